Source: an optimization exercise on an open RTL-to-GDS flow (aim: small area, a short achievable clock period and few clock cycles). Production flows keep margins and buffers that such runs may drop.
Where RTL was checked, it was by simulation tests only, not by an equivalence proof against the original.
Order is by start time. A run may have started before the one above it ended, and the first run may already hold edits.
Not every run is shown, and edits may drop behaviour that the tests do not exercise.
The RTL of runs 4, 5, 7, 11, 12, 22 and 28 was laid out without a check of its function.

## flow/design.v

```verilog
`timescale 1ns/100ps
`default_nettype none
module US_CSC (
   input  logic            Clock,
   input  logic            Resetn,
   output logic   		   SRAM_we_n,
   output logic   [17:0]   SRAM_address,
   input  logic   [15:0]   SRAM_read_data,
   output logic   [15:0]   SRAM_write_data,
	input  logic 				US_CSC_enable,
	output logic				US_CSC_complete
);
localparam logic [4:0]
	S_US_CSC_IDLE             = 5'd0,
	S_US_CSC_LEADIN_NEW_ROW   = 5'd1,
	S_US_CSC_LEADIN_DELAY_0   = 5'd2,
	S_US_CSC_LEADIN_DELAY_1   = 5'd3,
	S_US_CSC_LEADIN_MULTI_U_0 = 5'd4,
	S_US_CSC_LEADIN_MULTI_U_1 = 5'd5,
	S_US_CSC_LEADIN_MULTI_V_0 = 5'd6,
	S_US_CSC_LEADIN_MULTI_V_1 = 5'd7,
	S_US_CSC_LEADIN_YUV_PRIME = 5'd8,
	S_US_CSC_LEADIN_RB        = 5'd9,
	S_US_CSC_WRITE_0          = 5'd10,
	S_US_CSC_READ_Y           = 5'd11,
	S_US_CSC_READ_U           = 5'd12,
	S_US_CSC_WRITE_1          = 5'd13,
	S_US_CSC_WRITE_2          = 5'd14,
	S_US_CSC_READ_V           = 5'd15,
	S_US_CSC_DELAY            = 5'd16,
	S_US_CSC_END              = 5'd17;
localparam logic [17:0]
	U_START_ADDRESS = 18'd38400,
	V_START_ADDRESS = 18'd57600,
	Y_START_ADDRESS = 18'd0,
	RGB_START_ADRRESS = 18'd146944;
logic [4:0] US_CSC_state;
logic CSC_select;
logic U_V_RB_G_select;
logic [16:0] write_address_counter;
logic [15:0] read_address_counter;
logic [7:0] col_counter;
logic [7:0] U_prime, V_prime, Y_prime;
logic [7:0] Y_buf;
logic [7:0] U_buf [4:0];
logic [15:0] U_21 [4:0];
logic [15:0] U_52 [2:0];
logic [15:0] U_159;
logic [7:0] V_buf [3:0];
logic [15:0] V_21 [4:0];
logic [15:0] V_52 [2:0];
logic [15:0] V_159;
logic [7:0] R, G, B;
logic signed [31:0] R_acc, G_acc, B_acc;
logic [7:0] R_buf, B_buf;
logic signed [31:0] Multi0_op1, Multi0_op2, Multi1_op1, Multi1_op2, Multi2_op1, Multi2_op2;
logic signed [31:0] Multi0_out, Multi1_out, Multi2_out;
assign Multi0_out = Multi0_op1 * Multi0_op2;
assign Multi1_out = Multi1_op1 * Multi1_op2;
assign Multi2_out = Multi2_op1 * Multi2_op2;
always_comb begin
if (col_counter == 8'b0) begin						 
	Multi0_op1 = 32'd21;
	Multi1_op1 = 32'd52;
	if (CSC_select == 1'b0) Multi2_op1 = 32'd159;
	else Multi2_op1 = 32'd21;
	if (U_V_RB_G_select == 1'b0) begin 
		if (CSC_select == 1'b0) begin
			Multi0_op2 = U_buf[0];
			Multi1_op2 = U_buf[0];
			Multi2_op2 = U_buf[0];
		end
		else begin
			Multi0_op2 = U_buf[1];
			Multi1_op2 = U_buf[1];
			Multi2_op2 = U_buf[2];
		end
	end
	else begin
		if (CSC_select == 1'b0) begin
			Multi0_op2 = V_buf[0];
			Multi1_op2 = V_buf[0];
			Multi2_op2 = V_buf[0];
		end
		else begin
			Multi0_op2 = V_buf[1];
			Multi1_op2 = V_buf[1];
			Multi2_op2 = V_buf[2];
		end
	end
end
else begin										 
	if (CSC_select == 1'b0) begin 				 
		Multi0_op1 = 32'd21;
		Multi1_op1 = 32'd52;
		Multi2_op1 = 32'd159;
		if (U_V_RB_G_select == 1'b0) begin			 
			Multi0_op2 = U_buf[2];
			Multi1_op2 = U_buf[1];
			Multi2_op2 = U_buf[0];
		end
		else begin											 
			Multi0_op2 = V_buf[2];
			Multi1_op2 = V_buf[1];
			Multi2_op2 = V_buf[0];
		end
	end
	else begin											 
		Multi0_op1 = Y_prime-8'd16;
		Multi1_op1 = U_prime-8'd128;
		Multi2_op1 = V_prime-8'd128;
		Multi0_op2 = 32'd76284;
		if (U_V_RB_G_select == 1'b0) begin			 
			Multi1_op2 = 32'd132251;
			Multi2_op2 = 32'd104595;
		end
		else begin											 
			Multi1_op2 = -32'd25624;
			Multi2_op2 = -32'd53281;
		end
	end
end
end
logic signed [31:0] U_acc, V_acc;
logic [7:0] U, V;
assign U_acc = U_21[0] - U_52[0] + U_159 + Multi2_out - Multi1_out + Multi0_out + 32'd128;
assign V_acc = V_21[0] - V_52[0] + V_159 + Multi2_out - Multi1_out + Multi0_out + 32'd128;
assign U = U_acc[31] ? 8'b0 : ((U_acc[30:16] > 1'b0) ? 8'hff : U_acc[15:8]);
assign V = V_acc[31] ? 8'b0 : ((V_acc[30:16] > 1'b0) ? 8'hff : V_acc[15:8]);
assign R_acc = Multi0_out + Multi2_out;
assign G_acc = Multi0_out + Multi1_out + Multi2_out;
assign B_acc = Multi0_out + Multi1_out;
assign R = R_acc[31] ? 8'b0 : ((R_acc[30:24] > 1'b0) ? 8'hff : R_acc[23:16]);
assign G = G_acc[31] ? 8'b0 : ((G_acc[30:24] > 1'b0) ? 8'hff : G_acc[23:16]);
assign B = B_acc[31] ? 8'b0 : ((B_acc[30:24] > 1'b0) ? 8'hff : B_acc[23:16]);
integer i;
always_ff @ (posedge Clock or negedge Resetn) begin
	if (Resetn == 1'b0) begin
		US_CSC_state <= S_US_CSC_IDLE;
		SRAM_we_n <= 1'b1;
		SRAM_address <= 18'd0;
		SRAM_write_data <= 16'd0;
		CSC_select <= 1'b0;
		U_V_RB_G_select <= 1'b0;
		write_address_counter <= 17'b0;
		read_address_counter <= 16'b0;
		col_counter <= 8'b0;
		US_CSC_complete <= 1'b0;
		Y_prime <= 8'b0;		
		U_prime <= 8'b0;
		V_prime <= 8'b0;
		for (i=0; i < 5; i=i+1) U_21[i] <= 16'b0;
		for (i=0; i < 3; i=i+1) U_52[i] <= 16'b0;
		U_159 <= 8'b0;
		for (i=0; i < 5; i=i+1) V_21[i] <= 16'b0;
		for (i=0; i < 3; i=i+1) V_52[i] <= 16'b0;
		V_159 <= 8'b0;
		for (i=0; i < 5; i=i+1) U_buf[i] <= 8'b0;
		for (i=0; i < 4; i=i+1) V_buf[i] <= 8'b0;
	end else begin
		case (US_CSC_state)
		S_US_CSC_IDLE: begin
			if (US_CSC_enable == 1'b1) begin
				write_address_counter <= 17'b0;
				read_address_counter <= 16'b0;
				US_CSC_state <= S_US_CSC_LEADIN_NEW_ROW;
			end
		end
		S_US_CSC_LEADIN_NEW_ROW: begin							 
			SRAM_address <= U_START_ADDRESS + (read_address_counter >> 1);
			SRAM_we_n <= 1'b1;
			US_CSC_state <= S_US_CSC_LEADIN_DELAY_0;
		end
		S_US_CSC_LEADIN_DELAY_0: begin							 
			SRAM_address <= U_START_ADDRESS + (read_address_counter >> 1) + 1'b1;
			US_CSC_state <= S_US_CSC_LEADIN_DELAY_1;
		end
		S_US_CSC_LEADIN_DELAY_1: begin							 
			SRAM_address <= V_START_ADDRESS + (read_address_counter >> 1);
			US_CSC_state <= S_US_CSC_LEADIN_MULTI_U_0;
		end
		S_US_CSC_LEADIN_MULTI_U_0: begin						 
			SRAM_address <= V_START_ADDRESS + (read_address_counter >> 1) + 1'b1;
			CSC_select <= 1'b0;
			U_V_RB_G_select <= 1'b0;
			U_buf[0] <= SRAM_read_data[15:8];
			U_buf[1] <= SRAM_read_data[7:0];
			US_CSC_state <= S_US_CSC_LEADIN_MULTI_U_1;
		end
		S_US_CSC_LEADIN_MULTI_U_1: begin						 
			SRAM_address <= Y_START_ADDRESS + read_address_counter;
			CSC_select <= 1'b1;
			U_buf[2] <= SRAM_read_data[15:8];
			U_buf[3] <= SRAM_read_data[7:0];
			U_21[0] <= Multi0_out[15:0];
			U_21[1] <= Multi0_out[15:0];
			U_21[2] <= Multi0_out[15:0];
			U_52[0] <= Multi1_out[15:0];
			U_52[1] <= Multi1_out[15:0];
			U_159 <= Multi2_out[15:0];
			US_CSC_state <= S_US_CSC_LEADIN_MULTI_V_0;
		end 
		S_US_CSC_LEADIN_MULTI_V_0: begin						 
			CSC_select <= 1'b0;
			U_V_RB_G_select <= 1'b1;
			V_buf[0] <= SRAM_read_data[15:8];
			V_buf[1] <= SRAM_read_data[7:0];
			U_21[3] <= Multi0_out;
			U_52[2] <= Multi1_out;
			U_21[4] <= Multi2_out;
			US_CSC_state <= S_US_CSC_LEADIN_MULTI_V_1;
		end 
		S_US_CSC_LEADIN_MULTI_V_1: begin								 
			CSC_select <= 1'b1;
			V_buf[2] <= SRAM_read_data[15:8];
			V_buf[3] <= SRAM_read_data[7:0];
			V_21[0] <= Multi0_out[15:0];
			V_21[1] <= Multi0_out[15:0];
			V_21[2] <= Multi0_out[15:0];
			V_52[0] <= Multi1_out[15:0];
			V_52[1] <= Multi1_out[15:0];
			V_159 <= Multi2_out[15:0];
			US_CSC_state <= S_US_CSC_LEADIN_YUV_PRIME;
		end 
		S_US_CSC_LEADIN_YUV_PRIME: begin								 
			U_V_RB_G_select <= 1'b0;
			U_prime <= U_buf[0];
			V_prime <= V_buf[0];
			Y_prime <= SRAM_read_data[15:8];
			Y_buf <= SRAM_read_data[7:0];
			col_counter <= col_counter + 8'b1;
			read_address_counter <= read_address_counter + 16'b1;
			V_21[3] <= Multi0_out;
			V_52[2] <= Multi1_out;
			V_21[4] <= Multi2_out;
			US_CSC_state <= S_US_CSC_LEADIN_RB;
		end 
		S_US_CSC_LEADIN_RB: begin										 
			U_V_RB_G_select <= 1'b1;
			R_buf <= R;
			B_buf <= B;
			US_CSC_state <= S_US_CSC_WRITE_0;
		end
		S_US_CSC_WRITE_0: begin											 
			SRAM_we_n <= 1'b0;
			SRAM_address <= RGB_START_ADRRESS + write_address_counter;
			write_address_counter <= write_address_counter + 17'b1;
			SRAM_write_data <= {R_buf, G};
			CSC_select <= 1'b0;
			U_V_RB_G_select <= 1'b0;		
			for (i=1; i<5;i=i+1) U_buf[i-1] <= U_buf[i];
			U_buf[4] <= 8'b0;
			US_CSC_state <= S_US_CSC_READ_Y;
		end
		S_US_CSC_READ_Y: begin 											 
			SRAM_we_n <= 1'b1;
			SRAM_address <= Y_START_ADDRESS + read_address_counter; 
			U_V_RB_G_select <= 1'b1;		
			for (i=1; i<5;i=i+1) U_21[i-1] <= U_21[i];
			U_21[4] <= Multi0_out[15:0];			
			for (i=1; i<3;i=i+1) U_52[i-1] <= U_52[i];
			U_52[2] <= Multi1_out[15:0];
			U_159 <= Multi2_out[15:0];
			V_buf[0] <= V_buf[1];
			V_buf[1] <= V_buf[2];
			if (read_address_counter[0] == 1'b1) begin
				V_buf[2] <= V_buf[3];
				V_buf[3] <= 8'b0;
			end
			else begin
				if (col_counter == 8'd158 || col_counter == 8'd160) begin
					V_buf[2] <= V_buf[2];
					V_buf[3] <= V_buf[2];
				end
				else begin
					V_buf[2] <= SRAM_read_data[15:8];
					V_buf[3] <= SRAM_read_data[7:0];
				end
			end
			U_prime <= U;
			Y_prime <= Y_buf;
			US_CSC_state <= S_US_CSC_READ_U;
		end
		S_US_CSC_READ_U: begin											 
			if (read_address_counter[0] == 16'b1) begin
				SRAM_address <= U_START_ADDRESS + (read_address_counter >> 1) + 16'd2; 
			end
			CSC_select <= 1'b1;
			U_V_RB_G_select <= 1'b0;		
			for (i=1; i<5;i=i+1) V_21[i-1] <= V_21[i];
			V_21[4] <= Multi0_out[15:0];
			for (i=1; i<3;i=i+1) V_52[i-1] <= V_52[i];
			V_52[2] <= Multi1_out[15:0];
			V_159 <= Multi2_out[15:0];
			V_prime <= V;
			US_CSC_state <= S_US_CSC_WRITE_1;
		end
		S_US_CSC_WRITE_1: begin 										 
			U_V_RB_G_select <= 1'b1;
			SRAM_we_n <= 1'b0;
			SRAM_address <= RGB_START_ADRRESS + write_address_counter;
			write_address_counter <= write_address_counter + 17'b1;
			SRAM_write_data <= {B_buf, R};
			B_buf <= B;
			US_CSC_state <= S_US_CSC_WRITE_2;
		end
		S_US_CSC_WRITE_2: begin 										 
			SRAM_address <= RGB_START_ADRRESS + write_address_counter;
			write_address_counter <= write_address_counter + 17'b1;
			SRAM_write_data <= {G, B_buf};
			Y_prime <= SRAM_read_data[15:8];
			U_prime <= U_buf[0];
			V_prime <= V_buf[0];
			Y_buf <= SRAM_read_data[7:0];			
			US_CSC_state <= S_US_CSC_READ_V;
		end
		S_US_CSC_READ_V: begin 											 
			SRAM_we_n <= 1'b1;
			if (read_address_counter[0] == 1'b1) begin
				SRAM_address <= V_START_ADDRESS + (read_address_counter >> 1) + 16'd2;
			end
			U_V_RB_G_select <= 1'b0;
			if (col_counter == 8'd157 || col_counter == 8'd159) begin  
				U_buf[3] <= U_buf[2];
				U_buf[4] <= U_buf[2];
			end
			else begin
				if (read_address_counter[0] == 1'b1) begin 
					U_buf[3] <= SRAM_read_data[15:8];
					U_buf[4] <= SRAM_read_data[7:0];
				end
			end
			US_CSC_state <= S_US_CSC_DELAY;
		end
		S_US_CSC_DELAY: begin 											 
			U_V_RB_G_select <= 1'b1;
			R_buf <= R;
			B_buf <= B;
			if (col_counter == 8'd160) begin
				col_counter <= 8'b0;
				US_CSC_state <= S_US_CSC_LEADIN_NEW_ROW;
				if (write_address_counter == 17'd115200)
					US_CSC_state <= S_US_CSC_END;
			end
			else begin
				col_counter <= col_counter + 8'b1;
				read_address_counter <= read_address_counter + 16'b1;
				US_CSC_state <= S_US_CSC_WRITE_0;
			end
		end
		S_US_CSC_END: begin
			US_CSC_complete <= 1'b1;
		end
		default: US_CSC_state <= S_US_CSC_IDLE;
		endcase
	end
end
endmodule
```

## flow/run.sh

```bash
#!/bin/bash
# synth_recipe.tcl (not shown) runs the flow's synth.tcl, then flattens the netlist and writes it again
# the make line also repeats each setting of config.mk as NAME=value (left out here)
make -C /OpenROAD-flow-scripts/flow DESIGN_CONFIG=/design/flow/config.mk WORK_HOME=/design/flow/orfs CLKGATE_MAP_FILE= SYNTH_SCRIPT=/design/flow/synth_recipe.tcl finish
```

## flow/config.mk

```make
export PLATFORM = sky130hd
export DESIGN_NAME = US_CSC
export DESIGN_NICKNAME = US_CSC
export VERILOG_FILES = /design/flow/design.v
export SDC_FILE = /design/flow/constraint.sdc
export NUM_CORES = 4
export LEC_CHECK = 0
export CAP_MARGIN = 20
export CORE_MARGIN = 2
export CORE_UTILIZATION = 40
export SLEW_MARGIN = 20
```

## flow/constraint.sdc

```tcl
create_clock -name core_clock -period 13.5 [get_ports {Clock}]
set_input_delay 2.7000 -clock core_clock [delete_from_list [all_inputs] [get_ports {Clock}]]
set_output_delay 2.7000 -clock core_clock [all_outputs]
set_load 0.01 [all_outputs]
```

==> results_dict.tcl, run 1 <==
set metrics [dict create \
    num_io_pins 55 \
    num_rows 139 \
    avgSynthCellArea_um2 9.27 \
    dp_worst_setup_slack_ns -0.251 \
    cap_viol_max_count 0 \
    reg2regPathDepth 54 \
    yosysUniqueCellTypes 106 \
    finalMaxSlewViolations 0 \
    ff2ff_setup_slack_ns 0.54 \
    min_path_type "reg -> reg" \
    ys.warnings.count 7 \
    yosysSeqAreaShare_pct 21.6 \
    synthCells 6221 \
    worstPathMaxFanout 19 \
    dr_total_vias 45633 \
    place_area_mm2 0.0615 \
    initial_core_util_pct 40.2 \
    fp.dieH_um 384 \
    final_layout_size_suffix_gt1_share_pct 6.87 \
    port_buffers 54 \
    grt_overflow 0 \
    r2r-end "V_prime[5]" \
    crit_end "V_prime[5]" \
    skew_ns 0.0544 \
    final_nets 7678 \
    max_slew.worst_pin.slew_ns 1.12 \
    clkTransAtPathRegs_ns 0.07 \
    root_buffer "clkbuf_16" \
    worstPathRequired_ns 13.98 \
    cts.sinks 492 \
    drtPass1Iterations 8 \
    cp_slowest_stage_delay_ns 0.65 \
    cp-startpoint "col_counter[1]" \
    netlist_area_mm2 0.0576 \
    clock_path_buffers 3 \
    drc 0 \
    hold_viol 0 \
    cp.arrival_ns 13.45 \
    wl_per_cell_um 21.8 \
    finalSetupViolCount 0 \
    area_growth_pct 10.5 \
    fin_crit_sh_pct 96.0 \
    cp-end-kind "flop" \
    cts_inserted_buffers 52 \
    fin_util_pct 44.4 \
    finalWorstSetupSlack_ns 0.535 \
    grt_max_degree 180 \
    relSlewSlack_pct 25.3 \
    fmax_ghz 0.0771 \
    min_period_ns 12.96 \
    status "complete, no violations" \
    finalWirelength_um 181000 \
    fp.dieArea_mm2 0.147 \
    async_reset_ff_share_pct 95.1 \
    path_class "reg -> reg" \
    clk-insertion-delay-late_ns 0.64 \
    dieWidth_um 384 \
    cts_max_level 2 \
    drtIter0Drc 3884 \
    synth_edf_count 24 \
    coreArea_mm2 0.143 \
    grt_pass1_vias 46504 \
    antenna_found_initial 2 \
    cpMostUsedCell "fa_1" \
    design_area_mm2 0.0637 \
    crit_slowest_cell "fa_1" \
    hold_buffers 0 \
    ant_nets 0 \
    grt_first_pass_wirelength_um 283000 \
    gp_congestion 0.998 \
    hpwl_um 145000 \
    timing.rr.start "col_counter[1]" \
    cts_tree "done" \
    viasPerCell 5.50 \
    cp-start-kind "flop" \
    finalSetupTns_ns 0 \
    gr-usage-all-layers_pct 24.9 \
    ys_ff_latch 492 \
    synth_top_flop_cell "dfrtp_1" \
]
worst min-delay path by stage:
stage	from	cells after the start	to
2_1_floorplan	Y_buf[0]	2	Y_prime[0]
3_3_place_gp	Y_buf[2]	2	Y_prime[2]
3_5_place_dp	Y_buf[3]	2	Y_prime[3]
4_1_cts	Y_buf[3]	2	Y_prime[3]
5_1_grt	Y_buf[3]	2	Y_prime[3]
6_report	Y_buf[3]	2	Y_prime[3]
Yosys cell counts (10+ instances only):
| master | instances | share of area (%) |
|---|---|---|
| a211oi_1 | 25 | 0.33 |
| a21boi_0 | 26 | 0.34 |
| a21o_1 | 83 | 1.1 |
| a21oi_1 | 278 | 2.4 |
| a221o_1 | 159 | 2.8 |
| a221oi_1 | 30 | 0.46 |
| a22oi_1 | 44 | 0.57 |
| a31oi_1 | 67 | 0.73 |
| and2_1 | 34 | 0.37 |
| and3_1 | 62 | 0.67 |
| buf_1 | 23 | 0.15 |
| clkbuf_1 | 181 | 1.2 |
| dfrtp_1 | 467 | 20 |
| edfxtp_1 | 24 | 1.3 |
| fa_1 | 702 | 24 |
| ha_1 | 607 | 13 |
| inv_1 | 1152 | 7.5 |
| mux2i_1 | 27 | 0.47 |
| nand2_1 | 511 | 3.3 |
| nand2b_1 | 40 | 0.43 |
| nand3_1 | 72 | 0.63 |
| nand4_1 | 21 | 0.23 |
| nor2_1 | 447 | 2.9 |
| nor2b_1 | 40 | 0.43 |
| nor3_1 | 74 | 0.64 |
| nor4_1 | 20 | 0.22 |
| o211ai_1 | 20 | 0.26 |
| o21a_1 | 60 | 0.78 |
| o21ai_0 | 303 | 2.6 |
| o21ai_1 | 10 | 0.087 |
| o21bai_1 | 26 | 0.34 |
| o221ai_1 | 22 | 0.33 |
| o22ai_1 | 28 | 0.30 |
| o31ai_1 | 24 | 0.31 |
| or2_2 | 15 | 0.16 |
| or3_1 | 32 | 0.35 |
| xnor2_1 | 200 | 3.0 |
| xor2_1 | 87 | 1.3 |
critical path: cells and delay by family (launching register included):
kind            cells  cell delay (ns)
simple gates       12             2.20
xor+xnor            1             0.28
flops               1             0.39
buf+inv            17             2.14
fa+ha+maj          14             5.99
compound gates     10             1.79
per-layer routing:
metal	global-route usage [%]	vias to the layer above	part of all wire, %
li1	-	20917	-
met1	35.5	22946	45
met2	39.1	1506	45
met4	7.20	0	3.2
met5	0	-	0
met3	3.82	264	6.9
cells in the final DEF (no fill, tap or decap), types with 54 or more instances in the layout:
cell type / synthesis / layout
a31oi_1: 67 / 67
xnor2_1: 200 / 187
a21oi_1: 278 / 268
buf_4: 0 / 201
o21a_1: 60 / 60
a221o_1: 159 / 159
ha_1: 607 / 607
clkbuf_16: 0 / 54
nand2_1: 511 / 508
xor2_1: 87 / 83
dfrtp_1: 467 / 465
and3_1: 62 / 61
fa_1: 702 / 700
nor3_1: 74 / 67
o21ai_0: 303 / 297
nor2_1: 447 / 438
nand3_1: 72 / 68
a21o_1: 83 / 83
inv_1: 1152 / 1149
cell type report:
class | instances | area, um^2
Clock inverter | 22 | 230
Tap cell | 1903 | 2380
Sequential cell | 492 | 12400
Clock buffer | 72 | 1510
Inverter | 1154 | 4330
Timing Repair Buffer | 262 | 2190
Fill cell | 14032 | 79600
Multi-Input combinational cell | 4388 | 40600
Antenna cell | 1 | 2.50
flip-flops by register name (all words and copies together) (netlist names), 17 cells and up:
signal and count:
U_21 80, V_21 80, U_52 48, V_52 48
U_buf 40, V_buf 32, SRAM_address 18, write_address_counter 17
cells by family (layout without fill, tap and decap cells):
kind of cell | Yosys count | in the layout | synth area share, %
AOI/OAI and AO/OA | 1311 | 1311 | 15.6
and+or+nand+nor | 1406 | 1406 | 10.9
buffers and inverters | 1366 | 1510 | 8.92
DFF | 492 | 492 | 21.6
muxes | 42 | 42 | 0.879
xor gates and xnor gates | 292 | 292 | 4.55
other | 2 | 28 | 0.0130
adders and majority gates | 1310 | 1310 | 37.6
metrics by stage:
step           hold WS, ns  instances
2_1_floorplan        0.438       6246
3_3_place_gp         0.451       8194
3_5_place_dp         0.460       8194
4_1_cts              0.467       8288
5_1_grt              0.482       8293
6_report             0.462       8294
timing repair:
action,CTS,global route
gates resized for setup,6,66
pin swaps,0,9
gates cloned,0,1
buffers inserted,0,4
endpoints found under the setup margin,22,32
Testbench counts, summed over its fixed seeds: cycles 2,167,704.
Power of run 1 is left out: the tool's default activity adds up to more than one toggle a clock period on the data nets, which glitch-free logic cannot reach.
==> run 2, diff against run 1 <==
==> flow/design.v (replaced) <==
`timescale 1ns/100ps
`default_nettype none
module US_CSC (
   input  logic            Clock,
   input  logic            Resetn,
   output logic            SRAM_we_n,
   output logic   [17:0]   SRAM_address,
   input  logic   [15:0]   SRAM_read_data,
   output logic   [15:0]   SRAM_write_data,
   input  logic            US_CSC_enable,
   output logic            US_CSC_complete
);
localparam logic [17:0] U_BASE = 18'd38400, V_BASE = 18'd57600, RGB_BASE = 18'd146944;
localparam logic [14:0] LAST_FR = 15'd19203;    
logic        run;           
logic [3:0]  ph;            
logic [14:0] fr;            
logic [6:0]  col;           
logic        wact;          
logic [17:0] waddr;         
logic [7:0]  sr [0:15];     
logic [15:0] ys;            
logic [7:0]  yp, up, vp;    
logic [7:0]  ufr;           
logic [7:0]  bufr, bufb;    
logic even_f;               
logic c0, c78, c79;         
assign even_f = (ph == 4'd8) || (ph == 4'd9);
assign c0 = (col == 7'd0);
assign c78 = (col == 7'd78);
assign c79 = (col == 7'd79);
logic [7:0] ta, tb, tc, td, te, tf;
always_comb begin
   ta = sr[0]; tb = sr[2]; tc = sr[4]; td = sr[6]; te = sr[8]; tf = sr[10];
   if (even_f) begin
      if (c0)  begin ta = sr[4]; tb = sr[4]; end
      if (c79) begin te = sr[6]; tf = sr[6]; end
   end else begin
      if (c0)  ta = sr[2];
      if (c78) tf = sr[8];
      if (c79) begin td = sr[4]; te = sr[4]; tf = sr[4]; end
   end
end
logic [8:0]  sA, sB, sC;
logic [18:0] facc;          
logic [7:0]  fout;
assign sA = {1'b0, ta} + {1'b0, tf};
assign sB = {1'b0, tb} + {1'b0, te};
assign sC = {1'b0, tc} + {1'b0, td};
assign facc = ({10'd0, sA} << 4) + ({10'd0, sA} << 2) + {10'd0, sA}
            - ({10'd0, sB} << 5) - ({10'd0, sB} << 4) - ({10'd0, sB} << 2)
            + ({10'd0, sC} << 7) + ({10'd0, sC} << 4) + ({10'd0, sC} << 3) + ({10'd0, sC} << 2)
            + ({10'd0, sC} << 1) + {10'd0, sC} + 19'd128;
assign fout = facc[18] ? 8'd0 : (facc[17:16] != 2'd0 ? 8'hff : facc[15:8]);
logic [26:0] racc, gacc, bacc, Y, U, V, yt;
logic [7:0] rr, gg, bb;
assign Y = {19'd0, yp};
assign U = {19'd0, up};
assign V = {19'd0, vp};
assign yt   = (Y << 16) + (Y << 13) + (Y << 11) + (Y << 9) - (Y << 2);
assign racc = yt + (V << 16) + (V << 15) + (V << 12) + (V << 11) + (V << 7) + (V << 4) + (V << 1) + V
            - 27'd14608704;
assign gacc = yt - (U << 14) - (U << 13) - (U << 10) - (U << 4) - (U << 3)
            - (V << 15) - (V << 14) - (V << 12) - (V << 5) - V + 27'd8879296;
assign bacc = yt + (U << 17) + (U << 10) + (U << 7) + (U << 4) + (U << 3) + (U << 1) + U
            - 27'd18148672;
assign rr = racc[26] ? 8'd0 : (racc[25:24] != 2'd0 ? 8'hff : racc[23:16]);
assign gg = gacc[26] ? 8'd0 : (gacc[25:24] != 2'd0 ? 8'hff : gacc[23:16]);
assign bb = bacc[26] ? 8'd0 : (bacc[25:24] != 2'd0 ? 8'hff : bacc[23:16]);
integer i;
always_ff @(posedge Clock) begin
   ufr <= fout;
   case (ph)
      4'd9:    yp <= SRAM_read_data[7:0];
      4'd2:    yp <= ys[7:0];
      default: yp <= ys[15:8];
   endcase
   if (ph == 4'd9 || ph == 4'd2) begin up <= ufr;   vp <= fout;  end
   else                          begin up <= sr[2]; vp <= sr[3]; end
   if (ph == 4'd9 || ph == 4'd0) ys <= SRAM_read_data;
   if (ph == 4'd8 || ph == 4'd9 || ph == 4'd1 || ph == 4'd2) begin
      for (i = 0; i < 15; i = i + 1) sr[i] <= sr[i+1];
      if (ph == 4'd1 || ph == 4'd2) begin
         sr[13] <= SRAM_read_data[15:8];
         sr[15] <= SRAM_read_data[7:0];
      end
   end
   case (ph)
      4'd0, 4'd3: begin SRAM_write_data <= {gg, bb}; bufr <= rr; end
      4'd1, 4'd4: begin SRAM_write_data <= {rr, gg}; bufb <= bb; end
      default:    SRAM_write_data <= {bufb, bufr};
   endcase
end
always_ff @(posedge Clock or negedge Resetn) begin
   if (!Resetn) begin
      run <= 1'b0;
      ph <= 4'd0;
      fr <= 15'd0;
      col <= 7'd77;
      wact <= 1'b0;
      waddr <= RGB_BASE + 18'd2;
      SRAM_we_n <= 1'b1;
      SRAM_address <= 18'd0;
      US_CSC_complete <= 1'b0;
   end else if (!run) begin
      SRAM_we_n <= 1'b1;
      if (US_CSC_enable && !US_CSC_complete) begin
         run <= 1'b1;
         ph <= 4'd9;
         SRAM_address <= U_BASE;           
      end
   end else begin
      ph <= (ph == 4'd9) ? 4'd0 : ph + 4'd1;
      if (ph == 4'd0) fr <= fr + 15'd1;
      if (ph == 4'd2) col <= (col == 7'd79) ? 7'd0 : col + 7'd1;
      if (ph == 4'd9 && fr == 15'd3) wact <= 1'b1;
      case (ph)
         4'd0, 4'd1, 4'd2, 4'd3, 4'd4, 4'd5: begin
            SRAM_address <= waddr;
            SRAM_we_n <= ~wact;
            if (wact) begin
               if (ph == 4'd0 || ph == 4'd3)      waddr <= waddr - 18'd2;
               else if (ph == 4'd1 || ph == 4'd4) waddr <= waddr + 18'd1;
               else                               waddr <= waddr + 18'd4;
            end
         end
         4'd6: begin
            SRAM_we_n <= 1'b1;
            SRAM_address <= {2'b00, fr - 15'd3, 1'b0};
            if (fr == LAST_FR) begin
               run <= 1'b0;
               US_CSC_complete <= 1'b1;
            end
         end
         4'd7: SRAM_address <= {2'b00, fr - 15'd3, 1'b1};
         4'd8: SRAM_address <= U_BASE + {3'd0, fr};
         default: SRAM_address <= V_BASE + {3'd0, fr};
      endcase
   end
end
endmodule
==> run 2 against run 1 <==
Effect of this change:
- fmax up 16%
- non-clock buffer count fell by 195
- clock-buffer cell count is 33 lower
- flip-flop and latch count is 218 lower
- utilization is 0.14 points higher
- critical endpoint is now vp[5]
- global-route usage down 6.6 points
- critical path depth shrank 22
- worst setup slack improved by 1.8 ns
- die area down 56%
- via count down 62%
- clock skew down 0.039 ns
- register-to-register slack better by 1.8 ns
==> results_dict.tcl, run 2 <==
set metrics [dict create \
    status "complete, no violations" \
    largest_register "sr" \
    fmax_ghz 0.0892 \
    synth_area_leaders "ha_1, edfxtp_1, fa_1, inv_1, dfrtp_1" \
    clock_path_buffers 3 \
    grt_overflow 0 \
    coreArea_mm2 0.0619 \
    final_cell_mix "inv_1, ha_1, fa_1" \
    fp.dieH_um 255 \
    largest_register_ffs 128 \
    gr-usage-all-layers_pct 18.3 \
    viasPerCell 5.18 \
    antenna_found_initial 0 \
    cp-start-kind "flop" \
    synth_most_common_cell "inv_1" \
    ys.warnings.count 2 \
    dr_total_vias 17320 \
    grt_first_pass_wirelength_um 93900 \
    gp_congestion 0.884 \
    cpMostUsedCell "fa_1" \
    cts_inserted_buffers 29 \
    min_path_type "reg -> reg" \
    ff2ff_setup_slack_ns 2.29 \
    final_layout_size_suffix_gt1_share_pct 5.07 \
    top_regs "sr: 128 flops, SRAM_address: 18 flops, waddr: 18 flops" \
    ant_nets 0 \
    cts_max_level 1 \
    synth_area_leader_cell "ha_1" \
    netlist_area_mm2 0.0252 \
    worstPathRequired_ns 13.99 \
    drtIter0Drc 1052 \
    holdPathEnd "sr[8][3]" \
    reg2regPathDepth 32 \
    worstPathMaxFanout 27 \
    root_buffer "clkbuf_16" \
    synth_common_cells "inv_1, ha_1, fa_1" \
    min_period_ns 11.21 \
    yosysTopAreaCellShare_pct 19.3 \
    area_growth_pct 9.72 \
    finalWirelength_um 58300 \
    synth_top_family_by_area "adder cells" \
    crit_slowest_cell "dfrtp_1" \
    max_slew.worst_pin.slew_ns 0.939 \
    finalSetupViolCount 0 \
    cap_viol_max_count 0 \
    cts_tree "done" \
    hpwl_um 47700 \
    dieWidth_um 255 \
    fp.dieArea_mm2 0.0649 \
    grt_pass1_vias 17493 \
    cp_slowest_stage_delay_ns 0.81 \
    cts.sinks 274 \
    synthCells 2441 \
    num_io_pins 55 \
    yosys.area_share.simple_pct 8.68 \
    cp.arrival_ns 11.70 \
    wl_per_cell_um 17.5 \
    clkTransAtPathRegs_ns 0.06 \
    drtPass1Iterations 5 \
    final_nets 3094 \
    dp_cells 3288 \
    synth_edf_count 160 \
    synth_xor_area_share_pct 5.50 \
    hold_buffers 0 \
    yosysUniqueCellTypes 90 \
    fin_crit_sh_pct 83.1 \
    initial_core_util_pct 40.6 \
    clk-insertion-delay-late_ns 0.59 \
    synth_top_flop_cell "edfxtp_1" \
    rsz0062_at_grt "no" \
    avgSynthCellArea_um2 10.3 \
    finalMaxSlewViolations 0 \
    async_reset_ff_share_pct 24.1 \
    num_rows 91 \
    num_antenna_cells 0 \
    ys_ff_latch 274 \
    skew_ns 0.0159 \
    hold_start "sr[9][3]" \
    final_cells 3342 \
    yosysSeqAreaShare_pct 29.5 \
    cp-end-kind "flop" \
    r2r-end "vp[5]" \
    relSlewSlack_pct 37.1 \
    hold_viol 0 \
    finalSetupTns_ns 0 \
    port_buffers 54 \
    synth_compound_area_share_pct 11.0 \
    layout_commonest_cell "inv_1" \
    timing.rr.start "ph[3]" \
    cts_setup_buffers 0 \
    path_class "reg -> reg" \
    synthAdderAreaFrac_pct 35.6 \
    synth.area.mux_share_pct 2.28 \
    holdPathStages 0 \
    drc 0 \
    grt_max_degree 67 \
    cts.repair.resized 0 \
]
[run 2: cell types whose count changed in the layout (fill, tap and decap cells not counted), moves of 154 or more]
| cell | before | now |
|---|---|---|
| inv_1 | 1149 | 437 |
| nor2_1 | 438 | 112 |
| ha_1 | 607 | 388 |
| a221o_1 | 159 | 5 |
| a21oi_1 | 268 | 102 |
| buf_4 | 201 | 13 |
| nand2_1 | 508 | 168 |
| fa_1 | 700 | 205 |
| dfrtp_1 | 465 | 54 |
| o21ai_0 | 297 | 83 |
[run 2: kinds of logic (layout without fill, tap and decap cells)]
logic type,count (synthesis),count (layout)
fa+ha+maj,593,593
simple gates,464,464
mux,54,54
flops,274,274
compound gates,410,410
buf+inv,496,560
xor+xnor,150,150
[run 2: how the worst max path moves through the flow]
stage	start	depth (start not counted)	slack, ns	to
2_1_floorplan	ph[3]	41	3.42	vp[4]
3_3_place_gp	ph[3]	37	2.60	vp[1]
3_5_place_dp	ph[3]	32	2.33	vp[5]
4_1_cts	ph[3]	32	2.33	vp[5]
5_1_grt	ph[3]	37	1.48	vp[5]
6_report	ph[3]	32	2.29	vp[5]
[run 2: area by class of cell]
type                    instances  area (um^2)
fillers                      5887        34300
multi-input cells            1671        15900
well taps                     837         1050
flip-flops and latches        274         7430
clock inverters                15          121
repair buffers                 67          633
clock buffers                  39          845
inverters                     439         1650
[run 2: metal layers]
layer  share of wire [%]  GRT usage, %  vias to the layer above  wire length, um
li1                    -             -                     8364                -
met1                  46          25.4                     8594            26900
met2                  48          30.9                      309            28300
met3                 3.9          1.82                       53             2260
met4                 1.5          3.76                        0              903
met5                   0             0                        -                0
[run 2: through the flow]
stage / instance area (um^2) / hold WS [ns] / util (%) / worst slack [ns]
4_1_cts: 27600 / 0.419 / 44.6 / 2.33
5_1_grt: 27600 / 0.422 / 44.6 / 1.48
2_1_floorplan: 25200 / 0.400 / - / 3.42
6_report: 27600 / 0.417 / 44.6 / 2.29
3_5_place_dp: 26600 / 0.405 / 43.0 / 2.33
3_3_place_gp: 26600 / 0.401 / 43.0 / 2.60
[run 2: critical path: cells and delay by family (launching register included)]
kind,cells,cell delay (ns)
adders and majority gates,11,4.44
AOI/OAI and AO/OA,8,2.30
muxes,1,0.43
and+or+nand+nor,6,1.77
xor gates and xnor gates,3,0.85
buffers and inverters,3,0.50
DFF,1,0.81
Testbench counts for the RTL of run 2, summed over its fixed seeds: cycles 1,536,240.
Power of run 2 is left out for the same reason.
==> run 3, diff against run 2 <==
==> flow/design.v (replaced) <==
`timescale 1ns/100ps
`default_nettype none
module US_CSC (
   input  logic            Clock,
   input  logic            Resetn,
   output logic            SRAM_we_n,
   output logic   [17:0]   SRAM_address,
   input  logic   [15:0]   SRAM_read_data,
   output logic   [15:0]   SRAM_write_data,
   input  logic            US_CSC_enable,
   output logic            US_CSC_complete
);
localparam logic [17:0] U_BASE = 18'd38402, V_BASE = 18'd57602, RGB_BASE = 18'd146944;
localparam logic [15:0] LAST_FR = 16'd19199;
logic        run;           
logic [3:0]  ph;            
logic [15:0] fr;            
logic [6:0]  col;           
logic [17:0] waddr;         
logic [7:0]  sr [0:12];
logic [7:0]  ys;            
logic [7:0]  yp, up, vp;    
logic [7:0]  ufr;           
logic [7:0]  bufb, bufg;    
logic [8:0]  sA, sB, sC;    
logic e0, o0, e79, o78, o79;
logic [7:0] ta, tb, tc, td, te, tf;
logic na, nb, nd, ne, nf;
assign na = ~(e0 | o0);
assign nb = ~e0;
assign nd = ~o79;
assign ne = ~(e79 | o79);
assign nf = ~(e79 | o78 | o79);
always_comb begin
   for (int k = 0; k < 8; k++) begin
      ta[k] = (na & sr[0][k]) | (e0 & sr[4][k]) | (o0 & sr[2][k]);
      tb[k] = (nb & sr[2][k]) | (e0 & sr[4][k]);
      tc[k] = sr[4][k];
      td[k] = (nd & sr[6][k]) | (o79 & sr[4][k]);
      te[k] = (ne & sr[8][k]) | (e79 & sr[6][k]) | (o79 & sr[4][k]);
      tf[k] = (nf & sr[10][k]) | (e79 & sr[6][k]) | (o78 & sr[8][k]) | (o79 & sr[4][k]);
   end
end
wire fs_w1 = sA[7] ^ sA[5];
wire fs_w2 = sA[7] & sA[5];
wire fs_w3 = sA[8] ^ sA[6];
wire fs_w4 = sA[8] & sA[6];
wire fs_w5 = sA[4] ^ sA[2];
wire fs_w6 = sA[4] & sA[2];
wire fs_w7 = sA[5] ^ sA[3] ^ sA[1];
wire fs_w8 = (sA[5] & sA[3]) | (sA[5] & sA[1]) | (sA[3] & sA[1]);
wire fs_w9 = ~sB[3] ^ ~sB[1] ^ ~sB[0];
wire fs_w10 = (~sB[3] & ~sB[1]) | (~sB[3] & ~sB[0]) | (~sB[1] & ~sB[0]);
wire fs_w11 = sA[6] ^ sA[4] ^ sA[2];
wire fs_w12 = (sA[6] & sA[4]) | (sA[6] & sA[2]) | (sA[4] & sA[2]);
wire fs_w13 = ~sB[4] ^ ~sB[2] ^ ~sB[1];
wire fs_w14 = (~sB[4] & ~sB[2]) | (~sB[4] & ~sB[1]) | (~sB[2] & ~sB[1]);
wire fs_w15 = sA[3] ^ ~sB[5] ^ ~sB[3];
wire fs_w16 = (sA[3] & ~sB[5]) | (sA[3] & ~sB[3]) | (~sB[5] & ~sB[3]);
wire fs_w17 = ~sB[2] ^ ~sC[7] ^ sC[2];
wire fs_w18 = (~sB[2] & ~sC[7]) | (~sB[2] & sC[2]) | (~sC[7] & sC[2]);
wire fs_w19 = sC[0] ^ 1'b1;
wire fs_w20 = sC[0] & 1'b1;
wire fs_w21 = sA[4] ^ ~sB[6] ^ ~sB[4];
wire fs_w22 = (sA[4] & ~sB[6]) | (sA[4] & ~sB[4]) | (~sB[6] & ~sB[4]);
wire fs_w23 = ~sB[3] ^ ~sC[8] ^ sC[3];
wire fs_w24 = (~sB[3] & ~sC[8]) | (~sB[3] & sC[3]) | (~sC[8] & sC[3]);
wire fs_w25 = sC[1] ^ fs_w3 ^ fs_w2;
wire fs_w26 = (sC[1] & fs_w3) | (sC[1] & fs_w2) | (fs_w3 & fs_w2);
wire fs_w27 = sA[7] ^ sA[5] ^ ~sB[7];
wire fs_w28 = (sA[7] & sA[5]) | (sA[7] & ~sB[7]) | (sA[5] & ~sB[7]);
wire fs_w29 = ~sB[5] ^ ~sB[4] ^ sC[4];
wire fs_w30 = (~sB[5] & ~sB[4]) | (~sB[5] & sC[4]) | (~sB[4] & sC[4]);
wire fs_w31 = sC[2] ^ 1'b1 ^ fs_w4;
wire fs_w32 = (sC[2] & 1'b1) | (sC[2] & fs_w4) | (1'b1 & fs_w4);
wire fs_w33 = sA[8] ^ sA[6] ^ ~sB[8];
wire fs_w34 = (sA[8] & sA[6]) | (sA[8] & ~sB[8]) | (sA[6] & ~sB[8]);
wire fs_w35 = ~sB[6] ^ ~sB[5] ^ sC[5];
wire fs_w36 = (~sB[6] & ~sB[5]) | (~sB[6] & sC[5]) | (~sB[5] & sC[5]);
wire fs_w37 = sC[3] ^ 1'b1;
wire fs_w38 = sC[3] & 1'b1;
wire fs_w39 = sA[7] ^ ~sB[7] ^ ~sB[6];
wire fs_w40 = (sA[7] & ~sB[7]) | (sA[7] & ~sB[6]) | (~sB[7] & ~sB[6]);
wire fs_w41 = sA[8] ^ ~sB[8];
wire fs_w42 = sA[8] & ~sB[8];
wire fs_w43 = sA[2] ^ sA[0];
wire fs_w44 = sA[2] & sA[0];
wire fs_w45 = sA[3] ^ sA[1];
wire fs_w46 = sA[3] & sA[1];
wire fs_w47 = sA[0] ^ ~sB[2] ^ ~sB[0];
wire fs_w48 = (sA[0] & ~sB[2]) | (sA[0] & ~sB[0]) | (~sB[2] & ~sB[0]);
wire fs_w49 = ~sC[4] ^ 1'b1;
wire fs_w50 = ~sC[4] & 1'b1;
wire fs_w51 = ~sC[5] ^ sC[0] ^ 1'b1;
wire fs_w52 = (~sC[5] & sC[0]) | (~sC[5] & 1'b1) | (sC[0] & 1'b1);
wire fs_w53 = fs_w7 ^ fs_w9 ^ fs_w6;
wire fs_w54 = (fs_w7 & fs_w9) | (fs_w7 & fs_w6) | (fs_w9 & fs_w6);
wire fs_w55 = ~sC[6] ^ sC[1] ^ fs_w11;
wire fs_w56 = (~sC[6] & sC[1]) | (~sC[6] & fs_w11) | (sC[1] & fs_w11);
wire fs_w57 = fs_w13 ^ fs_w8 ^ fs_w10;
wire fs_w58 = (fs_w13 & fs_w8) | (fs_w13 & fs_w10) | (fs_w8 & fs_w10);
wire fs_w59 = fs_w1 ^ fs_w15 ^ fs_w17;
wire fs_w60 = (fs_w1 & fs_w15) | (fs_w1 & fs_w17) | (fs_w15 & fs_w17);
wire fs_w61 = fs_w19 ^ fs_w12 ^ fs_w14;
wire fs_w62 = (fs_w19 & fs_w12) | (fs_w19 & fs_w14) | (fs_w12 & fs_w14);
wire fs_w63 = fs_w21 ^ fs_w23 ^ fs_w25;
wire fs_w64 = (fs_w21 & fs_w23) | (fs_w21 & fs_w25) | (fs_w23 & fs_w25);
wire fs_w65 = fs_w16 ^ fs_w18 ^ fs_w20;
wire fs_w66 = (fs_w16 & fs_w18) | (fs_w16 & fs_w20) | (fs_w18 & fs_w20);
wire fs_w67 = fs_w27 ^ fs_w29 ^ fs_w31;
wire fs_w68 = (fs_w27 & fs_w29) | (fs_w27 & fs_w31) | (fs_w29 & fs_w31);
wire fs_w69 = fs_w22 ^ fs_w24 ^ fs_w26;
wire fs_w70 = (fs_w22 & fs_w24) | (fs_w22 & fs_w26) | (fs_w24 & fs_w26);
wire fs_w71 = fs_w33 ^ fs_w35 ^ fs_w37;
wire fs_w72 = (fs_w33 & fs_w35) | (fs_w33 & fs_w37) | (fs_w35 & fs_w37);
wire fs_w73 = fs_w28 ^ fs_w30 ^ fs_w32;
wire fs_w74 = (fs_w28 & fs_w30) | (fs_w28 & fs_w32) | (fs_w30 & fs_w32);
wire fs_w75 = sC[6] ^ sC[4] ^ fs_w39;
wire fs_w76 = (sC[6] & sC[4]) | (sC[6] & fs_w39) | (sC[4] & fs_w39);
wire fs_w77 = fs_w34 ^ fs_w36 ^ fs_w38;
wire fs_w78 = (fs_w34 & fs_w36) | (fs_w34 & fs_w38) | (fs_w36 & fs_w38);
wire fs_w79 = ~sB[7] ^ sC[7] ^ sC[5];
wire fs_w80 = (~sB[7] & sC[7]) | (~sB[7] & sC[5]) | (sC[7] & sC[5]);
wire fs_w81 = 1'b1 ^ fs_w41 ^ fs_w40;
wire fs_w82 = (1'b1 & fs_w41) | (1'b1 & fs_w40) | (fs_w41 & fs_w40);
wire fs_w83 = ~sB[8] ^ sC[8] ^ sC[6];
wire fs_w84 = (~sB[8] & sC[8]) | (~sB[8] & sC[6]) | (sC[8] & sC[6]);
wire fs_w85 = ~sB[0] ^ ~sC[2];
wire fs_w86 = ~sB[0] & ~sC[2];
wire fs_w87 = ~sB[1] ^ ~sC[3] ^ fs_w45;
wire fs_w88 = (~sB[1] & ~sC[3]) | (~sB[1] & fs_w45) | (~sC[3] & fs_w45);
wire fs_w89 = fs_w5 ^ fs_w47 ^ fs_w49;
wire fs_w90 = (fs_w5 & fs_w47) | (fs_w5 & fs_w49) | (fs_w47 & fs_w49);
wire fs_w91 = fs_w51 ^ fs_w53 ^ fs_w48;
wire fs_w92 = (fs_w51 & fs_w53) | (fs_w51 & fs_w48) | (fs_w53 & fs_w48);
wire fs_w93 = fs_w55 ^ fs_w57 ^ fs_w52;
wire fs_w94 = (fs_w55 & fs_w57) | (fs_w55 & fs_w52) | (fs_w57 & fs_w52);
wire fs_w95 = fs_w59 ^ fs_w61 ^ fs_w56;
wire fs_w96 = (fs_w59 & fs_w61) | (fs_w59 & fs_w56) | (fs_w61 & fs_w56);
wire fs_w97 = fs_w63 ^ fs_w65 ^ fs_w60;
wire fs_w98 = (fs_w63 & fs_w65) | (fs_w63 & fs_w60) | (fs_w65 & fs_w60);
wire fs_w99 = fs_w67 ^ fs_w69 ^ fs_w64;
wire fs_w100 = (fs_w67 & fs_w69) | (fs_w67 & fs_w64) | (fs_w69 & fs_w64);
wire fs_w101 = fs_w71 ^ fs_w73 ^ fs_w68;
wire fs_w102 = (fs_w71 & fs_w73) | (fs_w71 & fs_w68) | (fs_w73 & fs_w68);
wire fs_w103 = fs_w75 ^ fs_w77 ^ fs_w72;
wire fs_w104 = (fs_w75 & fs_w77) | (fs_w75 & fs_w72) | (fs_w77 & fs_w72);
wire fs_w105 = fs_w79 ^ fs_w81 ^ fs_w76;
wire fs_w106 = (fs_w79 & fs_w81) | (fs_w79 & fs_w76) | (fs_w81 & fs_w76);
wire fs_w107 = fs_w42 ^ fs_w83 ^ fs_w80;
wire fs_w108 = (fs_w42 & fs_w83) | (fs_w42 & fs_w80) | (fs_w83 & fs_w80);
wire fs_w109 = sA[0] ^ ~sC[0];
wire fs_w110 = sA[0] & ~sC[0];
wire fs_w111 = sA[1] ^ ~sC[1];
wire fs_w112 = sA[1] & ~sC[1];
wire fs_w113 = 1'b1 ^ fs_w43 ^ fs_w85;
wire fs_w114 = (1'b1 & fs_w43) | (1'b1 & fs_w85) | (fs_w43 & fs_w85);
wire fs_w115 = fs_w44 ^ fs_w87 ^ fs_w86;
wire fs_w116 = (fs_w44 & fs_w87) | (fs_w44 & fs_w86) | (fs_w87 & fs_w86);
wire fs_w117 = fs_w46 ^ fs_w89 ^ fs_w88;
wire fs_w118 = (fs_w46 & fs_w89) | (fs_w46 & fs_w88) | (fs_w89 & fs_w88);
wire fs_w119 = fs_w50 ^ fs_w91 ^ fs_w90;
wire fs_w120 = (fs_w50 & fs_w91) | (fs_w50 & fs_w90) | (fs_w91 & fs_w90);
wire fs_w121 = fs_w54 ^ fs_w93 ^ fs_w92;
wire fs_w122 = (fs_w54 & fs_w93) | (fs_w54 & fs_w92) | (fs_w93 & fs_w92);
wire fs_w123 = fs_w58 ^ fs_w95 ^ fs_w94;
wire fs_w124 = (fs_w58 & fs_w95) | (fs_w58 & fs_w94) | (fs_w95 & fs_w94);
wire fs_w125 = fs_w62 ^ fs_w97 ^ fs_w96;
wire fs_w126 = (fs_w62 & fs_w97) | (fs_w62 & fs_w96) | (fs_w97 & fs_w96);
wire fs_w127 = fs_w66 ^ fs_w99 ^ fs_w98;
wire fs_w128 = (fs_w66 & fs_w99) | (fs_w66 & fs_w98) | (fs_w99 & fs_w98);
wire fs_w129 = fs_w70 ^ fs_w101 ^ fs_w100;
wire fs_w130 = (fs_w70 & fs_w101) | (fs_w70 & fs_w100) | (fs_w101 & fs_w100);
wire fs_w131 = fs_w74 ^ fs_w103 ^ fs_w102;
wire fs_w132 = (fs_w74 & fs_w103) | (fs_w74 & fs_w102) | (fs_w103 & fs_w102);
wire fs_w133 = fs_w78 ^ fs_w105 ^ fs_w104;
wire fs_w134 = (fs_w78 & fs_w105) | (fs_w78 & fs_w104) | (fs_w105 & fs_w104);
wire fs_w135 = fs_w82 ^ fs_w107 ^ fs_w106;
wire fs_w136 = (fs_w82 & fs_w107) | (fs_w82 & fs_w106) | (fs_w107 & fs_w106);
wire fs_w137 = sC[7] ^ fs_w84 ^ fs_w108;
wire fs_w138 = (sC[7] & fs_w84) | (sC[7] & fs_w108) | (fs_w84 & fs_w108);
wire fs_w139 = sC[8] ^ 1'b1;
wire fs_w140 = sC[8] & 1'b1;
wire fs_w141 = 1'b1 & fs_w109;
wire fs_w142 = 1'b1 ^ fs_w109;
wire fs_w143 = fs_w111 & fs_w110;
wire fs_w144 = fs_w111 ^ fs_w110;
wire fs_w145 = fs_w113 & fs_w112;
wire fs_w146 = fs_w113 ^ fs_w112;
wire fs_w147 = fs_w115 & fs_w114;
wire fs_w148 = fs_w115 ^ fs_w114;
wire fs_w149 = fs_w117 & fs_w116;
wire fs_w150 = fs_w117 ^ fs_w116;
wire fs_w151 = fs_w119 & fs_w118;
wire fs_w152 = fs_w119 ^ fs_w118;
wire fs_w153 = fs_w121 & fs_w120;
wire fs_w154 = fs_w121 ^ fs_w120;
wire fs_w155 = fs_w123 & fs_w122;
wire fs_w156 = fs_w123 ^ fs_w122;
wire fs_w157 = fs_w125 & fs_w124;
wire fs_w158 = fs_w125 ^ fs_w124;
wire fs_w159 = fs_w127 & fs_w126;
wire fs_w160 = fs_w127 ^ fs_w126;
wire fs_w161 = fs_w129 & fs_w128;
wire fs_w162 = fs_w129 ^ fs_w128;
wire fs_w163 = fs_w131 & fs_w130;
wire fs_w164 = fs_w131 ^ fs_w130;
wire fs_w165 = fs_w133 & fs_w132;
wire fs_w166 = fs_w133 ^ fs_w132;
wire fs_w167 = fs_w135 & fs_w134;
wire fs_w168 = fs_w135 ^ fs_w134;
wire fs_w169 = fs_w137 & fs_w136;
wire fs_w170 = fs_w137 ^ fs_w136;
wire fs_w171 = fs_w139 & fs_w138;
wire fs_w172 = fs_w139 ^ fs_w138;
wire fs_w173 = 1'b1 & fs_w140;
wire fs_w174 = 1'b1 ^ fs_w140;
wire fs_w175 = 1'b1 & 1'b0;
wire fs_w176 = 1'b1 ^ 1'b0;
wire fs_w177 = fs_w143 | (fs_w144 & fs_w141);
wire fs_w178 = fs_w144 & fs_w142;
wire fs_w179 = fs_w147 | (fs_w148 & fs_w145);
wire fs_w180 = fs_w148 & fs_w146;
wire fs_w181 = fs_w151 | (fs_w152 & fs_w149);
wire fs_w182 = fs_w152 & fs_w150;
wire fs_w183 = fs_w155 | (fs_w156 & fs_w153);
wire fs_w184 = fs_w156 & fs_w154;
wire fs_w185 = fs_w159 | (fs_w160 & fs_w157);
wire fs_w186 = fs_w160 & fs_w158;
wire fs_w187 = fs_w163 | (fs_w164 & fs_w161);
wire fs_w188 = fs_w164 & fs_w162;
wire fs_w189 = fs_w167 | (fs_w168 & fs_w165);
wire fs_w190 = fs_w168 & fs_w166;
wire fs_w191 = fs_w171 | (fs_w172 & fs_w169);
wire fs_w192 = fs_w172 & fs_w170;
wire fs_w193 = fs_w175 | (fs_w176 & fs_w173);
wire fs_w194 = fs_w176 & fs_w174;
wire fs_w195 = fs_w145 | (fs_w146 & fs_w177);
wire fs_w196 = fs_w146 & fs_w178;
wire fs_w197 = fs_w179 | (fs_w180 & fs_w177);
wire fs_w198 = fs_w180 & fs_w178;
wire fs_w199 = fs_w153 | (fs_w154 & fs_w181);
wire fs_w200 = fs_w154 & fs_w182;
wire fs_w201 = fs_w183 | (fs_w184 & fs_w181);
wire fs_w202 = fs_w184 & fs_w182;
wire fs_w203 = fs_w161 | (fs_w162 & fs_w185);
wire fs_w204 = fs_w162 & fs_w186;
wire fs_w205 = fs_w187 | (fs_w188 & fs_w185);
wire fs_w206 = fs_w188 & fs_w186;
wire fs_w207 = fs_w169 | (fs_w170 & fs_w189);
wire fs_w208 = fs_w170 & fs_w190;
wire fs_w209 = fs_w191 | (fs_w192 & fs_w189);
wire fs_w210 = fs_w192 & fs_w190;
wire fs_w211 = fs_w149 | (fs_w150 & fs_w197);
wire fs_w212 = fs_w150 & fs_w198;
wire fs_w213 = fs_w181 | (fs_w182 & fs_w197);
wire fs_w214 = fs_w182 & fs_w198;
wire fs_w215 = fs_w199 | (fs_w200 & fs_w197);
wire fs_w216 = fs_w200 & fs_w198;
wire fs_w217 = fs_w201 | (fs_w202 & fs_w197);
wire fs_w218 = fs_w202 & fs_w198;
wire fs_w219 = fs_w165 | (fs_w166 & fs_w205);
wire fs_w220 = fs_w166 & fs_w206;
wire fs_w221 = fs_w189 | (fs_w190 & fs_w205);
wire fs_w222 = fs_w190 & fs_w206;
wire fs_w223 = fs_w207 | (fs_w208 & fs_w205);
wire fs_w224 = fs_w208 & fs_w206;
wire fs_w225 = fs_w209 | (fs_w210 & fs_w205);
wire fs_w226 = fs_w210 & fs_w206;
wire fs_w227 = fs_w157 | (fs_w158 & fs_w217);
wire fs_w228 = fs_w158 & fs_w218;
wire fs_w229 = fs_w185 | (fs_w186 & fs_w217);
wire fs_w230 = fs_w186 & fs_w218;
wire fs_w231 = fs_w203 | (fs_w204 & fs_w217);
wire fs_w232 = fs_w204 & fs_w218;
wire fs_w233 = fs_w205 | (fs_w206 & fs_w217);
wire fs_w234 = fs_w206 & fs_w218;
wire fs_w235 = fs_w219 | (fs_w220 & fs_w217);
wire fs_w236 = fs_w220 & fs_w218;
wire fs_w237 = fs_w221 | (fs_w222 & fs_w217);
wire fs_w238 = fs_w222 & fs_w218;
wire fs_w239 = fs_w223 | (fs_w224 & fs_w217);
wire fs_w240 = fs_w224 & fs_w218;
wire fs_w241 = fs_w225 | (fs_w226 & fs_w217);
wire fs_w242 = fs_w226 & fs_w218;
wire fs_w243 = fs_w173 | (fs_w174 & fs_w241);
wire fs_w244 = fs_w174 & fs_w242;
wire fs_w245 = fs_w193 | (fs_w194 & fs_w241);
wire fs_w246 = fs_w194 & fs_w242;
wire [17:0] fs_s;
assign fs_s[8] = fs_w158 ^ fs_w217;
assign fs_s[9] = fs_w160 ^ fs_w227;
assign fs_s[10] = fs_w162 ^ fs_w229;
assign fs_s[11] = fs_w164 ^ fs_w231;
assign fs_s[12] = fs_w166 ^ fs_w233;
assign fs_s[13] = fs_w168 ^ fs_w235;
assign fs_s[14] = fs_w170 ^ fs_w237;
assign fs_s[15] = fs_w172 ^ fs_w239;
assign fs_s[16] = fs_w174 ^ fs_w241;
assign fs_s[17] = fs_w176 ^ fs_w243;
assign fs_s[7:0] = 8'd0;
logic [7:0] fout;
assign fout = fs_s[17] ? 8'd0 : (fs_s[16] ? 8'hff : fs_s[15:8]);
wire rs_w1 = yp[7] ^ yp[5] ^ yp[3];
wire rs_w2 = (yp[7] & yp[5]) | (yp[7] & yp[3]) | (yp[5] & yp[3]);
wire rs_w3 = yp[0] ^ vp[5];
wire rs_w4 = yp[0] & vp[5];
wire rs_w5 = yp[6] ^ yp[4] ^ yp[1];
wire rs_w6 = (yp[6] & yp[4]) | (yp[6] & yp[1]) | (yp[4] & yp[1]);
wire rs_w7 = vp[6] ^ vp[5];
wire rs_w8 = vp[6] & vp[5];
wire rs_w9 = yp[7] ^ yp[5] ^ yp[2];
wire rs_w10 = (yp[7] & yp[5]) | (yp[7] & yp[2]) | (yp[5] & yp[2]);
wire rs_w11 = vp[7] ^ vp[6];
wire rs_w12 = vp[7] & vp[6];
wire rs_w13 = yp[6] ^ yp[3];
wire rs_w14 = yp[6] & yp[3];
wire rs_w15 = ~yp[4] ^ vp[6];
wire rs_w16 = ~yp[4] & vp[6];
wire rs_w17 = ~yp[5] ^ vp[7] ^ vp[6];
wire rs_w18 = (~yp[5] & vp[7]) | (~yp[5] & vp[6]) | (vp[7] & vp[6]);
wire rs_w19 = vp[3] ^ vp[0];
wire rs_w20 = vp[3] & vp[0];
wire rs_w21 = ~yp[6] ^ vp[7] ^ vp[4];
wire rs_w22 = (~yp[6] & vp[7]) | (~yp[6] & vp[4]) | (vp[7] & vp[4]);
wire rs_w23 = ~yp[7] ^ yp[0] ^ vp[5];
wire rs_w24 = (~yp[7] & yp[0]) | (~yp[7] & vp[5]) | (yp[0] & vp[5]);
wire rs_w25 = yp[2] ^ yp[0];
wire rs_w26 = yp[2] & yp[0];
wire rs_w27 = yp[3] ^ yp[1] ^ vp[5];
wire rs_w28 = (yp[3] & yp[1]) | (yp[3] & vp[5]) | (yp[1] & vp[5]);
wire rs_w29 = vp[1] ^ vp[0];
wire rs_w30 = vp[1] & vp[0];
wire rs_w31 = yp[4] ^ yp[2] ^ yp[0];
wire rs_w32 = (yp[4] & yp[2]) | (yp[4] & yp[0]) | (yp[2] & yp[0]);
wire rs_w33 = vp[6] ^ vp[2] ^ vp[1];
wire rs_w34 = (vp[6] & vp[2]) | (vp[6] & vp[1]) | (vp[2] & vp[1]);
wire rs_w35 = yp[5] ^ yp[3] ^ yp[1];
wire rs_w36 = (yp[5] & yp[3]) | (yp[5] & yp[1]) | (yp[3] & yp[1]);
wire rs_w37 = vp[7] ^ vp[3] ^ vp[2];
wire rs_w38 = (vp[7] & vp[3]) | (vp[7] & vp[2]) | (vp[3] & vp[2]);
wire rs_w39 = yp[6] ^ yp[4] ^ yp[2];
wire rs_w40 = (yp[6] & yp[4]) | (yp[6] & yp[2]) | (yp[4] & yp[2]);
wire rs_w41 = vp[4] ^ vp[3] ^ vp[0];
wire rs_w42 = (vp[4] & vp[3]) | (vp[4] & vp[0]) | (vp[3] & vp[0]);
wire rs_w43 = vp[4] ^ vp[1] ^ vp[0];
wire rs_w44 = (vp[4] & vp[1]) | (vp[4] & vp[0]) | (vp[1] & vp[0]);
wire rs_w45 = 1'b1 ^ rs_w1 ^ rs_w3;
wire rs_w46 = (1'b1 & rs_w1) | (1'b1 & rs_w3) | (rs_w1 & rs_w3);
wire rs_w47 = vp[2] ^ vp[1] ^ rs_w5;
wire rs_w48 = (vp[2] & vp[1]) | (vp[2] & rs_w5) | (vp[1] & rs_w5);
wire rs_w49 = rs_w7 ^ rs_w2 ^ rs_w4;
wire rs_w50 = (rs_w7 & rs_w2) | (rs_w7 & rs_w4) | (rs_w2 & rs_w4);
wire rs_w51 = vp[3] ^ vp[2] ^ rs_w9;
wire rs_w52 = (vp[3] & vp[2]) | (vp[3] & rs_w9) | (vp[2] & rs_w9);
wire rs_w53 = rs_w11 ^ rs_w6 ^ rs_w8;
wire rs_w54 = (rs_w11 & rs_w6) | (rs_w11 & rs_w8) | (rs_w6 & rs_w8);
wire rs_w55 = vp[7] ^ vp[4] ^ vp[3];
wire rs_w56 = (vp[7] & vp[4]) | (vp[7] & vp[3]) | (vp[4] & vp[3]);
wire rs_w57 = rs_w13 ^ rs_w10 ^ rs_w12;
wire rs_w58 = (rs_w13 & rs_w10) | (rs_w13 & rs_w12) | (rs_w10 & rs_w12);
wire rs_w59 = yp[7] ^ yp[4] ^ vp[5];
wire rs_w60 = (yp[7] & yp[4]) | (yp[7] & vp[5]) | (yp[4] & vp[5]);
wire rs_w61 = vp[4] ^ rs_w14;
wire rs_w62 = vp[4] & rs_w14;
wire rs_w63 = yp[5] ^ vp[6] ^ vp[5];
wire rs_w64 = (yp[5] & vp[6]) | (yp[5] & vp[5]) | (vp[6] & vp[5]);
wire rs_w65 = ~yp[0] ^ vp[2];
wire rs_w66 = ~yp[0] & vp[2];
wire rs_w67 = ~yp[1] ^ vp[3];
wire rs_w68 = ~yp[1] & vp[3];
wire rs_w69 = ~yp[2] ^ vp[4] ^ vp[3];
wire rs_w70 = (~yp[2] & vp[4]) | (~yp[2] & vp[3]) | (vp[4] & vp[3]);
wire rs_w71 = ~yp[3] ^ vp[5] ^ vp[4];
wire rs_w72 = (~yp[3] & vp[5]) | (~yp[3] & vp[4]) | (vp[5] & vp[4]);
wire rs_w73 = vp[5] ^ vp[2] ^ 1'b1;
wire rs_w74 = (vp[5] & vp[2]) | (vp[5] & 1'b1) | (vp[2] & 1'b1);
wire rs_w75 = 1'b1 ^ rs_w17 ^ rs_w19;
wire rs_w76 = (1'b1 & rs_w17) | (1'b1 & rs_w19) | (rs_w17 & rs_w19);
wire rs_w77 = vp[1] ^ rs_w21 ^ rs_w18;
wire rs_w78 = (vp[1] & rs_w21) | (vp[1] & rs_w18) | (rs_w21 & rs_w18);
wire rs_w79 = vp[2] ^ 1'b1 ^ rs_w23;
wire rs_w80 = (vp[2] & 1'b1) | (vp[2] & rs_w23) | (1'b1 & rs_w23);
wire rs_w81 = yp[1] ^ vp[6] ^ vp[3];
wire rs_w82 = (yp[1] & vp[6]) | (yp[1] & vp[3]) | (vp[6] & vp[3]);
wire rs_w83 = vp[7] ^ vp[4] ^ vp[0];
wire rs_w84 = (vp[7] & vp[4]) | (vp[7] & vp[0]) | (vp[4] & vp[0]);
wire rs_w85 = 1'b1 ^ rs_w27 ^ rs_w29;
wire rs_w86 = (1'b1 & rs_w27) | (1'b1 & rs_w29) | (rs_w27 & rs_w29);
wire rs_w87 = rs_w31 ^ rs_w33 ^ rs_w28;
wire rs_w88 = (rs_w31 & rs_w33) | (rs_w31 & rs_w28) | (rs_w33 & rs_w28);
wire rs_w89 = rs_w35 ^ rs_w37 ^ rs_w32;
wire rs_w90 = (rs_w35 & rs_w37) | (rs_w35 & rs_w32) | (rs_w37 & rs_w32);
wire rs_w91 = rs_w39 ^ rs_w41 ^ rs_w36;
wire rs_w92 = (rs_w39 & rs_w41) | (rs_w39 & rs_w36) | (rs_w41 & rs_w36);
wire rs_w93 = rs_w43 ^ rs_w45 ^ rs_w40;
wire rs_w94 = (rs_w43 & rs_w45) | (rs_w43 & rs_w40) | (rs_w45 & rs_w40);
wire rs_w95 = rs_w47 ^ rs_w49 ^ rs_w44;
wire rs_w96 = (rs_w47 & rs_w49) | (rs_w47 & rs_w44) | (rs_w49 & rs_w44);
wire rs_w97 = rs_w51 ^ rs_w53 ^ rs_w48;
wire rs_w98 = (rs_w51 & rs_w53) | (rs_w51 & rs_w48) | (rs_w53 & rs_w48);
wire rs_w99 = rs_w55 ^ rs_w57 ^ rs_w52;
wire rs_w100 = (rs_w55 & rs_w57) | (rs_w55 & rs_w52) | (rs_w57 & rs_w52);
wire rs_w101 = rs_w59 ^ rs_w61 ^ rs_w56;
wire rs_w102 = (rs_w59 & rs_w61) | (rs_w59 & rs_w56) | (rs_w61 & rs_w56);
wire rs_w103 = 1'b1 ^ rs_w63 ^ rs_w60;
wire rs_w104 = (1'b1 & rs_w63) | (1'b1 & rs_w60) | (rs_w63 & rs_w60);
wire rs_w105 = yp[6] ^ vp[7] ^ vp[6];
wire rs_w106 = (yp[6] & vp[7]) | (yp[6] & vp[6]) | (vp[7] & vp[6]);
wire rs_w107 = vp[1] ^ 1'b1;
wire rs_w108 = vp[1] & 1'b1;
wire rs_w109 = vp[2] ^ rs_w67 ^ rs_w66;
wire rs_w110 = (vp[2] & rs_w67) | (vp[2] & rs_w66) | (rs_w67 & rs_w66);
wire rs_w111 = vp[0] ^ rs_w69 ^ rs_w68;
wire rs_w112 = (vp[0] & rs_w69) | (vp[0] & rs_w68) | (rs_w69 & rs_w68);
wire rs_w113 = vp[1] ^ rs_w71 ^ rs_w70;
wire rs_w114 = (vp[1] & rs_w71) | (vp[1] & rs_w70) | (rs_w71 & rs_w70);
wire rs_w115 = rs_w15 ^ rs_w73 ^ rs_w72;
wire rs_w116 = (rs_w15 & rs_w73) | (rs_w15 & rs_w72) | (rs_w73 & rs_w72);
wire rs_w117 = rs_w16 ^ rs_w75 ^ rs_w74;
wire rs_w118 = (rs_w16 & rs_w75) | (rs_w16 & rs_w74) | (rs_w75 & rs_w74);
wire rs_w119 = rs_w20 ^ rs_w77 ^ rs_w76;
wire rs_w120 = (rs_w20 & rs_w77) | (rs_w20 & rs_w76) | (rs_w77 & rs_w76);
wire rs_w121 = rs_w22 ^ rs_w79 ^ rs_w78;
wire rs_w122 = (rs_w22 & rs_w79) | (rs_w22 & rs_w78) | (rs_w79 & rs_w78);
wire rs_w123 = rs_w24 ^ rs_w81 ^ rs_w80;
wire rs_w124 = (rs_w24 & rs_w81) | (rs_w24 & rs_w80) | (rs_w81 & rs_w80);
wire rs_w125 = rs_w25 ^ rs_w83 ^ rs_w82;
wire rs_w126 = (rs_w25 & rs_w83) | (rs_w25 & rs_w82) | (rs_w83 & rs_w82);
wire rs_w127 = rs_w26 ^ rs_w85 ^ rs_w84;
wire rs_w128 = (rs_w26 & rs_w85) | (rs_w26 & rs_w84) | (rs_w85 & rs_w84);
wire rs_w129 = rs_w30 ^ rs_w87 ^ rs_w86;
wire rs_w130 = (rs_w30 & rs_w87) | (rs_w30 & rs_w86) | (rs_w87 & rs_w86);
wire rs_w131 = rs_w34 ^ rs_w89 ^ rs_w88;
wire rs_w132 = (rs_w34 & rs_w89) | (rs_w34 & rs_w88) | (rs_w89 & rs_w88);
wire rs_w133 = rs_w38 ^ rs_w91 ^ rs_w90;
wire rs_w134 = (rs_w38 & rs_w91) | (rs_w38 & rs_w90) | (rs_w91 & rs_w90);
wire rs_w135 = rs_w42 ^ rs_w93 ^ rs_w92;
wire rs_w136 = (rs_w42 & rs_w93) | (rs_w42 & rs_w92) | (rs_w93 & rs_w92);
wire rs_w137 = rs_w46 ^ rs_w95 ^ rs_w94;
wire rs_w138 = (rs_w46 & rs_w95) | (rs_w46 & rs_w94) | (rs_w95 & rs_w94);
wire rs_w139 = rs_w50 ^ rs_w97 ^ rs_w96;
wire rs_w140 = (rs_w50 & rs_w97) | (rs_w50 & rs_w96) | (rs_w97 & rs_w96);
wire rs_w141 = rs_w54 ^ rs_w99 ^ rs_w98;
wire rs_w142 = (rs_w54 & rs_w99) | (rs_w54 & rs_w98) | (rs_w99 & rs_w98);
wire rs_w143 = rs_w58 ^ rs_w101 ^ rs_w100;
wire rs_w144 = (rs_w58 & rs_w101) | (rs_w58 & rs_w100) | (rs_w101 & rs_w100);
wire rs_w145 = rs_w62 ^ rs_w103 ^ rs_w102;
wire rs_w146 = (rs_w62 & rs_w103) | (rs_w62 & rs_w102) | (rs_w103 & rs_w102);
wire rs_w147 = rs_w64 ^ rs_w105 ^ rs_w104;
wire rs_w148 = (rs_w64 & rs_w105) | (rs_w64 & rs_w104) | (rs_w105 & rs_w104);
wire rs_w149 = yp[7] ^ vp[7] ^ rs_w106;
wire rs_w150 = (yp[7] & vp[7]) | (yp[7] & rs_w106) | (vp[7] & rs_w106);
wire rs_w151 = vp[0] & 1'b0;
wire rs_w152 = vp[0] ^ 1'b0;
wire rs_w153 = vp[1] & vp[0];
wire rs_w154 = vp[1] ^ vp[0];
wire rs_w155 = rs_w65 & rs_w107;
wire rs_w156 = rs_w65 ^ rs_w107;
wire rs_w157 = rs_w109 & rs_w108;
wire rs_w158 = rs_w109 ^ rs_w108;
wire rs_w159 = rs_w111 & rs_w110;
wire rs_w160 = rs_w111 ^ rs_w110;
wire rs_w161 = rs_w113 & rs_w112;
wire rs_w162 = rs_w113 ^ rs_w112;
wire rs_w163 = rs_w115 & rs_w114;
wire rs_w164 = rs_w115 ^ rs_w114;
wire rs_w165 = rs_w117 & rs_w116;
wire rs_w166 = rs_w117 ^ rs_w116;
wire rs_w167 = rs_w119 & rs_w118;
wire rs_w168 = rs_w119 ^ rs_w118;
wire rs_w169 = rs_w121 & rs_w120;
wire rs_w170 = rs_w121 ^ rs_w120;
wire rs_w171 = rs_w123 & rs_w122;
wire rs_w172 = rs_w123 ^ rs_w122;
wire rs_w173 = rs_w125 & rs_w124;
wire rs_w174 = rs_w125 ^ rs_w124;
wire rs_w175 = rs_w127 & rs_w126;
wire rs_w176 = rs_w127 ^ rs_w126;
wire rs_w177 = rs_w129 & rs_w128;
wire rs_w178 = rs_w129 ^ rs_w128;
wire rs_w179 = rs_w131 & rs_w130;
wire rs_w180 = rs_w131 ^ rs_w130;
wire rs_w181 = rs_w133 & rs_w132;
wire rs_w182 = rs_w133 ^ rs_w132;
wire rs_w183 = rs_w135 & rs_w134;
wire rs_w184 = rs_w135 ^ rs_w134;
wire rs_w185 = rs_w137 & rs_w136;
wire rs_w186 = rs_w137 ^ rs_w136;
wire rs_w187 = rs_w139 & rs_w138;
wire rs_w188 = rs_w139 ^ rs_w138;
wire rs_w189 = rs_w141 & rs_w140;
wire rs_w190 = rs_w141 ^ rs_w140;
wire rs_w191 = rs_w143 & rs_w142;
wire rs_w192 = rs_w143 ^ rs_w142;
wire rs_w193 = rs_w145 & rs_w144;
wire rs_w194 = rs_w145 ^ rs_w144;
wire rs_w195 = rs_w147 & rs_w146;
wire rs_w196 = rs_w147 ^ rs_w146;
wire rs_w197 = rs_w149 & rs_w148;
wire rs_w198 = rs_w149 ^ rs_w148;
wire rs_w199 = 1'b1 & rs_w150;
wire rs_w200 = 1'b1 ^ rs_w150;
wire rs_w201 = 1'b1 & 1'b0;
wire rs_w202 = 1'b1 ^ 1'b0;
wire rs_w203 = 1'b1 & 1'b0;
wire rs_w204 = 1'b1 ^ 1'b0;
wire rs_w205 = rs_w153 | (rs_w154 & rs_w151);
wire rs_w206 = rs_w154 & rs_w152;
wire rs_w207 = rs_w157 | (rs_w158 & rs_w155);
wire rs_w208 = rs_w158 & rs_w156;
wire rs_w209 = rs_w161 | (rs_w162 & rs_w159);
wire rs_w210 = rs_w162 & rs_w160;
wire rs_w211 = rs_w165 | (rs_w166 & rs_w163);
wire rs_w212 = rs_w166 & rs_w164;
wire rs_w213 = rs_w169 | (rs_w170 & rs_w167);
wire rs_w214 = rs_w170 & rs_w168;
wire rs_w215 = rs_w173 | (rs_w174 & rs_w171);
wire rs_w216 = rs_w174 & rs_w172;
wire rs_w217 = rs_w177 | (rs_w178 & rs_w175);
wire rs_w218 = rs_w178 & rs_w176;
wire rs_w219 = rs_w181 | (rs_w182 & rs_w179);
wire rs_w220 = rs_w182 & rs_w180;
wire rs_w221 = rs_w185 | (rs_w186 & rs_w183);
wire rs_w222 = rs_w186 & rs_w184;
wire rs_w223 = rs_w189 | (rs_w190 & rs_w187);
wire rs_w224 = rs_w190 & rs_w188;
wire rs_w225 = rs_w193 | (rs_w194 & rs_w191);
wire rs_w226 = rs_w194 & rs_w192;
wire rs_w227 = rs_w197 | (rs_w198 & rs_w195);
wire rs_w228 = rs_w198 & rs_w196;
wire rs_w229 = rs_w201 | (rs_w202 & rs_w199);
wire rs_w230 = rs_w202 & rs_w200;
wire rs_w231 = rs_w155 | (rs_w156 & rs_w205);
wire rs_w232 = rs_w156 & rs_w206;
wire rs_w233 = rs_w207 | (rs_w208 & rs_w205);
wire rs_w234 = rs_w208 & rs_w206;
wire rs_w235 = rs_w163 | (rs_w164 & rs_w209);
wire rs_w236 = rs_w164 & rs_w210;
wire rs_w237 = rs_w211 | (rs_w212 & rs_w209);
wire rs_w238 = rs_w212 & rs_w210;
wire rs_w239 = rs_w171 | (rs_w172 & rs_w213);
wire rs_w240 = rs_w172 & rs_w214;
wire rs_w241 = rs_w215 | (rs_w216 & rs_w213);
wire rs_w242 = rs_w216 & rs_w214;
wire rs_w243 = rs_w179 | (rs_w180 & rs_w217);
wire rs_w244 = rs_w180 & rs_w218;
wire rs_w245 = rs_w219 | (rs_w220 & rs_w217);
wire rs_w246 = rs_w220 & rs_w218;
wire rs_w247 = rs_w187 | (rs_w188 & rs_w221);
wire rs_w248 = rs_w188 & rs_w222;
wire rs_w249 = rs_w223 | (rs_w224 & rs_w221);
wire rs_w250 = rs_w224 & rs_w222;
wire rs_w251 = rs_w195 | (rs_w196 & rs_w225);
wire rs_w252 = rs_w196 & rs_w226;
wire rs_w253 = rs_w227 | (rs_w228 & rs_w225);
wire rs_w254 = rs_w228 & rs_w226;
wire rs_w255 = rs_w203 | (rs_w204 & rs_w229);
wire rs_w256 = rs_w204 & rs_w230;
wire rs_w257 = rs_w159 | (rs_w160 & rs_w233);
wire rs_w258 = rs_w160 & rs_w234;
wire rs_w259 = rs_w209 | (rs_w210 & rs_w233);
wire rs_w260 = rs_w210 & rs_w234;
wire rs_w261 = rs_w235 | (rs_w236 & rs_w233);
wire rs_w262 = rs_w236 & rs_w234;
wire rs_w263 = rs_w237 | (rs_w238 & rs_w233);
wire rs_w264 = rs_w238 & rs_w234;
wire rs_w265 = rs_w175 | (rs_w176 & rs_w241);
wire rs_w266 = rs_w176 & rs_w242;
wire rs_w267 = rs_w217 | (rs_w218 & rs_w241);
wire rs_w268 = rs_w218 & rs_w242;
wire rs_w269 = rs_w243 | (rs_w244 & rs_w241);
wire rs_w270 = rs_w244 & rs_w242;
wire rs_w271 = rs_w245 | (rs_w246 & rs_w241);
wire rs_w272 = rs_w246 & rs_w242;
wire rs_w273 = rs_w191 | (rs_w192 & rs_w249);
wire rs_w274 = rs_w192 & rs_w250;
wire rs_w275 = rs_w225 | (rs_w226 & rs_w249);
wire rs_w276 = rs_w226 & rs_w250;
wire rs_w277 = rs_w251 | (rs_w252 & rs_w249);
wire rs_w278 = rs_w252 & rs_w250;
wire rs_w279 = rs_w253 | (rs_w254 & rs_w249);
wire rs_w280 = rs_w254 & rs_w250;
wire rs_w281 = rs_w167 | (rs_w168 & rs_w263);
wire rs_w282 = rs_w168 & rs_w264;
wire rs_w283 = rs_w213 | (rs_w214 & rs_w263);
wire rs_w284 = rs_w214 & rs_w264;
wire rs_w285 = rs_w239 | (rs_w240 & rs_w263);
wire rs_w286 = rs_w240 & rs_w264;
wire rs_w287 = rs_w241 | (rs_w242 & rs_w263);
wire rs_w288 = rs_w242 & rs_w264;
wire rs_w289 = rs_w265 | (rs_w266 & rs_w263);
wire rs_w290 = rs_w266 & rs_w264;
wire rs_w291 = rs_w267 | (rs_w268 & rs_w263);
wire rs_w292 = rs_w268 & rs_w264;
wire rs_w293 = rs_w269 | (rs_w270 & rs_w263);
wire rs_w294 = rs_w270 & rs_w264;
wire rs_w295 = rs_w271 | (rs_w272 & rs_w263);
wire rs_w296 = rs_w272 & rs_w264;
wire rs_w297 = rs_w199 | (rs_w200 & rs_w279);
wire rs_w298 = rs_w200 & rs_w280;
wire rs_w299 = rs_w229 | (rs_w230 & rs_w279);
wire rs_w300 = rs_w230 & rs_w280;
wire rs_w301 = rs_w255 | (rs_w256 & rs_w279);
wire rs_w302 = rs_w256 & rs_w280;
wire rs_w303 = rs_w183 | (rs_w184 & rs_w295);
wire rs_w304 = rs_w184 & rs_w296;
wire rs_w305 = rs_w221 | (rs_w222 & rs_w295);
wire rs_w306 = rs_w222 & rs_w296;
wire rs_w307 = rs_w247 | (rs_w248 & rs_w295);
wire rs_w308 = rs_w248 & rs_w296;
wire rs_w309 = rs_w249 | (rs_w250 & rs_w295);
wire rs_w310 = rs_w250 & rs_w296;
wire rs_w311 = rs_w273 | (rs_w274 & rs_w295);
wire rs_w312 = rs_w274 & rs_w296;
wire rs_w313 = rs_w275 | (rs_w276 & rs_w295);
wire rs_w314 = rs_w276 & rs_w296;
wire rs_w315 = rs_w277 | (rs_w278 & rs_w295);
wire rs_w316 = rs_w278 & rs_w296;
wire rs_w317 = rs_w279 | (rs_w280 & rs_w295);
wire rs_w318 = rs_w280 & rs_w296;
wire rs_w319 = rs_w297 | (rs_w298 & rs_w295);
wire rs_w320 = rs_w298 & rs_w296;
wire rs_w321 = rs_w299 | (rs_w300 & rs_w295);
wire rs_w322 = rs_w300 & rs_w296;
wire rs_w323 = rs_w301 | (rs_w302 & rs_w295);
wire rs_w324 = rs_w302 & rs_w296;
wire [26:0] rs_s;
assign rs_s[16] = rs_w184 ^ rs_w295;
assign rs_s[17] = rs_w186 ^ rs_w303;
assign rs_s[18] = rs_w188 ^ rs_w305;
assign rs_s[19] = rs_w190 ^ rs_w307;
assign rs_s[20] = rs_w192 ^ rs_w309;
assign rs_s[21] = rs_w194 ^ rs_w311;
assign rs_s[22] = rs_w196 ^ rs_w313;
assign rs_s[23] = rs_w198 ^ rs_w315;
assign rs_s[24] = rs_w200 ^ rs_w317;
assign rs_s[25] = rs_w202 ^ rs_w319;
assign rs_s[26] = rs_w204 ^ rs_w321;
assign rs_s[15:0] = 16'd0;
wire gs_w1 = yp[7] ^ yp[5];
wire gs_w2 = yp[7] & yp[5];
wire gs_w3 = yp[6] ^ yp[4];
wire gs_w4 = yp[6] & yp[4];
wire gs_w5 = yp[7] ^ yp[5];
wire gs_w6 = yp[7] & yp[5];
wire gs_w7 = yp[4] ^ yp[2];
wire gs_w8 = yp[4] & yp[2];
wire gs_w9 = yp[5] ^ yp[3] ^ yp[1];
wire gs_w10 = (yp[5] & yp[3]) | (yp[5] & yp[1]) | (yp[3] & yp[1]);
wire gs_w11 = ~up[4] ^ ~up[1] ^ ~up[0];
wire gs_w12 = (~up[4] & ~up[1]) | (~up[4] & ~up[0]) | (~up[1] & ~up[0]);
wire gs_w13 = yp[6] ^ yp[4] ^ yp[2];
wire gs_w14 = (yp[6] & yp[4]) | (yp[6] & yp[2]) | (yp[4] & yp[2]);
wire gs_w15 = ~up[5] ^ ~up[2] ^ ~up[1];
wire gs_w16 = (~up[5] & ~up[2]) | (~up[5] & ~up[1]) | (~up[2] & ~up[1]);
wire gs_w17 = ~vp[3] ^ ~vp[1];
wire gs_w18 = ~vp[3] & ~vp[1];
wire gs_w19 = yp[3] ^ yp[0] ^ ~up[6];
wire gs_w20 = (yp[3] & yp[0]) | (yp[3] & ~up[6]) | (yp[0] & ~up[6]);
wire gs_w21 = ~up[3] ^ ~up[2] ^ ~vp[4];
wire gs_w22 = (~up[3] & ~up[2]) | (~up[3] & ~vp[4]) | (~up[2] & ~vp[4]);
wire gs_w23 = ~vp[2] ^ ~vp[1] ^ gs_w1;
wire gs_w24 = (~vp[2] & ~vp[1]) | (~vp[2] & gs_w1) | (~vp[1] & gs_w1);
wire gs_w25 = yp[1] ^ ~up[7] ^ ~up[4];
wire gs_w26 = (yp[1] & ~up[7]) | (yp[1] & ~up[4]) | (~up[7] & ~up[4]);
wire gs_w27 = ~up[3] ^ ~vp[5] ^ ~vp[3];
wire gs_w28 = (~up[3] & ~vp[5]) | (~up[3] & ~vp[3]) | (~vp[5] & ~vp[3]);
wire gs_w29 = ~vp[2] ^ gs_w3 ^ gs_w2;
wire gs_w30 = (~vp[2] & gs_w3) | (~vp[2] & gs_w2) | (gs_w3 & gs_w2);
wire gs_w31 = yp[2] ^ ~up[5] ^ ~up[4];
wire gs_w32 = (yp[2] & ~up[5]) | (yp[2] & ~up[4]) | (~up[5] & ~up[4]);
wire gs_w33 = ~vp[6] ^ ~vp[4] ^ ~vp[3];
wire gs_w34 = (~vp[6] & ~vp[4]) | (~vp[6] & ~vp[3]) | (~vp[4] & ~vp[3]);
wire gs_w35 = 1'b1 ^ gs_w5 ^ gs_w4;
wire gs_w36 = (1'b1 & gs_w5) | (1'b1 & gs_w4) | (gs_w5 & gs_w4);
wire gs_w37 = yp[6] ^ yp[3] ^ ~up[6];
wire gs_w38 = (yp[6] & yp[3]) | (yp[6] & ~up[6]) | (yp[3] & ~up[6]);
wire gs_w39 = ~up[5] ^ ~vp[7] ^ ~vp[5];
wire gs_w40 = (~up[5] & ~vp[7]) | (~up[5] & ~vp[5]) | (~vp[7] & ~vp[5]);
wire gs_w41 = ~vp[4] ^ gs_w6;
wire gs_w42 = ~vp[4] & gs_w6;
wire gs_w43 = yp[7] ^ yp[4] ^ ~up[7];
wire gs_w44 = (yp[7] & yp[4]) | (yp[7] & ~up[7]) | (yp[4] & ~up[7]);
wire gs_w45 = ~up[6] ^ ~vp[6] ^ ~vp[5];
wire gs_w46 = (~up[6] & ~vp[6]) | (~up[6] & ~vp[5]) | (~vp[6] & ~vp[5]);
wire gs_w47 = ~yp[2] ^ ~up[1];
wire gs_w48 = ~yp[2] & ~up[1];
wire gs_w49 = ~yp[3] ^ ~up[2] ^ ~up[1];
wire gs_w50 = (~yp[3] & ~up[2]) | (~yp[3] & ~up[1]) | (~up[2] & ~up[1]);
wire gs_w51 = ~vp[5] ^ ~vp[0];
wire gs_w52 = ~vp[5] & ~vp[0];
wire gs_w53 = ~yp[4] ^ ~up[3] ^ ~up[2];
wire gs_w54 = (~yp[4] & ~up[3]) | (~yp[4] & ~up[2]) | (~up[3] & ~up[2]);
wire gs_w55 = ~vp[6] ^ ~vp[1] ^ 1'b1;
wire gs_w56 = (~vp[6] & ~vp[1]) | (~vp[6] & 1'b1) | (~vp[1] & 1'b1);
wire gs_w57 = ~yp[5] ^ ~up[4] ^ ~up[3];
wire gs_w58 = (~yp[5] & ~up[4]) | (~yp[5] & ~up[3]) | (~up[4] & ~up[3]);
wire gs_w59 = ~vp[7] ^ ~vp[2] ^ 1'b1;
wire gs_w60 = (~vp[7] & ~vp[2]) | (~vp[7] & 1'b1) | (~vp[2] & 1'b1);
wire gs_w61 = ~yp[6] ^ ~up[5] ^ ~up[4];
wire gs_w62 = (~yp[6] & ~up[5]) | (~yp[6] & ~up[4]) | (~up[5] & ~up[4]);
wire gs_w63 = ~vp[3] ^ 1'b1;
wire gs_w64 = ~vp[3] & 1'b1;
wire gs_w65 = ~yp[7] ^ yp[0] ^ ~up[6];
wire gs_w66 = (~yp[7] & yp[0]) | (~yp[7] & ~up[6]) | (yp[0] & ~up[6]);
wire gs_w67 = ~up[5] ^ ~vp[4] ^ 1'b1;
wire gs_w68 = (~up[5] & ~vp[4]) | (~up[5] & 1'b1) | (~vp[4] & 1'b1);
wire gs_w69 = yp[1] ^ ~up[7] ^ ~up[6];
wire gs_w70 = (yp[1] & ~up[7]) | (yp[1] & ~up[6]) | (~up[7] & ~up[6]);
wire gs_w71 = ~up[0] ^ ~vp[5];
wire gs_w72 = ~up[0] & ~vp[5];
wire gs_w73 = yp[2] ^ yp[0] ^ ~up[7];
wire gs_w74 = (yp[2] & yp[0]) | (yp[2] & ~up[7]) | (yp[0] & ~up[7]);
wire gs_w75 = ~up[1] ^ ~vp[6];
wire gs_w76 = ~up[1] & ~vp[6];
wire gs_w77 = yp[3] ^ yp[1] ^ ~up[2];
wire gs_w78 = (yp[3] & yp[1]) | (yp[3] & ~up[2]) | (yp[1] & ~up[2]);
wire gs_w79 = ~vp[7] ^ ~vp[0] ^ 1'b1;
wire gs_w80 = (~vp[7] & ~vp[0]) | (~vp[7] & 1'b1) | (~vp[0] & 1'b1);
wire gs_w81 = yp[0] ^ ~up[3] ^ ~up[0];
wire gs_w82 = (yp[0] & ~up[3]) | (yp[0] & ~up[0]) | (~up[3] & ~up[0]);
wire gs_w83 = ~vp[1] ^ 1'b1 ^ gs_w7;
wire gs_w84 = (~vp[1] & 1'b1) | (~vp[1] & gs_w7) | (1'b1 & gs_w7);
wire gs_w85 = ~vp[2] ^ ~vp[0] ^ 1'b1;
wire gs_w86 = (~vp[2] & ~vp[0]) | (~vp[2] & 1'b1) | (~vp[0] & 1'b1);
wire gs_w87 = gs_w9 ^ gs_w11 ^ gs_w8;
wire gs_w88 = (gs_w9 & gs_w11) | (gs_w9 & gs_w8) | (gs_w11 & gs_w8);
wire gs_w89 = ~vp[0] ^ gs_w13 ^ gs_w15;
wire gs_w90 = (~vp[0] & gs_w13) | (~vp[0] & gs_w15) | (gs_w13 & gs_w15);
wire gs_w91 = gs_w17 ^ gs_w10 ^ gs_w12;
wire gs_w92 = (gs_w17 & gs_w10) | (gs_w17 & gs_w12) | (gs_w10 & gs_w12);
wire gs_w93 = gs_w19 ^ gs_w21 ^ gs_w23;
wire gs_w94 = (gs_w19 & gs_w21) | (gs_w19 & gs_w23) | (gs_w21 & gs_w23);
wire gs_w95 = gs_w14 ^ gs_w16 ^ gs_w18;
wire gs_w96 = (gs_w14 & gs_w16) | (gs_w14 & gs_w18) | (gs_w16 & gs_w18);
wire gs_w97 = gs_w25 ^ gs_w27 ^ gs_w29;
wire gs_w98 = (gs_w25 & gs_w27) | (gs_w25 & gs_w29) | (gs_w27 & gs_w29);
wire gs_w99 = gs_w20 ^ gs_w22 ^ gs_w24;
wire gs_w100 = (gs_w20 & gs_w22) | (gs_w20 & gs_w24) | (gs_w22 & gs_w24);
wire gs_w101 = gs_w31 ^ gs_w33 ^ gs_w35;
wire gs_w102 = (gs_w31 & gs_w33) | (gs_w31 & gs_w35) | (gs_w33 & gs_w35);
wire gs_w103 = gs_w26 ^ gs_w28 ^ gs_w30;
wire gs_w104 = (gs_w26 & gs_w28) | (gs_w26 & gs_w30) | (gs_w28 & gs_w30);
wire gs_w105 = gs_w37 ^ gs_w39 ^ gs_w41;
wire gs_w106 = (gs_w37 & gs_w39) | (gs_w37 & gs_w41) | (gs_w39 & gs_w41);
wire gs_w107 = gs_w32 ^ gs_w34 ^ gs_w36;
wire gs_w108 = (gs_w32 & gs_w34) | (gs_w32 & gs_w36) | (gs_w34 & gs_w36);
wire gs_w109 = 1'b1 ^ gs_w43 ^ gs_w45;
wire gs_w110 = (1'b1 & gs_w43) | (1'b1 & gs_w45) | (gs_w43 & gs_w45);
wire gs_w111 = gs_w38 ^ gs_w40 ^ gs_w42;
wire gs_w112 = (gs_w38 & gs_w40) | (gs_w38 & gs_w42) | (gs_w40 & gs_w42);
wire gs_w113 = yp[5] ^ ~up[7] ^ ~vp[7];
wire gs_w114 = (yp[5] & ~up[7]) | (yp[5] & ~vp[7]) | (~up[7] & ~vp[7]);
wire gs_w115 = ~vp[6] ^ gs_w44 ^ gs_w46;
wire gs_w116 = (~vp[6] & gs_w44) | (~vp[6] & gs_w46) | (gs_w44 & gs_w46);
wire gs_w117 = yp[6] ^ ~vp[7];
wire gs_w118 = yp[6] & ~vp[7];
wire gs_w119 = ~yp[1] ^ ~up[0];
wire gs_w120 = ~yp[1] & ~up[0];
wire gs_w121 = ~up[0] ^ ~vp[4] ^ 1'b1;
wire gs_w122 = (~up[0] & ~vp[4]) | (~up[0] & 1'b1) | (~vp[4] & 1'b1);
wire gs_w123 = 1'b1 ^ gs_w49 ^ gs_w51;
wire gs_w124 = (1'b1 & gs_w49) | (1'b1 & gs_w51) | (gs_w49 & gs_w51);
wire gs_w125 = gs_w53 ^ gs_w55 ^ gs_w50;
wire gs_w126 = (gs_w53 & gs_w55) | (gs_w53 & gs_w50) | (gs_w55 & gs_w50);
wire gs_w127 = gs_w57 ^ gs_w59 ^ gs_w54;
wire gs_w128 = (gs_w57 & gs_w59) | (gs_w57 & gs_w54) | (gs_w59 & gs_w54);
wire gs_w129 = gs_w61 ^ gs_w63 ^ gs_w58;
wire gs_w130 = (gs_w61 & gs_w63) | (gs_w61 & gs_w58) | (gs_w63 & gs_w58);
wire gs_w131 = gs_w65 ^ gs_w67 ^ gs_w62;
wire gs_w132 = (gs_w65 & gs_w67) | (gs_w65 & gs_w62) | (gs_w67 & gs_w62);
wire gs_w133 = gs_w69 ^ gs_w71 ^ gs_w66;
wire gs_w134 = (gs_w69 & gs_w71) | (gs_w69 & gs_w66) | (gs_w71 & gs_w66);
wire gs_w135 = gs_w73 ^ gs_w75 ^ gs_w70;
wire gs_w136 = (gs_w73 & gs_w75) | (gs_w73 & gs_w70) | (gs_w75 & gs_w70);
wire gs_w137 = gs_w77 ^ gs_w79 ^ gs_w74;
wire gs_w138 = (gs_w77 & gs_w79) | (gs_w77 & gs_w74) | (gs_w79 & gs_w74);
wire gs_w139 = gs_w81 ^ gs_w83 ^ gs_w78;
wire gs_w140 = (gs_w81 & gs_w83) | (gs_w81 & gs_w78) | (gs_w83 & gs_w78);
wire gs_w141 = gs_w85 ^ gs_w87 ^ gs_w82;
wire gs_w142 = (gs_w85 & gs_w87) | (gs_w85 & gs_w82) | (gs_w87 & gs_w82);
wire gs_w143 = gs_w89 ^ gs_w91 ^ gs_w86;
wire gs_w144 = (gs_w89 & gs_w91) | (gs_w89 & gs_w86) | (gs_w91 & gs_w86);
wire gs_w145 = gs_w93 ^ gs_w95 ^ gs_w90;
wire gs_w146 = (gs_w93 & gs_w95) | (gs_w93 & gs_w90) | (gs_w95 & gs_w90);
wire gs_w147 = gs_w97 ^ gs_w99 ^ gs_w94;
wire gs_w148 = (gs_w97 & gs_w99) | (gs_w97 & gs_w94) | (gs_w99 & gs_w94);
wire gs_w149 = gs_w101 ^ gs_w103 ^ gs_w98;
wire gs_w150 = (gs_w101 & gs_w103) | (gs_w101 & gs_w98) | (gs_w103 & gs_w98);
wire gs_w151 = gs_w105 ^ gs_w107 ^ gs_w102;
wire gs_w152 = (gs_w105 & gs_w107) | (gs_w105 & gs_w102) | (gs_w107 & gs_w102);
wire gs_w153 = gs_w109 ^ gs_w111 ^ gs_w106;
wire gs_w154 = (gs_w109 & gs_w111) | (gs_w109 & gs_w106) | (gs_w111 & gs_w106);
wire gs_w155 = gs_w113 ^ gs_w115 ^ gs_w110;
wire gs_w156 = (gs_w113 & gs_w115) | (gs_w113 & gs_w110) | (gs_w115 & gs_w110);
wire gs_w157 = 1'b1 ^ gs_w117 ^ gs_w114;
wire gs_w158 = (1'b1 & gs_w117) | (1'b1 & gs_w114) | (gs_w117 & gs_w114);
wire gs_w159 = ~yp[0] ^ ~vp[2];
wire gs_w160 = ~yp[0] & ~vp[2];
wire gs_w161 = ~vp[3] ^ 1'b1 ^ gs_w119;
wire gs_w162 = (~vp[3] & 1'b1) | (~vp[3] & gs_w119) | (1'b1 & gs_w119);
wire gs_w163 = gs_w47 ^ gs_w121 ^ gs_w120;
wire gs_w164 = (gs_w47 & gs_w121) | (gs_w47 & gs_w120) | (gs_w121 & gs_w120);
wire gs_w165 = gs_w48 ^ gs_w123 ^ gs_w122;
wire gs_w166 = (gs_w48 & gs_w123) | (gs_w48 & gs_w122) | (gs_w123 & gs_w122);
wire gs_w167 = gs_w52 ^ gs_w125 ^ gs_w124;
wire gs_w168 = (gs_w52 & gs_w125) | (gs_w52 & gs_w124) | (gs_w125 & gs_w124);
wire gs_w169 = gs_w56 ^ gs_w127 ^ gs_w126;
wire gs_w170 = (gs_w56 & gs_w127) | (gs_w56 & gs_w126) | (gs_w127 & gs_w126);
wire gs_w171 = gs_w60 ^ gs_w129 ^ gs_w128;
wire gs_w172 = (gs_w60 & gs_w129) | (gs_w60 & gs_w128) | (gs_w129 & gs_w128);
wire gs_w173 = gs_w64 ^ gs_w131 ^ gs_w130;
wire gs_w174 = (gs_w64 & gs_w131) | (gs_w64 & gs_w130) | (gs_w131 & gs_w130);
wire gs_w175 = gs_w68 ^ gs_w133 ^ gs_w132;
wire gs_w176 = (gs_w68 & gs_w133) | (gs_w68 & gs_w132) | (gs_w133 & gs_w132);
wire gs_w177 = gs_w72 ^ gs_w135 ^ gs_w134;
wire gs_w178 = (gs_w72 & gs_w135) | (gs_w72 & gs_w134) | (gs_w135 & gs_w134);
wire gs_w179 = gs_w76 ^ gs_w137 ^ gs_w136;
wire gs_w180 = (gs_w76 & gs_w137) | (gs_w76 & gs_w136) | (gs_w137 & gs_w136);
wire gs_w181 = gs_w80 ^ gs_w139 ^ gs_w138;
wire gs_w182 = (gs_w80 & gs_w139) | (gs_w80 & gs_w138) | (gs_w139 & gs_w138);
wire gs_w183 = gs_w84 ^ gs_w141 ^ gs_w140;
wire gs_w184 = (gs_w84 & gs_w141) | (gs_w84 & gs_w140) | (gs_w141 & gs_w140);
wire gs_w185 = gs_w88 ^ gs_w143 ^ gs_w142;
wire gs_w186 = (gs_w88 & gs_w143) | (gs_w88 & gs_w142) | (gs_w143 & gs_w142);
wire gs_w187 = gs_w92 ^ gs_w145 ^ gs_w144;
wire gs_w188 = (gs_w92 & gs_w145) | (gs_w92 & gs_w144) | (gs_w145 & gs_w144);
wire gs_w189 = gs_w96 ^ gs_w147 ^ gs_w146;
wire gs_w190 = (gs_w96 & gs_w147) | (gs_w96 & gs_w146) | (gs_w147 & gs_w146);
wire gs_w191 = gs_w100 ^ gs_w149 ^ gs_w148;
wire gs_w192 = (gs_w100 & gs_w149) | (gs_w100 & gs_w148) | (gs_w149 & gs_w148);
wire gs_w193 = gs_w104 ^ gs_w151 ^ gs_w150;
wire gs_w194 = (gs_w104 & gs_w151) | (gs_w104 & gs_w150) | (gs_w151 & gs_w150);
wire gs_w195 = gs_w108 ^ gs_w153 ^ gs_w152;
wire gs_w196 = (gs_w108 & gs_w153) | (gs_w108 & gs_w152) | (gs_w153 & gs_w152);
wire gs_w197 = gs_w112 ^ gs_w155 ^ gs_w154;
wire gs_w198 = (gs_w112 & gs_w155) | (gs_w112 & gs_w154) | (gs_w155 & gs_w154);
wire gs_w199 = gs_w116 ^ gs_w157 ^ gs_w156;
wire gs_w200 = (gs_w116 & gs_w157) | (gs_w116 & gs_w156) | (gs_w157 & gs_w156);
wire gs_w201 = yp[7] ^ gs_w118 ^ gs_w158;
wire gs_w202 = (yp[7] & gs_w118) | (yp[7] & gs_w158) | (gs_w118 & gs_w158);
wire gs_w203 = ~vp[0] & 1'b1;
wire gs_w204 = ~vp[0] ^ 1'b1;
wire gs_w205 = ~vp[1] & 1'b0;
wire gs_w206 = ~vp[1] ^ 1'b0;
wire gs_w207 = 1'b1 & gs_w159;
wire gs_w208 = 1'b1 ^ gs_w159;
wire gs_w209 = gs_w161 & gs_w160;
wire gs_w210 = gs_w161 ^ gs_w160;
wire gs_w211 = gs_w163 & gs_w162;
wire gs_w212 = gs_w163 ^ gs_w162;
wire gs_w213 = gs_w165 & gs_w164;
wire gs_w214 = gs_w165 ^ gs_w164;
wire gs_w215 = gs_w167 & gs_w166;
wire gs_w216 = gs_w167 ^ gs_w166;
wire gs_w217 = gs_w169 & gs_w168;
wire gs_w218 = gs_w169 ^ gs_w168;
wire gs_w219 = gs_w171 & gs_w170;
wire gs_w220 = gs_w171 ^ gs_w170;
wire gs_w221 = gs_w173 & gs_w172;
wire gs_w222 = gs_w173 ^ gs_w172;
wire gs_w223 = gs_w175 & gs_w174;
wire gs_w224 = gs_w175 ^ gs_w174;
wire gs_w225 = gs_w177 & gs_w176;
wire gs_w226 = gs_w177 ^ gs_w176;
wire gs_w227 = gs_w179 & gs_w178;
wire gs_w228 = gs_w179 ^ gs_w178;
wire gs_w229 = gs_w181 & gs_w180;
wire gs_w230 = gs_w181 ^ gs_w180;
wire gs_w231 = gs_w183 & gs_w182;
wire gs_w232 = gs_w183 ^ gs_w182;
wire gs_w233 = gs_w185 & gs_w184;
wire gs_w234 = gs_w185 ^ gs_w184;
wire gs_w235 = gs_w187 & gs_w186;
wire gs_w236 = gs_w187 ^ gs_w186;
wire gs_w237 = gs_w189 & gs_w188;
wire gs_w238 = gs_w189 ^ gs_w188;
wire gs_w239 = gs_w191 & gs_w190;
wire gs_w240 = gs_w191 ^ gs_w190;
wire gs_w241 = gs_w193 & gs_w192;
wire gs_w242 = gs_w193 ^ gs_w192;
wire gs_w243 = gs_w195 & gs_w194;
wire gs_w244 = gs_w195 ^ gs_w194;
wire gs_w245 = gs_w197 & gs_w196;
wire gs_w246 = gs_w197 ^ gs_w196;
wire gs_w247 = gs_w199 & gs_w198;
wire gs_w248 = gs_w199 ^ gs_w198;
wire gs_w249 = gs_w201 & gs_w200;
wire gs_w250 = gs_w201 ^ gs_w200;
wire gs_w251 = 1'b1 & gs_w202;
wire gs_w252 = 1'b1 ^ gs_w202;
wire gs_w253 = 1'b1 & 1'b0;
wire gs_w254 = 1'b1 ^ 1'b0;
wire gs_w255 = 1'b1 & 1'b0;
wire gs_w256 = 1'b1 ^ 1'b0;
wire gs_w257 = gs_w205 | (gs_w206 & gs_w203);
wire gs_w258 = gs_w206 & gs_w204;
wire gs_w259 = gs_w209 | (gs_w210 & gs_w207);
wire gs_w260 = gs_w210 & gs_w208;
wire gs_w261 = gs_w213 | (gs_w214 & gs_w211);
wire gs_w262 = gs_w214 & gs_w212;
wire gs_w263 = gs_w217 | (gs_w218 & gs_w215);
wire gs_w264 = gs_w218 & gs_w216;
wire gs_w265 = gs_w221 | (gs_w222 & gs_w219);
wire gs_w266 = gs_w222 & gs_w220;
wire gs_w267 = gs_w225 | (gs_w226 & gs_w223);
wire gs_w268 = gs_w226 & gs_w224;
wire gs_w269 = gs_w229 | (gs_w230 & gs_w227);
wire gs_w270 = gs_w230 & gs_w228;
wire gs_w271 = gs_w233 | (gs_w234 & gs_w231);
wire gs_w272 = gs_w234 & gs_w232;
wire gs_w273 = gs_w237 | (gs_w238 & gs_w235);
wire gs_w274 = gs_w238 & gs_w236;
wire gs_w275 = gs_w241 | (gs_w242 & gs_w239);
wire gs_w276 = gs_w242 & gs_w240;
wire gs_w277 = gs_w245 | (gs_w246 & gs_w243);
wire gs_w278 = gs_w246 & gs_w244;
wire gs_w279 = gs_w249 | (gs_w250 & gs_w247);
wire gs_w280 = gs_w250 & gs_w248;
wire gs_w281 = gs_w253 | (gs_w254 & gs_w251);
wire gs_w282 = gs_w254 & gs_w252;
wire gs_w283 = gs_w207 | (gs_w208 & gs_w257);
wire gs_w284 = gs_w208 & gs_w258;
wire gs_w285 = gs_w259 | (gs_w260 & gs_w257);
wire gs_w286 = gs_w260 & gs_w258;
wire gs_w287 = gs_w215 | (gs_w216 & gs_w261);
wire gs_w288 = gs_w216 & gs_w262;
wire gs_w289 = gs_w263 | (gs_w264 & gs_w261);
wire gs_w290 = gs_w264 & gs_w262;
wire gs_w291 = gs_w223 | (gs_w224 & gs_w265);
wire gs_w292 = gs_w224 & gs_w266;
wire gs_w293 = gs_w267 | (gs_w268 & gs_w265);
wire gs_w294 = gs_w268 & gs_w266;
wire gs_w295 = gs_w231 | (gs_w232 & gs_w269);
wire gs_w296 = gs_w232 & gs_w270;
wire gs_w297 = gs_w271 | (gs_w272 & gs_w269);
wire gs_w298 = gs_w272 & gs_w270;
wire gs_w299 = gs_w239 | (gs_w240 & gs_w273);
wire gs_w300 = gs_w240 & gs_w274;
wire gs_w301 = gs_w275 | (gs_w276 & gs_w273);
wire gs_w302 = gs_w276 & gs_w274;
wire gs_w303 = gs_w247 | (gs_w248 & gs_w277);
wire gs_w304 = gs_w248 & gs_w278;
wire gs_w305 = gs_w279 | (gs_w280 & gs_w277);
wire gs_w306 = gs_w280 & gs_w278;
wire gs_w307 = gs_w255 | (gs_w256 & gs_w281);
wire gs_w308 = gs_w256 & gs_w282;
wire gs_w309 = gs_w211 | (gs_w212 & gs_w285);
wire gs_w310 = gs_w212 & gs_w286;
wire gs_w311 = gs_w261 | (gs_w262 & gs_w285);
wire gs_w312 = gs_w262 & gs_w286;
wire gs_w313 = gs_w287 | (gs_w288 & gs_w285);
wire gs_w314 = gs_w288 & gs_w286;
wire gs_w315 = gs_w289 | (gs_w290 & gs_w285);
wire gs_w316 = gs_w290 & gs_w286;
wire gs_w317 = gs_w227 | (gs_w228 & gs_w293);
wire gs_w318 = gs_w228 & gs_w294;
wire gs_w319 = gs_w269 | (gs_w270 & gs_w293);
wire gs_w320 = gs_w270 & gs_w294;
wire gs_w321 = gs_w295 | (gs_w296 & gs_w293);
wire gs_w322 = gs_w296 & gs_w294;
wire gs_w323 = gs_w297 | (gs_w298 & gs_w293);
wire gs_w324 = gs_w298 & gs_w294;
wire gs_w325 = gs_w243 | (gs_w244 & gs_w301);
wire gs_w326 = gs_w244 & gs_w302;
wire gs_w327 = gs_w277 | (gs_w278 & gs_w301);
wire gs_w328 = gs_w278 & gs_w302;
wire gs_w329 = gs_w303 | (gs_w304 & gs_w301);
wire gs_w330 = gs_w304 & gs_w302;
wire gs_w331 = gs_w305 | (gs_w306 & gs_w301);
wire gs_w332 = gs_w306 & gs_w302;
wire gs_w333 = gs_w219 | (gs_w220 & gs_w315);
wire gs_w334 = gs_w220 & gs_w316;
wire gs_w335 = gs_w265 | (gs_w266 & gs_w315);
wire gs_w336 = gs_w266 & gs_w316;
wire gs_w337 = gs_w291 | (gs_w292 & gs_w315);
wire gs_w338 = gs_w292 & gs_w316;
wire gs_w339 = gs_w293 | (gs_w294 & gs_w315);
wire gs_w340 = gs_w294 & gs_w316;
wire gs_w341 = gs_w317 | (gs_w318 & gs_w315);
wire gs_w342 = gs_w318 & gs_w316;
wire gs_w343 = gs_w319 | (gs_w320 & gs_w315);
wire gs_w344 = gs_w320 & gs_w316;
wire gs_w345 = gs_w321 | (gs_w322 & gs_w315);
wire gs_w346 = gs_w322 & gs_w316;
wire gs_w347 = gs_w323 | (gs_w324 & gs_w315);
wire gs_w348 = gs_w324 & gs_w316;
wire gs_w349 = gs_w251 | (gs_w252 & gs_w331);
wire gs_w350 = gs_w252 & gs_w332;
wire gs_w351 = gs_w281 | (gs_w282 & gs_w331);
wire gs_w352 = gs_w282 & gs_w332;
wire gs_w353 = gs_w307 | (gs_w308 & gs_w331);
wire gs_w354 = gs_w308 & gs_w332;
wire gs_w355 = gs_w235 | (gs_w236 & gs_w347);
wire gs_w356 = gs_w236 & gs_w348;
wire gs_w357 = gs_w273 | (gs_w274 & gs_w347);
wire gs_w358 = gs_w274 & gs_w348;
wire gs_w359 = gs_w299 | (gs_w300 & gs_w347);
wire gs_w360 = gs_w300 & gs_w348;
wire gs_w361 = gs_w301 | (gs_w302 & gs_w347);
wire gs_w362 = gs_w302 & gs_w348;
wire gs_w363 = gs_w325 | (gs_w326 & gs_w347);
wire gs_w364 = gs_w326 & gs_w348;
wire gs_w365 = gs_w327 | (gs_w328 & gs_w347);
wire gs_w366 = gs_w328 & gs_w348;
wire gs_w367 = gs_w329 | (gs_w330 & gs_w347);
wire gs_w368 = gs_w330 & gs_w348;
wire gs_w369 = gs_w331 | (gs_w332 & gs_w347);
wire gs_w370 = gs_w332 & gs_w348;
wire gs_w371 = gs_w349 | (gs_w350 & gs_w347);
wire gs_w372 = gs_w350 & gs_w348;
wire gs_w373 = gs_w351 | (gs_w352 & gs_w347);
wire gs_w374 = gs_w352 & gs_w348;
wire gs_w375 = gs_w353 | (gs_w354 & gs_w347);
wire gs_w376 = gs_w354 & gs_w348;
wire [26:0] gs_s;
assign gs_s[16] = gs_w236 ^ gs_w347;
assign gs_s[17] = gs_w238 ^ gs_w355;
assign gs_s[18] = gs_w240 ^ gs_w357;
assign gs_s[19] = gs_w242 ^ gs_w359;
assign gs_s[20] = gs_w244 ^ gs_w361;
assign gs_s[21] = gs_w246 ^ gs_w363;
assign gs_s[22] = gs_w248 ^ gs_w365;
assign gs_s[23] = gs_w250 ^ gs_w367;
assign gs_s[24] = gs_w252 ^ gs_w369;
assign gs_s[25] = gs_w254 ^ gs_w371;
assign gs_s[26] = gs_w256 ^ gs_w373;
assign gs_s[15:0] = 16'd0;
wire bs_w1 = ~yp[4] ^ ~up[6];
wire bs_w2 = ~yp[4] & ~up[6];
wire bs_w3 = ~yp[5] ^ ~up[7] ^ ~up[5];
wire bs_w4 = (~yp[5] & ~up[7]) | (~yp[5] & ~up[5]) | (~up[7] & ~up[5]);
wire bs_w5 = up[2] ^ up[0];
wire bs_w6 = up[2] & up[0];
wire bs_w7 = ~yp[6] ^ ~up[6] ^ up[3];
wire bs_w8 = (~yp[6] & ~up[6]) | (~yp[6] & up[3]) | (~up[6] & up[3]);
wire bs_w9 = up[1] ^ 1'b1;
wire bs_w10 = up[1] & 1'b1;
wire bs_w11 = ~yp[7] ^ yp[0] ^ ~up[7];
wire bs_w12 = (~yp[7] & yp[0]) | (~yp[7] & ~up[7]) | (yp[0] & ~up[7]);
wire bs_w13 = up[4] ^ up[2];
wire bs_w14 = up[4] & up[2];
wire bs_w15 = yp[1] ^ up[5] ^ up[3];
wire bs_w16 = (yp[1] & up[5]) | (yp[1] & up[3]) | (up[5] & up[3]);
wire bs_w17 = yp[2] ^ yp[0] ^ up[6];
wire bs_w18 = (yp[2] & yp[0]) | (yp[2] & up[6]) | (yp[0] & up[6]);
wire bs_w19 = up[4] ^ up[1];
wire bs_w20 = up[4] & up[1];
wire bs_w21 = yp[3] ^ yp[1] ^ up[7];
wire bs_w22 = (yp[3] & yp[1]) | (yp[3] & up[7]) | (yp[1] & up[7]);
wire bs_w23 = up[5] ^ up[2];
wire bs_w24 = up[5] & up[2];
wire bs_w25 = yp[4] ^ yp[2] ^ yp[0];
wire bs_w26 = (yp[4] & yp[2]) | (yp[4] & yp[0]) | (yp[2] & yp[0]);
wire bs_w27 = up[6] ^ up[3];
wire bs_w28 = up[6] & up[3];
wire bs_w29 = yp[5] ^ yp[3] ^ yp[1];
wire bs_w30 = (yp[5] & yp[3]) | (yp[5] & yp[1]) | (yp[3] & yp[1]);
wire bs_w31 = up[7] ^ up[4];
wire bs_w32 = up[7] & up[4];
wire bs_w33 = yp[6] ^ yp[4] ^ yp[2];
wire bs_w34 = (yp[6] & yp[4]) | (yp[6] & yp[2]) | (yp[4] & yp[2]);
wire bs_w35 = yp[7] ^ yp[5] ^ yp[3];
wire bs_w36 = (yp[7] & yp[5]) | (yp[7] & yp[3]) | (yp[5] & yp[3]);
wire bs_w37 = yp[0] ^ up[6];
wire bs_w38 = yp[0] & up[6];
wire bs_w39 = yp[6] ^ yp[4] ^ yp[1];
wire bs_w40 = (yp[6] & yp[4]) | (yp[6] & yp[1]) | (yp[4] & yp[1]);
wire bs_w41 = up[7] ^ up[0] ^ 1'b1;
wire bs_w42 = (up[7] & up[0]) | (up[7] & 1'b1) | (up[0] & 1'b1);
wire bs_w43 = yp[7] ^ yp[5] ^ yp[2];
wire bs_w44 = (yp[7] & yp[5]) | (yp[7] & yp[2]) | (yp[5] & yp[2]);
wire bs_w45 = yp[6] ^ yp[3];
wire bs_w46 = yp[6] & yp[3];
wire bs_w47 = ~yp[1] ^ ~up[3];
wire bs_w48 = ~yp[1] & ~up[3];
wire bs_w49 = ~yp[2] ^ ~up[4];
wire bs_w50 = ~yp[2] & ~up[4];
wire bs_w51 = ~yp[3] ^ ~up[5] ^ ~up[3];
wire bs_w52 = (~yp[3] & ~up[5]) | (~yp[3] & ~up[3]) | (~up[5] & ~up[3]);
wire bs_w53 = ~up[4] ^ up[1] ^ 1'b1;
wire bs_w54 = (~up[4] & up[1]) | (~up[4] & 1'b1) | (up[1] & 1'b1);
wire bs_w55 = 1'b1 ^ bs_w3 ^ bs_w5;
wire bs_w56 = (1'b1 & bs_w3) | (1'b1 & bs_w5) | (bs_w3 & bs_w5);
wire bs_w57 = bs_w7 ^ bs_w9 ^ bs_w4;
wire bs_w58 = (bs_w7 & bs_w9) | (bs_w7 & bs_w4) | (bs_w9 & bs_w4);
wire bs_w59 = bs_w11 ^ bs_w13 ^ bs_w8;
wire bs_w60 = (bs_w11 & bs_w13) | (bs_w11 & bs_w8) | (bs_w13 & bs_w8);
wire bs_w61 = up[0] ^ bs_w15 ^ bs_w12;
wire bs_w62 = (up[0] & bs_w15) | (up[0] & bs_w12) | (bs_w15 & bs_w12);
wire bs_w63 = 1'b1 ^ bs_w17 ^ bs_w19;
wire bs_w64 = (1'b1 & bs_w17) | (1'b1 & bs_w19) | (bs_w17 & bs_w19);
wire bs_w65 = bs_w21 ^ bs_w23 ^ bs_w18;
wire bs_w66 = (bs_w21 & bs_w23) | (bs_w21 & bs_w18) | (bs_w23 & bs_w18);
wire bs_w67 = bs_w25 ^ bs_w27 ^ bs_w22;
wire bs_w68 = (bs_w25 & bs_w27) | (bs_w25 & bs_w22) | (bs_w27 & bs_w22);
wire bs_w69 = bs_w29 ^ bs_w31 ^ bs_w26;
wire bs_w70 = (bs_w29 & bs_w31) | (bs_w29 & bs_w26) | (bs_w31 & bs_w26);
wire bs_w71 = up[5] ^ bs_w33 ^ bs_w30;
wire bs_w72 = (up[5] & bs_w33) | (up[5] & bs_w30) | (bs_w33 & bs_w30);
wire bs_w73 = 1'b1 ^ bs_w35 ^ bs_w37;
wire bs_w74 = (1'b1 & bs_w35) | (1'b1 & bs_w37) | (bs_w35 & bs_w37);
wire bs_w75 = bs_w39 ^ bs_w41 ^ bs_w36;
wire bs_w76 = (bs_w39 & bs_w41) | (bs_w39 & bs_w36) | (bs_w41 & bs_w36);
wire bs_w77 = up[1] ^ bs_w43 ^ bs_w40;
wire bs_w78 = (up[1] & bs_w43) | (up[1] & bs_w40) | (bs_w43 & bs_w40);
wire bs_w79 = up[2] ^ 1'b1 ^ bs_w45;
wire bs_w80 = (up[2] & 1'b1) | (up[2] & bs_w45) | (1'b1 & bs_w45);
wire bs_w81 = yp[7] ^ yp[4] ^ up[3];
wire bs_w82 = (yp[7] & yp[4]) | (yp[7] & up[3]) | (yp[4] & up[3]);
wire bs_w83 = yp[5] ^ up[4];
wire bs_w84 = yp[5] & up[4];
wire bs_w85 = yp[6] ^ up[5];
wire bs_w86 = yp[6] & up[5];
wire bs_w87 = yp[7] ^ up[6];
wire bs_w88 = yp[7] & up[6];
wire bs_w89 = ~yp[0] ^ ~up[2];
wire bs_w90 = ~yp[0] & ~up[2];
wire bs_w91 = ~up[1] ^ 1'b1 ^ bs_w47;
wire bs_w92 = (~up[1] & 1'b1) | (~up[1] & bs_w47) | (1'b1 & bs_w47);
wire bs_w93 = ~up[2] ^ bs_w49 ^ bs_w48;
wire bs_w94 = (~up[2] & bs_w49) | (~up[2] & bs_w48) | (bs_w49 & bs_w48);
wire bs_w95 = up[0] ^ bs_w51 ^ bs_w50;
wire bs_w96 = (up[0] & bs_w51) | (up[0] & bs_w50) | (bs_w51 & bs_w50);
wire bs_w97 = bs_w1 ^ bs_w53 ^ bs_w52;
wire bs_w98 = (bs_w1 & bs_w53) | (bs_w1 & bs_w52) | (bs_w53 & bs_w52);
wire bs_w99 = bs_w2 ^ bs_w55 ^ bs_w54;
wire bs_w100 = (bs_w2 & bs_w55) | (bs_w2 & bs_w54) | (bs_w55 & bs_w54);
wire bs_w101 = bs_w6 ^ bs_w57 ^ bs_w56;
wire bs_w102 = (bs_w6 & bs_w57) | (bs_w6 & bs_w56) | (bs_w57 & bs_w56);
wire bs_w103 = bs_w10 ^ bs_w59 ^ bs_w58;
wire bs_w104 = (bs_w10 & bs_w59) | (bs_w10 & bs_w58) | (bs_w59 & bs_w58);
wire bs_w105 = bs_w14 ^ bs_w61 ^ bs_w60;
wire bs_w106 = (bs_w14 & bs_w61) | (bs_w14 & bs_w60) | (bs_w61 & bs_w60);
wire bs_w107 = bs_w16 ^ bs_w63 ^ bs_w62;
wire bs_w108 = (bs_w16 & bs_w63) | (bs_w16 & bs_w62) | (bs_w63 & bs_w62);
wire bs_w109 = bs_w20 ^ bs_w65 ^ bs_w64;
wire bs_w110 = (bs_w20 & bs_w65) | (bs_w20 & bs_w64) | (bs_w65 & bs_w64);
wire bs_w111 = bs_w24 ^ bs_w67 ^ bs_w66;
wire bs_w112 = (bs_w24 & bs_w67) | (bs_w24 & bs_w66) | (bs_w67 & bs_w66);
wire bs_w113 = bs_w28 ^ bs_w69 ^ bs_w68;
wire bs_w114 = (bs_w28 & bs_w69) | (bs_w28 & bs_w68) | (bs_w69 & bs_w68);
wire bs_w115 = bs_w32 ^ bs_w71 ^ bs_w70;
wire bs_w116 = (bs_w32 & bs_w71) | (bs_w32 & bs_w70) | (bs_w71 & bs_w70);
wire bs_w117 = bs_w34 ^ bs_w73 ^ bs_w72;
wire bs_w118 = (bs_w34 & bs_w73) | (bs_w34 & bs_w72) | (bs_w73 & bs_w72);
wire bs_w119 = bs_w38 ^ bs_w75 ^ bs_w74;
wire bs_w120 = (bs_w38 & bs_w75) | (bs_w38 & bs_w74) | (bs_w75 & bs_w74);
wire bs_w121 = bs_w42 ^ bs_w77 ^ bs_w76;
wire bs_w122 = (bs_w42 & bs_w77) | (bs_w42 & bs_w76) | (bs_w77 & bs_w76);
wire bs_w123 = bs_w44 ^ bs_w79 ^ bs_w78;
wire bs_w124 = (bs_w44 & bs_w79) | (bs_w44 & bs_w78) | (bs_w79 & bs_w78);
wire bs_w125 = bs_w46 ^ bs_w81 ^ bs_w80;
wire bs_w126 = (bs_w46 & bs_w81) | (bs_w46 & bs_w80) | (bs_w81 & bs_w80);
wire bs_w127 = 1'b1 ^ bs_w83 ^ bs_w82;
wire bs_w128 = (1'b1 & bs_w83) | (1'b1 & bs_w82) | (bs_w83 & bs_w82);
wire bs_w129 = 1'b1 ^ bs_w85 ^ bs_w84;
wire bs_w130 = (1'b1 & bs_w85) | (1'b1 & bs_w84) | (bs_w85 & bs_w84);
wire bs_w131 = 1'b1 ^ bs_w87 ^ bs_w86;
wire bs_w132 = (1'b1 & bs_w87) | (1'b1 & bs_w86) | (bs_w87 & bs_w86);
wire bs_w133 = up[7] ^ bs_w88;
wire bs_w134 = up[7] & bs_w88;
wire bs_w135 = ~up[0] & 1'b1;
wire bs_w136 = ~up[0] ^ 1'b1;
wire bs_w137 = ~up[1] & 1'b0;
wire bs_w138 = ~up[1] ^ 1'b0;
wire bs_w139 = ~up[0] & bs_w89;
wire bs_w140 = ~up[0] ^ bs_w89;
wire bs_w141 = bs_w91 & bs_w90;
wire bs_w142 = bs_w91 ^ bs_w90;
wire bs_w143 = bs_w93 & bs_w92;
wire bs_w144 = bs_w93 ^ bs_w92;
wire bs_w145 = bs_w95 & bs_w94;
wire bs_w146 = bs_w95 ^ bs_w94;
wire bs_w147 = bs_w97 & bs_w96;
wire bs_w148 = bs_w97 ^ bs_w96;
wire bs_w149 = bs_w99 & bs_w98;
wire bs_w150 = bs_w99 ^ bs_w98;
wire bs_w151 = bs_w101 & bs_w100;
wire bs_w152 = bs_w101 ^ bs_w100;
wire bs_w153 = bs_w103 & bs_w102;
wire bs_w154 = bs_w103 ^ bs_w102;
wire bs_w155 = bs_w105 & bs_w104;
wire bs_w156 = bs_w105 ^ bs_w104;
wire bs_w157 = bs_w107 & bs_w106;
wire bs_w158 = bs_w107 ^ bs_w106;
wire bs_w159 = bs_w109 & bs_w108;
wire bs_w160 = bs_w109 ^ bs_w108;
wire bs_w161 = bs_w111 & bs_w110;
wire bs_w162 = bs_w111 ^ bs_w110;
wire bs_w163 = bs_w113 & bs_w112;
wire bs_w164 = bs_w113 ^ bs_w112;
wire bs_w165 = bs_w115 & bs_w114;
wire bs_w166 = bs_w115 ^ bs_w114;
wire bs_w167 = bs_w117 & bs_w116;
wire bs_w168 = bs_w117 ^ bs_w116;
wire bs_w169 = bs_w119 & bs_w118;
wire bs_w170 = bs_w119 ^ bs_w118;
wire bs_w171 = bs_w121 & bs_w120;
wire bs_w172 = bs_w121 ^ bs_w120;
wire bs_w173 = bs_w123 & bs_w122;
wire bs_w174 = bs_w123 ^ bs_w122;
wire bs_w175 = bs_w125 & bs_w124;
wire bs_w176 = bs_w125 ^ bs_w124;
wire bs_w177 = bs_w127 & bs_w126;
wire bs_w178 = bs_w127 ^ bs_w126;
wire bs_w179 = bs_w129 & bs_w128;
wire bs_w180 = bs_w129 ^ bs_w128;
wire bs_w181 = bs_w131 & bs_w130;
wire bs_w182 = bs_w131 ^ bs_w130;
wire bs_w183 = bs_w133 & bs_w132;
wire bs_w184 = bs_w133 ^ bs_w132;
wire bs_w185 = 1'b1 & bs_w134;
wire bs_w186 = 1'b1 ^ bs_w134;
wire bs_w187 = 1'b1 & 1'b0;
wire bs_w188 = 1'b1 ^ 1'b0;
wire bs_w189 = bs_w137 | (bs_w138 & bs_w135);
wire bs_w190 = bs_w138 & bs_w136;
wire bs_w191 = bs_w141 | (bs_w142 & bs_w139);
wire bs_w192 = bs_w142 & bs_w140;
wire bs_w193 = bs_w145 | (bs_w146 & bs_w143);
wire bs_w194 = bs_w146 & bs_w144;
wire bs_w195 = bs_w149 | (bs_w150 & bs_w147);
wire bs_w196 = bs_w150 & bs_w148;
wire bs_w197 = bs_w153 | (bs_w154 & bs_w151);
wire bs_w198 = bs_w154 & bs_w152;
wire bs_w199 = bs_w157 | (bs_w158 & bs_w155);
wire bs_w200 = bs_w158 & bs_w156;
wire bs_w201 = bs_w161 | (bs_w162 & bs_w159);
wire bs_w202 = bs_w162 & bs_w160;
wire bs_w203 = bs_w165 | (bs_w166 & bs_w163);
wire bs_w204 = bs_w166 & bs_w164;
wire bs_w205 = bs_w169 | (bs_w170 & bs_w167);
wire bs_w206 = bs_w170 & bs_w168;
wire bs_w207 = bs_w173 | (bs_w174 & bs_w171);
wire bs_w208 = bs_w174 & bs_w172;
wire bs_w209 = bs_w177 | (bs_w178 & bs_w175);
wire bs_w210 = bs_w178 & bs_w176;
wire bs_w211 = bs_w181 | (bs_w182 & bs_w179);
wire bs_w212 = bs_w182 & bs_w180;
wire bs_w213 = bs_w185 | (bs_w186 & bs_w183);
wire bs_w214 = bs_w186 & bs_w184;
wire bs_w215 = bs_w139 | (bs_w140 & bs_w189);
wire bs_w216 = bs_w140 & bs_w190;
wire bs_w217 = bs_w191 | (bs_w192 & bs_w189);
wire bs_w218 = bs_w192 & bs_w190;
wire bs_w219 = bs_w147 | (bs_w148 & bs_w193);
wire bs_w220 = bs_w148 & bs_w194;
wire bs_w221 = bs_w195 | (bs_w196 & bs_w193);
wire bs_w222 = bs_w196 & bs_w194;
wire bs_w223 = bs_w155 | (bs_w156 & bs_w197);
wire bs_w224 = bs_w156 & bs_w198;
wire bs_w225 = bs_w199 | (bs_w200 & bs_w197);
wire bs_w226 = bs_w200 & bs_w198;
wire bs_w227 = bs_w163 | (bs_w164 & bs_w201);
wire bs_w228 = bs_w164 & bs_w202;
wire bs_w229 = bs_w203 | (bs_w204 & bs_w201);
wire bs_w230 = bs_w204 & bs_w202;
wire bs_w231 = bs_w171 | (bs_w172 & bs_w205);
wire bs_w232 = bs_w172 & bs_w206;
wire bs_w233 = bs_w207 | (bs_w208 & bs_w205);
wire bs_w234 = bs_w208 & bs_w206;
wire bs_w235 = bs_w179 | (bs_w180 & bs_w209);
wire bs_w236 = bs_w180 & bs_w210;
wire bs_w237 = bs_w211 | (bs_w212 & bs_w209);
wire bs_w238 = bs_w212 & bs_w210;
wire bs_w239 = bs_w187 | (bs_w188 & bs_w213);
wire bs_w240 = bs_w188 & bs_w214;
wire bs_w241 = bs_w143 | (bs_w144 & bs_w217);
wire bs_w242 = bs_w144 & bs_w218;
wire bs_w243 = bs_w193 | (bs_w194 & bs_w217);
wire bs_w244 = bs_w194 & bs_w218;
wire bs_w245 = bs_w219 | (bs_w220 & bs_w217);
wire bs_w246 = bs_w220 & bs_w218;
wire bs_w247 = bs_w221 | (bs_w222 & bs_w217);
wire bs_w248 = bs_w222 & bs_w218;
wire bs_w249 = bs_w159 | (bs_w160 & bs_w225);
wire bs_w250 = bs_w160 & bs_w226;
wire bs_w251 = bs_w201 | (bs_w202 & bs_w225);
wire bs_w252 = bs_w202 & bs_w226;
wire bs_w253 = bs_w227 | (bs_w228 & bs_w225);
wire bs_w254 = bs_w228 & bs_w226;
wire bs_w255 = bs_w229 | (bs_w230 & bs_w225);
wire bs_w256 = bs_w230 & bs_w226;
wire bs_w257 = bs_w175 | (bs_w176 & bs_w233);
wire bs_w258 = bs_w176 & bs_w234;
wire bs_w259 = bs_w209 | (bs_w210 & bs_w233);
wire bs_w260 = bs_w210 & bs_w234;
wire bs_w261 = bs_w235 | (bs_w236 & bs_w233);
wire bs_w262 = bs_w236 & bs_w234;
wire bs_w263 = bs_w237 | (bs_w238 & bs_w233);
wire bs_w264 = bs_w238 & bs_w234;
wire bs_w265 = bs_w151 | (bs_w152 & bs_w247);
wire bs_w266 = bs_w152 & bs_w248;
wire bs_w267 = bs_w197 | (bs_w198 & bs_w247);
wire bs_w268 = bs_w198 & bs_w248;
wire bs_w269 = bs_w223 | (bs_w224 & bs_w247);
wire bs_w270 = bs_w224 & bs_w248;
wire bs_w271 = bs_w225 | (bs_w226 & bs_w247);
wire bs_w272 = bs_w226 & bs_w248;
wire bs_w273 = bs_w249 | (bs_w250 & bs_w247);
wire bs_w274 = bs_w250 & bs_w248;
wire bs_w275 = bs_w251 | (bs_w252 & bs_w247);
wire bs_w276 = bs_w252 & bs_w248;
wire bs_w277 = bs_w253 | (bs_w254 & bs_w247);
wire bs_w278 = bs_w254 & bs_w248;
wire bs_w279 = bs_w255 | (bs_w256 & bs_w247);
wire bs_w280 = bs_w256 & bs_w248;
wire bs_w281 = bs_w183 | (bs_w184 & bs_w263);
wire bs_w282 = bs_w184 & bs_w264;
wire bs_w283 = bs_w213 | (bs_w214 & bs_w263);
wire bs_w284 = bs_w214 & bs_w264;
wire bs_w285 = bs_w239 | (bs_w240 & bs_w263);
wire bs_w286 = bs_w240 & bs_w264;
wire bs_w287 = bs_w167 | (bs_w168 & bs_w279);
wire bs_w288 = bs_w168 & bs_w280;
wire bs_w289 = bs_w205 | (bs_w206 & bs_w279);
wire bs_w290 = bs_w206 & bs_w280;
wire bs_w291 = bs_w231 | (bs_w232 & bs_w279);
wire bs_w292 = bs_w232 & bs_w280;
wire bs_w293 = bs_w233 | (bs_w234 & bs_w279);
wire bs_w294 = bs_w234 & bs_w280;
wire bs_w295 = bs_w257 | (bs_w258 & bs_w279);
wire bs_w296 = bs_w258 & bs_w280;
wire bs_w297 = bs_w259 | (bs_w260 & bs_w279);
wire bs_w298 = bs_w260 & bs_w280;
wire bs_w299 = bs_w261 | (bs_w262 & bs_w279);
wire bs_w300 = bs_w262 & bs_w280;
wire bs_w301 = bs_w263 | (bs_w264 & bs_w279);
wire bs_w302 = bs_w264 & bs_w280;
wire bs_w303 = bs_w281 | (bs_w282 & bs_w279);
wire bs_w304 = bs_w282 & bs_w280;
wire bs_w305 = bs_w283 | (bs_w284 & bs_w279);
wire bs_w306 = bs_w284 & bs_w280;
wire bs_w307 = bs_w285 | (bs_w286 & bs_w279);
wire bs_w308 = bs_w286 & bs_w280;
wire [26:0] bs_s;
assign bs_s[16] = bs_w168 ^ bs_w279;
assign bs_s[17] = bs_w170 ^ bs_w287;
assign bs_s[18] = bs_w172 ^ bs_w289;
assign bs_s[19] = bs_w174 ^ bs_w291;
assign bs_s[20] = bs_w176 ^ bs_w293;
assign bs_s[21] = bs_w178 ^ bs_w295;
assign bs_s[22] = bs_w180 ^ bs_w297;
assign bs_s[23] = bs_w182 ^ bs_w299;
assign bs_s[24] = bs_w184 ^ bs_w301;
assign bs_s[25] = bs_w186 ^ bs_w303;
assign bs_s[26] = bs_w188 ^ bs_w305;
assign bs_s[15:0] = 16'd0;
logic [7:0] rr, gg, bb;
assign rr = rs_s[26] ? 8'd0 : (rs_s[25:24] != 2'd0 ? 8'hff : rs_s[23:16]);
assign gg = gs_s[26] ? 8'd0 : (gs_s[25:24] != 2'd0 ? 8'hff : gs_s[23:16]);
assign bb = bs_s[26] ? 8'd0 : (bs_s[25:24] != 2'd0 ? 8'hff : bs_s[23:16]);
integer i;
always_ff @(posedge Clock) begin
   e0  <= (col == 7'd0)  && (ph == 4'd0 || ph == 4'd1);
   e79 <= (col == 7'd79) && (ph == 4'd0 || ph == 4'd1);
   o0  <= (col == 7'd0)  && (ph == 4'd3 || ph == 4'd4);
   o78 <= (col == 7'd78) && (ph == 4'd3 || ph == 4'd4);
   o79 <= (col == 7'd79) && (ph == 4'd3 || ph == 4'd4);
   sA <= {1'b0, ta} + {1'b0, tf};
   sB <= {1'b0, tb} + {1'b0, te};
   sC <= {1'b0, tc} + {1'b0, td};
   ufr <= fout;
   if (ph == 4'd2 || ph == 4'd5) yp <= SRAM_read_data[15:8];
   else                          yp <= ys;
   if (ph == 4'd3 || ph == 4'd6) begin up <= ufr;   vp <= fout;  end
   else                          begin up <= sr[3]; vp <= sr[4]; end
   if (ph == 4'd2 || ph == 4'd5) ys <= SRAM_read_data[7:0];
   if (ph == 4'd1 || ph == 4'd2 || ph == 4'd4 || ph == 4'd5) begin
      for (i = 0; i < 12; i = i + 1) sr[i] <= sr[i+1];
   end
   if (ph == 4'd3 || ph == 4'd4) begin
      sr[10] <= SRAM_read_data[15:8];
      sr[12] <= SRAM_read_data[7:0];
   end
   case (ph)
      4'd3, 4'd6: begin SRAM_write_data <= {rr, gg}; bufb <= bb; end
      4'd4, 4'd7: begin SRAM_write_data <= {bufb, rr}; bufg <= gg; bufb <= bb; end
      default:    SRAM_write_data <= {bufg, bufb};
   endcase
end
always_ff @(posedge Clock or negedge Resetn) begin
   if (!Resetn) begin
      run <= 1'b0;
      ph <= 4'd0;
      fr <= 16'hfffe;
      col <= 7'd78;
      waddr <= RGB_BASE;
      SRAM_we_n <= 1'b1;
      SRAM_address <= 18'd0;
      US_CSC_complete <= 1'b0;
   end else if (!run) begin
      SRAM_we_n <= 1'b1;
      if (US_CSC_enable && !US_CSC_complete) begin
         run <= 1'b1;
         ph <= 4'd1;
         SRAM_address <= U_BASE - 18'd2;    
      end
   end else begin
      ph <= (ph == 4'd9) ? 4'd0 : ph + 4'd1;
      if (ph == 4'd9) begin
         fr <= fr + 16'd1;
         col <= (col == 7'd79) ? 7'd0 : col + 7'd1;
      end
      case (ph)
         4'd0: SRAM_address <= U_BASE + {{2{fr[15]}}, fr};
         4'd1: SRAM_address <= V_BASE + {{2{fr[15]}}, fr};
         4'd2: SRAM_address <= {1'b0, fr, 1'b1};
         4'd9: SRAM_address <= {1'b0, fr + 16'd1, 1'b0};
         default: SRAM_address <= waddr;
      endcase
      if (ph >= 4'd3 && ph <= 4'd8 && !fr[15]) begin
         SRAM_we_n <= 1'b0;
         waddr <= waddr + 18'd1;
      end else
         SRAM_we_n <= 1'b1;
      if (ph == 4'd9 && fr == LAST_FR) begin
         run <= 1'b0;
         US_CSC_complete <= 1'b1;
      end
   end
end
endmodule
==> run 3 against run 2 <==
Effect of this change:
- synthesized area fell by 17%
- global-route usage rose by 0.91 points
- highest routed layer is now met5
- sequential share of layout area rose by 3.6 points
- cell count fell by 19%
==> results_dict.tcl, run 3 <==
set metrics [dict create \
    status "complete, no violations" \
    drtIter0Drc 1110 \
    clock_path_buffers 3 \
    crit_end "SRAM_write_data[2]" \
    fp.dieArea_mm2 0.0539 \
    synth_area_leader_cell "fa_1" \
    final_nets 2459 \
    gp_congestion 0.910 \
    cp_slowest_stage_delay_ns 0.77 \
    layout_commonest_cell "inv_1" \
    fin_crit_sh_pct 43.8 \
    finalWirelength_um 49700 \
    r2r-end "SRAM_write_data[2]" \
    timing.rr.start "yp[0]" \
    num_rows 83 \
    synth_compound_area_share_pct 9.32 \
    synth_top_flop_cell "edfxtp_1" \
    largest_register "sr" \
    relSlewSlack_pct 35.2 \
    crit_buf_inv 4 \
    synth.area.mux_share_pct 2.10 \
    final_layout_size_suffix_gt1_share_pct 7.53 \
    crit_slowest_cell "dfxtp_1" \
    skew_ns 0.0194 \
    synthAdderAreaFrac_pct 34.7 \
    ys.warnings.count 2 \
    rsz0062_at_grt "no" \
    cp-startpoint "yp[0]" \
    gr-usage-all-layers_pct 19.2 \
    top_regs "sr: 104 flops, SRAM_address: 18 flops, waddr: 18 flops" \
    num_antenna_cells 0 \
    final_cell_mix "inv_1, fa_1, ha_1" \
    finalSetupTns_ns 0 \
    synth_top_family_by_area "adder cells" \
    clkTransAtPathRegs_ns 0.07 \
    cts.sinks 274 \
    yosysTopAreaCellShare_pct 21.4 \
    port_buffers 54 \
    clk-insertion-delay-late_ns 0.60 \
    yosys.area_share.simple_pct 7.57 \
    initial_core_util_pct 40.5 \
    path_cells "inv_1 > fa_1 > inv_1 > fa_1 > inv_1 > fa_1 > inv_1 > fa_1 > ha_1 > a21o_1 > a21o_1 > a21o_1 > nor3_1 > o21ai_1 > a41o_1 > maj3_1 > a22oi_1 > o21ai_0" \
    worstPathMaxFanout 10 \
    ff2ff_setup_slack_ns 7.58 \
    fp.dieH_um 232 \
    async_reset_ff_share_pct 24.1 \
    cp-start-kind "flop" \
    grt_pass1_vias 14176 \
    cp_top_family "adder cells" \
    cp-end-kind "flop" \
    hpwl_um 39300 \
    dp_cells 2654 \
    netlist_area_mm2 0.0208 \
    dieWidth_um 232 \
    yosysSeqAreaShare_pct 34.2 \
    antenna_found_initial 3 \
    synth_common_cells "inv_1, fa_1, ha_1" \
    nFillCells 4718 \
    cap_viol_max_count 0 \
    viasPerCell 5.03 \
    wl_per_cell_um 18.3 \
    dr_total_vias 13646 \
    drc 0 \
    area_growth_pct 12.1 \
    final_cells 2712 \
    path_class "reg -> reg" \
    synth_xor_area_share_pct 3.87 \
    grt_overflow 0 \
    synth_most_common_cell "inv_1" \
    cp.arrival_ns 6.39 \
    min_path_type "reg -> reg" \
    max_slew.worst_pin.slew_ns 0.971 \
    synth_area_leaders "fa_1, edfxtp_1, ha_1, dfxtp_1, inv_1" \
    drtPass1Iterations 6 \
    finalSetupViolCount 0 \
    avgSynthCellArea_um2 10.7 \
    cts_max_level 1 \
    ys_ff_latch 274 \
    num_io_pins 55 \
    hold_buffers 0 \
    cts_inserted_buffers 31 \
    coreArea_mm2 0.0514 \
    reg2regPathDepth 18 \
    synthCells 1948 \
    hold_viol 0 \
    cts_setup_buffers 0 \
    ant_nets 0 \
    largest_register_ffs 104 \
    root_buffer "clkbuf_16" \
    cp.depth 18 \
    finalMaxSlewViolations 0 \
    fmax_ghz 0.169 \
    grt_first_pass_wirelength_um 80000 \
    yosysUniqueCellTypes 71 \
    worstPathRequired_ns 13.97 \
    cts.repair.resized 0 \
    cts_tree "done" \
    min_period_ns 5.92 \
    grt_max_degree 89 \
    synth_edf_count 128 \
]
## run 3: changes by cell type in the layout (fill, tap and decap cells not counted), sizes merged, moves of 15 or more
cell,delta
a21oi,-16
a22oi,+19
dfxtp,+32
edfxtp,-32
fa,+18
ha,-178
inv,-28
mux2i,-26
nor2,-55
o21ai,-22
o221ai,-15
xnor2,-39
xor2,-16
## run 3: final cells by class
class | instances | area, um^2 | area share, %
Sequential cell | 274 | 7130 | 30.6
Tap cell | 680 | 851 | 3.65
Clock buffer | 40 | 882 | 3.78
Timing Repair Buffer | 69 | 652 | 2.79
Clock inverter | 18 | 260 | 1.12
Inverter | 409 | 1540 | 6.58
Multi-Input combinational cell | 1222 | 12000 | 51.5
## run 3: how the worst min path moves through the flow
stage / depth (start not counted) / startpoint / to
2_1_floorplan: 2 / ufr[0] / up[0]
3_3_place_gp: 2 / ufr[3] / up[3]
3_5_place_dp: 2 / ufr[6] / up[6]
4_1_cts: 0 / sr[7][5] / sr[6][5]
5_1_grt: 0 / sr[9][7] / sr[8][7]
6_report: 0 / sr[7][5] / sr[6][5]
## run 3: per-stage QoR
stage	util, %	hold slack (ns)	instance area [um^2]	setup slack [ns]
after floorplan	-	0.392	20800	7.61
after global placement	43.1	0.398	22200	7.67
after detailed placement	43.1	0.401	22200	7.62
after CTS	45.4	0.415	23300	7.61
after global routing	45.4	0.423	23300	7.26
final	45.4	0.412	23300	7.58
## run 3: cells by family (layout without fill, tap and decap cells)
| logic type | after synthesis | count (layout) |
|---|---|---|
| flops | 274 | 274 |
| compound gates | 300 | 300 |
| simple gates | 344 | 344 |
| buf+inv | 452 | 536 |
| xor+xnor | 92 | 92 |
| fa+ha+maj | 447 | 447 |
| mux | 39 | 39 |
## run 3: routing by layer
metal	global-route usage (%)	wire length, um
met5	0	44
met4	4.15	1020
met3	3.28	2580
met2	30.4	22500
met1	27.4	23600
Testbench counts for the RTL of run 3, summed over its fixed seeds: cycles 1,536,168.
Power of run 3 is left out for the same reason.
==> run 4, diff against run 3 <==
--- a/flow/design.v
+++ b/flow/design.v
@@ -1367,7 +1367,7 @@
    else                          yp <= ys;
    if (ph == 4'd3 || ph == 4'd6) begin up <= ufr;   vp <= fout;  end
    else                          begin up <= sr[3]; vp <= sr[4]; end
-   if (ph == 4'd2 || ph == 4'd5) ys <= SRAM_read_data[7:0];
+   ys <= SRAM_read_data[7:0];    
    if (ph == 4'd1 || ph == 4'd2 || ph == 4'd4 || ph == 4'd5) begin
       for (i = 0; i < 12; i = i + 1) sr[i] <= sr[i+1];
    end
@@ -1375,9 +1375,11 @@
       sr[10] <= SRAM_read_data[15:8];
       sr[12] <= SRAM_read_data[7:0];
    end
+   bufb <= bb;
+   bufg <= gg;
    case (ph)
-      4'd3, 4'd6: begin SRAM_write_data <= {rr, gg}; bufb <= bb; end
-      4'd4, 4'd7: begin SRAM_write_data <= {bufb, rr}; bufg <= gg; bufb <= bb; end
+      4'd3, 4'd6: SRAM_write_data <= {rr, gg};
+      4'd4, 4'd7: SRAM_write_data <= {bufb, rr};
       default:    SRAM_write_data <= {bufg, bufb};
    endcase
 end
==> flow/flow/run.sh (new file) <==
#!/bin/bash
# Standard ORFS layout at the design's clock period and constraints; repair_timing
# is asked to keep 9 ns of setup slack, so it works on every path over 4.5 ns.
bash standard.sh SETUP_SLACK_MARGIN=9 CORE_UTILIZATION=60 finish > standard_run.log 2>&1
==> flow/standard.sh (new file) <==
#!/bin/bash
# synth_recipe.tcl (not shown) runs the flow's synth.tcl, then flattens the netlist and writes it again
# the make line also repeats each setting of config.mk as NAME=value (left out here)
make -C /OpenROAD-flow-scripts/flow DESIGN_CONFIG=/design/flow/config.mk WORK_HOME=/design/flow/orfs CLKGATE_MAP_FILE= SYNTH_SCRIPT=/design/flow/synth_recipe.tcl "${@:-finish}"
removed: flow/run.sh
==> run 4 against run 3 <==
Effect of this change:
- critical path depth fell by 4
- clock skew decreased by 0.0059 ns
- fmax rose by 22%
- first-iteration DRC count is 18% lower
- via count up 7.4%
- highest routed layer unchanged
==> results_dict.tcl, run 4 <==
set metrics [dict create \
    status "complete, no violations" \
    avgSynthCellArea_um2 10.5 \
    synth_area_leaders "fa_1, edfxtp_1, ha_1, dfxtp_1, inv_1" \
    cp-start-kind "flop" \
    grt_first_pass_wirelength_um 81900 \
    root_buffer "clkbuf_16" \
    grt_max_degree 72 \
    drc 0 \
    initial_core_util_pct 60.9 \
    yosysTopAreaCellShare_pct 21.3 \
    nFillCells 2507 \
    finalSetupViolCount 0 \
    ys_ff_latch 274 \
    finalMaxSlewViolations 0 \
    holdPathStages 2 \
    cts_inserted_buffers 29 \
    cap_viol_max_count 0 \
    cts.sinks 274 \
    relSlewSlack_pct 27.8 \
    holdPathEnd "up[5]" \
    synth_common_cells "inv_1, fa_1, ha_1" \
    num_io_pins 55 \
    fp.dieH_um 191 \
    synth_xor_area_share_pct 3.92 \
    antenna_found_initial 1 \
    fin_util_pct 71.6 \
    hold_start "ufr[5]" \
    skew_ns 0.0135 \
    ff2ff_setup_slack_ns 8.64 \
    grt_pass1_vias 15054 \
    final_nets 2600 \
    synth_area_leader_cell "fa_1" \
    min_path_type "reg -> reg" \
    hpwl_um 39400 \
    gp_congestion 0.956 \
    synthAdderAreaFrac_pct 34.4 \
    netlist_area_mm2 0.0210 \
    clkTransAtPathRegs_ns 0.06 \
    yosysUniqueCellTypes 84 \
    drtIter0Drc 909 \
    rsz0062_at_grt "yes" \
    gr-usage-all-layers_pct 29.3 \
    fin_crit_sh_pct 36.0 \
    cp.arrival_ns 5.29 \
    max_slew.worst_pin.slew_ns 1.08 \
    drtPass1Iterations 5 \
    timing.rr.start "yp[1]" \
    final_layout_size_suffix_gt1_share_pct 19.8 \
    r2r-end "SRAM_write_data[2]" \
    largest_register_ffs 104 \
    whs_ns 0.406 \
    yosysSeqAreaShare_pct 32.8 \
    synthCells 1999 \
    path_class "reg -> reg" \
    async_reset_ff_share_pct 24.1 \
    synth.area.mux_share_pct 2.19 \
    synth_most_common_cell "inv_1" \
    fp.dieArea_mm2 0.0365 \
    synth_compound_area_share_pct 10.3 \
    synth_top_flop_cell "edfxtp_1" \
    ys.warnings.count 2 \
    dr_total_vias 14656 \
    final_cell_mix "inv_1, fa_1, ha_1" \
    worstPathRequired_ns 13.93 \
    worstPathMaxFanout 6 \
    finalWirelength_um 52300 \
    synth_top_family_by_area "adder cells" \
    hold_buffers 0 \
    coreArea_mm2 0.0345 \
    port_buffers 54 \
    dieWidth_um 191 \
    cp-end-kind "flop" \
    finalSetupTns_ns 0 \
    grt_overflow 0 \
    top_regs "sr: 104 flops, SRAM_address: 18 flops, waddr: 18 flops" \
    largest_register "sr" \
    cts_tree "done" \
    hold_viol 0 \
    cts_max_level 1 \
    viasPerCell 5.58 \
    area_growth_pct 17.5 \
    clk-insertion-delay-late_ns 0.56 \
    clock_path_buffers 3 \
    ant_nets 0 \
    min_period_ns 4.86 \
    reg2regPathDepth 14 \
    fmax_ghz 0.206 \
    num_rows 68 \
    synth_edf_count 104 \
    wl_per_cell_um 19.9 \
    yosys.area_share.simple_pct 8.04 \
    layout_commonest_cell "inv_1" \
]
==> run 4: cells by family after synthesis <==
kind of cell,count (synthesis)
flops,274
compound gates,325
fa+ha+maj,446
simple gates,367
buf+inv,452
mux,41
xor+xnor,94
==> run 4: worst max-delay path by stage <==
stage           from            endpoint  slack, ns  cells past startpoint
6_report       yp[1]  SRAM_write_data[2]       8.64                     14
5_1_grt        yp[5]  SRAM_write_data[2]       8.52                     17
4_1_cts        yp[6]  SRAM_write_data[2]       8.61                     15
3_5_place_dp   yp[2]  SRAM_write_data[5]       8.36                     16
3_3_place_gp   yp[5]  SRAM_write_data[5]       8.44                     14
2_1_floorplan  yp[6]  SRAM_write_data[5]       8.78                     16
==> run 4: metal layers <==
layer | track usage, % | up-vias | wire length [um] | part of all wire [%]
met5 | 0 | - | 16 | 0.031
met4 | 7.84 | 2 | 1530 | 2.9
met3 | 5.98 | 83 | 3100 | 5.9
met2 | 45.8 | 374 | 23900 | 46
met1 | 41.8 | 7324 | 23800 | 45
li1 | - | 6873 | - | -
==> run 4: cell type report <==
cell class	instances	area, um^2	area share [%]
Tap cell	455	569	2.31
Clock inverter	9	45.0	0.183
Sequential cell	274	6990	28.4
Inverter	403	1560	6.33
Antenna cell	1	2.50	0.0101
Timing Repair Buffer	167	1470	5.97
Clock buffer	44	885	3.59
Multi-Input combinational cell	1273	13100	53.3
==> run 4: timing repair <==
action                                  4_1_cts  5_1_grt
resized for setup                           104       95
pin swaps                                    54       90
endpoints found under the setup margin       48       48
setup buffers                                66       37
==> run 4: worst max-delay path: stages (launching register included) <==
cell,delay [ns]
dfxtp_4,0.37
buf_4,0.15
buf_12,0.12
fa_1,0.51
fa_1,0.57
fa_1,0.44
fa_2,0.59
ha_4,0.21
a21o_1,0.17
a21o_1,0.20
a21o_1,0.20
a211o_1,0.28
o21a_4,0.23
maj3_2,0.33
a221o_1,0.35
==> run 4: per-stage QoR <==
step / area, um^2 / instances / setup slack, ns
global route: 24700 / 2625 / 8.52
CTS: 24000 / 2588 / 8.61
floorplan: 21200 / 1999 / 8.78
finish: 24700 / 2626 / 8.64
detailed placement: 22200 / 2469 / 8.36
global placement: 22100 / 2469 / 8.44
Power of run 4 is left out for the same reason.
==> run 5, diff against run 4 <==
==> flow/flow/run.sh (replaced) <==
#!/bin/bash
# Standard ORFS layout at the design's clock period and constraints; repair_timing
# is asked to keep 9 ns of setup slack, so it works on every path over 4.5 ns.
bash standard.sh SETUP_SLACK_MARGIN=9 finish > standard_run.log 2>&1
==> run 5 against run 4 <==
Effect of this change:
- still clean
- non-clock buffer count is 10 higher
- cell count is 8.9% higher
- worst setup slack worse by 0.039 ns
- synthesized cell count stayed put
==> results_dict.tcl, run 5 <==
set metrics [dict create \
    synth_common_cells "inv_1, fa_1, ha_1" \
    drc 0 \
    async_reset_ff_share_pct 24.1 \
    drtIter0Drc 861 \
    max_slew.worst_pin.slew_ns 1.05 \
    cp-startpoint "yp[7]" \
    top_regs "sr: 104 flops, SRAM_address: 18 flops, waddr: 18 flops" \
    timing.rr.start "yp[7]" \
    fin_util_pct 48.4 \
    dp_cells 2693 \
    num_rows 83 \
    rsz0062_at_grt "yes" \
    fp.dieArea_mm2 0.0543 \
    antenna_found_initial 0 \
    ys.warnings.count 2 \
    yosysSeqAreaShare_pct 32.8 \
    holdPathEnd "sr[4][4]" \
    fin_crit_sh_pct 36.3 \
    status "complete, no violations" \
    port_buffers 54 \
    wl_per_cell_um 18.8 \
    ant_nets 0 \
    cts.sinks 274 \
    grt_pass1_vias 14993 \
    dr_total_vias 14548 \
    min_period_ns 4.90 \
    synth_top_flop_cell "edfxtp_1" \
    fmax_ghz 0.204 \
    nFillCells 4719 \
    final_cell_mix "inv_1, fa_1, ha_1" \
    finalSetupViolCount 0 \
    gp_congestion 0.906 \
    worstPathMaxFanout 7 \
    finalWorstSetupSlack_ns 8.60 \
    relSlewSlack_pct 29.8 \
    yosysTopAreaCellShare_pct 21.3 \
    clock_path_buffers 3 \
    hpwl_um 40000 \
    dieWidth_um 233 \
    layout_commonest_cell "inv_1" \
    synth_area_leader_cell "fa_1" \
    finalMaxSlewViolations 0 \
    yosysUniqueCellTypes 84 \
    ff2ff_setup_slack_ns 8.60 \
    gr-usage-all-layers_pct 20.1 \
    cp-start-kind "flop" \
    min_path_type "reg -> reg" \
    num_io_pins 55 \
    largest_register_ffs 104 \
    area_growth_pct 19.1 \
    hold_start "sr[5][4]" \
    holdPathStages 0 \
    cap_viol_max_count 0 \
    clk-insertion-delay-late_ns 0.59 \
    cp-end-kind "flop" \
    ys_ff_latch 274 \
    num_antenna_cells 0 \
    finalSetupTns_ns 0 \
    cts_max_level 1 \
    clkTransAtPathRegs_ns 0.07 \
    synth_most_common_cell "inv_1" \
    cp.arrival_ns 5.37 \
    finalWirelength_um 53800 \
    reg2regPathDepth 18 \
    r2r-end "SRAM_write_data[5]" \
    final_cells 2861 \
    hold_viol 0 \
    final_nets 2610 \
    synthCells 1999 \
    synth_area_leaders "fa_1, edfxtp_1, ha_1, dfxtp_1, inv_1" \
    grt_overflow 0 \
    synth_edf_count 104 \
    dp_worst_setup_slack_ns 8.35 \
    avgSynthCellArea_um2 10.5 \
    final_layout_size_suffix_gt1_share_pct 20.3 \
    cts_tree "done" \
    hold_buffers 0 \
    largest_register "sr" \
    cts_inserted_buffers 29 \
    skew_ns 0.0179 \
    worstPathRequired_ns 13.97 \
    grt_first_pass_wirelength_um 84100 \
    root_buffer "clkbuf_16" \
    viasPerCell 5.08 \
    fp.dieH_um 233 \
    coreArea_mm2 0.0516 \
    netlist_area_mm2 0.0210 \
    path_class "reg -> reg" \
    initial_core_util_pct 40.7 \
    grt_max_degree 87 \
    drtPass1Iterations 7 \
]
-- run 5: logic make-up (layout without fill, tap and decap cells) --
kind of cell | after synthesis | after routing | synth area share [%]
compound gates | 325 | 325 | 10.3
xor+xnor | 94 | 94 | 3.92
fa+ha+maj | 446 | 446 | 34.4
buf+inv | 452 | 634 | 8.24
flops | 274 | 274 | 32.8
mux | 41 | 41 | 2.19
simple gates | 367 | 367 | 8.04
-- run 5: worst max-delay path, stage by stage (launching register included) --
cell	delay, ns
dfxtp_4	0.40
ha_4	0.28
inv_2	0.04
fa_1	0.47
inv_1	0.05
fa_2	0.52
inv_2	0.04
fa_2	0.52
inv_2	0.04
fa_2	0.46
ha_4	0.18
a21o_1	0.15
a21o_1	0.19
a21oi_2	0.19
nor2_2	0.08
or3_4	0.40
xor2_2	0.15
maj3_2	0.32
a221o_1	0.31
-- run 5: routing by layer --
| layer | share of wire, % | track usage (%) | up-vias |
|---|---|---|---|
| met3 | 4.8 | 2.88 | 81 |
| met4 | 2.5 | 4.98 | 0 |
| met2 | 47 | 33.1 | 322 |
| met1 | 45 | 27.8 | 7247 |
| met5 | 0 | 0 | - |
| li1 | - | - | 6898 |
-- run 5: how the worst max path moves through the flow --
stage,to,slack (ns)
after detailed placement,SRAM_write_data[5],8.35
after global routing,SRAM_write_data[2],8.50
after floorplan,SRAM_write_data[5],8.78
after CTS,SRAM_write_data[5],8.63
after global placement,SRAM_write_data[5],8.40
final,SRAM_write_data[5],8.60
-- run 5: layout make-up --
type | instances | area, um^2 | area share (%)
clock inverter | 18 | 155 | 0.621
inverter | 403 | 1570 | 6.26
tap | 680 | 851 | 3.40
timing repair buffer | 177 | 1540 | 6.15
sequential | 274 | 6990 | 28.0
multi-input combinational | 1273 | 13100 | 52.4
clock buffer | 36 | 792 | 3.17
-- run 5: timing repair --
| action | in CTS | in global routing |
|---|---|---|
| hold endpoints to repair | 0 | 0 |
| resized for setup | 107 | 86 |
| endpoints found under the setup margin | 48 | 48 |
| buffers inserted | 85 | 29 |
| pin swaps | 58 | 83 |
-- run 5: stage by stage --
stage	hold slack, ns	area, um^2
3_5_place_dp	0.405	22400
4_1_cts	0.408	24400
3_3_place_gp	0.401	22400
2_1_floorplan	0.391	21200
5_1_grt	0.416	25000
6_report	0.417	25000
Power of run 5 is left out for the same reason.
==> run 6, diff against run 5 <==
--- a/flow/design.v
+++ b/flow/design.v
@@ -1367,7 +1367,7 @@
    else                          yp <= ys;
    if (ph == 4'd3 || ph == 4'd6) begin up <= ufr;   vp <= fout;  end
    else                          begin up <= sr[3]; vp <= sr[4]; end
-   ys <= SRAM_read_data[7:0];    
+   if (ph == 4'd2 || ph == 4'd5) ys <= SRAM_read_data[7:0];
    if (ph == 4'd1 || ph == 4'd2 || ph == 4'd4 || ph == 4'd5) begin
       for (i = 0; i < 12; i = i + 1) sr[i] <= sr[i+1];
    end
@@ -1375,11 +1375,9 @@
       sr[10] <= SRAM_read_data[15:8];
       sr[12] <= SRAM_read_data[7:0];
    end
-   bufb <= bb;
-   bufg <= gg;
    case (ph)
-      4'd3, 4'd6: SRAM_write_data <= {rr, gg};
-      4'd4, 4'd7: SRAM_write_data <= {bufb, rr};
+      4'd3, 4'd6: begin SRAM_write_data <= {rr, gg}; bufb <= bb; end
+      4'd4, 4'd7: begin SRAM_write_data <= {bufb, rr}; bufg <= gg; bufb <= bb; end
       default:    SRAM_write_data <= {bufg, bufb};
    endcase
 end
==> run 6 against run 5 <==
Effect of this change:
- still clean on timing, DRC and antenna
- die area down 0.79%
- utilization down 0.84 points
- worst hold slack about the same
- critical path depth down 2
- sequential share of layout area up 1.6 points
- via count down 3.1%
- cell area down 2.1%
- cell count down 2.5%
- global-route usage down 0.77 points
- register-to-register slack worse by 0.03 ns
- non-clock buffer count down 24
- critical path type unchanged
- highest routed layer unchanged
==> results_dict.tcl, run 6 <==
set metrics [dict create \
    async_reset_ff_share_pct 24.1 \
    cap_viol_max_count 0 \
    fp.dieH_um 232 \
    crit_slowest_cell "fa_2" \
    nFillCells 4658 \
    initial_core_util_pct 40.5 \
    port_buffers 54 \
    num_rows 83 \
    layout_commonest_cell "inv_1" \
    synth_area_leaders "fa_1, edfxtp_1, ha_1, dfxtp_1, inv_1" \
    avgSynthCellArea_um2 10.7 \
    grt_overflow 0 \
    cts.sinks 274 \
    min_path_type "reg -> reg" \
    largest_register "sr" \
    finalWirelength_um 50800 \
    clk-insertion-delay-late_ns 0.58 \
    ys_ff_latch 274 \
    final_nets 2540 \
    wl_per_cell_um 18.2 \
    rsz0062_at_grt "yes" \
    final_layout_size_suffix_gt1_share_pct 17.5 \
    cp_slowest_stage_delay_ns 0.65 \
    num_antenna_cells 0 \
    max_slew.worst_pin.slew_ns 1.04 \
    num_io_pins 55 \
    grt_pass1_vias 14766 \
    cp-start-kind "flop" \
    ant_nets 0 \
    coreArea_mm2 0.0514 \
    synth_edf_count 128 \
    finalSetupViolCount 0 \
    path_cells "buf_6 > fa_2 > fa_1 > inv_1 > fa_1 > fa_1 > inv_2 > ha_4 > a21o_1 > a21oi_2 > o221ai_1 > or2_4 > a211o_1 > xor2_1 > maj3_2 > a221o_1" \
    path_class "reg -> reg" \
    synthCells 1948 \
    yosysSeqAreaShare_pct 34.2 \
    fin_crit_sh_pct 36.5 \
    synth_area_leader_cell "fa_1" \
    viasPerCell 5.05 \
    fmax_ghz 0.203 \
    synth_common_cells "inv_1, fa_1, ha_1" \
    worstPathRequired_ns 13.96 \
    largest_register_ffs 104 \
    relSlewSlack_pct 30.4 \
    area_growth_pct 17.5 \
    synth_most_common_cell "inv_1" \
    cts_inserted_buffers 28 \
    antenna_found_initial 0 \
    gr-usage-all-layers_pct 19.3 \
    worstPathMaxFanout 4 \
    drtPass1Iterations 5 \
    grt_max_degree 67 \
    yosysUniqueCellTypes 71 \
    yosysTopAreaCellShare_pct 21.4 \
    cts_tree "done" \
    whs_ns 0.417 \
    cp.arrival_ns 5.38 \
    ys.warnings.count 2 \
    drtIter0Drc 795 \
    final_cell_mix "inv_1, fa_1, ha_1" \
    dieWidth_um 232 \
    dr_total_vias 14095 \
    gp_congestion 0.896 \
    cp-end-kind "flop" \
    ff2ff_setup_slack_ns 8.57 \
    cts_max_level 1 \
    synth_top_flop_cell "edfxtp_1" \
    clkTransAtPathRegs_ns 0.07 \
    skew_ns 0.0156 \
    min_period_ns 4.93 \
    hpwl_um 38700 \
    netlist_area_mm2 0.0208 \
    hold_viol 0 \
    finalSetupTns_ns 0 \
    cpMostUsedCell "fa_1" \
    finalMaxSlewViolations 0 \
    top_regs "sr: 104 flops, SRAM_address: 18 flops, waddr: 18 flops" \
    root_buffer "clkbuf_16" \
    grt_first_pass_wirelength_um 81100 \
    fp.dieArea_mm2 0.0539 \
    status "complete, no violations" \
    clock_path_buffers 3 \
    drc 0 \
]
run 6: cell count changes after synthesis, moves of 13 or more:
| cell | change |
|---|---|
| dfxtp_1 | -24 |
| edfxtp_1 | +24 |
| a21oi_1 | -13 |
| nor2_1 | -20 |
run 6: path summary, 6_finish.rpt:
check	startpoint	end	cells after the start
min in group asynchronous	Resetn	SRAM_address[16]	2
min	sr[12][2]	sr[11][2]	0
min reg2reg	sr[12][2]	sr[11][2]	0
max	yp[6]	SRAM_write_data[6]	16
max in group asynchronous	Resetn	col[0]	2
max reg2reg	yp[6]	SRAM_write_data[6]	16
run 6: area by class of cell:
type | count | area [um^2] | share of cell area (%)
Multi-Input combinational cell | 1222 | 12500 | 51.3
Inverter | 409 | 1580 | 6.46
Clock buffer | 39 | 772 | 3.16
Sequential cell | 274 | 7220 | 29.5
Timing Repair Buffer | 153 | 1340 | 5.46
Clock inverter | 13 | 149 | 0.609
Tap cell | 680 | 851 | 3.48
run 6: metrics by stage:
stage	worst slack, ns	utilization, %	area (um^2)	instances
2_1_floorplan	8.71	-	21000	1948
3_3_place_gp	8.21	43.4	22300	2651
3_5_place_dp	8.05	43.4	22300	2651
4_1_cts	8.56	46.8	24100	2767
5_1_grt	8.37	47.6	24500	2790
6_report	8.57	47.6	24500	2790
run 6: logic make-up after synthesis:
family,Yosys count,synth area share [%]
AOI/OAI and AO/OA,300,9.32
xor gates and xnor gates,92,3.87
adders and majority gates,447,34.7
buffers and inverters,452,8.15
DFF,274,34.2
muxes,39,2.10
and+or+nand+nor,344,7.57
run 6: routing by layer:
metal | routed length, um | track usage, % | vias to the layer above | part of all wire [%]
li1 | - | - | 6668 | -
met2 | 24500 | 32.2 | 332 | 48
met4 | 1270 | 5.37 | 0 | 2.5
met5 | 0 | 0 | - | 0
met3 | 2710 | 2.98 | 80 | 5.3
met1 | 22300 | 26.1 | 7015 | 44
run 6: worst max-delay path, delay by kind of cell (launching register included):
family                   cells  cell delay [ns]
adder cells (fa/ha/maj)      6             2.61
AO/OA/AOI/OAI                5             1.08
flip-flops                   1             0.37
AND/OR/NAND/NOR              1             0.31
buffers and inverters        3             0.26
XOR/XNOR                     1             0.17
run 6: what timing repair did:
action                                  4_1_cts  5_1_grt
resized for setup                           103       48
hold buffers                                  0        0
buffers inserted                             64       23
pin swaps                                    60       40
endpoints found under the setup margin       48       48
Testbench counts for the RTL of run 6, summed over its fixed seeds: cycles 1,536,168.
Power of run 6 is left out for the same reason.
## Run 7: large edit since run 6, in outline
flow/design.v: 1425 -> 1394 lines; modules unchanged: 0
  US_CSC: edited, 1423 -> 1392 lines, shown in part
==> module US_CSC as of run 7, first 52 of 1392 lines <==
module US_CSC (
   input  logic            Clock,
   input  logic            Resetn,
   output logic            SRAM_we_n,
   output logic   [17:0]   SRAM_address,
   input  logic   [15:0]   SRAM_read_data,
   output logic   [15:0]   SRAM_write_data,
   input  logic            US_CSC_enable,
   output logic            US_CSC_complete
);
localparam logic [17:0] U_BASE = 18'd38402, V_BASE = 18'd57602, RGB_BASE = 18'd146944;
localparam logic [15:0] LAST_FR = 16'd19199;
logic        run;           
logic [3:0]  ph;            
logic [15:0] fr;            
logic [6:0]  col;           
logic [17:0] waddr;         
logic [7:0]  sr [0:12];
logic [7:0]  ys;            
logic [7:0]  yp, up, vp;    
logic [9:0]  up3;           
logic [7:0]  usel;
logic [7:0]  ufr;           
logic [7:0]  bufb, bufg;    
logic [8:0]  sA, sB, sC;    
logic e0, o0, e79, o78, o79;
logic [7:0] ta, tb, tc, td, te, tf;
logic na, nb, nd, ne, nf;
assign na = ~(e0 | o0);
assign nb = ~e0;
assign nd = ~o79;
assign ne = ~(e79 | o79);
assign nf = ~(e79 | o78 | o79);
always_comb begin
   for (int k = 0; k < 8; k++) begin
      ta[k] = (na & sr[0][k]) | (e0 & sr[4][k]) | (o0 & sr[2][k]);
      tb[k] = (nb & sr[2][k]) | (e0 & sr[4][k]);
      tc[k] = sr[4][k];
      td[k] = (nd & sr[6][k]) | (o79 & sr[4][k]);
      te[k] = (ne & sr[8][k]) | (e79 & sr[6][k]) | (o79 & sr[4][k]);
      tf[k] = (nf & sr[10][k]) | (e79 & sr[6][k]) | (o78 & sr[8][k]) | (o79 & sr[4][k]);
   end
end
assign usel = (ph == 4'd3 || ph == 4'd6) ? ufr : sr[3];
wire fs_w1 = sA[7] ^ sA[5];
wire fs_w2 = sA[7] & sA[5];
wire fs_w3 = sA[8] ^ sA[6];
wire fs_w4 = sA[8] & sA[6];
wire fs_w5 = sA[4] ^ sA[2];
wire fs_w6 = sA[4] & sA[2];
wire fs_w7 = sA[5] ^ sA[3] ^ sA[1];
wire fs_w8 = (sA[5] & sA[3]) | (sA[5] & sA[1]) | (sA[3] & sA[1]);
==> flow/flow/run.sh (replaced) <==
#!/bin/bash
# Standard ORFS layout at the design's clock period and constraints; repair_timing
# is asked to keep 9 ns of setup slack, so it works on every path over 4.5 ns.
bash standard.sh SETUP_SLACK_MARGIN=9 CORE_UTILIZATION=60 finish > standard_run.log 2>&1
==> run 7 against run 6 <==
Effect of this change:
- utilization up 23 points
- still clean on timing, DRC and antenna
- fmax grew 0.27%
- cell count is 6.1% lower
- worst hold slack worse by 0.0011 ns
- non-clock buffer count increased by 12
- first-iteration DRC count rose by 28%
- via count increased by 3.3%
- critical path depth rose by 2
- flip-flop and latch count grew 9
- largest cell class unchanged
==> results_dict.tcl, run 7 <==
set metrics [dict create \
    status "complete, no violations" \
    hold_buffers 0 \
    worstPathMaxFanout 2 \
    r2r-end "SRAM_write_data[0]" \
    synth_area_leaders "fa_1, edfxtp_1, ha_1, dfxtp_1, inv_1" \
    finalMaxSlewViolations 0 \
    largest_register_ffs 104 \
    worstPathRequired_ns 13.95 \
    finalSetupTns_ns 0 \
    cp_slowest_stage_delay_ns 0.58 \
    dieWidth_um 190 \
    cp.arrival_ns 5.36 \
    yosysTopAreaCellShare_pct 19.2 \
    ys_ff_latch 283 \
    clk-insertion-delay-late_ns 0.57 \
    final_nets 2570 \
    dr_total_vias 14561 \
    netlist_area_mm2 0.0207 \
    ys.warnings.count 2 \
    path_cells "inv_8 > fa_2 > inv_2 > fa_1 > inv_1 > fa_1 > inv_2 > fa_1 > ha_4 > nand3_4 > nor2_4 > o2111ai_4 > buf_4 > buf_4 > nand3_4 > fa_2 > maj3_2 > a221o_1" \
    synthCells 1993 \
    avgSynthCellArea_um2 10.4 \
    antenna_found_initial 0 \
    num_io_pins 55 \
    max_slew.worst_pin.slew_ns 0.953 \
    holdPathStages 0 \
    holdPathEnd "sr[0][2]" \
    finalWirelength_um 51400 \
    largest_register "sr" \
    synth_most_common_cell "inv_1" \
    cpMostUsedCell "fa_1" \
    whs_ns 0.416 \
    skew_ns 0.0191 \
    drtPass1Iterations 5 \
    fin_util_pct 70.9 \
    ff2ff_setup_slack_ns 8.59 \
    synth_area_leader_cell "fa_1" \
    min_path_type "reg -> reg" \
    area_growth_pct 17.4 \
    drc 0 \
    root_buffer "clkbuf_16" \
    grt_pass1_vias 14808 \
    cap_viol_max_count 0 \
    layout_commonest_cell "inv_1" \
    wl_met3_um 2470 \
    wl_per_cell_um 19.6 \
    rsz0062_at_grt "yes" \
    fmax_ghz 0.204 \
    synth_top_flop_cell "dfxtp_1" \
    num_antenna_cells 0 \
    cts_max_level 1 \
    cp-end-kind "flop" \
    num_rows 68 \
    grt_max_degree 89 \
    path_class "reg -> reg" \
    ant_nets 0 \
    port_buffers 54 \
    hpwl_um 38700 \
    highest-signal-layer "met4" \
    final_cell_mix "inv_1, ha_1, fa_1" \
    wl_met1_um 22700 \
    top_regs "sr: 104 flops, SRAM_address: 18 flops, waddr: 18 flops" \
    relSlewSlack_pct 36.2 \
    min_period_ns 4.91 \
    hold_viol 0 \
    fp.dieH_um 190 \
    timing.rr.start "yp[4]" \
    gr-usage-all-layers_pct 29.0 \
    grt_first_pass_wirelength_um 81100 \
    fin_crit_sh_pct 36.4 \
    wl_met2_um 24600 \
    finalSetupViolCount 0 \
    cts.sinks 283 \
    synth_common_cells "inv_1, ha_1, fa_1" \
    final_layout_size_suffix_gt1_share_pct 17.3 \
    cp_top_family "adder cells" \
    async_reset_ff_share_pct 23.3 \
    crit_buf_inv 6 \
    drtIter0Drc 1021 \
    clock_path_buffers 3 \
    initial_core_util_pct 60.4 \
    clkTransAtPathRegs_ns 0.07 \
    yosysSeqAreaShare_pct 34.1 \
    crit_slowest_cell "fa_2" \
    hold_start "sr[1][2]" \
    cts_tree "done" \
    yosysUniqueCellTypes 75 \
    cts_inserted_buffers 29 \
    synth_edf_count 104 \
    coreArea_mm2 0.0343 \
    grt_overflow 0 \
    fp.dieArea_mm2 0.0360 \
    viasPerCell 5.56 \
    cp-start-kind "flop" \
    reg2regPathDepth 18 \
    gp_congestion 0.933 \
]
[run 7: area by class of cell]
type / instances / area (um^2)
Multi-Input combinational cell: 1269 / 12700
Fill cell: 2534 / 9980
Sequential cell: 283 / 7140
Inverter: 394 / 1530
Timing Repair Buffer: 165 / 1410
Clock buffer: 36 / 762
Tap cell: 455 / 569
Clock inverter: 18 / 245
[run 7: worst register-to-register path, cell delays in order, from the launching register on]
cell and delay (ns):
dfxtp_4 0.41, inv_8 0.05, fa_2 0.58, inv_2 0.04, fa_1 0.49, inv_1 0.05
fa_1 0.49, inv_2 0.04, fa_1 0.48, ha_4 0.31, nand3_4 0.09, nor2_4 0.11
o2111ai_4 0.13, buf_4 0.17, buf_4 0.13, nand3_4 0.09, fa_2 0.46, maj3_2 0.35
a221o_1 0.32
[run 7: cell families after synthesis]
logic type,synth area share (%)
AO/OA/AOI/OAI,10.4
XOR/XNOR,4.53
adder cells (fa/ha/maj),32.7
buffers and inverters,7.99
flip-flops,34.1
multiplexers,1.93
AND/OR/NAND/NOR,8.29
[run 7: layer usage]
layer	vias to the layer above	track usage (%)
li1	6859	-
met3	111	3.15
met1	7227	40.9
met5	-	0
met4	0	8.77
met2	364	47.8
[run 7: repair_timing]
| action | 4_1_cts | 5_1_grt |
|---|---|---|
| setup buffers | 52 | 48 |
| pin swaps | 43 | 71 |
| hold endpoints to repair | 0 | 0 |
| endpoints found under the setup margin | 48 | 48 |
| cloned | 0 | 0 |
| resized for setup | 87 | 69 |
[run 7: metrics by stage]
stage | cells | worst slack, ns | cell area [um^2]
after floorplan | 1993 | 8.85 | 20900
after global placement | 2466 | 8.33 | 21900
after detailed placement | 2466 | 8.28 | 21900
after CTS | 2572 | 8.63 | 23700
after global routing | 2620 | 8.47 | 24300
final | 2620 | 8.59 | 24300
[run 7: worst max-delay path by stage]
stage,cells past startpoint,endpoint,from,slack [ns]
after floorplan,18,SRAM_write_data[6],yp[6],8.85
after global placement,18,SRAM_write_data[6],yp[4],8.33
after detailed placement,18,SRAM_write_data[4],yp[4],8.28
after CTS,18,SRAM_write_data[6],yp[4],8.63
after global routing,18,SRAM_write_data[4],yp[4],8.47
final,18,SRAM_write_data[0],yp[4],8.59
Power of run 7 is left out for the same reason.
==> run 8, diff against run 7 <==
--- a/flow/design.v
+++ b/flow/design.v
@@ -24,6 +24,8 @@
 logic [7:0]  usel;
 logic [7:0]  ufr;           
 logic [7:0]  bufb, bufg;    
+logic [7:0]  rreg, greg, breg;   
+logic        osel1, osel2;       
 logic [8:0]  sA, sB, sC;    
 logic e0, o0, e79, o78, o79;
 logic [7:0] ta, tb, tc, td, te, tf;
@@ -44,6 +46,7 @@
    end
 end
 assign usel = (ph == 4'd3 || ph == 4'd6) ? ufr : sr[3];
+assign SRAM_write_data = osel1 ? {bufb, rreg} : (osel2 ? {bufg, bufb} : {rreg, greg});
 wire fs_w1 = sA[7] ^ sA[5];
 wire fs_w2 = sA[7] & sA[5];
 wire fs_w3 = sA[8] ^ sA[6];
@@ -1342,13 +1345,21 @@
       sr[10] <= SRAM_read_data[15:8];
       sr[12] <= SRAM_read_data[7:0];
    end
-   bufb <= bb;
-   bufg <= gg;
-   case (ph)
-      4'd3, 4'd6: SRAM_write_data <= {rr, gg};
-      4'd4, 4'd7: SRAM_write_data <= {bufb, rr};
-      default:    SRAM_write_data <= {bufg, bufb};
+   if (!run) SRAM_address <= U_BASE - 18'd2;    
+   else case (ph)
+      4'd0: SRAM_address <= U_BASE + {{2{fr[15]}}, fr};
+      4'd1: SRAM_address <= V_BASE + {{2{fr[15]}}, fr};
+      4'd2: SRAM_address <= {1'b0, fr, 1'b1};
+      4'd9: SRAM_address <= {1'b0, fr + 16'd1, 1'b0};
+      default: SRAM_address <= waddr;
    endcase
+   rreg <= rr;
+   greg <= gg;
+   breg <= bb;
+   bufb <= breg;
+   bufg <= greg;
+   osel1 <= (ph == 4'd4 || ph == 4'd7);
+   osel2 <= (ph == 4'd5 || ph == 4'd8);
 end
 always_ff @(posedge Clock or negedge Resetn) begin
    if (!Resetn) begin
@@ -1358,14 +1369,12 @@
       col <= 7'd78;
       waddr <= RGB_BASE;
       SRAM_we_n <= 1'b1;
-      SRAM_address <= 18'd0;
       US_CSC_complete <= 1'b0;
    end else if (!run) begin
       SRAM_we_n <= 1'b1;
       if (US_CSC_enable && !US_CSC_complete) begin
          run <= 1'b1;
          ph <= 4'd1;
-         SRAM_address <= U_BASE - 18'd2;    
       end
    end else begin
       ph <= (ph == 4'd9) ? 4'd0 : ph + 4'd1;
@@ -1373,13 +1382,6 @@
          fr <= fr + 16'd1;
          col <= (col == 7'd79) ? 7'd0 : col + 7'd1;
       end
-      case (ph)
-         4'd0: SRAM_address <= U_BASE + {{2{fr[15]}}, fr};
-         4'd1: SRAM_address <= V_BASE + {{2{fr[15]}}, fr};
-         4'd2: SRAM_address <= {1'b0, fr, 1'b1};
-         4'd9: SRAM_address <= {1'b0, fr + 16'd1, 1'b0};
-         default: SRAM_address <= waddr;
-      endcase
       if (ph >= 4'd3 && ph <= 4'd8 && !fr[15]) begin
          SRAM_we_n <= 1'b0;
          waddr <= waddr + 18'd1;
==> run 8 against run 7 <==
Effect of this change:
- worst hold slack worse by 0.091 ns
- cell area down 0.62%
- synthesized area down 0.12%
- via count down 4.6%
- fmax up 4.6%
- critical path depth down 14
- largest cell class unchanged
- synthesized cell count down 2.6%
- clock skew down 0.0057 ns
- first-iteration DRC count down 3.0%
- global-route usage down 0.33 points
- clock-buffer cell count up 5
==> results_dict.tcl, run 8 <==
set metrics [dict create \
    yosysTopAreaCellShare_pct 19.9 \
    holdPathStages 0 \
    clkTransAtPathRegs_ns 0.06 \
    synth_common_cells "inv_1, ha_1, fa_1" \
    ant_nets 0 \
    ys.warnings.count 2 \
    timing.rr.start "sB[2]" \
    avgSynthCellArea_um2 10.6 \
    fp.dieArea_mm2 0.0360 \
    grt_overflow 0 \
    yosysSeqAreaShare_pct 34.7 \
    synth_area_leaders "fa_1, edfxtp_1, dfxtp_1, ha_1, inv_1" \
    cap_viol_max_count 0 \
    cp.arrival_ns 2.00 \
    async_reset_ff_share_pct 16.4 \
    dr_total_vias 13896 \
    top_regs "sr: 104 flops, SRAM_address: 18 flops, waddr: 18 flops" \
    wl_per_cell_um 19.6 \
    fin_crit_sh_pct 34.8 \
    synth_top_flop_cell "dfxtp_1" \
    cts_max_level 1 \
    area_growth_pct 16.8 \
    finalWirelength_um 49600 \
    fmax_ghz 0.213 \
    ys_ff_latch 293 \
    coreArea_mm2 0.0337 \
    path_class "reg -> out" \
    holdPathEnd "bufb[3]" \
    port_buffers 54 \
    largest_register "sr" \
    final_cell_mix "inv_1, fa_1, ha_1" \
    hpwl_um 37800 \
    rsz0062_at_grt "yes" \
    hold_viol 0 \
    viasPerCell 5.48 \
    cp-start-kind "flop" \
    grt_max_degree 81 \
    num_antenna_cells 0 \
    fp.dieH_um 190 \
    cts_inserted_buffers 31 \
    hold_start "breg[3]" \
    drtIter0Drc 990 \
    antenna_found_initial 0 \
    largest_register_ffs 104 \
    worstPathRequired_ns 10.80 \
    r2r-end "vp[6]" \
    clock_path_buffers 3 \
    finalSetupTns_ns 0 \
    max_slew.worst_pin.slew_ns 0.991 \
    layout_commonest_cell "inv_1" \
    synth_most_common_cell "inv_1" \
    status "complete, no violations" \
    final_layout_size_suffix_gt1_share_pct 17.9 \
    min_path_type "reg -> reg" \
    num_rows 67 \
    cts_tree "done" \
    final_nets 2496 \
    hold_buffers 0 \
    initial_core_util_pct 61.4 \
    place_area_mm2 0.0217 \
    grt_first_pass_wirelength_um 79200 \
    ff2ff_setup_slack_ns 8.85 \
    netlist_area_mm2 0.0207 \
    reg2regPathDepth 17 \
    finalMaxSlewViolations 0 \
    dieWidth_um 190 \
    synth_area_leader_cell "fa_1" \
    design_area_mm2 0.0242 \
    synth_edf_count 104 \
    relSlewSlack_pct 33.9 \
    worstPathMaxFanout 13 \
    drtPass1Iterations 7 \
    cts.sinks 293 \
    cp-end-kind "output port" \
    skew_ns 0.0135 \
    gr-usage-all-layers_pct 28.7 \
    gp_congestion 0.923 \
    grt_pass1_vias 14427 \
    synthCells 1942 \
    min_period_ns 4.70 \
    drc 0 \
    root_buffer "clkbuf_16" \
    num_io_pins 55 \
    finalSetupViolCount 0 \
    clk-insertion-delay-late_ns 0.58 \
    yosysUniqueCellTypes 74 \
]
[run 8: cell count changes in the layout (fill, tap and decap cells not counted), moves of 13 or more]
cell	before	now
buf_4	102	71
nor2_1	85	59
nand2_1	153	132
dfrtp_1	40	22
dfxtp_1	85	102
mux2i_1	7	24
inv_1	368	384
mux2_2	26	39
[run 8: cell families (layout without fill, tap and decap cells)]
family / count (synthesis) / count (layout) / synth area share (%)
XOR/XNOR: 97 / 97 / 4.11
AO/OA/AOI/OAI: 301 / 301 / 9.39
multiplexers: 67 / 67 / 3.50
flip-flops: 293 / 293 / 34.7
buffers and inverters: 454 / 599 / 8.30
adder cells (fa/ha/maj): 424 / 424 / 33.0
AND/OR/NAND/NOR: 306 / 306 / 6.96
[run 8: per-stage QoR]
stage | worst slack [ns] | util, % | instances | hold WS, ns
2_1_floorplan | 8.85 | - | 1942 | 0.310
3_3_place_gp | 8.19 | 64.4 | 2404 | 0.316
3_5_place_dp | 8.19 | 64.4 | 2404 | 0.313
4_1_cts | 8.78 | 70.0 | 2508 | 0.327
5_1_grt | 8.67 | 71.7 | 2535 | 0.336
6_report | 8.80 | 71.7 | 2535 | 0.325
[run 8: what timing repair did]
| action | CTS | global route |
|---|---|---|
| gates resized for setup | 115 | 84 |
| setup endpoints to repair | 56 | 56 |
| pin swaps | 39 | 56 |
| buffers inserted | 46 | 27 |
[run 8: how the worst max path moves through the flow]
stage,startpoint,to,slack [ns],cells after the start
global route,osel2,SRAM_write_data[6],8.67,4
detailed placement,yp[0],greg[1],8.19,15
finish,osel2,SRAM_write_data[6],8.80,4
global placement,yp[0],greg[1],8.19,15
floorplan,vp[4],greg[0],8.85,17
CTS,sC[7],vp[6],8.78,17
[run 8: layout make-up]
class | count | area [um^2]
multi-input cells | 1195 | 12400
fillers | 2458 | 9540
flip-flops and latches | 293 | 7290
inverters | 408 | 1560
repair buffers | 133 | 1180
clock buffers | 41 | 896
well taps | 448 | 561
clock inverters | 17 | 229
[run 8: per-layer routing]
metal	up-vias	track usage, %	wire length (um)
met2	398	44.3	22100
met1	6851	42.6	23300
met3	66	5.04	3230
met4	0	6.35	871
li1	6581	-	-
met5	-	0	0
[run 8: worst max-delay path, stage by stage, from the launching register on]
cell and delay [ns]:
dfxtp_4 0.47, buf_12 0.14, mux2i_1 0.06, o21ai_0 0.17, clkdlybuf4s50_1 0.58
Testbench counts for the RTL of run 8, summed over its fixed seeds: cycles 1,536,168.
Power of run 8 is left out for the same reason.
==> run 9, diff against run 8 <==
==> flow/flow/run.sh (replaced) <==
#!/bin/bash
# Standard ORFS layout at the design's clock period and constraints; repair_timing
# is asked to keep extra setup slack so it works on the longest paths.
bash standard.sh SETUP_SLACK_MARGIN=9 CORE_UTILIZATION=60 CTS_BUF_LIST=sky130_fd_sc_hd__clkbuf_4 finish > standard_run.log 2>&1
==> run 9 against run 8 <==
Effect of this change:
- still clean on timing, DRC and antenna
- wire length up 1.2%
- synthesized cell count stayed put
- global-route usage grew 0.35 points
- cell area shrank 0.61%
- clock skew up 0.057 ns
- critical path depth increased by 13
- worst hold slack better by 0.00062 ns
- cell count grew 3.4%
- critical path type is now reg -> reg
- largest cell class unchanged
==> results_dict.tcl, run 9 <==
set metrics [dict create \
    status "complete, no violations" \
    cts.sinks 293 \
    clkTransAtPathRegs_ns 0.06 \
    netlist_area_mm2 0.0207 \
    final_layout_size_suffix_gt1_share_pct 21.2 \
    antenna_found_initial 1 \
    fin_util_pct 71.3 \
    hold_start "breg[3]" \
    holdPathEnd "bufb[3]" \
    finalMaxSlewViolations 0 \
    cpMostUsedCell "fa_1" \
    grt_first_pass_wirelength_um 79600 \
    r2r-end "vp[3]" \
    root_buffer "clkbuf_4" \
    path_class "reg -> reg" \
    final_cell_mix "inv_1, fa_1, ha_1" \
    cp.arrival_ns 5.33 \
    hpwl_um 37800 \
    wl_per_cell_um 19.1 \
    gr-usage-all-layers_pct 29.0 \
    cts_max_level 3 \
    drtPass1Iterations 5 \
    synth_top_flop_cell "dfxtp_1" \
    grt_max_degree 81 \
    top_regs "sr: 104 flops, SRAM_address: 18 flops, waddr: 18 flops" \
    largest_register_ffs 104 \
    final_nets 2541 \
    cts_inserted_buffers 78 \
    synthCells 1942 \
    ys_ff_latch 293 \
    layout_commonest_cell "inv_1" \
    min_period_ns 4.70 \
    num_io_pins 55 \
    multi_input_area_mm2 0.0124 \
    ys.warnings.count 2 \
    clk-insertion-delay-late_ns 0.78 \
    port_buffers 54 \
    min_path_type "reg -> reg" \
    viasPerCell 5.41 \
    fin_crit_sh_pct 34.8 \
    ff2ff_setup_slack_ns 8.80 \
    grt_overflow 0 \
    crit_slowest_cell "fa_1" \
    cp-start-kind "flop" \
    avgSynthCellArea_um2 10.6 \
    cts_tree "done" \
    initial_core_util_pct 61.4 \
    fp.dieArea_mm2 0.0360 \
    hold_viol 0 \
    timing.rr.start "sB[0]" \
    dr_total_vias 14176 \
    gp_congestion 0.923 \
    holdPathStages 0 \
    cap_viol_max_count 0 \
    hold_buffers 0 \
    cp-end-kind "flop" \
    rsz0062_at_grt "yes" \
    synth_common_cells "inv_1, ha_1, fa_1" \
    yosysUniqueCellTypes 74 \
    synth_edf_count 104 \
    synth_most_common_cell "inv_1" \
    async_reset_ff_share_pct 16.4 \
    yosysSeqAreaShare_pct 34.7 \
    worstPathRequired_ns 14.12 \
    finalSetupTns_ns 0 \
    skew_ns 0.0709 \
    yosysTopAreaCellShare_pct 19.9 \
    fmax_ghz 0.213 \
    finalSetupViolCount 0 \
    seq_area_mm2 0.00729 \
    drc 0 \
    synth_area_leader_cell "fa_1" \
    finalWirelength_um 50200 \
    drtIter0Drc 887 \
    path_cells "fa_1 > inv_1 > fa_1 > inv_1 > fa_1 > fa_1 > inv_1 > ha_4 > a21oi_2 > o211ai_1 > a21oi_2 > o311ai_4 > a31oi_2 > o21ba_4 > ha_4 > a21oi_4 > mux2_4" \
    whs_ns 0.326 \
    relSlewSlack_pct 33.8 \
    cp_slowest_stage_delay_ns 0.52 \
    reg2regPathDepth 17 \
    worstPathMaxFanout 8 \
    fp.dieH_um 190 \
    max_slew.worst_pin.slew_ns 0.993 \
    grt_pass1_vias 14862 \
    synth_area_leaders "fa_1, edfxtp_1, dfxtp_1, ha_1, inv_1" \
    nFillCells 2554 \
    coreArea_mm2 0.0337 \
    area_growth_pct 16.1 \
    ant_nets 0 \
    largest_register "sr" \
    clock_path_buffers 3 \
    num_rows 67 \
    dieWidth_um 190 \
]
## run 9: cell counts after synthesis
Identical to the previous run, type by type.
## run 9: worst max path at each step
stage / startpoint / endpoint / slack [ns] / cells past startpoint
after CTS: sC[7] / vp[6] / 8.77 / 17
after detailed placement: yp[0] / greg[1] / 8.19 / 15
final: sB[0] / vp[3] / 8.80 / 17
after global placement: yp[0] / greg[1] / 8.19 / 15
after global routing: yp[4] / greg[3] / 8.61 / 18
after floorplan: vp[4] / greg[0] / 8.85 / 17
## run 9: metrics by stage
stage | cell area [um^2] | std cells | setup slack (ns)
6_report | 24000 | 2621 | 8.80
5_1_grt | 24000 | 2621 | 8.61
4_1_cts | 23500 | 2592 | 8.77
3_5_place_dp | 21700 | 2404 | 8.19
3_3_place_gp | 21700 | 2404 | 8.19
2_1_floorplan | 20700 | 1942 | 8.85
## run 9: area by class of cell
cell class	count	area share [%]
well taps	448	2.33
clock buffers	118	3.69
diodes	1	0.0104
inverters	408	6.48
clock inverters	27	0.703
repair buffers	131	4.60
multi-input cells	1195	51.8
flip-flops and latches	293	30.3
## run 9: metal layers
layer  vias up  routed length, um  GRT usage, %
met1      6955              23300          41.5
met5         -                  0             0
met3        76               3620          6.53
met2       413              22200          44.3
met4         0               1050          9.09
li1       6732                  -             -
## run 9: logic make-up after synthesis
kind of cell	share of synthesized area, %
simple gates	6.96
buf+inv	8.30
flops	34.7
mux	3.50
compound gates	9.39
fa+ha+maj	33.0
xor+xnor	4.11
## run 9: critical path, delay by kind of cell (launching register included)
family	cells	cell delay [ns]
buf+inv	3	0.17
flops	1	0.33
fa+ha+maj	6	2.62
mux	1	0.30
compound gates	7	1.18
## run 9: what timing repair did
item,CTS,global route
setup buffers,43,28
gates resized for setup,186,83
pin swaps,44,53
endpoints found under the setup margin,57,50
gates cloned,0,0
Power of run 9 is left out for the same reason.
==> run 10, diff against run 9 <==
==> flow/flow/run.sh (replaced) <==
#!/bin/bash
# Standard ORFS layout at the design's clock period and constraints; repair_timing
# is asked to keep extra setup slack so it works on the longest paths.
bash standard.sh SETUP_SLACK_MARGIN=9 CORE_UTILIZATION=70 finish > standard_run.log 2>&1
==> run 10 against run 9 <==
Effect of this change:
- cell count shrank 6.5%
- utilization is 11 points higher
- sequential share of layout area grew 0.29 points
- worst hold slack got worse by 0.0021 ns
- critical path depth increased by 1
- worst setup slack worse by 0.12 ns
- wire length shrank 0.64%
- synthesized area unchanged
- flip-flop and latch count stayed put
- first-iteration DRC count rose by 29%
- die area shrank 14%
==> results_dict.tcl, run 10 <==
set metrics [dict create \
    avgSynthCellArea_um2 10.6 \
    netlist_area_mm2 0.0207 \
    coreArea_mm2 0.0289 \
    finalWorstSetupSlack_ns 8.68 \
    grt_pass1_vias 14756 \
    cp-start-kind "flop" \
    yosysUniqueCellTypes 74 \
    synth_top_flop_cell "dfxtp_1" \
    fmax_ghz 0.207 \
    antenna_found_initial 0 \
    cts_inserted_buffers 28 \
    viasPerCell 5.82 \
    grt_max_degree 81 \
    cts.sinks 293 \
    port_buffers 54 \
    layout_commonest_cell "inv_1" \
    finalWirelength_um 49800 \
    yosysTopAreaCellShare_pct 19.9 \
    synthCells 1942 \
    gp_congestion 0.922 \
    wl_per_cell_um 20.3 \
    num_io_pins 55 \
    timing.rr.start "sB[1]" \
    synth_common_cells "inv_1, ha_1, fa_1" \
    min_path_type "reg -> reg" \
    root_buffer "clkbuf_16" \
    dp_cells 2339 \
    grt_first_pass_wirelength_um 78400 \
    path_class "reg -> reg" \
    fp.dieH_um 176 \
    synth_area_leaders "fa_1, edfxtp_1, dfxtp_1, ha_1, inv_1" \
    dr_total_vias 14263 \
    cts_tree "done" \
    final_cell_mix "inv_1, fa_1, ha_1" \
    finalSetupViolCount 0 \
    skew_ns 0.0291 \
    seq_area_mm2 0.00728 \
    worstPathRequired_ns 13.94 \
    synth_most_common_cell "inv_1" \
    async_reset_ff_share_pct 16.4 \
    drtIter0Drc 1147 \
    worstPathMaxFanout 3 \
    hold_start "breg[7]" \
    dieWidth_um 176 \
    dp_worst_setup_slack_ns 8.20 \
    cp-end-kind "flop" \
    multi_input_area_mm2 0.0124 \
    fin_crit_sh_pct 35.7 \
    top_regs "sr: 104 flops, SRAM_address: 18 flops, waddr: 18 flops" \
    cap_viol_max_count 0 \
    final_nets 2478 \
    hold_viol 0 \
    ys_ff_latch 293 \
    area_growth_pct 14.9 \
    rsz0062_at_grt "yes" \
    final_layout_size_suffix_gt1_share_pct 17.5 \
    yosysSeqAreaShare_pct 34.7 \
    finalMaxSlewViolations 0 \
    synth_area_leader_cell "fa_1" \
    initial_core_util_pct 71.5 \
    finalSetupTns_ns 0 \
    fin_util_pct 82.1 \
    largest_register_ffs 104 \
    max_slew.worst_pin.slew_ns 0.979 \
    gr-usage-all-layers_pct 32.7 \
    min_period_ns 4.82 \
    grt_overflow 0 \
    cts_max_level 1 \
    ant_nets 0 \
    drtPass1Iterations 5 \
    nFillCells 1661 \
    largest_register "sr" \
    cp.arrival_ns 5.26 \
    hold_buffers 0 \
    synth_edf_count 104 \
    hpwl_um 36200 \
    fp.dieArea_mm2 0.0309 \
    relSlewSlack_pct 34.5 \
    clkTransAtPathRegs_ns 0.07 \
    num_rows 62 \
    cp-startpoint "sB[1]" \
    ys.warnings.count 2 \
    clock_path_buffers 3 \
    status "complete, no violations" \
    num_antenna_cells 0 \
    clk-insertion-delay-late_ns 0.58 \
    drc 0 \
    final_cells 2450 \
]
==> run 10: cell counts after synthesis <==
No cell type changed its count.
==> run 10: kinds of logic (layout without fill, tap and decap cells) <==
family	Yosys count	count (layout)	synth area share, %
AOI/OAI and AO/OA	301	301	9.39
xor gates and xnor gates	97	97	4.11
and+or+nand+nor	306	306	6.96
DFF	293	293	34.7
muxes	67	67	3.50
buffers and inverters	454	578	8.30
adders and majority gates	424	424	33.0
==> run 10: worst paths after layout <==
check	endpoint	slack (ns)	depth (start not counted)
worst max-delay path	vp[5]	8.68	18
worst min-delay path	bufb[7]	0.32	0
worst max register to register	vp[5]	8.68	18
worst min register to register	bufb[7]	0.32	0
max in group asynchronous	fr[0]	10.95	1
min in group asynchronous	ph[0]	2.14	1
==> run 10: layer usage <==
metal,GRT usage (%),share of wire [%],up-vias
met5,0,0,-
met4,8.23,2.5,0
met3,4.63,7.7,92
met2,52.5,47,559
met1,47.6,43,7050
li1,-,-,6562
==> run 10: area by class of cell <==
class | instances | area share [%]
clock buffers | 31 | 3.04
clock inverters | 21 | 1.13
inverters | 408 | 6.54
multi-input cells | 1195 | 52.3
flip-flops and latches | 293 | 30.6
well taps | 384 | 2.02
repair buffers | 118 | 4.37
==> run 10: what timing repair did <==
action	4_1_cts	5_1_grt
setup endpoints to repair	56	40
pin swaps	31	47
buffers inserted	42	17
endpoints found under the hold margin	0	0
gates resized for setup	124	88
==> run 10: stage by stage <==
| stage | hold slack, ns | instance area (um^2) |
|---|---|---|
| after floorplan | 0.310 | 20700 |
| after global placement | 0.317 | 21600 |
| after detailed placement | 0.316 | 21600 |
| after CTS | 0.327 | 23300 |
| after global routing | 0.330 | 23800 |
| final | 0.324 | 23800 |
==> run 10: worst max-delay path, cell delays in order, from the launching register on <==
cell and delay [ns]:
dfxtp_4 0.37, inv_2 0.04, fa_2 0.46, fa_1 0.51, inv_2 0.05, fa_1 0.49
fa_1 0.49, inv_1 0.04, ha_1 0.30, nand2_2 0.08, nor2_1 0.17, a21oi_2 0.12
buf_4 0.15, buf_4 0.13, o31ai_2 0.41, a21oi_2 0.13, xor2_1 0.31, a21oi_4 0.13
mux2_4 0.29
Power of run 10 is left out for the same reason.
--- run 11: outline of the changes from run 10 ---
flow/design.v: 1396 -> 1561 lines; modules unchanged: 0
  US_CSC: edited, 1394 -> 1559 lines, not shown
==> flow/flow/run.sh (replaced) <==
#!/bin/bash
# Standard ORFS layout at the design's clock period and constraints; repair_timing
# is asked to keep extra setup slack so it works on the longest paths.
bash standard.sh SETUP_SLACK_MARGIN=9 CORE_UTILIZATION=60 CTS_BUF_LIST=sky130_fd_sc_hd__clkbuf_8 finish > standard_run.log 2>&1
==> run 11 against run 10 <==
Effect of this change:
- still clean
- fmax grew 6.1%
- non-clock buffer count increased by 28
- sequential share of layout area fell by 1.1 points
- synthesized cell count increased by 3.1%
- flip-flop and latch count is 2 higher
- highest routed layer unchanged
- largest cell class unchanged
- utilization down 11 points
- wire length increased by 3.0%
==> results_dict.tcl, run 11 <==
set metrics [dict create \
    hold_buffers 0 \
    cts.sinks 295 \
    worstPathRequired_ns 13.98 \
    cp-start-kind "flop" \
    largest_register_ffs 104 \
    holdPathEnd "bufb[2]" \
    coreArea_mm2 0.0347 \
    synth_top_flop_cell "dfxtp_1" \
    synthAdderAreaFrac_pct 33.1 \
    viasPerCell 5.46 \
    wl_met3_um 2990 \
    root_buffer "clkbuf_8" \
    ys_ff_latch 295 \
    synth_edf_count 104 \
    worstPathMaxFanout 7 \
    gp_congestion 0.926 \
    status "complete, no violations" \
    cap_viol_max_count 0 \
    timing.rr.start "yp[5]" \
    cts_inserted_buffers 48 \
    synth.area.mux_share_pct 3.44 \
    yosysSeqAreaShare_pct 33.9 \
    min_path_type "reg -> reg" \
    num_antenna_cells 0 \
    drc 0 \
    wl_met1_um 24200 \
    ff2ff_setup_slack_ns 8.96 \
    finalWirelength_um 51300 \
    wl_met2_um 23000 \
    fp.dieArea_mm2 0.0370 \
    dr_total_vias 14440 \
    fmax_ghz 0.220 \
    grt_first_pass_wirelength_um 80600 \
    final_cell_mix "inv_1, ha_1, fa_1" \
    drtPass1Iterations 5 \
    skew_ns 0.0257 \
    synth_area_leader_cell "fa_1" \
    largest_register "sr" \
    clock_path_buffers 3 \
    grt_pass1_vias 14812 \
    wl_per_cell_um 19.4 \
    avgSynthCellArea_um2 10.6 \
    synth_area_leaders "fa_1, edfxtp_1, dfxtp_1, ha_1, inv_1" \
    top_regs "sr: 104 flops, SRAM_address: 18 flops, waddr: 18 flops" \
    final_nets 2596 \
    relSlewSlack_pct 32.6 \
    hold_viol 0 \
    cp_top_family "adder cells" \
    cp_slowest_stage_delay_ns 0.58 \
    cp-startpoint "yp[5]" \
    path_class "reg -> reg" \
    num_io_pins 55 \
    grt_max_degree 81 \
    synth_xor_area_share_pct 4.70 \
    async_reset_ff_share_pct 16.3 \
    cts_max_level 2 \
    cp-end-kind "flop" \
    synth_compound_area_share_pct 9.36 \
    hold_start "breg[2]" \
    area_growth_pct 16.2 \
    clk-insertion-delay-late_ns 0.61 \
    num_rows 68 \
    yosysUniqueCellTypes 86 \
    netlist_area_mm2 0.0213 \
    finalSetupViolCount 0 \
    r2r-end "greg[2]" \
    grt_overflow 0 \
    synth_most_common_cell "inv_1" \
    fin_crit_sh_pct 33.6 \
    clkTransAtPathRegs_ns 0.07 \
    finalSetupTns_ns 0 \
    ant_nets 0 \
    layout_commonest_cell "inv_1" \
    finalMaxSlewViolations 0 \
    ys.warnings.count 2 \
    rsz0062_at_grt "yes" \
    yosys.area_share.simple_pct 7.53 \
    drtIter0Drc 880 \
    synth_top_family_by_area "adder cells" \
    crit_buf_inv 4 \
    dieWidth_um 192 \
    synth_common_cells "inv_1, ha_1, fa_1" \
    fp.dieH_um 192 \
    yosysTopAreaCellShare_pct 19.3 \
    crit_slowest_cell "fa_1" \
    gr-usage-all-layers_pct 28.7 \
    max_slew.worst_pin.slew_ns 1.01 \
    antenna_found_initial 0 \
    cp.arrival_ns 5.03 \
    highest-signal-layer "met4" \
    port_buffers 54 \
    cts_tree "done" \
    hpwl_um 38200 \
    final_layout_size_suffix_gt1_share_pct 18.6 \
    reg2regPathDepth 16 \
    min_period_ns 4.54 \
    holdPathStages 0 \
    path_cells "clkinvlp_4 > fa_1 > inv_2 > fa_1 > inv_2 > fa_1 > inv_2 > fa_2 > ha_4 > nand4_1 > nor2b_2 > a22oi_2 > nand2_2 > o21a_1 > a211o_4 > maj3_2" \
    nFillCells 2595 \
    initial_core_util_pct 61.3 \
    synthCells 2003 \
]
-- run 11: cell types whose count changed after synthesis, sizes merged, moves of 6 or more --
| cell | delta |
|---|---|
| maj3 | +7 |
| a21boi | +13 |
| and3 | +6 |
| a21oi | -29 |
| mux2i | +15 |
| inv | -12 |
| mux2 | -13 |
| xnor2 | +14 |
| nor2 | +11 |
| ha | +13 |
| or2 | +7 |
| nor2b | +8 |
| nor3 | +9 |
-- run 11: what timing repair did --
item | CTS | global route
resized for setup | 135 | 113
pin swaps | 43 | 86
setup buffers | 50 | 35
endpoints found under the setup margin | 62 | 54
-- run 11: logic make-up after synthesis --
kind of cell,after synthesis
AOI/OAI and AO/OA,290
xor gates and xnor gates,114
adders and majority gates,443
buffers and inverters,445
DFF,295
muxes,69
and+or+nand+nor,347
-- run 11: stage by stage --
stage	setup WS [ns]	instances	utilization (%)	cell area, um^2	hold WS [ns]
2_1_floorplan	8.98	2003	-	21300	0.310
3_3_place_gp	8.32	2470	64.1	22200	0.324
3_5_place_dp	8.25	2470	64.1	22200	0.318
4_1_cts	8.80	2610	69.2	24000	0.327
5_1_grt	8.82	2645	71.2	24700	0.343
6_report	8.96	2645	71.2	24700	0.325
-- run 11: layout make-up --
cell class / count / area [um^2] / share of cell area [%]
multi-input cells: 1263 / 13100 / 52.9
flip-flops and latches: 295 / 7310 / 29.6
inverters: 396 / 1530 / 6.17
repair buffers: 146 / 1270 / 5.13
clock buffers: 55 / 757 / 3.06
well taps: 455 / 569 / 2.30
clock inverters: 35 / 210 / 0.851
-- run 11: layer usage --
layer  vias to the layer above  GRT usage [%]
met5                         -              0
met4                         0           7.90
met3                        76           4.35
met2                       369           44.5
met1                      7115           42.3
li1                       6880              -
-- run 11: worst max-delay path by stage --
stage               slack (ns)                  end  cells past startpoint
global placement          8.32              greg[0]                     16
global route              8.82                vp[7]                     20
detailed placement        8.25              greg[6]                     16
finish                    8.96              greg[2]                     16
CTS                       8.80  SRAM_write_data[12]                      3
floorplan                 8.98              greg[6]                     14
Power of run 11 is left out for the same reason.
--- run 12: outline of the changes from run 11 ---
flow/design.v: 1561 -> 1670 lines; modules unchanged: 0
  US_CSC: edited, 1559 -> 1668 lines, shown in part
==> module US_CSC, changes in run 12, first 51 of 2227 lines <==
@@ -9,17 +9,18 @@
    output logic            US_CSC_complete
 );
 localparam logic [17:0] U_BASE = 18'd38402, V_BASE = 18'd57602, RGB_BASE = 18'd146944;
-localparam logic [15:0] LAST_FR = 16'd19199;
+localparam logic [15:0] LAST_FR = 16'd19200;    
 logic        run;           
 logic [3:0]  ph;            
 logic [15:0] fr;            
 logic [6:0]  col;           
 logic [17:0] waddr;         
-logic [7:0]  sr [0:12];
-logic [7:0]  ys;            
-logic [7:0]  yp, up, vp;    
+logic [7:0]  sr [0:13];
+logic [15:0] ys;            
+logic [22:0] yq;            
+logic [7:0]  up, vp;        
 logic [9:0]  up3;           
-logic [7:0]  usel;
+logic [7:0]  usel, ysel;
 logic [7:0]  ufr;           
 logic [7:0]  bufb, bufg;    
 logic [7:0]  rreg, greg, breg;   
@@ -45,6 +46,7 @@
    end
 end
 assign usel = (ph == 4'd3 || ph == 4'd6) ? ufr : sr[3];
+assign ysel = (ph == 4'd2 || ph == 4'd5) ? ys[15:8] : ys[7:0];
 assign SRAM_write_data = osel1 ? {bufb, rreg} : (osel2 ? {bufg, bufb} : {rreg, greg});
 wire dd_w1 = ta[1] ^ tf[1];
 wire dd_w2 = ta[1] & tf[1];
@@ -470,1014 +472,1111 @@
 assign fs_s[7:0] = 8'd0;
 logic [7:0] fout;
 assign fout = fs_s[17] ? 8'd0 : (fs_s[16] ? 8'hff : fs_s[15:8]);
-wire rs_w1 = yp[7] ^ yp[5] ^ yp[3];
-wire rs_w2 = (yp[7] & yp[5]) | (yp[7] & yp[3]) | (yp[5] & yp[3]);
-wire rs_w3 = yp[0] ^ vp[5];
-wire rs_w4 = yp[0] & vp[5];
-wire rs_w5 = yp[6] ^ yp[4] ^ yp[1];
-wire rs_w6 = (yp[6] & yp[4]) | (yp[6] & yp[1]) | (yp[4] & yp[1]);
-wire rs_w7 = vp[6] ^ vp[5];
-wire rs_w8 = vp[6] & vp[5];
-wire rs_w9 = yp[7] ^ yp[5] ^ yp[2];
-wire rs_w10 = (yp[7] & yp[5]) | (yp[7] & yp[2]) | (yp[5] & yp[2]);
-wire rs_w11 = vp[7] ^ vp[6];
-wire rs_w12 = vp[7] & vp[6];
-wire rs_w13 = yp[6] ^ yp[3];
-wire rs_w14 = yp[6] & yp[3];
-wire rs_w15 = ~yp[4] ^ vp[6];
==> run 12 against run 11 <==
Effect of this change:
- still clean
- utilization fell by 2.5 points
- via count is 7.3% higher
- synthesized area up 6.7%
- cell area up 4.2%
- cell count up 7.5%
- sequential share of layout area grew 2.6 points
- fmax is 2.9% higher
- die area up 6.6%
- flip-flop and latch count increased by 31
- clock-buffer cell count up 8
- worst setup slack better by 0.13 ns
- critical path depth is 11 lower
- critical path type is now reg -> out
==> results_dict.tcl, run 12 <==
set metrics [dict create \
    status "complete, no violations" \
    largest_register "sr" \
    dr_total_vias 15498 \
    finalMaxSlewViolations 0 \
    synth_most_common_cell "inv_1" \
    viasPerCell 5.45 \
    top_regs "sr: 112 flops, yq: 23 flops" \
    synth_top_flop_cell "edfxtp_1" \
    rsz0062_at_grt "yes" \
    grt_overflow 0 \
    final_nets 2735 \
    dp_cells 2694 \
    cap_viol_max_count 0 \
    gr-usage-all-layers_pct 27.2 \
    grt_first_pass_wirelength_um 82700 \
    port_buffers 54 \
    fmax_ghz 0.227 \
    hold_viol 0 \
    hpwl_um 38900 \
    grt_pass1_vias 15760 \
    clock_path_buffers 3 \
    async_reset_ff_share_pct 14.7 \
    cp-end-kind "output port" \
    ant_nets 0 \
    relSlewSlack_pct 28.8 \
    skew_ns 0.0459 \
    grt_max_degree 81 \
    min_path_type "reg -> reg" \
    clk-insertion-delay-late_ns 0.68 \
    initial_core_util_pct 60.5 \
    worstPathMaxFanout 8 \
    num_rows 71 \
    final_layout_size_suffix_gt1_share_pct 12.3 \
    fin_util_pct 68.7 \
    ys.warnings.count 2 \
    final_cells 2844 \
    yosysTopAreaCellShare_pct 19.1 \
    finalSetupTns_ns 0 \
    ys_ff_latch 326 \
    fp.dieArea_mm2 0.0394 \
    wl_per_cell_um 18.1 \
    cts.sinks 326 \
    root_buffer "clkbuf_8" \
    synthCells 2188 \
    cts_tree "done" \
    area_growth_pct 13.4 \
    yosysSeqAreaShare_pct 36.3 \
    ff2ff_setup_slack_ns 9.14 \
    dieWidth_um 198 \
    drtPass1Iterations 6 \
    num_antenna_cells 0 \
    hold_buffers 0 \
    cp.arrival_ns 1.71 \
    cts_inserted_buffers 56 \
    finalSetupViolCount 0 \
    fin_crit_sh_pct 32.7 \
    largest_register_ffs 112 \
    num_io_pins 55 \
    fp.dieH_um 198 \
    netlist_area_mm2 0.0227 \
    synth_area_leader_cell "edfxtp_1" \
    final_cell_mix "inv_1, ha_1, nand2_1" \
    layout_commonest_cell "inv_1" \
    yosysUniqueCellTypes 80 \
    cp-start-kind "flop" \
    max_slew.worst_pin.slew_ns 1.07 \
    synth_area_leaders "edfxtp_1, fa_1, ha_1, dfxtp_1, inv_1" \
    clkTransAtPathRegs_ns 0.06 \
    nFillCells 2968 \
    drc 0 \
    synth_common_cells "inv_1, ha_1, nand2_1" \
    cts_max_level 2 \
    antenna_found_initial 0 \
    synth_edf_count 144 \
    avgSynthCellArea_um2 10.4 \
    min_period_ns 4.41 \
    path_class "reg -> out" \
    coreArea_mm2 0.0375 \
    worstPathRequired_ns 10.80 \
    drtIter0Drc 1138 \
    gp_congestion 0.914 \
    finalWirelength_um 51500 \
]
## run 12: cell types whose count changed in the layout (fill, tap and decap cells not counted), sizes merged, moves of 12 or more
| cell | delta |
|---|---|
| xnor2 | -13 |
| o21ai | +29 |
| a31oi | +14 |
| a21oi | +16 |
| ha | +30 |
| nand2 | +54 |
| buf | -30 |
| dlygate4sd2 | -12 |
| maj3 | -16 |
| edfxtp | +40 |
| a21o | +12 |
| mux2 | -16 |
| nor2 | +21 |
| fa | -26 |
## run 12: worst max-delay path, cell delays in order (launching register included)
cell     delay, ns
dfxtp_4       0.37
buf_12        0.13
buf_16        0.13
mux2i_1       0.19
o21ai_1       0.07
buf_2         0.15
## run 12: final timing paths
check	endpoint	cells past startpoint	start
hold reg to reg	bufb[0]	0	breg[0]
max in group asynchronous	ph[2]	2	Resetn
min in group asynchronous	waddr[14]	2	Resetn
setup / recovery	SRAM_write_data[11]	5	osel2
hold / removal	bufb[0]	0	breg[0]
setup reg to reg	yq[22]	17	ph[2]
## run 12: what timing repair did
item	CTS	global route
pin swaps	7	18
cloned	2	1
gates resized for setup	110	65
buffers inserted	9	32
setup endpoints to repair	68	56
## run 12: layout make-up
type / count / area, um^2 / share of cell area (%)
Clock buffer: 63 / 867 / 3.37
Multi-Input combinational cell: 1396 / 13100 / 51.0
Sequential cell: 326 / 8290 / 32.2
Timing Repair Buffer: 103 / 893 / 3.47
Tap cell: 511 / 639 / 2.48
Inverter: 402 / 1520 / 5.91
Clock inverter: 43 / 404 / 1.57
## run 12: logic make-up after synthesis
logic type	count (synthesis)	share of synthesized area (%)
fa+ha+maj	431	29.7
mux	57	2.59
compound gates	362	10.5
buf+inv	468	7.84
simple gates	434	8.86
xor+xnor	110	4.25
flops	326	36.3
## run 12: layer usage
layer | part of all wire [%] | GRT usage (%) | vias up
met2 | 46 | 43.7 | 351
met5 | 0 | 0 | -
met3 | 4.7 | 3.92 | 78
met1 | 47 | 38.6 | 7594
li1 | - | - | 7475
met4 | 2.4 | 7.85 | 0
## run 12: metrics by stage
stage                     area, um^2  setup WS (ns)  hold WS (ns)
after floorplan                22700           9.04         0.386
after global routing           25700           8.89         0.413
after detailed placement       23700           8.29         0.389
final                          25700           9.09         0.402
after CTS                      25300           8.94         0.402
after global placement         23700           8.44         0.389
Power of run 12 is left out for the same reason.
==> run 13, diff against run 12 <==
==> flow/design.v: back to that of run 8 <==
==> run 13 against run 12 <==
Effect of this change:
- wire length is 4.3% lower
- fmax is 5.4% lower
- sequential share of layout area is 1.7 points lower
- register-to-register slack worse by 0.31 ns
- worst setup slack worse by 0.25 ns
- highest routed layer unchanged
- die area is 8.7% lower
- synthesized area is 8.9% lower
==> results_dict.tcl, run 13 <==
set metrics [dict create \
    dr_total_vias 13876 \
    yosysTopAreaCellShare_pct 19.9 \
    synth_area_leaders "fa_1, edfxtp_1, dfxtp_1, ha_1, inv_1" \
    yosys.area_share.simple_pct 6.96 \
    fin_crit_sh_pct 34.6 \
    largest_register "sr" \
    synth_xor_area_share_pct 4.11 \
    synthCells 1942 \
    path_class "reg -> reg" \
    clk-insertion-delay-late_ns 0.59 \
    ys_ff_latch 293 \
    path_cells "inv_2 > fa_1 > fa_1 > inv_1 > fa_1 > fa_1 > inv_2 > ha_4 > nand2_4 > o211ai_1 > a21oi_2 > o311ai_2 > a31oi_2 > o21ba_4 > ha_4 > a21oi_2 > mux2_2" \
    hold_viol 0 \
    root_buffer "clkbuf_8" \
    viasPerCell 5.44 \
    synth_top_flop_cell "dfxtp_1" \
    worstPathRequired_ns 13.97 \
    synth.area.mux_share_pct 3.50 \
    relSlewSlack_pct 34.2 \
    min_path_type "reg -> reg" \
    finalSetupTns_ns 0 \
    synth_common_cells "inv_1, ha_1, fa_1" \
    synth_compound_area_share_pct 9.39 \
    worstPathMaxFanout 8 \
    max_slew.worst_pin.slew_ns 0.988 \
    top_regs "sr: 104 flops, SRAM_address: 18 flops, waddr: 18 flops" \
    rsz0062_at_grt "yes" \
    grt_first_pass_wirelength_um 79300 \
    cts.sinks 293 \
    final_nets 2498 \
    min_period_ns 4.67 \
    gp_congestion 0.923 \
    cts_tree "done" \
    crit_slowest_cell "fa_1" \
    crit_buf_inv 3 \
    clkTransAtPathRegs_ns 0.06 \
    reg2regPathDepth 17 \
    fp.dieH_um 190 \
    avgSynthCellArea_um2 10.6 \
    yosysSeqAreaShare_pct 34.7 \
    layout_commonest_cell "inv_1" \
    synth_area_leader_cell "fa_1" \
    wl_per_cell_um 19.3 \
    num_rows 67 \
    ant_nets 0 \
    hpwl_um 37800 \
    area_growth_pct 15.4 \
    clock_path_buffers 3 \
    final_cell_mix "inv_1, fa_1, ha_1" \
    yosysUniqueCellTypes 74 \
    cp.arrival_ns 5.14 \
    cp-start-kind "flop" \
    drtIter0Drc 874 \
    largest_register_ffs 104 \
    grt_pass1_vias 14614 \
    coreArea_mm2 0.0337 \
    fp.dieArea_mm2 0.0360 \
    port_buffers 54 \
    netlist_area_mm2 0.0207 \
    synth_most_common_cell "inv_1" \
    status "complete, no violations" \
    num_antenna_cells 0 \
    synth_top_family_by_area "adder cells" \
    grt_overflow 0 \
    cp_top_family "adder cells" \
    ys.warnings.count 2 \
    async_reset_ff_share_pct 16.4 \
    cap_viol_max_count 0 \
    grt_max_degree 81 \
    synth_edf_count 104 \
    hold_buffers 0 \
    ff2ff_setup_slack_ns 8.83 \
    nFillCells 2545 \
    initial_core_util_pct 61.4 \
    finalWirelength_um 49300 \
    final_layout_size_suffix_gt1_share_pct 17.9 \
    synthAdderAreaFrac_pct 33.0 \
    antenna_found_initial 0 \
    cts_inserted_buffers 49 \
    finalSetupViolCount 0 \
    num_io_pins 55 \
    cp-end-kind "flop" \
    gr-usage-all-layers_pct 28.7 \
    holdPathStages 0 \
    cts_max_level 2 \
    cpMostUsedCell "fa_1" \
    dieWidth_um 190 \
    drc 0 \
    drtPass1Iterations 6 \
    cp.depth 17 \
    skew_ns 0.0203 \
    fmax_ghz 0.214 \
    finalMaxSlewViolations 0 \
    cp_slowest_stage_delay_ns 0.53 \
]
run 13: cell types whose count changed in the layout (fill, tap and decap cells not counted), moves of 26 or more:
cell,previous run,this run
edfxtp_1,144,104
nor2_1,92,59
mux2_2,14,40
ha_1,247,194
o21ai_0,82,50
nand2_1,187,132
run 13: cells by family after synthesis:
family                   Yosys count
XOR/XNOR                          97
AND/OR/NAND/NOR                  306
flip-flops                       293
adder cells (fa/ha/maj)          424
AO/OA/AOI/OAI                    301
buffers and inverters            454
multiplexers                      67
run 13: through the flow:
| stage | cells | instance area [um^2] | setup slack [ns] | hold slack, ns | utilization (%) |
|---|---|---|---|---|---|
| 2_1_floorplan | 1942 | 20700 | 8.85 | 0.310 | - |
| 3_3_place_gp | 2404 | 21700 | 8.19 | 0.316 | 64.4 |
| 3_5_place_dp | 2404 | 21700 | 8.19 | 0.313 | 64.4 |
| 4_1_cts | 2536 | 23500 | 8.79 | 0.324 | 69.6 |
| 5_1_grt | 2551 | 23900 | 8.64 | 0.336 | 70.8 |
| 6_report | 2551 | 23900 | 8.83 | 0.322 | 70.8 |
run 13: final timing paths:
kind / startpoint / end
max: sC[7] / vp[7]
min: breg[6] / bufb[6]
max in group asynchronous: Resetn / col[0]
min reg2reg: breg[6] / bufb[6]
min in group asynchronous: Resetn / US_CSC_complete
max reg2reg: sC[7] / vp[7]
run 13: metal layers:
layer / track usage [%] / vias up / wire, um
li1: - / 6596 / -
met1: 42.1 / 6828 / 23100
met2: 43.9 / 381 / 21900
met3: 5.66 / 71 / 3280
met4: 7.96 / 0 / 1060
met5: 0 / - / 0
run 13: repair_timing:
action | CTS | global route
buffers inserted | 42 | 15
pin swaps | 43 | 45
setup endpoints to repair | 56 | 45
gates resized for setup | 147 | 74
run 13: cell type report:
| cell class | count | area (um^2) | share of cell area (%) |
|---|---|---|---|
| clock inverter | 32 | 278 | 1.16 |
| multi-input combinational | 1195 | 12400 | 51.9 |
| tap | 448 | 561 | 2.35 |
| clock buffer | 58 | 798 | 3.35 |
| inverter | 408 | 1560 | 6.56 |
| timing repair buffer | 117 | 1010 | 4.22 |
| sequential | 293 | 7280 | 30.5 |
run 13: worst reg2reg max path: stages (launching register included):
cell and delay [ns]:
dfxtp_2 0.33, inv_2 0.05, fa_1 0.50, fa_1 0.53, inv_1 0.05, fa_1 0.45
fa_1 0.51, inv_2 0.05, ha_4 0.27, nand2_4 0.06, o211ai_1 0.21, a21oi_2 0.09
o311ai_2 0.33, a31oi_2 0.16, o21ba_4 0.22, ha_4 0.35, a21oi_2 0.11, mux2_2 0.30
Testbench counts for the RTL of run 13, summed over its fixed seeds: cycles 1,536,168.
Power of run 13 is left out for the same reason.
==> run 14, diff against run 13 <==
==> flow/flow/run.sh (replaced) <==
#!/bin/bash
# Standard ORFS layout at the design's clock period and constraints; repair_timing
# is asked to keep extra setup slack so it works on the longest paths.
bash standard.sh SETUP_SLACK_MARGIN=9 CORE_UTILIZATION=60 CTS_BUF_LIST=sky130_fd_sc_hd__clkbuf_8 CTS_CLUSTER_SIZE=20 CTS_CLUSTER_DIAMETER=60 finish > standard_run.log 2>&1
==> run 14 against run 13 <==
Effect of this change:
- still clean
- die area did not move
- worst hold slack improved by 0.016 ns
- flip-flop and latch count did not move
- register-to-register slack got worse by 0.04 ns
- critical path depth fell by 3
- sequential share of layout area rose by 0.39 points
- clock skew rose by 0.0090 ns
- fmax fell by 0.83%
- global-route usage fell by 0.54 points
- critical path type unchanged
- highest routed layer unchanged
==> results_dict.tcl, run 14 <==
set metrics [dict create \
    status "complete, no violations" \
    netlist_area_mm2 0.0207 \
    synth_top_flop_cell "dfxtp_1" \
    hold_viol 0 \
    synth_most_common_cell "inv_1" \
    clk-insertion-delay-late_ns 0.64 \
    num_io_pins 55 \
    largest_register "sr" \
    ant_nets 0 \
    synth_area_leaders "fa_1, edfxtp_1, dfxtp_1, ha_1, inv_1" \
    cap_viol_max_count 0 \
    synth_area_leader_cell "fa_1" \
    final_layout_size_suffix_gt1_share_pct 18.0 \
    path_cells "buf_6 > fa_2 > fa_1 > fa_1 > fa_1 > ha_4 > and3_4 > nor2b_2 > o211ai_1 > a31oi_2 > o21a_1 > o21ai_2 > nand2b_4 > maj3_1" \
    rsz0062_at_grt "yes" \
    design_area_mm2 0.0236 \
    skew_ns 0.0293 \
    finalMaxSlewViolations 0 \
    cp-end-kind "flop" \
    cts_tree "done" \
    crit_slowest_cell "fa_1" \
    ys.warnings.count 2 \
    min_path_type "reg -> reg" \
    finalSetupViolCount 0 \
    initial_core_util_pct 61.4 \
    num_rows 67 \
    yosysSeqAreaShare_pct 34.7 \
    grt_pass1_vias 14252 \
    hpwl_um 37800 \
    area_growth_pct 14.0 \
    drc 0 \
    grt_first_pass_wirelength_um 78000 \
    cp-start-kind "flop" \
    synth_common_cells "inv_1, ha_1, fa_1" \
    grtUsageMet3_pct 5.39 \
    top_regs "sr: 104 flops, SRAM_address: 18 flops, waddr: 18 flops" \
    synth_edf_count 104 \
    max_slew.worst_pin.slew_ns 0.991 \
    coreArea_mm2 0.0337 \
    layout_commonest_cell "inv_1" \
    avgSynthCellArea_um2 10.6 \
    worstPathMaxFanout 7 \
    yosysUniqueCellTypes 74 \
    cts.sinks 293 \
    root_buffer "clkbuf_8" \
    clock_path_buffers 3 \
    cp_slowest_stage_delay_ns 0.58 \
    worstPathRequired_ns 14.00 \
    fmax_ghz 0.213 \
    wl_per_cell_um 19.4 \
    met1_usage_pct 41.9 \
    ys_ff_latch 293 \
    fp.dieArea_mm2 0.0360 \
    fin_crit_sh_pct 34.9 \
    synthCells 1942 \
    dr_total_vias 13801 \
    fin_util_pct 70.0 \
    antenna_found_initial 1 \
    largest_register_ffs 104 \
    final_cell_mix "inv_1, fa_1, ha_1" \
    yosysTopAreaCellShare_pct 19.9 \
    nFillCells 2572 \
    clkTransAtPathRegs_ns 0.11 \
    finalSetupTns_ns 0 \
    finalWirelength_um 49000 \
    drtPass1Iterations 7 \
    grt.busiest_layer "met2" \
    dieWidth_um 190 \
    cpMostUsedCell "fa_1" \
    gr-usage-all-layers_pct 28.2 \
    relSlewSlack_pct 33.9 \
    grt_util_met2_pct 43.2 \
    viasPerCell 5.46 \
    num_antenna_cells 0 \
    cts_max_level 1 \
    drtIter0Drc 1009 \
    grt_max_degree 81 \
    async_reset_ff_share_pct 16.4 \
    hold_buffers 0 \
    grt_overflow 0 \
    cts_inserted_buffers 26 \
    gp_congestion 0.923 \
    final_nets 2493 \
    place_area_mm2 0.0217 \
    path_class "reg -> reg" \
    fp.dieH_um 190 \
    cp.arrival_ns 5.21 \
    port_buffers 54 \
    min_period_ns 4.71 \
]
## run 14: cell counts after synthesis
No cell type changed its count.
## run 14: path summary, 6_finish.rpt
check	startpoint	slack, ns	to	cells after the start
max	yp[4]	8.80	greg[0]	14
min	breg[3]	0.34	bufb[3]	0
max reg2reg	yp[4]	8.80	greg[0]	14
min reg2reg	breg[3]	0.34	bufb[3]	0
max in group asynchronous	Resetn	10.93	col[4]	2
min in group asynchronous	Resetn	2.15	US_CSC_complete	2
## run 14: critical path, delay by kind of cell (launching register included)
kind	cells	cell delay [ns]
fa+ha+maj	6	2.71
simple gates	3	0.46
compound gates	4	0.87
flops	1	0.41
buf+inv	1	0.14
## run 14: stage by stage
step	hold slack [ns]	cells	setup slack, ns
floorplan	0.310	1942	8.85
global placement	0.316	2404	8.19
detailed placement	0.313	2404	8.19
CTS	0.340	2490	8.78
global route	0.349	2527	8.63
finish	0.338	2527	8.80
## run 14: what timing repair did
action                                  in CTS  in global routing
gates resized for setup                    144                 98
endpoints found under the hold margin        0                  0
endpoints found under the setup margin      56                 49
buffers inserted                            38                 37
pin swaps                                   29                 46
## run 14: cell type report
class | instances | area (um^2) | share of cell area (%)
Inverter | 408 | 1560 | 6.60
Clock inverter | 20 | 204 | 0.865
Timing Repair Buffer | 135 | 1160 | 4.91
Multi-Input combinational cell | 1195 | 12400 | 52.7
Tap cell | 448 | 561 | 2.38
Sequential cell | 293 | 7280 | 30.9
Clock buffer | 28 | 385 | 1.63
## run 14: logic make-up after synthesis
family / count (synthesis) / synth area share [%]
multiplexers: 67 / 3.50
AND/OR/NAND/NOR: 306 / 6.96
XOR/XNOR: 97 / 4.11
flip-flops: 293 / 34.7
adder cells (fa/ha/maj): 424 / 33.0
AO/OA/AOI/OAI: 301 / 9.39
buffers and inverters: 454 / 8.30
## run 14: per-layer routing
metal | wire length, um | part of all wire, % | vias to the layer above
li1 | - | - | 6569
met1 | 23400 | 48 | 6822
met2 | 21700 | 44 | 357
met3 | 3060 | 6.3 | 53
met4 | 867 | 1.8 | 0
met5 | 0 | 0 | -
Power of run 14 is left out for the same reason.
==> run 15, diff against run 14 <==
==> flow/flow/run.sh (replaced) <==
#!/bin/bash
# Standard ORFS layout at the design's clock period and constraints; repair_timing
# is asked to keep extra setup slack so it works on the longest paths.
bash standard.sh SETUP_SLACK_MARGIN=9 CORE_UTILIZATION=60 CTS_BUF_LIST=sky130_fd_sc_hd__clkbuf_16 CTS_CLUSTER_SIZE=24 CTS_CLUSTER_DIAMETER=60 finish > standard_run.log 2>&1
==> run 15 against run 14 <==
Effect of this change:
- synthesized cell count is the same
- utilization is essentially flat
- clock skew shrank 0.012 ns
- register-to-register slack is essentially flat
- sequential share of layout area is essentially flat
- via count shrank 0.97%
- critical endpoint is now vp[6]
- largest cell class unchanged
- highest routed layer unchanged
==> results_dict.tcl, run 15 <==
set metrics [dict create \
    status "complete, no violations" \
    synth_area_leaders "fa_1, edfxtp_1, dfxtp_1, ha_1, inv_1" \
    path_cells "inv_2 > fa_1 > fa_1 > inv_1 > fa_1 > fa_1 > inv_2 > ha_4 > nand2_4 > o211ai_1 > a21oi_2 > o311ai_4 > a31oi_2 > o21ba_4 > ha_4 > a21oi_4 > mux2_4" \
    cp-start-kind "flop" \
    cts_inserted_buffers 25 \
    top_regs "sr: 104 flops, SRAM_address: 18 flops, waddr: 18 flops" \
    finalSetupViolCount 0 \
    clock_path_buffers 3 \
    synth_edf_count 104 \
    fp.dieArea_mm2 0.0360 \
    cts_tree "done" \
    grt_max_degree 81 \
    final_layout_size_suffix_gt1_share_pct 15.8 \
    ys.warnings.count 2 \
    relSlewSlack_pct 33.9 \
    ff2ff_setup_slack_ns 8.80 \
    cts_max_level 1 \
    largest_register_ffs 104 \
    num_rows 67 \
    worstPathMaxFanout 8 \
    port_buffers 54 \
    min_path_type "reg -> reg" \
    hold_viol 0 \
    min_period_ns 4.70 \
    initial_core_util_pct 61.4 \
    yosysSeqAreaShare_pct 34.7 \
    clk-insertion-delay-late_ns 0.56 \
    fp.dieH_um 190 \
    num_io_pins 55 \
    nFillCells 2564 \
    antenna_found_initial 0 \
    ys_ff_latch 293 \
    fmax_ghz 0.213 \
    netlist_area_mm2 0.0207 \
    wl_per_cell_um 19.4 \
    cpMostUsedCell "fa_1" \
    rsz0062_at_grt "yes" \
    synthCells 1942 \
    synth_top_flop_cell "dfxtp_1" \
    dieWidth_um 190 \
    worstPathRequired_ns 13.95 \
    layout_commonest_cell "inv_1" \
    final_cell_mix "inv_1, fa_1, ha_1" \
    gr-usage-all-layers_pct 28.4 \
    dr_total_vias 13667 \
    clkTransAtPathRegs_ns 0.08 \
    synth_area_leader_cell "fa_1" \
    synth_common_cells "inv_1, ha_1, fa_1" \
    final_nets 2472 \
    coreArea_mm2 0.0337 \
    largest_register "sr" \
    drc 0 \
    cap_viol_max_count 0 \
    cp-end-kind "flop" \
    cp_slowest_stage_delay_ns 0.54 \
    async_reset_ff_share_pct 16.4 \
    max_slew.worst_pin.slew_ns 0.992 \
    synth_most_common_cell "inv_1" \
    root_buffer "clkbuf_16" \
    grt_pass1_vias 14298 \
    avgSynthCellArea_um2 10.6 \
    cp.arrival_ns 5.15 \
    ant_nets 0 \
    drtIter0Drc 919 \
    cts.sinks 293 \
    finalSetupTns_ns 0 \
    num_antenna_cells 0 \
    yosysUniqueCellTypes 74 \
    path_class "reg -> reg" \
    grt_overflow 0 \
    area_growth_pct 14.1 \
    crit_slowest_cell "fa_1" \
    finalWirelength_um 48600 \
    drtPass1Iterations 5 \
    grt_first_pass_wirelength_um 78300 \
    hpwl_um 37800 \
    yosysTopAreaCellShare_pct 19.9 \
    skew_ns 0.0173 \
    finalMaxSlewViolations 0 \
    viasPerCell 5.46 \
    fin_crit_sh_pct 34.8 \
    gp_congestion 0.923 \
]
run 15: final timing paths:
path,startpoint,end,depth (start not counted)
max in group asynchronous,Resetn,col[4],2
setup reg to reg,sB[5],vp[6],17
hold reg to reg,breg[3],bufb[3],0
min in group asynchronous,Resetn,US_CSC_complete,2
hold / removal,breg[3],bufb[3],0
setup / recovery,sB[5],vp[6],17
run 15: final cells by class:
cell class	count	area, um^2	share of cell area (%)
Timing Repair Buffer	115	1010	4.28
Inverter	408	1550	6.58
Sequential cell	293	7280	30.9
Clock buffer	25	626	2.65
Tap cell	448	561	2.38
Clock inverter	21	224	0.949
Multi-Input combinational cell	1195	12300	52.3
run 15: timing repair:
item / 4_1_cts / 5_1_grt
hold buffers: 0 / 0
setup buffers: 40 / 15
pin swaps: 39 / 34
gates resized for setup: 117 / 45
endpoints found under the setup margin: 56 / 56
run 15: layer usage:
| metal | GRT usage [%] | part of all wire [%] | vias to the layer above |
|---|---|---|---|
| met1 | 41.9 | 48 | 6700 |
| li1 | - | - | 6529 |
| met4 | 6.59 | 2.0 | 0 |
| met2 | 43.6 | 44 | 376 |
| met3 | 5.42 | 6.2 | 62 |
| met5 | 0 | 0 | - |
run 15: metrics by stage:
step	worst slack [ns]	hold WS [ns]	utilization (%)	cell area, um^2	instances
6_report	8.80	0.329	70.0	23600	2505
4_1_cts	8.80	0.331	69.1	23300	2490
2_1_floorplan	8.85	0.310	-	20700	1942
3_3_place_gp	8.19	0.316	64.4	21700	2404
3_5_place_dp	8.19	0.313	64.4	21700	2404
5_1_grt	8.66	0.341	70.0	23600	2505
run 15: worst max-delay path: cells and delay by family, from the launching register on:
| family | cells | cell delay [ns] |
|---|---|---|
| AOI/OAI and AO/OA | 6 | 1.13 |
| adders and majority gates | 6 | 2.61 |
| buffers and inverters | 3 | 0.15 |
| DFF | 1 | 0.35 |
| muxes | 1 | 0.29 |
| and+or+nand+nor | 1 | 0.05 |
run 15: cells by family (layout without fill, tap and decap cells):
group	after synthesis	count (layout)	synth area share, %
buffers and inverters	454	569	8.30
adder cells (fa/ha/maj)	424	424	33.0
AND/OR/NAND/NOR	306	306	6.96
AO/OA/AOI/OAI	301	301	9.39
flip-flops	293	293	34.7
XOR/XNOR	97	97	4.11
multiplexers	67	67	3.50
Power of run 15 is left out for the same reason.
==> run 16, diff against run 15 <==
==> flow/flow/run.sh (replaced) <==
#!/bin/bash
# Standard ORFS layout at the design's clock period and constraints; repair_timing
# is asked to keep extra setup slack so it works on the longest paths.
bash standard.sh SETUP_SLACK_MARGIN=9 TNS_END_PERCENT=10 CORE_UTILIZATION=60 CTS_BUF_LIST=sky130_fd_sc_hd__clkbuf_8 finish > standard_run.log 2>&1
==> run 16 against run 15 <==
Effect of this change:
- global-route usage down 0.60 points
- register-to-register slack worse by 0.03 ns
- via count up 0.31%
- highest routed layer unchanged
- first-iteration DRC count increased by 7.2%
- still clean on timing, DRC and antenna
==> results_dict.tcl, run 16 <==
set metrics [dict create \
    final_layout_size_suffix_gt1_share_pct 17.0 \
    gp_congestion 0.914 \
    synth_most_common_cell "inv_1" \
    cts_max_level 2 \
    fmax_ghz 0.212 \
    root_buffer "clkbuf_8" \
    yosysUniqueCellTypes 74 \
    fp.dieArea_mm2 0.0360 \
    relSlewSlack_pct 34.1 \
    status "complete, no violations" \
    finalWirelength_um 47800 \
    synth_common_cells "inv_1, ha_1, fa_1" \
    num_antenna_cells 0 \
    coreArea_mm2 0.0337 \
    ff2ff_setup_slack_ns 8.78 \
    path_class "reg -> reg" \
    rsz0062_at_grt "yes" \
    ys_ff_latch 293 \
    final_nets 2491 \
    cts_tree "done" \
    finalSetupTns_ns 0 \
    fp.dieH_um 190 \
    top_regs "sr: 104 flops, SRAM_address: 18 flops, waddr: 18 flops" \
    grt_first_pass_wirelength_um 77000 \
    dp_cells 2405 \
    clk-insertion-delay-late_ns 0.58 \
    netlist_area_mm2 0.0207 \
    place_area_mm2 0.0217 \
    worstPathRequired_ns 13.95 \
    grt_overflow 0 \
    finalMaxSlewViolations 0 \
    ant_nets 0 \
    initial_core_util_pct 61.4 \
    cap_viol_max_count 0 \
    final_cell_mix "inv_1, fa_1, ha_1" \
    design_area_mm2 0.0238 \
    finalSetupViolCount 0 \
    hpwl_um 36800 \
    cp-end-kind "flop" \
    hold_start "breg[6]" \
    cp-start-kind "flop" \
    drtIter0Drc 985 \
    hold_viol 0 \
    timing.rr.start "sA[2]" \
    port_buffers 54 \
    area_growth_pct 15.1 \
    cpMostUsedCell "fa_1" \
    num_rows 67 \
    wl_per_cell_um 18.8 \
    cts.sinks 293 \
    synth_area_leaders "fa_1, edfxtp_1, dfxtp_1, ha_1, inv_1" \
    gr-usage-all-layers_pct 27.8 \
    antenna_found_initial 0 \
    synth_area_leader_cell "fa_1" \
    yosysSeqAreaShare_pct 34.7 \
    holdPathStages 0 \
    max_slew.worst_pin.slew_ns 0.989 \
    synth_top_flop_cell "dfxtp_1" \
    cp_slowest_stage_delay_ns 0.53 \
    dieWidth_um 190 \
    drtPass1Iterations 5 \
    min_path_type "reg -> reg" \
    num_io_pins 55 \
    grt_max_degree 82 \
    async_reset_ff_share_pct 16.4 \
    cts_inserted_buffers 45 \
    cp.arrival_ns 5.17 \
    drc 0 \
    holdPathEnd "bufb[6]" \
    dr_total_vias 13710 \
    avgSynthCellArea_um2 10.6 \
    crit_slowest_cell "fa_1" \
    clock_path_buffers 3 \
    reg2regPathDepth 16 \
    worstPathMaxFanout 8 \
    ys.warnings.count 2 \
    grt_pass1_vias 14228 \
    synthCells 1942 \
    clkTransAtPathRegs_ns 0.07 \
    largest_register "sr" \
    skew_ns 0.0313 \
    nFillCells 2569 \
    min_period_ns 4.72 \
    fin_crit_sh_pct 35.0 \
    synth_edf_count 104 \
    yosysTopAreaCellShare_pct 19.9 \
    final_cells 2542 \
    largest_register_ffs 104 \
    viasPerCell 5.39 \
    layout_commonest_cell "inv_1" \
    path_cells "fa_1 > inv_1 > fa_1 > fa_1 > fa_1 > inv_1 > ha_1 > nand2_2 > o211ai_1 > a21oi_2 > o311ai_4 > a31oi_4 > o21ba_4 > ha_4 > a21oi_4 > mux2_4" \
    r2r-end "vp[7]" \
]
-- run 16: timing repair --
action,in CTS,in global routing
setup endpoints to repair,56,55
gates resized for setup,122,68
hold buffers,0,0
endpoints found under the hold margin,0,0
buffers inserted,33,19
pin swaps,48,40
-- run 16: worst max-delay path by stage --
stage	slack, ns	startpoint	endpoint	cells after the start
after global placement	8.12	yp[6]	greg[0]	17
after floorplan	8.77	yp[7]	greg[0]	16
final	8.78	sA[2]	vp[7]	16
after CTS	8.78	osel2	SRAM_write_data[0]	4
after detailed placement	8.09	yp[6]	greg[0]	17
after global routing	8.65	sA[2]	vp[7]	16
-- run 16: area by class of cell --
| type | instances | area (um^2) | share of cell area (%) |
|---|---|---|---|
| Tap cell | 448 | 561 | 2.36 |
| Inverter | 408 | 1570 | 6.59 |
| Multi-Input combinational cell | 1195 | 12400 | 51.9 |
| Clock buffer | 53 | 729 | 3.07 |
| Clock inverter | 31 | 275 | 1.16 |
| Timing Repair Buffer | 114 | 1040 | 4.37 |
| Sequential cell | 293 | 7270 | 30.6 |
-- run 16: metal layers --
metal	track usage, %	vias to the layer above	wire length [um]
li1	-	6589	-
met1	41.9	6765	23500
met2	42.9	300	21200
met3	4.32	56	2390
met4	5.52	0	768
met5	0	-	0
-- run 16: cells by family after synthesis --
kind of cell	count (synthesis)	share of synthesized area [%]
buf+inv	454	8.30
fa+ha+maj	424	33.0
simple gates	306	6.96
compound gates	301	9.39
flops	293	34.7
xor+xnor	97	4.11
mux	67	3.50
-- run 16: worst max-delay path: cells and delay by family (launching register included) --
kind | cells | cell delay [ns]
AO/OA/AOI/OAI | 6 | 1.14
adder cells (fa/ha/maj) | 6 | 2.65
buffers and inverters | 2 | 0.09
flip-flops | 1 | 0.35
multiplexers | 1 | 0.30
AND/OR/NAND/NOR | 1 | 0.07
-- run 16: metrics by stage --
stage | setup WS (ns) | util [%] | hold WS [ns]
3_3_place_gp | 8.12 | 64.3 | 0.314
5_1_grt | 8.65 | 70.6 | 0.338
3_5_place_dp | 8.09 | 64.3 | 0.315
6_report | 8.78 | 70.6 | 0.326
4_1_cts | 8.78 | 69.2 | 0.329
2_1_floorplan | 8.77 | - | 0.310
Power of run 16 is left out for the same reason.
==> run 17, diff against run 16 <==
==> flow/flow/run.sh (replaced) <==
#!/bin/bash
# Standard ORFS layout at the design's clock period and constraints; repair_timing
# is asked to keep extra setup slack so it works on the longest paths.
bash standard.sh SETUP_SLACK_MARGIN=8.8 CORE_UTILIZATION=60 CTS_BUF_LIST=sky130_fd_sc_hd__clkbuf_8 finish > standard_run.log 2>&1
==> run 17 against run 16 <==
Effect of this change:
- worst hold slack improved by 0.0085 ns
- via count grew 1.3%
- first-iteration DRC count is 12% lower
- register-to-register slack gained 0.02 ns
- clock-buffer cell count down 1
- clock skew is 0.015 ns lower
- global-route usage rose by 0.84 points
- utilization shrank 0.53 points
- non-clock buffer count grew 5
- cell area down 0.76%
==> results_dict.tcl, run 17 <==
set metrics [dict create \
    drc 0 \
    gp_congestion 0.951 \
    top_regs "sr: 104 flops, SRAM_address: 18 flops, waddr: 18 flops" \
    fp.dieH_um 190 \
    fin_crit_sh_pct 34.8 \
    largest_register "sr" \
    final_layout_size_suffix_gt1_share_pct 16.1 \
    synth_area_leaders "fa_1, edfxtp_1, dfxtp_1, ha_1, inv_1" \
    clock_path_buffers 3 \
    cp.arrival_ns 5.21 \
    coreArea_mm2 0.0337 \
    nFillCells 2607 \
    rsz0062_at_grt "yes" \
    netlist_area_mm2 0.0207 \
    area_growth_pct 14.2 \
    num_antenna_cells 0 \
    largest_register_ffs 104 \
    path_class "reg -> reg" \
    yosysTopAreaCellShare_pct 19.9 \
    drtIter0Drc 863 \
    gr-usage-all-layers_pct 28.6 \
    root_buffer "clkbuf_8" \
    initial_core_util_pct 61.4 \
    grt_pass1_vias 14428 \
    hold_buffers 0 \
    cts_max_level 2 \
    hpwl_um 37100 \
    synthCells 1942 \
    grt_overflow 0 \
    fp.dieArea_mm2 0.0360 \
    clkTransAtPathRegs_ns 0.07 \
    yosysUniqueCellTypes 74 \
    port_buffers 54 \
    avgSynthCellArea_um2 10.6 \
    cts.sinks 293 \
    async_reset_ff_share_pct 16.4 \
    relSlewSlack_pct 32.5 \
    finalWirelength_um 49100 \
    antenna_found_initial 1 \
    synth_top_flop_cell "dfxtp_1" \
    yosysSeqAreaShare_pct 34.7 \
    grt_max_degree 82 \
    layout_commonest_cell "inv_1" \
    ys_ff_latch 293 \
    min_path_type "reg -> reg" \
    ys.warnings.count 2 \
    synth_common_cells "inv_1, ha_1, fa_1" \
    final_cell_mix "inv_1, fa_1, ha_1" \
    fmax_ghz 0.213 \
    synth_edf_count 104 \
    skew_ns 0.0165 \
    finalSetupViolCount 0 \
    cts_tree "done" \
    synth_most_common_cell "inv_1" \
    cp-end-kind "flop" \
    dr_total_vias 13889 \
    ant_nets 0 \
    drtPass1Iterations 5 \
    grt_first_pass_wirelength_um 78700 \
    min_period_ns 4.70 \
    hold_viol 0 \
    cts_inserted_buffers 49 \
    max_slew.worst_pin.slew_ns 1.01 \
    finalMaxSlewViolations 0 \
    worstPathMaxFanout 8 \
    status "complete, no violations" \
    viasPerCell 5.44 \
    num_io_pins 55 \
    finalSetupTns_ns 0 \
    num_rows 67 \
    final_nets 2500 \
    clk-insertion-delay-late_ns 0.62 \
    dieWidth_um 190 \
    synth_area_leader_cell "fa_1" \
    wl_per_cell_um 19.2 \
    cp-start-kind "flop" \
    cap_viol_max_count 0 \
    worstPathRequired_ns 14.01 \
]
run 17: metal layers:
layer  GRT usage [%]  share of wire, %  routed length [um]  vias up
met2            42.8                44               21700      380
li1                -                 -                   -     6595
met3            6.14               6.6                3260       82
met1            42.2                47               22900     6832
met4            8.32               2.5                1250        0
met5               0                 0                   0        -
run 17: what timing repair did:
item | 4_1_cts | 5_1_grt
resized for setup | 80 | 85
buffers inserted | 28 | 28
setup endpoints to repair | 56 | 41
pin swaps | 14 | 49
cloned | 0 | 0
run 17: per-stage QoR:
stage | util [%] | hold slack, ns | area, um^2 | setup slack (ns) | instances
finish | 70.1 | 0.334 | 23600 | 8.80 | 2554
global route | 70.1 | 0.344 | 23600 | 8.64 | 2554
CTS | 68.5 | 0.339 | 23100 | 8.80 | 2526
detailed placement | 64.3 | 0.319 | 21700 | 8.16 | 2407
global placement | 64.3 | 0.325 | 21700 | 8.25 | 2407
floorplan | - | 0.310 | 20700 | 8.80 | 1942
run 17: layout make-up:
type                       instances  area [um^2]  share of cell area [%]
multi-input combinational       1195        12200                    51.6
sequential                       293         7270                    30.8
inverter                         408         1570                    6.64
timing repair buffer             119         1030                    4.37
clock buffer                      52          716                    3.03
tap                              448          561                    2.37
clock inverter                    39          282                    1.19
run 17: worst paths after layout:
kind | endpoint | slack [ns] | cells after the start | startpoint
worst max register to register | vp[3] | 8.80 | 17 | sB[1]
worst min register to register | bufb[4] | 0.33 | 0 | breg[4]
max in group asynchronous | col[5] | 10.90 | 2 | Resetn
worst max-delay path | vp[3] | 8.80 | 17 | sB[1]
min in group asynchronous | ph[3] | 2.19 | 2 | Resetn
worst min-delay path | bufb[4] | 0.33 | 0 | breg[4]
run 17: logic make-up after synthesis:
kind of cell,Yosys count,share of synthesized area (%)
flip-flops,293,34.7
buffers and inverters,454,8.30
adder cells (fa/ha/maj),424,33.0
multiplexers,67,3.50
AO/OA/AOI/OAI,301,9.39
AND/OR/NAND/NOR,306,6.96
XOR/XNOR,97,4.11
run 17: critical path, cell delays in order, from the launching register on:
cell	delay, ns
dfxtp_4	0.36
inv_2	0.04
fa_1	0.51
fa_1	0.57
inv_1	0.05
fa_1	0.45
fa_1	0.49
inv_1	0.04
ha_1	0.28
nand2_2	0.07
o211ai_1	0.21
a21oi_2	0.10
o311ai_4	0.38
a31oi_4	0.14
o21ba_4	0.22
ha_4	0.33
a21oi_1	0.10
mux2_4	0.28
Power of run 17 is left out for the same reason.
==> run 18, diff against run 17 <==
--- a/flow/design.v
+++ b/flow/design.v
@@ -19,12 +19,16 @@
 logic [17:0] waddr;         
 logic [7:0]  sr [0:12];
 logic [7:0]  ys;            
-logic [7:0]  yp, up, vp;    
+logic [7:0]  yp, up;        
+logic [9:0]  vp;            
+logic [7:0]  vpc;           
 logic [9:0]  up3;           
 logic [7:0]  usel;
-logic [7:0]  ufr;           
+logic [9:0]  ufr;           
+logic [9:0]  usel10;
 logic [7:0]  bufb, bufg;    
-logic [7:0]  rreg, greg, breg;   
+logic [10:0] rreg, greg, breg;   
+logic [7:0]  rcl, gcl, bcl;      
 logic        osel1, osel2;       
 logic [8:0]  sA, sB, sC;    
 logic e0, o0, e79, o78, o79;
@@ -45,8 +49,13 @@
       tf[k] = (nf & sr[10][k]) | (e79 & sr[6][k]) | (o78 & sr[8][k]) | (o79 & sr[4][k]);
    end
 end
-assign usel = (ph == 4'd3 || ph == 4'd6) ? ufr : sr[3];
-assign SRAM_write_data = osel1 ? {bufb, rreg} : (osel2 ? {bufg, bufb} : {rreg, greg});
+assign usel10 = (ph == 4'd3 || ph == 4'd6) ? ufr : {2'b00, sr[3]};
+assign usel = usel10[9] ? 8'd0 : (usel10[8] ? 8'hff : usel10[7:0]);
+assign rcl = rreg[10] ? 8'd0 : (rreg[9:8] != 2'd0 ? 8'hff : rreg[7:0]);
+assign gcl = greg[10] ? 8'd0 : (greg[9:8] != 2'd0 ? 8'hff : greg[7:0]);
+assign bcl = breg[10] ? 8'd0 : (breg[9:8] != 2'd0 ? 8'hff : breg[7:0]);
+assign vpc = vp[9] ? 8'd0 : (vp[8] ? 8'hff : vp[7:0]);
+assign SRAM_write_data = osel1 ? {bufb, rcl} : (osel2 ? {bufg, bufb} : {rcl, gcl});
 wire fs_w1 = sA[7] ^ sA[5];
 wire fs_w2 = sA[7] & sA[5];
 wire fs_w3 = sA[8] ^ sA[6];
@@ -306,91 +315,92 @@
 assign fs_s[17] = fs_w176 ^ fs_w243;
 assign fs_s[7:0] = 8'd0;
 logic [7:0] fout;
+wire [9:0] fo10 = {fs_s[17], fs_s[16], fs_s[15:8]};
 assign fout = fs_s[17] ? 8'd0 : (fs_s[16] ? 8'hff : fs_s[15:8]);
 wire rs_w1 = yp[7] ^ yp[5] ^ yp[3];
 wire rs_w2 = (yp[7] & yp[5]) | (yp[7] & yp[3]) | (yp[5] & yp[3]);
-wire rs_w3 = yp[0] ^ vp[5];
-wire rs_w4 = yp[0] & vp[5];
+wire rs_w3 = yp[0] ^ vpc[5];
+wire rs_w4 = yp[0] & vpc[5];
 wire rs_w5 = yp[6] ^ yp[4] ^ yp[1];
 wire rs_w6 = (yp[6] & yp[4]) | (yp[6] & yp[1]) | (yp[4] & yp[1]);
-wire rs_w7 = vp[6] ^ vp[5];
-wire rs_w8 = vp[6] & vp[5];
+wire rs_w7 = vpc[6] ^ vpc[5];
+wire rs_w8 = vpc[6] & vpc[5];
 wire rs_w9 = yp[7] ^ yp[5] ^ yp[2];
 wire rs_w10 = (yp[7] & yp[5]) | (yp[7] & yp[2]) | (yp[5] & yp[2]);
-wire rs_w11 = vp[7] ^ vp[6];
-wire rs_w12 = vp[7] & vp[6];
+wire rs_w11 = vpc[7] ^ vpc[6];
+wire rs_w12 = vpc[7] & vpc[6];
 wire rs_w13 = yp[6] ^ yp[3];
 wire rs_w14 = yp[6] & yp[3];
-wire rs_w15 = ~yp[4] ^ vp[6];
-wire rs_w16 = ~yp[4] & vp[6];
-wire rs_w17 = ~yp[5] ^ vp[7] ^ vp[6];
-wire rs_w18 = (~yp[5] & vp[7]) | (~yp[5] & vp[6]) | (vp[7] & vp[6]);
-wire rs_w19 = vp[3] ^ vp[0];
-wire rs_w20 = vp[3] & vp[0];
-wire rs_w21 = ~yp[6] ^ vp[7] ^ vp[4];
-wire rs_w22 = (~yp[6] & vp[7]) | (~yp[6] & vp[4]) | (vp[7] & vp[4]);
-wire rs_w23 = ~yp[7] ^ yp[0] ^ vp[5];
-wire rs_w24 = (~yp[7] & yp[0]) | (~yp[7] & vp[5]) | (yp[0] & vp[5]);
+wire rs_w15 = ~yp[4] ^ vpc[6];
+wire rs_w16 = ~yp[4] & vpc[6];
+wire rs_w17 = ~yp[5] ^ vpc[7] ^ vpc[6];
+wire rs_w18 = (~yp[5] & vpc[7]) | (~yp[5] & vpc[6]) | (vpc[7] & vpc[6]);
+wire rs_w19 = vpc[3] ^ vpc[0];
+wire rs_w20 = vpc[3] & vpc[0];
+wire rs_w21 = ~yp[6] ^ vpc[7] ^ vpc[4];
+wire rs_w22 = (~yp[6] & vpc[7]) | (~yp[6] & vpc[4]) | (vpc[7] & vpc[4]);
+wire rs_w23 = ~yp[7] ^ yp[0] ^ vpc[5];
+wire rs_w24 = (~yp[7] & yp[0]) | (~yp[7] & vpc[5]) | (yp[0] & vpc[5]);
 wire rs_w25 = yp[2] ^ yp[0];
 wire rs_w26 = yp[2] & yp[0];
-wire rs_w27 = yp[3] ^ yp[1] ^ vp[5];
-wire rs_w28 = (yp[3] & yp[1]) | (yp[3] & vp[5]) | (yp[1] & vp[5]);
-wire rs_w29 = vp[1] ^ vp[0];
-wire rs_w30 = vp[1] & vp[0];
+wire rs_w27 = yp[3] ^ yp[1] ^ vpc[5];
+wire rs_w28 = (yp[3] & yp[1]) | (yp[3] & vpc[5]) | (yp[1] & vpc[5]);
+wire rs_w29 = vpc[1] ^ vpc[0];
+wire rs_w30 = vpc[1] & vpc[0];
 wire rs_w31 = yp[4] ^ yp[2] ^ yp[0];
 wire rs_w32 = (yp[4] & yp[2]) | (yp[4] & yp[0]) | (yp[2] & yp[0]);
-wire rs_w33 = vp[6] ^ vp[2] ^ vp[1];
-wire rs_w34 = (vp[6] & vp[2]) | (vp[6] & vp[1]) | (vp[2] & vp[1]);
+wire rs_w33 = vpc[6] ^ vpc[2] ^ vpc[1];
+wire rs_w34 = (vpc[6] & vpc[2]) | (vpc[6] & vpc[1]) | (vpc[2] & vpc[1]);
 wire rs_w35 = yp[5] ^ yp[3] ^ yp[1];
 wire rs_w36 = (yp[5] & yp[3]) | (yp[5] & yp[1]) | (yp[3] & yp[1]);
-wire rs_w37 = vp[7] ^ vp[3] ^ vp[2];
-wire rs_w38 = (vp[7] & vp[3]) | (vp[7] & vp[2]) | (vp[3] & vp[2]);
+wire rs_w37 = vpc[7] ^ vpc[3] ^ vpc[2];
+wire rs_w38 = (vpc[7] & vpc[3]) | (vpc[7] & vpc[2]) | (vpc[3] & vpc[2]);
 wire rs_w39 = yp[6] ^ yp[4] ^ yp[2];
 wire rs_w40 = (yp[6] & yp[4]) | (yp[6] & yp[2]) | (yp[4] & yp[2]);
-wire rs_w41 = vp[4] ^ vp[3] ^ vp[0];
-wire rs_w42 = (vp[4] & vp[3]) | (vp[4] & vp[0]) | (vp[3] & vp[0]);
-wire rs_w43 = vp[4] ^ vp[1] ^ vp[0];
-wire rs_w44 = (vp[4] & vp[1]) | (vp[4] & vp[0]) | (vp[1] & vp[0]);
+wire rs_w41 = vpc[4] ^ vpc[3] ^ vpc[0];
+wire rs_w42 = (vpc[4] & vpc[3]) | (vpc[4] & vpc[0]) | (vpc[3] & vpc[0]);
+wire rs_w43 = vpc[4] ^ vpc[1] ^ vpc[0];
+wire rs_w44 = (vpc[4] & vpc[1]) | (vpc[4] & vpc[0]) | (vpc[1] & vpc[0]);
 wire rs_w45 = 1'b1 ^ rs_w1 ^ rs_w3;
 wire rs_w46 = (1'b1 & rs_w1) | (1'b1 & rs_w3) | (rs_w1 & rs_w3);
-wire rs_w47 = vp[2] ^ vp[1] ^ rs_w5;
-wire rs_w48 = (vp[2] & vp[1]) | (vp[2] & rs_w5) | (vp[1] & rs_w5);
+wire rs_w47 = vpc[2] ^ vpc[1] ^ rs_w5;
+wire rs_w48 = (vpc[2] & vpc[1]) | (vpc[2] & rs_w5) | (vpc[1] & rs_w5);
 wire rs_w49 = rs_w7 ^ rs_w2 ^ rs_w4;
 wire rs_w50 = (rs_w7 & rs_w2) | (rs_w7 & rs_w4) | (rs_w2 & rs_w4);
-wire rs_w51 = vp[3] ^ vp[2] ^ rs_w9;
-wire rs_w52 = (vp[3] & vp[2]) | (vp[3] & rs_w9) | (vp[2] & rs_w9);
+wire rs_w51 = vpc[3] ^ vpc[2] ^ rs_w9;
+wire rs_w52 = (vpc[3] & vpc[2]) | (vpc[3] & rs_w9) | (vpc[2] & rs_w9);
 wire rs_w53 = rs_w11 ^ rs_w6 ^ rs_w8;
 wire rs_w54 = (rs_w11 & rs_w6) | (rs_w11 & rs_w8) | (rs_w6 & rs_w8);
-wire rs_w55 = vp[7] ^ vp[4] ^ vp[3];
-wire rs_w56 = (vp[7] & vp[4]) | (vp[7] & vp[3]) | (vp[4] & vp[3]);
+wire rs_w55 = vpc[7] ^ vpc[4] ^ vpc[3];
+wire rs_w56 = (vpc[7] & vpc[4]) | (vpc[7] & vpc[3]) | (vpc[4] & vpc[3]);
 wire rs_w57 = rs_w13 ^ rs_w10 ^ rs_w12;
 wire rs_w58 = (rs_w13 & rs_w10) | (rs_w13 & rs_w12) | (rs_w10 & rs_w12);
-wire rs_w59 = yp[7] ^ yp[4] ^ vp[5];
-wire rs_w60 = (yp[7] & yp[4]) | (yp[7] & vp[5]) | (yp[4] & vp[5]);
-wire rs_w61 = vp[4] ^ rs_w14;
-wire rs_w62 = vp[4] & rs_w14;
-wire rs_w63 = yp[5] ^ vp[6] ^ vp[5];
-wire rs_w64 = (yp[5] & vp[6]) | (yp[5] & vp[5]) | (vp[6] & vp[5]);
-wire rs_w65 = ~yp[0] ^ vp[2];
-wire rs_w66 = ~yp[0] & vp[2];
-wire rs_w67 = ~yp[1] ^ vp[3];
-wire rs_w68 = ~yp[1] & vp[3];
-wire rs_w69 = ~yp[2] ^ vp[4] ^ vp[3];
-wire rs_w70 = (~yp[2] & vp[4]) | (~yp[2] & vp[3]) | (vp[4] & vp[3]);
-wire rs_w71 = ~yp[3] ^ vp[5] ^ vp[4];
-wire rs_w72 = (~yp[3] & vp[5]) | (~yp[3] & vp[4]) | (vp[5] & vp[4]);
-wire rs_w73 = vp[5] ^ vp[2] ^ 1'b1;
-wire rs_w74 = (vp[5] & vp[2]) | (vp[5] & 1'b1) | (vp[2] & 1'b1);
+wire rs_w59 = yp[7] ^ yp[4] ^ vpc[5];
+wire rs_w60 = (yp[7] & yp[4]) | (yp[7] & vpc[5]) | (yp[4] & vpc[5]);
+wire rs_w61 = vpc[4] ^ rs_w14;
+wire rs_w62 = vpc[4] & rs_w14;
+wire rs_w63 = yp[5] ^ vpc[6] ^ vpc[5];
+wire rs_w64 = (yp[5] & vpc[6]) | (yp[5] & vpc[5]) | (vpc[6] & vpc[5]);
+wire rs_w65 = ~yp[0] ^ vpc[2];
+wire rs_w66 = ~yp[0] & vpc[2];
+wire rs_w67 = ~yp[1] ^ vpc[3];
+wire rs_w68 = ~yp[1] & vpc[3];
+wire rs_w69 = ~yp[2] ^ vpc[4] ^ vpc[3];
+wire rs_w70 = (~yp[2] & vpc[4]) | (~yp[2] & vpc[3]) | (vpc[4] & vpc[3]);
+wire rs_w71 = ~yp[3] ^ vpc[5] ^ vpc[4];
+wire rs_w72 = (~yp[3] & vpc[5]) | (~yp[3] & vpc[4]) | (vpc[5] & vpc[4]);
+wire rs_w73 = vpc[5] ^ vpc[2] ^ 1'b1;
+wire rs_w74 = (vpc[5] & vpc[2]) | (vpc[5] & 1'b1) | (vpc[2] & 1'b1);
 wire rs_w75 = 1'b1 ^ rs_w17 ^ rs_w19;
 wire rs_w76 = (1'b1 & rs_w17) | (1'b1 & rs_w19) | (rs_w17 & rs_w19);
-wire rs_w77 = vp[1] ^ rs_w21 ^ rs_w18;
-wire rs_w78 = (vp[1] & rs_w21) | (vp[1] & rs_w18) | (rs_w21 & rs_w18);
-wire rs_w79 = vp[2] ^ 1'b1 ^ rs_w23;
-wire rs_w80 = (vp[2] & 1'b1) | (vp[2] & rs_w23) | (1'b1 & rs_w23);
-wire rs_w81 = yp[1] ^ vp[6] ^ vp[3];
-wire rs_w82 = (yp[1] & vp[6]) | (yp[1] & vp[3]) | (vp[6] & vp[3]);
-wire rs_w83 = vp[7] ^ vp[4] ^ vp[0];
-wire rs_w84 = (vp[7] & vp[4]) | (vp[7] & vp[0]) | (vp[4] & vp[0]);
+wire rs_w77 = vpc[1] ^ rs_w21 ^ rs_w18;
+wire rs_w78 = (vpc[1] & rs_w21) | (vpc[1] & rs_w18) | (rs_w21 & rs_w18);
+wire rs_w79 = vpc[2] ^ 1'b1 ^ rs_w23;
+wire rs_w80 = (vpc[2] & 1'b1) | (vpc[2] & rs_w23) | (1'b1 & rs_w23);
+wire rs_w81 = yp[1] ^ vpc[6] ^ vpc[3];
+wire rs_w82 = (yp[1] & vpc[6]) | (yp[1] & vpc[3]) | (vpc[6] & vpc[3]);
+wire rs_w83 = vpc[7] ^ vpc[4] ^ vpc[0];
+wire rs_w84 = (vpc[7] & vpc[4]) | (vpc[7] & vpc[0]) | (vpc[4] & vpc[0]);
 wire rs_w85 = 1'b1 ^ rs_w27 ^ rs_w29;
 wire rs_w86 = (1'b1 & rs_w27) | (1'b1 & rs_w29) | (rs_w27 & rs_w29);
 wire rs_w87 = rs_w31 ^ rs_w33 ^ rs_w28;
@@ -411,16 +421,16 @@
 wire rs_w102 = (rs_w59 & rs_w61) | (rs_w59 & rs_w56) | (rs_w61 & rs_w56);
 wire rs_w103 = 1'b1 ^ rs_w63 ^ rs_w60;
 wire rs_w104 = (1'b1 & rs_w63) | (1'b1 & rs_w60) | (rs_w63 & rs_w60);
-wire rs_w105 = yp[6] ^ vp[7] ^ vp[6];
-wire rs_w106 = (yp[6] & vp[7]) | (yp[6] & vp[6]) | (vp[7] & vp[6]);
-wire rs_w107 = vp[1] ^ 1'b1;
-wire rs_w108 = vp[1] & 1'b1;
-wire rs_w109 = vp[2] ^ rs_w67 ^ rs_w66;
-wire rs_w110 = (vp[2] & rs_w67) | (vp[2] & rs_w66) | (rs_w67 & rs_w66);
-wire rs_w111 = vp[0] ^ rs_w69 ^ rs_w68;
-wire rs_w112 = (vp[0] & rs_w69) | (vp[0] & rs_w68) | (rs_w69 & rs_w68);
-wire rs_w113 = vp[1] ^ rs_w71 ^ rs_w70;
-wire rs_w114 = (vp[1] & rs_w71) | (vp[1] & rs_w70) | (rs_w71 & rs_w70);
+wire rs_w105 = yp[6] ^ vpc[7] ^ vpc[6];
+wire rs_w106 = (yp[6] & vpc[7]) | (yp[6] & vpc[6]) | (vpc[7] & vpc[6]);
+wire rs_w107 = vpc[1] ^ 1'b1;
+wire rs_w108 = vpc[1] & 1'b1;
+wire rs_w109 = vpc[2] ^ rs_w67 ^ rs_w66;
+wire rs_w110 = (vpc[2] & rs_w67) | (vpc[2] & rs_w66) | (rs_w67 & rs_w66);
+wire rs_w111 = vpc[0] ^ rs_w69 ^ rs_w68;
+wire rs_w112 = (vpc[0] & rs_w69) | (vpc[0] & rs_w68) | (rs_w69 & rs_w68);
+wire rs_w113 = vpc[1] ^ rs_w71 ^ rs_w70;
+wire rs_w114 = (vpc[1] & rs_w71) | (vpc[1] & rs_w70) | (rs_w71 & rs_w70);
 wire rs_w115 = rs_w15 ^ rs_w73 ^ rs_w72;
 wire rs_w116 = (rs_w15 & rs_w73) | (rs_w15 & rs_w72) | (rs_w73 & rs_w72);
 wire rs_w117 = rs_w16 ^ rs_w75 ^ rs_w74;
@@ -455,12 +465,12 @@
 wire rs_w146 = (rs_w62 & rs_w103) | (rs_w62 & rs_w102) | (rs_w103 & rs_w102);
 wire rs_w147 = rs_w64 ^ rs_w105 ^ rs_w104;
 wire rs_w148 = (rs_w64 & rs_w105) | (rs_w64 & rs_w104) | (rs_w105 & rs_w104);
-wire rs_w149 = yp[7] ^ vp[7] ^ rs_w106;
-wire rs_w150 = (yp[7] & vp[7]) | (yp[7] & rs_w106) | (vp[7] & rs_w106);
-wire rs_w151 = vp[0] & 1'b0;
-wire rs_w152 = vp[0] ^ 1'b0;
-wire rs_w153 = vp[1] & vp[0];
-wire rs_w154 = vp[1] ^ vp[0];
+wire rs_w149 = yp[7] ^ vpc[7] ^ rs_w106;
+wire rs_w150 = (yp[7] & vpc[7]) | (yp[7] & rs_w106) | (vpc[7] & rs_w106);
+wire rs_w151 = vpc[0] & 1'b0;
+wire rs_w152 = vpc[0] ^ 1'b0;
+wire rs_w153 = vpc[1] & vpc[0];
+wire rs_w154 = vpc[1] ^ vpc[0];
 wire rs_w155 = rs_w65 & rs_w107;
 wire rs_w156 = rs_w65 ^ rs_w107;
 wire rs_w157 = rs_w109 & rs_w108;
@@ -656,32 +666,32 @@
 wire gs_w10 = (yp[7] & yp[5]) | (yp[7] & yp[3]) | (yp[5] & yp[3]);
 wire gs_w11 = yp[0] ^ ~up3[3] ^ ~up[6];
 wire gs_w12 = (yp[0] & ~up3[3]) | (yp[0] & ~up[6]) | (~up3[3] & ~up[6]);
-wire gs_w13 = ~vp[4] ^ ~vp[2];
-wire gs_w14 = ~vp[4] & ~vp[2];
+wire gs_w13 = ~vpc[4] ^ ~vpc[2];
+wire gs_w14 = ~vpc[4] & ~vpc[2];
 wire gs_w15 = yp[6] ^ yp[4] ^ yp[1];
 wire gs_w16 = (yp[6] & yp[4]) | (yp[6] & yp[1]) | (yp[4] & yp[1]);
-wire gs_w17 = ~up3[4] ^ ~up[7] ^ ~vp[5];
-wire gs_w18 = (~up3[4] & ~up[7]) | (~up3[4] & ~vp[5]) | (~up[7] & ~vp[5]);
-wire gs_w19 = ~vp[3] ^ ~vp[2];
-wire gs_w20 = ~vp[3] & ~vp[2];
+wire gs_w17 = ~up3[4] ^ ~up[7] ^ ~vpc[5];
+wire gs_w18 = (~up3[4] & ~up[7]) | (~up3[4] & ~vpc[5]) | (~up[7] & ~vpc[5]);
+wire gs_w19 = ~vpc[3] ^ ~vpc[2];
+wire gs_w20 = ~vpc[3] & ~vpc[2];
 wire gs_w21 = yp[7] ^ yp[5] ^ yp[2];
 wire gs_w22 = (yp[7] & yp[5]) | (yp[7] & yp[2]) | (yp[5] & yp[2]);
-wire gs_w23 = ~up3[5] ^ ~vp[6] ^ ~vp[4];
-wire gs_w24 = (~up3[5] & ~vp[6]) | (~up3[5] & ~vp[4]) | (~vp[6] & ~vp[4]);
-wire gs_w25 = ~vp[3] ^ 1'b1;
-wire gs_w26 = ~vp[3] & 1'b1;
+wire gs_w23 = ~up3[5] ^ ~vpc[6] ^ ~vpc[4];
+wire gs_w24 = (~up3[5] & ~vpc[6]) | (~up3[5] & ~vpc[4]) | (~vpc[6] & ~vpc[4]);
+wire gs_w25 = ~vpc[3] ^ 1'b1;
+wire gs_w26 = ~vpc[3] & 1'b1;
 wire gs_w27 = yp[6] ^ yp[3] ^ ~up3[6];
 wire gs_w28 = (yp[6] & yp[3]) | (yp[6] & ~up3[6]) | (yp[3] & ~up3[6]);
-wire gs_w29 = ~vp[7] ^ ~vp[5];
-wire gs_w30 = ~vp[7] & ~vp[5];
+wire gs_w29 = ~vpc[7] ^ ~vpc[5];
+wire gs_w30 = ~vpc[7] & ~vpc[5];
 wire gs_w31 = yp[7] ^ yp[4] ^ ~up3[7];
 wire gs_w32 = (yp[7] & yp[4]) | (yp[7] & ~up3[7]) | (yp[4] & ~up3[7]);
 wire gs_w33 = ~yp[3] ^ ~up3[2];
 wire gs_w34 = ~yp[3] & ~up3[2];
-wire gs_w35 = ~yp[4] ^ ~up3[3] ^ ~vp[6];
-wire gs_w36 = (~yp[4] & ~up3[3]) | (~yp[4] & ~vp[6]) | (~up3[3] & ~vp[6]);
-wire gs_w37 = ~yp[5] ^ ~up3[4] ^ ~vp[7];
-wire gs_w38 = (~yp[5] & ~up3[4]) | (~yp[5] & ~vp[7]) | (~up3[4] & ~vp[7]);
+wire gs_w35 = ~yp[4] ^ ~up3[3] ^ ~vpc[6];
+wire gs_w36 = (~yp[4] & ~up3[3]) | (~yp[4] & ~vpc[6]) | (~up3[3] & ~vpc[6]);
+wire gs_w37 = ~yp[5] ^ ~up3[4] ^ ~vpc[7];
+wire gs_w38 = (~yp[5] & ~up3[4]) | (~yp[5] & ~vpc[7]) | (~up3[4] & ~vpc[7]);
 wire gs_w39 = ~yp[6] ^ ~up3[5];
 wire gs_w40 = ~yp[6] & ~up3[5];
 wire gs_w41 = ~yp[7] ^ yp[0] ^ ~up3[6];
@@ -690,26 +700,26 @@
 wire gs_w44 = yp[1] & ~up[0];
 wire gs_w45 = yp[2] ^ yp[0] ^ ~up[1];
 wire gs_w46 = (yp[2] & yp[0]) | (yp[2] & ~up[1]) | (yp[0] & ~up[1]);
-wire gs_w47 = ~up3[8] ^ ~vp[6];
-wire gs_w48 = ~up3[8] & ~vp[6];
+wire gs_w47 = ~up3[8] ^ ~vpc[6];
+wire gs_w48 = ~up3[8] & ~vpc[6];
 wire gs_w49 = yp[3] ^ yp[1] ^ ~up[2];
 wire gs_w50 = (yp[3] & yp[1]) | (yp[3] & ~up[2]) | (yp[1] & ~up[2]);
-wire gs_w51 = ~up3[9] ^ ~vp[7] ^ ~vp[0];
-wire gs_w52 = (~up3[9] & ~vp[7]) | (~up3[9] & ~vp[0]) | (~vp[7] & ~vp[0]);
+wire gs_w51 = ~up3[9] ^ ~vpc[7] ^ ~vpc[0];
+wire gs_w52 = (~up3[9] & ~vpc[7]) | (~up3[9] & ~vpc[0]) | (~vpc[7] & ~vpc[0]);
 wire gs_w53 = yp[0] ^ ~up3[0] ^ ~up[3];
 wire gs_w54 = (yp[0] & ~up3[0]) | (yp[0] & ~up[3]) | (~up3[0] & ~up[3]);
-wire gs_w55 = ~vp[1] ^ 1'b1 ^ gs_w1;
-wire gs_w56 = (~vp[1] & 1'b1) | (~vp[1] & gs_w1) | (1'b1 & gs_w1);
-wire gs_w57 = ~up3[1] ^ ~up[4] ^ ~vp[2];
-wire gs_w58 = (~up3[1] & ~up[4]) | (~up3[1] & ~vp[2]) | (~up[4] & ~vp[2]);
-wire gs_w59 = ~vp[0] ^ gs_w3 ^ gs_w2;
-wire gs_w60 = (~vp[0] & gs_w3) | (~vp[0] & gs_w2) | (gs_w3 & gs_w2);
-wire gs_w61 = ~vp[3] ^ ~vp[1] ^ ~vp[0];
-wire gs_w62 = (~vp[3] & ~vp[1]) | (~vp[3] & ~vp[0]) | (~vp[1] & ~vp[0]);
+wire gs_w55 = ~vpc[1] ^ 1'b1 ^ gs_w1;
+wire gs_w56 = (~vpc[1] & 1'b1) | (~vpc[1] & gs_w1) | (1'b1 & gs_w1);
+wire gs_w57 = ~up3[1] ^ ~up[4] ^ ~vpc[2];
+wire gs_w58 = (~up3[1] & ~up[4]) | (~up3[1] & ~vpc[2]) | (~up[4] & ~vpc[2]);
+wire gs_w59 = ~vpc[0] ^ gs_w3 ^ gs_w2;
+wire gs_w60 = (~vpc[0] & gs_w3) | (~vpc[0] & gs_w2) | (gs_w3 & gs_w2);
+wire gs_w61 = ~vpc[3] ^ ~vpc[1] ^ ~vpc[0];
+wire gs_w62 = (~vpc[3] & ~vpc[1]) | (~vpc[3] & ~vpc[0]) | (~vpc[1] & ~vpc[0]);
 wire gs_w63 = gs_w5 ^ gs_w7 ^ gs_w4;
 wire gs_w64 = (gs_w5 & gs_w7) | (gs_w5 & gs_w4) | (gs_w7 & gs_w4);
-wire gs_w65 = ~vp[1] ^ gs_w9 ^ gs_w11;
-wire gs_w66 = (~vp[1] & gs_w9) | (~vp[1] & gs_w11) | (gs_w9 & gs_w11);
+wire gs_w65 = ~vpc[1] ^ gs_w9 ^ gs_w11;
+wire gs_w66 = (~vpc[1] & gs_w9) | (~vpc[1] & gs_w11) | (gs_w9 & gs_w11);
 wire gs_w67 = gs_w13 ^ gs_w6 ^ gs_w8;
 wire gs_w68 = (gs_w13 & gs_w6) | (gs_w13 & gs_w8) | (gs_w6 & gs_w8);
 wire gs_w69 = gs_w15 ^ gs_w17 ^ gs_w19;
@@ -720,36 +730,36 @@
 wire gs_w74 = (gs_w21 & gs_w23) | (gs_w21 & gs_w25) | (gs_w23 & gs_w25);
 wire gs_w75 = gs_w16 ^ gs_w18 ^ gs_w20;
 wire gs_w76 = (gs_w16 & gs_w18) | (gs_w16 & gs_w20) | (gs_w18 & gs_w20);
-wire gs_w77 = ~vp[4] ^ gs_w27 ^ gs_w29;
-wire gs_w78 = (~vp[4] & gs_w27) | (~vp[4] & gs_w29) | (gs_w27 & gs_w29);
+wire gs_w77 = ~vpc[4] ^ gs_w27 ^ gs_w29;
+wire gs_w78 = (~vpc[4] & gs_w27) | (~vpc[4] & gs_w29) | (gs_w27 & gs_w29);
 wire gs_w79 = gs_w22 ^ gs_w24 ^ gs_w26;
 wire gs_w80 = (gs_w22 & gs_w24) | (gs_w22 & gs_w26) | (gs_w24 & gs_w26);
-wire gs_w81 = ~vp[6] ^ ~vp[5] ^ 1'b1;
-wire gs_w82 = (~vp[6] & ~vp[5]) | (~vp[6] & 1'b1) | (~vp[5] & 1'b1);
+wire gs_w81 = ~vpc[6] ^ ~vpc[5] ^ 1'b1;
+wire gs_w82 = (~vpc[6] & ~vpc[5]) | (~vpc[6] & 1'b1) | (~vpc[5] & 1'b1);
 wire gs_w83 = gs_w31 ^ gs_w28 ^ gs_w30;
 wire gs_w84 = (gs_w31 & gs_w28) | (gs_w31 & gs_w30) | (gs_w28 & gs_w30);
-wire gs_w85 = yp[5] ^ ~up3[8] ^ ~vp[7];
-wire gs_w86 = (yp[5] & ~up3[8]) | (yp[5] & ~vp[7]) | (~up3[8] & ~vp[7]);
-wire gs_w87 = ~vp[6] ^ 1'b1 ^ gs_w32;
-wire gs_w88 = (~vp[6] & 1'b1) | (~vp[6] & gs_w32) | (1'b1 & gs_w32);
+wire gs_w85 = yp[5] ^ ~up3[8] ^ ~vpc[7];
+wire gs_w86 = (yp[5] & ~up3[8]) | (yp[5] & ~vpc[7]) | (~up3[8] & ~vpc[7]);
+wire gs_w87 = ~vpc[6] ^ 1'b1 ^ gs_w32;
+wire gs_w88 = (~vpc[6] & 1'b1) | (~vpc[6] & gs_w32) | (1'b1 & gs_w32);
 wire gs_w89 = yp[6] ^ ~up3[9];
 wire gs_w90 = yp[6] & ~up3[9];
 wire gs_w91 = ~yp[1] ^ ~up3[0];
 wire gs_w92 = ~yp[1] & ~up3[0];
 wire gs_w93 = ~yp[2] ^ ~up3[1];
 wire gs_w94 = ~yp[2] & ~up3[1];
-wire gs_w95 = ~vp[5] ^ ~vp[0] ^ 1'b1;
-wire gs_w96 = (~vp[5] & ~vp[0]) | (~vp[5] & 1'b1) | (~vp[0] & 1'b1);
-wire gs_w97 = ~vp[1] ^ 1'b1 ^ gs_w35;
-wire gs_w98 = (~vp[1] & 1'b1) | (~vp[1] & gs_w35) | (1'b1 & gs_w35);
-wire gs_w99 = ~vp[2] ^ 1'b1 ^ gs_w37;
-wire gs_w100 = (~vp[2] & 1'b1) | (~vp[2] & gs_w37) | (1'b1 & gs_w37);
-wire gs_w101 = ~vp[3] ^ 1'b1 ^ gs_w39;
-wire gs_w102 = (~vp[3] & 1'b1) | (~vp[3] & gs_w39) | (1'b1 & gs_w39);
-wire gs_w103 = ~vp[4] ^ 1'b1 ^ gs_w41;
-wire gs_w104 = (~vp[4] & 1'b1) | (~vp[4] & gs_w41) | (1'b1 & gs_w41);
-wire gs_w105 = ~up3[7] ^ ~vp[5] ^ gs_w43;
-wire gs_w106 = (~up3[7] & ~vp[5]) | (~up3[7] & gs_w43) | (~vp[5] & gs_w43);
+wire gs_w95 = ~vpc[5] ^ ~vpc[0] ^ 1'b1;
+wire gs_w96 = (~vpc[5] & ~vpc[0]) | (~vpc[5] & 1'b1) | (~vpc[0] & 1'b1);
+wire gs_w97 = ~vpc[1] ^ 1'b1 ^ gs_w35;
+wire gs_w98 = (~vpc[1] & 1'b1) | (~vpc[1] & gs_w35) | (1'b1 & gs_w35);
+wire gs_w99 = ~vpc[2] ^ 1'b1 ^ gs_w37;
+wire gs_w100 = (~vpc[2] & 1'b1) | (~vpc[2] & gs_w37) | (1'b1 & gs_w37);
+wire gs_w101 = ~vpc[3] ^ 1'b1 ^ gs_w39;
+wire gs_w102 = (~vpc[3] & 1'b1) | (~vpc[3] & gs_w39) | (1'b1 & gs_w39);
+wire gs_w103 = ~vpc[4] ^ 1'b1 ^ gs_w41;
+wire gs_w104 = (~vpc[4] & 1'b1) | (~vpc[4] & gs_w41) | (1'b1 & gs_w41);
+wire gs_w105 = ~up3[7] ^ ~vpc[5] ^ gs_w43;
+wire gs_w106 = (~up3[7] & ~vpc[5]) | (~up3[7] & gs_w43) | (~vpc[5] & gs_w43);
 wire gs_w107 = 1'b1 ^ gs_w45 ^ gs_w47;
 wire gs_w108 = (1'b1 & gs_w45) | (1'b1 & gs_w47) | (gs_w45 & gs_w47);
 wire gs_w109 = gs_w49 ^ gs_w51 ^ gs_w46;
@@ -772,14 +782,14 @@
 wire gs_w126 = (gs_w81 & gs_w83) | (gs_w81 & gs_w78) | (gs_w83 & gs_w78);
 wire gs_w127 = gs_w85 ^ gs_w87 ^ gs_w82;
 wire gs_w128 = (gs_w85 & gs_w87) | (gs_w85 & gs_w82) | (gs_w87 & gs_w82);
-wire gs_w129 = ~vp[7] ^ gs_w89 ^ gs_w86;
-wire gs_w130 = (~vp[7] & gs_w89) | (~vp[7] & gs_w86) | (gs_w89 & gs_w86);
-wire gs_w131 = ~yp[0] ^ ~vp[2];
-wire gs_w132 = ~yp[0] & ~vp[2];
-wire gs_w133 = ~vp[3] ^ 1'b1 ^ gs_w91;
-wire gs_w134 = (~vp[3] & 1'b1) | (~vp[3] & gs_w91) | (1'b1 & gs_w91);
-wire gs_w135 = ~vp[4] ^ gs_w93 ^ gs_w92;
-wire gs_w136 = (~vp[4] & gs_w93) | (~vp[4] & gs_w92) | (gs_w93 & gs_w92);
+wire gs_w129 = ~vpc[7] ^ gs_w89 ^ gs_w86;
+wire gs_w130 = (~vpc[7] & gs_w89) | (~vpc[7] & gs_w86) | (gs_w89 & gs_w86);
+wire gs_w131 = ~yp[0] ^ ~vpc[2];
+wire gs_w132 = ~yp[0] & ~vpc[2];
+wire gs_w133 = ~vpc[3] ^ 1'b1 ^ gs_w91;
+wire gs_w134 = (~vpc[3] & 1'b1) | (~vpc[3] & gs_w91) | (1'b1 & gs_w91);
+wire gs_w135 = ~vpc[4] ^ gs_w93 ^ gs_w92;
+wire gs_w136 = (~vpc[4] & gs_w93) | (~vpc[4] & gs_w92) | (gs_w93 & gs_w92);
 wire gs_w137 = gs_w33 ^ gs_w95 ^ gs_w94;
 wire gs_w138 = (gs_w33 & gs_w95) | (gs_w33 & gs_w94) | (gs_w95 & gs_w94);
 wire gs_w139 = gs_w34 ^ gs_w97 ^ gs_w96;
@@ -818,10 +828,10 @@
 wire gs_w172 = (gs_w88 & gs_w129) | (gs_w88 & gs_w128) | (gs_w129 & gs_w128);
 wire gs_w173 = yp[7] ^ gs_w90 ^ gs_w130;
 wire gs_w174 = (yp[7] & gs_w90) | (yp[7] & gs_w130) | (gs_w90 & gs_w130);
-wire gs_w175 = ~vp[0] & 1'b1;
-wire gs_w176 = ~vp[0] ^ 1'b1;
-wire gs_w177 = ~vp[1] & 1'b0;
-wire gs_w178 = ~vp[1] ^ 1'b0;
+wire gs_w175 = ~vpc[0] & 1'b1;
+wire gs_w176 = ~vpc[0] ^ 1'b1;
+wire gs_w177 = ~vpc[1] & 1'b0;
+wire gs_w178 = ~vpc[1] ^ 1'b0;
 wire gs_w179 = 1'b1 & gs_w131;
 wire gs_w180 = 1'b1 ^ gs_w131;
 wire gs_w181 = gs_w133 & gs_w132;
@@ -1330,13 +1340,13 @@
    sA <= {1'b0, ta} + {1'b0, tf};
    sB <= {1'b0, tb} + {1'b0, te};
    sC <= {1'b0, tc} + {1'b0, td};
-   ufr <= fout;
+   ufr <= fo10;
    if (ph == 4'd2 || ph == 4'd5) yp <= SRAM_read_data[15:8];
    else                          yp <= ys;
    up <= usel;
    up3 <= {2'b00, usel} + {1'b0, usel, 1'b0};
-   if (ph == 4'd3 || ph == 4'd6) vp <= fout;
-   else                          vp <= sr[4];
+   if (ph == 4'd3 || ph == 4'd6) vp <= fo10;
+   else                          vp <= {2'b00, sr[4]};
    ys <= SRAM_read_data[7:0];    
    if (ph == 4'd1 || ph == 4'd2 || ph == 4'd4 || ph == 4'd5) begin
       for (i = 0; i < 12; i = i + 1) sr[i] <= sr[i+1];
@@ -1353,11 +1363,11 @@
       4'd9: SRAM_address <= {1'b0, fr + 16'd1, 1'b0};
       default: SRAM_address <= waddr;
    endcase
-   rreg <= rr;
-   greg <= gg;
-   breg <= bb;
-   bufb <= breg;
-   bufg <= greg;
+   rreg <= rs_s[26:16];
+   greg <= gs_s[26:16];
+   breg <= bs_s[26:16];
+   bufb <= bcl;
+   bufg <= gcl;
    osel1 <= (ph == 4'd4 || ph == 4'd7);
    osel2 <= (ph == 4'd5 || ph == 4'd8);
 end
==> flow/flow/run.sh (replaced) <==
#!/bin/bash
# Standard ORFS layout at the design's clock period and constraints; repair_timing
# is asked to keep extra setup slack so it works on the longest paths.
bash standard.sh SETUP_SLACK_MARGIN=9 CORE_UTILIZATION=60 CTS_BUF_LIST=sky130_fd_sc_hd__clkbuf_16 CTS_CLUSTER_SIZE=24 CTS_CLUSTER_DIAMETER=60 finish > standard_run.log 2>&1
==> run 18 against run 17 <==
Effect of this change:
- still clean on timing, DRC and antenna
- global-route usage fell by 1.3 points
- cell area rose by 0.98%
- fmax rose by 2.1%
- register-to-register slack improved by 0.099 ns
- non-clock buffer count rose by 4
- worst setup slack improved by 0.099 ns
- worst hold slack improved by 0.082 ns
- critical path type unchanged
- critical endpoint is now vp[9]
==> results_dict.tcl, run 18 <==
set metrics [dict create \
    wl_per_cell_um 18.5 \
    yosysTopAreaCellShare_pct 18.5 \
    ys_ff_latch 304 \
    cap_viol_max_count 0 \
    port_buffers 54 \
    hpwl_um 37200 \
    cp-startpoint "sA[6]" \
    path_cells "ha_4 > ha_4 > xor2_4 > fa_1 > fa_1 > inv_1 > fa_1 > inv_1 > ha_1 > and2_4 > nor3b_1 > a221oi_2 > buf_4 > a21oi_4 > a211oi_2 > and2b_1 > nor2_4 > ha_4 > and3_4" \
    yosysUniqueCellTypes 70 \
    grt_pass1_vias 14466 \
    cts.sinks 304 \
    r2r-end "vp[9]" \
    ys.warnings.count 2 \
    relSlewSlack_pct 32.2 \
    cp-start-kind "flop" \
    dieWidth_um 191 \
    status "complete, no violations" \
    crit_slowest_cell "fa_1" \
    fp.dieH_um 191 \
    synth_top_flop_cell "dfxtp_1" \
    grt_first_pass_wirelength_um 76300 \
    hold_viol 0 \
    synth_area_leaders "fa_1, edfxtp_1, dfxtp_1, ha_1, inv_1" \
    antenna_found_initial 0 \
    cp.arrival_ns 5.12 \
    drc 0 \
    netlist_area_mm2 0.0211 \
    fin_crit_sh_pct 34.1 \
    fp.dieArea_mm2 0.0366 \
    drtIter0Drc 914 \
    area_growth_pct 13.2 \
    finalSetupViolCount 0 \
    coreArea_mm2 0.0345 \
    final_layout_size_suffix_gt1_share_pct 13.7 \
    cts_max_level 1 \
    crit_end "vp[9]" \
    clock_path_buffers 3 \
    cp-end-kind "flop" \
    reg2regPathDepth 19 \
    clk-insertion-delay-late_ns 0.59 \
    synth_common_cells "inv_1, ha_1, fa_1" \
    final_cell_mix "inv_1, ha_1, fa_1" \
    largest_register_ffs 104 \
    finalWirelength_um 48100 \
    clkTransAtPathRegs_ns 0.08 \
    grt_overflow 0 \
    num_antenna_cells 0 \
    cts_inserted_buffers 25 \
    drtPass1Iterations 5 \
    max_slew.worst_pin.slew_ns 1.02 \
    yosysSeqAreaShare_pct 35.1 \
    root_buffer "clkbuf_16" \
    largest_register "sr" \
    cp_slowest_stage_delay_ns 0.50 \
    hold_buffers 0 \
    top_regs "sr: 104 flops, SRAM_address: 18 flops, waddr: 18 flops" \
    worstPathRequired_ns 14.02 \
    nFillCells 2725 \
    gr-usage-all-layers_pct 27.3 \
    timing.rr.start "sA[6]" \
    rsz0062_at_grt "yes" \
    num_io_pins 55 \
    cp_top_family "adder cells" \
    whs_ns 0.417 \
    synthCells 2033 \
    ff2ff_setup_slack_ns 8.90 \
    viasPerCell 5.51 \
    final_nets 2557 \
    grt_max_degree 84 \
    cts_tree "done" \
    gp_congestion 0.936 \
    cp.depth 19 \
    async_reset_ff_share_pct 15.8 \
    finalMaxSlewViolations 0 \
    synth_area_leader_cell "fa_1" \
    finalSetupTns_ns 0 \
    avgSynthCellArea_um2 10.4 \
    fmax_ghz 0.217 \
    crit_buf_inv 3 \
    path_class "reg -> reg" \
    synth_edf_count 104 \
    initial_core_util_pct 61.0 \
    layout_commonest_cell "inv_1" \
    num_rows 68 \
    dr_total_vias 14347 \
    min_path_type "reg -> reg" \
    synth_most_common_cell "inv_1" \
    ant_nets 0 \
    skew_ns 0.0274 \
    worstPathMaxFanout 3 \
    min_period_ns 4.60 \
]
## run 18: cell types whose count changed after synthesis, moves of 7 or more
cell and delta:
fa_1 -11, xnor2_1 +18, o21ai_0 -10, a211oi_1 +10, nor3_1 +7, nor2_1 +65, mux2i_1 -21, maj3_1 -7
nand2_1 +9, inv_1 -35, dfxtp_1 +11
## run 18: cell type report
class / instances / area (um^2) / share of cell area (%)
Sequential cell: 304 / 7470 / 31.3
Timing Repair Buffer: 123 / 1040 / 4.35
Clock inverter: 21 / 294 / 1.23
Inverter: 375 / 1450 / 6.07
Tap cell: 455 / 569 / 2.39
Clock buffer: 25 / 626 / 2.62
Multi-Input combinational cell: 1300 / 12400 / 52.0
## run 18: per-layer routing
metal / routed length, um / vias up / part of all wire [%] / global-route usage, %
met2: 22100 / 348 / 46 / 44.3
met1: 22100 / 7077 / 46 / 38.4
li1: - / 6861 / - / -
met3: 2850 / 61 / 5.9 / 4.68
met5: 0 / - / 0 / 0
met4: 1070 / 0 / 2.2 / 6.01
## run 18: worst register-to-register path, delay by kind of cell (launching register included)
family,cells,cell delay [ns]
AOI/OAI and AO/OA,3,0.51
xor gates and xnor gates,1,0.16
adders and majority gates,7,2.41
buffers and inverters,3,0.28
DFF,1,0.36
and+or+nand+nor,5,0.83
## run 18: metrics by stage
| step | area (um^2) | worst slack, ns | utilization, % | instances |
|---|---|---|---|---|
| after floorplan | 21100 | 9.01 | - | 2033 |
| after global placement | 22100 | 8.20 | 64.0 | 2497 |
| after detailed placement | 22100 | 8.00 | 64.0 | 2497 |
| after CTS | 23400 | 8.85 | 67.8 | 2575 |
| after global routing | 23800 | 8.74 | 69.0 | 2603 |
| final | 23800 | 8.90 | 69.0 | 2603 |
## run 18: logic make-up (layout without fill, tap and decap cells)
logic type,after synthesis,after routing,share of synthesized area [%]
flops,304,304,35.1
fa+ha+maj,411,411,31.3
xor+xnor,120,120,4.99
compound gates,324,324,9.96
mux,42,42,2.23
buf+inv,429,544,7.67
simple gates,403,403,8.71
## run 18: what timing repair did
action | in CTS | in global routing
setup endpoints to repair | 50 | 42
pin swaps | 19 | 20
gates resized for setup | 77 | 76
setup buffers | 32 | 28
cloned | 0 | 0
## run 18: worst min-delay path by stage
| stage | start | depth (start not counted) | endpoint | slack (ns) |
|---|---|---|---|---|
| after floorplan | sr[1][0] | 0 | sr[0][0] | 0.40 |
| after global placement | sr[5][1] | 0 | sr[4][1] | 0.40 |
| after detailed placement | sr[1][2] | 0 | sr[0][2] | 0.40 |
| after CTS | sr[5][2] | 0 | sr[4][2] | 0.42 |
| after global routing | sr[9][0] | 0 | sr[8][0] | 0.43 |
| final | sr[5][2] | 0 | sr[4][2] | 0.42 |
Testbench counts for the RTL of run 18, summed over its fixed seeds: cycles 1,536,168.
Power of run 18 is left out for the same reason.
==> run 19, diff against run 18 <==
--- a/flow/design.v
+++ b/flow/design.v
@@ -30,7 +30,8 @@
 logic [10:0] rreg, greg, breg;   
 logic [7:0]  rcl, gcl, bcl;      
 logic        osel1, osel2;       
-logic [8:0]  sA, sB, sC;    
+logic [9:0]  fD, fE;        
+logic [8:0]  fC;            
 logic e0, o0, e79, o78, o79;
 logic [7:0] ta, tb, tc, td, te, tf;
 logic na, nb, nd, ne, nf;
@@ -56,263 +57,427 @@
 assign bcl = breg[10] ? 8'd0 : (breg[9:8] != 2'd0 ? 8'hff : breg[7:0]);
 assign vpc = vp[9] ? 8'd0 : (vp[8] ? 8'hff : vp[7:0]);
 assign SRAM_write_data = osel1 ? {bufb, rcl} : (osel2 ? {bufg, bufb} : {rcl, gcl});
-wire fs_w1 = sA[7] ^ sA[5];
-wire fs_w2 = sA[7] & sA[5];
-wire fs_w3 = sA[8] ^ sA[6];
-wire fs_w4 = sA[8] & sA[6];
-wire fs_w5 = sA[4] ^ sA[2];
-wire fs_w6 = sA[4] & sA[2];
-wire fs_w7 = sA[5] ^ sA[3] ^ sA[1];
-wire fs_w8 = (sA[5] & sA[3]) | (sA[5] & sA[1]) | (sA[3] & sA[1]);
-wire fs_w9 = ~sB[3] ^ ~sB[1] ^ ~sB[0];
-wire fs_w10 = (~sB[3] & ~sB[1]) | (~sB[3] & ~sB[0]) | (~sB[1] & ~sB[0]);
-wire fs_w11 = sA[6] ^ sA[4] ^ sA[2];
-wire fs_w12 = (sA[6] & sA[4]) | (sA[6] & sA[2]) | (sA[4] & sA[2]);
-wire fs_w13 = ~sB[4] ^ ~sB[2] ^ ~sB[1];
-wire fs_w14 = (~sB[4] & ~sB[2]) | (~sB[4] & ~sB[1]) | (~sB[2] & ~sB[1]);
-wire fs_w15 = sA[3] ^ ~sB[5] ^ ~sB[3];
-wire fs_w16 = (sA[3] & ~sB[5]) | (sA[3] & ~sB[3]) | (~sB[5] & ~sB[3]);
-wire fs_w17 = ~sB[2] ^ ~sC[7] ^ sC[2];
-wire fs_w18 = (~sB[2] & ~sC[7]) | (~sB[2] & sC[2]) | (~sC[7] & sC[2]);
-wire fs_w19 = sC[0] ^ 1'b1;
-wire fs_w20 = sC[0] & 1'b1;
-wire fs_w21 = sA[4] ^ ~sB[6] ^ ~sB[4];
-wire fs_w22 = (sA[4] & ~sB[6]) | (sA[4] & ~sB[4]) | (~sB[6] & ~sB[4]);
-wire fs_w23 = ~sB[3] ^ ~sC[8] ^ sC[3];
-wire fs_w24 = (~sB[3] & ~sC[8]) | (~sB[3] & sC[3]) | (~sC[8] & sC[3]);
-wire fs_w25 = sC[1] ^ fs_w3 ^ fs_w2;
-wire fs_w26 = (sC[1] & fs_w3) | (sC[1] & fs_w2) | (fs_w3 & fs_w2);
-wire fs_w27 = sA[7] ^ sA[5] ^ ~sB[7];
-wire fs_w28 = (sA[7] & sA[5]) | (sA[7] & ~sB[7]) | (sA[5] & ~sB[7]);
-wire fs_w29 = ~sB[5] ^ ~sB[4] ^ sC[4];
-wire fs_w30 = (~sB[5] & ~sB[4]) | (~sB[5] & sC[4]) | (~sB[4] & sC[4]);
-wire fs_w31 = sC[2] ^ 1'b1 ^ fs_w4;
-wire fs_w32 = (sC[2] & 1'b1) | (sC[2] & fs_w4) | (1'b1 & fs_w4);
-wire fs_w33 = sA[8] ^ sA[6] ^ ~sB[8];
-wire fs_w34 = (sA[8] & sA[6]) | (sA[8] & ~sB[8]) | (sA[6] & ~sB[8]);
-wire fs_w35 = ~sB[6] ^ ~sB[5] ^ sC[5];
-wire fs_w36 = (~sB[6] & ~sB[5]) | (~sB[6] & sC[5]) | (~sB[5] & sC[5]);
-wire fs_w37 = sC[3] ^ 1'b1;
-wire fs_w38 = sC[3] & 1'b1;
-wire fs_w39 = sA[7] ^ ~sB[7] ^ ~sB[6];
-wire fs_w40 = (sA[7] & ~sB[7]) | (sA[7] & ~sB[6]) | (~sB[7] & ~sB[6]);
-wire fs_w41 = sA[8] ^ ~sB[8];
-wire fs_w42 = sA[8] & ~sB[8];
-wire fs_w43 = sA[2] ^ sA[0];
-wire fs_w44 = sA[2] & sA[0];
-wire fs_w45 = sA[3] ^ sA[1];
-wire fs_w46 = sA[3] & sA[1];
-wire fs_w47 = sA[0] ^ ~sB[2] ^ ~sB[0];
-wire fs_w48 = (sA[0] & ~sB[2]) | (sA[0] & ~sB[0]) | (~sB[2] & ~sB[0]);
-wire fs_w49 = ~sC[4] ^ 1'b1;
-wire fs_w50 = ~sC[4] & 1'b1;
-wire fs_w51 = ~sC[5] ^ sC[0] ^ 1'b1;
-wire fs_w52 = (~sC[5] & sC[0]) | (~sC[5] & 1'b1) | (sC[0] & 1'b1);
-wire fs_w53 = fs_w7 ^ fs_w9 ^ fs_w6;
-wire fs_w54 = (fs_w7 & fs_w9) | (fs_w7 & fs_w6) | (fs_w9 & fs_w6);
-wire fs_w55 = ~sC[6] ^ sC[1] ^ fs_w11;
-wire fs_w56 = (~sC[6] & sC[1]) | (~sC[6] & fs_w11) | (sC[1] & fs_w11);
-wire fs_w57 = fs_w13 ^ fs_w8 ^ fs_w10;
-wire fs_w58 = (fs_w13 & fs_w8) | (fs_w13 & fs_w10) | (fs_w8 & fs_w10);
-wire fs_w59 = fs_w1 ^ fs_w15 ^ fs_w17;
-wire fs_w60 = (fs_w1 & fs_w15) | (fs_w1 & fs_w17) | (fs_w15 & fs_w17);
-wire fs_w61 = fs_w19 ^ fs_w12 ^ fs_w14;
-wire fs_w62 = (fs_w19 & fs_w12) | (fs_w19 & fs_w14) | (fs_w12 & fs_w14);
-wire fs_w63 = fs_w21 ^ fs_w23 ^ fs_w25;
-wire fs_w64 = (fs_w21 & fs_w23) | (fs_w21 & fs_w25) | (fs_w23 & fs_w25);
-wire fs_w65 = fs_w16 ^ fs_w18 ^ fs_w20;
-wire fs_w66 = (fs_w16 & fs_w18) | (fs_w16 & fs_w20) | (fs_w18 & fs_w20);
-wire fs_w67 = fs_w27 ^ fs_w29 ^ fs_w31;
-wire fs_w68 = (fs_w27 & fs_w29) | (fs_w27 & fs_w31) | (fs_w29 & fs_w31);
-wire fs_w69 = fs_w22 ^ fs_w24 ^ fs_w26;
-wire fs_w70 = (fs_w22 & fs_w24) | (fs_w22 & fs_w26) | (fs_w24 & fs_w26);
-wire fs_w71 = fs_w33 ^ fs_w35 ^ fs_w37;
-wire fs_w72 = (fs_w33 & fs_w35) | (fs_w33 & fs_w37) | (fs_w35 & fs_w37);
-wire fs_w73 = fs_w28 ^ fs_w30 ^ fs_w32;
-wire fs_w74 = (fs_w28 & fs_w30) | (fs_w28 & fs_w32) | (fs_w30 & fs_w32);
-wire fs_w75 = sC[6] ^ sC[4] ^ fs_w39;
-wire fs_w76 = (sC[6] & sC[4]) | (sC[6] & fs_w39) | (sC[4] & fs_w39);
-wire fs_w77 = fs_w34 ^ fs_w36 ^ fs_w38;
-wire fs_w78 = (fs_w34 & fs_w36) | (fs_w34 & fs_w38) | (fs_w36 & fs_w38);
-wire fs_w79 = ~sB[7] ^ sC[7] ^ sC[5];
-wire fs_w80 = (~sB[7] & sC[7]) | (~sB[7] & sC[5]) | (sC[7] & sC[5]);
-wire fs_w81 = 1'b1 ^ fs_w41 ^ fs_w40;
-wire fs_w82 = (1'b1 & fs_w41) | (1'b1 & fs_w40) | (fs_w41 & fs_w40);
-wire fs_w83 = ~sB[8] ^ sC[8] ^ sC[6];
-wire fs_w84 = (~sB[8] & sC[8]) | (~sB[8] & sC[6]) | (sC[8] & sC[6]);
-wire fs_w85 = ~sB[0] ^ ~sC[2];
-wire fs_w86 = ~sB[0] & ~sC[2];
-wire fs_w87 = ~sB[1] ^ ~sC[3] ^ fs_w45;
-wire fs_w88 = (~sB[1] & ~sC[3]) | (~sB[1] & fs_w45) | (~sC[3] & fs_w45);
-wire fs_w89 = fs_w5 ^ fs_w47 ^ fs_w49;
-wire fs_w90 = (fs_w5 & fs_w47) | (fs_w5 & fs_w49) | (fs_w47 & fs_w49);
-wire fs_w91 = fs_w51 ^ fs_w53 ^ fs_w48;
-wire fs_w92 = (fs_w51 & fs_w53) | (fs_w51 & fs_w48) | (fs_w53 & fs_w48);
-wire fs_w93 = fs_w55 ^ fs_w57 ^ fs_w52;
-wire fs_w94 = (fs_w55 & fs_w57) | (fs_w55 & fs_w52) | (fs_w57 & fs_w52);
-wire fs_w95 = fs_w59 ^ fs_w61 ^ fs_w56;
-wire fs_w96 = (fs_w59 & fs_w61) | (fs_w59 & fs_w56) | (fs_w61 & fs_w56);
-wire fs_w97 = fs_w63 ^ fs_w65 ^ fs_w60;
-wire fs_w98 = (fs_w63 & fs_w65) | (fs_w63 & fs_w60) | (fs_w65 & fs_w60);
-wire fs_w99 = fs_w67 ^ fs_w69 ^ fs_w64;
-wire fs_w100 = (fs_w67 & fs_w69) | (fs_w67 & fs_w64) | (fs_w69 & fs_w64);
-wire fs_w101 = fs_w71 ^ fs_w73 ^ fs_w68;
-wire fs_w102 = (fs_w71 & fs_w73) | (fs_w71 & fs_w68) | (fs_w73 & fs_w68);
-wire fs_w103 = fs_w75 ^ fs_w77 ^ fs_w72;
-wire fs_w104 = (fs_w75 & fs_w77) | (fs_w75 & fs_w72) | (fs_w77 & fs_w72);
-wire fs_w105 = fs_w79 ^ fs_w81 ^ fs_w76;
-wire fs_w106 = (fs_w79 & fs_w81) | (fs_w79 & fs_w76) | (fs_w81 & fs_w76);
-wire fs_w107 = fs_w42 ^ fs_w83 ^ fs_w80;
-wire fs_w108 = (fs_w42 & fs_w83) | (fs_w42 & fs_w80) | (fs_w83 & fs_w80);
-wire fs_w109 = sA[0] ^ ~sC[0];
-wire fs_w110 = sA[0] & ~sC[0];
-wire fs_w111 = sA[1] ^ ~sC[1];
-wire fs_w112 = sA[1] & ~sC[1];
-wire fs_w113 = 1'b1 ^ fs_w43 ^ fs_w85;
-wire fs_w114 = (1'b1 & fs_w43) | (1'b1 & fs_w85) | (fs_w43 & fs_w85);
-wire fs_w115 = fs_w44 ^ fs_w87 ^ fs_w86;
-wire fs_w116 = (fs_w44 & fs_w87) | (fs_w44 & fs_w86) | (fs_w87 & fs_w86);
-wire fs_w117 = fs_w46 ^ fs_w89 ^ fs_w88;
-wire fs_w118 = (fs_w46 & fs_w89) | (fs_w46 & fs_w88) | (fs_w89 & fs_w88);
-wire fs_w119 = fs_w50 ^ fs_w91 ^ fs_w90;
-wire fs_w120 = (fs_w50 & fs_w91) | (fs_w50 & fs_w90) | (fs_w91 & fs_w90);
-wire fs_w121 = fs_w54 ^ fs_w93 ^ fs_w92;
-wire fs_w122 = (fs_w54 & fs_w93) | (fs_w54 & fs_w92) | (fs_w93 & fs_w92);
-wire fs_w123 = fs_w58 ^ fs_w95 ^ fs_w94;
-wire fs_w124 = (fs_w58 & fs_w95) | (fs_w58 & fs_w94) | (fs_w95 & fs_w94);
-wire fs_w125 = fs_w62 ^ fs_w97 ^ fs_w96;
-wire fs_w126 = (fs_w62 & fs_w97) | (fs_w62 & fs_w96) | (fs_w97 & fs_w96);
-wire fs_w127 = fs_w66 ^ fs_w99 ^ fs_w98;
-wire fs_w128 = (fs_w66 & fs_w99) | (fs_w66 & fs_w98) | (fs_w99 & fs_w98);
-wire fs_w129 = fs_w70 ^ fs_w101 ^ fs_w100;
-wire fs_w130 = (fs_w70 & fs_w101) | (fs_w70 & fs_w100) | (fs_w101 & fs_w100);
-wire fs_w131 = fs_w74 ^ fs_w103 ^ fs_w102;
-wire fs_w132 = (fs_w74 & fs_w103) | (fs_w74 & fs_w102) | (fs_w103 & fs_w102);
-wire fs_w133 = fs_w78 ^ fs_w105 ^ fs_w104;
-wire fs_w134 = (fs_w78 & fs_w105) | (fs_w78 & fs_w104) | (fs_w105 & fs_w104);
-wire fs_w135 = fs_w82 ^ fs_w107 ^ fs_w106;
-wire fs_w136 = (fs_w82 & fs_w107) | (fs_w82 & fs_w106) | (fs_w107 & fs_w106);
-wire fs_w137 = sC[7] ^ fs_w84 ^ fs_w108;
-wire fs_w138 = (sC[7] & fs_w84) | (sC[7] & fs_w108) | (fs_w84 & fs_w108);
-wire fs_w139 = sC[8] ^ 1'b1;
-wire fs_w140 = sC[8] & 1'b1;
-wire fs_w141 = 1'b1 & fs_w109;
-wire fs_w142 = 1'b1 ^ fs_w109;
-wire fs_w143 = fs_w111 & fs_w110;
-wire fs_w144 = fs_w111 ^ fs_w110;
-wire fs_w145 = fs_w113 & fs_w112;
-wire fs_w146 = fs_w113 ^ fs_w112;
-wire fs_w147 = fs_w115 & fs_w114;
-wire fs_w148 = fs_w115 ^ fs_w114;
-wire fs_w149 = fs_w117 & fs_w116;
-wire fs_w150 = fs_w117 ^ fs_w116;
-wire fs_w151 = fs_w119 & fs_w118;
-wire fs_w152 = fs_w119 ^ fs_w118;
-wire fs_w153 = fs_w121 & fs_w120;
-wire fs_w154 = fs_w121 ^ fs_w120;
-wire fs_w155 = fs_w123 & fs_w122;
-wire fs_w156 = fs_w123 ^ fs_w122;
-wire fs_w157 = fs_w125 & fs_w124;
-wire fs_w158 = fs_w125 ^ fs_w124;
-wire fs_w159 = fs_w127 & fs_w126;
-wire fs_w160 = fs_w127 ^ fs_w126;
-wire fs_w161 = fs_w129 & fs_w128;
-wire fs_w162 = fs_w129 ^ fs_w128;
-wire fs_w163 = fs_w131 & fs_w130;
-wire fs_w164 = fs_w131 ^ fs_w130;
-wire fs_w165 = fs_w133 & fs_w132;
-wire fs_w166 = fs_w133 ^ fs_w132;
-wire fs_w167 = fs_w135 & fs_w134;
-wire fs_w168 = fs_w135 ^ fs_w134;
-wire fs_w169 = fs_w137 & fs_w136;
-wire fs_w170 = fs_w137 ^ fs_w136;
-wire fs_w171 = fs_w139 & fs_w138;
-wire fs_w172 = fs_w139 ^ fs_w138;
-wire fs_w173 = 1'b1 & fs_w140;
-wire fs_w174 = 1'b1 ^ fs_w140;
-wire fs_w175 = 1'b1 & 1'b0;
-wire fs_w176 = 1'b1 ^ 1'b0;
-wire fs_w177 = fs_w143 | (fs_w144 & fs_w141);
-wire fs_w178 = fs_w144 & fs_w142;
-wire fs_w179 = fs_w147 | (fs_w148 & fs_w145);
-wire fs_w180 = fs_w148 & fs_w146;
-wire fs_w181 = fs_w151 | (fs_w152 & fs_w149);
-wire fs_w182 = fs_w152 & fs_w150;
-wire fs_w183 = fs_w155 | (fs_w156 & fs_w153);
-wire fs_w184 = fs_w156 & fs_w154;
-wire fs_w185 = fs_w159 | (fs_w160 & fs_w157);
-wire fs_w186 = fs_w160 & fs_w158;
-wire fs_w187 = fs_w163 | (fs_w164 & fs_w161);
-wire fs_w188 = fs_w164 & fs_w162;
-wire fs_w189 = fs_w167 | (fs_w168 & fs_w165);
-wire fs_w190 = fs_w168 & fs_w166;
-wire fs_w191 = fs_w171 | (fs_w172 & fs_w169);
-wire fs_w192 = fs_w172 & fs_w170;
-wire fs_w193 = fs_w175 | (fs_w176 & fs_w173);
-wire fs_w194 = fs_w176 & fs_w174;
-wire fs_w195 = fs_w145 | (fs_w146 & fs_w177);
-wire fs_w196 = fs_w146 & fs_w178;
-wire fs_w197 = fs_w179 | (fs_w180 & fs_w177);
-wire fs_w198 = fs_w180 & fs_w178;
-wire fs_w199 = fs_w153 | (fs_w154 & fs_w181);
-wire fs_w200 = fs_w154 & fs_w182;
-wire fs_w201 = fs_w183 | (fs_w184 & fs_w181);
-wire fs_w202 = fs_w184 & fs_w182;
-wire fs_w203 = fs_w161 | (fs_w162 & fs_w185);
-wire fs_w204 = fs_w162 & fs_w186;
-wire fs_w205 = fs_w187 | (fs_w188 & fs_w185);
-wire fs_w206 = fs_w188 & fs_w186;
-wire fs_w207 = fs_w169 | (fs_w170 & fs_w189);
-wire fs_w208 = fs_w170 & fs_w190;
-wire fs_w209 = fs_w191 | (fs_w192 & fs_w189);
-wire fs_w210 = fs_w192 & fs_w190;
-wire fs_w211 = fs_w149 | (fs_w150 & fs_w197);
-wire fs_w212 = fs_w150 & fs_w198;
-wire fs_w213 = fs_w181 | (fs_w182 & fs_w197);
-wire fs_w214 = fs_w182 & fs_w198;
-wire fs_w215 = fs_w199 | (fs_w200 & fs_w197);
-wire fs_w216 = fs_w200 & fs_w198;
-wire fs_w217 = fs_w201 | (fs_w202 & fs_w197);
-wire fs_w218 = fs_w202 & fs_w198;
-wire fs_w219 = fs_w165 | (fs_w166 & fs_w205);
-wire fs_w220 = fs_w166 & fs_w206;
-wire fs_w221 = fs_w189 | (fs_w190 & fs_w205);
-wire fs_w222 = fs_w190 & fs_w206;
-wire fs_w223 = fs_w207 | (fs_w208 & fs_w205);
-wire fs_w224 = fs_w208 & fs_w206;
-wire fs_w225 = fs_w209 | (fs_w210 & fs_w205);
-wire fs_w226 = fs_w210 & fs_w206;
-wire fs_w227 = fs_w157 | (fs_w158 & fs_w217);
-wire fs_w228 = fs_w158 & fs_w218;
-wire fs_w229 = fs_w185 | (fs_w186 & fs_w217);
-wire fs_w230 = fs_w186 & fs_w218;
-wire fs_w231 = fs_w203 | (fs_w204 & fs_w217);
-wire fs_w232 = fs_w204 & fs_w218;
-wire fs_w233 = fs_w205 | (fs_w206 & fs_w217);
-wire fs_w234 = fs_w206 & fs_w218;
-wire fs_w235 = fs_w219 | (fs_w220 & fs_w217);
-wire fs_w236 = fs_w220 & fs_w218;
-wire fs_w237 = fs_w221 | (fs_w222 & fs_w217);
-wire fs_w238 = fs_w222 & fs_w218;
-wire fs_w239 = fs_w223 | (fs_w224 & fs_w217);
-wire fs_w240 = fs_w224 & fs_w218;
-wire fs_w241 = fs_w225 | (fs_w226 & fs_w217);
-wire fs_w242 = fs_w226 & fs_w218;
-wire fs_w243 = fs_w173 | (fs_w174 & fs_w241);
-wire fs_w244 = fs_w174 & fs_w242;
-wire fs_w245 = fs_w193 | (fs_w194 & fs_w241);
-wire fs_w246 = fs_w194 & fs_w242;
+wire dd_w1 = ta[1] ^ tf[1];
+wire dd_w2 = ta[1] & tf[1];
+wire dd_w3 = ta[2] ^ tf[2];
+wire dd_w4 = ta[2] & tf[2];
+wire dd_w5 = ta[3] ^ tf[3];
+wire dd_w6 = ta[3] & tf[3];
+wire dd_w7 = ta[4] ^ tf[4];
+wire dd_w8 = ta[4] & tf[4];
+wire dd_w9 = ta[5] ^ tf[5];
+wire dd_w10 = ta[5] & tf[5];
+wire dd_w11 = ta[6] ^ tf[6];
+wire dd_w12 = ta[6] & tf[6];
+wire dd_w13 = ta[7] ^ tf[7];
+wire dd_w14 = ta[7] & tf[7];
+wire dd_w15 = ta[0] ^ tf[0];
+wire dd_w16 = ta[0] & tf[0];
+wire dd_w17 = ~tb[1] ^ ~te[1] ^ 1'b1;
+wire dd_w18 = (~tb[1] & ~te[1]) | (~tb[1] & 1'b1) | (~te[1] & 1'b1);
+wire dd_w19 = ~tb[2] ^ ~te[2] ^ dd_w3;
+wire dd_w20 = (~tb[2] & ~te[2]) | (~tb[2] & dd_w3) | (~te[2] & dd_w3);
+wire dd_w21 = ~tb[3] ^ ~te[3] ^ dd_w5;
+wire dd_w22 = (~tb[3] & ~te[3]) | (~tb[3] & dd_w5) | (~te[3] & dd_w5);
+wire dd_w23 = ~tb[4] ^ ~te[4] ^ dd_w7;
+wire dd_w24 = (~tb[4] & ~te[4]) | (~tb[4] & dd_w7) | (~te[4] & dd_w7);
+wire dd_w25 = ~tb[5] ^ ~te[5] ^ dd_w9;
+wire dd_w26 = (~tb[5] & ~te[5]) | (~tb[5] & dd_w9) | (~te[5] & dd_w9);
+wire dd_w27 = ~tb[6] ^ ~te[6] ^ dd_w11;
+wire dd_w28 = (~tb[6] & ~te[6]) | (~tb[6] & dd_w11) | (~te[6] & dd_w11);
+wire dd_w29 = ~tb[7] ^ ~te[7] ^ dd_w13;
+wire dd_w30 = (~tb[7] & ~te[7]) | (~tb[7] & dd_w13) | (~te[7] & dd_w13);
+wire dd_w31 = ~tb[0] ^ ~te[0];
+wire dd_w32 = ~tb[0] & ~te[0];
+wire dd_w33 = dd_w1 ^ dd_w17 ^ dd_w16;
+wire dd_w34 = (dd_w1 & dd_w17) | (dd_w1 & dd_w16) | (dd_w17 & dd_w16);
+wire dd_w35 = dd_w2 ^ dd_w19 ^ dd_w18;
+wire dd_w36 = (dd_w2 & dd_w19) | (dd_w2 & dd_w18) | (dd_w19 & dd_w18);
+wire dd_w37 = dd_w4 ^ dd_w21 ^ dd_w20;
+wire dd_w38 = (dd_w4 & dd_w21) | (dd_w4 & dd_w20) | (dd_w21 & dd_w20);
+wire dd_w39 = dd_w6 ^ dd_w23 ^ dd_w22;
+wire dd_w40 = (dd_w6 & dd_w23) | (dd_w6 & dd_w22) | (dd_w23 & dd_w22);
+wire dd_w41 = dd_w8 ^ dd_w25 ^ dd_w24;
+wire dd_w42 = (dd_w8 & dd_w25) | (dd_w8 & dd_w24) | (dd_w25 & dd_w24);
+wire dd_w43 = dd_w10 ^ dd_w27 ^ dd_w26;
+wire dd_w44 = (dd_w10 & dd_w27) | (dd_w10 & dd_w26) | (dd_w27 & dd_w26);
+wire dd_w45 = dd_w12 ^ dd_w29 ^ dd_w28;
+wire dd_w46 = (dd_w12 & dd_w29) | (dd_w12 & dd_w28) | (dd_w29 & dd_w28);
+wire dd_w47 = dd_w14 ^ dd_w30;
+wire dd_w48 = dd_w14 & dd_w30;
+wire dd_w49 = dd_w15 & dd_w31;
+wire dd_w50 = dd_w15 ^ dd_w31;
+wire dd_w51 = dd_w33 & dd_w32;
+wire dd_w52 = dd_w33 ^ dd_w32;
+wire dd_w53 = dd_w35 & dd_w34;
+wire dd_w54 = dd_w35 ^ dd_w34;
+wire dd_w55 = dd_w37 & dd_w36;
+wire dd_w56 = dd_w37 ^ dd_w36;
+wire dd_w57 = dd_w39 & dd_w38;
+wire dd_w58 = dd_w39 ^ dd_w38;
+wire dd_w59 = dd_w41 & dd_w40;
+wire dd_w60 = dd_w41 ^ dd_w40;
+wire dd_w61 = dd_w43 & dd_w42;
+wire dd_w62 = dd_w43 ^ dd_w42;
+wire dd_w63 = dd_w45 & dd_w44;
+wire dd_w64 = dd_w45 ^ dd_w44;
+wire dd_w65 = dd_w47 & dd_w46;
+wire dd_w66 = dd_w47 ^ dd_w46;
+wire dd_w67 = 1'b1 & dd_w48;
+wire dd_w68 = 1'b1 ^ dd_w48;
+wire dd_w69 = dd_w51 | (dd_w52 & dd_w49);
+wire dd_w70 = dd_w52 & dd_w50;
+wire dd_w71 = dd_w55 | (dd_w56 & dd_w53);
+wire dd_w72 = dd_w56 & dd_w54;
+wire dd_w73 = dd_w59 | (dd_w60 & dd_w57);
+wire dd_w74 = dd_w60 & dd_w58;
+wire dd_w75 = dd_w63 | (dd_w64 & dd_w61);
+wire dd_w76 = dd_w64 & dd_w62;
+wire dd_w77 = dd_w67 | (dd_w68 & dd_w65);
+wire dd_w78 = dd_w68 & dd_w66;
+wire dd_w79 = dd_w53 | (dd_w54 & dd_w69);
+wire dd_w80 = dd_w54 & dd_w70;
+wire dd_w81 = dd_w71 | (dd_w72 & dd_w69);
+wire dd_w82 = dd_w72 & dd_w70;
+wire dd_w83 = dd_w61 | (dd_w62 & dd_w73);
+wire dd_w84 = dd_w62 & dd_w74;
+wire dd_w85 = dd_w75 | (dd_w76 & dd_w73);
+wire dd_w86 = dd_w76 & dd_w74;
+wire dd_w87 = dd_w57 | (dd_w58 & dd_w81);
+wire dd_w88 = dd_w58 & dd_w82;
+wire dd_w89 = dd_w73 | (dd_w74 & dd_w81);
+wire dd_w90 = dd_w74 & dd_w82;
+wire dd_w91 = dd_w83 | (dd_w84 & dd_w81);
+wire dd_w92 = dd_w84 & dd_w82;
+wire dd_w93 = dd_w85 | (dd_w86 & dd_w81);
+wire dd_w94 = dd_w86 & dd_w82;
+wire dd_w95 = dd_w65 | (dd_w66 & dd_w93);
+wire dd_w96 = dd_w66 & dd_w94;
+wire dd_w97 = dd_w77 | (dd_w78 & dd_w93);
+wire dd_w98 = dd_w78 & dd_w94;
+wire [9:0] dd_s;
+assign dd_s[0] = dd_w50 ^ 1'b0;
+assign dd_s[1] = dd_w52 ^ dd_w49;
+assign dd_s[2] = dd_w54 ^ dd_w69;
+assign dd_s[3] = dd_w56 ^ dd_w79;
+assign dd_s[4] = dd_w58 ^ dd_w81;
+assign dd_s[5] = dd_w60 ^ dd_w87;
+assign dd_s[6] = dd_w62 ^ dd_w89;
+assign dd_s[7] = dd_w64 ^ dd_w91;
+assign dd_s[8] = dd_w66 ^ dd_w93;
+assign dd_s[9] = dd_w68 ^ dd_w95;
+wire [9:0] dd_o = dd_s;
+wire de_w1 = ta[1] ^ tf[1];
+wire de_w2 = ta[1] & tf[1];
+wire de_w3 = ta[2] ^ tf[2];
+wire de_w4 = ta[2] & tf[2];
+wire de_w5 = ta[3] ^ tf[3];
+wire de_w6 = ta[3] & tf[3];
+wire de_w7 = ta[4] ^ tf[4];
+wire de_w8 = ta[4] & tf[4];
+wire de_w9 = ta[5] ^ tf[5];
+wire de_w10 = ta[5] & tf[5];
+wire de_w11 = ta[6] ^ tf[6];
+wire de_w12 = ta[6] & tf[6];
+wire de_w13 = ta[7] ^ tf[7];
+wire de_w14 = ta[7] & tf[7];
+wire de_w15 = ta[0] ^ tf[0];
+wire de_w16 = ta[0] & tf[0];
+wire de_w17 = ~tc[1] ^ ~td[1] ^ 1'b1;
+wire de_w18 = (~tc[1] & ~td[1]) | (~tc[1] & 1'b1) | (~td[1] & 1'b1);
+wire de_w19 = ~tc[2] ^ ~td[2] ^ de_w3;
+wire de_w20 = (~tc[2] & ~td[2]) | (~tc[2] & de_w3) | (~td[2] & de_w3);
+wire de_w21 = ~tc[3] ^ ~td[3] ^ de_w5;
+wire de_w22 = (~tc[3] & ~td[3]) | (~tc[3] & de_w5) | (~td[3] & de_w5);
+wire de_w23 = ~tc[4] ^ ~td[4] ^ de_w7;
+wire de_w24 = (~tc[4] & ~td[4]) | (~tc[4] & de_w7) | (~td[4] & de_w7);
+wire de_w25 = ~tc[5] ^ ~td[5] ^ de_w9;
+wire de_w26 = (~tc[5] & ~td[5]) | (~tc[5] & de_w9) | (~td[5] & de_w9);
+wire de_w27 = ~tc[6] ^ ~td[6] ^ de_w11;
+wire de_w28 = (~tc[6] & ~td[6]) | (~tc[6] & de_w11) | (~td[6] & de_w11);
+wire de_w29 = ~tc[7] ^ ~td[7] ^ de_w13;
+wire de_w30 = (~tc[7] & ~td[7]) | (~tc[7] & de_w13) | (~td[7] & de_w13);
+wire de_w31 = ~tc[0] ^ ~td[0];
+wire de_w32 = ~tc[0] & ~td[0];
+wire de_w33 = de_w1 ^ de_w17 ^ de_w16;
+wire de_w34 = (de_w1 & de_w17) | (de_w1 & de_w16) | (de_w17 & de_w16);
+wire de_w35 = de_w2 ^ de_w19 ^ de_w18;
+wire de_w36 = (de_w2 & de_w19) | (de_w2 & de_w18) | (de_w19 & de_w18);
+wire de_w37 = de_w4 ^ de_w21 ^ de_w20;
+wire de_w38 = (de_w4 & de_w21) | (de_w4 & de_w20) | (de_w21 & de_w20);
+wire de_w39 = de_w6 ^ de_w23 ^ de_w22;
+wire de_w40 = (de_w6 & de_w23) | (de_w6 & de_w22) | (de_w23 & de_w22);
+wire de_w41 = de_w8 ^ de_w25 ^ de_w24;
+wire de_w42 = (de_w8 & de_w25) | (de_w8 & de_w24) | (de_w25 & de_w24);
+wire de_w43 = de_w10 ^ de_w27 ^ de_w26;
+wire de_w44 = (de_w10 & de_w27) | (de_w10 & de_w26) | (de_w27 & de_w26);
+wire de_w45 = de_w12 ^ de_w29 ^ de_w28;
+wire de_w46 = (de_w12 & de_w29) | (de_w12 & de_w28) | (de_w29 & de_w28);
+wire de_w47 = de_w14 ^ de_w30;
+wire de_w48 = de_w14 & de_w30;
+wire de_w49 = de_w15 & de_w31;
+wire de_w50 = de_w15 ^ de_w31;
+wire de_w51 = de_w33 & de_w32;
+wire de_w52 = de_w33 ^ de_w32;
+wire de_w53 = de_w35 & de_w34;
+wire de_w54 = de_w35 ^ de_w34;
+wire de_w55 = de_w37 & de_w36;
+wire de_w56 = de_w37 ^ de_w36;
+wire de_w57 = de_w39 & de_w38;
+wire de_w58 = de_w39 ^ de_w38;
+wire de_w59 = de_w41 & de_w40;
+wire de_w60 = de_w41 ^ de_w40;
+wire de_w61 = de_w43 & de_w42;
+wire de_w62 = de_w43 ^ de_w42;
+wire de_w63 = de_w45 & de_w44;
+wire de_w64 = de_w45 ^ de_w44;
+wire de_w65 = de_w47 & de_w46;
+wire de_w66 = de_w47 ^ de_w46;
+wire de_w67 = 1'b1 & de_w48;
+wire de_w68 = 1'b1 ^ de_w48;
+wire de_w69 = de_w51 | (de_w52 & de_w49);
+wire de_w70 = de_w52 & de_w50;
+wire de_w71 = de_w55 | (de_w56 & de_w53);
+wire de_w72 = de_w56 & de_w54;
+wire de_w73 = de_w59 | (de_w60 & de_w57);
+wire de_w74 = de_w60 & de_w58;
+wire de_w75 = de_w63 | (de_w64 & de_w61);
+wire de_w76 = de_w64 & de_w62;
+wire de_w77 = de_w67 | (de_w68 & de_w65);
+wire de_w78 = de_w68 & de_w66;
+wire de_w79 = de_w53 | (de_w54 & de_w69);
+wire de_w80 = de_w54 & de_w70;
+wire de_w81 = de_w71 | (de_w72 & de_w69);
+wire de_w82 = de_w72 & de_w70;
+wire de_w83 = de_w61 | (de_w62 & de_w73);
+wire de_w84 = de_w62 & de_w74;
+wire de_w85 = de_w75 | (de_w76 & de_w73);
+wire de_w86 = de_w76 & de_w74;
+wire de_w87 = de_w57 | (de_w58 & de_w81);
+wire de_w88 = de_w58 & de_w82;
+wire de_w89 = de_w73 | (de_w74 & de_w81);
+wire de_w90 = de_w74 & de_w82;
+wire de_w91 = de_w83 | (de_w84 & de_w81);
+wire de_w92 = de_w84 & de_w82;
+wire de_w93 = de_w85 | (de_w86 & de_w81);
+wire de_w94 = de_w86 & de_w82;
+wire de_w95 = de_w65 | (de_w66 & de_w93);
+wire de_w96 = de_w66 & de_w94;
+wire de_w97 = de_w77 | (de_w78 & de_w93);
+wire de_w98 = de_w78 & de_w94;
+wire [9:0] de_s;
+assign de_s[0] = de_w50 ^ 1'b0;
+assign de_s[1] = de_w52 ^ de_w49;
+assign de_s[2] = de_w54 ^ de_w69;
+assign de_s[3] = de_w56 ^ de_w79;
+assign de_s[4] = de_w58 ^ de_w81;
+assign de_s[5] = de_w60 ^ de_w87;
+assign de_s[6] = de_w62 ^ de_w89;
+assign de_s[7] = de_w64 ^ de_w91;
+assign de_s[8] = de_w66 ^ de_w93;
+assign de_s[9] = de_w68 ^ de_w95;
+wire [9:0] de_o = de_s;
+wire fs_w1 = fD[5] ^ fD[3];
+wire fs_w2 = fD[5] & fD[3];
+wire fs_w3 = fD[6] ^ fD[4];
+wire fs_w4 = fD[6] & fD[4];
+wire fs_w5 = fD[7] ^ fD[5] ^ fD[4];
+wire fs_w6 = (fD[7] & fD[5]) | (fD[7] & fD[4]) | (fD[5] & fD[4]);
+wire fs_w7 = fD[8] ^ fD[6];
+wire fs_w8 = fD[8] & fD[6];
+wire fs_w9 = fD[3] ^ fD[1] ^ fD[0];
+wire fs_w10 = (fD[3] & fD[1]) | (fD[3] & fD[0]) | (fD[1] & fD[0]);
+wire fs_w11 = fD[4] ^ fD[2] ^ fD[1];
+wire fs_w12 = (fD[4] & fD[2]) | (fD[4] & fD[1]) | (fD[2] & fD[1]);
+wire fs_w13 = fD[2] ^ fE[7] ^ ~fE[2];
+wire fs_w14 = (fD[2] & fE[7]) | (fD[2] & ~fE[2]) | (fE[7] & ~fE[2]);
+wire fs_w15 = fC[0] ^ 1'b1;
+wire fs_w16 = fC[0] & 1'b1;
+wire fs_w17 = fD[3] ^ fE[8] ^ ~fE[3];
+wire fs_w18 = (fD[3] & fE[8]) | (fD[3] & ~fE[3]) | (fE[8] & ~fE[3]);
+wire fs_w19 = fC[1] ^ fs_w3 ^ fs_w2;
+wire fs_w20 = (fC[1] & fs_w3) | (fC[1] & fs_w2) | (fs_w3 & fs_w2);
+wire fs_w21 = ~fE[9] ^ ~fE[4] ^ fC[2];
+wire fs_w22 = (~fE[9] & ~fE[4]) | (~fE[9] & fC[2]) | (~fE[4] & fC[2]);
+wire fs_w23 = 1'b1 ^ fs_w5 ^ fs_w4;
+wire fs_w24 = (1'b1 & fs_w5) | (1'b1 & fs_w4) | (fs_w5 & fs_w4);
+wire fs_w25 = fD[5] ^ ~fE[5] ^ fC[3];
+wire fs_w26 = (fD[5] & ~fE[5]) | (fD[5] & fC[3]) | (~fE[5] & fC[3]);
+wire fs_w27 = 1'b1 ^ fs_w7 ^ fs_w6;
+wire fs_w28 = (1'b1 & fs_w7) | (1'b1 & fs_w6) | (fs_w7 & fs_w6);
+wire fs_w29 = ~fD[9] ^ fD[7] ^ fD[6];
+wire fs_w30 = (~fD[9] & fD[7]) | (~fD[9] & fD[6]) | (fD[7] & fD[6]);
+wire fs_w31 = ~fE[6] ^ fC[4] ^ fs_w8;
+wire fs_w32 = (~fE[6] & fC[4]) | (~fE[6] & fs_w8) | (fC[4] & fs_w8);
+wire fs_w33 = fD[8] ^ fD[7] ^ ~fE[7];
+wire fs_w34 = (fD[8] & fD[7]) | (fD[8] & ~fE[7]) | (fD[7] & ~fE[7]);
+wire fs_w35 = fC[5] ^ 1'b1;
+wire fs_w36 = fC[5] & 1'b1;
+wire fs_w37 = ~fD[9] ^ fD[8] ^ ~fE[8];
+wire fs_w38 = (~fD[9] & fD[8]) | (~fD[9] & ~fE[8]) | (fD[8] & ~fE[8]);
+wire fs_w39 = ~fD[9] ^ fE[9];
+wire fs_w40 = ~fD[9] & fE[9];
+wire fs_w41 = fE[5] ^ ~fE[0];
+wire fs_w42 = fE[5] & ~fE[0];
+wire fs_w43 = fE[6] ^ ~fE[1] ^ fs_w11;
+wire fs_w44 = (fE[6] & ~fE[1]) | (fE[6] & fs_w11) | (~fE[1] & fs_w11);
+wire fs_w45 = fs_w1 ^ fs_w13 ^ fs_w15;
+wire fs_w46 = (fs_w1 & fs_w13) | (fs_w1 & fs_w15) | (fs_w13 & fs_w15);
+wire fs_w47 = fs_w17 ^ fs_w19 ^ fs_w14;
+wire fs_w48 = (fs_w17 & fs_w19) | (fs_w17 & fs_w14) | (fs_w19 & fs_w14);
+wire fs_w49 = fs_w21 ^ fs_w23 ^ fs_w18;
+wire fs_w50 = (fs_w21 & fs_w23) | (fs_w21 & fs_w18) | (fs_w23 & fs_w18);
+wire fs_w51 = fs_w25 ^ fs_w27 ^ fs_w22;
+wire fs_w52 = (fs_w25 & fs_w27) | (fs_w25 & fs_w22) | (fs_w27 & fs_w22);
+wire fs_w53 = fs_w29 ^ fs_w31 ^ fs_w26;
+wire fs_w54 = (fs_w29 & fs_w31) | (fs_w29 & fs_w26) | (fs_w31 & fs_w26);
+wire fs_w55 = fs_w33 ^ fs_w35 ^ fs_w30;
+wire fs_w56 = (fs_w33 & fs_w35) | (fs_w33 & fs_w30) | (fs_w35 & fs_w30);
+wire fs_w57 = fC[6] ^ fs_w37 ^ fs_w34;
+wire fs_w58 = (fC[6] & fs_w37) | (fC[6] & fs_w34) | (fs_w37 & fs_w34);
+wire fs_w59 = fC[7] ^ 1'b1 ^ fs_w39;
+wire fs_w60 = (fC[7] & 1'b1) | (fC[7] & fs_w39) | (1'b1 & fs_w39);
+wire fs_w61 = fD[2] ^ fD[0];
+wire fs_w62 = fD[2] & fD[0];
+wire fs_w63 = 1'b1 ^ fs_w9 ^ fs_w41;
+wire fs_w64 = (1'b1 & fs_w9) | (1'b1 & fs_w41) | (fs_w9 & fs_w41);
+wire fs_w65 = fs_w10 ^ fs_w43 ^ fs_w42;
+wire fs_w66 = (fs_w10 & fs_w43) | (fs_w10 & fs_w42) | (fs_w43 & fs_w42);
+wire fs_w67 = fs_w12 ^ fs_w45 ^ fs_w44;
+wire fs_w68 = (fs_w12 & fs_w45) | (fs_w12 & fs_w44) | (fs_w45 & fs_w44);
+wire fs_w69 = fs_w16 ^ fs_w47 ^ fs_w46;
+wire fs_w70 = (fs_w16 & fs_w47) | (fs_w16 & fs_w46) | (fs_w47 & fs_w46);
+wire fs_w71 = fs_w20 ^ fs_w49 ^ fs_w48;
+wire fs_w72 = (fs_w20 & fs_w49) | (fs_w20 & fs_w48) | (fs_w49 & fs_w48);
+wire fs_w73 = fs_w24 ^ fs_w51 ^ fs_w50;
+wire fs_w74 = (fs_w24 & fs_w51) | (fs_w24 & fs_w50) | (fs_w51 & fs_w50);
+wire fs_w75 = fs_w28 ^ fs_w53 ^ fs_w52;
+wire fs_w76 = (fs_w28 & fs_w53) | (fs_w28 & fs_w52) | (fs_w53 & fs_w52);
+wire fs_w77 = fs_w32 ^ fs_w55 ^ fs_w54;
+wire fs_w78 = (fs_w32 & fs_w55) | (fs_w32 & fs_w54) | (fs_w55 & fs_w54);
+wire fs_w79 = fs_w36 ^ fs_w57 ^ fs_w56;
+wire fs_w80 = (fs_w36 & fs_w57) | (fs_w36 & fs_w56) | (fs_w57 & fs_w56);
+wire fs_w81 = fs_w38 ^ fs_w59 ^ fs_w58;
+wire fs_w82 = (fs_w38 & fs_w59) | (fs_w38 & fs_w58) | (fs_w59 & fs_w58);
+wire fs_w83 = fC[8] ^ fs_w40 ^ fs_w60;
+wire fs_w84 = (fC[8] & fs_w40) | (fC[8] & fs_w60) | (fs_w40 & fs_w60);
+wire fs_w85 = fE[0] & 1'b0;
+wire fs_w86 = fE[0] ^ 1'b0;
+wire fs_w87 = fE[1] & 1'b0;
+wire fs_w88 = fE[1] ^ 1'b0;
+wire fs_w89 = fD[0] & fE[2];
+wire fs_w90 = fD[0] ^ fE[2];
+wire fs_w91 = fD[1] & fE[3];
+wire fs_w92 = fD[1] ^ fE[3];
+wire fs_w93 = fE[4] & fs_w61;
+wire fs_w94 = fE[4] ^ fs_w61;
+wire fs_w95 = fs_w63 & fs_w62;
+wire fs_w96 = fs_w63 ^ fs_w62;
+wire fs_w97 = fs_w65 & fs_w64;
+wire fs_w98 = fs_w65 ^ fs_w64;
+wire fs_w99 = fs_w67 & fs_w66;
+wire fs_w100 = fs_w67 ^ fs_w66;
+wire fs_w101 = fs_w69 & fs_w68;
+wire fs_w102 = fs_w69 ^ fs_w68;
+wire fs_w103 = fs_w71 & fs_w70;
+wire fs_w104 = fs_w71 ^ fs_w70;
+wire fs_w105 = fs_w73 & fs_w72;
+wire fs_w106 = fs_w73 ^ fs_w72;
+wire fs_w107 = fs_w75 & fs_w74;
+wire fs_w108 = fs_w75 ^ fs_w74;
+wire fs_w109 = fs_w77 & fs_w76;
+wire fs_w110 = fs_w77 ^ fs_w76;
+wire fs_w111 = fs_w79 & fs_w78;
+wire fs_w112 = fs_w79 ^ fs_w78;
+wire fs_w113 = fs_w81 & fs_w80;
+wire fs_w114 = fs_w81 ^ fs_w80;
+wire fs_w115 = fs_w83 & fs_w82;
+wire fs_w116 = fs_w83 ^ fs_w82;
+wire fs_w117 = 1'b1 & fs_w84;
+wire fs_w118 = 1'b1 ^ fs_w84;
+wire fs_w119 = 1'b1 & 1'b0;
+wire fs_w120 = 1'b1 ^ 1'b0;
+wire fs_w121 = fs_w87 | (fs_w88 & fs_w85);
+wire fs_w122 = fs_w88 & fs_w86;
+wire fs_w123 = fs_w91 | (fs_w92 & fs_w89);
+wire fs_w124 = fs_w92 & fs_w90;
+wire fs_w125 = fs_w95 | (fs_w96 & fs_w93);
+wire fs_w126 = fs_w96 & fs_w94;
+wire fs_w127 = fs_w99 | (fs_w100 & fs_w97);
+wire fs_w128 = fs_w100 & fs_w98;
+wire fs_w129 = fs_w103 | (fs_w104 & fs_w101);
+wire fs_w130 = fs_w104 & fs_w102;
+wire fs_w131 = fs_w107 | (fs_w108 & fs_w105);
+wire fs_w132 = fs_w108 & fs_w106;
+wire fs_w133 = fs_w111 | (fs_w112 & fs_w109);
+wire fs_w134 = fs_w112 & fs_w110;
+wire fs_w135 = fs_w115 | (fs_w116 & fs_w113);
+wire fs_w136 = fs_w116 & fs_w114;
+wire fs_w137 = fs_w119 | (fs_w120 & fs_w117);
+wire fs_w138 = fs_w120 & fs_w118;
+wire fs_w139 = fs_w89 | (fs_w90 & fs_w121);
+wire fs_w140 = fs_w90 & fs_w122;
+wire fs_w141 = fs_w123 | (fs_w124 & fs_w121);
+wire fs_w142 = fs_w124 & fs_w122;
+wire fs_w143 = fs_w97 | (fs_w98 & fs_w125);
+wire fs_w144 = fs_w98 & fs_w126;
+wire fs_w145 = fs_w127 | (fs_w128 & fs_w125);
+wire fs_w146 = fs_w128 & fs_w126;
+wire fs_w147 = fs_w105 | (fs_w106 & fs_w129);
+wire fs_w148 = fs_w106 & fs_w130;
+wire fs_w149 = fs_w131 | (fs_w132 & fs_w129);
+wire fs_w150 = fs_w132 & fs_w130;
+wire fs_w151 = fs_w113 | (fs_w114 & fs_w133);
+wire fs_w152 = fs_w114 & fs_w134;
+wire fs_w153 = fs_w135 | (fs_w136 & fs_w133);
+wire fs_w154 = fs_w136 & fs_w134;
+wire fs_w155 = fs_w93 | (fs_w94 & fs_w141);
+wire fs_w156 = fs_w94 & fs_w142;
+wire fs_w157 = fs_w125 | (fs_w126 & fs_w141);
+wire fs_w158 = fs_w126 & fs_w142;
+wire fs_w159 = fs_w143 | (fs_w144 & fs_w141);
+wire fs_w160 = fs_w144 & fs_w142;
+wire fs_w161 = fs_w145 | (fs_w146 & fs_w141);
+wire fs_w162 = fs_w146 & fs_w142;
+wire fs_w163 = fs_w109 | (fs_w110 & fs_w149);
+wire fs_w164 = fs_w110 & fs_w150;
+wire fs_w165 = fs_w133 | (fs_w134 & fs_w149);
+wire fs_w166 = fs_w134 & fs_w150;
+wire fs_w167 = fs_w151 | (fs_w152 & fs_w149);
+wire fs_w168 = fs_w152 & fs_w150;
+wire fs_w169 = fs_w153 | (fs_w154 & fs_w149);
+wire fs_w170 = fs_w154 & fs_w150;
+wire fs_w171 = fs_w101 | (fs_w102 & fs_w161);
+wire fs_w172 = fs_w102 & fs_w162;
+wire fs_w173 = fs_w129 | (fs_w130 & fs_w161);
+wire fs_w174 = fs_w130 & fs_w162;
+wire fs_w175 = fs_w147 | (fs_w148 & fs_w161);
+wire fs_w176 = fs_w148 & fs_w162;
+wire fs_w177 = fs_w149 | (fs_w150 & fs_w161);
+wire fs_w178 = fs_w150 & fs_w162;
+wire fs_w179 = fs_w163 | (fs_w164 & fs_w161);
+wire fs_w180 = fs_w164 & fs_w162;
+wire fs_w181 = fs_w165 | (fs_w166 & fs_w161);
+wire fs_w182 = fs_w166 & fs_w162;
+wire fs_w183 = fs_w167 | (fs_w168 & fs_w161);
+wire fs_w184 = fs_w168 & fs_w162;
+wire fs_w185 = fs_w169 | (fs_w170 & fs_w161);
+wire fs_w186 = fs_w170 & fs_w162;
+wire fs_w187 = fs_w117 | (fs_w118 & fs_w185);
+wire fs_w188 = fs_w118 & fs_w186;
+wire fs_w189 = fs_w137 | (fs_w138 & fs_w185);
+wire fs_w190 = fs_w138 & fs_w186;
 wire [17:0] fs_s;
-assign fs_s[8] = fs_w158 ^ fs_w217;
-assign fs_s[9] = fs_w160 ^ fs_w227;
-assign fs_s[10] = fs_w162 ^ fs_w229;
-assign fs_s[11] = fs_w164 ^ fs_w231;
-assign fs_s[12] = fs_w166 ^ fs_w233;
-assign fs_s[13] = fs_w168 ^ fs_w235;
-assign fs_s[14] = fs_w170 ^ fs_w237;
-assign fs_s[15] = fs_w172 ^ fs_w239;
-assign fs_s[16] = fs_w174 ^ fs_w241;
-assign fs_s[17] = fs_w176 ^ fs_w243;
+assign fs_s[8] = fs_w102 ^ fs_w161;
+assign fs_s[9] = fs_w104 ^ fs_w171;
+assign fs_s[10] = fs_w106 ^ fs_w173;
+assign fs_s[11] = fs_w108 ^ fs_w175;
+assign fs_s[12] = fs_w110 ^ fs_w177;
+assign fs_s[13] = fs_w112 ^ fs_w179;
+assign fs_s[14] = fs_w114 ^ fs_w181;
+assign fs_s[15] = fs_w116 ^ fs_w183;
+assign fs_s[16] = fs_w118 ^ fs_w185;
+assign fs_s[17] = fs_w120 ^ fs_w187;
 assign fs_s[7:0] = 8'd0;
 logic [7:0] fout;
 wire [9:0] fo10 = {fs_s[17], fs_s[16], fs_s[15:8]};
@@ -1337,9 +1502,9 @@
    o0  <= (col == 7'd0)  && (ph == 4'd3 || ph == 4'd4);
    o78 <= (col == 7'd78) && (ph == 4'd3 || ph == 4'd4);
    o79 <= (col == 7'd79) && (ph == 4'd3 || ph == 4'd4);
-   sA <= {1'b0, ta} + {1'b0, tf};
-   sB <= {1'b0, tb} + {1'b0, te};
-   sC <= {1'b0, tc} + {1'b0, td};
+   fD <= dd_o;
+   fE <= de_o;
+   fC <= {1'b0, tc} + {1'b0, td};
    ufr <= fo10;
    if (ph == 4'd2 || ph == 4'd5) yp <= SRAM_read_data[15:8];
    else                          yp <= ys;
==> run 19 against run 18 <==
Effect of this change:
- flip-flop and latch count increased by 2
- synthesized area increased by 1.2%
- clock-buffer cell count increased by 1
- cell count increased by 0.65%
- fmax increased by 1.2%
- via count decreased by 0.75%
- synthesized cell count decreased by 0.44%
- cell area increased by 1.1%
- first-iteration DRC count increased by 5.4%
- utilization decreased by 0.77 points
- worst setup slack improved by 0.055 ns
- worst hold slack got worse by 0.0056 ns
- critical path type is now reg -> out
==> results_dict.tcl, run 19 <==
set metrics [dict create \
    hpwl_um 37700 \
    top_regs "sr: 104 flops, SRAM_address: 18 flops, waddr: 18 flops" \
    cap_viol_max_count 0 \
    synthCells 2024 \
    synth_common_cells "inv_1, ha_1, fa_1" \
    num_rows 69 \
    cts_tree "done" \
    ys.warnings.count 2 \
    initial_core_util_pct 60.4 \
    cp-start-kind "flop" \
    coreArea_mm2 0.0353 \
    finalSetupViolCount 0 \
    yosysUniqueCellTypes 71 \
    holdPathStages 0 \
    root_buffer "clkbuf_16" \
    worstPathMaxFanout 5 \
    drc 0 \
    worstPathRequired_ns 10.80 \
    fp.dieH_um 193 \
    reg2regPathDepth 16 \
    async_reset_ff_share_pct 15.7 \
    max_slew.worst_pin.slew_ns 0.908 \
    finalSetupTns_ns 0 \
    grt.busiest_layer "met1" \
    final_layout_size_suffix_gt1_share_pct 12.8 \
    grtUsageMet3_pct 4.46 \
    clk-insertion-delay-late_ns 0.56 \
    wl_per_cell_um 18.6 \
    grt_overflow 0 \
    gp_congestion 0.939 \
    num_antenna_cells 0 \
    synth_most_common_cell "inv_1" \
    cts.sinks 306 \
    synth_top_flop_cell "dfxtp_1" \
    finalWirelength_um 48700 \
    area_growth_pct 13.1 \
    clkTransAtPathRegs_ns 0.08 \
    skew_ns 0.0327 \
    yosysSeqAreaShare_pct 34.9 \
    gr-usage-all-layers_pct 27.4 \
    num_io_pins 55 \
    relSlewSlack_pct 39.4 \
    clock_path_buffers 3 \
    largest_register "sr" \
    path_class "reg -> out" \
    grt_util_met2_pct 41.4 \
    fin_crit_sh_pct 33.7 \
    fmax_ghz 0.220 \
    grt_max_degree 89 \
    ys_ff_latch 306 \
    grt_pass1_vias 14203 \
    cts_inserted_buffers 25 \
    port_buffers 54 \
    final_cell_mix "inv_1, ha_1, fa_1" \
    rsz0062_at_grt "yes" \
    fp.dieArea_mm2 0.0371 \
    synth_area_leader_cell "fa_1" \
    viasPerCell 5.43 \
    cts_max_level 1 \
    drtPass1Iterations 5 \
    fin_util_pct 68.3 \
    largest_register_ffs 104 \
    min_path_type "reg -> reg" \
    final_nets 2596 \
    met1_usage_pct 41.7 \
    netlist_area_mm2 0.0213 \
    synth_area_leaders "fa_1, edfxtp_1, dfxtp_1, ha_1, inv_1" \
    layout_commonest_cell "inv_1" \
    grt_first_pass_wirelength_um 77300 \
    cp.arrival_ns 1.85 \
    min_period_ns 4.55 \
    dr_total_vias 14239 \
    ant_nets 0 \
    drtIter0Drc 963 \
    synth_edf_count 104 \
    dieWidth_um 193 \
    yosysTopAreaCellShare_pct 20.3 \
    antenna_found_initial 1 \
    finalMaxSlewViolations 0 \
    cp-end-kind "output port" \
    status "complete, no violations" \
    hold_viol 0 \
    avgSynthCellArea_um2 10.5 \
]
[run 19: cell types whose count changed after synthesis, moves of 7 or more]
cell	change
o21ai_0	-9
a21oi_1	-12
a21boi_0	+9
nand2_1	-35
inv_1	+36
xnor2_1	-16
fa_1	+21
nor3_1	+7
mux2i_1	+14
mux2_2	-15
a31oi_1	+7
xor2_1	-7
[run 19: metrics by stage]
| step | hold WS, ns | setup WS (ns) | std cells | cell area, um^2 |
|---|---|---|---|---|
| finish | 0.411 | 8.95 | 2620 | 24100 |
| CTS | 0.413 | 8.83 | 2580 | 23700 |
| floorplan | 0.400 | 9.00 | 2024 | 21400 |
| global route | 0.427 | 8.84 | 2620 | 24100 |
| detailed placement | 0.405 | 8.37 | 2494 | 22400 |
| global placement | 0.400 | 8.45 | 2494 | 22400 |
[run 19: layout make-up]
cell class	instances	area, um^2
multi-input combinational	1257	12400
fill	2761	11200
sequential	306	7510
inverter	408	1570
timing repair buffer	143	1200
clock buffer	26	651
tap	461	577
clock inverter	19	211
[run 19: worst max-delay path, cell delays in order, from the launching register on]
cell and delay (ns):
dfxtp_4 0.37, buf_4 0.17, nor2_2 0.12, nor3_1 0.06
a211oi_1 0.22, a21oi_1 0.06, dlygate4sd2_1 0.31
[run 19: worst paths after layout]
path | start | end | slack, ns
worst max-delay path | greg[8] | SRAM_write_data[3] | 8.95
worst min-delay path | sr[12][6] | sr[11][6] | 0.41
worst max register to register | vp[8] | greg[7] | 9.00
worst min register to register | sr[12][6] | sr[11][6] | 0.41
max in group asynchronous | Resetn | fr[0] | 10.82
min in group asynchronous | Resetn | col[5] | 2.24
[run 19: logic make-up after synthesis]
family | after synthesis | share of synthesized area, %
flip-flops | 306 | 34.9
AND/OR/NAND/NOR | 383 | 8.39
adder cells (fa/ha/maj) | 436 | 33.2
XOR/XNOR | 97 | 3.98
AO/OA/AOI/OAI | 300 | 9.32
multiplexers | 41 | 2.07
buffers and inverters | 461 | 8.17
[run 19: repair_timing]
action | 4_1_cts | 5_1_grt
pin swaps | 17 | 31
endpoints found under the setup margin | 48 | 36
setup buffers | 41 | 40
gates resized for setup | 71 | 45
hold buffers | 0 | 0
[run 19: routing by layer]
metal  vias to the layer above  wire length [um]  share of wire (%)
li1                       6809                 -                  -
met1                      6990             23600                 48
met2                       380             21200                 43
met3                        60              3000                6.2
met4                         0               959                2.0
met5                         -                 0                  0
Testbench counts for the RTL of run 19, summed over its fixed seeds: cycles 1,536,168.
Power of run 19 is left out for the same reason.
==> run 20, diff against run 19 <==
==> flow/design.v: back to that of run 18 <==
==> flow/flow/run.sh (replaced) <==
#!/bin/bash
# The standard ORFS layout (standard.sh: standard synthesis, the design's clock
# period and constraints), with these changes to how the layout is made:
#  - repair_timing keeps 9 ns of setup slack as margin, so it also shortens paths
#    that already meet the 13.5 ns clock (upsizing, buffering, pin swaps);
#  - 60% core utilization;
#  - clock tree from clkbuf_16 cells with sink clusters of at most 24 sinks / 60 um.
# make's output goes to standard_run.log; ORFS keeps each step's log under orfs/logs/.
bash standard.sh SETUP_SLACK_MARGIN=9 CORE_UTILIZATION=60 \
  CTS_BUF_LIST=sky130_fd_sc_hd__clkbuf_16 CTS_CLUSTER_SIZE=24 CTS_CLUSTER_DIAMETER=60 \
  finish > standard_run.log 2>&1
==> run 20 against run 19 <==
Effect of this change:
- still clean
- fmax shrank 1.2%
- worst hold slack gained 0.0056 ns
- worst setup slack lost 0.055 ns
- clock-buffer cell count shrank 1
- critical path depth grew 13
- global-route usage is 0.16 points lower
- cell area decreased by 1.1%
- die area down 1.2%
- non-clock buffer count is 20 lower
- cell count decreased by 0.65%
- sequential share of layout area rose by 0.18 points
- synthesized area decreased by 1.2%
- critical path type is now reg -> reg
- largest cell class unchanged
==> results_dict.tcl, run 20 <==
set metrics [dict create \
    status "complete, no violations" \
    coreArea_mm2 0.0345 \
    antenna_found_initial 0 \
    holdPathStages 0 \
    gp_congestion 0.936 \
    cts_inserted_buffers 25 \
    dieWidth_um 191 \
    grt_overflow 0 \
    final_cell_mix "inv_1, ha_1, fa_1" \
    num_io_pins 55 \
    final_cells 2603 \
    cts.sinks 304 \
    num_rows 68 \
    yosysUniqueCellTypes 70 \
    hpwl_um 37200 \
    ys_ff_latch 304 \
    clkTransAtPathRegs_ns 0.08 \
    reg2regPathDepth 19 \
    path_cells "ha_4 > ha_4 > xor2_4 > fa_1 > fa_1 > inv_1 > fa_1 > inv_1 > ha_1 > and2_4 > nor3b_1 > a221oi_2 > buf_4 > a21oi_4 > a211oi_2 > and2b_1 > nor2_4 > ha_4 > and3_4" \
    drtIter0Drc 914 \
    largest_register "sr" \
    cap_viol_max_count 0 \
    netlist_area_mm2 0.0211 \
    drtPass1Iterations 5 \
    nFillCells 2725 \
    synth_area_leader_cell "fa_1" \
    grt_max_degree 84 \
    cp-start-kind "flop" \
    synthCells 2033 \
    cp.arrival_ns 5.12 \
    port_buffers 54 \
    synth_top_flop_cell "dfxtp_1" \
    wl_per_cell_um 18.5 \
    cp-end-kind "flop" \
    cts_tree "done" \
    relSlewSlack_pct 32.2 \
    cts_max_level 1 \
    synth_common_cells "inv_1, ha_1, fa_1" \
    layout_commonest_cell "inv_1" \
    grt_pass1_vias 14466 \
    finalWirelength_um 48100 \
    initial_core_util_pct 61.0 \
    clk-insertion-delay-late_ns 0.59 \
    dp_cells 2497 \
    root_buffer "clkbuf_16" \
    dr_total_vias 14347 \
    grt_first_pass_wirelength_um 76300 \
    hold_start "sr[5][2]" \
    hold_viol 0 \
    worstPathRequired_ns 14.02 \
    final_layout_size_suffix_gt1_share_pct 13.7 \
    holdPathEnd "sr[4][2]" \
    clock_path_buffers 3 \
    area_growth_pct 13.2 \
    ff2ff_setup_slack_ns 8.90 \
    min_path_type "reg -> reg" \
    synth_most_common_cell "inv_1" \
    max_slew.worst_pin.slew_ns 1.02 \
    drc 0 \
    skew_ns 0.0274 \
    synth_area_leaders "fa_1, edfxtp_1, dfxtp_1, ha_1, inv_1" \
    yosysSeqAreaShare_pct 35.1 \
    worstPathMaxFanout 3 \
    top_regs "sr: 104 flops, SRAM_address: 18 flops, waddr: 18 flops" \
    avgSynthCellArea_um2 10.4 \
    largest_register_ffs 104 \
    hold_buffers 0 \
    rsz0062_at_grt "yes" \
    yosysTopAreaCellShare_pct 18.5 \
    finalSetupViolCount 0 \
    gr-usage-all-layers_pct 27.3 \
    final_nets 2557 \
    finalMaxSlewViolations 0 \
    async_reset_ff_share_pct 15.8 \
    timing.rr.start "sA[6]" \
    viasPerCell 5.51 \
    r2r-end "vp[9]" \
    num_antenna_cells 0 \
    synth_edf_count 104 \
    seq_area_mm2 0.00747 \
    fmax_ghz 0.217 \
    ys.warnings.count 2 \
    ant_nets 0 \
    crit_slowest_cell "fa_1" \
    path_class "reg -> reg" \
    fp.dieArea_mm2 0.0366 \
    fp.dieH_um 191 \
    fin_crit_sh_pct 34.1 \
    multi_input_area_mm2 0.0124 \
    cp_slowest_stage_delay_ns 0.50 \
    min_period_ns 4.60 \
    finalSetupTns_ns 0 \
]
[run 20: cell count changes after synthesis, sizes merged, moves of 8 or more]
cell / delta
xnor2: +16
a21oi: +12
o21ai: +8
fa: -21
mux2i: -14
inv: -36
a31oi: -8
mux2: +15
a21boi: -10
nand2: +35
[run 20: area by class of cell]
cell class,count,area share [%]
clock buffers,25,2.62
multi-input cells,1300,52.0
inverters,375,6.07
flip-flops and latches,304,31.3
repair buffers,123,4.35
clock inverters,21,1.23
well taps,455,2.39
[run 20: worst max path at each step]
| stage | end | slack (ns) | cells after the start | start |
|---|---|---|---|---|
| floorplan | vp[8] | 9.01 | 18 | sC[3] |
| finish | vp[9] | 8.90 | 19 | sA[6] |
| CTS | vp[9] | 8.85 | 19 | sA[6] |
| detailed placement | greg[8] | 8.00 | 17 | vp[8] |
| global placement | greg[8] | 8.20 | 17 | vp[8] |
| global route | vp[9] | 8.74 | 19 | sA[6] |
[run 20: kinds of logic after synthesis]
logic type	after synthesis	share of synthesized area [%]
multiplexers	42	2.23
buffers and inverters	429	7.67
flip-flops	304	35.1
AND/OR/NAND/NOR	403	8.71
XOR/XNOR	120	4.99
adder cells (fa/ha/maj)	411	31.3
AO/OA/AOI/OAI	324	9.96
[run 20: worst max-delay path: cells and delay by family (launching register included)]
kind	cells	cell delay, ns
compound gates	3	0.50
flops	1	0.36
buf+inv	3	0.28
fa+ha+maj	7	2.41
xor+xnor	1	0.16
simple gates	5	0.83
[run 20: layer usage]
layer / share of wire (%) / vias to the layer above / GRT usage, %
li1: - / 6861 / -
met1: 46 / 7077 / 38.4
met2: 46 / 348 / 44.3
met3: 5.9 / 61 / 4.68
met4: 2.2 / 0 / 6.01
met5: 0 / - / 0
[run 20: stage by stage]
stage	setup slack (ns)	cell area, um^2	hold slack, ns	utilization, %
2_1_floorplan	9.01	21100	0.400	-
3_3_place_gp	8.20	22100	0.400	64.0
3_5_place_dp	8.00	22100	0.405	64.0
4_1_cts	8.85	23400	0.421	67.8
5_1_grt	8.74	23800	0.430	69.0
6_report	8.90	23800	0.417	69.0
[run 20: repair_timing]
| item | CTS | global route |
|---|---|---|
| gates resized for setup | 77 | 76 |
| setup endpoints to repair | 50 | 42 |
| pin swaps | 19 | 20 |
| setup buffers | 32 | 28 |
Testbench counts for the RTL of run 20, summed over its fixed seeds: cycles 1,536,168.
Power of run 20 is left out for the same reason.
==> run 21, diff against run 20 <==
==> flow/design.v: back to that of run 19 <==
==> flow/flow/run.sh (replaced) <==
#!/bin/bash
# The standard ORFS layout (standard.sh) with a larger repair_timing setup margin,
# a different core utilization and clock-tree buffers; make's output goes to
# standard_run.log, ORFS keeps each step's log under orfs/logs/.
bash standard.sh SETUP_SLACK_MARGIN=9.5 CORE_UTILIZATION=60 CTS_BUF_LIST=sky130_fd_sc_hd__clkbuf_16 CTS_CLUSTER_SIZE=24 CTS_CLUSTER_DIAMETER=60 finish > standard_run.log 2>&1
==> run 21 against run 20 <==
Effect of this change:
- cell count is 2.5% higher
- die area grew 1.2%
- clock skew down 0.011 ns
- non-clock buffer count grew 65
- global-route usage increased by 1.2 points
- first-iteration DRC count grew 9.8%
- critical path depth is 3 lower
==> results_dict.tcl, run 21 <==
set metrics [dict create \
    status "complete, no violations" \
    min_period_ns 4.46 \
    grt_max_degree 89 \
    hpwl_um 38100 \
    skew_ns 0.0160 \
    fp.dieArea_mm2 0.0371 \
    dp_cells 2494 \
    final_cell_mix "inv_1, fa_1, ha_1" \
    area_growth_pct 17.9 \
    async_reset_ff_share_pct 15.7 \
    synth_area_leader_cell "fa_1" \
    initial_core_util_pct 60.4 \
    synth_most_common_cell "inv_1" \
    multi_input_area_mm2 0.0129 \
    clock_path_buffers 3 \
    layout_commonest_cell "inv_1" \
    cp-end-kind "flop" \
    hold_start "sr[12][5]" \
    fp.dieH_um 193 \
    timing.rr.start "vp[8]" \
    grt_pass1_vias 14845 \
    grt_overflow 0 \
    fin_crit_sh_pct 33.1 \
    max_slew.worst_pin.slew_ns 0.878 \
    ant_nets 0 \
    dieWidth_um 193 \
    ys.warnings.count 2 \
    coreArea_mm2 0.0353 \
    netlist_area_mm2 0.0213 \
    final_nets 2641 \
    nFillCells 2570 \
    wl_per_cell_um 19.2 \
    hold_viol 0 \
    yosysUniqueCellTypes 71 \
    dr_total_vias 14541 \
    final_cells 2667 \
    drtIter0Drc 1004 \
    top_regs "sr: 104 flops, SRAM_address: 18 flops, waddr: 18 flops" \
    synth_area_leaders "fa_1, edfxtp_1, dfxtp_1, ha_1, inv_1" \
    port_buffers 54 \
    cpMostUsedCell "fa_1" \
    finalSetupTns_ns 0 \
    synth_top_flop_cell "dfxtp_1" \
    viasPerCell 5.45 \
    cts_tree "done" \
    min_path_type "reg -> reg" \
    relSlewSlack_pct 40.9 \
    crit_slowest_cell "fa_1" \
    finalWirelength_um 51100 \
    cp-startpoint "vp[8]" \
    final_layout_size_suffix_gt1_share_pct 19.8 \
    design_area_mm2 0.0251 \
    cts.sinks 306 \
    place_area_mm2 0.0224 \
    finalMaxSlewViolations 0 \
    cts_max_level 1 \
    yosysTopAreaCellShare_pct 20.3 \
    synthCells 2024 \
    largest_register_ffs 104 \
    gr-usage-all-layers_pct 28.5 \
    ys_ff_latch 306 \
    whs_ns 0.423 \
    cts_inserted_buffers 25 \
    synth_edf_count 104 \
    clk-insertion-delay-late_ns 0.58 \
    cap_viol_max_count 0 \
    drc 0 \
    num_rows 69 \
    clkTransAtPathRegs_ns 0.08 \
    finalSetupViolCount 0 \
    antenna_found_initial 1 \
    avgSynthCellArea_um2 10.5 \
    gp_congestion 0.919 \
    drtPass1Iterations 5 \
    path_class "reg -> reg" \
    cp_slowest_stage_delay_ns 0.50 \
    cp.arrival_ns 4.97 \
    grt_first_pass_wirelength_um 80500 \
    largest_register "sr" \
    worstPathRequired_ns 14.00 \
    rsz0062_at_grt "yes" \
    root_buffer "clkbuf_16" \
    path_cells "nor2_1 > or2_4 > inv_8 > fa_1 > fa_1 > inv_1 > fa_1 > inv_1 > fa_1 > inv_2 > ha_4 > a2111oi_4 > a31oi_4 > a221o_1 > a21oi_2 > xnor2_1" \
    yosysSeqAreaShare_pct 34.9 \
    seq_area_mm2 0.00753 \
    fmax_ghz 0.224 \
    synth_common_cells "inv_1, ha_1, fa_1" \
    num_io_pins 55 \
    hold_buffers 0 \
    worstPathMaxFanout 8 \
    cp-start-kind "flop" \
]
-- run 21: cell count changes in the layout (fill, tap and decap cells not counted), moves of 20 or more --
cell / delta
o21ai_0: -20
nand2_1: -38
nor2_1: -20
clkdlybuf4s50_1: -20
buf_6: +20
buf_4: +39
-- run 21: critical path: cells and delay by family (launching register included) --
| family | cells | cell delay, ns |
|---|---|---|
| and+or+nand+nor | 2 | 0.34 |
| adders and majority gates | 5 | 2.14 |
| buffers and inverters | 4 | 0.23 |
| DFF | 1 | 0.41 |
| AOI/OAI and AO/OA | 4 | 1.13 |
| xor gates and xnor gates | 1 | 0.13 |
-- run 21: per-stage QoR --
step	util (%)	setup slack, ns
after floorplan	-	9.01
after global placement	63.5	8.70
after detailed placement	63.5	8.68
after CTS	69.3	9.04
after global routing	71.2	8.88
final	71.2	9.04
-- run 21: timing repair --
item / in CTS / in global routing
gates resized for setup: 249 / 77
hold endpoints to repair: 0 / 0
buffers inserted: 84 / 42
endpoints found under the setup margin: 88 / 57
pin swaps: 90 / 60
-- run 21: kinds of logic (layout without fill, tap and decap cells) --
kind of cell	count (synthesis)	in the layout	share of synthesized area, %
buffers and inverters	461	641	8.17
adders and majority gates	436	436	33.2
and+or+nand+nor	383	383	8.39
DFF	306	306	34.9
AOI/OAI and AO/OA	300	300	9.32
xor gates and xnor gates	97	97	3.98
muxes	41	41	2.07
other	0	2	0
-- run 21: cell type report --
class / count / area share [%]
Multi-Input combinational cell: 1257 / 51.5
Timing Repair Buffer: 188 / 6.32
Antenna cell: 2 / 0.0199
Tap cell: 461 / 2.29
Clock inverter: 20 / 1.15
Inverter: 408 / 6.29
Clock buffer: 25 / 2.49
Sequential cell: 306 / 29.9
-- run 21: path summary, 6_finish.rpt --
| path | cells past startpoint | slack (ns) | endpoint |
|---|---|---|---|
| setup reg to reg | 16 | 9.04 | greg[8] |
| setup / recovery | 16 | 9.04 | greg[8] |
| hold / removal | 0 | 0.42 | sr[11][5] |
| hold reg to reg | 0 | 0.42 | sr[11][5] |
| max in group asynchronous | 2 | 10.83 | US_CSC_complete |
| min in group asynchronous | 2 | 2.21 | waddr[16] |
-- run 21: routing by layer --
| layer | up-vias | routed length [um] | track usage, % |
|---|---|---|---|
| met4 | 0 | 928 | 5.26 |
| met1 | 7170 | 23800 | 42.4 |
| met2 | 385 | 22800 | 44.2 |
| li1 | 6915 | - | - |
| met3 | 71 | 3540 | 5.18 |
| met5 | - | 0 | 0 |
Testbench counts for the RTL of run 21, summed over its fixed seeds: cycles 1,536,168.
Power of run 21 is left out for the same reason.
--- run 22: outline of the changes from run 21 ---
flow/design.v: 1571 -> 1680 lines; modules unchanged: 0
  US_CSC: edited, 1569 -> 1678 lines, shown in part
==> module US_CSC, changes in run 22, first 44 of 2226 lines <==
@@ -9,19 +9,20 @@
    output logic            US_CSC_complete
 );
 localparam logic [17:0] U_BASE = 18'd38402, V_BASE = 18'd57602, RGB_BASE = 18'd146944;
-localparam logic [15:0] LAST_FR = 16'd19199;
+localparam logic [15:0] LAST_FR = 16'd19200;    
 logic        run;           
 logic [3:0]  ph;            
 logic [15:0] fr;            
 logic [6:0]  col;           
 logic [17:0] waddr;         
 logic [7:0]  sr [0:12];
-logic [7:0]  ys;            
-logic [7:0]  yp, up;        
+logic [15:0] ys;            
+logic [22:0] yq;            
+logic [7:0]  up;            
 logic [9:0]  vp;            
 logic [7:0]  vpc;           
 logic [9:0]  up3;           
-logic [7:0]  usel;
+logic [7:0]  usel, ysel;
 logic [9:0]  ufr;           
 logic [9:0]  usel10;
 logic [7:0]  bufb, bufg;    
@@ -50,6 +51,7 @@
 end
 assign usel10 = (ph == 4'd3 || ph == 4'd6) ? ufr : {2'b00, sr[3]};
 assign usel = usel10[9] ? 8'd0 : (usel10[8] ? 8'hff : usel10[7:0]);
+assign ysel = (ph == 4'd2 || ph == 4'd5) ? ys[15:8] : ys[7:0];
 assign rcl = rreg[10] ? 8'd0 : (rreg[9:8] != 2'd0 ? 8'hff : rreg[7:0]);
 assign gcl = greg[10] ? 8'd0 : (greg[9:8] != 2'd0 ? 8'hff : greg[7:0]);
 assign bcl = breg[10] ? 8'd0 : (breg[9:8] != 2'd0 ? 8'hff : breg[7:0]);
@@ -480,1014 +482,1111 @@
 logic [7:0] fout;
 wire [9:0] fo10 = {fs_s[17], fs_s[16], fs_s[15:8]};
 assign fout = fs_s[17] ? 8'd0 : (fs_s[16] ? 8'hff : fs_s[15:8]);
-wire rs_w1 = yp[7] ^ yp[5] ^ yp[3];
-wire rs_w2 = (yp[7] & yp[5]) | (yp[7] & yp[3]) | (yp[5] & yp[3]);
-wire rs_w3 = yp[0] ^ vpc[5];
-wire rs_w4 = yp[0] & vpc[5];
-wire rs_w5 = yp[6] ^ yp[4] ^ yp[1];
-wire rs_w6 = (yp[6] & yp[4]) | (yp[6] & yp[1]) | (yp[4] & yp[1]);
-wire rs_w7 = vpc[6] ^ vpc[5];
==> flow/flow/run.sh (replaced) <==
#!/bin/bash
# The standard ORFS layout (standard.sh: standard synthesis, the design's clock
# period and constraints), with these changes to how the layout is made:
#  - repair_timing keeps 9 ns of setup slack as margin, so it also shortens paths
#    that already meet the 13.5 ns clock (upsizing, buffering, pin swaps);
#  - 60% core utilization;
#  - clock tree from clkbuf_16 cells with sink clusters of at most 24 sinks / 60 um.
# make's output goes to standard_run.log; ORFS keeps each step's log under orfs/logs/.
bash standard.sh SETUP_SLACK_MARGIN=9 CORE_UTILIZATION=60 \
  CTS_BUF_LIST=sky130_fd_sc_hd__clkbuf_16 CTS_CLUSTER_SIZE=24 CTS_CLUSTER_DIAMETER=60 \
  finish > standard_run.log 2>&1
==> run 22 against run 21 <==
Effect of this change:
- fmax decreased by 1.5%
- register-to-register slack better by 0.15 ns
- worst setup slack got worse by 0.070 ns
- first-iteration DRC count fell by 5.0%
- non-clock buffer count fell by 98
- clock skew up 0.038 ns
- die area increased by 6.5%
- critical path type is now reg -> out
- critical endpoint is now SRAM_write_data[0]
- largest cell class unchanged
==> results_dict.tcl, run 22 <==
set metrics [dict create \
    drc 0 \
    synth_edf_count 136 \
    async_reset_ff_share_pct 14.5 \
    initial_core_util_pct 60.7 \
    hold_buffers 0 \
    grt_max_degree 89 \
    cp.arrival_ns 1.83 \
    cts_max_level 1 \
    rsz0062_at_grt "yes" \
    netlist_area_mm2 0.0227 \
    largest_register_ffs 104 \
    yosysSeqAreaShare_pct 36.3 \
    design_area_mm2 0.0253 \
    synth_area_leader_cell "edfxtp_1" \
    grt_overflow 0 \
    grt_pass1_vias 15707 \
    finalSetupTns_ns 0 \
    viasPerCell 5.50 \
    cp-start-kind "flop" \
    fp.dieH_um 199 \
    finalMaxSlewViolations 0 \
    num_antenna_cells 0 \
    gr-usage-all-layers_pct 27.3 \
    wl_per_cell_um 18.2 \
    clkTransAtPathRegs_ns 0.09 \
    place_area_mm2 0.0238 \
    worstPathRequired_ns 10.80 \
    layout_commonest_cell "inv_1" \
    final_cell_mix "inv_1, ha_1, fa_1" \
    synth_most_common_cell "inv_1" \
    path_class "reg -> out" \
    ant_nets 0 \
    drtPass1Iterations 5 \
    ys.warnings.count 2 \
    antenna_found_initial 0 \
    cts_tree "done" \
    clock_path_buffers 3 \
    skew_ns 0.0541 \
    hold_viol 0 \
    largest_register "sr" \
    synth_common_cells "inv_1, ha_1, fa_1" \
    max_slew.worst_pin.slew_ns 0.833 \
    synth_top_flop_cell "dfxtp_1" \
    relSlewSlack_pct 44.3 \
    synthCells 2250 \
    num_rows 71 \
    yosysUniqueCellTypes 68 \
    coreArea_mm2 0.0375 \
    ys_ff_latch 331 \
    cts.sinks 331 \
    area_growth_pct 11.5 \
    finalSetupViolCount 0 \
    root_buffer "clkbuf_16" \
    worstPathMaxFanout 6 \
    grt_first_pass_wirelength_um 83500 \
    finalWirelength_um 51700 \
    cts_inserted_buffers 28 \
    top_regs "sr: 104 flops, yq: 23 flops" \
    dr_total_vias 15597 \
    dieWidth_um 199 \
    final_nets 2751 \
    yosysTopAreaCellShare_pct 18.0 \
    drtIter0Drc 954 \
    hpwl_um 40200 \
    clk-insertion-delay-late_ns 0.62 \
    fmax_ghz 0.221 \
    min_path_type "reg -> reg" \
    port_buffers 54 \
    fp.dieArea_mm2 0.0395 \
    status "complete, no violations" \
    fin_crit_sh_pct 33.6 \
    cp-end-kind "output port" \
    fin_util_pct 67.6 \
    avgSynthCellArea_um2 10.1 \
    gp_congestion 0.866 \
    final_layout_size_suffix_gt1_share_pct 9.71 \
    cap_viol_max_count 0 \
    num_io_pins 55 \
    synth_area_leaders "edfxtp_1, fa_1, ha_1, dfxtp_1, inv_1" \
    min_period_ns 4.53 \
]
[run 22: cell types whose count changed after synthesis, moves of 9 or more]
cell	delta
o21ai_0	+18
fa_1	-46
xor2_1	+10
mux2_2	-16
xnor2_1	+25
edfxtp_1	+32
nor3_1	+22
o22ai_1	+9
clkbuf_1	+20
nor2_1	+34
ha_1	+37
nand2_1	+59
[run 22: final cells by class]
type,instances,area [um^2]
inverter,404,1530
tap,511,639
clock inverter,24,359
fill,3034,12100
clock buffer,28,701
sequential,331,8300
multi-input combinational,1450,13000
timing repair buffer,90,772
[run 22: worst paths after layout]
check / startpoint / end / slack, ns / cells past startpoint
min reg2reg: sr[12][4] / sr[11][4] / 0.42 / 0
max in group asynchronous: Resetn / ph[3] / 10.82 / 2
min: sr[12][4] / sr[11][4] / 0.42 / 0
min in group asynchronous: Resetn / waddr[4] / 2.19 / 2
max reg2reg: vp[9] / rreg[9] / 9.19 / 15
max: greg[9] / SRAM_write_data[0] / 8.97 / 7
[run 22: per-layer routing]
| metal | share of wire [%] | GRT usage, % |
|---|---|---|
| met1 | 48 | 39.8 |
| met2 | 45 | 44.0 |
| met3 | 4.4 | 3.10 |
| met4 | 2.3 | 6.11 |
| met5 | 0 | 0 |
[run 22: metrics by stage]
step                hold slack (ns)  setup slack (ns)  instances
floorplan                     0.400              9.10       2250
global placement              0.402              8.35       2760
detailed placement            0.405              8.27       2760
CTS                           0.424              8.94       2825
global route                  0.427              8.85       2838
finish                        0.423              8.97       2838
[run 22: cell families (layout without fill, tap and decap cells)]
family                     after synthesis  in the layout  synth area share, %
and+or+nand+nor                        522            522                 10.5
buffers and inverters                  469            546                 7.77
adders and majority gates              428            428                 29.1
AOI/OAI and AO/OA                      338            338                 9.82
DFF                                    331            331                 36.3
xor gates and xnor gates               132            132                 5.08
muxes                                   30             30                 1.36
[run 22: worst max-delay path: stages (launching register included)]
cell     delay [ns]
dfxtp_1        0.31
or2_4          0.29
buf_12         0.14
nor2_2         0.10
nor3_1         0.05
a21oi_1        0.13
o21ai_1        0.08
buf_2          0.16
[run 22: repair_timing]
item	4_1_cts	5_1_grt
setup buffers	13	13
setup endpoints to repair	48	46
gates resized for setup	128	47
pin swaps	10	10
Power of run 22 is left out for the same reason.
==> run 23, diff against run 22 <==
==> flow/design.v: back to that of run 19 <==
==> flow/flow/run.sh (replaced) <==
#!/bin/bash
# The standard ORFS layout (standard.sh) with a larger repair_timing setup margin,
# a different core utilization and clock-tree buffers; make's output goes to
# standard_run.log, ORFS keeps each step's log under orfs/logs/.
bash standard.sh SETUP_SLACK_MARGIN=9 CORE_UTILIZATION=55 CTS_BUF_LIST=sky130_fd_sc_hd__clkbuf_16 CTS_CLUSTER_SIZE=24 CTS_CLUSTER_DIAMETER=60 finish > standard_run.log 2>&1
==> run 23 against run 22 <==
Effect of this change:
- worst hold slack is essentially flat
- clock-buffer cell count unchanged
- via count is 9.2% lower
- critical path type unchanged
- critical endpoint is now SRAM_write_data[4]
==> results_dict.tcl, run 23 <==
set metrics [dict create \
    status "complete, no violations" \
    nFillCells 3233 \
    cp_slowest_stage_delay_ns 0.50 \
    min_path_type "reg -> reg" \
    grt_util_met2_pct 39.7 \
    async_reset_ff_share_pct 15.7 \
    cp-end-kind "output port" \
    finalSetupTns_ns 0 \
    yosysUniqueCellTypes 71 \
    seq_area_mm2 0.00750 \
    skew_ns 0.0258 \
    cap_viol_max_count 0 \
    final_nets 2589 \
    viasPerCell 5.30 \
    design_area_mm2 0.0243 \
    ys.warnings.count 2 \
    clock_path_buffers 3 \
    gr-usage-all-layers_pct 25.7 \
    synth_area_leader_cell "fa_1" \
    drtIter0Drc 979 \
    finalWirelength_um 50000 \
    reg2regPathDepth 14 \
    path_cells "nor2_2 > nor3_1 > a211oi_1 > a21oi_1 > clkdlybuf4s50_1" \
    holdPathStages 0 \
    place_area_mm2 0.0224 \
    synth_area_leaders "fa_1, edfxtp_1, dfxtp_1, ha_1, inv_1" \
    min_period_ns 4.71 \
    fmax_ghz 0.212 \
    crit_buf_inv 1 \
    r2r-end "greg[7]" \
    num_antenna_cells 0 \
    coreArea_mm2 0.0385 \
    grt_first_pass_wirelength_um 80900 \
    fp.dieH_um 201 \
    grt_max_degree 69 \
    grt_pass1_vias 14807 \
    yosysTopAreaCellShare_pct 20.3 \
    fin_util_pct 63.2 \
    initial_core_util_pct 55.4 \
    synth_top_flop_cell "dfxtp_1" \
    ant_nets 0 \
    cp-start-kind "flop" \
    root_buffer "clkbuf_16" \
    num_rows 72 \
    cts_max_level 1 \
    largest_register "sr" \
    top_regs "sr: 104 flops, SRAM_address: 18 flops, waddr: 18 flops" \
    synth_edf_count 104 \
    cp.arrival_ns 2.01 \
    hold_viol 0 \
    final_layout_size_suffix_gt1_share_pct 13.0 \
    ff2ff_setup_slack_ns 8.97 \
    clkTransAtPathRegs_ns 0.09 \
    max_slew.worst_pin.slew_ns 0.990 \
    worstPathMaxFanout 7 \
    drtPass1Iterations 5 \
    path_class "reg -> out" \
    cts.sinks 306 \
    hold_start "sr[9][5]" \
    synth_common_cells "inv_1, ha_1, fa_1" \
    gp_congestion 0.954 \
    final_cell_mix "inv_1, ha_1, fa_1" \
    dieWidth_um 201 \
    cp_top_family "buffers and inverters" \
    port_buffers 54 \
    finalMaxSlewViolations 0 \
    cts_tree "done" \
    finalSetupViolCount 0 \
    num_io_pins 55 \
    grt_overflow 0 \
    wl_per_cell_um 18.7 \
    drc 0 \
    grtUsageMet3_pct 4.03 \
    multi_input_area_mm2 0.0124 \
    cts_inserted_buffers 26 \
    grt.busiest_layer "met2" \
    final_cells 2672 \
    antenna_found_initial 2 \
    largest_register_ffs 104 \
    synth_most_common_cell "inv_1" \
    yosysSeqAreaShare_pct 34.9 \
    fp.dieArea_mm2 0.0404 \
    netlist_area_mm2 0.0213 \
    timing.rr.start "yp[2]" \
    met1_usage_pct 38.2 \
    ys_ff_latch 306 \
    avgSynthCellArea_um2 10.5 \
    worstPathRequired_ns 10.80 \
    clk-insertion-delay-late_ns 0.56 \
    dr_total_vias 14163 \
    dp_cells 2550 \
    layout_commonest_cell "inv_1" \
    crit_slowest_cell "clkdlybuf4s50_1" \
    rsz0062_at_grt "yes" \
    synthCells 2024 \
    holdPathEnd "sr[8][5]" \
    fin_crit_sh_pct 34.9 \
    hpwl_um 38900 \
    area_growth_pct 13.9 \
    relSlewSlack_pct 33.4 \
]
==> run 23: cell types whose count changed after synthesis, moves of 9 or more <==
| cell | previous run | this run |
|---|---|---|
| clkbuf_1 | 57 | 37 |
| edfxtp_1 | 136 | 104 |
| fa_1 | 170 | 216 |
| ha_1 | 257 | 220 |
| mux2_2 | 8 | 24 |
| nand2_1 | 168 | 109 |
| nor2_1 | 156 | 122 |
| nor3_1 | 49 | 27 |
| o21ai_0 | 65 | 47 |
| o22ai_1 | 10 | 1 |
| xnor2_1 | 91 | 66 |
| xor2_1 | 41 | 31 |
==> run 23: cell families after synthesis <==
logic type | share of synthesized area (%)
xor gates and xnor gates | 3.98
buffers and inverters | 8.17
adders and majority gates | 33.2
AOI/OAI and AO/OA | 9.32
muxes | 2.07
and+or+nand+nor | 8.39
DFF | 34.9
==> run 23: final cells by class <==
| cell class | count | area share (%) |
|---|---|---|
| sequential | 306 | 30.9 |
| inverter | 408 | 6.50 |
| timing repair buffer | 135 | 4.98 |
| multi-input combinational | 1257 | 51.2 |
| clock inverter | 20 | 0.932 |
| clock buffer | 28 | 2.88 |
| tap | 518 | 2.67 |
==> run 23: how the worst max path moves through the flow <==
stage          slack, ns                 end  cells after the start  startpoint
2_1_floorplan       9.00             greg[8]                     19       vp[8]
3_3_place_gp        8.47             greg[8]                     14       yp[6]
3_5_place_dp        8.41               fE[9]                     18         o79
4_1_cts             8.74  SRAM_write_data[3]                      5     greg[8]
5_1_grt             8.70  SRAM_write_data[4]                      5     greg[8]
6_report            8.79  SRAM_write_data[4]                      5     greg[8]
==> run 23: what timing repair did <==
item | in CTS | in global routing
hold buffers | 0 | 0
buffers inserted | 45 | 29
gates resized for setup | 57 | 63
pin swaps | 16 | 26
setup endpoints to repair | 50 | 41
==> run 23: per-stage QoR <==
| step | hold WS [ns] | setup WS [ns] |
|---|---|---|
| after floorplan | 0.400 | 9.00 |
| after global placement | 0.400 | 8.47 |
| after detailed placement | 0.405 | 8.41 |
| after CTS | 0.421 | 8.74 |
| after global routing | 0.430 | 8.70 |
| final | 0.423 | 8.79 |
==> run 23: per-layer routing <==
layer  wire (um)  up-vias
met1       24200     6972
li1            -     6798
met3        2650       71
met5          13        -
met2       21900      320
met4        1250        2
Testbench counts for the RTL of run 23, summed over its fixed seeds: cycles 1,536,168.
Power of run 23 is left out for the same reason.
==> run 24, diff against run 23 <==
==> flow/flow/run.sh (replaced) <==
#!/bin/bash
# The standard ORFS layout (standard.sh: standard synthesis, the design's clock
# period and constraints), with these changes to how the layout is made:
#  - repair_timing keeps 9 ns of setup slack as margin, so it also shortens paths
#    that already meet the 13.5 ns clock (upsizing, buffering, pin swaps);
#  - 60% core utilization;
#  - clock tree from clkbuf_16 cells with sink clusters of at most 24 sinks / 60 um.
# make's output goes to standard_run.log; ORFS keeps each step's log under orfs/logs/.
bash standard.sh SETUP_SLACK_MARGIN=9 CORE_UTILIZATION=60 \
  CTS_BUF_LIST=sky130_fd_sc_hd__clkbuf_16 CTS_CLUSTER_SIZE=24 CTS_CLUSTER_DIAMETER=60 \
  finish > standard_run.log 2>&1
==> run 24 against run 23 <==
Effect of this change:
- still clean on timing, DRC and antenna
- sequential share of layout area is 0.28 points higher
- clock skew up 0.0069 ns
- non-clock buffer count grew 8
- flip-flop and latch count is the same
- wire length is 2.7% lower
- worst hold slack worse by 0.012 ns
- critical path depth rose by 1
- cell area decreased by 0.77%
==> results_dict.tcl, run 24 <==
set metrics [dict create \
    status "complete, no violations" \
    fp.dieArea_mm2 0.0371 \
    finalSetupTns_ns 0 \
    final_nets 2596 \
    dieWidth_um 193 \
    dr_total_vias 14239 \
    largest_register "sr" \
    num_antenna_cells 0 \
    finalSetupViolCount 0 \
    drtPass1Iterations 5 \
    synth_most_common_cell "inv_1" \
    seq_area_mm2 0.00751 \
    synth_area_leader_cell "fa_1" \
    root_buffer "clkbuf_16" \
    final_cells 2620 \
    cts_inserted_buffers 25 \
    initial_core_util_pct 60.4 \
    cts_tree "done" \
    min_path_type "reg -> reg" \
    skew_ns 0.0327 \
    cp-startpoint "greg[8]" \
    grt_first_pass_wirelength_um 77300 \
    cp-start-kind "flop" \
    grt_overflow 0 \
    yosysTopAreaCellShare_pct 20.3 \
    hpwl_um 37700 \
    multi_input_area_mm2 0.0124 \
    path_class "reg -> out" \
    final_cell_mix "inv_1, ha_1, fa_1" \
    avgSynthCellArea_um2 10.5 \
    num_io_pins 55 \
    drc 0 \
    cap_viol_max_count 0 \
    dp_cells 2494 \
    netlist_area_mm2 0.0213 \
    synth_area_leaders "fa_1, edfxtp_1, dfxtp_1, ha_1, inv_1" \
    final_layout_size_suffix_gt1_share_pct 12.8 \
    antenna_found_initial 1 \
    wl_per_cell_um 18.6 \
    min_period_ns 4.55 \
    cts.sinks 306 \
    place_area_mm2 0.0224 \
    area_growth_pct 13.1 \
    synth_common_cells "inv_1, ha_1, fa_1" \
    fmax_ghz 0.220 \
    cp-end-kind "output port" \
    design_area_mm2 0.0241 \
    cp.arrival_ns 1.85 \
    gp_congestion 0.939 \
    yosysUniqueCellTypes 71 \
    timing.rr.start "vp[8]" \
    worstPathRequired_ns 10.80 \
    finalWirelength_um 48700 \
    gr-usage-all-layers_pct 27.4 \
    num_rows 69 \
    port_buffers 54 \
    grt_max_degree 89 \
    hold_start "sr[12][6]" \
    async_reset_ff_share_pct 15.7 \
    clock_path_buffers 3 \
    cts_max_level 1 \
    rsz0062_at_grt "yes" \
    finalMaxSlewViolations 0 \
    ys_ff_latch 306 \
    synthCells 2024 \
    coreArea_mm2 0.0353 \
    viasPerCell 5.43 \
    ant_nets 0 \
    nFillCells 2761 \
    ys.warnings.count 2 \
    largest_register_ffs 104 \
    layout_commonest_cell "inv_1" \
    top_regs "sr: 104 flops, SRAM_address: 18 flops, waddr: 18 flops" \
    fp.dieH_um 193 \
    synth_edf_count 104 \
    relSlewSlack_pct 39.4 \
    synth_top_flop_cell "dfxtp_1" \
    fin_crit_sh_pct 33.7 \
    yosysSeqAreaShare_pct 34.9 \
    grt_pass1_vias 14203 \
    drtIter0Drc 963 \
    clkTransAtPathRegs_ns 0.08 \
    clk-insertion-delay-late_ns 0.56 \
    worstPathMaxFanout 5 \
    hold_viol 0 \
    max_slew.worst_pin.slew_ns 0.908 \
]
-- run 24: critical path: stages, from the launching register on --
cell and delay (ns):
dfxtp_4 0.37, buf_4 0.17, nor2_2 0.12, nor3_1 0.06, a211oi_1 0.22, a21oi_1 0.06, dlygate4sd2_1 0.31
-- run 24: area by class of cell --
class                           count  share of cell area [%]
Clock buffer                       26                    2.70
Clock inverter                     19                   0.877
Inverter                          408                    6.52
Multi-Input combinational cell   1257                    51.4
Sequential cell                   306                    31.1
Tap cell                          461                    2.39
Timing Repair Buffer              143                    4.99
-- run 24: layer usage --
metal  vias up  share of wire (%)  track usage (%)
met3        60                6.2             4.46
met2       380                 43             41.4
met5         -                  0                0
met4         0                2.0             6.19
met1      6990                 48             41.7
li1       6809                  -                -
-- run 24: kinds of logic (layout without fill, tap and decap cells) --
family	Yosys count	in the layout	synth area share, %
AO/OA/AOI/OAI	300	300	9.32
multiplexers	41	41	2.07
buffers and inverters	461	596	8.17
flip-flops	306	306	34.9
XOR/XNOR	97	97	3.98
adder cells (fa/ha/maj)	436	436	33.2
AND/OR/NAND/NOR	383	383	8.39
-- run 24: stage by stage --
stage | worst slack [ns] | hold WS, ns | util, %
global placement | 8.45 | 0.400 | 63.3
global route | 8.84 | 0.427 | 68.3
floorplan | 9.00 | 0.400 | -
CTS | 8.83 | 0.413 | 67.0
finish | 8.95 | 0.411 | 68.3
detailed placement | 8.37 | 0.405 | 63.3
-- run 24: path summary, 6_finish.rpt --
check                                     end  slack (ns)  cells after the start
hold reg to reg                     sr[11][6]        0.41                      0
hold / removal                      sr[11][6]        0.41                      0
setup reg to reg                      greg[7]        9.00                     16
max in group asynchronous               fr[0]       10.82                      2
min in group asynchronous              col[5]        2.24                      2
setup / recovery           SRAM_write_data[3]        8.95                      6
-- run 24: what timing repair did --
item                       CTS  global route
gates resized for setup     71            45
pin swaps                   17            31
setup buffers               41            40
hold buffers                 0             0
setup endpoints to repair   48            36
Power of run 24 is left out for the same reason.
==> run 25, diff against run 24 <==
==> flow/flow/run.sh (replaced) <==
#!/bin/bash
# The standard ORFS layout (standard.sh: standard synthesis, the design's clock
# period and constraints), with these changes to how the layout is made:
#  - every input and output port still gets a buffer, but a plain buf_2 instead of
#    the clkdlybuf4s50_1 delay cell that buffer_ports picks by default;
#  - repair_timing keeps 9 ns of setup slack as margin, so it also shortens paths
#    that already meet the 13.5 ns clock (upsizing, buffering, pin swaps);
#  - 60% core utilization;
#  - clock tree from clkbuf_16 cells with sink clusters of at most 24 sinks / 60 um.
# make's output goes to standard_run.log; ORFS keeps each step's log under orfs/logs/.
bash standard.sh SETUP_SLACK_MARGIN=9 CORE_UTILIZATION=60 \
  "BUFFER_PORTS_ARGS=-buffer_cell sky130_fd_sc_hd__buf_2" \
  CTS_BUF_LIST=sky130_fd_sc_hd__clkbuf_16 CTS_CLUSTER_SIZE=24 CTS_CLUSTER_DIAMETER=60 \
  finish > standard_run.log 2>&1
==> run 25 against run 24 <==
Effect of this change:
- via count decreased by 1.3%
- wire length down 0.75%
- fmax up 0.56%
- clock-buffer cell count shrank 1
- worst setup slack gained 0.025 ns
- die area stayed put
- sequential share of layout area rose by 0.46 points
- critical path type is now reg -> reg
- critical endpoint is now greg[7]
==> results_dict.tcl, run 25 <==
set metrics [dict create \
    status "complete, no violations" \
    num_io_pins 55 \
    cts_inserted_buffers 24 \
    nFillCells 2790 \
    fmax_ghz 0.221 \
    gr-usage-all-layers_pct 27.3 \
    yosysSeqAreaShare_pct 34.9 \
    hold_viol 0 \
    cp-end-kind "flop" \
    fp.dieArea_mm2 0.0371 \
    largest_register_ffs 104 \
    cp_slowest_stage_delay_ns 0.54 \
    drc 0 \
    synth_area_leaders "fa_1, edfxtp_1, dfxtp_1, ha_1, inv_1" \
    cp.arrival_ns 4.97 \
    worstPathMaxFanout 8 \
    finalMaxSlewViolations 0 \
    cpMostUsedCell "fa_1" \
    grt_max_degree 89 \
    antenna_found_initial 1 \
    coreArea_mm2 0.0353 \
    min_period_ns 4.52 \
    min_path_type "reg -> reg" \
    fin_crit_sh_pct 33.5 \
    largest_register "sr" \
    path_class "reg -> reg" \
    grt_overflow 0 \
    clkTransAtPathRegs_ns 0.09 \
    async_reset_ff_share_pct 15.7 \
    drtIter0Drc 930 \
    synthCells 2024 \
    final_layout_size_suffix_gt1_share_pct 13.9 \
    root_buffer "clkbuf_16" \
    fp.dieH_um 193 \
    crit_buf_inv 5 \
    layout_commonest_cell "inv_1" \
    cts.sinks 306 \
    max_slew.worst_pin.slew_ns 0.889 \
    netlist_area_mm2 0.0213 \
    clk-insertion-delay-late_ns 0.56 \
    grt_first_pass_wirelength_um 77100 \
    yosysTopAreaCellShare_pct 20.3 \
    synth_most_common_cell "inv_1" \
    finalWirelength_um 48300 \
    cts_tree "done" \
    num_rows 69 \
    wl_per_cell_um 18.6 \
    port_buffers 54 \
    relSlewSlack_pct 40.2 \
    finalSetupTns_ns 0 \
    ant_nets 0 \
    gp_congestion 0.939 \
    synth_edf_count 104 \
    crit_slowest_cell "fa_1" \
    cp_top_family "adder cells" \
    cap_viol_max_count 0 \
    ys.warnings.count 2 \
    drtPass1Iterations 5 \
    viasPerCell 5.41 \
    final_cell_mix "inv_1, fa_1, ha_1" \
    synth_area_leader_cell "fa_1" \
    area_growth_pct 11.2 \
    hpwl_um 37800 \
    final_nets 2575 \
    cts_max_level 1 \
    avgSynthCellArea_um2 10.5 \
    dieWidth_um 193 \
    skew_ns 0.0229 \
    clock_path_buffers 3 \
    yosysUniqueCellTypes 71 \
    grt_pass1_vias 14077 \
    cp-start-kind "flop" \
    seq_area_mm2 0.00749 \
    initial_core_util_pct 60.4 \
    whs_ns 0.413 \
    top_regs "sr: 104 flops, SRAM_address: 18 flops, waddr: 18 flops" \
    worstPathRequired_ns 13.94 \
    multi_input_area_mm2 0.0123 \
    synth_common_cells "inv_1, ha_1, fa_1" \
    dr_total_vias 14059 \
    path_cells "nor2_2 > or2_4 > clkinvlp_4 > fa_1 > fa_1 > inv_2 > fa_1 > inv_2 > fa_1 > inv_2 > ha_4 > a2111oi_4 > a31oi_4 > a221o_1 > buf_4 > xor2_1" \
    finalSetupViolCount 0 \
    synth_top_flop_cell "dfxtp_1" \
    num_antenna_cells 0 \
    ys_ff_latch 306 \
    rsz0062_at_grt "yes" \
]
-- run 25: path summary, 6_finish.rpt --
check                         start         to  slack, ns  cells after the start
min in group asynchronous    Resetn  waddr[16]       2.23                      2
setup / recovery              vp[8]    greg[7]       8.98                     16
hold reg to reg            sr[7][3]   sr[6][3]       0.41                      0
setup reg to reg              vp[8]    greg[7]       8.98                     16
max in group asynchronous    Resetn      ph[2]      10.82                      2
hold / removal             sr[7][3]   sr[6][3]       0.41                      0
-- run 25: worst register-to-register path, cell delays in order (launching register included) --
cell	delay (ns)
dfxtp_4	0.40
nor2_2	0.04
or2_4	0.25
clkinvlp_4	0.12
fa_1	0.46
fa_1	0.54
inv_2	0.04
fa_1	0.51
inv_2	0.04
fa_1	0.48
inv_2	0.05
ha_4	0.25
a2111oi_4	0.39
a31oi_4	0.14
a221o_1	0.41
buf_4	0.15
xor2_1	0.13
-- run 25: per-stage QoR --
| stage | setup slack (ns) | cell area [um^2] | std cells | util [%] |
|---|---|---|---|---|
| 3_3_place_gp | 8.48 | 22100 | 2494 | 62.6 |
| 6_report | 8.98 | 23700 | 2599 | 67.1 |
| 2_1_floorplan | 9.00 | 21400 | 2024 | - |
| 5_1_grt | 8.87 | 23700 | 2599 | 67.1 |
| 4_1_cts | 9.00 | 23400 | 2577 | 66.3 |
| 3_5_place_dp | 8.43 | 22100 | 2494 | 62.6 |
-- run 25: cell families after synthesis --
kind of cell               count (synthesis)  synth area share (%)
AOI/OAI and AO/OA                        300                  9.32
xor gates and xnor gates                  97                  3.98
adders and majority gates                436                  33.2
buffers and inverters                    461                  8.17
DFF                                      306                  34.9
muxes                                     41                  2.07
and+or+nand+nor                          383                  8.39
-- run 25: cell type report --
| cell class | instances | area share, % |
|---|---|---|
| Multi-Input combinational cell | 1257 | 52.1 |
| Sequential cell | 306 | 31.6 |
| Inverter | 408 | 6.65 |
| Timing Repair Buffer | 123 | 3.48 |
| Clock buffer | 25 | 2.64 |
| Tap cell | 461 | 2.43 |
| Clock inverter | 19 | 1.13 |
-- run 25: what timing repair did --
| action | in CTS | in global routing |
|---|---|---|
| pin swaps | 10 | 20 |
| endpoints found under the setup margin | 47 | 30 |
| setup buffers | 39 | 21 |
| resized for setup | 38 | 36 |
| hold buffers | 0 | 0 |
-- run 25: per-layer routing --
metal | up-vias | global-route usage, % | part of all wire [%]
met3 | 75 | 3.53 | 5.7
met4 | 0 | 6.99 | 2.6
met1 | 6860 | 41.6 | 49
met2 | 358 | 41.5 | 43
met5 | - | 0 | 0
li1 | 6766 | - | -
Power of run 25 is left out for the same reason.
==> run 26, diff against run 25 <==
--- a/flow/design.v
+++ b/flow/design.v
@@ -55,7 +55,7 @@
 assign rcl = rreg[10] ? 8'd0 : (rreg[9:8] != 2'd0 ? 8'hff : rreg[7:0]);
 assign gcl = greg[10] ? 8'd0 : (greg[9:8] != 2'd0 ? 8'hff : greg[7:0]);
 assign bcl = breg[10] ? 8'd0 : (breg[9:8] != 2'd0 ? 8'hff : breg[7:0]);
-assign vpc = vp[9] ? 8'd0 : (vp[8] ? 8'hff : vp[7:0]);
+assign vpc = (vp[7:0] & {8{vp[8]}}) | {8{vp[9]}};
 assign SRAM_write_data = osel1 ? {bufb, rcl} : (osel2 ? {bufg, bufb} : {rcl, gcl});
 wire dd_w1 = ta[1] ^ tf[1];
 wire dd_w2 = ta[1] & tf[1];
@@ -1510,8 +1510,8 @@
    else                          yp <= ys;
    up <= usel;
    up3 <= {2'b00, usel} + {1'b0, usel, 1'b0};
-   if (ph == 4'd3 || ph == 4'd6) vp <= fo10;
-   else                          vp <= {2'b00, sr[4]};
+   if (ph == 4'd3 || ph == 4'd6) vp <= {~fo10[9] & fo10[8], ~fo10[9] & ~fo10[8], fo10[7:0]};
+   else                          vp <= {2'b01, sr[4]};
    ys <= SRAM_read_data[7:0];    
    if (ph == 4'd1 || ph == 4'd2 || ph == 4'd4 || ph == 4'd5) begin
       for (i = 0; i < 12; i = i + 1) sr[i] <= sr[i+1];
==> run 26 against run 25 <==
Effect of this change:
- still clean on timing, DRC and antenna
- flip-flop and latch count is the same
- utilization up 1.0 points
- synthesized cell count down 0.35%
- worst hold slack gained 0.0028 ns
- clock skew fell by 0.0074 ns
- first-iteration DRC count fell by 10%
- critical path depth unchanged
- largest cell class unchanged
- highest routed layer unchanged
==> results_dict.tcl, run 26 <==
set metrics [dict create \
    final_cell_mix "inv_1, ha_1, fa_1" \
    timing.rr.start "vp[8]" \
    largest_register "sr" \
    cpMostUsedCell "fa_1" \
    dr_total_vias 13966 \
    r2r-end "greg[7]" \
    gp_congestion 0.993 \
    drtIter0Drc 833 \
    gr-usage-all-layers_pct 27.1 \
    antenna_found_initial 0 \
    drc 0 \
    synth_top_flop_cell "dfxtp_1" \
    avgSynthCellArea_um2 10.6 \
    ff2ff_setup_slack_ns 9.09 \
    viasPerCell 5.42 \
    fmax_ghz 0.227 \
    finalWirelength_um 47900 \
    cts.sinks 306 \
    grt_max_degree 83 \
    cap_viol_max_count 0 \
    grt_first_pass_wirelength_um 76400 \
    num_antenna_cells 0 \
    largest_register_ffs 104 \
    wl_per_cell_um 18.6 \
    yosysTopAreaCellShare_pct 20.3 \
    cts_max_level 1 \
    finalSetupTns_ns 0 \
    finalMaxSlewViolations 0 \
    final_layout_size_suffix_gt1_share_pct 14.4 \
    ys.warnings.count 2 \
    cp_slowest_stage_delay_ns 0.58 \
    status "complete, no violations" \
    relSlewSlack_pct 32.5 \
    dieWidth_um 192 \
    synth_edf_count 104 \
    place_area_mm2 0.0220 \
    cts_tree "done" \
    final_nets 2560 \
    cp-end-kind "flop" \
    clk-insertion-delay-late_ns 0.56 \
    ys_ff_latch 306 \
    rsz0062_at_grt "yes" \
    hold_viol 0 \
    cts_inserted_buffers 24 \
    cp_top_family "adder cells" \
    crit_slowest_cell "fa_1" \
    min_path_type "reg -> reg" \
    synth_area_leader_cell "fa_1" \
    synth_most_common_cell "inv_1" \
    max_slew.worst_pin.slew_ns 1.01 \
    cp.arrival_ns 4.85 \
    skew_ns 0.0154 \
    min_period_ns 4.41 \
    root_buffer "clkbuf_16" \
    holdPathEnd "sr[11][6]" \
    layout_commonest_cell "inv_1" \
    hold_buffers 0 \
    fin_crit_sh_pct 32.7 \
    synthCells 2017 \
    hold_start "sr[12][6]" \
    initial_core_util_pct 61.3 \
    clkTransAtPathRegs_ns 0.09 \
    crit_buf_inv 3 \
    finalSetupViolCount 0 \
    drtPass1Iterations 5 \
    async_reset_ff_share_pct 15.7 \
    finalWorstSetupSlack_ns 9.09 \
    path_class "reg -> reg" \
    cp-start-kind "flop" \
    area_growth_pct 11.2 \
    reg2regPathDepth 16 \
    synth_common_cells "inv_1, ha_1, fa_1" \
    fp.dieH_um 192 \
    fin_util_pct 68.2 \
    path_cells "a21o_4 > clkinvlp_4 > fa_1 > fa_1 > fa_1 > inv_1 > fa_1 > inv_1 > ha_4 > a21o_1 > a21oi_2 > o2111ai_2 > a21oi_2 > or2_4 > o21bai_1 > xor2_1" \
    worstPathMaxFanout 8 \
    port_buffers 54 \
    grt_pass1_vias 14145 \
    num_io_pins 55 \
    synth_area_leaders "fa_1, edfxtp_1, dfxtp_1, ha_1, inv_1" \
    fp.dieArea_mm2 0.0370 \
    yosysUniqueCellTypes 68 \
    worstPathRequired_ns 13.94 \
    dp_worst_setup_slack_ns 8.26 \
    design_area_mm2 0.0237 \
    holdPathStages 0 \
    grt_overflow 0 \
    yosysSeqAreaShare_pct 34.9 \
    coreArea_mm2 0.0347 \
    top_regs "sr: 104 flops, SRAM_address: 18 flops, waddr: 18 flops" \
    ant_nets 0 \
    netlist_area_mm2 0.0213 \
    hpwl_um 37700 \
    clock_path_buffers 3 \
    num_rows 68 \
]
==> run 26: area by class of cell <==
type                            count  area [um^2]
Clock inverter                     20          240
Timing Repair Buffer              117          768
Sequential cell                   306         7500
Inverter                          411         1580
Fill cell                        2750        11000
Multi-Input combinational cell   1244        12400
Clock buffer                       24          601
Tap cell                          455          569
==> run 26: what timing repair did <==
| action | 4_1_cts | 5_1_grt |
|---|---|---|
| pin swaps | 6 | 36 |
| endpoints found under the setup margin | 54 | 33 |
| setup buffers | 13 | 41 |
| gates resized for setup | 55 | 61 |
==> run 26: per-layer routing <==
metal | vias up | GRT usage (%) | wire [um]
li1 | 6727 | - | -
met1 | 6864 | 39.8 | 22800
met2 | 314 | 41.8 | 21000
met3 | 61 | 5.20 | 3040
met4 | 0 | 6.11 | 950
met5 | - | 0 | 0
==> run 26: cells by family after synthesis <==
| logic type | synth area share (%) |
|---|---|
| fa+ha+maj | 33.3 |
| compound gates | 9.62 |
| flops | 34.9 |
| simple gates | 7.70 |
| xor+xnor | 4.03 |
| buf+inv | 8.35 |
| mux | 2.07 |
==> run 26: worst register-to-register path, delay by kind of cell (launching register included) <==
| kind | cells | cell delay, ns |
|---|---|---|
| buffers and inverters | 3 | 0.27 |
| AO/OA/AOI/OAI | 6 | 0.98 |
| AND/OR/NAND/NOR | 1 | 0.20 |
| XOR/XNOR | 1 | 0.17 |
| flip-flops | 1 | 0.42 |
| adder cells (fa/ha/maj) | 5 | 2.25 |
==> run 26: worst max path at each step <==
stage / endpoint / cells past startpoint / start
2_1_floorplan: greg[8] / 17 / vp[8]
3_3_place_gp: greg[3] / 13 / yp[2]
3_5_place_dp: greg[8] / 13 / yp[2]
4_1_cts: greg[8] / 16 / vp[8]
5_1_grt: vp[8] / 17 / fD[5]
6_report: greg[7] / 16 / vp[8]
==> run 26: through the flow <==
stage,instances,hold slack [ns]
after detailed placement,2479,0.405
final,2577,0.416
after CTS,2536,0.418
after floorplan,2017,0.400
after global placement,2478,0.401
after global routing,2577,0.418
Testbench counts for the RTL of run 26, summed over its fixed seeds: cycles 1,536,168.
Power of run 26 is left out for the same reason.
==> run 27, diff against run 26 <==
--- a/flow/flow/run.sh
+++ b/flow/flow/run.sh
@@ -8,7 +8,7 @@
 #  - 60% core utilization;
 #  - clock tree from clkbuf_16 cells with sink clusters of at most 24 sinks / 60 um.
 # make's output goes to standard_run.log; ORFS keeps each step's log under orfs/logs/.
-bash standard.sh SETUP_SLACK_MARGIN=9 CORE_UTILIZATION=60 \
+bash standard.sh SETUP_SLACK_MARGIN=9 CORE_UTILIZATION=60 GPL_TIMING_DRIVEN=1 \
   "BUFFER_PORTS_ARGS=-buffer_cell sky130_fd_sc_hd__buf_2" \
   CTS_BUF_LIST=sky130_fd_sc_hd__clkbuf_16 CTS_CLUSTER_SIZE=24 CTS_CLUSTER_DIAMETER=60 \
   finish > standard_run.log 2>&1
==> run 27 against run 26 <==
Effect of this change:
- cell area stayed put
- first-iteration DRC count stayed put
- wire length stayed put
- flip-flop and latch count stayed put
- fmax stayed put
- clock-buffer cell count stayed put
- via count stayed put
- cell count stayed put
- worst hold slack stayed put
- critical path depth stayed put
- non-clock buffer count stayed put
- highest routed layer unchanged
==> results_dict.tcl, run 27 <==
set metrics [dict create \
    crit_slowest_cell "fa_1" \
    min_period_ns 4.41 \
    ys.warnings.count 2 \
    root_buffer "clkbuf_16" \
    fp.dieH_um 192 \
    finalSetupViolCount 0 \
    nFillCells 2750 \
    layout_commonest_cell "inv_1" \
    synth_most_common_cell "inv_1" \
    rsz0062_at_grt "yes" \
    hpwl_um 37700 \
    yosysUniqueCellTypes 68 \
    clock_path_buffers 3 \
    top_regs "sr: 104 flops, SRAM_address: 18 flops, waddr: 18 flops" \
    synth_area_leader_cell "fa_1" \
    antenna_found_initial 0 \
    netlist_area_mm2 0.0213 \
    synthCells 2017 \
    cp.arrival_ns 4.85 \
    skew_ns 0.0154 \
    worstPathMaxFanout 8 \
    path_cells "a21o_4 > clkinvlp_4 > fa_1 > fa_1 > fa_1 > inv_1 > fa_1 > inv_1 > ha_4 > a21o_1 > a21oi_2 > o2111ai_2 > a21oi_2 > or2_4 > o21bai_1 > xor2_1" \
    finalSetupTns_ns 0 \
    drtPass1Iterations 5 \
    clkTransAtPathRegs_ns 0.09 \
    yosysSeqAreaShare_pct 34.9 \
    synth_common_cells "inv_1, ha_1, fa_1" \
    min_path_type "reg -> reg" \
    ant_nets 0 \
    grt_overflow 0 \
    status "complete, no violations" \
    num_io_pins 55 \
    fin_crit_sh_pct 32.7 \
    wl_per_cell_um 18.6 \
    finalMaxSlewViolations 0 \
    async_reset_ff_share_pct 15.7 \
    hold_viol 0 \
    cp-start-kind "flop" \
    finalWirelength_um 47900 \
    gr-usage-all-layers_pct 27.1 \
    hold_buffers 0 \
    clk-insertion-delay-late_ns 0.56 \
    cts_inserted_buffers 24 \
    final_nets 2560 \
    cp_slowest_stage_delay_ns 0.58 \
    cp-end-kind "flop" \
    num_rows 68 \
    yosysTopAreaCellShare_pct 20.3 \
    grt_max_degree 83 \
    drc 0 \
    fmax_ghz 0.227 \
    worstPathRequired_ns 13.94 \
    path_class "reg -> reg" \
    coreArea_mm2 0.0347 \
    area_growth_pct 11.2 \
    gp_congestion 0.993 \
    dieWidth_um 192 \
    largest_register_ffs 104 \
    cts_tree "done" \
    cts.sinks 306 \
    cpMostUsedCell "fa_1" \
    final_layout_size_suffix_gt1_share_pct 14.4 \
    synth_area_leaders "fa_1, edfxtp_1, dfxtp_1, ha_1, inv_1" \
    synth_top_flop_cell "dfxtp_1" \
    cts_max_level 1 \
    initial_core_util_pct 61.3 \
    num_antenna_cells 0 \
    dr_total_vias 13966 \
    grt_first_pass_wirelength_um 76400 \
    synth_edf_count 104 \
    avgSynthCellArea_um2 10.6 \
    viasPerCell 5.42 \
    max_slew.worst_pin.slew_ns 1.01 \
    cap_viol_max_count 0 \
    grt_pass1_vias 14145 \
    drtIter0Drc 833 \
    port_buffers 54 \
    ys_ff_latch 306 \
    final_cell_mix "inv_1, ha_1, fa_1" \
    relSlewSlack_pct 32.5 \
    largest_register "sr" \
    fp.dieArea_mm2 0.0370 \
]
-- run 27: timing repair --
action	4_1_cts	5_1_grt
gates resized for setup	55	61
gates cloned	0	0
pin swaps	6	36
setup endpoints to repair	54	33
setup buffers	13	41
-- run 27: path summary, 6_finish.rpt --
kind | start | slack [ns] | cells after the start | to
worst max-delay path | vp[8] | 9.09 | 16 | greg[7]
worst min-delay path | sr[12][6] | 0.42 | 0 | sr[11][6]
max in group asynchronous | Resetn | 10.85 | 2 | col[5]
min in group asynchronous | Resetn | 2.23 | 2 | waddr[1]
worst min register to register | sr[12][6] | 0.42 | 0 | sr[11][6]
worst max register to register | vp[8] | 9.09 | 16 | greg[7]
-- run 27: cell families after synthesis --
group,count (synthesis),share of synthesized area (%)
AO/OA/AOI/OAI,313,9.62
adder cells (fa/ha/maj),437,33.3
XOR/XNOR,98,4.03
AND/OR/NAND/NOR,355,7.70
buffers and inverters,467,8.35
multiplexers,41,2.07
flip-flops,306,34.9
-- run 27: final cells by class --
| class | instances | area [um^2] | share of cell area (%) |
|---|---|---|---|
| clock buffer | 24 | 601 | 2.54 |
| clock inverter | 20 | 240 | 1.01 |
| inverter | 411 | 1580 | 6.66 |
| multi-input combinational | 1244 | 12400 | 52.4 |
| sequential | 306 | 7500 | 31.7 |
| tap | 455 | 569 | 2.41 |
| timing repair buffer | 117 | 768 | 3.25 |
-- run 27: per-layer routing --
metal	vias to the layer above	track usage (%)	wire (um)
li1	6727	-	-
met1	6864	39.8	22800
met2	314	41.8	21000
met3	61	5.20	3040
met4	0	6.11	950
met5	-	0	0
-- run 27: through the flow --
stage	instances	cell area [um^2]	utilization [%]	worst slack, ns	hold WS (ns)
4_1_cts	2536	23100	66.5	8.99	0.418
2_1_floorplan	2017	21300	-	9.06	0.400
5_1_grt	2577	23700	68.2	8.90	0.418
3_5_place_dp	2479	22000	63.3	8.26	0.405
6_report	2577	23700	68.2	9.09	0.416
3_3_place_gp	2478	22000	63.3	8.31	0.401
-- run 27: worst max-delay path, delay by kind of cell, from the launching register on --
family,cells,cell delay (ns)
buffers and inverters,3,0.27
DFF,1,0.42
adders and majority gates,5,2.25
and+or+nand+nor,1,0.20
xor gates and xnor gates,1,0.17
AOI/OAI and AO/OA,6,0.98
Power of run 27 is left out for the same reason.
==> run 28, diff against run 27 <==
--- a/flow/design.v
+++ b/flow/design.v
@@ -22,6 +22,8 @@
 logic [7:0]  yp, up;        
 logic [9:0]  vp;            
 logic [7:0]  vpc;           
+logic [9:0]  vq;            
+logic [7:0]  vpn;           
 logic [9:0]  up3;           
 logic [7:0]  usel;
 logic [9:0]  ufr;           
@@ -56,6 +58,7 @@
 assign gcl = greg[10] ? 8'd0 : (greg[9:8] != 2'd0 ? 8'hff : greg[7:0]);
 assign bcl = breg[10] ? 8'd0 : (breg[9:8] != 2'd0 ? 8'hff : breg[7:0]);
 assign vpc = (vp[7:0] & {8{vp[8]}}) | {8{vp[9]}};
+assign vpn = (vq[7:0] | {8{vq[8]}}) & {8{vq[9]}};
 assign SRAM_write_data = osel1 ? {bufb, rcl} : (osel2 ? {bufg, bufb} : {rcl, gcl});
 wire dd_w1 = ta[1] ^ tf[1];
 wire dd_w2 = ta[1] & tf[1];
@@ -831,32 +834,32 @@
 wire gs_w10 = (yp[7] & yp[5]) | (yp[7] & yp[3]) | (yp[5] & yp[3]);
 wire gs_w11 = yp[0] ^ ~up3[3] ^ ~up[6];
 wire gs_w12 = (yp[0] & ~up3[3]) | (yp[0] & ~up[6]) | (~up3[3] & ~up[6]);
-wire gs_w13 = ~vpc[4] ^ ~vpc[2];
-wire gs_w14 = ~vpc[4] & ~vpc[2];
+wire gs_w13 = vpn[4] ^ vpn[2];
+wire gs_w14 = vpn[4] & vpn[2];
 wire gs_w15 = yp[6] ^ yp[4] ^ yp[1];
 wire gs_w16 = (yp[6] & yp[4]) | (yp[6] & yp[1]) | (yp[4] & yp[1]);
-wire gs_w17 = ~up3[4] ^ ~up[7] ^ ~vpc[5];
-wire gs_w18 = (~up3[4] & ~up[7]) | (~up3[4] & ~vpc[5]) | (~up[7] & ~vpc[5]);
-wire gs_w19 = ~vpc[3] ^ ~vpc[2];
-wire gs_w20 = ~vpc[3] & ~vpc[2];
+wire gs_w17 = ~up3[4] ^ ~up[7] ^ vpn[5];
+wire gs_w18 = (~up3[4] & ~up[7]) | (~up3[4] & vpn[5]) | (~up[7] & vpn[5]);
+wire gs_w19 = vpn[3] ^ vpn[2];
+wire gs_w20 = vpn[3] & vpn[2];
 wire gs_w21 = yp[7] ^ yp[5] ^ yp[2];
 wire gs_w22 = (yp[7] & yp[5]) | (yp[7] & yp[2]) | (yp[5] & yp[2]);
-wire gs_w23 = ~up3[5] ^ ~vpc[6] ^ ~vpc[4];
-wire gs_w24 = (~up3[5] & ~vpc[6]) | (~up3[5] & ~vpc[4]) | (~vpc[6] & ~vpc[4]);
-wire gs_w25 = ~vpc[3] ^ 1'b1;
-wire gs_w26 = ~vpc[3] & 1'b1;
+wire gs_w23 = ~up3[5] ^ vpn[6] ^ vpn[4];
+wire gs_w24 = (~up3[5] & vpn[6]) | (~up3[5] & vpn[4]) | (vpn[6] & vpn[4]);
+wire gs_w25 = vpn[3] ^ 1'b1;
+wire gs_w26 = vpn[3] & 1'b1;
 wire gs_w27 = yp[6] ^ yp[3] ^ ~up3[6];
 wire gs_w28 = (yp[6] & yp[3]) | (yp[6] & ~up3[6]) | (yp[3] & ~up3[6]);
-wire gs_w29 = ~vpc[7] ^ ~vpc[5];
-wire gs_w30 = ~vpc[7] & ~vpc[5];
+wire gs_w29 = vpn[7] ^ vpn[5];
+wire gs_w30 = vpn[7] & vpn[5];
 wire gs_w31 = yp[7] ^ yp[4] ^ ~up3[7];
 wire gs_w32 = (yp[7] & yp[4]) | (yp[7] & ~up3[7]) | (yp[4] & ~up3[7]);
 wire gs_w33 = ~yp[3] ^ ~up3[2];
 wire gs_w34 = ~yp[3] & ~up3[2];
-wire gs_w35 = ~yp[4] ^ ~up3[3] ^ ~vpc[6];
-wire gs_w36 = (~yp[4] & ~up3[3]) | (~yp[4] & ~vpc[6]) | (~up3[3] & ~vpc[6]);
-wire gs_w37 = ~yp[5] ^ ~up3[4] ^ ~vpc[7];
-wire gs_w38 = (~yp[5] & ~up3[4]) | (~yp[5] & ~vpc[7]) | (~up3[4] & ~vpc[7]);
+wire gs_w35 = ~yp[4] ^ ~up3[3] ^ vpn[6];
+wire gs_w36 = (~yp[4] & ~up3[3]) | (~yp[4] & vpn[6]) | (~up3[3] & vpn[6]);
+wire gs_w37 = ~yp[5] ^ ~up3[4] ^ vpn[7];
+wire gs_w38 = (~yp[5] & ~up3[4]) | (~yp[5] & vpn[7]) | (~up3[4] & vpn[7]);
 wire gs_w39 = ~yp[6] ^ ~up3[5];
 wire gs_w40 = ~yp[6] & ~up3[5];
 wire gs_w41 = ~yp[7] ^ yp[0] ^ ~up3[6];
@@ -865,26 +868,26 @@
 wire gs_w44 = yp[1] & ~up[0];
 wire gs_w45 = yp[2] ^ yp[0] ^ ~up[1];
 wire gs_w46 = (yp[2] & yp[0]) | (yp[2] & ~up[1]) | (yp[0] & ~up[1]);
-wire gs_w47 = ~up3[8] ^ ~vpc[6];
-wire gs_w48 = ~up3[8] & ~vpc[6];
+wire gs_w47 = ~up3[8] ^ vpn[6];
+wire gs_w48 = ~up3[8] & vpn[6];
 wire gs_w49 = yp[3] ^ yp[1] ^ ~up[2];
 wire gs_w50 = (yp[3] & yp[1]) | (yp[3] & ~up[2]) | (yp[1] & ~up[2]);
-wire gs_w51 = ~up3[9] ^ ~vpc[7] ^ ~vpc[0];
-wire gs_w52 = (~up3[9] & ~vpc[7]) | (~up3[9] & ~vpc[0]) | (~vpc[7] & ~vpc[0]);
+wire gs_w51 = ~up3[9] ^ vpn[7] ^ vpn[0];
+wire gs_w52 = (~up3[9] & vpn[7]) | (~up3[9] & vpn[0]) | (vpn[7] & vpn[0]);
 wire gs_w53 = yp[0] ^ ~up3[0] ^ ~up[3];
 wire gs_w54 = (yp[0] & ~up3[0]) | (yp[0] & ~up[3]) | (~up3[0] & ~up[3]);
-wire gs_w55 = ~vpc[1] ^ 1'b1 ^ gs_w1;
-wire gs_w56 = (~vpc[1] & 1'b1) | (~vpc[1] & gs_w1) | (1'b1 & gs_w1);
-wire gs_w57 = ~up3[1] ^ ~up[4] ^ ~vpc[2];
-wire gs_w58 = (~up3[1] & ~up[4]) | (~up3[1] & ~vpc[2]) | (~up[4] & ~vpc[2]);
-wire gs_w59 = ~vpc[0] ^ gs_w3 ^ gs_w2;
-wire gs_w60 = (~vpc[0] & gs_w3) | (~vpc[0] & gs_w2) | (gs_w3 & gs_w2);
-wire gs_w61 = ~vpc[3] ^ ~vpc[1] ^ ~vpc[0];
-wire gs_w62 = (~vpc[3] & ~vpc[1]) | (~vpc[3] & ~vpc[0]) | (~vpc[1] & ~vpc[0]);
+wire gs_w55 = vpn[1] ^ 1'b1 ^ gs_w1;
+wire gs_w56 = (vpn[1] & 1'b1) | (vpn[1] & gs_w1) | (1'b1 & gs_w1);
+wire gs_w57 = ~up3[1] ^ ~up[4] ^ vpn[2];
+wire gs_w58 = (~up3[1] & ~up[4]) | (~up3[1] & vpn[2]) | (~up[4] & vpn[2]);
+wire gs_w59 = vpn[0] ^ gs_w3 ^ gs_w2;
+wire gs_w60 = (vpn[0] & gs_w3) | (vpn[0] & gs_w2) | (gs_w3 & gs_w2);
+wire gs_w61 = vpn[3] ^ vpn[1] ^ vpn[0];
+wire gs_w62 = (vpn[3] & vpn[1]) | (vpn[3] & vpn[0]) | (vpn[1] & vpn[0]);
 wire gs_w63 = gs_w5 ^ gs_w7 ^ gs_w4;
 wire gs_w64 = (gs_w5 & gs_w7) | (gs_w5 & gs_w4) | (gs_w7 & gs_w4);
-wire gs_w65 = ~vpc[1] ^ gs_w9 ^ gs_w11;
-wire gs_w66 = (~vpc[1] & gs_w9) | (~vpc[1] & gs_w11) | (gs_w9 & gs_w11);
+wire gs_w65 = vpn[1] ^ gs_w9 ^ gs_w11;
+wire gs_w66 = (vpn[1] & gs_w9) | (vpn[1] & gs_w11) | (gs_w9 & gs_w11);
 wire gs_w67 = gs_w13 ^ gs_w6 ^ gs_w8;
 wire gs_w68 = (gs_w13 & gs_w6) | (gs_w13 & gs_w8) | (gs_w6 & gs_w8);
 wire gs_w69 = gs_w15 ^ gs_w17 ^ gs_w19;
@@ -895,36 +898,36 @@
 wire gs_w74 = (gs_w21 & gs_w23) | (gs_w21 & gs_w25) | (gs_w23 & gs_w25);
 wire gs_w75 = gs_w16 ^ gs_w18 ^ gs_w20;
 wire gs_w76 = (gs_w16 & gs_w18) | (gs_w16 & gs_w20) | (gs_w18 & gs_w20);
-wire gs_w77 = ~vpc[4] ^ gs_w27 ^ gs_w29;
-wire gs_w78 = (~vpc[4] & gs_w27) | (~vpc[4] & gs_w29) | (gs_w27 & gs_w29);
+wire gs_w77 = vpn[4] ^ gs_w27 ^ gs_w29;
+wire gs_w78 = (vpn[4] & gs_w27) | (vpn[4] & gs_w29) | (gs_w27 & gs_w29);
 wire gs_w79 = gs_w22 ^ gs_w24 ^ gs_w26;
 wire gs_w80 = (gs_w22 & gs_w24) | (gs_w22 & gs_w26) | (gs_w24 & gs_w26);
-wire gs_w81 = ~vpc[6] ^ ~vpc[5] ^ 1'b1;
-wire gs_w82 = (~vpc[6] & ~vpc[5]) | (~vpc[6] & 1'b1) | (~vpc[5] & 1'b1);
+wire gs_w81 = vpn[6] ^ vpn[5] ^ 1'b1;
+wire gs_w82 = (vpn[6] & vpn[5]) | (vpn[6] & 1'b1) | (vpn[5] & 1'b1);
 wire gs_w83 = gs_w31 ^ gs_w28 ^ gs_w30;
 wire gs_w84 = (gs_w31 & gs_w28) | (gs_w31 & gs_w30) | (gs_w28 & gs_w30);
-wire gs_w85 = yp[5] ^ ~up3[8] ^ ~vpc[7];
-wire gs_w86 = (yp[5] & ~up3[8]) | (yp[5] & ~vpc[7]) | (~up3[8] & ~vpc[7]);
-wire gs_w87 = ~vpc[6] ^ 1'b1 ^ gs_w32;
-wire gs_w88 = (~vpc[6] & 1'b1) | (~vpc[6] & gs_w32) | (1'b1 & gs_w32);
+wire gs_w85 = yp[5] ^ ~up3[8] ^ vpn[7];
+wire gs_w86 = (yp[5] & ~up3[8]) | (yp[5] & vpn[7]) | (~up3[8] & vpn[7]);
+wire gs_w87 = vpn[6] ^ 1'b1 ^ gs_w32;
+wire gs_w88 = (vpn[6] & 1'b1) | (vpn[6] & gs_w32) | (1'b1 & gs_w32);
 wire gs_w89 = yp[6] ^ ~up3[9];
 wire gs_w90 = yp[6] & ~up3[9];
 wire gs_w91 = ~yp[1] ^ ~up3[0];
 wire gs_w92 = ~yp[1] & ~up3[0];
 wire gs_w93 = ~yp[2] ^ ~up3[1];
 wire gs_w94 = ~yp[2] & ~up3[1];
-wire gs_w95 = ~vpc[5] ^ ~vpc[0] ^ 1'b1;
-wire gs_w96 = (~vpc[5] & ~vpc[0]) | (~vpc[5] & 1'b1) | (~vpc[0] & 1'b1);
-wire gs_w97 = ~vpc[1] ^ 1'b1 ^ gs_w35;
-wire gs_w98 = (~vpc[1] & 1'b1) | (~vpc[1] & gs_w35) | (1'b1 & gs_w35);
-wire gs_w99 = ~vpc[2] ^ 1'b1 ^ gs_w37;
-wire gs_w100 = (~vpc[2] & 1'b1) | (~vpc[2] & gs_w37) | (1'b1 & gs_w37);
-wire gs_w101 = ~vpc[3] ^ 1'b1 ^ gs_w39;
-wire gs_w102 = (~vpc[3] & 1'b1) | (~vpc[3] & gs_w39) | (1'b1 & gs_w39);
-wire gs_w103 = ~vpc[4] ^ 1'b1 ^ gs_w41;
-wire gs_w104 = (~vpc[4] & 1'b1) | (~vpc[4] & gs_w41) | (1'b1 & gs_w41);
-wire gs_w105 = ~up3[7] ^ ~vpc[5] ^ gs_w43;
-wire gs_w106 = (~up3[7] & ~vpc[5]) | (~up3[7] & gs_w43) | (~vpc[5] & gs_w43);
+wire gs_w95 = vpn[5] ^ vpn[0] ^ 1'b1;
+wire gs_w96 = (vpn[5] & vpn[0]) | (vpn[5] & 1'b1) | (vpn[0] & 1'b1);
+wire gs_w97 = vpn[1] ^ 1'b1 ^ gs_w35;
+wire gs_w98 = (vpn[1] & 1'b1) | (vpn[1] & gs_w35) | (1'b1 & gs_w35);
+wire gs_w99 = vpn[2] ^ 1'b1 ^ gs_w37;
+wire gs_w100 = (vpn[2] & 1'b1) | (vpn[2] & gs_w37) | (1'b1 & gs_w37);
+wire gs_w101 = vpn[3] ^ 1'b1 ^ gs_w39;
+wire gs_w102 = (vpn[3] & 1'b1) | (vpn[3] & gs_w39) | (1'b1 & gs_w39);
+wire gs_w103 = vpn[4] ^ 1'b1 ^ gs_w41;
+wire gs_w104 = (vpn[4] & 1'b1) | (vpn[4] & gs_w41) | (1'b1 & gs_w41);
+wire gs_w105 = ~up3[7] ^ vpn[5] ^ gs_w43;
+wire gs_w106 = (~up3[7] & vpn[5]) | (~up3[7] & gs_w43) | (vpn[5] & gs_w43);
 wire gs_w107 = 1'b1 ^ gs_w45 ^ gs_w47;
 wire gs_w108 = (1'b1 & gs_w45) | (1'b1 & gs_w47) | (gs_w45 & gs_w47);
 wire gs_w109 = gs_w49 ^ gs_w51 ^ gs_w46;
@@ -947,14 +950,14 @@
 wire gs_w126 = (gs_w81 & gs_w83) | (gs_w81 & gs_w78) | (gs_w83 & gs_w78);
 wire gs_w127 = gs_w85 ^ gs_w87 ^ gs_w82;
 wire gs_w128 = (gs_w85 & gs_w87) | (gs_w85 & gs_w82) | (gs_w87 & gs_w82);
-wire gs_w129 = ~vpc[7] ^ gs_w89 ^ gs_w86;
-wire gs_w130 = (~vpc[7] & gs_w89) | (~vpc[7] & gs_w86) | (gs_w89 & gs_w86);
-wire gs_w131 = ~yp[0] ^ ~vpc[2];
-wire gs_w132 = ~yp[0] & ~vpc[2];
-wire gs_w133 = ~vpc[3] ^ 1'b1 ^ gs_w91;
-wire gs_w134 = (~vpc[3] & 1'b1) | (~vpc[3] & gs_w91) | (1'b1 & gs_w91);
-wire gs_w135 = ~vpc[4] ^ gs_w93 ^ gs_w92;
-wire gs_w136 = (~vpc[4] & gs_w93) | (~vpc[4] & gs_w92) | (gs_w93 & gs_w92);
+wire gs_w129 = vpn[7] ^ gs_w89 ^ gs_w86;
+wire gs_w130 = (vpn[7] & gs_w89) | (vpn[7] & gs_w86) | (gs_w89 & gs_w86);
+wire gs_w131 = ~yp[0] ^ vpn[2];
+wire gs_w132 = ~yp[0] & vpn[2];
+wire gs_w133 = vpn[3] ^ 1'b1 ^ gs_w91;
+wire gs_w134 = (vpn[3] & 1'b1) | (vpn[3] & gs_w91) | (1'b1 & gs_w91);
+wire gs_w135 = vpn[4] ^ gs_w93 ^ gs_w92;
+wire gs_w136 = (vpn[4] & gs_w93) | (vpn[4] & gs_w92) | (gs_w93 & gs_w92);
 wire gs_w137 = gs_w33 ^ gs_w95 ^ gs_w94;
 wire gs_w138 = (gs_w33 & gs_w95) | (gs_w33 & gs_w94) | (gs_w95 & gs_w94);
 wire gs_w139 = gs_w34 ^ gs_w97 ^ gs_w96;
@@ -993,10 +996,10 @@
 wire gs_w172 = (gs_w88 & gs_w129) | (gs_w88 & gs_w128) | (gs_w129 & gs_w128);
 wire gs_w173 = yp[7] ^ gs_w90 ^ gs_w130;
 wire gs_w174 = (yp[7] & gs_w90) | (yp[7] & gs_w130) | (gs_w90 & gs_w130);
-wire gs_w175 = ~vpc[0] & 1'b1;
-wire gs_w176 = ~vpc[0] ^ 1'b1;
-wire gs_w177 = ~vpc[1] & 1'b0;
-wire gs_w178 = ~vpc[1] ^ 1'b0;
+wire gs_w175 = vpn[0] & 1'b1;
+wire gs_w176 = vpn[0] ^ 1'b1;
+wire gs_w177 = vpn[1] & 1'b0;
+wire gs_w178 = vpn[1] ^ 1'b0;
 wire gs_w179 = 1'b1 & gs_w131;
 wire gs_w180 = 1'b1 ^ gs_w131;
 wire gs_w181 = gs_w133 & gs_w132;
@@ -1510,8 +1513,13 @@
    else                          yp <= ys;
    up <= usel;
    up3 <= {2'b00, usel} + {1'b0, usel, 1'b0};
-   if (ph == 4'd3 || ph == 4'd6) vp <= {~fo10[9] & fo10[8], ~fo10[9] & ~fo10[8], fo10[7:0]};
-   else                          vp <= {2'b01, sr[4]};
+   if (ph == 4'd3 || ph == 4'd6) begin
+      vp <= {~fo10[9] & fo10[8], ~fo10[9] & ~fo10[8], fo10[7:0]};
+      vq <= ~{~fo10[9] & fo10[8], ~fo10[9] & ~fo10[8], fo10[7:0]};
+   end else begin
+      vp <= {2'b01, sr[4]};
+      vq <= ~{2'b01, sr[4]};
+   end
    ys <= SRAM_read_data[7:0];    
    if (ph == 4'd1 || ph == 4'd2 || ph == 4'd4 || ph == 4'd5) begin
       for (i = 0; i < 12; i = i + 1) sr[i] <= sr[i+1];
--- a/flow/flow/run.sh
+++ b/flow/flow/run.sh
@@ -8,7 +8,7 @@
 #  - 60% core utilization;
 #  - clock tree from clkbuf_16 cells with sink clusters of at most 24 sinks / 60 um.
 # make's output goes to standard_run.log; ORFS keeps each step's log under orfs/logs/.
-bash standard.sh SETUP_SLACK_MARGIN=9 CORE_UTILIZATION=60 GPL_TIMING_DRIVEN=1 \
+bash standard.sh SETUP_SLACK_MARGIN=9 CORE_UTILIZATION=60 \
   "BUFFER_PORTS_ARGS=-buffer_cell sky130_fd_sc_hd__buf_2" \
   CTS_BUF_LIST=sky130_fd_sc_hd__clkbuf_16 CTS_CLUSTER_SIZE=24 CTS_CLUSTER_DIAMETER=60 \
   finish > standard_run.log 2>&1
==> run 28 against run 27 <==
Effect of this change:
- cell area increased by 1.1%
- cell count increased by 1.6%
- synthesized area increased by 2.2%
- clock skew increased by 0.0064 ns
- flip-flop and latch count increased by 10
- critical endpoint unchanged
==> results_dict.tcl, run 28 <==
set metrics [dict create \
    clk-insertion-delay-late_ns 0.58 \
    ys_ff_latch 316 \
    grt_overflow 0 \
    seq_area_mm2 0.00770 \
    viasPerCell 5.45 \
    min_path_type "reg -> reg" \
    cp.arrival_ns 4.92 \
    path_class "reg -> reg" \
    hold_buffers 0 \
    clock_path_buffers 3 \
    initial_core_util_pct 61.0 \
    drtIter0Drc 826 \
    hold_start "sr[1][4]" \
    finalWirelength_um 49200 \
    area_growth_pct 10.0 \
    fmax_ghz 0.226 \
    cp-end-kind "flop" \
    path_cells "o21a_1 > inv_2 > fa_1 > inv_1 > fa_1 > fa_1 > inv_1 > fa_1 > inv_1 > ha_4 > a21o_1 > a21o_1 > a2111oi_4 > a21oi_2 > a31o_2 > a21oi_2 > xnor2_1" \
    num_rows 69 \
    synth_area_leaders "fa_1, dfxtp_1, edfxtp_1, ha_1, inv_1" \
    finalMaxSlewViolations 0 \
    design_area_mm2 0.0239 \
    root_buffer "clkbuf_16" \
    layout_commonest_cell "inv_1" \
    grt_pass1_vias 14594 \
    grt.busiest_layer "met2" \
    largest_register_ffs 104 \
    timing.rr.start "vq[9]" \
    nFillCells 2819 \
    place_area_mm2 0.0224 \
    hpwl_um 39000 \
    yosysTopAreaCellShare_pct 19.9 \
    async_reset_ff_share_pct 15.2 \
    cp_slowest_stage_delay_ns 0.54 \
    cp_top_family "adder cells" \
    multi_input_area_mm2 0.0126 \
    cpMostUsedCell "fa_1" \
    num_antenna_cells 0 \
    wl_per_cell_um 18.8 \
    port_buffers 54 \
    worstPathMaxFanout 6 \
    dieWidth_um 194 \
    final_layout_size_suffix_gt1_share_pct 13.1 \
    top_regs "sr: 104 flops, SRAM_address: 18 flops, waddr: 18 flops" \
    reg2regPathDepth 17 \
    yosysSeqAreaShare_pct 35.1 \
    largest_register "sr" \
    skew_ns 0.0218 \
    synth_top_flop_cell "dfxtp_1" \
    cts_max_level 1 \
    drtPass1Iterations 5 \
    grtUsageMet3_pct 4.15 \
    r2r-end "greg[7]" \
    yosysUniqueCellTypes 80 \
    ys.warnings.count 2 \
    cp.depth 17 \
    fp.dieH_um 194 \
    grt_util_met2_pct 42.7 \
    grt_first_pass_wirelength_um 78800 \
    ff2ff_setup_slack_ns 9.08 \
    cp-startpoint "vq[9]" \
    coreArea_mm2 0.0357 \
    crit_buf_inv 4 \
    gp_congestion 0.903 \
    ant_nets 0 \
    netlist_area_mm2 0.0218 \
    finalSetupTns_ns 0 \
    dr_total_vias 14257 \
    worstPathRequired_ns 14.00 \
    grt_max_degree 89 \
    fin_crit_sh_pct 32.7 \
    synth_area_leader_cell "fa_1" \
    min_period_ns 4.42 \
    num_io_pins 55 \
    final_cell_mix "inv_1, ha_1, fa_1" \
    synth_common_cells "inv_1, ha_1, fa_1" \
    drc 0 \
    fp.dieArea_mm2 0.0378 \
    cts.sinks 316 \
    cp-start-kind "flop" \
    synth_edf_count 104 \
    cts_inserted_buffers 24 \
    cap_viol_max_count 0 \
    crit_end "greg[7]" \
    synthCells 2067 \
    final_nets 2592 \
    clkTransAtPathRegs_ns 0.09 \
    synth_most_common_cell "inv_1" \
    avgSynthCellArea_um2 10.5 \
    gr-usage-all-layers_pct 26.7 \
    antenna_found_initial 1 \
    relSlewSlack_pct 34.0 \
    max_slew.worst_pin.slew_ns 0.981 \
    met1_usage_pct 39.5 \
    rsz0062_at_grt "yes" \
    hold_viol 0 \
    crit_slowest_cell "fa_1" \
    status "complete, no violations" \
    finalSetupViolCount 0 \
    cts_tree "done" \
]
==> run 28: kinds of logic after synthesis <==
kind of cell,after synthesis,synth area share [%]
AO/OA/AOI/OAI,316,9.75
multiplexers,46,2.24
adder cells (fa/ha/maj),435,32.5
flip-flops,316,35.1
AND/OR/NAND/NOR,379,8.07
XOR/XNOR,101,4.07
buffers and inverters,474,8.27
==> run 28: metrics by stage <==
step	instances	hold slack, ns	utilization, %	setup WS, ns
2_1_floorplan	2067	0.400	-	9.02
3_3_place_gp	2529	0.400	62.9	8.68
3_5_place_dp	2529	0.405	62.9	8.54
4_1_cts	2581	0.418	65.8	9.00
5_1_grt	2617	0.411	67.1	8.93
6_report	2617	0.412	67.1	9.08
==> run 28: layout make-up <==
| type | count | share of cell area (%) |
|---|---|---|
| multi-input combinational | 1277 | 52.5 |
| sequential | 316 | 32.2 |
| inverter | 415 | 6.60 |
| timing repair buffer | 104 | 2.71 |
| clock buffer | 24 | 2.51 |
| tap | 461 | 2.41 |
| clock inverter | 20 | 1.08 |
==> run 28: worst min path at each step <==
| stage | endpoint | slack (ns) | depth (start not counted) |
|---|---|---|---|
| after floorplan | sr[0][0] | 0.40 | 0 |
| after global placement | sr[6][4] | 0.40 | 0 |
| after detailed placement | sr[0][3] | 0.41 | 0 |
| after CTS | sr[0][4] | 0.42 | 0 |
| after global routing | sr[0][4] | 0.41 | 0 |
| final | sr[0][4] | 0.41 | 0 |
==> run 28: metal layers <==
metal,vias to the layer above,part of all wire (%)
li1,6870,-
met2,318,45
met3,56,5.5
met5,-,0
met1,7013,48
met4,0,1.6
==> run 28: repair_timing <==
action	4_1_cts	5_1_grt
endpoints found under the setup margin	40	40
endpoints found under the hold margin	0	0
gates cloned	0	0
resized for setup	49	47
setup buffers	8	36
pin swaps	4	12
Power of run 28 is left out for the same reason.
==> run 29, diff against run 28 <==
==> flow/design.v: back to that of run 26 <==
--- a/flow/flow/run.sh
+++ b/flow/flow/run.sh
@@ -5,10 +5,10 @@
 #    the clkdlybuf4s50_1 delay cell that buffer_ports picks by default;
 #  - repair_timing keeps 9 ns of setup slack as margin, so it also shortens paths
 #    that already meet the 13.5 ns clock (upsizing, buffering, pin swaps);
-#  - 60% core utilization;
+#  - 65% core utilization;
 #  - clock tree from clkbuf_16 cells with sink clusters of at most 24 sinks / 60 um.
 # make's output goes to standard_run.log; ORFS keeps each step's log under orfs/logs/.
-bash standard.sh SETUP_SLACK_MARGIN=9 CORE_UTILIZATION=60 \
+bash standard.sh SETUP_SLACK_MARGIN=9 CORE_UTILIZATION=65 \
   "BUFFER_PORTS_ARGS=-buffer_cell sky130_fd_sc_hd__buf_2" \
   CTS_BUF_LIST=sky130_fd_sc_hd__clkbuf_16 CTS_CLUSTER_SIZE=24 CTS_CLUSTER_DIAMETER=60 \
   finish > standard_run.log 2>&1
==> run 29 against run 28 <==
Effect of this change:
- non-clock buffer count up 6
- still clean on timing, DRC and antenna
- via count down 1.3%
- die area down 9.5%
- critical endpoint is now SRAM_write_data[5]
- highest routed layer unchanged
- sequential share of layout area down 0.28 points
- first-iteration DRC count up 32%
- clock-buffer cell count unchanged
- register-to-register slack better by 0.05 ns
- clock skew up 0.0048 ns
- cell count down 2.3%
- fmax up 0.80%
- critical path type is now reg -> out
- cell area down 1.7%
==> results_dict.tcl, run 29 <==
set metrics [dict create \
    synthCells 2017 \
    largest_register "sr" \
    dp_worst_setup_slack_ns 8.31 \
    top_regs "sr: 104 flops, SRAM_address: 18 flops, waddr: 18 flops" \
    min_path_type "reg -> reg" \
    netlist_area_mm2 0.0213 \
    multi_input_area_mm2 0.0123 \
    status "complete, no violations" \
    relSlewSlack_pct 31.3 \
    yosysUniqueCellTypes 68 \
    port_buffers 54 \
    synth_edf_count 104 \
    num_io_pins 55 \
    wl_met1_um 22200 \
    drtPass1Iterations 5 \
    dp_cells 2466 \
    cp_slowest_stage_delay_ns 0.37 \
    wl_met3_um 3370 \
    layout_commonest_cell "inv_1" \
    final_cells 2557 \
    fp.dieH_um 185 \
    root_buffer "clkbuf_16" \
    num_rows 66 \
    num_antenna_cells 0 \
    cp.arrival_ns 1.68 \
    grt_first_pass_wirelength_um 76200 \
    synth_area_leaders "fa_1, edfxtp_1, dfxtp_1, ha_1, inv_1" \
    nFillCells 2432 \
    dr_total_vias 14067 \
    rsz0062_at_grt "yes" \
    yosysTopAreaCellShare_pct 20.3 \
    synth_top_flop_cell "dfxtp_1" \
    hpwl_um 37100 \
    fin_util_pct 72.7 \
    drtIter0Drc 1093 \
    yosysSeqAreaShare_pct 34.9 \
    initial_core_util_pct 65.8 \
    largest_register_ffs 104 \
    ys_ff_latch 306 \
    clk-insertion-delay-late_ns 0.57 \
    finalMaxSlewViolations 0 \
    drc 0 \
    cts_max_level 1 \
    worstPathRequired_ns 10.80 \
    fmax_ghz 0.228 \
    crit_slowest_cell "dfxtp_2" \
    synth_area_leader_cell "fa_1" \
    cp-start-kind "flop" \
    grt_overflow 0 \
    gr-usage-all-layers_pct 29.2 \
    grt_max_degree 84 \
    crit_buf_inv 1 \
    viasPerCell 5.50 \
    clock_path_buffers 3 \
    ys.warnings.count 2 \
    synth_most_common_cell "inv_1" \
    seq_area_mm2 0.00750 \
    wl_met2_um 21600 \
    min_period_ns 4.38 \
    clkTransAtPathRegs_ns 0.09 \
    skew_ns 0.0266 \
    path_class "reg -> out" \
    final_nets 2553 \
    finalSetupTns_ns 0 \
    finalWorstSetupSlack_ns 9.12 \
    avgSynthCellArea_um2 10.6 \
    async_reset_ff_share_pct 15.7 \
    cts.sinks 306 \
    coreArea_mm2 0.0324 \
    wl_per_cell_um 18.8 \
    path_cells "nor2_1 > nor3_1 > a211oi_1 > a21oi_1 > buf_2" \
    ant_nets 0 \
    finalSetupViolCount 0 \
    cts_inserted_buffers 24 \
    fin_crit_sh_pct 32.5 \
    cap_viol_max_count 0 \
    synth_common_cells "inv_1, ha_1, fa_1" \
    final_layout_size_suffix_gt1_share_pct 13.3 \
    cts_tree "done" \
    hold_viol 0 \
    worstPathMaxFanout 8 \
    antenna_found_initial 0 \
    fp.dieArea_mm2 0.0342 \
    highest-signal-layer "met4" \
    area_growth_pct 10.5 \
    cp_top_family "flip-flops" \
    max_slew.worst_pin.slew_ns 1.03 \
    grt_pass1_vias 14183 \
    gp_congestion 0.974 \
    finalWirelength_um 48200 \
    cp-end-kind "output port" \
    final_cell_mix "inv_1, ha_1, fa_1" \
    dieWidth_um 185 \
]
[run 29: cell count changes after synthesis, sizes merged, moves of 5 or more]
cell and delta:
a21oi +7, buf -5, dfxtp -10, xor2 -6, nand2 -14, o21ai -11, mux2i -7, inv -5
a21o +10
[run 29: timing repair]
action,in CTS,in global routing
pin swaps,11,28
setup endpoints to repair,50,25
hold buffers,0,0
buffers inserted,12,35
gates resized for setup,57,45
[run 29: layer usage]
metal,up-vias,track usage (%)
met2,365,45.1
li1,6734,-
met3,75,6.00
met4,0,6.38
met5,-,0
met1,6893,42.9
[run 29: through the flow]
stage	cell area (um^2)	hold slack, ns
3_5_place_dp	22000	0.405
5_1_grt	23500	0.410
3_3_place_gp	22000	0.401
4_1_cts	23100	0.399
2_1_floorplan	21300	0.400
6_report	23500	0.409
[run 29: cell families (layout without fill, tap and decap cells)]
kind of cell,count (synthesis),after routing,share of synthesized area (%)
buf+inv,467,565,8.35
fa+ha+maj,437,437,33.3
simple gates,355,355,7.70
compound gates,313,313,9.62
flops,306,306,34.9
xor+xnor,98,98,4.03
mux,41,41,2.07
[run 29: worst paths after layout]
kind                            startpoint                  to  slack [ns]  depth (start not counted)
worst max-delay path               greg[8]  SRAM_write_data[5]        9.12                          5
worst min-delay path             sr[12][4]           sr[11][4]        0.41                          0
worst max register to register       vp[8]             greg[7]        9.13                         16
worst min register to register   sr[12][4]           sr[11][4]        0.41                          0
max in group asynchronous           Resetn              col[4]       10.85                          2
min in group asynchronous           Resetn            waddr[2]        2.22                          2
[run 29: layout make-up]
| class | count | share of cell area, % |
|---|---|---|
| Clock inverter | 20 | 1.10 |
| Inverter | 411 | 6.67 |
| Sequential cell | 306 | 31.9 |
| Tap cell | 442 | 2.35 |
| Clock buffer | 24 | 2.55 |
| Multi-Input combinational cell | 1244 | 52.4 |
| Timing Repair Buffer | 110 | 3.02 |
Testbench counts for the RTL of run 29, summed over its fixed seeds: cycles 1,536,168.
Power of run 29 is left out for the same reason.
==> run 30, diff against run 29 <==
--- a/flow/flow/run.sh
+++ b/flow/flow/run.sh
@@ -6,9 +6,9 @@
 #  - repair_timing keeps 9 ns of setup slack as margin, so it also shortens paths
 #    that already meet the 13.5 ns clock (upsizing, buffering, pin swaps);
 #  - 65% core utilization;
-#  - clock tree from clkbuf_16 cells with sink clusters of at most 24 sinks / 60 um.
+#  - clock tree from clkbuf_16 cells with sink clusters of at most 32 sinks / 60 um.
 # make's output goes to standard_run.log; ORFS keeps each step's log under orfs/logs/.
 bash standard.sh SETUP_SLACK_MARGIN=9 CORE_UTILIZATION=65 \
   "BUFFER_PORTS_ARGS=-buffer_cell sky130_fd_sc_hd__buf_2" \
-  CTS_BUF_LIST=sky130_fd_sc_hd__clkbuf_16 CTS_CLUSTER_SIZE=24 CTS_CLUSTER_DIAMETER=60 \
+  CTS_BUF_LIST=sky130_fd_sc_hd__clkbuf_16 CTS_CLUSTER_SIZE=32 CTS_CLUSTER_DIAMETER=60 \
   finish > standard_run.log 2>&1
==> run 30 against run 29 <==
Effect of this change:
- still clean on timing, DRC and antenna
- flip-flop and latch count unchanged
- register-to-register slack about the same
- non-clock buffer count unchanged
- global-route usage unchanged
- cell count unchanged
- sequential share of layout area unchanged
- wire length unchanged
- critical path depth unchanged
- first-iteration DRC count unchanged
- critical path type unchanged
==> results_dict.tcl, run 30 <==
set metrics [dict create \
    grt_max_degree 84 \
    yosysTopAreaCellShare_pct 20.3 \
    relSlewSlack_pct 31.3 \
    area_growth_pct 10.5 \
    status "complete, no violations" \
    cp_slowest_stage_delay_ns 0.37 \
    clk-insertion-delay-late_ns 0.57 \
    root_buffer "clkbuf_16" \
    gp_congestion 0.974 \
    synth_edf_count 104 \
    cp.depth 5 \
    ant_nets 0 \
    grt_first_pass_wirelength_um 76200 \
    finalMaxSlewViolations 0 \
    nFillCells 2432 \
    cts_max_level 1 \
    netlist_area_mm2 0.0213 \
    timing.rr.start "vp[8]" \
    finalSetupViolCount 0 \
    drtPass1Iterations 5 \
    min_period_ns 4.38 \
    num_rows 66 \
    fp.dieH_um 185 \
    initial_core_util_pct 65.8 \
    reg2regPathDepth 16 \
    crit_slowest_cell "dfxtp_2" \
    synth_top_flop_cell "dfxtp_1" \
    synth_most_common_cell "inv_1" \
    yosysUniqueCellTypes 68 \
    ys_ff_latch 306 \
    cp-startpoint "greg[8]" \
    yosysSeqAreaShare_pct 34.9 \
    clkTransAtPathRegs_ns 0.09 \
    hold_buffers 0 \
    port_buffers 54 \
    cp.arrival_ns 1.68 \
    path_class "reg -> out" \
    rsz0062_at_grt "yes" \
    grt_overflow 0 \
    worstPathRequired_ns 10.80 \
    cts_inserted_buffers 24 \
    largest_register_ffs 104 \
    cp-start-kind "flop" \
    coreArea_mm2 0.0324 \
    largest_register "sr" \
    ys.warnings.count 2 \
    path_cells "nor2_1 > nor3_1 > a211oi_1 > a21oi_1 > buf_2" \
    layout_commonest_cell "inv_1" \
    final_cell_mix "inv_1, ha_1, fa_1" \
    async_reset_ff_share_pct 15.7 \
    num_io_pins 55 \
    num_antenna_cells 0 \
    cts.sinks 306 \
    crit_buf_inv 1 \
    cp_top_family "flip-flops" \
    whs_ns 0.409 \
    final_layout_size_suffix_gt1_share_pct 13.3 \
    synth_common_cells "inv_1, ha_1, fa_1" \
    cp-end-kind "output port" \
    antenna_found_initial 0 \
    cap_viol_max_count 0 \
    ff2ff_setup_slack_ns 9.13 \
    grt_pass1_vias 14183 \
    max_slew.worst_pin.slew_ns 1.03 \
    synthCells 2017 \
    viasPerCell 5.50 \
    finalSetupTns_ns 0 \
    dieWidth_um 185 \
    r2r-end "greg[7]" \
    worstPathMaxFanout 8 \
    fin_crit_sh_pct 32.5 \
    synth_area_leader_cell "fa_1" \
    final_nets 2553 \
    hold_viol 0 \
    wl_per_cell_um 18.8 \
    skew_ns 0.0266 \
    synth_area_leaders "fa_1, edfxtp_1, dfxtp_1, ha_1, inv_1" \
    seq_area_mm2 0.00750 \
    top_regs "sr: 104 flops, SRAM_address: 18 flops, waddr: 18 flops" \
    avgSynthCellArea_um2 10.6 \
    min_path_type "reg -> reg" \
    multi_input_area_mm2 0.0123 \
    fp.dieArea_mm2 0.0342 \
    gr-usage-all-layers_pct 29.2 \
    drc 0 \
    finalWirelength_um 48200 \
    fmax_ghz 0.228 \
    crit_end "SRAM_write_data[5]" \
    clock_path_buffers 3 \
    hpwl_um 37100 \
    cts_tree "done" \
    dr_total_vias 14067 \
    drtIter0Drc 1093 \
]
## run 30: cell counts after synthesis
No cell type changed its count.
## run 30: per-layer routing
layer  global-route usage, %  part of all wire [%]  up-vias
li1                        -                     -     6734
met1                    42.9                    46     6893
met2                    45.1                    45      365
met3                    6.00                   7.0       75
met4                    6.38                   2.0        0
met5                       0                     0        -
## run 30: how the worst min path moves through the flow
stage                     startpoint        end  slack, ns  cells past startpoint
after CTS                  sr[12][4]  sr[11][4]       0.40                      0
final                      sr[12][4]  sr[11][4]       0.41                      0
after global placement      sr[1][5]   sr[0][5]       0.40                      0
after floorplan             sr[1][0]   sr[0][0]       0.40                      0
after global routing       sr[12][4]  sr[11][4]       0.41                      0
after detailed placement   sr[12][6]  sr[11][6]       0.40                      0
## run 30: timing repair
action | CTS | global route
pin swaps | 11 | 28
buffers inserted | 12 | 35
endpoints found under the setup margin | 50 | 25
resized for setup | 57 | 45
## run 30: through the flow
stage          util, %  cell area [um^2]  cells  worst slack [ns]
5_1_grt           72.7             23500   2557              8.87
6_report          72.7             23500   2557              9.12
3_5_place_dp      67.8             22000   2466              8.31
2_1_floorplan        -             21300   2017              9.06
3_3_place_gp      67.8             22000   2466              8.30
4_1_cts           71.3             23100   2522              9.00
## run 30: final cells by class
cell class / instances / area share [%]
tap: 442 / 2.35
clock inverter: 20 / 1.10
inverter: 411 / 6.67
clock buffer: 24 / 2.55
timing repair buffer: 110 / 3.02
sequential: 306 / 31.9
multi-input combinational: 1244 / 52.4
## run 30: logic make-up after synthesis
logic type | after synthesis | synth area share (%)
AO/OA/AOI/OAI | 313 | 9.62
flip-flops | 306 | 34.9
buffers and inverters | 467 | 8.35
multiplexers | 41 | 2.07
XOR/XNOR | 98 | 4.03
adder cells (fa/ha/maj) | 437 | 33.3
AND/OR/NAND/NOR | 355 | 7.70
Power of run 30 is left out for the same reason.
==> run 31, diff against run 30 <==
==> flow/flow/run.sh (replaced) <==
#!/bin/bash
# The standard ORFS layout (standard.sh: standard synthesis, the design's clock
# period and constraints), with these changes to how the layout is made:
#  - every input and output port still gets a buffer, but a plain buf_2 instead of
#    the clkdlybuf4s50_1 delay cell that buffer_ports picks by default;
#  - repair_timing keeps 9.2 ns of setup slack as margin, so it also shortens paths
#    that already meet the 13.5 ns clock (upsizing, buffering, pin swaps);
#  - 65% core utilization;
#  - clock tree from clkbuf_16 cells with sink clusters of at most 24 sinks / 60 um.
# make's output goes to standard_run.log; ORFS keeps each step's log under orfs/logs/.
bash standard.sh SETUP_SLACK_MARGIN=9.2 CORE_UTILIZATION=65 \
  "BUFFER_PORTS_ARGS=-buffer_cell sky130_fd_sc_hd__buf_2" \
  CTS_BUF_LIST=sky130_fd_sc_hd__clkbuf_16 CTS_CLUSTER_SIZE=24 CTS_CLUSTER_DIAMETER=60 \
  finish > standard_run.log 2>&1
==> run 31 against run 30 <==
Effect of this change:
- still clean
- worst hold slack improved by 0.0074 ns
- utilization rose by 3.3 points
- fmax down 0.25%
- synthesized cell count is the same
- global-route usage up 0.90 points
- cell area rose by 4.5%
- critical path type is now reg -> reg
==> results_dict.tcl, run 31 <==
set metrics [dict create \
    status "complete, no violations" \
    grt_pass1_vias 14483 \
    cp.arrival_ns 4.72 \
    grt_overflow 0 \
    root_buffer "clkbuf_16" \
    num_rows 66 \
    seq_area_mm2 0.00752 \
    cap_viol_max_count 0 \
    fmax_ghz 0.228 \
    hpwl_um 37500 \
    hold_start "sr[5][7]" \
    synth_area_leader_cell "fa_1" \
    final_nets 2626 \
    ff2ff_setup_slack_ns 9.10 \
    final_layout_size_suffix_gt1_share_pct 19.9 \
    synth_common_cells "inv_1, ha_1, fa_1" \
    finalSetupViolCount 0 \
    cts_tree "done" \
    num_antenna_cells 0 \
    cp-end-kind "flop" \
    dp_cells 2465 \
    timing.rr.start "fD[4]" \
    finalMaxSlewViolations 0 \
    cp-start-kind "flop" \
    drc 0 \
    avgSynthCellArea_um2 10.6 \
    fin_util_pct 76.0 \
    final_cell_mix "inv_1, fa_1, ha_1" \
    viasPerCell 5.51 \
    coreArea_mm2 0.0324 \
    skew_ns 0.0249 \
    wl_per_cell_um 19.5 \
    r2r-end "vp[8]" \
    clkTransAtPathRegs_ns 0.09 \
    holdPathStages 0 \
    fp.dieH_um 185 \
    multi_input_area_mm2 0.0128 \
    dieWidth_um 185 \
    port_buffers 54 \
    layout_commonest_cell "inv_1" \
    reg2regPathDepth 15 \
    cts_inserted_buffers 24 \
    synth_most_common_cell "inv_1" \
    initial_core_util_pct 65.8 \
    cts.sinks 306 \
    yosysTopAreaCellShare_pct 20.3 \
    cts_max_level 1 \
    area_growth_pct 15.5 \
    antenna_found_initial 2 \
    relSlewSlack_pct 26.0 \
    clk-insertion-delay-late_ns 0.57 \
    ys_ff_latch 306 \
    worstPathMaxFanout 3 \
    top_regs "sr: 104 flops, SRAM_address: 18 flops, waddr: 18 flops" \
    path_class "reg -> reg" \
    ys.warnings.count 2 \
    nFillCells 2233 \
    clock_path_buffers 3 \
    largest_register "sr" \
    ant_nets 0 \
    hold_viol 0 \
    yosysSeqAreaShare_pct 34.9 \
    fp.dieArea_mm2 0.0342 \
    synthCells 2017 \
    worstPathRequired_ns 13.83 \
    synth_area_leaders "fa_1, edfxtp_1, dfxtp_1, ha_1, inv_1" \
    drtPass1Iterations 5 \
    gp_congestion 0.934 \
    finalSetupTns_ns 0 \
    min_path_type "reg -> reg" \
    holdPathEnd "sr[4][7]" \
    final_cells 2630 \
    dr_total_vias 14503 \
    gr-usage-all-layers_pct 30.1 \
    grt_max_degree 66 \
    fin_crit_sh_pct 32.6 \
    min_period_ns 4.40 \
    netlist_area_mm2 0.0213 \
    async_reset_ff_share_pct 15.7 \
    whs_ns 0.416 \
    hold_buffers 0 \
    rsz0062_at_grt "yes" \
    num_io_pins 55 \
    yosysUniqueCellTypes 68 \
    largest_register_ffs 104 \
    max_slew.worst_pin.slew_ns 1.10 \
    grt_first_pass_wirelength_um 78200 \
    synth_top_flop_cell "dfxtp_1" \
    drtIter0Drc 963 \
    finalWirelength_um 51400 \
    synth_edf_count 104 \
]
-- run 31: cell counts after synthesis --
No cell type changed its count.
-- run 31: kinds of logic after synthesis --
kind of cell | Yosys count | synth area share [%]
AOI/OAI and AO/OA | 313 | 9.62
xor gates and xnor gates | 98 | 4.03
adders and majority gates | 437 | 33.3
buffers and inverters | 467 | 8.35
DFF | 306 | 34.9
muxes | 41 | 2.07
and+or+nand+nor | 355 | 7.70
-- run 31: worst max path at each step --
| stage | startpoint | endpoint | slack (ns) | cells past startpoint |
|---|---|---|---|---|
| 2_1_floorplan | yp[2] | greg[8] | 9.22 | 13 |
| 3_3_place_gp | fD[4] | vp[8] | 8.51 | 17 |
| 3_5_place_dp | fD[4] | vp[8] | 8.44 | 17 |
| 4_1_cts | fD[7] | vp[8] | 9.17 | 17 |
| 5_1_grt | fD[7] | vp[8] | 8.98 | 17 |
| 6_report | fD[4] | vp[8] | 9.10 | 15 |
-- run 31: metrics by stage --
step	area (um^2)	setup WS, ns
4_1_cts	23600	9.17
5_1_grt	24600	8.98
6_report	24600	9.10
3_5_place_dp	22000	8.44
2_1_floorplan	21300	9.22
3_3_place_gp	22000	8.51
-- run 31: area by class of cell --
type | instances | area share (%)
clock buffers | 24 | 2.44
clock inverters | 20 | 0.936
inverters | 411 | 6.47
multi-input cells | 1245 | 52.0
flip-flops and latches | 306 | 30.6
well taps | 442 | 2.25
repair buffers | 182 | 5.35
-- run 31: per-layer routing --
layer	vias up	share of wire, %	global-route usage, %
met1	7098	43	42.6
met4	4	2.2	7.40
met2	447	47	48.2
li1	6881	-	-
met5	-	0.035	0
met3	73	7.5	5.92
-- run 31: what timing repair did --
item / in CTS / in global routing
gates resized for setup: 107 / 125
buffers inserted: 63 / 57
pin swaps: 33 / 81
cloned: 0 / 1
setup endpoints to repair: 61 / 45
-- run 31: critical path: stages (launching register included) --
cell	delay, ns
dfxtp_4	0.36
buf_4	0.13
fa_1	0.50
fa_1	0.44
fa_1	0.48
ha_1	0.32
nand3_1	0.09
o221ai_1	0.22
o21ai_2	0.24
nand3b_1	0.19
a31oi_4	0.25
o21ai_2	0.09
a21o_1	0.18
ha_1	0.28
inv_2	0.11
nand4_1	0.26
Power of run 31 is left out for the same reason.

-- re-timing with driven ports --
No port has a modelled driver above. Below, the same layouts with a new extraction and two added sets of constraints.
Step 1 sets driving cells, clkbuf_16 on the clock port and buf_2 on the other inputs (assumed; they add their load-dependent delay and slew).
Step 2 moves the port delays by t, midway between the first and last clock arrival at a register: inputs arrive t later, outputs are due t later. That takes back most of the time a late clock gives input paths.
a / b / c = no drivers / after step 1 / after step 2; a / b = the first two.
run | t (ns) | setup slack, ns | worst setup path after step 2
run 1 | 0.682 | 0.535 / 0.535 / 0.535 | register to register
run 2 | 0.643 | 2.286 / 2.286 / 2.286 | register to register
run 3 | 0.643 | 7.585 / 7.585 / 7.585 | register to register
run 4 | 0.601 | 8.642 / 8.642 / 8.642 | register to register
run 5 | 0.631 | 8.603 / 8.603 / 8.603 | register to register
run 6 | 0.630 | 8.574 / 8.574 / 8.574 | register to register
run 7 | 0.615 | 8.588 / 8.588 / 8.588 | register to register
run 8 | 0.629 | 8.803 / 8.750 / 8.854 | register to register
run 9 | 0.795 | 8.797 / 8.797 / 8.797 | register to register
run 10 | 0.615 | 8.680 / 8.680 / 8.680 | register to register
run 11 | 0.649 | 8.958 / 8.949 / 8.958 | register to register
run 12 | 0.710 | 9.087 / 9.035 / 9.138 | register to register
run 13 | 0.633 | 8.834 / 8.834 / 8.834 | register to register
run 14 | 0.674 | 8.795 / 8.795 / 8.795 | register to register
run 15 | 0.607 | 8.801 / 8.763 / 8.801 | register to register
run 16 | 0.613 | 8.775 / 8.752 / 8.775 | register to register
run 17 | 0.665 | 8.798 / 8.798 / 8.798 | register to register
run 18 | 0.629 | 8.897 / 8.897 / 8.897 | register to register
run 19 | 0.598 | 8.951 / 8.896 / 9.003 | register to register
run 20 | 0.629 | 8.897 / 8.897 / 8.897 | register to register
run 21 | 0.627 | 9.036 / 8.992 / 9.036 | register to register
run 22 | 0.649 | 8.966 / 8.910 / 9.191 | register to register
run 23 | 0.606 | 8.791 / 8.734 / 8.971 | register to register
run 24 | 0.598 | 8.951 / 8.896 / 9.003 | register to register
run 25 | 0.607 | 8.977 / 8.949 / 8.977 | register to register
run 26 | 0.605 | 9.090 / 9.040 / 9.090 | register to register
run 27 | 0.605 | 9.090 / 9.040 / 9.090 | register to register
run 28 | 0.624 | 9.081 / 9.037 / 9.081 | register to register
run 29 | 0.611 | 9.116 / 9.058 / 9.130 | register to register
run 30 | 0.611 | 9.116 / 9.058 / 9.130 | register to register
run 31 | 0.612 | 9.105 / 9.105 / 9.105 | register to register
After both steps every run listed still meets setup and hold.
